This design comes from an exercise in tuning for small area, a short achievable clock period and few clock cycles on the open sky130 flow, not from production work.
Where RTL was checked, it was by simulation tests only, not by an equivalence proof against the original.
Runs are listed by start time; runs that overlapped did not see each other's results, and the first one shown may already differ from the original design.
The series may have gaps, and a smaller design here may also do less where the tests do not look.
Only the layout flow was run in run 3; the RTL was not checked for function there.
Power and IR drop assume default switching activity.

File: design/flow/constraint.sdc
create_clock -name core_clock -period 9.0 [get_ports {clk}]
set_input_delay 1.8000 -clock core_clock [delete_from_list [all_inputs] [get_ports {clk}]]
set_output_delay 1.8000 -clock core_clock [all_outputs]
set_load 0.01 [all_outputs]
File: design/flow/config.mk
export PLATFORM = sky130hd
export DESIGN_NAME = SET
export DESIGN_NICKNAME = SET
export VERILOG_FILES = /design/flow/design.v
export SDC_FILE = /design/flow/constraint.sdc
export NUM_CORES = 4
export LEC_CHECK = 0
export CAP_MARGIN = 20
export CORE_MARGIN = 2
export CORE_UTILIZATION = 40
export SLEW_MARGIN = 20
File: design/flow/design.v
module SET ( clk , rst, en, central, radius, mode, busy, valid, candidate );
input clk, rst;
input en;
input [23:0] central;
input [11:0] radius;
input [1:0] mode;
output reg busy;
output reg valid;
output reg [7:0] candidate;
parameter IDLE = 0,
          GET = 1,
          CAL = 2,
          SCAN_MVX = 3,
          SCAN_MVY = 4,
          SCAN_DONE = 5;
reg [ 5: 0] cs,ns;
reg [3:0] x1;
reg [3:0] x2;
reg [3:0] x3;
reg [3:0] y1;
reg [3:0] y2;
reg [3:0] y3;
reg [3:0] r1;
reg [3:0] r2;
reg [3:0] r3;
reg [1:0] mode_r;
reg [3:0] scan_x;
reg [3:0] scan_y;
wire [8:0] square_plus_1;
wire [8:0] square_plus_2;
wire [8:0] square_plus_3;
wire belong1;
wire belong2;
wire belong3;
wire belong1n2;
wire belong2n3;
wire belong1n3;
wire belong_all;
wire [3:0] sign_x1;
wire [3:0] sign_x2;
wire [3:0] sign_x3;
wire [3:0] sign_y1;
wire [3:0] sign_y2;
wire [3:0] sign_y3;
wire [3:0] sign_r1;
wire [3:0] sign_r2;
wire [3:0] sign_r3;
wire [7:0] sign_square_x1;
wire [7:0] sign_square_y1;
wire [7:0] sign_square_x2;
wire [7:0] sign_square_y2;
wire [7:0] sign_square_x3;
wire [7:0] sign_square_y3;
wire [7:0] sign_square_r1;
wire [7:0] sign_square_r2;
wire [7:0] sign_square_r3;
assign sign_x1 = (scan_x <= x1)? (x1 - scan_x):(scan_x - x1);
assign sign_y1 = (scan_y <= y1)? (y1 - scan_y):(scan_y - y1);
assign sign_r1 = r1;
assign sign_x2 = (scan_x <= x2)? (x2 - scan_x):(scan_x - x2);
assign sign_y2 = (scan_y <= y2)? (y2 - scan_y):(scan_y - y2);
assign sign_r2 = r2;
assign sign_x3 = (scan_x <= x3)? (x3 - scan_x):(scan_x - x3);
assign sign_y3 = (scan_y <= y3)? (y3 - scan_y):(scan_y - y3);
assign sign_r3 = r3;
assign sign_square_x1 = sign_x1 * sign_x1;
assign sign_square_y1 = sign_y1 * sign_y1;
assign sign_square_r1 = sign_r1 * sign_r1;
assign square_plus_1 = sign_square_x1 + sign_square_y1;
assign belong1 = (square_plus_1 <= sign_square_r1)? 1'b1: 1'b0;
assign sign_square_x2 = sign_x2 * sign_x2;
assign sign_square_y2 = sign_y2 * sign_y2;
assign sign_square_r2 = sign_r2 * sign_r2;
assign square_plus_2 = sign_square_x2 + sign_square_y2;
assign belong2 = (square_plus_2 <= sign_square_r2)? 1'b1: 1'b0;
assign sign_square_x3 = sign_x3 * sign_x3;
assign sign_square_y3 = sign_y3 * sign_y3;
assign sign_square_r3 = sign_r3 * sign_r3;
assign square_plus_3 = sign_square_x3 + sign_square_y3;
assign belong3 = (square_plus_3 <= sign_square_r3)? 1'b1: 1'b0;
assign belong1n2 = (belong1 && belong2);
assign belong2n3 = (belong2 && belong3);
assign belong1n3 = (belong1 && belong3);
assign belong_all = (belong1 && belong2 && belong3);
always@(posedge clk or posedge rst)begin
    if(rst)begin
        cs <= 'd0;
        cs[IDLE] <= 1'd1;
    end
    else cs <= ns;
end
always@(*)begin
    ns = 'd0;
    case(1'd1)
        cs[IDLE]:begin
            if(en) ns[GET] = 1'd1;
            else ns[IDLE] = 1'd1;
        end
        cs[GET]: ns[CAL] = 1'd1;
        cs[CAL]:begin
            if(scan_x == 4'd8 && scan_y == 4'd8) ns[SCAN_DONE] = 1'd1;
            else if(scan_x == 4'd8) ns[SCAN_MVY] = 1'd1;
            else ns[SCAN_MVX] = 1'd1; 
        end
        cs[SCAN_MVX]: ns[CAL] = 1'd1;
        cs[SCAN_MVY]: ns[CAL] = 1'd1;
        cs[SCAN_DONE]: ns[IDLE] = 1'd1;
        default: ns[IDLE] = 1'd1;
    endcase
end
always@(posedge clk or posedge rst)begin
    if(rst)begin
        busy <= 1'd0;
        valid <= 1'd0;
        candidate <= 'd0;
        x1 <= 'd0;
        x2 <= 'd0;
        x3 <= 'd0;
        y1 <= 'd0;
        y2 <= 'd0;
        y3 <= 'd0;
        r1 <= 'd0;
        r2 <= 'd0;
        r3 <= 'd0;
        scan_x <= 4'd1;
        scan_y <= 4'd1;
        mode_r <= 'd0;
    end
    else begin
        case(1'd1)
            cs[IDLE]:begin 
                busy <= 1'd0;
                valid <= 1'd0;
                candidate <= 'd0;
                scan_x <= 4'd1;
                scan_y <= 4'd1;
            end
            cs[GET]: begin
                busy <= 1'd1;
                x1 <= central[23:20];
                y1 <= central[19:16];
                x2 <= central[15:12];
                y2 <= central[11:8];
                x3 <= central[7:4];
                y3 <= central[3:0];
                r1 <= radius[11:8];
                r2 <= radius[7:4];
                r3 <= radius[3:0];
                mode_r <= mode;
            end
            cs[CAL]:begin
                case(mode_r)
                    2'b00:begin
                        candidate <= (belong1)? (candidate + 1'd1): candidate;
                    end
                    2'b01:begin
                        candidate <= (belong1n2)? (candidate + 1'd1): candidate;
                    end
                    2'b10:begin
                        if(belong1n2) candidate <= candidate;
                        else if(belong1 || belong2) candidate <= candidate + 1'd1;
                    end
                    2'b11:begin
                        if(belong_all) candidate <= candidate;
                        else if(belong1n2 || belong1n3 || belong2n3) candidate <= candidate + 1'd1;
                    end
                endcase
            end
            cs[SCAN_MVX]:begin
                scan_x <= scan_x + 1'd1;
            end
            cs[SCAN_MVY]:begin
                scan_x <= 4'd1;
                scan_y <= scan_y + 1'd1;
            end
            cs[SCAN_DONE]:begin
                scan_x <= 4'd1;
                scan_y <= 4'd1;
                valid <= 1'd1;
                busy <= 1'd1;
            end
        endcase
    end
end
endmodule
File: design/flow/run.sh
#!/bin/bash
# synth_recipe.tcl (not shown) runs the flow's synth.tcl, then flattens the netlist and writes it again
# the make line also repeats each setting of config.mk as NAME=value (left out here)
make -C /OpenROAD-flow-scripts/flow DESIGN_CONFIG=/design/flow/config.mk WORK_HOME=/design/flow/orfs CLKGATE_MAP_FILE= SYNTH_SCRIPT=/design/flow/synth_recipe.tcl finish
==> flow_results.xml, run 1 <==
<?xml version="1.0" encoding="UTF-8"?>
<metrics>
  <group name="outcome">
    <metric name="result_of_the_run" unit="">timing/DRC/antenna clean</metric>
  </group>
  <group name="setup_path">
    <metric name="worstPathArrival" unit="ps">8510</metric>
    <metric name="worst_path_max_delay_cell" unit="">sky130_fd_sc_hd__or4_1</metric>
    <metric name="worst-path-max-fanout" unit="">16</metric>
    <metric name="timing_worst_setup_path_type" unit="">reg -&gt; reg</metric>
    <metric name="critPathCaptureType" unit="">flop</metric>
    <metric name="path_common_cell" unit="">sky130_fd_sc_hd__fa_1</metric>
    <metric name="timing.reg2reg.worst_path_depth" unit="">30</metric>
    <metric name="worstPathRequired" unit="ps">9260</metric>
    <metric name="worst_path_largest_cell_delay" unit="ps">630</metric>
    <metric name="cp-start-kind" unit="">flop</metric>
  </group>
  <group name="clock_network">
    <metric name="cts_tree" unit="">done</metric>
    <metric name="worstSkewPairLatency" unit="ps">340</metric>
    <metric name="post_cts_resize_count" unit="">0</metric>
    <metric name="cts_post_setup_buffers_inserted" unit="">0</metric>
    <metric name="root_buf_cell" unit="">sky130_fd_sc_hd__clkbuf_16</metric>
    <metric name="path_clk_slew" unit="ps">50</metric>
    <metric name="max-clock-path-buffers" unit="">2</metric>
    <metric name="clkSinkCount" unit="">62</metric>
    <metric name="cts_inserted_buffers" unit="">9</metric>
    <metric name="cts_max_level" unit="">3</metric>
    <metric name="cts_hold_repair.buffers" unit="">0</metric>
  </group>
  <group name="floorplan">
    <metric name="core_area" unit="um2">18000</metric>
    <metric name="die_area" unit="um2">19300</metric>
    <metric name="die_height" unit="um">139</metric>
    <metric name="initial_utilization" unit="">0.406</metric>
    <metric name="placementRows" unit="">49</metric>
    <metric name="top_level_ports" unit="">51</metric>
    <metric name="fp.dieW" unit="um">139</metric>
  </group>
  <group name="grt">
    <metric name="grt_pass1_vias" unit="">5435</metric>
    <metric name="globalRouteTotalUtil" unit="">0.166</metric>
    <metric name="global_route.overflow_total" unit="">0</metric>
    <metric name="wire_length_of_the_first_global_routing_pass" unit="um">26200</metric>
    <metric name="grt_start_max_net_pins" unit="">63</metric>
    <metric name="antenna_violations_before_repair" unit="">0</metric>
  </group>
  <group name="sta">
    <metric name="fmax" unit="GHz">0.121</metric>
    <metric name="slew_violations" unit="">0</metric>
    <metric name="timing.slew.headroom" unit="">0.313</metric>
    <metric name="skew_final" unit="ps">8.07</metric>
    <metric name="grt_setup_unrepaired" unit="">no</metric>
    <metric name="final.period_utilization" unit="">0.917</metric>
    <metric name="setup-violations-final" unit="">0</metric>
    <metric name="hold_viol_final" unit="">0</metric>
    <metric name="setup_tns" unit="ps">0</metric>
    <metric name="finalCriticalPeriod" unit="ps">8250</metric>
    <metric name="tightestPinTransition" unit="ps">1030</metric>
  </group>
  <group name="layout">
    <metric name="number_of_flip_flops_in_the_largest_register" unit="">8</metric>
    <metric name="area_growth_syn_to_layout" unit="%">14.6</metric>
    <metric name="largest_register" unit="">candidate</metric>
    <metric name="drive_above_1_share" unit="">0.0482</metric>
    <metric name="antenna_cells_inserted" unit="">0</metric>
    <metric name="nets" unit="">1068</metric>
    <metric name="largestRegisters" unit="">candidate x8, cs x6</metric>
  </group>
  <group name="logic_synthesis">
    <metric name="synthCells" unit="">794</metric>
    <metric name="synthesis.area" unit="um2">7300</metric>
    <metric name="synthTopCellsByArea" unit="">sky130_fd_sc_hd__ha_1 23%, sky130_fd_sc_hd__dfrtp_1 20%, sky130_fd_sc_hd__fa_1 13%</metric>
    <metric name="asyncSetResetFlopFracSynth" unit="">1.00</metric>
    <metric name="netlist.area_leader.share" unit="">0.231</metric>
    <metric name="yosysTopAreaCell" unit="">sky130_fd_sc_hd__ha_1</metric>
    <metric name="ys_ff_latch" unit="">62</metric>
    <metric name="synth-seq-area-share" unit="">0.213</metric>
    <metric name="average_footprint_of_a_synthesized_cell" unit="um2">9.19</metric>
    <metric name="synthesis.yosys.warnings" unit="">1</metric>
    <metric name="synthFlopType" unit="">sky130_fd_sc_hd__dfrtp_1</metric>
    <metric name="yosysUniqueCellTypes" unit="">55</metric>
    <metric name="synthTopCellsByCount" unit="">142 x sky130_fd_sc_hd__inv_1, 135 x sky130_fd_sc_hd__ha_1, 59 x sky130_fd_sc_hd__dfrtp_1, 46 x sky130_fd_sc_hd__fa_1, 46 x sky130_fd_sc_hd__nor2_1</metric>
    <metric name="yosys.cell_count.top_type" unit="">sky130_fd_sc_hd__inv_1</metric>
    <metric name="number_of_synthesized_flops_with_an_enable_pin" unit="">0</metric>
    <metric name="mappedNetlistNets" unit="">1016</metric>
  </group>
  <group name="drt">
    <metric name="remaining_drc_errors" unit="">0</metric>
    <metric name="wl" unit="um">15300</metric>
    <metric name="final_antenna_net_count" unit="">0</metric>
    <metric name="drt_iter0_markers" unit="">251</metric>
    <metric name="first_pass_iters" unit="">4</metric>
    <metric name="vias" unit="">5462</metric>
    <metric name="routedWlPerCell" unit="um">14.2</metric>
    <metric name="route.detailed.vias_per_inst" unit="">5.06</metric>
  </group>
  <group name="place">
    <metric name="finalWeightedCongestion" unit="">0.840</metric>
    <metric name="post-dp-hpwl" unit="um">12200</metric>
    <metric name="port_buf_inserts" unit="">50</metric>
  </group>
  <group name="run">
    <metric name="timing.max_cap.violations" unit="">0</metric>
  </group>
  <group name="worst_hold_path">
    <metric name="hold_path.class" unit="">reg -&gt; reg</metric>
    <metric name="hold_depth" unit="">2</metric>
  </group>
</metrics>
[worst max-delay path, delay by kind of cell, from the launching register on]
kind                       cells  cell delay (ps)
AOI/OAI and AO/OA             10             2300
buffers and inverters          4              350
adders and majority gates      9             3250
DFF                            1              620
muxes                          1              270
xor gates and xnor gates       2              410
and+or+nand+nor                4              970
[cells by family after synthesis]
| family | synth area share |
|---|---|
| compound gates | 0.145 |
| xor+xnor | 0.0408 |
| fa+ha+maj | 0.358 |
| buf+inv | 0.0804 |
| flops | 0.213 |
| mux | 0.0432 |
| simple gates | 0.120 |
[path summary, 6_finish.rpt]
check	end	from	slack (ps)
min in group asynchronous	mode_r[1]$_DFFE_PP0P_	rst	1990
worst min register to register	valid$_DFFE_PP0P_	valid$_DFFE_PP0P_	510
worst max register to register	candidate[3]$_DFFE_PP0P_	scan_x[0]$_DFFE_PP1P_	750
worst max-delay path	candidate[3]$_DFFE_PP0P_	scan_x[0]$_DFFE_PP1P_	750
max in group asynchronous	r3[0]$_DFFE_PP0P_	rst	6450
worst min-delay path	valid$_DFFE_PP0P_	valid$_DFFE_PP0P_	510
[through the flow]
stage	instance area, um2	setup WS [ps]	hold WS (ps)	util	std cells
floorplan	7300	1560	494	-	794
global placement	8060	786	492	0.449	1064
detailed placement	8060	704	498	0.449	1064
CTS	8360	693	511	0.465	1080
global route	8360	210	546	0.465	1080
finish	8360	749	507	0.465	1080
[placed cells by master, fill, tap and decap left out, types with 18 or more instances in the layout]
| master | synthesis | routed |
|---|---|---|
| sky130_fd_sc_hd__mux2i_1 | 18 | 18 |
| sky130_fd_sc_hd__dfrtp_1 | 59 | 59 |
| sky130_fd_sc_hd__xnor2_1 | 18 | 18 |
| sky130_fd_sc_hd__nor2_1 | 46 | 46 |
| sky130_fd_sc_hd__inv_1 | 142 | 141 |
| sky130_fd_sc_hd__fa_1 | 46 | 46 |
| sky130_fd_sc_hd__a21o_1 | 27 | 27 |
| sky130_fd_sc_hd__ha_1 | 135 | 135 |
| sky130_fd_sc_hd__nand2_1 | 45 | 45 |
| sky130_fd_sc_hd__a21oi_1 | 37 | 37 |
| sky130_fd_sc_hd__o21ai_0 | 41 | 41 |
| sky130_fd_sc_hd__clkdlybuf4s50_1 | 0 | 50 |
[cell type report]
cell class	count	area, um2
clock buffer	12	246
clock inverter	4	56.3
fill	1741	9600
inverter	143	537
multi-input combinational	578	5160
sequential	62	1560
tap	229	287
timing repair buffer	52	515
[metal layers]
metal / part of all wire / track usage / routed length (um) / up-vias
li1: - / - / - / 2797
met1: 0.51 / 0.235 / 7740 / 2579
met2: 0.45 / 0.260 / 6840 / 70
met3: 0.031 / 0.0311 / 468 / 16
met4: 0.017 / 0.0447 / 259 / 0
met5: 0 / 0 / 0 / -
Testbench counts, summed over its fixed seeds: cycles 41,608.
Power of run 1 is not shown: default switching activity piles up to over one toggle a cycle in this logic, so the estimate is an artifact.
--- run 2: outline of the changes from run 1 ---
design/flow/design.v: 185 -> 2361 lines; modules unchanged: 0
  SET: edited, 185 -> 2361 lines, shown in part
==> module SET as of run 2, first 69 of 2361 lines <==
module SET ( clk , rst, en, central, radius, mode, busy, valid, candidate );
input clk, rst;
input en;
input [23:0] central;
input [11:0] radius;
input [1:0] mode;
output busy;
output reg valid;
output reg [7:0] candidate;
function [4:0] rowh1; input [3:0] yc; input [3:0] r;
  case ({yc, r})
    8'd0: rowh1 = 5'd0;
    8'd1: rowh1 = 5'd16;
    8'd2: rowh1 = 5'd17;
    8'd3: rowh1 = 5'd18;
    8'd4: rowh1 = 5'd19;
    8'd5: rowh1 = 5'd20;
    8'd6: rowh1 = 5'd21;
    8'd7: rowh1 = 5'd22;
    8'd8: rowh1 = 5'd23;
    8'd9: rowh1 = 5'd24;
    8'd10: rowh1 = 5'd25;
    8'd11: rowh1 = 5'd26;
    8'd12: rowh1 = 5'd27;
    8'd13: rowh1 = 5'd28;
    8'd14: rowh1 = 5'd29;
    8'd15: rowh1 = 5'd30;
    8'd16: rowh1 = 5'd16;
    8'd17: rowh1 = 5'd17;
    8'd18: rowh1 = 5'd18;
    8'd19: rowh1 = 5'd19;
    8'd20: rowh1 = 5'd20;
    8'd21: rowh1 = 5'd21;
    8'd22: rowh1 = 5'd22;
    8'd23: rowh1 = 5'd23;
    8'd24: rowh1 = 5'd24;
    8'd25: rowh1 = 5'd25;
    8'd26: rowh1 = 5'd26;
    8'd27: rowh1 = 5'd27;
    8'd28: rowh1 = 5'd28;
    8'd29: rowh1 = 5'd29;
    8'd30: rowh1 = 5'd30;
    8'd31: rowh1 = 5'd31;
    8'd32: rowh1 = 5'd0;
    8'd33: rowh1 = 5'd16;
    8'd34: rowh1 = 5'd17;
    8'd35: rowh1 = 5'd18;
    8'd36: rowh1 = 5'd19;
    8'd37: rowh1 = 5'd20;
    8'd38: rowh1 = 5'd21;
    8'd39: rowh1 = 5'd22;
    8'd40: rowh1 = 5'd23;
    8'd41: rowh1 = 5'd24;
    8'd42: rowh1 = 5'd25;
    8'd43: rowh1 = 5'd26;
    8'd44: rowh1 = 5'd27;
    8'd45: rowh1 = 5'd28;
    8'd46: rowh1 = 5'd29;
    8'd47: rowh1 = 5'd30;
    8'd48: rowh1 = 5'd0;
    8'd49: rowh1 = 5'd0;
    8'd50: rowh1 = 5'd16;
    8'd51: rowh1 = 5'd18;
    8'd52: rowh1 = 5'd19;
    8'd53: rowh1 = 5'd20;
    8'd54: rowh1 = 5'd21;
    8'd55: rowh1 = 5'd22;
    8'd56: rowh1 = 5'd23;
    8'd57: rowh1 = 5'd24;
==> flow_results.xml, run 2 <==
<?xml version="1.0" encoding="UTF-8"?>
<metrics>
  <group name="outcome">
    <metric name="result_of_the_run" unit="">failed layout checks</metric>
    <metric name="so.violations" unit="">setup timing</metric>
  </group>
  <group name="logic_synthesis">
    <metric name="synthCells" unit="">4350</metric>
    <metric name="synthesis.yosys.warnings" unit="">1</metric>
    <metric name="yosysUniqueCellTypes" unit="">114</metric>
    <metric name="synthTopCellsByCount" unit="">729 x sky130_fd_sc_hd__ha_1, 443 x sky130_fd_sc_hd__a21oi_1, 410 x sky130_fd_sc_hd__o21ai_0, 368 x sky130_fd_sc_hd__nand2_1, 278 x sky130_fd_sc_hd__nor2_1</metric>
    <metric name="synthTopCellsByArea" unit="">sky130_fd_sc_hd__ha_1 29%, sky130_fd_sc_hd__a21oi_1 7.0%, sky130_fd_sc_hd__o21ai_0 6.5%</metric>
    <metric name="yosys.cell_count.top_type" unit="">sky130_fd_sc_hd__ha_1</metric>
    <metric name="mappedNetlistNets" unit="">5174</metric>
    <metric name="asyncSetResetFlopFracSynth" unit="">0.125</metric>
    <metric name="number_of_synthesized_flops_with_an_enable_pin" unit="">0</metric>
    <metric name="synth-seq-area-share" unit="">0.00520</metric>
    <metric name="average_footprint_of_a_synthesized_cell" unit="um2">7.31</metric>
    <metric name="ys_ff_latch" unit="">8</metric>
    <metric name="synthesis.area" unit="um2">31800</metric>
    <metric name="synthFlopType" unit="">sky130_fd_sc_hd__dfxtp_1</metric>
    <metric name="netlist.area_leader.share" unit="">0.287</metric>
    <metric name="yosysTopAreaCell" unit="">sky130_fd_sc_hd__ha_1</metric>
  </group>
  <group name="setup_path">
    <metric name="worst_path_max_delay_cell" unit="">sky130_fd_sc_hd__fa_2</metric>
    <metric name="cp-start-kind" unit="">input pin</metric>
    <metric name="critPathCaptureType" unit="">flop</metric>
    <metric name="worst-path-max-fanout" unit="">8</metric>
    <metric name="worst_path_largest_cell_delay" unit="ps">570</metric>
    <metric name="worstPathRequired" unit="ps">9130</metric>
    <metric name="timing_worst_setup_path_type" unit="">in -&gt; reg</metric>
    <metric name="worstPathArrival" unit="ps">10730</metric>
  </group>
  <group name="place">
    <metric name="port_buf_inserts" unit="">49</metric>
    <metric name="finalWeightedCongestion" unit="">1.01</metric>
    <metric name="place_inst" unit="">6528</metric>
    <metric name="post-dp-hpwl" unit="um">120000</metric>
  </group>
  <group name="layout">
    <metric name="drive_above_1_share" unit="">0.356</metric>
    <metric name="antenna_cells_inserted" unit="">0</metric>
    <metric name="number_of_flip_flops_in_the_largest_register" unit="">7</metric>
    <metric name="most_frequent_cells_in_the_layout" unit="">1347 x sky130_fd_sc_hd__buf_4, 667 x sky130_fd_sc_hd__ha_1, 372 x sky130_fd_sc_hd__a21oi_1</metric>
    <metric name="fill_cells" unit="">7293</metric>
    <metric name="nets" unit="">6383</metric>
    <metric name="area_growth_syn_to_layout" unit="%">45.0</metric>
    <metric name="largest_register" unit="">candidate</metric>
    <metric name="layout.cells.most_common" unit="">sky130_fd_sc_hd__buf_4</metric>
    <metric name="largestRegisters" unit="">candidate x7, valid x1</metric>
    <metric name="final_cells" unit="">6608</metric>
  </group>
  <group name="grt">
    <metric name="grt_start_max_net_pins" unit="">38</metric>
    <metric name="wire_length_of_the_first_global_routing_pass" unit="um">226000</metric>
    <metric name="globalRouteTotalUtil" unit="">0.345</metric>
    <metric name="antenna_violations_before_repair" unit="">1</metric>
    <metric name="grt_pass1_vias" unit="">38637</metric>
    <metric name="global_route.overflow_total" unit="">0</metric>
  </group>
  <group name="clock_network">
    <metric name="cts_max_level" unit="">1</metric>
    <metric name="clkSinkCount" unit="">8</metric>
    <metric name="path_clk_slew" unit="ps">50</metric>
    <metric name="max-clock-path-buffers" unit="">2</metric>
    <metric name="cts_hold_repair.buffers" unit="">0</metric>
    <metric name="cts_inserted_buffers" unit="">3</metric>
    <metric name="root_buf_cell" unit="">sky130_fd_sc_hd__clkbuf_16</metric>
    <metric name="cts_tree" unit="">done</metric>
  </group>
  <group name="floorplan">
    <metric name="fp.dieW" unit="um">286</metric>
    <metric name="top_level_ports" unit="">51</metric>
    <metric name="die_area" unit="um2">81700</metric>
    <metric name="initial_utilization" unit="">0.403</metric>
    <metric name="core_area" unit="um2">78900</metric>
    <metric name="die_height" unit="um">286</metric>
    <metric name="placementRows" unit="">103</metric>
  </group>
  <group name="drt">
    <metric name="remaining_drc_errors" unit="">0</metric>
    <metric name="first_pass_iters" unit="">9</metric>
    <metric name="routedWlPerCell" unit="um">22.1</metric>
    <metric name="route.detailed.vias_per_inst" unit="">6.10</metric>
    <metric name="vias" unit="">40279</metric>
    <metric name="wl" unit="um">146000</metric>
    <metric name="drt_iter0_markers" unit="">4211</metric>
    <metric name="final_antenna_net_count" unit="">0</metric>
  </group>
  <group name="sta">
    <metric name="fmax" unit="GHz">0.0943</metric>
    <metric name="setup-violations-final" unit="">7</metric>
    <metric name="final.period_utilization" unit="">1.18</metric>
    <metric name="slew_violations" unit="">0</metric>
    <metric name="final.hold.worst_slack" unit="ps">1700</metric>
    <metric name="grt_setup_unrepaired" unit="">yes</metric>
    <metric name="final.setup.worst_slack" unit="ps">-1600</metric>
    <metric name="timing.slew.headroom" unit="">0.373</metric>
    <metric name="finalCriticalPeriod" unit="ps">10600</metric>
    <metric name="tightestPinTransition" unit="ps">929</metric>
    <metric name="hold_viol_final" unit="">0</metric>
    <metric name="setup_tns" unit="ps">-9950</metric>
  </group>
  <group name="run">
    <metric name="timing.max_cap.violations" unit="">0</metric>
  </group>
  <group name="worst_hold_path">
    <metric name="hold_path.class" unit="">in -&gt; async</metric>
  </group>
</metrics>
-- run 2: changes by cell type after synthesis, sizes merged, moves of 58 or more --
cell	change
ha	+594
dfrtp	-58
a211oi	+118
nor2b	+205
clkbuf	+134
nand3	+65
a31oi	+70
buf	+120
a21oi	+410
nor2	+234
a41o	+130
nand2	+324
o21ai	+377
nand2b	+190
-- run 2: metrics by stage --
step | util | setup WS (ps) | area, um2
floorplan | - | -1680 | 32400
global placement | 0.553 | -2270 | 43600
detailed placement | 0.553 | -2260 | 43600
CTS | 0.570 | -1550 | 44900
global route | 0.584 | -1900 | 46100
finish | 0.584 | -1600 | 46100
-- run 2: worst max-delay path: cells and delay by family --
kind            cells  cell delay, ps
simple gates        7            1090
xor+xnor            2             290
buf+inv            11             950
fa+ha+maj          12            4870
compound gates     10            1700
-- run 2: logic make-up after synthesis --
logic type      share of synthesized area
compound gates                      0.349
xor+xnor                           0.0273
fa+ha+maj                           0.322
buf+inv                            0.0511
flops                             0.00520
mux                                0.0374
other cells                      0.000118
simple gates                        0.208
-- run 2: final cells by class --
type / instances / area (um2) / area share
inverter: 113 / 430 / 0.00934
sequential: 8 / 165 / 0.00358
multi-input combinational: 3964 / 32200 / 0.699
tap: 1050 / 1310 / 0.0285
clock buffer: 4 / 78.8 / 0.00171
timing repair buffer: 1469 / 11900 / 0.257
-- run 2: per-layer routing --
metal | GRT usage | vias up | wire, um
met5 | 0 | - | 10
met4 | 0.120 | 2 | 6310
met3 | 0.0408 | 378 | 12000
met2 | 0.556 | 1834 | 64200
met1 | 0.473 | 19060 | 63600
li1 | - | 19005 | -
-- run 2: how the worst max path moves through the flow --
| stage | from | endpoint | slack (ps) | depth (start not counted) |
|---|---|---|---|---|
| finish | mode[0] | candidate[4]$_DFF_P_ | -1600 | 42 |
| global route | mode[1] | candidate[6]$_DFF_P_ | -1900 | 45 |
| CTS | mode[1] | candidate[5]$_DFF_P_ | -1550 | 40 |
| detailed placement | radius[1] | candidate[5]$_DFF_P_ | -2260 | 40 |
| global placement | radius[1] | candidate[6]$_DFF_P_ | -2270 | 42 |
| floorplan | mode[0] | candidate[6]$_DFF_P_ | -1680 | 44 |
-- run 2: what timing repair did --
item	CTS	global route
buffers inserted	37	41
endpoints found under the setup margin	7	7
pin swaps	92	105
gates resized for setup	259	234
Testbench counts for the RTL of run 2, summed over its fixed seeds: cycles 328.
Power of run 2 is not shown: the default activity estimate is doubtful for this run.
==> inputs of run 3 (changes only) <==
==> design/flow/design.v (replaced) <==
module SET ( clk , rst, en, central, radius, mode, busy, valid, candidate );
input clk, rst;
input en;
input [23:0] central;
input [11:0] radius;
input [1:0] mode;
output busy;
output reg valid;
output reg [7:0] candidate;
function [79:0] profile; input [3:0] r;
  case (r)
    4'd0: profile = 80'd16;
    4'd1: profile = 80'd529;
    4'd2: profile = 80'd16946;
    4'd3: profile = 80'd543315;
    4'd4: profile = 80'd17387124;
    4'd5: profile = 80'd557470357;
    4'd6: profile = 80'd17839085238;
    4'd7: profile = 80'd570850761431;
    4'd8: profile = 80'd18268331695864;
    4'd9: profile = 80'd585686160532249;
    4'd10: profile = 80'd18743092083222330;
    4'd11: profile = 80'd599778947737938779;
    4'd12: profile = 80'd19192926328688865148;
    4'd13: profile = 80'd615327726207549469597;
    4'd14: profile = 80'd19691640161280095877054;
    4'd15: profile = 80'd630133675272383367183327;
    default: profile = 80'd0;
  endcase
endfunction
wire [3:0] xa = central[23:20], ya = central[19:16], ra = radius[11:8];
wire bempty = (mode == 2'd0);
wire [3:0] xb = bempty ? 4'd15 : central[15:12];
wire [3:0] yb = bempty ? 4'd15 : central[11:8];
wire [3:0] rb = bempty ? 4'd0 : radius[7:4];
wire call = ~mode[0];
wire cempty = (mode == 2'd1);
wire [3:0] xc = call ? 4'd4 : cempty ? 4'd15 : central[7:4];
wire [3:0] yc = call ? 4'd4 : cempty ? 4'd15 : central[3:0];
wire [3:0] rc = call ? 4'd15 : cempty ? 4'd0 : radius[3:0];
wire [63:0] ma, mb, mc;
wire [79:0] pa = profile(ra);
wire [4:0] s3a_14 = ya[3] ? pa[74:70] : pa[34:30];
wire [4:0] s3a_15 = ya[3] ? pa[69:65] : pa[29:25];
wire [4:0] s3a_16 = ya[3] ? pa[64:60] : pa[24:20];
wire [4:0] s3a_17 = ya[3] ? pa[59:55] : pa[19:15];
wire [4:0] s3a_18 = ya[3] ? pa[54:50] : pa[14:10];
wire [4:0] s3a_19 = ya[3] ? pa[49:45] : pa[9:5];
wire [4:0] s3a_20 = ya[3] ? pa[44:40] : pa[4:0];
wire [4:0] s3a_21 = ya[3] ? pa[39:35] : pa[9:5];
wire [4:0] s3a_22 = ya[3] ? pa[34:30] : pa[14:10];
wire [4:0] s3a_23 = ya[3] ? pa[29:25] : pa[19:15];
wire [4:0] s3a_24 = ya[3] ? pa[24:20] : pa[24:20];
wire [4:0] s3a_25 = ya[3] ? pa[19:15] : pa[29:25];
wire [4:0] s3a_26 = ya[3] ? pa[14:10] : pa[34:30];
wire [4:0] s3a_27 = ya[3] ? pa[9:5] : pa[39:35];
wire [4:0] s3a_28 = ya[3] ? pa[4:0] : pa[44:40];
wire [4:0] s2a_18 = ya[2] ? s3a_14 : s3a_18;
wire [4:0] s2a_19 = ya[2] ? s3a_15 : s3a_19;
wire [4:0] s2a_20 = ya[2] ? s3a_16 : s3a_20;
wire [4:0] s2a_21 = ya[2] ? s3a_17 : s3a_21;
wire [4:0] s2a_22 = ya[2] ? s3a_18 : s3a_22;
wire [4:0] s2a_23 = ya[2] ? s3a_19 : s3a_23;
wire [4:0] s2a_24 = ya[2] ? s3a_20 : s3a_24;
wire [4:0] s2a_25 = ya[2] ? s3a_21 : s3a_25;
wire [4:0] s2a_26 = ya[2] ? s3a_22 : s3a_26;
wire [4:0] s2a_27 = ya[2] ? s3a_23 : s3a_27;
wire [4:0] s2a_28 = ya[2] ? s3a_24 : s3a_28;
wire [4:0] s1a_20 = ya[1] ? s2a_18 : s2a_20;
wire [4:0] s1a_21 = ya[1] ? s2a_19 : s2a_21;
wire [4:0] s1a_22 = ya[1] ? s2a_20 : s2a_22;
wire [4:0] s1a_23 = ya[1] ? s2a_21 : s2a_23;
wire [4:0] s1a_24 = ya[1] ? s2a_22 : s2a_24;
wire [4:0] s1a_25 = ya[1] ? s2a_23 : s2a_25;
wire [4:0] s1a_26 = ya[1] ? s2a_24 : s2a_26;
wire [4:0] s1a_27 = ya[1] ? s2a_25 : s2a_27;
wire [4:0] s1a_28 = ya[1] ? s2a_26 : s2a_28;
wire [4:0] ha1 = ya[0] ? s1a_20 : s1a_21;
wire [4:0] ha2 = ya[0] ? s1a_21 : s1a_22;
wire [4:0] ha3 = ya[0] ? s1a_22 : s1a_23;
wire [4:0] ha4 = ya[0] ? s1a_23 : s1a_24;
wire [4:0] ha5 = ya[0] ? s1a_24 : s1a_25;
wire [4:0] ha6 = ya[0] ? s1a_25 : s1a_26;
wire [4:0] ha7 = ya[0] ? s1a_26 : s1a_27;
wire [4:0] ha8 = ya[0] ? s1a_27 : s1a_28;
reg [3:0] da1;
always @(*) case (xa)
  4'd0: da1 = 4'd1;
  4'd1: da1 = 4'd0;
  4'd2: da1 = 4'd1;
  4'd3: da1 = 4'd2;
  4'd4: da1 = 4'd3;
  4'd5: da1 = 4'd4;
  4'd6: da1 = 4'd5;
  4'd7: da1 = 4'd6;
  4'd8: da1 = 4'd7;
  4'd9: da1 = 4'd8;
  4'd10: da1 = 4'd9;
  4'd11: da1 = 4'd10;
  4'd12: da1 = 4'd11;
  4'd13: da1 = 4'd12;
  4'd14: da1 = 4'd13;
  4'd15: da1 = 4'd14;
endcase
reg [3:0] da2;
always @(*) case (xa)
  4'd0: da2 = 4'd2;
  4'd1: da2 = 4'd1;
  4'd2: da2 = 4'd0;
  4'd3: da2 = 4'd1;
  4'd4: da2 = 4'd2;
  4'd5: da2 = 4'd3;
  4'd6: da2 = 4'd4;
  4'd7: da2 = 4'd5;
  4'd8: da2 = 4'd6;
  4'd9: da2 = 4'd7;
  4'd10: da2 = 4'd8;
  4'd11: da2 = 4'd9;
  4'd12: da2 = 4'd10;
  4'd13: da2 = 4'd11;
  4'd14: da2 = 4'd12;
  4'd15: da2 = 4'd13;
endcase
reg [3:0] da3;
always @(*) case (xa)
  4'd0: da3 = 4'd3;
  4'd1: da3 = 4'd2;
  4'd2: da3 = 4'd1;
  4'd3: da3 = 4'd0;
  4'd4: da3 = 4'd1;
  4'd5: da3 = 4'd2;
  4'd6: da3 = 4'd3;
  4'd7: da3 = 4'd4;
  4'd8: da3 = 4'd5;
  4'd9: da3 = 4'd6;
  4'd10: da3 = 4'd7;
  4'd11: da3 = 4'd8;
  4'd12: da3 = 4'd9;
  4'd13: da3 = 4'd10;
  4'd14: da3 = 4'd11;
  4'd15: da3 = 4'd12;
endcase
reg [3:0] da4;
always @(*) case (xa)
  4'd0: da4 = 4'd4;
  4'd1: da4 = 4'd3;
  4'd2: da4 = 4'd2;
  4'd3: da4 = 4'd1;
  4'd4: da4 = 4'd0;
  4'd5: da4 = 4'd1;
  4'd6: da4 = 4'd2;
  4'd7: da4 = 4'd3;
  4'd8: da4 = 4'd4;
  4'd9: da4 = 4'd5;
  4'd10: da4 = 4'd6;
  4'd11: da4 = 4'd7;
  4'd12: da4 = 4'd8;
  4'd13: da4 = 4'd9;
  4'd14: da4 = 4'd10;
  4'd15: da4 = 4'd11;
endcase
reg [3:0] da5;
always @(*) case (xa)
  4'd0: da5 = 4'd5;
  4'd1: da5 = 4'd4;
  4'd2: da5 = 4'd3;
  4'd3: da5 = 4'd2;
  4'd4: da5 = 4'd1;
  4'd5: da5 = 4'd0;
  4'd6: da5 = 4'd1;
  4'd7: da5 = 4'd2;
  4'd8: da5 = 4'd3;
  4'd9: da5 = 4'd4;
  4'd10: da5 = 4'd5;
  4'd11: da5 = 4'd6;
  4'd12: da5 = 4'd7;
  4'd13: da5 = 4'd8;
  4'd14: da5 = 4'd9;
  4'd15: da5 = 4'd10;
endcase
reg [3:0] da6;
always @(*) case (xa)
  4'd0: da6 = 4'd6;
  4'd1: da6 = 4'd5;
  4'd2: da6 = 4'd4;
  4'd3: da6 = 4'd3;
  4'd4: da6 = 4'd2;
  4'd5: da6 = 4'd1;
  4'd6: da6 = 4'd0;
  4'd7: da6 = 4'd1;
  4'd8: da6 = 4'd2;
  4'd9: da6 = 4'd3;
  4'd10: da6 = 4'd4;
  4'd11: da6 = 4'd5;
  4'd12: da6 = 4'd6;
  4'd13: da6 = 4'd7;
  4'd14: da6 = 4'd8;
  4'd15: da6 = 4'd9;
endcase
reg [3:0] da7;
always @(*) case (xa)
  4'd0: da7 = 4'd7;
  4'd1: da7 = 4'd6;
  4'd2: da7 = 4'd5;
  4'd3: da7 = 4'd4;
  4'd4: da7 = 4'd3;
  4'd5: da7 = 4'd2;
  4'd6: da7 = 4'd1;
  4'd7: da7 = 4'd0;
  4'd8: da7 = 4'd1;
  4'd9: da7 = 4'd2;
  4'd10: da7 = 4'd3;
  4'd11: da7 = 4'd4;
  4'd12: da7 = 4'd5;
  4'd13: da7 = 4'd6;
  4'd14: da7 = 4'd7;
  4'd15: da7 = 4'd8;
endcase
reg [3:0] da8;
always @(*) case (xa)
  4'd0: da8 = 4'd8;
  4'd1: da8 = 4'd7;
  4'd2: da8 = 4'd6;
  4'd3: da8 = 4'd5;
  4'd4: da8 = 4'd4;
  4'd5: da8 = 4'd3;
  4'd6: da8 = 4'd2;
  4'd7: da8 = 4'd1;
  4'd8: da8 = 4'd0;
  4'd9: da8 = 4'd1;
  4'd10: da8 = 4'd2;
  4'd11: da8 = 4'd3;
  4'd12: da8 = 4'd4;
  4'd13: da8 = 4'd5;
  4'd14: da8 = 4'd6;
  4'd15: da8 = 4'd7;
endcase
assign ma[0] = ha1[4] & ~((da1[3]&~ha1[3]) | ((da1[3]|~ha1[3]) & ((da1[2]&~ha1[2]) | ((da1[2]|~ha1[2]) & ((da1[1]&~ha1[1]) | ((da1[1]|~ha1[1]) & (da1[0]&~ha1[0])))))));
assign ma[1] = ha1[4] & ~((da2[3]&~ha1[3]) | ((da2[3]|~ha1[3]) & ((da2[2]&~ha1[2]) | ((da2[2]|~ha1[2]) & ((da2[1]&~ha1[1]) | ((da2[1]|~ha1[1]) & (da2[0]&~ha1[0])))))));
assign ma[2] = ha1[4] & ~((da3[3]&~ha1[3]) | ((da3[3]|~ha1[3]) & ((da3[2]&~ha1[2]) | ((da3[2]|~ha1[2]) & ((da3[1]&~ha1[1]) | ((da3[1]|~ha1[1]) & (da3[0]&~ha1[0])))))));
assign ma[3] = ha1[4] & ~((da4[3]&~ha1[3]) | ((da4[3]|~ha1[3]) & ((da4[2]&~ha1[2]) | ((da4[2]|~ha1[2]) & ((da4[1]&~ha1[1]) | ((da4[1]|~ha1[1]) & (da4[0]&~ha1[0])))))));
assign ma[4] = ha1[4] & ~((da5[3]&~ha1[3]) | ((da5[3]|~ha1[3]) & ((da5[2]&~ha1[2]) | ((da5[2]|~ha1[2]) & ((da5[1]&~ha1[1]) | ((da5[1]|~ha1[1]) & (da5[0]&~ha1[0])))))));
assign ma[5] = ha1[4] & ~((da6[3]&~ha1[3]) | ((da6[3]|~ha1[3]) & ((da6[2]&~ha1[2]) | ((da6[2]|~ha1[2]) & ((da6[1]&~ha1[1]) | ((da6[1]|~ha1[1]) & (da6[0]&~ha1[0])))))));
assign ma[6] = ha1[4] & ~((da7[3]&~ha1[3]) | ((da7[3]|~ha1[3]) & ((da7[2]&~ha1[2]) | ((da7[2]|~ha1[2]) & ((da7[1]&~ha1[1]) | ((da7[1]|~ha1[1]) & (da7[0]&~ha1[0])))))));
assign ma[7] = ha1[4] & ~((da8[3]&~ha1[3]) | ((da8[3]|~ha1[3]) & ((da8[2]&~ha1[2]) | ((da8[2]|~ha1[2]) & ((da8[1]&~ha1[1]) | ((da8[1]|~ha1[1]) & (da8[0]&~ha1[0])))))));
assign ma[8] = ha2[4] & ~((da1[3]&~ha2[3]) | ((da1[3]|~ha2[3]) & ((da1[2]&~ha2[2]) | ((da1[2]|~ha2[2]) & ((da1[1]&~ha2[1]) | ((da1[1]|~ha2[1]) & (da1[0]&~ha2[0])))))));
assign ma[9] = ha2[4] & ~((da2[3]&~ha2[3]) | ((da2[3]|~ha2[3]) & ((da2[2]&~ha2[2]) | ((da2[2]|~ha2[2]) & ((da2[1]&~ha2[1]) | ((da2[1]|~ha2[1]) & (da2[0]&~ha2[0])))))));
assign ma[10] = ha2[4] & ~((da3[3]&~ha2[3]) | ((da3[3]|~ha2[3]) & ((da3[2]&~ha2[2]) | ((da3[2]|~ha2[2]) & ((da3[1]&~ha2[1]) | ((da3[1]|~ha2[1]) & (da3[0]&~ha2[0])))))));
assign ma[11] = ha2[4] & ~((da4[3]&~ha2[3]) | ((da4[3]|~ha2[3]) & ((da4[2]&~ha2[2]) | ((da4[2]|~ha2[2]) & ((da4[1]&~ha2[1]) | ((da4[1]|~ha2[1]) & (da4[0]&~ha2[0])))))));
assign ma[12] = ha2[4] & ~((da5[3]&~ha2[3]) | ((da5[3]|~ha2[3]) & ((da5[2]&~ha2[2]) | ((da5[2]|~ha2[2]) & ((da5[1]&~ha2[1]) | ((da5[1]|~ha2[1]) & (da5[0]&~ha2[0])))))));
assign ma[13] = ha2[4] & ~((da6[3]&~ha2[3]) | ((da6[3]|~ha2[3]) & ((da6[2]&~ha2[2]) | ((da6[2]|~ha2[2]) & ((da6[1]&~ha2[1]) | ((da6[1]|~ha2[1]) & (da6[0]&~ha2[0])))))));
assign ma[14] = ha2[4] & ~((da7[3]&~ha2[3]) | ((da7[3]|~ha2[3]) & ((da7[2]&~ha2[2]) | ((da7[2]|~ha2[2]) & ((da7[1]&~ha2[1]) | ((da7[1]|~ha2[1]) & (da7[0]&~ha2[0])))))));
assign ma[15] = ha2[4] & ~((da8[3]&~ha2[3]) | ((da8[3]|~ha2[3]) & ((da8[2]&~ha2[2]) | ((da8[2]|~ha2[2]) & ((da8[1]&~ha2[1]) | ((da8[1]|~ha2[1]) & (da8[0]&~ha2[0])))))));
assign ma[16] = ha3[4] & ~((da1[3]&~ha3[3]) | ((da1[3]|~ha3[3]) & ((da1[2]&~ha3[2]) | ((da1[2]|~ha3[2]) & ((da1[1]&~ha3[1]) | ((da1[1]|~ha3[1]) & (da1[0]&~ha3[0])))))));
assign ma[17] = ha3[4] & ~((da2[3]&~ha3[3]) | ((da2[3]|~ha3[3]) & ((da2[2]&~ha3[2]) | ((da2[2]|~ha3[2]) & ((da2[1]&~ha3[1]) | ((da2[1]|~ha3[1]) & (da2[0]&~ha3[0])))))));
assign ma[18] = ha3[4] & ~((da3[3]&~ha3[3]) | ((da3[3]|~ha3[3]) & ((da3[2]&~ha3[2]) | ((da3[2]|~ha3[2]) & ((da3[1]&~ha3[1]) | ((da3[1]|~ha3[1]) & (da3[0]&~ha3[0])))))));
assign ma[19] = ha3[4] & ~((da4[3]&~ha3[3]) | ((da4[3]|~ha3[3]) & ((da4[2]&~ha3[2]) | ((da4[2]|~ha3[2]) & ((da4[1]&~ha3[1]) | ((da4[1]|~ha3[1]) & (da4[0]&~ha3[0])))))));
assign ma[20] = ha3[4] & ~((da5[3]&~ha3[3]) | ((da5[3]|~ha3[3]) & ((da5[2]&~ha3[2]) | ((da5[2]|~ha3[2]) & ((da5[1]&~ha3[1]) | ((da5[1]|~ha3[1]) & (da5[0]&~ha3[0])))))));
assign ma[21] = ha3[4] & ~((da6[3]&~ha3[3]) | ((da6[3]|~ha3[3]) & ((da6[2]&~ha3[2]) | ((da6[2]|~ha3[2]) & ((da6[1]&~ha3[1]) | ((da6[1]|~ha3[1]) & (da6[0]&~ha3[0])))))));
assign ma[22] = ha3[4] & ~((da7[3]&~ha3[3]) | ((da7[3]|~ha3[3]) & ((da7[2]&~ha3[2]) | ((da7[2]|~ha3[2]) & ((da7[1]&~ha3[1]) | ((da7[1]|~ha3[1]) & (da7[0]&~ha3[0])))))));
assign ma[23] = ha3[4] & ~((da8[3]&~ha3[3]) | ((da8[3]|~ha3[3]) & ((da8[2]&~ha3[2]) | ((da8[2]|~ha3[2]) & ((da8[1]&~ha3[1]) | ((da8[1]|~ha3[1]) & (da8[0]&~ha3[0])))))));
assign ma[24] = ha4[4] & ~((da1[3]&~ha4[3]) | ((da1[3]|~ha4[3]) & ((da1[2]&~ha4[2]) | ((da1[2]|~ha4[2]) & ((da1[1]&~ha4[1]) | ((da1[1]|~ha4[1]) & (da1[0]&~ha4[0])))))));
assign ma[25] = ha4[4] & ~((da2[3]&~ha4[3]) | ((da2[3]|~ha4[3]) & ((da2[2]&~ha4[2]) | ((da2[2]|~ha4[2]) & ((da2[1]&~ha4[1]) | ((da2[1]|~ha4[1]) & (da2[0]&~ha4[0])))))));
assign ma[26] = ha4[4] & ~((da3[3]&~ha4[3]) | ((da3[3]|~ha4[3]) & ((da3[2]&~ha4[2]) | ((da3[2]|~ha4[2]) & ((da3[1]&~ha4[1]) | ((da3[1]|~ha4[1]) & (da3[0]&~ha4[0])))))));
assign ma[27] = ha4[4] & ~((da4[3]&~ha4[3]) | ((da4[3]|~ha4[3]) & ((da4[2]&~ha4[2]) | ((da4[2]|~ha4[2]) & ((da4[1]&~ha4[1]) | ((da4[1]|~ha4[1]) & (da4[0]&~ha4[0])))))));
assign ma[28] = ha4[4] & ~((da5[3]&~ha4[3]) | ((da5[3]|~ha4[3]) & ((da5[2]&~ha4[2]) | ((da5[2]|~ha4[2]) & ((da5[1]&~ha4[1]) | ((da5[1]|~ha4[1]) & (da5[0]&~ha4[0])))))));
assign ma[29] = ha4[4] & ~((da6[3]&~ha4[3]) | ((da6[3]|~ha4[3]) & ((da6[2]&~ha4[2]) | ((da6[2]|~ha4[2]) & ((da6[1]&~ha4[1]) | ((da6[1]|~ha4[1]) & (da6[0]&~ha4[0])))))));
assign ma[30] = ha4[4] & ~((da7[3]&~ha4[3]) | ((da7[3]|~ha4[3]) & ((da7[2]&~ha4[2]) | ((da7[2]|~ha4[2]) & ((da7[1]&~ha4[1]) | ((da7[1]|~ha4[1]) & (da7[0]&~ha4[0])))))));
assign ma[31] = ha4[4] & ~((da8[3]&~ha4[3]) | ((da8[3]|~ha4[3]) & ((da8[2]&~ha4[2]) | ((da8[2]|~ha4[2]) & ((da8[1]&~ha4[1]) | ((da8[1]|~ha4[1]) & (da8[0]&~ha4[0])))))));
assign ma[32] = ha5[4] & ~((da1[3]&~ha5[3]) | ((da1[3]|~ha5[3]) & ((da1[2]&~ha5[2]) | ((da1[2]|~ha5[2]) & ((da1[1]&~ha5[1]) | ((da1[1]|~ha5[1]) & (da1[0]&~ha5[0])))))));
assign ma[33] = ha5[4] & ~((da2[3]&~ha5[3]) | ((da2[3]|~ha5[3]) & ((da2[2]&~ha5[2]) | ((da2[2]|~ha5[2]) & ((da2[1]&~ha5[1]) | ((da2[1]|~ha5[1]) & (da2[0]&~ha5[0])))))));
assign ma[34] = ha5[4] & ~((da3[3]&~ha5[3]) | ((da3[3]|~ha5[3]) & ((da3[2]&~ha5[2]) | ((da3[2]|~ha5[2]) & ((da3[1]&~ha5[1]) | ((da3[1]|~ha5[1]) & (da3[0]&~ha5[0])))))));
assign ma[35] = ha5[4] & ~((da4[3]&~ha5[3]) | ((da4[3]|~ha5[3]) & ((da4[2]&~ha5[2]) | ((da4[2]|~ha5[2]) & ((da4[1]&~ha5[1]) | ((da4[1]|~ha5[1]) & (da4[0]&~ha5[0])))))));
assign ma[36] = ha5[4] & ~((da5[3]&~ha5[3]) | ((da5[3]|~ha5[3]) & ((da5[2]&~ha5[2]) | ((da5[2]|~ha5[2]) & ((da5[1]&~ha5[1]) | ((da5[1]|~ha5[1]) & (da5[0]&~ha5[0])))))));
assign ma[37] = ha5[4] & ~((da6[3]&~ha5[3]) | ((da6[3]|~ha5[3]) & ((da6[2]&~ha5[2]) | ((da6[2]|~ha5[2]) & ((da6[1]&~ha5[1]) | ((da6[1]|~ha5[1]) & (da6[0]&~ha5[0])))))));
assign ma[38] = ha5[4] & ~((da7[3]&~ha5[3]) | ((da7[3]|~ha5[3]) & ((da7[2]&~ha5[2]) | ((da7[2]|~ha5[2]) & ((da7[1]&~ha5[1]) | ((da7[1]|~ha5[1]) & (da7[0]&~ha5[0])))))));
assign ma[39] = ha5[4] & ~((da8[3]&~ha5[3]) | ((da8[3]|~ha5[3]) & ((da8[2]&~ha5[2]) | ((da8[2]|~ha5[2]) & ((da8[1]&~ha5[1]) | ((da8[1]|~ha5[1]) & (da8[0]&~ha5[0])))))));
assign ma[40] = ha6[4] & ~((da1[3]&~ha6[3]) | ((da1[3]|~ha6[3]) & ((da1[2]&~ha6[2]) | ((da1[2]|~ha6[2]) & ((da1[1]&~ha6[1]) | ((da1[1]|~ha6[1]) & (da1[0]&~ha6[0])))))));
assign ma[41] = ha6[4] & ~((da2[3]&~ha6[3]) | ((da2[3]|~ha6[3]) & ((da2[2]&~ha6[2]) | ((da2[2]|~ha6[2]) & ((da2[1]&~ha6[1]) | ((da2[1]|~ha6[1]) & (da2[0]&~ha6[0])))))));
assign ma[42] = ha6[4] & ~((da3[3]&~ha6[3]) | ((da3[3]|~ha6[3]) & ((da3[2]&~ha6[2]) | ((da3[2]|~ha6[2]) & ((da3[1]&~ha6[1]) | ((da3[1]|~ha6[1]) & (da3[0]&~ha6[0])))))));
assign ma[43] = ha6[4] & ~((da4[3]&~ha6[3]) | ((da4[3]|~ha6[3]) & ((da4[2]&~ha6[2]) | ((da4[2]|~ha6[2]) & ((da4[1]&~ha6[1]) | ((da4[1]|~ha6[1]) & (da4[0]&~ha6[0])))))));
assign ma[44] = ha6[4] & ~((da5[3]&~ha6[3]) | ((da5[3]|~ha6[3]) & ((da5[2]&~ha6[2]) | ((da5[2]|~ha6[2]) & ((da5[1]&~ha6[1]) | ((da5[1]|~ha6[1]) & (da5[0]&~ha6[0])))))));
assign ma[45] = ha6[4] & ~((da6[3]&~ha6[3]) | ((da6[3]|~ha6[3]) & ((da6[2]&~ha6[2]) | ((da6[2]|~ha6[2]) & ((da6[1]&~ha6[1]) | ((da6[1]|~ha6[1]) & (da6[0]&~ha6[0])))))));
assign ma[46] = ha6[4] & ~((da7[3]&~ha6[3]) | ((da7[3]|~ha6[3]) & ((da7[2]&~ha6[2]) | ((da7[2]|~ha6[2]) & ((da7[1]&~ha6[1]) | ((da7[1]|~ha6[1]) & (da7[0]&~ha6[0])))))));
assign ma[47] = ha6[4] & ~((da8[3]&~ha6[3]) | ((da8[3]|~ha6[3]) & ((da8[2]&~ha6[2]) | ((da8[2]|~ha6[2]) & ((da8[1]&~ha6[1]) | ((da8[1]|~ha6[1]) & (da8[0]&~ha6[0])))))));
assign ma[48] = ha7[4] & ~((da1[3]&~ha7[3]) | ((da1[3]|~ha7[3]) & ((da1[2]&~ha7[2]) | ((da1[2]|~ha7[2]) & ((da1[1]&~ha7[1]) | ((da1[1]|~ha7[1]) & (da1[0]&~ha7[0])))))));
assign ma[49] = ha7[4] & ~((da2[3]&~ha7[3]) | ((da2[3]|~ha7[3]) & ((da2[2]&~ha7[2]) | ((da2[2]|~ha7[2]) & ((da2[1]&~ha7[1]) | ((da2[1]|~ha7[1]) & (da2[0]&~ha7[0])))))));
assign ma[50] = ha7[4] & ~((da3[3]&~ha7[3]) | ((da3[3]|~ha7[3]) & ((da3[2]&~ha7[2]) | ((da3[2]|~ha7[2]) & ((da3[1]&~ha7[1]) | ((da3[1]|~ha7[1]) & (da3[0]&~ha7[0])))))));
assign ma[51] = ha7[4] & ~((da4[3]&~ha7[3]) | ((da4[3]|~ha7[3]) & ((da4[2]&~ha7[2]) | ((da4[2]|~ha7[2]) & ((da4[1]&~ha7[1]) | ((da4[1]|~ha7[1]) & (da4[0]&~ha7[0])))))));
assign ma[52] = ha7[4] & ~((da5[3]&~ha7[3]) | ((da5[3]|~ha7[3]) & ((da5[2]&~ha7[2]) | ((da5[2]|~ha7[2]) & ((da5[1]&~ha7[1]) | ((da5[1]|~ha7[1]) & (da5[0]&~ha7[0])))))));
assign ma[53] = ha7[4] & ~((da6[3]&~ha7[3]) | ((da6[3]|~ha7[3]) & ((da6[2]&~ha7[2]) | ((da6[2]|~ha7[2]) & ((da6[1]&~ha7[1]) | ((da6[1]|~ha7[1]) & (da6[0]&~ha7[0])))))));
assign ma[54] = ha7[4] & ~((da7[3]&~ha7[3]) | ((da7[3]|~ha7[3]) & ((da7[2]&~ha7[2]) | ((da7[2]|~ha7[2]) & ((da7[1]&~ha7[1]) | ((da7[1]|~ha7[1]) & (da7[0]&~ha7[0])))))));
assign ma[55] = ha7[4] & ~((da8[3]&~ha7[3]) | ((da8[3]|~ha7[3]) & ((da8[2]&~ha7[2]) | ((da8[2]|~ha7[2]) & ((da8[1]&~ha7[1]) | ((da8[1]|~ha7[1]) & (da8[0]&~ha7[0])))))));
assign ma[56] = ha8[4] & ~((da1[3]&~ha8[3]) | ((da1[3]|~ha8[3]) & ((da1[2]&~ha8[2]) | ((da1[2]|~ha8[2]) & ((da1[1]&~ha8[1]) | ((da1[1]|~ha8[1]) & (da1[0]&~ha8[0])))))));
assign ma[57] = ha8[4] & ~((da2[3]&~ha8[3]) | ((da2[3]|~ha8[3]) & ((da2[2]&~ha8[2]) | ((da2[2]|~ha8[2]) & ((da2[1]&~ha8[1]) | ((da2[1]|~ha8[1]) & (da2[0]&~ha8[0])))))));
assign ma[58] = ha8[4] & ~((da3[3]&~ha8[3]) | ((da3[3]|~ha8[3]) & ((da3[2]&~ha8[2]) | ((da3[2]|~ha8[2]) & ((da3[1]&~ha8[1]) | ((da3[1]|~ha8[1]) & (da3[0]&~ha8[0])))))));
assign ma[59] = ha8[4] & ~((da4[3]&~ha8[3]) | ((da4[3]|~ha8[3]) & ((da4[2]&~ha8[2]) | ((da4[2]|~ha8[2]) & ((da4[1]&~ha8[1]) | ((da4[1]|~ha8[1]) & (da4[0]&~ha8[0])))))));
assign ma[60] = ha8[4] & ~((da5[3]&~ha8[3]) | ((da5[3]|~ha8[3]) & ((da5[2]&~ha8[2]) | ((da5[2]|~ha8[2]) & ((da5[1]&~ha8[1]) | ((da5[1]|~ha8[1]) & (da5[0]&~ha8[0])))))));
assign ma[61] = ha8[4] & ~((da6[3]&~ha8[3]) | ((da6[3]|~ha8[3]) & ((da6[2]&~ha8[2]) | ((da6[2]|~ha8[2]) & ((da6[1]&~ha8[1]) | ((da6[1]|~ha8[1]) & (da6[0]&~ha8[0])))))));
assign ma[62] = ha8[4] & ~((da7[3]&~ha8[3]) | ((da7[3]|~ha8[3]) & ((da7[2]&~ha8[2]) | ((da7[2]|~ha8[2]) & ((da7[1]&~ha8[1]) | ((da7[1]|~ha8[1]) & (da7[0]&~ha8[0])))))));
assign ma[63] = ha8[4] & ~((da8[3]&~ha8[3]) | ((da8[3]|~ha8[3]) & ((da8[2]&~ha8[2]) | ((da8[2]|~ha8[2]) & ((da8[1]&~ha8[1]) | ((da8[1]|~ha8[1]) & (da8[0]&~ha8[0])))))));
wire [79:0] pb = profile(rb);
wire [4:0] s3b_14 = yb[3] ? pb[74:70] : pb[34:30];
wire [4:0] s3b_15 = yb[3] ? pb[69:65] : pb[29:25];
wire [4:0] s3b_16 = yb[3] ? pb[64:60] : pb[24:20];
wire [4:0] s3b_17 = yb[3] ? pb[59:55] : pb[19:15];
wire [4:0] s3b_18 = yb[3] ? pb[54:50] : pb[14:10];
wire [4:0] s3b_19 = yb[3] ? pb[49:45] : pb[9:5];
wire [4:0] s3b_20 = yb[3] ? pb[44:40] : pb[4:0];
wire [4:0] s3b_21 = yb[3] ? pb[39:35] : pb[9:5];
wire [4:0] s3b_22 = yb[3] ? pb[34:30] : pb[14:10];
wire [4:0] s3b_23 = yb[3] ? pb[29:25] : pb[19:15];
wire [4:0] s3b_24 = yb[3] ? pb[24:20] : pb[24:20];
wire [4:0] s3b_25 = yb[3] ? pb[19:15] : pb[29:25];
wire [4:0] s3b_26 = yb[3] ? pb[14:10] : pb[34:30];
wire [4:0] s3b_27 = yb[3] ? pb[9:5] : pb[39:35];
wire [4:0] s3b_28 = yb[3] ? pb[4:0] : pb[44:40];
wire [4:0] s2b_18 = yb[2] ? s3b_14 : s3b_18;
wire [4:0] s2b_19 = yb[2] ? s3b_15 : s3b_19;
wire [4:0] s2b_20 = yb[2] ? s3b_16 : s3b_20;
wire [4:0] s2b_21 = yb[2] ? s3b_17 : s3b_21;
wire [4:0] s2b_22 = yb[2] ? s3b_18 : s3b_22;
wire [4:0] s2b_23 = yb[2] ? s3b_19 : s3b_23;
wire [4:0] s2b_24 = yb[2] ? s3b_20 : s3b_24;
wire [4:0] s2b_25 = yb[2] ? s3b_21 : s3b_25;
wire [4:0] s2b_26 = yb[2] ? s3b_22 : s3b_26;
wire [4:0] s2b_27 = yb[2] ? s3b_23 : s3b_27;
wire [4:0] s2b_28 = yb[2] ? s3b_24 : s3b_28;
wire [4:0] s1b_20 = yb[1] ? s2b_18 : s2b_20;
wire [4:0] s1b_21 = yb[1] ? s2b_19 : s2b_21;
wire [4:0] s1b_22 = yb[1] ? s2b_20 : s2b_22;
wire [4:0] s1b_23 = yb[1] ? s2b_21 : s2b_23;
wire [4:0] s1b_24 = yb[1] ? s2b_22 : s2b_24;
wire [4:0] s1b_25 = yb[1] ? s2b_23 : s2b_25;
wire [4:0] s1b_26 = yb[1] ? s2b_24 : s2b_26;
wire [4:0] s1b_27 = yb[1] ? s2b_25 : s2b_27;
wire [4:0] s1b_28 = yb[1] ? s2b_26 : s2b_28;
wire [4:0] hb1 = yb[0] ? s1b_20 : s1b_21;
wire [4:0] hb2 = yb[0] ? s1b_21 : s1b_22;
wire [4:0] hb3 = yb[0] ? s1b_22 : s1b_23;
wire [4:0] hb4 = yb[0] ? s1b_23 : s1b_24;
wire [4:0] hb5 = yb[0] ? s1b_24 : s1b_25;
wire [4:0] hb6 = yb[0] ? s1b_25 : s1b_26;
wire [4:0] hb7 = yb[0] ? s1b_26 : s1b_27;
wire [4:0] hb8 = yb[0] ? s1b_27 : s1b_28;
reg [3:0] db1;
always @(*) case (xb)
  4'd0: db1 = 4'd1;
  4'd1: db1 = 4'd0;
  4'd2: db1 = 4'd1;
  4'd3: db1 = 4'd2;
  4'd4: db1 = 4'd3;
  4'd5: db1 = 4'd4;
  4'd6: db1 = 4'd5;
  4'd7: db1 = 4'd6;
  4'd8: db1 = 4'd7;
  4'd9: db1 = 4'd8;
  4'd10: db1 = 4'd9;
  4'd11: db1 = 4'd10;
  4'd12: db1 = 4'd11;
  4'd13: db1 = 4'd12;
  4'd14: db1 = 4'd13;
  4'd15: db1 = 4'd14;
endcase
reg [3:0] db2;
always @(*) case (xb)
  4'd0: db2 = 4'd2;
  4'd1: db2 = 4'd1;
  4'd2: db2 = 4'd0;
  4'd3: db2 = 4'd1;
  4'd4: db2 = 4'd2;
  4'd5: db2 = 4'd3;
  4'd6: db2 = 4'd4;
  4'd7: db2 = 4'd5;
  4'd8: db2 = 4'd6;
  4'd9: db2 = 4'd7;
  4'd10: db2 = 4'd8;
  4'd11: db2 = 4'd9;
  4'd12: db2 = 4'd10;
  4'd13: db2 = 4'd11;
  4'd14: db2 = 4'd12;
  4'd15: db2 = 4'd13;
endcase
reg [3:0] db3;
always @(*) case (xb)
  4'd0: db3 = 4'd3;
  4'd1: db3 = 4'd2;
  4'd2: db3 = 4'd1;
  4'd3: db3 = 4'd0;
  4'd4: db3 = 4'd1;
  4'd5: db3 = 4'd2;
  4'd6: db3 = 4'd3;
  4'd7: db3 = 4'd4;
  4'd8: db3 = 4'd5;
  4'd9: db3 = 4'd6;
  4'd10: db3 = 4'd7;
  4'd11: db3 = 4'd8;
  4'd12: db3 = 4'd9;
  4'd13: db3 = 4'd10;
  4'd14: db3 = 4'd11;
  4'd15: db3 = 4'd12;
endcase
reg [3:0] db4;
always @(*) case (xb)
  4'd0: db4 = 4'd4;
  4'd1: db4 = 4'd3;
  4'd2: db4 = 4'd2;
  4'd3: db4 = 4'd1;
  4'd4: db4 = 4'd0;
  4'd5: db4 = 4'd1;
  4'd6: db4 = 4'd2;
  4'd7: db4 = 4'd3;
  4'd8: db4 = 4'd4;
  4'd9: db4 = 4'd5;
  4'd10: db4 = 4'd6;
  4'd11: db4 = 4'd7;
  4'd12: db4 = 4'd8;
  4'd13: db4 = 4'd9;
  4'd14: db4 = 4'd10;
  4'd15: db4 = 4'd11;
endcase
reg [3:0] db5;
always @(*) case (xb)
  4'd0: db5 = 4'd5;
  4'd1: db5 = 4'd4;
  4'd2: db5 = 4'd3;
  4'd3: db5 = 4'd2;
  4'd4: db5 = 4'd1;
  4'd5: db5 = 4'd0;
  4'd6: db5 = 4'd1;
  4'd7: db5 = 4'd2;
  4'd8: db5 = 4'd3;
  4'd9: db5 = 4'd4;
  4'd10: db5 = 4'd5;
  4'd11: db5 = 4'd6;
  4'd12: db5 = 4'd7;
  4'd13: db5 = 4'd8;
  4'd14: db5 = 4'd9;
  4'd15: db5 = 4'd10;
endcase
reg [3:0] db6;
always @(*) case (xb)
  4'd0: db6 = 4'd6;
  4'd1: db6 = 4'd5;
  4'd2: db6 = 4'd4;
  4'd3: db6 = 4'd3;
  4'd4: db6 = 4'd2;
  4'd5: db6 = 4'd1;
  4'd6: db6 = 4'd0;
  4'd7: db6 = 4'd1;
  4'd8: db6 = 4'd2;
  4'd9: db6 = 4'd3;
  4'd10: db6 = 4'd4;
  4'd11: db6 = 4'd5;
  4'd12: db6 = 4'd6;
  4'd13: db6 = 4'd7;
  4'd14: db6 = 4'd8;
  4'd15: db6 = 4'd9;
endcase
reg [3:0] db7;
always @(*) case (xb)
  4'd0: db7 = 4'd7;
  4'd1: db7 = 4'd6;
  4'd2: db7 = 4'd5;
  4'd3: db7 = 4'd4;
  4'd4: db7 = 4'd3;
  4'd5: db7 = 4'd2;
  4'd6: db7 = 4'd1;
  4'd7: db7 = 4'd0;
  4'd8: db7 = 4'd1;
  4'd9: db7 = 4'd2;
  4'd10: db7 = 4'd3;
  4'd11: db7 = 4'd4;
  4'd12: db7 = 4'd5;
  4'd13: db7 = 4'd6;
  4'd14: db7 = 4'd7;
  4'd15: db7 = 4'd8;
endcase
reg [3:0] db8;
always @(*) case (xb)
  4'd0: db8 = 4'd8;
  4'd1: db8 = 4'd7;
  4'd2: db8 = 4'd6;
  4'd3: db8 = 4'd5;
  4'd4: db8 = 4'd4;
  4'd5: db8 = 4'd3;
  4'd6: db8 = 4'd2;
  4'd7: db8 = 4'd1;
  4'd8: db8 = 4'd0;
  4'd9: db8 = 4'd1;
  4'd10: db8 = 4'd2;
  4'd11: db8 = 4'd3;
  4'd12: db8 = 4'd4;
  4'd13: db8 = 4'd5;
  4'd14: db8 = 4'd6;
  4'd15: db8 = 4'd7;
endcase
assign mb[0] = hb1[4] & ~((db1[3]&~hb1[3]) | ((db1[3]|~hb1[3]) & ((db1[2]&~hb1[2]) | ((db1[2]|~hb1[2]) & ((db1[1]&~hb1[1]) | ((db1[1]|~hb1[1]) & (db1[0]&~hb1[0])))))));
assign mb[1] = hb1[4] & ~((db2[3]&~hb1[3]) | ((db2[3]|~hb1[3]) & ((db2[2]&~hb1[2]) | ((db2[2]|~hb1[2]) & ((db2[1]&~hb1[1]) | ((db2[1]|~hb1[1]) & (db2[0]&~hb1[0])))))));
assign mb[2] = hb1[4] & ~((db3[3]&~hb1[3]) | ((db3[3]|~hb1[3]) & ((db3[2]&~hb1[2]) | ((db3[2]|~hb1[2]) & ((db3[1]&~hb1[1]) | ((db3[1]|~hb1[1]) & (db3[0]&~hb1[0])))))));
assign mb[3] = hb1[4] & ~((db4[3]&~hb1[3]) | ((db4[3]|~hb1[3]) & ((db4[2]&~hb1[2]) | ((db4[2]|~hb1[2]) & ((db4[1]&~hb1[1]) | ((db4[1]|~hb1[1]) & (db4[0]&~hb1[0])))))));
assign mb[4] = hb1[4] & ~((db5[3]&~hb1[3]) | ((db5[3]|~hb1[3]) & ((db5[2]&~hb1[2]) | ((db5[2]|~hb1[2]) & ((db5[1]&~hb1[1]) | ((db5[1]|~hb1[1]) & (db5[0]&~hb1[0])))))));
assign mb[5] = hb1[4] & ~((db6[3]&~hb1[3]) | ((db6[3]|~hb1[3]) & ((db6[2]&~hb1[2]) | ((db6[2]|~hb1[2]) & ((db6[1]&~hb1[1]) | ((db6[1]|~hb1[1]) & (db6[0]&~hb1[0])))))));
assign mb[6] = hb1[4] & ~((db7[3]&~hb1[3]) | ((db7[3]|~hb1[3]) & ((db7[2]&~hb1[2]) | ((db7[2]|~hb1[2]) & ((db7[1]&~hb1[1]) | ((db7[1]|~hb1[1]) & (db7[0]&~hb1[0])))))));
assign mb[7] = hb1[4] & ~((db8[3]&~hb1[3]) | ((db8[3]|~hb1[3]) & ((db8[2]&~hb1[2]) | ((db8[2]|~hb1[2]) & ((db8[1]&~hb1[1]) | ((db8[1]|~hb1[1]) & (db8[0]&~hb1[0])))))));
assign mb[8] = hb2[4] & ~((db1[3]&~hb2[3]) | ((db1[3]|~hb2[3]) & ((db1[2]&~hb2[2]) | ((db1[2]|~hb2[2]) & ((db1[1]&~hb2[1]) | ((db1[1]|~hb2[1]) & (db1[0]&~hb2[0])))))));
assign mb[9] = hb2[4] & ~((db2[3]&~hb2[3]) | ((db2[3]|~hb2[3]) & ((db2[2]&~hb2[2]) | ((db2[2]|~hb2[2]) & ((db2[1]&~hb2[1]) | ((db2[1]|~hb2[1]) & (db2[0]&~hb2[0])))))));
assign mb[10] = hb2[4] & ~((db3[3]&~hb2[3]) | ((db3[3]|~hb2[3]) & ((db3[2]&~hb2[2]) | ((db3[2]|~hb2[2]) & ((db3[1]&~hb2[1]) | ((db3[1]|~hb2[1]) & (db3[0]&~hb2[0])))))));
assign mb[11] = hb2[4] & ~((db4[3]&~hb2[3]) | ((db4[3]|~hb2[3]) & ((db4[2]&~hb2[2]) | ((db4[2]|~hb2[2]) & ((db4[1]&~hb2[1]) | ((db4[1]|~hb2[1]) & (db4[0]&~hb2[0])))))));
assign mb[12] = hb2[4] & ~((db5[3]&~hb2[3]) | ((db5[3]|~hb2[3]) & ((db5[2]&~hb2[2]) | ((db5[2]|~hb2[2]) & ((db5[1]&~hb2[1]) | ((db5[1]|~hb2[1]) & (db5[0]&~hb2[0])))))));
assign mb[13] = hb2[4] & ~((db6[3]&~hb2[3]) | ((db6[3]|~hb2[3]) & ((db6[2]&~hb2[2]) | ((db6[2]|~hb2[2]) & ((db6[1]&~hb2[1]) | ((db6[1]|~hb2[1]) & (db6[0]&~hb2[0])))))));
assign mb[14] = hb2[4] & ~((db7[3]&~hb2[3]) | ((db7[3]|~hb2[3]) & ((db7[2]&~hb2[2]) | ((db7[2]|~hb2[2]) & ((db7[1]&~hb2[1]) | ((db7[1]|~hb2[1]) & (db7[0]&~hb2[0])))))));
assign mb[15] = hb2[4] & ~((db8[3]&~hb2[3]) | ((db8[3]|~hb2[3]) & ((db8[2]&~hb2[2]) | ((db8[2]|~hb2[2]) & ((db8[1]&~hb2[1]) | ((db8[1]|~hb2[1]) & (db8[0]&~hb2[0])))))));
assign mb[16] = hb3[4] & ~((db1[3]&~hb3[3]) | ((db1[3]|~hb3[3]) & ((db1[2]&~hb3[2]) | ((db1[2]|~hb3[2]) & ((db1[1]&~hb3[1]) | ((db1[1]|~hb3[1]) & (db1[0]&~hb3[0])))))));
assign mb[17] = hb3[4] & ~((db2[3]&~hb3[3]) | ((db2[3]|~hb3[3]) & ((db2[2]&~hb3[2]) | ((db2[2]|~hb3[2]) & ((db2[1]&~hb3[1]) | ((db2[1]|~hb3[1]) & (db2[0]&~hb3[0])))))));
assign mb[18] = hb3[4] & ~((db3[3]&~hb3[3]) | ((db3[3]|~hb3[3]) & ((db3[2]&~hb3[2]) | ((db3[2]|~hb3[2]) & ((db3[1]&~hb3[1]) | ((db3[1]|~hb3[1]) & (db3[0]&~hb3[0])))))));
assign mb[19] = hb3[4] & ~((db4[3]&~hb3[3]) | ((db4[3]|~hb3[3]) & ((db4[2]&~hb3[2]) | ((db4[2]|~hb3[2]) & ((db4[1]&~hb3[1]) | ((db4[1]|~hb3[1]) & (db4[0]&~hb3[0])))))));
assign mb[20] = hb3[4] & ~((db5[3]&~hb3[3]) | ((db5[3]|~hb3[3]) & ((db5[2]&~hb3[2]) | ((db5[2]|~hb3[2]) & ((db5[1]&~hb3[1]) | ((db5[1]|~hb3[1]) & (db5[0]&~hb3[0])))))));
assign mb[21] = hb3[4] & ~((db6[3]&~hb3[3]) | ((db6[3]|~hb3[3]) & ((db6[2]&~hb3[2]) | ((db6[2]|~hb3[2]) & ((db6[1]&~hb3[1]) | ((db6[1]|~hb3[1]) & (db6[0]&~hb3[0])))))));
assign mb[22] = hb3[4] & ~((db7[3]&~hb3[3]) | ((db7[3]|~hb3[3]) & ((db7[2]&~hb3[2]) | ((db7[2]|~hb3[2]) & ((db7[1]&~hb3[1]) | ((db7[1]|~hb3[1]) & (db7[0]&~hb3[0])))))));
assign mb[23] = hb3[4] & ~((db8[3]&~hb3[3]) | ((db8[3]|~hb3[3]) & ((db8[2]&~hb3[2]) | ((db8[2]|~hb3[2]) & ((db8[1]&~hb3[1]) | ((db8[1]|~hb3[1]) & (db8[0]&~hb3[0])))))));
assign mb[24] = hb4[4] & ~((db1[3]&~hb4[3]) | ((db1[3]|~hb4[3]) & ((db1[2]&~hb4[2]) | ((db1[2]|~hb4[2]) & ((db1[1]&~hb4[1]) | ((db1[1]|~hb4[1]) & (db1[0]&~hb4[0])))))));
assign mb[25] = hb4[4] & ~((db2[3]&~hb4[3]) | ((db2[3]|~hb4[3]) & ((db2[2]&~hb4[2]) | ((db2[2]|~hb4[2]) & ((db2[1]&~hb4[1]) | ((db2[1]|~hb4[1]) & (db2[0]&~hb4[0])))))));
assign mb[26] = hb4[4] & ~((db3[3]&~hb4[3]) | ((db3[3]|~hb4[3]) & ((db3[2]&~hb4[2]) | ((db3[2]|~hb4[2]) & ((db3[1]&~hb4[1]) | ((db3[1]|~hb4[1]) & (db3[0]&~hb4[0])))))));
assign mb[27] = hb4[4] & ~((db4[3]&~hb4[3]) | ((db4[3]|~hb4[3]) & ((db4[2]&~hb4[2]) | ((db4[2]|~hb4[2]) & ((db4[1]&~hb4[1]) | ((db4[1]|~hb4[1]) & (db4[0]&~hb4[0])))))));
assign mb[28] = hb4[4] & ~((db5[3]&~hb4[3]) | ((db5[3]|~hb4[3]) & ((db5[2]&~hb4[2]) | ((db5[2]|~hb4[2]) & ((db5[1]&~hb4[1]) | ((db5[1]|~hb4[1]) & (db5[0]&~hb4[0])))))));
assign mb[29] = hb4[4] & ~((db6[3]&~hb4[3]) | ((db6[3]|~hb4[3]) & ((db6[2]&~hb4[2]) | ((db6[2]|~hb4[2]) & ((db6[1]&~hb4[1]) | ((db6[1]|~hb4[1]) & (db6[0]&~hb4[0])))))));
assign mb[30] = hb4[4] & ~((db7[3]&~hb4[3]) | ((db7[3]|~hb4[3]) & ((db7[2]&~hb4[2]) | ((db7[2]|~hb4[2]) & ((db7[1]&~hb4[1]) | ((db7[1]|~hb4[1]) & (db7[0]&~hb4[0])))))));
assign mb[31] = hb4[4] & ~((db8[3]&~hb4[3]) | ((db8[3]|~hb4[3]) & ((db8[2]&~hb4[2]) | ((db8[2]|~hb4[2]) & ((db8[1]&~hb4[1]) | ((db8[1]|~hb4[1]) & (db8[0]&~hb4[0])))))));
assign mb[32] = hb5[4] & ~((db1[3]&~hb5[3]) | ((db1[3]|~hb5[3]) & ((db1[2]&~hb5[2]) | ((db1[2]|~hb5[2]) & ((db1[1]&~hb5[1]) | ((db1[1]|~hb5[1]) & (db1[0]&~hb5[0])))))));
assign mb[33] = hb5[4] & ~((db2[3]&~hb5[3]) | ((db2[3]|~hb5[3]) & ((db2[2]&~hb5[2]) | ((db2[2]|~hb5[2]) & ((db2[1]&~hb5[1]) | ((db2[1]|~hb5[1]) & (db2[0]&~hb5[0])))))));
assign mb[34] = hb5[4] & ~((db3[3]&~hb5[3]) | ((db3[3]|~hb5[3]) & ((db3[2]&~hb5[2]) | ((db3[2]|~hb5[2]) & ((db3[1]&~hb5[1]) | ((db3[1]|~hb5[1]) & (db3[0]&~hb5[0])))))));
assign mb[35] = hb5[4] & ~((db4[3]&~hb5[3]) | ((db4[3]|~hb5[3]) & ((db4[2]&~hb5[2]) | ((db4[2]|~hb5[2]) & ((db4[1]&~hb5[1]) | ((db4[1]|~hb5[1]) & (db4[0]&~hb5[0])))))));
assign mb[36] = hb5[4] & ~((db5[3]&~hb5[3]) | ((db5[3]|~hb5[3]) & ((db5[2]&~hb5[2]) | ((db5[2]|~hb5[2]) & ((db5[1]&~hb5[1]) | ((db5[1]|~hb5[1]) & (db5[0]&~hb5[0])))))));
assign mb[37] = hb5[4] & ~((db6[3]&~hb5[3]) | ((db6[3]|~hb5[3]) & ((db6[2]&~hb5[2]) | ((db6[2]|~hb5[2]) & ((db6[1]&~hb5[1]) | ((db6[1]|~hb5[1]) & (db6[0]&~hb5[0])))))));
assign mb[38] = hb5[4] & ~((db7[3]&~hb5[3]) | ((db7[3]|~hb5[3]) & ((db7[2]&~hb5[2]) | ((db7[2]|~hb5[2]) & ((db7[1]&~hb5[1]) | ((db7[1]|~hb5[1]) & (db7[0]&~hb5[0])))))));
assign mb[39] = hb5[4] & ~((db8[3]&~hb5[3]) | ((db8[3]|~hb5[3]) & ((db8[2]&~hb5[2]) | ((db8[2]|~hb5[2]) & ((db8[1]&~hb5[1]) | ((db8[1]|~hb5[1]) & (db8[0]&~hb5[0])))))));
assign mb[40] = hb6[4] & ~((db1[3]&~hb6[3]) | ((db1[3]|~hb6[3]) & ((db1[2]&~hb6[2]) | ((db1[2]|~hb6[2]) & ((db1[1]&~hb6[1]) | ((db1[1]|~hb6[1]) & (db1[0]&~hb6[0])))))));
assign mb[41] = hb6[4] & ~((db2[3]&~hb6[3]) | ((db2[3]|~hb6[3]) & ((db2[2]&~hb6[2]) | ((db2[2]|~hb6[2]) & ((db2[1]&~hb6[1]) | ((db2[1]|~hb6[1]) & (db2[0]&~hb6[0])))))));
assign mb[42] = hb6[4] & ~((db3[3]&~hb6[3]) | ((db3[3]|~hb6[3]) & ((db3[2]&~hb6[2]) | ((db3[2]|~hb6[2]) & ((db3[1]&~hb6[1]) | ((db3[1]|~hb6[1]) & (db3[0]&~hb6[0])))))));
assign mb[43] = hb6[4] & ~((db4[3]&~hb6[3]) | ((db4[3]|~hb6[3]) & ((db4[2]&~hb6[2]) | ((db4[2]|~hb6[2]) & ((db4[1]&~hb6[1]) | ((db4[1]|~hb6[1]) & (db4[0]&~hb6[0])))))));
assign mb[44] = hb6[4] & ~((db5[3]&~hb6[3]) | ((db5[3]|~hb6[3]) & ((db5[2]&~hb6[2]) | ((db5[2]|~hb6[2]) & ((db5[1]&~hb6[1]) | ((db5[1]|~hb6[1]) & (db5[0]&~hb6[0])))))));
assign mb[45] = hb6[4] & ~((db6[3]&~hb6[3]) | ((db6[3]|~hb6[3]) & ((db6[2]&~hb6[2]) | ((db6[2]|~hb6[2]) & ((db6[1]&~hb6[1]) | ((db6[1]|~hb6[1]) & (db6[0]&~hb6[0])))))));
assign mb[46] = hb6[4] & ~((db7[3]&~hb6[3]) | ((db7[3]|~hb6[3]) & ((db7[2]&~hb6[2]) | ((db7[2]|~hb6[2]) & ((db7[1]&~hb6[1]) | ((db7[1]|~hb6[1]) & (db7[0]&~hb6[0])))))));
assign mb[47] = hb6[4] & ~((db8[3]&~hb6[3]) | ((db8[3]|~hb6[3]) & ((db8[2]&~hb6[2]) | ((db8[2]|~hb6[2]) & ((db8[1]&~hb6[1]) | ((db8[1]|~hb6[1]) & (db8[0]&~hb6[0])))))));
assign mb[48] = hb7[4] & ~((db1[3]&~hb7[3]) | ((db1[3]|~hb7[3]) & ((db1[2]&~hb7[2]) | ((db1[2]|~hb7[2]) & ((db1[1]&~hb7[1]) | ((db1[1]|~hb7[1]) & (db1[0]&~hb7[0])))))));
assign mb[49] = hb7[4] & ~((db2[3]&~hb7[3]) | ((db2[3]|~hb7[3]) & ((db2[2]&~hb7[2]) | ((db2[2]|~hb7[2]) & ((db2[1]&~hb7[1]) | ((db2[1]|~hb7[1]) & (db2[0]&~hb7[0])))))));
assign mb[50] = hb7[4] & ~((db3[3]&~hb7[3]) | ((db3[3]|~hb7[3]) & ((db3[2]&~hb7[2]) | ((db3[2]|~hb7[2]) & ((db3[1]&~hb7[1]) | ((db3[1]|~hb7[1]) & (db3[0]&~hb7[0])))))));
assign mb[51] = hb7[4] & ~((db4[3]&~hb7[3]) | ((db4[3]|~hb7[3]) & ((db4[2]&~hb7[2]) | ((db4[2]|~hb7[2]) & ((db4[1]&~hb7[1]) | ((db4[1]|~hb7[1]) & (db4[0]&~hb7[0])))))));
assign mb[52] = hb7[4] & ~((db5[3]&~hb7[3]) | ((db5[3]|~hb7[3]) & ((db5[2]&~hb7[2]) | ((db5[2]|~hb7[2]) & ((db5[1]&~hb7[1]) | ((db5[1]|~hb7[1]) & (db5[0]&~hb7[0])))))));
assign mb[53] = hb7[4] & ~((db6[3]&~hb7[3]) | ((db6[3]|~hb7[3]) & ((db6[2]&~hb7[2]) | ((db6[2]|~hb7[2]) & ((db6[1]&~hb7[1]) | ((db6[1]|~hb7[1]) & (db6[0]&~hb7[0])))))));
assign mb[54] = hb7[4] & ~((db7[3]&~hb7[3]) | ((db7[3]|~hb7[3]) & ((db7[2]&~hb7[2]) | ((db7[2]|~hb7[2]) & ((db7[1]&~hb7[1]) | ((db7[1]|~hb7[1]) & (db7[0]&~hb7[0])))))));
assign mb[55] = hb7[4] & ~((db8[3]&~hb7[3]) | ((db8[3]|~hb7[3]) & ((db8[2]&~hb7[2]) | ((db8[2]|~hb7[2]) & ((db8[1]&~hb7[1]) | ((db8[1]|~hb7[1]) & (db8[0]&~hb7[0])))))));
assign mb[56] = hb8[4] & ~((db1[3]&~hb8[3]) | ((db1[3]|~hb8[3]) & ((db1[2]&~hb8[2]) | ((db1[2]|~hb8[2]) & ((db1[1]&~hb8[1]) | ((db1[1]|~hb8[1]) & (db1[0]&~hb8[0])))))));
assign mb[57] = hb8[4] & ~((db2[3]&~hb8[3]) | ((db2[3]|~hb8[3]) & ((db2[2]&~hb8[2]) | ((db2[2]|~hb8[2]) & ((db2[1]&~hb8[1]) | ((db2[1]|~hb8[1]) & (db2[0]&~hb8[0])))))));
assign mb[58] = hb8[4] & ~((db3[3]&~hb8[3]) | ((db3[3]|~hb8[3]) & ((db3[2]&~hb8[2]) | ((db3[2]|~hb8[2]) & ((db3[1]&~hb8[1]) | ((db3[1]|~hb8[1]) & (db3[0]&~hb8[0])))))));
assign mb[59] = hb8[4] & ~((db4[3]&~hb8[3]) | ((db4[3]|~hb8[3]) & ((db4[2]&~hb8[2]) | ((db4[2]|~hb8[2]) & ((db4[1]&~hb8[1]) | ((db4[1]|~hb8[1]) & (db4[0]&~hb8[0])))))));
assign mb[60] = hb8[4] & ~((db5[3]&~hb8[3]) | ((db5[3]|~hb8[3]) & ((db5[2]&~hb8[2]) | ((db5[2]|~hb8[2]) & ((db5[1]&~hb8[1]) | ((db5[1]|~hb8[1]) & (db5[0]&~hb8[0])))))));
assign mb[61] = hb8[4] & ~((db6[3]&~hb8[3]) | ((db6[3]|~hb8[3]) & ((db6[2]&~hb8[2]) | ((db6[2]|~hb8[2]) & ((db6[1]&~hb8[1]) | ((db6[1]|~hb8[1]) & (db6[0]&~hb8[0])))))));
assign mb[62] = hb8[4] & ~((db7[3]&~hb8[3]) | ((db7[3]|~hb8[3]) & ((db7[2]&~hb8[2]) | ((db7[2]|~hb8[2]) & ((db7[1]&~hb8[1]) | ((db7[1]|~hb8[1]) & (db7[0]&~hb8[0])))))));
assign mb[63] = hb8[4] & ~((db8[3]&~hb8[3]) | ((db8[3]|~hb8[3]) & ((db8[2]&~hb8[2]) | ((db8[2]|~hb8[2]) & ((db8[1]&~hb8[1]) | ((db8[1]|~hb8[1]) & (db8[0]&~hb8[0])))))));
wire [79:0] pc = profile(rc);
wire [4:0] s3c_14 = yc[3] ? pc[74:70] : pc[34:30];
wire [4:0] s3c_15 = yc[3] ? pc[69:65] : pc[29:25];
wire [4:0] s3c_16 = yc[3] ? pc[64:60] : pc[24:20];
wire [4:0] s3c_17 = yc[3] ? pc[59:55] : pc[19:15];
wire [4:0] s3c_18 = yc[3] ? pc[54:50] : pc[14:10];
wire [4:0] s3c_19 = yc[3] ? pc[49:45] : pc[9:5];
wire [4:0] s3c_20 = yc[3] ? pc[44:40] : pc[4:0];
wire [4:0] s3c_21 = yc[3] ? pc[39:35] : pc[9:5];
wire [4:0] s3c_22 = yc[3] ? pc[34:30] : pc[14:10];
wire [4:0] s3c_23 = yc[3] ? pc[29:25] : pc[19:15];
wire [4:0] s3c_24 = yc[3] ? pc[24:20] : pc[24:20];
wire [4:0] s3c_25 = yc[3] ? pc[19:15] : pc[29:25];
wire [4:0] s3c_26 = yc[3] ? pc[14:10] : pc[34:30];
wire [4:0] s3c_27 = yc[3] ? pc[9:5] : pc[39:35];
wire [4:0] s3c_28 = yc[3] ? pc[4:0] : pc[44:40];
wire [4:0] s2c_18 = yc[2] ? s3c_14 : s3c_18;
wire [4:0] s2c_19 = yc[2] ? s3c_15 : s3c_19;
wire [4:0] s2c_20 = yc[2] ? s3c_16 : s3c_20;
wire [4:0] s2c_21 = yc[2] ? s3c_17 : s3c_21;
wire [4:0] s2c_22 = yc[2] ? s3c_18 : s3c_22;
wire [4:0] s2c_23 = yc[2] ? s3c_19 : s3c_23;
wire [4:0] s2c_24 = yc[2] ? s3c_20 : s3c_24;
wire [4:0] s2c_25 = yc[2] ? s3c_21 : s3c_25;
wire [4:0] s2c_26 = yc[2] ? s3c_22 : s3c_26;
wire [4:0] s2c_27 = yc[2] ? s3c_23 : s3c_27;
wire [4:0] s2c_28 = yc[2] ? s3c_24 : s3c_28;
wire [4:0] s1c_20 = yc[1] ? s2c_18 : s2c_20;
wire [4:0] s1c_21 = yc[1] ? s2c_19 : s2c_21;
wire [4:0] s1c_22 = yc[1] ? s2c_20 : s2c_22;
wire [4:0] s1c_23 = yc[1] ? s2c_21 : s2c_23;
wire [4:0] s1c_24 = yc[1] ? s2c_22 : s2c_24;
wire [4:0] s1c_25 = yc[1] ? s2c_23 : s2c_25;
wire [4:0] s1c_26 = yc[1] ? s2c_24 : s2c_26;
wire [4:0] s1c_27 = yc[1] ? s2c_25 : s2c_27;
wire [4:0] s1c_28 = yc[1] ? s2c_26 : s2c_28;
wire [4:0] hc1 = yc[0] ? s1c_20 : s1c_21;
wire [4:0] hc2 = yc[0] ? s1c_21 : s1c_22;
wire [4:0] hc3 = yc[0] ? s1c_22 : s1c_23;
wire [4:0] hc4 = yc[0] ? s1c_23 : s1c_24;
wire [4:0] hc5 = yc[0] ? s1c_24 : s1c_25;
wire [4:0] hc6 = yc[0] ? s1c_25 : s1c_26;
wire [4:0] hc7 = yc[0] ? s1c_26 : s1c_27;
wire [4:0] hc8 = yc[0] ? s1c_27 : s1c_28;
reg [3:0] dc1;
always @(*) case (xc)
  4'd0: dc1 = 4'd1;
  4'd1: dc1 = 4'd0;
  4'd2: dc1 = 4'd1;
  4'd3: dc1 = 4'd2;
  4'd4: dc1 = 4'd3;
  4'd5: dc1 = 4'd4;
  4'd6: dc1 = 4'd5;
  4'd7: dc1 = 4'd6;
  4'd8: dc1 = 4'd7;
  4'd9: dc1 = 4'd8;
  4'd10: dc1 = 4'd9;
  4'd11: dc1 = 4'd10;
  4'd12: dc1 = 4'd11;
  4'd13: dc1 = 4'd12;
  4'd14: dc1 = 4'd13;
  4'd15: dc1 = 4'd14;
endcase
reg [3:0] dc2;
always @(*) case (xc)
  4'd0: dc2 = 4'd2;
  4'd1: dc2 = 4'd1;
  4'd2: dc2 = 4'd0;
  4'd3: dc2 = 4'd1;
  4'd4: dc2 = 4'd2;
  4'd5: dc2 = 4'd3;
  4'd6: dc2 = 4'd4;
  4'd7: dc2 = 4'd5;
  4'd8: dc2 = 4'd6;
  4'd9: dc2 = 4'd7;
  4'd10: dc2 = 4'd8;
  4'd11: dc2 = 4'd9;
  4'd12: dc2 = 4'd10;
  4'd13: dc2 = 4'd11;
  4'd14: dc2 = 4'd12;
  4'd15: dc2 = 4'd13;
endcase
reg [3:0] dc3;
always @(*) case (xc)
  4'd0: dc3 = 4'd3;
  4'd1: dc3 = 4'd2;
  4'd2: dc3 = 4'd1;
  4'd3: dc3 = 4'd0;
  4'd4: dc3 = 4'd1;
  4'd5: dc3 = 4'd2;
  4'd6: dc3 = 4'd3;
  4'd7: dc3 = 4'd4;
  4'd8: dc3 = 4'd5;
  4'd9: dc3 = 4'd6;
  4'd10: dc3 = 4'd7;
  4'd11: dc3 = 4'd8;
  4'd12: dc3 = 4'd9;
  4'd13: dc3 = 4'd10;
  4'd14: dc3 = 4'd11;
  4'd15: dc3 = 4'd12;
endcase
reg [3:0] dc4;
always @(*) case (xc)
  4'd0: dc4 = 4'd4;
  4'd1: dc4 = 4'd3;
  4'd2: dc4 = 4'd2;
  4'd3: dc4 = 4'd1;
  4'd4: dc4 = 4'd0;
  4'd5: dc4 = 4'd1;
  4'd6: dc4 = 4'd2;
  4'd7: dc4 = 4'd3;
  4'd8: dc4 = 4'd4;
  4'd9: dc4 = 4'd5;
  4'd10: dc4 = 4'd6;
  4'd11: dc4 = 4'd7;
  4'd12: dc4 = 4'd8;
  4'd13: dc4 = 4'd9;
  4'd14: dc4 = 4'd10;
  4'd15: dc4 = 4'd11;
endcase
reg [3:0] dc5;
always @(*) case (xc)
  4'd0: dc5 = 4'd5;
  4'd1: dc5 = 4'd4;
  4'd2: dc5 = 4'd3;
  4'd3: dc5 = 4'd2;
  4'd4: dc5 = 4'd1;
  4'd5: dc5 = 4'd0;
  4'd6: dc5 = 4'd1;
  4'd7: dc5 = 4'd2;
  4'd8: dc5 = 4'd3;
  4'd9: dc5 = 4'd4;
  4'd10: dc5 = 4'd5;
  4'd11: dc5 = 4'd6;
  4'd12: dc5 = 4'd7;
  4'd13: dc5 = 4'd8;
  4'd14: dc5 = 4'd9;
  4'd15: dc5 = 4'd10;
endcase
reg [3:0] dc6;
always @(*) case (xc)
  4'd0: dc6 = 4'd6;
  4'd1: dc6 = 4'd5;
  4'd2: dc6 = 4'd4;
  4'd3: dc6 = 4'd3;
  4'd4: dc6 = 4'd2;
  4'd5: dc6 = 4'd1;
  4'd6: dc6 = 4'd0;
  4'd7: dc6 = 4'd1;
  4'd8: dc6 = 4'd2;
  4'd9: dc6 = 4'd3;
  4'd10: dc6 = 4'd4;
  4'd11: dc6 = 4'd5;
  4'd12: dc6 = 4'd6;
  4'd13: dc6 = 4'd7;
  4'd14: dc6 = 4'd8;
  4'd15: dc6 = 4'd9;
endcase
reg [3:0] dc7;
always @(*) case (xc)
  4'd0: dc7 = 4'd7;
  4'd1: dc7 = 4'd6;
  4'd2: dc7 = 4'd5;
  4'd3: dc7 = 4'd4;
  4'd4: dc7 = 4'd3;
  4'd5: dc7 = 4'd2;
  4'd6: dc7 = 4'd1;
  4'd7: dc7 = 4'd0;
  4'd8: dc7 = 4'd1;
  4'd9: dc7 = 4'd2;
  4'd10: dc7 = 4'd3;
  4'd11: dc7 = 4'd4;
  4'd12: dc7 = 4'd5;
  4'd13: dc7 = 4'd6;
  4'd14: dc7 = 4'd7;
  4'd15: dc7 = 4'd8;
endcase
reg [3:0] dc8;
always @(*) case (xc)
  4'd0: dc8 = 4'd8;
  4'd1: dc8 = 4'd7;
  4'd2: dc8 = 4'd6;
  4'd3: dc8 = 4'd5;
  4'd4: dc8 = 4'd4;
  4'd5: dc8 = 4'd3;
  4'd6: dc8 = 4'd2;
  4'd7: dc8 = 4'd1;
  4'd8: dc8 = 4'd0;
  4'd9: dc8 = 4'd1;
  4'd10: dc8 = 4'd2;
  4'd11: dc8 = 4'd3;
  4'd12: dc8 = 4'd4;
  4'd13: dc8 = 4'd5;
  4'd14: dc8 = 4'd6;
  4'd15: dc8 = 4'd7;
endcase
assign mc[0] = hc1[4] & ~((dc1[3]&~hc1[3]) | ((dc1[3]|~hc1[3]) & ((dc1[2]&~hc1[2]) | ((dc1[2]|~hc1[2]) & ((dc1[1]&~hc1[1]) | ((dc1[1]|~hc1[1]) & (dc1[0]&~hc1[0])))))));
assign mc[1] = hc1[4] & ~((dc2[3]&~hc1[3]) | ((dc2[3]|~hc1[3]) & ((dc2[2]&~hc1[2]) | ((dc2[2]|~hc1[2]) & ((dc2[1]&~hc1[1]) | ((dc2[1]|~hc1[1]) & (dc2[0]&~hc1[0])))))));
assign mc[2] = hc1[4] & ~((dc3[3]&~hc1[3]) | ((dc3[3]|~hc1[3]) & ((dc3[2]&~hc1[2]) | ((dc3[2]|~hc1[2]) & ((dc3[1]&~hc1[1]) | ((dc3[1]|~hc1[1]) & (dc3[0]&~hc1[0])))))));
assign mc[3] = hc1[4] & ~((dc4[3]&~hc1[3]) | ((dc4[3]|~hc1[3]) & ((dc4[2]&~hc1[2]) | ((dc4[2]|~hc1[2]) & ((dc4[1]&~hc1[1]) | ((dc4[1]|~hc1[1]) & (dc4[0]&~hc1[0])))))));
assign mc[4] = hc1[4] & ~((dc5[3]&~hc1[3]) | ((dc5[3]|~hc1[3]) & ((dc5[2]&~hc1[2]) | ((dc5[2]|~hc1[2]) & ((dc5[1]&~hc1[1]) | ((dc5[1]|~hc1[1]) & (dc5[0]&~hc1[0])))))));
assign mc[5] = hc1[4] & ~((dc6[3]&~hc1[3]) | ((dc6[3]|~hc1[3]) & ((dc6[2]&~hc1[2]) | ((dc6[2]|~hc1[2]) & ((dc6[1]&~hc1[1]) | ((dc6[1]|~hc1[1]) & (dc6[0]&~hc1[0])))))));
assign mc[6] = hc1[4] & ~((dc7[3]&~hc1[3]) | ((dc7[3]|~hc1[3]) & ((dc7[2]&~hc1[2]) | ((dc7[2]|~hc1[2]) & ((dc7[1]&~hc1[1]) | ((dc7[1]|~hc1[1]) & (dc7[0]&~hc1[0])))))));
assign mc[7] = hc1[4] & ~((dc8[3]&~hc1[3]) | ((dc8[3]|~hc1[3]) & ((dc8[2]&~hc1[2]) | ((dc8[2]|~hc1[2]) & ((dc8[1]&~hc1[1]) | ((dc8[1]|~hc1[1]) & (dc8[0]&~hc1[0])))))));
assign mc[8] = hc2[4] & ~((dc1[3]&~hc2[3]) | ((dc1[3]|~hc2[3]) & ((dc1[2]&~hc2[2]) | ((dc1[2]|~hc2[2]) & ((dc1[1]&~hc2[1]) | ((dc1[1]|~hc2[1]) & (dc1[0]&~hc2[0])))))));
assign mc[9] = hc2[4] & ~((dc2[3]&~hc2[3]) | ((dc2[3]|~hc2[3]) & ((dc2[2]&~hc2[2]) | ((dc2[2]|~hc2[2]) & ((dc2[1]&~hc2[1]) | ((dc2[1]|~hc2[1]) & (dc2[0]&~hc2[0])))))));
assign mc[10] = hc2[4] & ~((dc3[3]&~hc2[3]) | ((dc3[3]|~hc2[3]) & ((dc3[2]&~hc2[2]) | ((dc3[2]|~hc2[2]) & ((dc3[1]&~hc2[1]) | ((dc3[1]|~hc2[1]) & (dc3[0]&~hc2[0])))))));
assign mc[11] = hc2[4] & ~((dc4[3]&~hc2[3]) | ((dc4[3]|~hc2[3]) & ((dc4[2]&~hc2[2]) | ((dc4[2]|~hc2[2]) & ((dc4[1]&~hc2[1]) | ((dc4[1]|~hc2[1]) & (dc4[0]&~hc2[0])))))));
assign mc[12] = hc2[4] & ~((dc5[3]&~hc2[3]) | ((dc5[3]|~hc2[3]) & ((dc5[2]&~hc2[2]) | ((dc5[2]|~hc2[2]) & ((dc5[1]&~hc2[1]) | ((dc5[1]|~hc2[1]) & (dc5[0]&~hc2[0])))))));
assign mc[13] = hc2[4] & ~((dc6[3]&~hc2[3]) | ((dc6[3]|~hc2[3]) & ((dc6[2]&~hc2[2]) | ((dc6[2]|~hc2[2]) & ((dc6[1]&~hc2[1]) | ((dc6[1]|~hc2[1]) & (dc6[0]&~hc2[0])))))));
assign mc[14] = hc2[4] & ~((dc7[3]&~hc2[3]) | ((dc7[3]|~hc2[3]) & ((dc7[2]&~hc2[2]) | ((dc7[2]|~hc2[2]) & ((dc7[1]&~hc2[1]) | ((dc7[1]|~hc2[1]) & (dc7[0]&~hc2[0])))))));
assign mc[15] = hc2[4] & ~((dc8[3]&~hc2[3]) | ((dc8[3]|~hc2[3]) & ((dc8[2]&~hc2[2]) | ((dc8[2]|~hc2[2]) & ((dc8[1]&~hc2[1]) | ((dc8[1]|~hc2[1]) & (dc8[0]&~hc2[0])))))));
assign mc[16] = hc3[4] & ~((dc1[3]&~hc3[3]) | ((dc1[3]|~hc3[3]) & ((dc1[2]&~hc3[2]) | ((dc1[2]|~hc3[2]) & ((dc1[1]&~hc3[1]) | ((dc1[1]|~hc3[1]) & (dc1[0]&~hc3[0])))))));
assign mc[17] = hc3[4] & ~((dc2[3]&~hc3[3]) | ((dc2[3]|~hc3[3]) & ((dc2[2]&~hc3[2]) | ((dc2[2]|~hc3[2]) & ((dc2[1]&~hc3[1]) | ((dc2[1]|~hc3[1]) & (dc2[0]&~hc3[0])))))));
assign mc[18] = hc3[4] & ~((dc3[3]&~hc3[3]) | ((dc3[3]|~hc3[3]) & ((dc3[2]&~hc3[2]) | ((dc3[2]|~hc3[2]) & ((dc3[1]&~hc3[1]) | ((dc3[1]|~hc3[1]) & (dc3[0]&~hc3[0])))))));
assign mc[19] = hc3[4] & ~((dc4[3]&~hc3[3]) | ((dc4[3]|~hc3[3]) & ((dc4[2]&~hc3[2]) | ((dc4[2]|~hc3[2]) & ((dc4[1]&~hc3[1]) | ((dc4[1]|~hc3[1]) & (dc4[0]&~hc3[0])))))));
assign mc[20] = hc3[4] & ~((dc5[3]&~hc3[3]) | ((dc5[3]|~hc3[3]) & ((dc5[2]&~hc3[2]) | ((dc5[2]|~hc3[2]) & ((dc5[1]&~hc3[1]) | ((dc5[1]|~hc3[1]) & (dc5[0]&~hc3[0])))))));
assign mc[21] = hc3[4] & ~((dc6[3]&~hc3[3]) | ((dc6[3]|~hc3[3]) & ((dc6[2]&~hc3[2]) | ((dc6[2]|~hc3[2]) & ((dc6[1]&~hc3[1]) | ((dc6[1]|~hc3[1]) & (dc6[0]&~hc3[0])))))));
assign mc[22] = hc3[4] & ~((dc7[3]&~hc3[3]) | ((dc7[3]|~hc3[3]) & ((dc7[2]&~hc3[2]) | ((dc7[2]|~hc3[2]) & ((dc7[1]&~hc3[1]) | ((dc7[1]|~hc3[1]) & (dc7[0]&~hc3[0])))))));
assign mc[23] = hc3[4] & ~((dc8[3]&~hc3[3]) | ((dc8[3]|~hc3[3]) & ((dc8[2]&~hc3[2]) | ((dc8[2]|~hc3[2]) & ((dc8[1]&~hc3[1]) | ((dc8[1]|~hc3[1]) & (dc8[0]&~hc3[0])))))));
assign mc[24] = hc4[4] & ~((dc1[3]&~hc4[3]) | ((dc1[3]|~hc4[3]) & ((dc1[2]&~hc4[2]) | ((dc1[2]|~hc4[2]) & ((dc1[1]&~hc4[1]) | ((dc1[1]|~hc4[1]) & (dc1[0]&~hc4[0])))))));
assign mc[25] = hc4[4] & ~((dc2[3]&~hc4[3]) | ((dc2[3]|~hc4[3]) & ((dc2[2]&~hc4[2]) | ((dc2[2]|~hc4[2]) & ((dc2[1]&~hc4[1]) | ((dc2[1]|~hc4[1]) & (dc2[0]&~hc4[0])))))));
assign mc[26] = hc4[4] & ~((dc3[3]&~hc4[3]) | ((dc3[3]|~hc4[3]) & ((dc3[2]&~hc4[2]) | ((dc3[2]|~hc4[2]) & ((dc3[1]&~hc4[1]) | ((dc3[1]|~hc4[1]) & (dc3[0]&~hc4[0])))))));
assign mc[27] = hc4[4] & ~((dc4[3]&~hc4[3]) | ((dc4[3]|~hc4[3]) & ((dc4[2]&~hc4[2]) | ((dc4[2]|~hc4[2]) & ((dc4[1]&~hc4[1]) | ((dc4[1]|~hc4[1]) & (dc4[0]&~hc4[0])))))));
assign mc[28] = hc4[4] & ~((dc5[3]&~hc4[3]) | ((dc5[3]|~hc4[3]) & ((dc5[2]&~hc4[2]) | ((dc5[2]|~hc4[2]) & ((dc5[1]&~hc4[1]) | ((dc5[1]|~hc4[1]) & (dc5[0]&~hc4[0])))))));
assign mc[29] = hc4[4] & ~((dc6[3]&~hc4[3]) | ((dc6[3]|~hc4[3]) & ((dc6[2]&~hc4[2]) | ((dc6[2]|~hc4[2]) & ((dc6[1]&~hc4[1]) | ((dc6[1]|~hc4[1]) & (dc6[0]&~hc4[0])))))));
assign mc[30] = hc4[4] & ~((dc7[3]&~hc4[3]) | ((dc7[3]|~hc4[3]) & ((dc7[2]&~hc4[2]) | ((dc7[2]|~hc4[2]) & ((dc7[1]&~hc4[1]) | ((dc7[1]|~hc4[1]) & (dc7[0]&~hc4[0])))))));
assign mc[31] = hc4[4] & ~((dc8[3]&~hc4[3]) | ((dc8[3]|~hc4[3]) & ((dc8[2]&~hc4[2]) | ((dc8[2]|~hc4[2]) & ((dc8[1]&~hc4[1]) | ((dc8[1]|~hc4[1]) & (dc8[0]&~hc4[0])))))));
assign mc[32] = hc5[4] & ~((dc1[3]&~hc5[3]) | ((dc1[3]|~hc5[3]) & ((dc1[2]&~hc5[2]) | ((dc1[2]|~hc5[2]) & ((dc1[1]&~hc5[1]) | ((dc1[1]|~hc5[1]) & (dc1[0]&~hc5[0])))))));
assign mc[33] = hc5[4] & ~((dc2[3]&~hc5[3]) | ((dc2[3]|~hc5[3]) & ((dc2[2]&~hc5[2]) | ((dc2[2]|~hc5[2]) & ((dc2[1]&~hc5[1]) | ((dc2[1]|~hc5[1]) & (dc2[0]&~hc5[0])))))));
assign mc[34] = hc5[4] & ~((dc3[3]&~hc5[3]) | ((dc3[3]|~hc5[3]) & ((dc3[2]&~hc5[2]) | ((dc3[2]|~hc5[2]) & ((dc3[1]&~hc5[1]) | ((dc3[1]|~hc5[1]) & (dc3[0]&~hc5[0])))))));
assign mc[35] = hc5[4] & ~((dc4[3]&~hc5[3]) | ((dc4[3]|~hc5[3]) & ((dc4[2]&~hc5[2]) | ((dc4[2]|~hc5[2]) & ((dc4[1]&~hc5[1]) | ((dc4[1]|~hc5[1]) & (dc4[0]&~hc5[0])))))));
assign mc[36] = hc5[4] & ~((dc5[3]&~hc5[3]) | ((dc5[3]|~hc5[3]) & ((dc5[2]&~hc5[2]) | ((dc5[2]|~hc5[2]) & ((dc5[1]&~hc5[1]) | ((dc5[1]|~hc5[1]) & (dc5[0]&~hc5[0])))))));
assign mc[37] = hc5[4] & ~((dc6[3]&~hc5[3]) | ((dc6[3]|~hc5[3]) & ((dc6[2]&~hc5[2]) | ((dc6[2]|~hc5[2]) & ((dc6[1]&~hc5[1]) | ((dc6[1]|~hc5[1]) & (dc6[0]&~hc5[0])))))));
assign mc[38] = hc5[4] & ~((dc7[3]&~hc5[3]) | ((dc7[3]|~hc5[3]) & ((dc7[2]&~hc5[2]) | ((dc7[2]|~hc5[2]) & ((dc7[1]&~hc5[1]) | ((dc7[1]|~hc5[1]) & (dc7[0]&~hc5[0])))))));
assign mc[39] = hc5[4] & ~((dc8[3]&~hc5[3]) | ((dc8[3]|~hc5[3]) & ((dc8[2]&~hc5[2]) | ((dc8[2]|~hc5[2]) & ((dc8[1]&~hc5[1]) | ((dc8[1]|~hc5[1]) & (dc8[0]&~hc5[0])))))));
assign mc[40] = hc6[4] & ~((dc1[3]&~hc6[3]) | ((dc1[3]|~hc6[3]) & ((dc1[2]&~hc6[2]) | ((dc1[2]|~hc6[2]) & ((dc1[1]&~hc6[1]) | ((dc1[1]|~hc6[1]) & (dc1[0]&~hc6[0])))))));
assign mc[41] = hc6[4] & ~((dc2[3]&~hc6[3]) | ((dc2[3]|~hc6[3]) & ((dc2[2]&~hc6[2]) | ((dc2[2]|~hc6[2]) & ((dc2[1]&~hc6[1]) | ((dc2[1]|~hc6[1]) & (dc2[0]&~hc6[0])))))));
assign mc[42] = hc6[4] & ~((dc3[3]&~hc6[3]) | ((dc3[3]|~hc6[3]) & ((dc3[2]&~hc6[2]) | ((dc3[2]|~hc6[2]) & ((dc3[1]&~hc6[1]) | ((dc3[1]|~hc6[1]) & (dc3[0]&~hc6[0])))))));
assign mc[43] = hc6[4] & ~((dc4[3]&~hc6[3]) | ((dc4[3]|~hc6[3]) & ((dc4[2]&~hc6[2]) | ((dc4[2]|~hc6[2]) & ((dc4[1]&~hc6[1]) | ((dc4[1]|~hc6[1]) & (dc4[0]&~hc6[0])))))));
assign mc[44] = hc6[4] & ~((dc5[3]&~hc6[3]) | ((dc5[3]|~hc6[3]) & ((dc5[2]&~hc6[2]) | ((dc5[2]|~hc6[2]) & ((dc5[1]&~hc6[1]) | ((dc5[1]|~hc6[1]) & (dc5[0]&~hc6[0])))))));
assign mc[45] = hc6[4] & ~((dc6[3]&~hc6[3]) | ((dc6[3]|~hc6[3]) & ((dc6[2]&~hc6[2]) | ((dc6[2]|~hc6[2]) & ((dc6[1]&~hc6[1]) | ((dc6[1]|~hc6[1]) & (dc6[0]&~hc6[0])))))));
assign mc[46] = hc6[4] & ~((dc7[3]&~hc6[3]) | ((dc7[3]|~hc6[3]) & ((dc7[2]&~hc6[2]) | ((dc7[2]|~hc6[2]) & ((dc7[1]&~hc6[1]) | ((dc7[1]|~hc6[1]) & (dc7[0]&~hc6[0])))))));
assign mc[47] = hc6[4] & ~((dc8[3]&~hc6[3]) | ((dc8[3]|~hc6[3]) & ((dc8[2]&~hc6[2]) | ((dc8[2]|~hc6[2]) & ((dc8[1]&~hc6[1]) | ((dc8[1]|~hc6[1]) & (dc8[0]&~hc6[0])))))));
assign mc[48] = hc7[4] & ~((dc1[3]&~hc7[3]) | ((dc1[3]|~hc7[3]) & ((dc1[2]&~hc7[2]) | ((dc1[2]|~hc7[2]) & ((dc1[1]&~hc7[1]) | ((dc1[1]|~hc7[1]) & (dc1[0]&~hc7[0])))))));
assign mc[49] = hc7[4] & ~((dc2[3]&~hc7[3]) | ((dc2[3]|~hc7[3]) & ((dc2[2]&~hc7[2]) | ((dc2[2]|~hc7[2]) & ((dc2[1]&~hc7[1]) | ((dc2[1]|~hc7[1]) & (dc2[0]&~hc7[0])))))));
assign mc[50] = hc7[4] & ~((dc3[3]&~hc7[3]) | ((dc3[3]|~hc7[3]) & ((dc3[2]&~hc7[2]) | ((dc3[2]|~hc7[2]) & ((dc3[1]&~hc7[1]) | ((dc3[1]|~hc7[1]) & (dc3[0]&~hc7[0])))))));
assign mc[51] = hc7[4] & ~((dc4[3]&~hc7[3]) | ((dc4[3]|~hc7[3]) & ((dc4[2]&~hc7[2]) | ((dc4[2]|~hc7[2]) & ((dc4[1]&~hc7[1]) | ((dc4[1]|~hc7[1]) & (dc4[0]&~hc7[0])))))));
assign mc[52] = hc7[4] & ~((dc5[3]&~hc7[3]) | ((dc5[3]|~hc7[3]) & ((dc5[2]&~hc7[2]) | ((dc5[2]|~hc7[2]) & ((dc5[1]&~hc7[1]) | ((dc5[1]|~hc7[1]) & (dc5[0]&~hc7[0])))))));
assign mc[53] = hc7[4] & ~((dc6[3]&~hc7[3]) | ((dc6[3]|~hc7[3]) & ((dc6[2]&~hc7[2]) | ((dc6[2]|~hc7[2]) & ((dc6[1]&~hc7[1]) | ((dc6[1]|~hc7[1]) & (dc6[0]&~hc7[0])))))));
assign mc[54] = hc7[4] & ~((dc7[3]&~hc7[3]) | ((dc7[3]|~hc7[3]) & ((dc7[2]&~hc7[2]) | ((dc7[2]|~hc7[2]) & ((dc7[1]&~hc7[1]) | ((dc7[1]|~hc7[1]) & (dc7[0]&~hc7[0])))))));
assign mc[55] = hc7[4] & ~((dc8[3]&~hc7[3]) | ((dc8[3]|~hc7[3]) & ((dc8[2]&~hc7[2]) | ((dc8[2]|~hc7[2]) & ((dc8[1]&~hc7[1]) | ((dc8[1]|~hc7[1]) & (dc8[0]&~hc7[0])))))));
assign mc[56] = hc8[4] & ~((dc1[3]&~hc8[3]) | ((dc1[3]|~hc8[3]) & ((dc1[2]&~hc8[2]) | ((dc1[2]|~hc8[2]) & ((dc1[1]&~hc8[1]) | ((dc1[1]|~hc8[1]) & (dc1[0]&~hc8[0])))))));
assign mc[57] = hc8[4] & ~((dc2[3]&~hc8[3]) | ((dc2[3]|~hc8[3]) & ((dc2[2]&~hc8[2]) | ((dc2[2]|~hc8[2]) & ((dc2[1]&~hc8[1]) | ((dc2[1]|~hc8[1]) & (dc2[0]&~hc8[0])))))));
assign mc[58] = hc8[4] & ~((dc3[3]&~hc8[3]) | ((dc3[3]|~hc8[3]) & ((dc3[2]&~hc8[2]) | ((dc3[2]|~hc8[2]) & ((dc3[1]&~hc8[1]) | ((dc3[1]|~hc8[1]) & (dc3[0]&~hc8[0])))))));
assign mc[59] = hc8[4] & ~((dc4[3]&~hc8[3]) | ((dc4[3]|~hc8[3]) & ((dc4[2]&~hc8[2]) | ((dc4[2]|~hc8[2]) & ((dc4[1]&~hc8[1]) | ((dc4[1]|~hc8[1]) & (dc4[0]&~hc8[0])))))));
assign mc[60] = hc8[4] & ~((dc5[3]&~hc8[3]) | ((dc5[3]|~hc8[3]) & ((dc5[2]&~hc8[2]) | ((dc5[2]|~hc8[2]) & ((dc5[1]&~hc8[1]) | ((dc5[1]|~hc8[1]) & (dc5[0]&~hc8[0])))))));
assign mc[61] = hc8[4] & ~((dc6[3]&~hc8[3]) | ((dc6[3]|~hc8[3]) & ((dc6[2]&~hc8[2]) | ((dc6[2]|~hc8[2]) & ((dc6[1]&~hc8[1]) | ((dc6[1]|~hc8[1]) & (dc6[0]&~hc8[0])))))));
assign mc[62] = hc8[4] & ~((dc7[3]&~hc8[3]) | ((dc7[3]|~hc8[3]) & ((dc7[2]&~hc8[2]) | ((dc7[2]|~hc8[2]) & ((dc7[1]&~hc8[1]) | ((dc7[1]|~hc8[1]) & (dc7[0]&~hc8[0])))))));
assign mc[63] = hc8[4] & ~((dc8[3]&~hc8[3]) | ((dc8[3]|~hc8[3]) & ((dc8[2]&~hc8[2]) | ((dc8[2]|~hc8[2]) & ((dc8[1]&~hc8[1]) | ((dc8[1]|~hc8[1]) & (dc8[0]&~hc8[0])))))));
wire [63:0] hit = (ma & mb & ~mc) | (ma & ~mb & mc) | (~ma & mb & mc);
wire [6:0] cnt;
wire pc1;
wire pc2;
assign pc1 = hit[0] ^ hit[1] ^ hit[2];
assign pc2 = (hit[0] & hit[1]) | (hit[0] & hit[2]) | (hit[1] & hit[2]);
wire pc3;
wire pc4;
assign pc3 = hit[3] ^ hit[4] ^ hit[5];
assign pc4 = (hit[3] & hit[4]) | (hit[3] & hit[5]) | (hit[4] & hit[5]);
wire pc5;
wire pc6;
assign pc5 = hit[6] ^ hit[7] ^ hit[8];
assign pc6 = (hit[6] & hit[7]) | (hit[6] & hit[8]) | (hit[7] & hit[8]);
wire pc7;
wire pc8;
assign pc7 = hit[9] ^ hit[10] ^ hit[11];
assign pc8 = (hit[9] & hit[10]) | (hit[9] & hit[11]) | (hit[10] & hit[11]);
wire pc9;
wire pc10;
assign pc9 = hit[12] ^ hit[13] ^ hit[14];
assign pc10 = (hit[12] & hit[13]) | (hit[12] & hit[14]) | (hit[13] & hit[14]);
wire pc11;
wire pc12;
assign pc11 = hit[15] ^ hit[16] ^ hit[17];
assign pc12 = (hit[15] & hit[16]) | (hit[15] & hit[17]) | (hit[16] & hit[17]);
wire pc13;
wire pc14;
assign pc13 = hit[18] ^ hit[19] ^ hit[20];
assign pc14 = (hit[18] & hit[19]) | (hit[18] & hit[20]) | (hit[19] & hit[20]);
wire pc15;
wire pc16;
assign pc15 = hit[21] ^ hit[22] ^ hit[23];
assign pc16 = (hit[21] & hit[22]) | (hit[21] & hit[23]) | (hit[22] & hit[23]);
wire pc17;
wire pc18;
assign pc17 = hit[24] ^ hit[25] ^ hit[26];
assign pc18 = (hit[24] & hit[25]) | (hit[24] & hit[26]) | (hit[25] & hit[26]);
wire pc19;
wire pc20;
assign pc19 = hit[27] ^ hit[28] ^ hit[29];
assign pc20 = (hit[27] & hit[28]) | (hit[27] & hit[29]) | (hit[28] & hit[29]);
wire pc21;
wire pc22;
assign pc21 = hit[30] ^ hit[31] ^ hit[32];
assign pc22 = (hit[30] & hit[31]) | (hit[30] & hit[32]) | (hit[31] & hit[32]);
wire pc23;
wire pc24;
assign pc23 = hit[33] ^ hit[34] ^ hit[35];
assign pc24 = (hit[33] & hit[34]) | (hit[33] & hit[35]) | (hit[34] & hit[35]);
wire pc25;
wire pc26;
assign pc25 = hit[36] ^ hit[37] ^ hit[38];
assign pc26 = (hit[36] & hit[37]) | (hit[36] & hit[38]) | (hit[37] & hit[38]);
wire pc27;
wire pc28;
assign pc27 = hit[39] ^ hit[40] ^ hit[41];
assign pc28 = (hit[39] & hit[40]) | (hit[39] & hit[41]) | (hit[40] & hit[41]);
wire pc29;
wire pc30;
assign pc29 = hit[42] ^ hit[43] ^ hit[44];
assign pc30 = (hit[42] & hit[43]) | (hit[42] & hit[44]) | (hit[43] & hit[44]);
wire pc31;
wire pc32;
assign pc31 = hit[45] ^ hit[46] ^ hit[47];
assign pc32 = (hit[45] & hit[46]) | (hit[45] & hit[47]) | (hit[46] & hit[47]);
wire pc33;
wire pc34;
assign pc33 = hit[48] ^ hit[49] ^ hit[50];
assign pc34 = (hit[48] & hit[49]) | (hit[48] & hit[50]) | (hit[49] & hit[50]);
wire pc35;
wire pc36;
assign pc35 = hit[51] ^ hit[52] ^ hit[53];
assign pc36 = (hit[51] & hit[52]) | (hit[51] & hit[53]) | (hit[52] & hit[53]);
wire pc37;
wire pc38;
assign pc37 = hit[54] ^ hit[55] ^ hit[56];
assign pc38 = (hit[54] & hit[55]) | (hit[54] & hit[56]) | (hit[55] & hit[56]);
wire pc39;
wire pc40;
assign pc39 = hit[57] ^ hit[58] ^ hit[59];
assign pc40 = (hit[57] & hit[58]) | (hit[57] & hit[59]) | (hit[58] & hit[59]);
wire pc41;
wire pc42;
assign pc41 = hit[60] ^ hit[61] ^ hit[62];
assign pc42 = (hit[60] & hit[61]) | (hit[60] & hit[62]) | (hit[61] & hit[62]);
wire pc43;
wire pc44;
assign pc43 = pc1 ^ pc3 ^ pc5;
assign pc44 = (pc1 & pc3) | (pc1 & pc5) | (pc3 & pc5);
wire pc45;
wire pc46;
assign pc45 = pc7 ^ pc9 ^ pc11;
assign pc46 = (pc7 & pc9) | (pc7 & pc11) | (pc9 & pc11);
wire pc47;
wire pc48;
assign pc47 = pc13 ^ pc15 ^ pc17;
assign pc48 = (pc13 & pc15) | (pc13 & pc17) | (pc15 & pc17);
wire pc49;
wire pc50;
assign pc49 = pc19 ^ pc21 ^ pc23;
assign pc50 = (pc19 & pc21) | (pc19 & pc23) | (pc21 & pc23);
wire pc51;
wire pc52;
assign pc51 = pc25 ^ pc27 ^ pc29;
assign pc52 = (pc25 & pc27) | (pc25 & pc29) | (pc27 & pc29);
wire pc53;
wire pc54;
assign pc53 = pc31 ^ pc33 ^ pc35;
assign pc54 = (pc31 & pc33) | (pc31 & pc35) | (pc33 & pc35);
wire pc55;
wire pc56;
assign pc55 = pc37 ^ pc39 ^ pc41;
assign pc56 = (pc37 & pc39) | (pc37 & pc41) | (pc39 & pc41);
wire pc57;
wire pc58;
assign pc57 = pc2 ^ pc4 ^ pc6;
assign pc58 = (pc2 & pc4) | (pc2 & pc6) | (pc4 & pc6);
wire pc59;
wire pc60;
assign pc59 = pc8 ^ pc10 ^ pc12;
assign pc60 = (pc8 & pc10) | (pc8 & pc12) | (pc10 & pc12);
wire pc61;
wire pc62;
assign pc61 = pc14 ^ pc16 ^ pc18;
assign pc62 = (pc14 & pc16) | (pc14 & pc18) | (pc16 & pc18);
wire pc63;
wire pc64;
assign pc63 = pc20 ^ pc22 ^ pc24;
assign pc64 = (pc20 & pc22) | (pc20 & pc24) | (pc22 & pc24);
wire pc65;
wire pc66;
assign pc65 = pc26 ^ pc28 ^ pc30;
assign pc66 = (pc26 & pc28) | (pc26 & pc30) | (pc28 & pc30);
wire pc67;
wire pc68;
assign pc67 = pc32 ^ pc34 ^ pc36;
assign pc68 = (pc32 & pc34) | (pc32 & pc36) | (pc34 & pc36);
wire pc69;
wire pc70;
assign pc69 = pc38 ^ pc40 ^ pc42;
assign pc70 = (pc38 & pc40) | (pc38 & pc42) | (pc40 & pc42);
wire pc71;
wire pc72;
assign pc71 = pc43 ^ pc45 ^ pc47;
assign pc72 = (pc43 & pc45) | (pc43 & pc47) | (pc45 & pc47);
wire pc73;
wire pc74;
assign pc73 = pc49 ^ pc51 ^ pc53;
assign pc74 = (pc49 & pc51) | (pc49 & pc53) | (pc51 & pc53);
wire pc75;
wire pc76;
assign pc75 = pc55 ^ hit[63];
assign pc76 = pc55 & hit[63];
wire pc77;
wire pc78;
assign pc77 = pc44 ^ pc46 ^ pc48;
assign pc78 = (pc44 & pc46) | (pc44 & pc48) | (pc46 & pc48);
wire pc79;
wire pc80;
assign pc79 = pc50 ^ pc52 ^ pc54;
assign pc80 = (pc50 & pc52) | (pc50 & pc54) | (pc52 & pc54);
wire pc81;
wire pc82;
assign pc81 = pc56 ^ pc57 ^ pc59;
assign pc82 = (pc56 & pc57) | (pc56 & pc59) | (pc57 & pc59);
wire pc83;
wire pc84;
assign pc83 = pc61 ^ pc63 ^ pc65;
assign pc84 = (pc61 & pc63) | (pc61 & pc65) | (pc63 & pc65);
wire pc85;
wire pc86;
assign pc85 = pc67 ^ pc69;
assign pc86 = pc67 & pc69;
wire pc87;
wire pc88;
assign pc87 = pc58 ^ pc60 ^ pc62;
assign pc88 = (pc58 & pc60) | (pc58 & pc62) | (pc60 & pc62);
wire pc89;
wire pc90;
assign pc89 = pc64 ^ pc66 ^ pc68;
assign pc90 = (pc64 & pc66) | (pc64 & pc68) | (pc66 & pc68);
wire pc91;
wire pc92;
assign pc91 = pc71 ^ pc73 ^ pc75;
assign pc92 = (pc71 & pc73) | (pc71 & pc75) | (pc73 & pc75);
wire pc93;
wire pc94;
assign pc93 = pc72 ^ pc74 ^ pc76;
assign pc94 = (pc72 & pc74) | (pc72 & pc76) | (pc74 & pc76);
wire pc95;
wire pc96;
assign pc95 = pc77 ^ pc79 ^ pc81;
assign pc96 = (pc77 & pc79) | (pc77 & pc81) | (pc79 & pc81);
wire pc97;
wire pc98;
assign pc97 = pc83 ^ pc85;
assign pc98 = pc83 & pc85;
wire pc99;
wire pc100;
assign pc99 = pc78 ^ pc80 ^ pc82;
assign pc100 = (pc78 & pc80) | (pc78 & pc82) | (pc80 & pc82);
wire pc101;
wire pc102;
assign pc101 = pc84 ^ pc86 ^ pc87;
assign pc102 = (pc84 & pc86) | (pc84 & pc87) | (pc86 & pc87);
wire pc103;
wire pc104;
assign pc103 = pc89 ^ pc70;
assign pc104 = pc89 & pc70;
wire pc105;
wire pc106;
assign pc105 = pc92 ^ pc93 ^ pc95;
assign pc106 = (pc92 & pc93) | (pc92 & pc95) | (pc93 & pc95);
wire pc107;
wire pc108;
assign pc107 = pc94 ^ pc96 ^ pc98;
assign pc108 = (pc94 & pc96) | (pc94 & pc98) | (pc96 & pc98);
wire pc109;
wire pc110;
assign pc109 = pc99 ^ pc101 ^ pc103;
assign pc110 = (pc99 & pc101) | (pc99 & pc103) | (pc101 & pc103);
wire pc111;
wire pc112;
assign pc111 = pc100 ^ pc102 ^ pc104;
assign pc112 = (pc100 & pc102) | (pc100 & pc104) | (pc102 & pc104);
wire pc113;
wire pc114;
assign pc113 = pc88 ^ pc90;
assign pc114 = pc88 & pc90;
wire pc115;
wire pc116;
assign pc115 = pc106 ^ pc107 ^ pc109;
assign pc116 = (pc106 & pc107) | (pc106 & pc109) | (pc107 & pc109);
wire pc117;
wire pc118;
assign pc117 = pc108 ^ pc110 ^ pc111;
assign pc118 = (pc108 & pc110) | (pc108 & pc111) | (pc110 & pc111);
wire pc119;
wire pc120;
assign pc119 = pc116 ^ pc117 ^ pc113;
assign pc120 = (pc116 & pc117) | (pc116 & pc113) | (pc117 & pc113);
wire pc121;
wire pc122;
assign pc121 = pc118 ^ pc112 ^ pc114;
assign pc122 = (pc118 & pc112) | (pc118 & pc114) | (pc112 & pc114);
wire [6:0] pc_sum = {1'b0,pc122,pc120,pc119,pc115,pc105,pc91} + {1'b0,1'b0,pc121,1'b0,1'b0,pc97,1'b0};
assign cnt = pc_sum[6:0];
always @(posedge clk or posedge rst)
  if (rst) valid <= 1'b0;
  else valid <= en;
assign busy = valid;
always @(posedge clk) candidate <= {1'b0, cnt};
endmodule
==> flow_results.xml, run 3 <==
<?xml version="1.0" encoding="UTF-8"?>
<metrics>
  <group name="logic_synthesis">
    <metric name="netlist.area_leader.share" unit="">0.106</metric>
    <metric name="asyncSetResetFlopFracSynth" unit="">0.125</metric>
    <metric name="synthTopCellsByArea" unit="">sky130_fd_sc_hd__maj3_1 11%, sky130_fd_sc_hd__a21oi_1 6.2%, sky130_fd_sc_hd__o21ai_0 5.9%</metric>
    <metric name="number_of_synthesized_flops_with_an_enable_pin" unit="">0</metric>
    <metric name="yosysTopAreaCell" unit="">sky130_fd_sc_hd__maj3_1</metric>
    <metric name="average_footprint_of_a_synthesized_cell" unit="um2">6.66</metric>
    <metric name="synthFlopType" unit="">sky130_fd_sc_hd__dfxtp_1</metric>
    <metric name="synthCells" unit="">3511</metric>
    <metric name="synth-seq-area-share" unit="">0.00707</metric>
    <metric name="yosysUniqueCellTypes" unit="">109</metric>
    <metric name="ys_ff_latch" unit="">8</metric>
    <metric name="synthTopCellsByCount" unit="">306 x sky130_fd_sc_hd__nand2_1, 299 x sky130_fd_sc_hd__nor2_1, 289 x sky130_fd_sc_hd__a21oi_1, 275 x sky130_fd_sc_hd__o21ai_0, 247 x sky130_fd_sc_hd__maj3_1</metric>
    <metric name="yosys.cell_count.top_type" unit="">sky130_fd_sc_hd__nand2_1</metric>
    <metric name="synthesis.area" unit="um2">23400</metric>
    <metric name="mappedNetlistNets" unit="">3668</metric>
    <metric name="synthesis.yosys.warnings" unit="">1</metric>
  </group>
  <group name="clock_network">
    <metric name="clkSinkCount" unit="">8</metric>
    <metric name="cts_tree" unit="">done</metric>
    <metric name="max-clock-path-buffers" unit="">2</metric>
    <metric name="cts_inserted_buffers" unit="">3</metric>
    <metric name="cts_max_level" unit="">1</metric>
    <metric name="root_buf_cell" unit="">sky130_fd_sc_hd__clkbuf_16</metric>
    <metric name="path_clk_slew" unit="ps">40</metric>
    <metric name="cts_hold_repair.buffers" unit="">0</metric>
  </group>
  <group name="sta">
    <metric name="slew_violations" unit="">0</metric>
    <metric name="hold_viol_final" unit="">0</metric>
    <metric name="final.period_utilization" unit="">1.02</metric>
    <metric name="setup-violations-final" unit="">4</metric>
    <metric name="grt_setup_unrepaired" unit="">yes</metric>
    <metric name="setup_tns" unit="ps">-462</metric>
    <metric name="fmax" unit="GHz">0.109</metric>
    <metric name="finalCriticalPeriod" unit="ps">9150</metric>
    <metric name="final.hold.worst_slack" unit="ps">1700</metric>
    <metric name="timing.slew.headroom" unit="">0.252</metric>
    <metric name="final.setup.worst_slack" unit="ps">-150</metric>
    <metric name="tightestPinTransition" unit="ps">1120</metric>
  </group>
  <group name="layout">
    <metric name="layout.cells.most_common" unit="">sky130_fd_sc_hd__buf_4</metric>
    <metric name="largest_register" unit="">candidate</metric>
    <metric name="most_frequent_cells_in_the_layout" unit="">1105 x sky130_fd_sc_hd__buf_4, 290 x sky130_fd_sc_hd__nand2_1, 278 x sky130_fd_sc_hd__nor2_1</metric>
    <metric name="area_growth_syn_to_layout" unit="%">49.3</metric>
    <metric name="number_of_flip_flops_in_the_largest_register" unit="">7</metric>
    <metric name="fill_cells" unit="">5600</metric>
    <metric name="drive_above_1_share" unit="">0.390</metric>
    <metric name="largestRegisters" unit="">candidate x7, valid x1</metric>
    <metric name="final_cells" unit="">5187</metric>
    <metric name="nets" unit="">4580</metric>
    <metric name="antenna_cells_inserted" unit="">0</metric>
  </group>
  <group name="outcome">
    <metric name="so.violations" unit="">setup timing</metric>
    <metric name="result_of_the_run" unit="">failed layout checks</metric>
  </group>
  <group name="power_and_ir_drop">
    <metric name="leakagePower" unit="nW">14.3</metric>
    <metric name="pwr_density_cell" unit="nW/um2">277</metric>
    <metric name="ir_drop" unit="uV">2400</metric>
  </group>
  <group name="floorplan">
    <metric name="die_height" unit="um">246</metric>
    <metric name="die_area" unit="um2">60400</metric>
    <metric name="initial_utilization" unit="">0.405</metric>
    <metric name="fp.dieW" unit="um">246</metric>
    <metric name="placementRows" unit="">88</metric>
    <metric name="core_area" unit="um2">57700</metric>
    <metric name="top_level_ports" unit="">51</metric>
  </group>
  <group name="grt">
    <metric name="globalRouteTotalUtil" unit="">0.417</metric>
    <metric name="global_route.overflow_total" unit="">0</metric>
    <metric name="wire_length_of_the_first_global_routing_pass" unit="um">194000</metric>
    <metric name="antenna_violations_before_repair" unit="">1</metric>
    <metric name="grt_pass1_vias" unit="">30591</metric>
    <metric name="grt_start_max_net_pins" unit="">55</metric>
  </group>
  <group name="drt">
    <metric name="routedWlPerCell" unit="um">25.4</metric>
    <metric name="vias" unit="">33514</metric>
    <metric name="remaining_drc_errors" unit="">0</metric>
    <metric name="wl" unit="um">132000</metric>
    <metric name="drt_iter0_markers" unit="">4352</metric>
    <metric name="final_antenna_net_count" unit="">0</metric>
    <metric name="first_pass_iters" unit="">5</metric>
    <metric name="route.detailed.vias_per_inst" unit="">6.46</metric>
  </group>
  <group name="setup_path">
    <metric name="worstPathArrival" unit="ps">9270</metric>
    <metric name="path_common_cell" unit="">sky130_fd_sc_hd__fa_2</metric>
    <metric name="worst_path_max_delay_cell" unit="">sky130_fd_sc_hd__fa_2</metric>
    <metric name="worstPathRequired" unit="ps">9120</metric>
    <metric name="critPathCaptureType" unit="">flop</metric>
    <metric name="worst_path_largest_cell_delay" unit="ps">560</metric>
    <metric name="timing_worst_setup_path_type" unit="">in -&gt; reg</metric>
    <metric name="worst-path-max-fanout" unit="">5</metric>
    <metric name="critical_path.endpoint" unit="">candidate[4]$_DFF_P_</metric>
    <metric name="cp-start-kind" unit="">input pin</metric>
    <metric name="critPathLaunch" unit="">mode[0]</metric>
  </group>
  <group name="place">
    <metric name="finalWeightedCongestion" unit="">1.06</metric>
    <metric name="post-dp-hpwl" unit="um">108000</metric>
    <metric name="port_buf_inserts" unit="">49</metric>
    <metric name="preCtsSetupSlack" unit="ps">-808</metric>
    <metric name="place_inst" unit="">5133</metric>
  </group>
  <group name="run">
    <metric name="timing.max_cap.violations" unit="">0</metric>
  </group>
  <group name="worst_hold_path">
    <metric name="hold_path.class" unit="">in -&gt; async</metric>
  </group>
</metrics>
-- run 3: cell types whose count changed after synthesis, moves of 25 or more --
cell,change
sky130_fd_sc_hd__ha_1,-669
sky130_fd_sc_hd__nand2_1,-62
sky130_fd_sc_hd__nor3_1,+31
sky130_fd_sc_hd__xor2_1,-26
sky130_fd_sc_hd__a41o_1,-128
sky130_fd_sc_hd__nor2b_1,-180
sky130_fd_sc_hd__maj3_1,+246
sky130_fd_sc_hd__nand2b_1,-137
sky130_fd_sc_hd__a21oi_1,-154
sky130_fd_sc_hd__a31o_2,-25
sky130_fd_sc_hd__o21ai_0,-135
sky130_fd_sc_hd__a211oi_1,-60
-- run 3: worst min-delay path by stage --
stage,to,cells past startpoint
floorplan,valid$_DFF_PP0_,1
global placement,valid$_DFF_PP0_,2
detailed placement,valid$_DFF_PP0_,2
CTS,valid$_DFF_PP0_,2
global route,valid$_DFF_PP0_,2
finish,valid$_DFF_PP0_,2
-- run 3: area by class of cell --
class                      count  area (um2)  area share
clock buffer                   4        78.8     0.00226
inverter                     121         469      0.0134
multi-input combinational   3078       23500       0.672
sequential                     8         165     0.00473
tap                          765         957      0.0274
timing repair buffer        1211        9770       0.280
-- run 3: cells by family after synthesis --
logic type | count (synthesis) | share of synthesized area
compound gates | 1384 | 0.401
xor+xnor | 78 | 0.0292
mux | 118 | 0.0560
buf+inv | 425 | 0.0774
flops | 8 | 0.00707
simple gates | 1112 | 0.233
other cells | 1 | 0.000160
fa+ha+maj | 385 | 0.196
-- run 3: routing by layer --
| metal | GRT usage | routed length [um] | vias to the layer above | share of wire |
|---|---|---|---|---|
| met5 | 0 | 0 | - | 0 |
| met4 | 0.0829 | 3640 | 0 | 0.028 |
| met3 | 0.0717 | 15500 | 281 | 0.12 |
| met2 | 0.619 | 53900 | 2139 | 0.41 |
| met1 | 0.621 | 58800 | 15901 | 0.45 |
| li1 | - | - | 15193 | - |
-- run 3: report_power, final --
group	leakage (nW)	switching, mW	internal (mW)
sequential	0.0701	0.00358	0.167
combinational	14.2	4.74	4.68
clock	0.0382	0.0180	0.0590
total	14.3	4.76	4.91
-- run 3: worst max-delay path: cells and delay by family --
family / cells / cell delay [ps]
compound gates: 4 / 1010
xor+xnor: 2 / 310
fa+ha+maj: 11 / 4470
buf+inv: 7 / 620
mux: 1 / 110
simple gates: 5 / 940
-- run 3: what timing repair did --
item,in CTS,in global routing
setup endpoints to repair,5,5
setup buffers,27,22
cloned,0,3
resized for setup,152,260
pin swaps,74,102
-- run 3: stage by stage --
stage               power [mW]  cell area [um2]   util
floorplan                 5.30            24200      -
global placement          8.19            32800  0.569
detailed placement        8.29            32800  0.569
CTS                       9.32            33600  0.583
global route              10.5            34900  0.605
finish                    9.67            34900  0.605
==> inputs of run 4 (changes only) <==
--- a/design/flow/design.v
+++ b/design/flow/design.v
@@ -31,11 +31,7 @@
 wire [3:0] xa = central[23:20], ya = central[19:16], ra = radius[11:8];
+wire [3:0] xb = central[15:12], yb = central[11:8],  rb = radius[7:4];
+wire [3:0] xc = central[7:4],   yc = central[3:0],   rc = radius[3:0];
 wire bempty = (mode == 2'd0);
-wire [3:0] xb = bempty ? 4'd15 : central[15:12];
-wire [3:0] yb = bempty ? 4'd15 : central[11:8];
-wire [3:0] rb = bempty ? 4'd0 : radius[7:4];
-wire call = ~mode[0];
 wire cempty = (mode == 2'd1);
-wire [3:0] xc = call ? 4'd4 : cempty ? 4'd15 : central[7:4];
-wire [3:0] yc = call ? 4'd4 : cempty ? 4'd15 : central[3:0];
-wire [3:0] rc = call ? 4'd15 : cempty ? 4'd0 : radius[3:0];
+wire call = ~mode[0];
 wire [63:0] ma, mb, mc;
@@ -77,10 +73,18 @@
 wire [4:0] s1a_28 = ya[1] ? s2a_26 : s2a_28;
-wire [4:0] ha1 = ya[0] ? s1a_20 : s1a_21;
-wire [4:0] ha2 = ya[0] ? s1a_21 : s1a_22;
-wire [4:0] ha3 = ya[0] ? s1a_22 : s1a_23;
-wire [4:0] ha4 = ya[0] ? s1a_23 : s1a_24;
-wire [4:0] ha5 = ya[0] ? s1a_24 : s1a_25;
-wire [4:0] ha6 = ya[0] ? s1a_25 : s1a_26;
-wire [4:0] ha7 = ya[0] ? s1a_26 : s1a_27;
-wire [4:0] ha8 = ya[0] ? s1a_27 : s1a_28;
+wire [4:0] ga1 = ya[0] ? s1a_20 : s1a_21;
+wire [4:0] ha1 = ga1;
+wire [4:0] ga2 = ya[0] ? s1a_21 : s1a_22;
+wire [4:0] ha2 = ga2;
+wire [4:0] ga3 = ya[0] ? s1a_22 : s1a_23;
+wire [4:0] ha3 = ga3;
+wire [4:0] ga4 = ya[0] ? s1a_23 : s1a_24;
+wire [4:0] ha4 = ga4;
+wire [4:0] ga5 = ya[0] ? s1a_24 : s1a_25;
+wire [4:0] ha5 = ga5;
+wire [4:0] ga6 = ya[0] ? s1a_25 : s1a_26;
+wire [4:0] ha6 = ga6;
+wire [4:0] ga7 = ya[0] ? s1a_26 : s1a_27;
+wire [4:0] ha7 = ga7;
+wire [4:0] ga8 = ya[0] ? s1a_27 : s1a_28;
+wire [4:0] ha8 = ga8;
 reg [3:0] da1;
@@ -337,10 +341,18 @@
 wire [4:0] s1b_28 = yb[1] ? s2b_26 : s2b_28;
-wire [4:0] hb1 = yb[0] ? s1b_20 : s1b_21;
-wire [4:0] hb2 = yb[0] ? s1b_21 : s1b_22;
-wire [4:0] hb3 = yb[0] ? s1b_22 : s1b_23;
-wire [4:0] hb4 = yb[0] ? s1b_23 : s1b_24;
-wire [4:0] hb5 = yb[0] ? s1b_24 : s1b_25;
-wire [4:0] hb6 = yb[0] ? s1b_25 : s1b_26;
-wire [4:0] hb7 = yb[0] ? s1b_26 : s1b_27;
-wire [4:0] hb8 = yb[0] ? s1b_27 : s1b_28;
+wire [4:0] gb1 = yb[0] ? s1b_20 : s1b_21;
+wire [4:0] hb1 = {gb1[4] & ~bempty, gb1[3:0]};
+wire [4:0] gb2 = yb[0] ? s1b_21 : s1b_22;
+wire [4:0] hb2 = {gb2[4] & ~bempty, gb2[3:0]};
+wire [4:0] gb3 = yb[0] ? s1b_22 : s1b_23;
+wire [4:0] hb3 = {gb3[4] & ~bempty, gb3[3:0]};
+wire [4:0] gb4 = yb[0] ? s1b_23 : s1b_24;
+wire [4:0] hb4 = {gb4[4] & ~bempty, gb4[3:0]};
+wire [4:0] gb5 = yb[0] ? s1b_24 : s1b_25;
+wire [4:0] hb5 = {gb5[4] & ~bempty, gb5[3:0]};
+wire [4:0] gb6 = yb[0] ? s1b_25 : s1b_26;
+wire [4:0] hb6 = {gb6[4] & ~bempty, gb6[3:0]};
+wire [4:0] gb7 = yb[0] ? s1b_26 : s1b_27;
+wire [4:0] hb7 = {gb7[4] & ~bempty, gb7[3:0]};
+wire [4:0] gb8 = yb[0] ? s1b_27 : s1b_28;
+wire [4:0] hb8 = {gb8[4] & ~bempty, gb8[3:0]};
 reg [3:0] db1;
@@ -597,10 +609,18 @@
 wire [4:0] s1c_28 = yc[1] ? s2c_26 : s2c_28;
-wire [4:0] hc1 = yc[0] ? s1c_20 : s1c_21;
-wire [4:0] hc2 = yc[0] ? s1c_21 : s1c_22;
-wire [4:0] hc3 = yc[0] ? s1c_22 : s1c_23;
-wire [4:0] hc4 = yc[0] ? s1c_23 : s1c_24;
-wire [4:0] hc5 = yc[0] ? s1c_24 : s1c_25;
-wire [4:0] hc6 = yc[0] ? s1c_25 : s1c_26;
-wire [4:0] hc7 = yc[0] ? s1c_26 : s1c_27;
-wire [4:0] hc8 = yc[0] ? s1c_27 : s1c_28;
+wire [4:0] gc1 = yc[0] ? s1c_20 : s1c_21;
+wire [4:0] hc1 = {(gc1[4] & ~cempty) | call, gc1[3:0] | {4{call}}};
+wire [4:0] gc2 = yc[0] ? s1c_21 : s1c_22;
+wire [4:0] hc2 = {(gc2[4] & ~cempty) | call, gc2[3:0] | {4{call}}};
+wire [4:0] gc3 = yc[0] ? s1c_22 : s1c_23;
+wire [4:0] hc3 = {(gc3[4] & ~cempty) | call, gc3[3:0] | {4{call}}};
+wire [4:0] gc4 = yc[0] ? s1c_23 : s1c_24;
+wire [4:0] hc4 = {(gc4[4] & ~cempty) | call, gc4[3:0] | {4{call}}};
+wire [4:0] gc5 = yc[0] ? s1c_24 : s1c_25;
+wire [4:0] hc5 = {(gc5[4] & ~cempty) | call, gc5[3:0] | {4{call}}};
+wire [4:0] gc6 = yc[0] ? s1c_25 : s1c_26;
+wire [4:0] hc6 = {(gc6[4] & ~cempty) | call, gc6[3:0] | {4{call}}};
+wire [4:0] gc7 = yc[0] ? s1c_26 : s1c_27;
+wire [4:0] hc7 = {(gc7[4] & ~cempty) | call, gc7[3:0] | {4{call}}};
+wire [4:0] gc8 = yc[0] ? s1c_27 : s1c_28;
+wire [4:0] hc8 = {(gc8[4] & ~cempty) | call, gc8[3:0] | {4{call}}};
 reg [3:0] dc1;
@@ -822,2 +842,4 @@
 wire [63:0] hit = (ma & mb & ~mc) | (ma & ~mb & mc) | (~ma & mb & mc);
+reg [63:0] hit_r;
+always @(posedge clk) hit_r <= hit;
 wire [6:0] cnt;
@@ -825,84 +847,84 @@
 wire pc2;
-assign pc1 = hit[0] ^ hit[1] ^ hit[2];
-assign pc2 = (hit[0] & hit[1]) | (hit[0] & hit[2]) | (hit[1] & hit[2]);
+assign pc1 = hit_r[0] ^ hit_r[1] ^ hit_r[2];
+assign pc2 = (hit_r[0] & hit_r[1]) | (hit_r[0] & hit_r[2]) | (hit_r[1] & hit_r[2]);
 wire pc3;
 wire pc4;
-assign pc3 = hit[3] ^ hit[4] ^ hit[5];
-assign pc4 = (hit[3] & hit[4]) | (hit[3] & hit[5]) | (hit[4] & hit[5]);
+assign pc3 = hit_r[3] ^ hit_r[4] ^ hit_r[5];
+assign pc4 = (hit_r[3] & hit_r[4]) | (hit_r[3] & hit_r[5]) | (hit_r[4] & hit_r[5]);
 wire pc5;
 wire pc6;
-assign pc5 = hit[6] ^ hit[7] ^ hit[8];
-assign pc6 = (hit[6] & hit[7]) | (hit[6] & hit[8]) | (hit[7] & hit[8]);
+assign pc5 = hit_r[6] ^ hit_r[7] ^ hit_r[8];
+assign pc6 = (hit_r[6] & hit_r[7]) | (hit_r[6] & hit_r[8]) | (hit_r[7] & hit_r[8]);
 wire pc7;
 wire pc8;
-assign pc7 = hit[9] ^ hit[10] ^ hit[11];
-assign pc8 = (hit[9] & hit[10]) | (hit[9] & hit[11]) | (hit[10] & hit[11]);
+assign pc7 = hit_r[9] ^ hit_r[10] ^ hit_r[11];
+assign pc8 = (hit_r[9] & hit_r[10]) | (hit_r[9] & hit_r[11]) | (hit_r[10] & hit_r[11]);
 wire pc9;
 wire pc10;
-assign pc9 = hit[12] ^ hit[13] ^ hit[14];
-assign pc10 = (hit[12] & hit[13]) | (hit[12] & hit[14]) | (hit[13] & hit[14]);
+assign pc9 = hit_r[12] ^ hit_r[13] ^ hit_r[14];
+assign pc10 = (hit_r[12] & hit_r[13]) | (hit_r[12] & hit_r[14]) | (hit_r[13] & hit_r[14]);
 wire pc11;
 wire pc12;
-assign pc11 = hit[15] ^ hit[16] ^ hit[17];
-assign pc12 = (hit[15] & hit[16]) | (hit[15] & hit[17]) | (hit[16] & hit[17]);
+assign pc11 = hit_r[15] ^ hit_r[16] ^ hit_r[17];
+assign pc12 = (hit_r[15] & hit_r[16]) | (hit_r[15] & hit_r[17]) | (hit_r[16] & hit_r[17]);
 wire pc13;
 wire pc14;
-assign pc13 = hit[18] ^ hit[19] ^ hit[20];
-assign pc14 = (hit[18] & hit[19]) | (hit[18] & hit[20]) | (hit[19] & hit[20]);
+assign pc13 = hit_r[18] ^ hit_r[19] ^ hit_r[20];
+assign pc14 = (hit_r[18] & hit_r[19]) | (hit_r[18] & hit_r[20]) | (hit_r[19] & hit_r[20]);
 wire pc15;
 wire pc16;
-assign pc15 = hit[21] ^ hit[22] ^ hit[23];
-assign pc16 = (hit[21] & hit[22]) | (hit[21] & hit[23]) | (hit[22] & hit[23]);
+assign pc15 = hit_r[21] ^ hit_r[22] ^ hit_r[23];
+assign pc16 = (hit_r[21] & hit_r[22]) | (hit_r[21] & hit_r[23]) | (hit_r[22] & hit_r[23]);
 wire pc17;
 wire pc18;
-assign pc17 = hit[24] ^ hit[25] ^ hit[26];
-assign pc18 = (hit[24] & hit[25]) | (hit[24] & hit[26]) | (hit[25] & hit[26]);
+assign pc17 = hit_r[24] ^ hit_r[25] ^ hit_r[26];
+assign pc18 = (hit_r[24] & hit_r[25]) | (hit_r[24] & hit_r[26]) | (hit_r[25] & hit_r[26]);
 wire pc19;
 wire pc20;
-assign pc19 = hit[27] ^ hit[28] ^ hit[29];
-assign pc20 = (hit[27] & hit[28]) | (hit[27] & hit[29]) | (hit[28] & hit[29]);
+assign pc19 = hit_r[27] ^ hit_r[28] ^ hit_r[29];
+assign pc20 = (hit_r[27] & hit_r[28]) | (hit_r[27] & hit_r[29]) | (hit_r[28] & hit_r[29]);
 wire pc21;
 wire pc22;
-assign pc21 = hit[30] ^ hit[31] ^ hit[32];
-assign pc22 = (hit[30] & hit[31]) | (hit[30] & hit[32]) | (hit[31] & hit[32]);
+assign pc21 = hit_r[30] ^ hit_r[31] ^ hit_r[32];
+assign pc22 = (hit_r[30] & hit_r[31]) | (hit_r[30] & hit_r[32]) | (hit_r[31] & hit_r[32]);
 wire pc23;
 wire pc24;
-assign pc23 = hit[33] ^ hit[34] ^ hit[35];
-assign pc24 = (hit[33] & hit[34]) | (hit[33] & hit[35]) | (hit[34] & hit[35]);
+assign pc23 = hit_r[33] ^ hit_r[34] ^ hit_r[35];
+assign pc24 = (hit_r[33] & hit_r[34]) | (hit_r[33] & hit_r[35]) | (hit_r[34] & hit_r[35]);
 wire pc25;
 wire pc26;
-assign pc25 = hit[36] ^ hit[37] ^ hit[38];
-assign pc26 = (hit[36] & hit[37]) | (hit[36] & hit[38]) | (hit[37] & hit[38]);
+assign pc25 = hit_r[36] ^ hit_r[37] ^ hit_r[38];
+assign pc26 = (hit_r[36] & hit_r[37]) | (hit_r[36] & hit_r[38]) | (hit_r[37] & hit_r[38]);
 wire pc27;
 wire pc28;
-assign pc27 = hit[39] ^ hit[40] ^ hit[41];
-assign pc28 = (hit[39] & hit[40]) | (hit[39] & hit[41]) | (hit[40] & hit[41]);
+assign pc27 = hit_r[39] ^ hit_r[40] ^ hit_r[41];
+assign pc28 = (hit_r[39] & hit_r[40]) | (hit_r[39] & hit_r[41]) | (hit_r[40] & hit_r[41]);
 wire pc29;
 wire pc30;
-assign pc29 = hit[42] ^ hit[43] ^ hit[44];
-assign pc30 = (hit[42] & hit[43]) | (hit[42] & hit[44]) | (hit[43] & hit[44]);
+assign pc29 = hit_r[42] ^ hit_r[43] ^ hit_r[44];
+assign pc30 = (hit_r[42] & hit_r[43]) | (hit_r[42] & hit_r[44]) | (hit_r[43] & hit_r[44]);
 wire pc31;
 wire pc32;
-assign pc31 = hit[45] ^ hit[46] ^ hit[47];
-assign pc32 = (hit[45] & hit[46]) | (hit[45] & hit[47]) | (hit[46] & hit[47]);
+assign pc31 = hit_r[45] ^ hit_r[46] ^ hit_r[47];
+assign pc32 = (hit_r[45] & hit_r[46]) | (hit_r[45] & hit_r[47]) | (hit_r[46] & hit_r[47]);
 wire pc33;
 wire pc34;
-assign pc33 = hit[48] ^ hit[49] ^ hit[50];
-assign pc34 = (hit[48] & hit[49]) | (hit[48] & hit[50]) | (hit[49] & hit[50]);
+assign pc33 = hit_r[48] ^ hit_r[49] ^ hit_r[50];
+assign pc34 = (hit_r[48] & hit_r[49]) | (hit_r[48] & hit_r[50]) | (hit_r[49] & hit_r[50]);
 wire pc35;
 wire pc36;
-assign pc35 = hit[51] ^ hit[52] ^ hit[53];
-assign pc36 = (hit[51] & hit[52]) | (hit[51] & hit[53]) | (hit[52] & hit[53]);
+assign pc35 = hit_r[51] ^ hit_r[52] ^ hit_r[53];
+assign pc36 = (hit_r[51] & hit_r[52]) | (hit_r[51] & hit_r[53]) | (hit_r[52] & hit_r[53]);
 wire pc37;
 wire pc38;
-assign pc37 = hit[54] ^ hit[55] ^ hit[56];
-assign pc38 = (hit[54] & hit[55]) | (hit[54] & hit[56]) | (hit[55] & hit[56]);
+assign pc37 = hit_r[54] ^ hit_r[55] ^ hit_r[56];
+assign pc38 = (hit_r[54] & hit_r[55]) | (hit_r[54] & hit_r[56]) | (hit_r[55] & hit_r[56]);
 wire pc39;
 wire pc40;
-assign pc39 = hit[57] ^ hit[58] ^ hit[59];
-assign pc40 = (hit[57] & hit[58]) | (hit[57] & hit[59]) | (hit[58] & hit[59]);
+assign pc39 = hit_r[57] ^ hit_r[58] ^ hit_r[59];
+assign pc40 = (hit_r[57] & hit_r[58]) | (hit_r[57] & hit_r[59]) | (hit_r[58] & hit_r[59]);
 wire pc41;
 wire pc42;
-assign pc41 = hit[60] ^ hit[61] ^ hit[62];
-assign pc42 = (hit[60] & hit[61]) | (hit[60] & hit[62]) | (hit[61] & hit[62]);
+assign pc41 = hit_r[60] ^ hit_r[61] ^ hit_r[62];
+assign pc42 = (hit_r[60] & hit_r[61]) | (hit_r[60] & hit_r[62]) | (hit_r[61] & hit_r[62]);
 wire pc43;
@@ -973,4 +995,4 @@
 wire pc76;
-assign pc75 = pc55 ^ hit[63];
-assign pc76 = pc55 & hit[63];
+assign pc75 = pc55 ^ hit_r[63];
+assign pc76 = pc55 & hit_r[63];
 wire pc77;
@@ -1069,6 +1091,12 @@
 assign cnt = pc_sum[6:0];
+reg stage1;
 always @(posedge clk or posedge rst)
-  if (rst) valid <= 1'b0;
-  else valid <= en;
-assign busy = valid;
+  if (rst) begin
+    stage1 <= 1'b0;
+    valid <= 1'b0;
+  end else begin
+    stage1 <= en;
+    valid <= stage1;
+  end
+assign busy = stage1;
 always @(posedge clk) candidate <= {1'b0, cnt};
==> flow_results.xml, run 4 <==
<?xml version="1.0" encoding="UTF-8"?>
<metrics>
  <group name="floorplan">
    <metric name="initial_utilization" unit="">0.404</metric>
    <metric name="placementRows" unit="">91</metric>
    <metric name="fp.dieW" unit="um">253</metric>
    <metric name="die_area" unit="um2">64100</metric>
    <metric name="top_level_ports" unit="">51</metric>
    <metric name="core_area" unit="um2">61500</metric>
    <metric name="die_height" unit="um">253</metric>
  </group>
  <group name="logic_synthesis">
    <metric name="synth_xor_area_frac" unit="">0.0301</metric>
    <metric name="average_footprint_of_a_synthesized_cell" unit="um2">6.91</metric>
    <metric name="number_of_synthesized_flops_with_an_enable_pin" unit="">0</metric>
    <metric name="synthTopCellsByArea" unit="">sky130_fd_sc_hd__maj3_1 9.6%, sky130_fd_sc_hd__dfxtp_1 5.7%, sky130_fd_sc_hd__a21oi_1 5.6%</metric>
    <metric name="synth-adder-area-share" unit="">0.181</metric>
    <metric name="synthMuxAreaShare" unit="">0.0501</metric>
    <metric name="synthFlopType" unit="">sky130_fd_sc_hd__dfxtp_1</metric>
    <metric name="synth_compound_area_frac" unit="">0.375</metric>
    <metric name="yosysUniqueCellTypes" unit="">116</metric>
    <metric name="synthesis.yosys.warnings" unit="">1</metric>
    <metric name="ys_ff_latch" unit="">73</metric>
    <metric name="mappedNetlistNets" unit="">3749</metric>
    <metric name="synthTopCellsByCount" unit="">348 x sky130_fd_sc_hd__nand2_1, 277 x sky130_fd_sc_hd__a21oi_1, 274 x sky130_fd_sc_hd__nor2_1, 248 x sky130_fd_sc_hd__o21ai_0, 239 x sky130_fd_sc_hd__maj3_1</metric>
    <metric name="yosys.cell_count.top_type" unit="">sky130_fd_sc_hd__nand2_1</metric>
    <metric name="synthCells" unit="">3594</metric>
    <metric name="synth-seq-area-share" unit="">0.0593</metric>
    <metric name="synthesis.area" unit="um2">24800</metric>
    <metric name="yosysTopAreaCell" unit="">sky130_fd_sc_hd__maj3_1</metric>
    <metric name="netlist.area_leader.share" unit="">0.0964</metric>
    <metric name="combinational_family_with_the_most_area_after_synthesis" unit="">compound AO/OA/AOI/OAI gates</metric>
    <metric name="synth_simple_gate_area_frac" unit="">0.226</metric>
    <metric name="asyncSetResetFlopFracSynth" unit="">0.0274</metric>
  </group>
  <group name="drt">
    <metric name="route.detailed.vias_per_inst" unit="">6.86</metric>
    <metric name="final_antenna_net_count" unit="">0</metric>
    <metric name="wirelength_met1" unit="um">44800</metric>
    <metric name="wl" unit="um">105000</metric>
    <metric name="routedWlPerCell" unit="um">24.9</metric>
    <metric name="drt_iter0_markers" unit="">4222</metric>
    <metric name="route.met3.wl" unit="um">10800</metric>
    <metric name="first_pass_iters" unit="">8</metric>
    <metric name="vias" unit="">28842</metric>
    <metric name="wl_met2" unit="um">44700</metric>
    <metric name="highest_layer" unit="">met4</metric>
    <metric name="remaining_drc_errors" unit="">0</metric>
  </group>
  <group name="power_and_ir_drop">
    <metric name="ir_drop" unit="uV">921</metric>
    <metric name="leakagePower" unit="nW">9.35</metric>
    <metric name="pwr_density_cell" unit="nW/um2">272</metric>
  </group>
  <group name="layout">
    <metric name="number_of_flip_flops_in_the_largest_register" unit="">64</metric>
    <metric name="most_frequent_cells_in_the_layout" unit="">348 x sky130_fd_sc_hd__nand2_1, 276 x sky130_fd_sc_hd__a21oi_1, 274 x sky130_fd_sc_hd__nor2_1</metric>
    <metric name="area_growth_syn_to_layout" unit="%">3.04</metric>
    <metric name="nets" unit="">3567</metric>
    <metric name="antenna_cells_inserted" unit="">0</metric>
    <metric name="final_cells" unit="">4207</metric>
    <metric name="largest_register" unit="">hit_r</metric>
    <metric name="largestRegisters" unit="">hit_r x64, candidate x7</metric>
    <metric name="drive_above_1_share" unit="">0.0755</metric>
    <metric name="layout.cells.most_common" unit="">sky130_fd_sc_hd__nand2_1</metric>
    <metric name="fill_cells" unit="">6464</metric>
  </group>
  <group name="setup_path">
    <metric name="timing.reg2reg.setup_slack" unit="ps">4420</metric>
    <metric name="worstPathRequired" unit="ps">9210</metric>
    <metric name="worst-path-stages" unit="">14</metric>
    <metric name="critPathCaptureType" unit="">flop</metric>
    <metric name="timing_worst_setup_path_type" unit="">in -&gt; reg</metric>
    <metric name="cp-start-kind" unit="">input pin</metric>
    <metric name="worstPathArrival" unit="ps">6990</metric>
    <metric name="worst_path_dominant_cell_family" unit="">compound AO/OA/AOI/OAI gates</metric>
    <metric name="worst_path_max_delay_cell" unit="">sky130_fd_sc_hd__clkdlybuf4s50_1</metric>
    <metric name="critical_path.reg2reg.startpoint" unit="">hit_r[51]$_DFF_P_</metric>
    <metric name="timing.critical_path.buf_inv" unit="">2</metric>
    <metric name="crit_path_cell_trace" unit="">clkdlybuf4s50_1 &gt; inv_1 &gt; ha_1 &gt; and3_1 &gt; a211oi_1 &gt; nand2_1 &gt; mux4_2 &gt; a22oi_1 &gt; a221oi_1 &gt; a221oi_1 &gt; o21ai_0 &gt; a21boi_0 &gt; xor2_1 &gt; o22ai_1</metric>
    <metric name="crit-reg2reg-capture" unit="">candidate[5]$_DFF_P_</metric>
    <metric name="critPathLaunch" unit="">radius[4]</metric>
    <metric name="worst-path-max-fanout" unit="">20</metric>
    <metric name="timing.reg2reg.worst_path_depth" unit="">14</metric>
    <metric name="worst_path_largest_cell_delay" unit="ps">900</metric>
    <metric name="path_common_cell" unit="">sky130_fd_sc_hd__a221oi_1</metric>
  </group>
  <group name="worst_hold_path">
    <metric name="holdPathEnd" unit="">valid$_DFF_PP0_</metric>
    <metric name="hold_depth" unit="">0</metric>
    <metric name="hold_path.class" unit="">reg -&gt; reg</metric>
    <metric name="hold_start" unit="">stage1$_DFF_PP0_</metric>
  </group>
  <group name="place">
    <metric name="port_buf_inserts" unit="">49</metric>
    <metric name="finalWeightedCongestion" unit="">1.05</metric>
    <metric name="post-dp-hpwl" unit="um">81000</metric>
    <metric name="place_inst" unit="">4190</metric>
  </group>
  <group name="sta">
    <metric name="final.period_utilization" unit="">0.754</metric>
    <metric name="hold_viol_final" unit="">0</metric>
    <metric name="finalCriticalPeriod" unit="ps">6790</metric>
    <metric name="timing.slew.headroom" unit="">0.221</metric>
    <metric name="grt_setup_unrepaired" unit="">no</metric>
    <metric name="setup_tns" unit="ps">0</metric>
    <metric name="tightestPinTransition" unit="ps">1170</metric>
    <metric name="setup-violations-final" unit="">0</metric>
    <metric name="slew_violations" unit="">0</metric>
    <metric name="skew_final" unit="ps">8.14</metric>
    <metric name="fmax" unit="GHz">0.147</metric>
  </group>
  <group name="clock_network">
    <metric name="clkSinkCount" unit="">73</metric>
    <metric name="post_cts_resize_count" unit="">0</metric>
    <metric name="cts_max_level" unit="">3</metric>
    <metric name="path_clk_slew" unit="ps">60</metric>
    <metric name="cts_tree" unit="">done</metric>
    <metric name="cts_inserted_buffers" unit="">9</metric>
    <metric name="root_buf_cell" unit="">sky130_fd_sc_hd__clkbuf_16</metric>
    <metric name="cts_hold_repair.buffers" unit="">0</metric>
    <metric name="max-clock-path-buffers" unit="">2</metric>
    <metric name="worstSkewPairLatency" unit="ps">340</metric>
    <metric name="cts_post_setup_buffers_inserted" unit="">0</metric>
  </group>
  <group name="outcome">
    <metric name="result_of_the_run" unit="">timing/DRC/antenna clean</metric>
  </group>
  <group name="grt">
    <metric name="grt_pass1_vias" unit="">25058</metric>
    <metric name="globalRouteTotalUtil" unit="">0.314</metric>
    <metric name="antenna_violations_before_repair" unit="">0</metric>
    <metric name="global_route.overflow_total" unit="">0</metric>
    <metric name="grt_start_max_net_pins" unit="">76</metric>
    <metric name="wire_length_of_the_first_global_routing_pass" unit="um">158000</metric>
  </group>
  <group name="run">
    <metric name="timing.max_cap.violations" unit="">0</metric>
  </group>
</metrics>
==> run 4: report_power, final <==
part           total, mW  switching (mW)  internal (mW)
clock network      0.385           0.143          0.242
logic               5.98            3.45           2.53
registers          0.604          0.0562          0.548
total               6.96            3.65           3.32
==> run 4: worst max-delay path by stage <==
| stage | endpoint | slack (ps) |
|---|---|---|
| 2_1_floorplan | hit_r[36]$_DFF_P_ | 3610 |
| 3_3_place_gp | hit_r[34]$_DFF_P_ | 2130 |
| 3_5_place_dp | hit_r[34]$_DFF_P_ | 1970 |
| 4_1_cts | hit_r[34]$_DFF_P_ | 2330 |
| 5_1_grt | hit_r[34]$_DFF_P_ | 1960 |
| 6_report | hit_r[34]$_DFF_P_ | 2210 |
==> run 4: per-layer routing <==
metal  vias up  GRT usage
met5         -          0
met3       255     0.0394
met1     13541      0.451
li1      13184          -
met4         0      0.114
met2      1862      0.477
==> run 4: worst register-to-register path: stages, from the launching register on <==
cell and delay (ps):
sky130_fd_sc_hd__dfxtp_1 350, sky130_fd_sc_hd__fa_1 550, sky130_fd_sc_hd__inv_1 70, sky130_fd_sc_hd__fa_1 510, sky130_fd_sc_hd__fa_1 510, sky130_fd_sc_hd__inv_1 110, sky130_fd_sc_hd__fa_1 420, sky130_fd_sc_hd__inv_1 80
sky130_fd_sc_hd__fa_1 430, sky130_fd_sc_hd__fa_1 450, sky130_fd_sc_hd__fa_1 360, sky130_fd_sc_hd__inv_1 60, sky130_fd_sc_hd__ha_1 260, sky130_fd_sc_hd__a31oi_1 210, sky130_fd_sc_hd__xnor2_1 130
==> run 4: through the flow <==
stage / hold slack [ps] / setup WS (ps) / instance area (um2) / utilization / power [mW]
6_report: 384 / 2210 / 25600 / 0.416 / 6.96
5_1_grt: 396 / 1960 / 25600 / 0.416 / 7.95
2_1_floorplan: 416 / 3610 / 24800 / - / 5.06
4_1_cts: 386 / 2330 / 25600 / 0.416 / 7.03
3_5_place_dp: 372 / 1970 / 25200 / 0.411 / 6.59
3_3_place_gp: 364 / 2130 / 25200 / 0.410 / 6.59
==> run 4: logic make-up (layout without fill, tap and decap cells) <==
kind of cell / after synthesis / after routing
AO/OA/AOI/OAI: 1357 / 1357
buffers and inverters: 444 / 267
XOR/XNOR: 81 / 81
flip-flops: 73 / 73
other: 1 / 1
adder cells (fa/ha/maj): 376 / 376
multiplexers: 116 / 116
AND/OR/NAND/NOR: 1146 / 1146
==> run 4: final cells by class <==
| cell class | count | area, um2 | share of cell area |
|---|---|---|---|
| clock buffers | 10 | 229 | 0.00895 |
| well taps | 790 | 988 | 0.0387 |
| clock inverters | 6 | 83.8 | 0.00328 |
| repair buffers | 104 | 808 | 0.0316 |
| multi-input cells | 3077 | 21400 | 0.838 |
| inverters | 147 | 552 | 0.0216 |
| flip-flops and latches | 73 | 1470 | 0.0575 |
Testbench counts for the RTL of run 4, summed over its fixed seeds: cycles 648.
==> inputs of run 5 (changes only) <==
==> design/flow/design.v (replaced) <==
module SET ( clk , rst, en, central, radius, mode, busy, valid, candidate );
input clk, rst;
input en;
input [23:0] central;
input [11:0] radius;
input [1:0] mode;
output busy;
output reg valid;
output [7:0] candidate;
function [3:0] dist0; input [4:0] i;
  case (i)
    5'd0: dist0 = 4'd1;
    5'd1: dist0 = 4'd5;
    5'd2: dist0 = 4'd0;
    5'd3: dist0 = 4'd4;
    5'd4: dist0 = 4'd1;
    5'd5: dist0 = 4'd3;
    5'd6: dist0 = 4'd2;
    5'd7: dist0 = 4'd2;
    5'd8: dist0 = 4'd3;
    5'd9: dist0 = 4'd1;
    5'd10: dist0 = 4'd4;
    5'd11: dist0 = 4'd0;
    5'd12: dist0 = 4'd5;
    5'd13: dist0 = 4'd1;
    5'd14: dist0 = 4'd6;
    5'd15: dist0 = 4'd2;
    5'd16: dist0 = 4'd7;
    5'd17: dist0 = 4'd3;
    5'd18: dist0 = 4'd8;
    5'd19: dist0 = 4'd4;
    5'd20: dist0 = 4'd9;
    5'd21: dist0 = 4'd5;
    5'd22: dist0 = 4'd10;
    5'd23: dist0 = 4'd6;
    5'd24: dist0 = 4'd11;
    5'd25: dist0 = 4'd7;
    5'd26: dist0 = 4'd12;
    5'd27: dist0 = 4'd8;
    5'd28: dist0 = 4'd13;
    5'd29: dist0 = 4'd9;
    5'd30: dist0 = 4'd14;
    5'd31: dist0 = 4'd10;
    default: dist0 = 4'd0;
  endcase
endfunction
function [3:0] dist1; input [4:0] i;
  case (i)
    5'd0: dist1 = 4'd2;
    5'd1: dist1 = 4'd6;
    5'd2: dist1 = 4'd1;
    5'd3: dist1 = 4'd5;
    5'd4: dist1 = 4'd0;
    5'd5: dist1 = 4'd4;
    5'd6: dist1 = 4'd1;
    5'd7: dist1 = 4'd3;
    5'd8: dist1 = 4'd2;
    5'd9: dist1 = 4'd2;
    5'd10: dist1 = 4'd3;
    5'd11: dist1 = 4'd1;
    5'd12: dist1 = 4'd4;
    5'd13: dist1 = 4'd0;
    5'd14: dist1 = 4'd5;
    5'd15: dist1 = 4'd1;
    5'd16: dist1 = 4'd6;
    5'd17: dist1 = 4'd2;
    5'd18: dist1 = 4'd7;
    5'd19: dist1 = 4'd3;
    5'd20: dist1 = 4'd8;
    5'd21: dist1 = 4'd4;
    5'd22: dist1 = 4'd9;
    5'd23: dist1 = 4'd5;
    5'd24: dist1 = 4'd10;
    5'd25: dist1 = 4'd6;
    5'd26: dist1 = 4'd11;
    5'd27: dist1 = 4'd7;
    5'd28: dist1 = 4'd12;
    5'd29: dist1 = 4'd8;
    5'd30: dist1 = 4'd13;
    5'd31: dist1 = 4'd9;
    default: dist1 = 4'd0;
  endcase
endfunction
function [3:0] dist2; input [4:0] i;
  case (i)
    5'd0: dist2 = 4'd3;
    5'd1: dist2 = 4'd7;
    5'd2: dist2 = 4'd2;
    5'd3: dist2 = 4'd6;
    5'd4: dist2 = 4'd1;
    5'd5: dist2 = 4'd5;
    5'd6: dist2 = 4'd0;
    5'd7: dist2 = 4'd4;
    5'd8: dist2 = 4'd1;
    5'd9: dist2 = 4'd3;
    5'd10: dist2 = 4'd2;
    5'd11: dist2 = 4'd2;
    5'd12: dist2 = 4'd3;
    5'd13: dist2 = 4'd1;
    5'd14: dist2 = 4'd4;
    5'd15: dist2 = 4'd0;
    5'd16: dist2 = 4'd5;
    5'd17: dist2 = 4'd1;
    5'd18: dist2 = 4'd6;
    5'd19: dist2 = 4'd2;
    5'd20: dist2 = 4'd7;
    5'd21: dist2 = 4'd3;
    5'd22: dist2 = 4'd8;
    5'd23: dist2 = 4'd4;
    5'd24: dist2 = 4'd9;
    5'd25: dist2 = 4'd5;
    5'd26: dist2 = 4'd10;
    5'd27: dist2 = 4'd6;
    5'd28: dist2 = 4'd11;
    5'd29: dist2 = 4'd7;
    5'd30: dist2 = 4'd12;
    5'd31: dist2 = 4'd8;
    default: dist2 = 4'd0;
  endcase
endfunction
function [3:0] dist3; input [4:0] i;
  case (i)
    5'd0: dist3 = 4'd4;
    5'd1: dist3 = 4'd8;
    5'd2: dist3 = 4'd3;
    5'd3: dist3 = 4'd7;
    5'd4: dist3 = 4'd2;
    5'd5: dist3 = 4'd6;
    5'd6: dist3 = 4'd1;
    5'd7: dist3 = 4'd5;
    5'd8: dist3 = 4'd0;
    5'd9: dist3 = 4'd4;
    5'd10: dist3 = 4'd1;
    5'd11: dist3 = 4'd3;
    5'd12: dist3 = 4'd2;
    5'd13: dist3 = 4'd2;
    5'd14: dist3 = 4'd3;
    5'd15: dist3 = 4'd1;
    5'd16: dist3 = 4'd4;
    5'd17: dist3 = 4'd0;
    5'd18: dist3 = 4'd5;
    5'd19: dist3 = 4'd1;
    5'd20: dist3 = 4'd6;
    5'd21: dist3 = 4'd2;
    5'd22: dist3 = 4'd7;
    5'd23: dist3 = 4'd3;
    5'd24: dist3 = 4'd8;
    5'd25: dist3 = 4'd4;
    5'd26: dist3 = 4'd9;
    5'd27: dist3 = 4'd5;
    5'd28: dist3 = 4'd10;
    5'd29: dist3 = 4'd6;
    5'd30: dist3 = 4'd11;
    5'd31: dist3 = 4'd7;
    default: dist3 = 4'd0;
  endcase
endfunction
wire [3:0] xa = central[23:20], ya = central[19:16], ra = radius[11:8];
wire [3:0] xb = central[15:12], yb = central[11:8],  rb = radius[7:4];
wire [3:0] xc = central[7:4],   yc = central[3:0],   rc = radius[3:0];
wire bempty = (mode == 2'd0);
wire cempty = (mode == 2'd1);
wire call = ~mode[0];
reg phase;
wire [31:0] ma, mb, mc;
wire [4:0] ga0;
chordm u_cha0 (.i({dist0({ya, phase}), ra}), .o(ga0));
wire [4:0] ha0 = ga0;
rowm u_rma0 (.i({xa, ha0}), .o(ma[7:0]));
wire [4:0] ga1;
chordm u_cha1 (.i({dist1({ya, phase}), ra}), .o(ga1));
wire [4:0] ha1 = ga1;
rowm u_rma1 (.i({xa, ha1}), .o(ma[15:8]));
wire [4:0] ga2;
chordm u_cha2 (.i({dist2({ya, phase}), ra}), .o(ga2));
wire [4:0] ha2 = ga2;
rowm u_rma2 (.i({xa, ha2}), .o(ma[23:16]));
wire [4:0] ga3;
chordm u_cha3 (.i({dist3({ya, phase}), ra}), .o(ga3));
wire [4:0] ha3 = ga3;
rowm u_rma3 (.i({xa, ha3}), .o(ma[31:24]));
wire [4:0] gb0;
chordm u_chb0 (.i({dist0({yb, phase}), rb}), .o(gb0));
wire [4:0] hb0 = {gb0[4] & ~bempty, gb0[3:0]};
rowm u_rmb0 (.i({xb, hb0}), .o(mb[7:0]));
wire [4:0] gb1;
chordm u_chb1 (.i({dist1({yb, phase}), rb}), .o(gb1));
wire [4:0] hb1 = {gb1[4] & ~bempty, gb1[3:0]};
rowm u_rmb1 (.i({xb, hb1}), .o(mb[15:8]));
wire [4:0] gb2;
chordm u_chb2 (.i({dist2({yb, phase}), rb}), .o(gb2));
wire [4:0] hb2 = {gb2[4] & ~bempty, gb2[3:0]};
rowm u_rmb2 (.i({xb, hb2}), .o(mb[23:16]));
wire [4:0] gb3;
chordm u_chb3 (.i({dist3({yb, phase}), rb}), .o(gb3));
wire [4:0] hb3 = {gb3[4] & ~bempty, gb3[3:0]};
rowm u_rmb3 (.i({xb, hb3}), .o(mb[31:24]));
wire [4:0] gc0;
chordm u_chc0 (.i({dist0({yc, phase}), rc}), .o(gc0));
wire [4:0] hc0 = {(gc0[4] & ~cempty) | call, gc0[3:0] | {4{call}}};
rowm u_rmc0 (.i({xc, hc0}), .o(mc[7:0]));
wire [4:0] gc1;
chordm u_chc1 (.i({dist1({yc, phase}), rc}), .o(gc1));
wire [4:0] hc1 = {(gc1[4] & ~cempty) | call, gc1[3:0] | {4{call}}};
rowm u_rmc1 (.i({xc, hc1}), .o(mc[15:8]));
wire [4:0] gc2;
chordm u_chc2 (.i({dist2({yc, phase}), rc}), .o(gc2));
wire [4:0] hc2 = {(gc2[4] & ~cempty) | call, gc2[3:0] | {4{call}}};
rowm u_rmc2 (.i({xc, hc2}), .o(mc[23:16]));
wire [4:0] gc3;
chordm u_chc3 (.i({dist3({yc, phase}), rc}), .o(gc3));
wire [4:0] hc3 = {(gc3[4] & ~cempty) | call, gc3[3:0] | {4{call}}};
rowm u_rmc3 (.i({xc, hc3}), .o(mc[31:24]));
wire [31:0] hit = (ma & mb & ~mc) | (ma & ~mb & mc) | (~ma & mb & mc);
reg [6:0] cs_a, cs_b;
wire [6:0] acc_a = cs_a & {7{phase}};
wire [6:0] acc_b = cs_b & {7{phase}};
wire pc1;
wire pc2;
assign pc1 = hit[0] ^ hit[1] ^ hit[2];
assign pc2 = (hit[0] & hit[1]) | (hit[0] & hit[2]) | (hit[1] & hit[2]);
wire pc3;
wire pc4;
assign pc3 = hit[3] ^ hit[4] ^ hit[5];
assign pc4 = (hit[3] & hit[4]) | (hit[3] & hit[5]) | (hit[4] & hit[5]);
wire pc5;
wire pc6;
assign pc5 = hit[6] ^ hit[7] ^ hit[8];
assign pc6 = (hit[6] & hit[7]) | (hit[6] & hit[8]) | (hit[7] & hit[8]);
wire pc7;
wire pc8;
assign pc7 = hit[9] ^ hit[10] ^ hit[11];
assign pc8 = (hit[9] & hit[10]) | (hit[9] & hit[11]) | (hit[10] & hit[11]);
wire pc9;
wire pc10;
assign pc9 = hit[12] ^ hit[13] ^ hit[14];
assign pc10 = (hit[12] & hit[13]) | (hit[12] & hit[14]) | (hit[13] & hit[14]);
wire pc11;
wire pc12;
assign pc11 = hit[15] ^ hit[16] ^ hit[17];
assign pc12 = (hit[15] & hit[16]) | (hit[15] & hit[17]) | (hit[16] & hit[17]);
wire pc13;
wire pc14;
assign pc13 = hit[18] ^ hit[19] ^ hit[20];
assign pc14 = (hit[18] & hit[19]) | (hit[18] & hit[20]) | (hit[19] & hit[20]);
wire pc15;
wire pc16;
assign pc15 = hit[21] ^ hit[22] ^ hit[23];
assign pc16 = (hit[21] & hit[22]) | (hit[21] & hit[23]) | (hit[22] & hit[23]);
wire pc17;
wire pc18;
assign pc17 = hit[24] ^ hit[25] ^ hit[26];
assign pc18 = (hit[24] & hit[25]) | (hit[24] & hit[26]) | (hit[25] & hit[26]);
wire pc19;
wire pc20;
assign pc19 = hit[27] ^ hit[28] ^ hit[29];
assign pc20 = (hit[27] & hit[28]) | (hit[27] & hit[29]) | (hit[28] & hit[29]);
wire pc21;
wire pc22;
assign pc21 = hit[30] ^ hit[31] ^ acc_a[0];
assign pc22 = (hit[30] & hit[31]) | (hit[30] & acc_a[0]) | (hit[31] & acc_a[0]);
wire pc23;
wire pc24;
assign pc23 = pc1 ^ pc3 ^ pc5;
assign pc24 = (pc1 & pc3) | (pc1 & pc5) | (pc3 & pc5);
wire pc25;
wire pc26;
assign pc25 = pc7 ^ pc9 ^ pc11;
assign pc26 = (pc7 & pc9) | (pc7 & pc11) | (pc9 & pc11);
wire pc27;
wire pc28;
assign pc27 = pc13 ^ pc15 ^ pc17;
assign pc28 = (pc13 & pc15) | (pc13 & pc17) | (pc15 & pc17);
wire pc29;
wire pc30;
assign pc29 = pc19 ^ pc21 ^ acc_b[0];
assign pc30 = (pc19 & pc21) | (pc19 & acc_b[0]) | (pc21 & acc_b[0]);
wire pc31;
wire pc32;
assign pc31 = pc2 ^ pc4 ^ pc6;
assign pc32 = (pc2 & pc4) | (pc2 & pc6) | (pc4 & pc6);
wire pc33;
wire pc34;
assign pc33 = pc8 ^ pc10 ^ pc12;
assign pc34 = (pc8 & pc10) | (pc8 & pc12) | (pc10 & pc12);
wire pc35;
wire pc36;
assign pc35 = pc14 ^ pc16 ^ pc18;
assign pc36 = (pc14 & pc16) | (pc14 & pc18) | (pc16 & pc18);
wire pc37;
wire pc38;
assign pc37 = pc20 ^ pc22 ^ acc_a[1];
assign pc38 = (pc20 & pc22) | (pc20 & acc_a[1]) | (pc22 & acc_a[1]);
wire pc39;
wire pc40;
assign pc39 = pc23 ^ pc25 ^ pc27;
assign pc40 = (pc23 & pc25) | (pc23 & pc27) | (pc25 & pc27);
wire pc41;
wire pc42;
assign pc41 = pc24 ^ pc26 ^ pc28;
assign pc42 = (pc24 & pc26) | (pc24 & pc28) | (pc26 & pc28);
wire pc43;
wire pc44;
assign pc43 = pc30 ^ pc31 ^ pc33;
assign pc44 = (pc30 & pc31) | (pc30 & pc33) | (pc31 & pc33);
wire pc45;
wire pc46;
assign pc45 = pc35 ^ pc37 ^ acc_b[1];
assign pc46 = (pc35 & pc37) | (pc35 & acc_b[1]) | (pc37 & acc_b[1]);
wire pc47;
wire pc48;
assign pc47 = pc32 ^ pc34 ^ pc36;
assign pc48 = (pc32 & pc34) | (pc32 & pc36) | (pc34 & pc36);
wire pc49;
wire pc50;
assign pc49 = pc38 ^ acc_a[2] ^ acc_b[2];
assign pc50 = (pc38 & acc_a[2]) | (pc38 & acc_b[2]) | (acc_a[2] & acc_b[2]);
wire pc51;
wire pc52;
assign pc51 = pc40 ^ pc41 ^ pc43;
assign pc52 = (pc40 & pc41) | (pc40 & pc43) | (pc41 & pc43);
wire pc53;
wire pc54;
assign pc53 = pc42 ^ pc44 ^ pc46;
assign pc54 = (pc42 & pc44) | (pc42 & pc46) | (pc44 & pc46);
wire pc55;
wire pc56;
assign pc55 = pc47 ^ pc49;
assign pc56 = pc47 & pc49;
wire pc57;
wire pc58;
assign pc57 = pc48 ^ pc50 ^ acc_a[3];
assign pc58 = (pc48 & pc50) | (pc48 & acc_a[3]) | (pc50 & acc_a[3]);
wire pc59;
wire pc60;
assign pc59 = pc52 ^ pc53 ^ pc55;
assign pc60 = (pc52 & pc53) | (pc52 & pc55) | (pc53 & pc55);
wire pc61;
wire pc62;
assign pc61 = pc54 ^ pc56 ^ pc57;
assign pc62 = (pc54 & pc56) | (pc54 & pc57) | (pc56 & pc57);
wire pc63;
wire pc64;
assign pc63 = pc58 ^ acc_a[4] ^ acc_b[4];
assign pc64 = (pc58 & acc_a[4]) | (pc58 & acc_b[4]) | (acc_a[4] & acc_b[4]);
wire pc65;
wire pc66;
assign pc65 = pc60 ^ pc61 ^ acc_b[3];
assign pc66 = (pc60 & pc61) | (pc60 & acc_b[3]) | (pc61 & acc_b[3]);
wire pc67;
wire pc68;
assign pc67 = pc64 ^ acc_a[5] ^ acc_b[5];
assign pc68 = (pc64 & acc_a[5]) | (pc64 & acc_b[5]) | (acc_a[5] & acc_b[5]);
wire pc69;
wire pc70;
assign pc69 = pc66 ^ pc62 ^ pc63;
assign pc70 = (pc66 & pc62) | (pc66 & pc63) | (pc62 & pc63);
wire pc71;
wire pc72;
assign pc71 = pc68 ^ acc_a[6] ^ acc_b[6];
assign pc72 = (pc68 & acc_a[6]) | (pc68 & acc_b[6]) | (acc_a[6] & acc_b[6]);
always @(posedge clk) begin
  cs_a <= {pc71,pc70,pc69,pc65,pc59,pc51,pc39};
  cs_b <= {1'b0,pc67,1'b0,1'b0,1'b0,pc45,pc29};
end
assign candidate = {1'b0, cs_a + cs_b};
always @(posedge clk or posedge rst)
  if (rst) begin
    phase <= 1'b0;
    valid <= 1'b0;
  end else begin
    phase <= en;
    valid <= phase;
  end
assign busy = phase;
endmodule
module chordm(i, o);
  input [7:0] i;
  wire [7:0] i;
  output [4:0] o;
  wire [4:0] o;
  wire _000_;
  wire _001_;
  wire _002_;
  wire _003_;
  wire _004_;
  wire _005_;
  wire _006_;
  wire _007_;
  wire _008_;
  wire _009_;
  wire _010_;
  wire _011_;
  wire _012_;
  wire _013_;
  wire _014_;
  wire _015_;
  wire _016_;
  wire _017_;
  wire _018_;
  wire _019_;
  wire _020_;
  wire _021_;
  wire _022_;
  wire _023_;
  wire _024_;
  wire _025_;
  wire _026_;
  wire _027_;
  wire _028_;
  wire _029_;
  wire _030_;
  wire _031_;
  wire _032_;
  wire _033_;
  wire _034_;
  wire _035_;
  wire _036_;
  wire _037_;
  wire _038_;
  wire _039_;
  wire _040_;
  wire _041_;
  wire _042_;
  wire _043_;
  wire _044_;
  wire _045_;
  wire _046_;
  wire _047_;
  wire _048_;
  wire _049_;
  wire _050_;
  wire _051_;
  wire _052_;
  wire _053_;
  wire _054_;
  wire _055_;
  wire _056_;
  wire _057_;
  wire _058_;
  wire _059_;
  wire _060_;
  wire _061_;
  wire _062_;
  wire _063_;
  wire _064_;
  wire _065_;
  wire _066_;
  wire _067_;
  wire _068_;
  wire _069_;
  wire _070_;
  wire _071_;
  wire _072_;
  wire _073_;
  wire _074_;
  wire _075_;
  wire _076_;
  wire _077_;
  wire _078_;
  wire _079_;
  wire _080_;
  wire _081_;
  wire _082_;
  wire _083_;
  wire _084_;
  wire _085_;
  wire _086_;
  wire _087_;
  assign _005_ = ~i[2];
  assign _006_ = ~i[7];
  assign _007_ = i[0] & ~(i[4]);
  assign _008_ = i[1] & ~(i[5]);
  assign _009_ = ~((_008_ & _007_) | _006_);
  assign _010_ = _009_ | _005_;
  assign _011_ = ~i[1];
  assign _012_ = i[0] & ~(i[5]);
  assign _013_ = _012_ ^ _011_;
  assign _014_ = i[4] & ~(i[2]);
  assign _015_ = i[5] & ~(i[0]);
  assign _016_ = ~(_015_ | _014_);
  assign _017_ = i[2] & ~(i[4]);
  assign _018_ = _011_ & ~(_017_);
  assign _019_ = _016_ & ~(_018_);
  assign _020_ = _013_ & ~(_019_);
  assign _021_ = i[2] & ~(i[6]);
  assign _022_ = ~_021_;
  assign _023_ = ~((_022_ | _020_) & _010_);
  assign _024_ = ~i[6];
  assign _025_ = i[5] & ~(i[1]);
  assign _026_ = _025_ & ~(_024_);
  assign _027_ = ~_026_;
  assign _028_ = ~i[3];
  assign _029_ = ~(_008_ | _007_);
  assign _030_ = ~((i[6] & _005_) | _025_);
  assign _031_ = _030_ & ~(_029_);
  assign _032_ = _022_ & ~(_031_);
  assign _033_ = _032_ | _028_;
  assign _034_ = i[7] & ~(_033_);
  assign _035_ = _016_ & _013_;
  assign _036_ = ~((_012_ & i[4]) | _015_);
  assign _037_ = _035_ | ~(_036_);
  assign _038_ = i[4] & ~(i[0]);
  assign _039_ = ~(_038_ | _007_);
  assign _040_ = ~(_039_ | _035_);
  assign _041_ = _023_ ? _037_ : _040_;
  assign _042_ = _041_ | ~(_034_);
  assign _043_ = ~_014_;
  assign _044_ = i[4] & ~(i[1]);
  assign _045_ = _044_ & ~(i[5]);
  assign _046_ = ~(_045_ | _015_);
  assign _047_ = _046_ | _043_;
  assign _048_ = ~_017_;
  assign _049_ = ~_025_;
  assign _050_ = ~((_049_ | _048_) & i[6]);
  assign _051_ = _047_ & ~(_050_);
  assign _052_ = ~((_035_ | i[3]) & _051_);
  assign _053_ = ~((_035_ & i[3]) | _052_);
  assign _054_ = ~((_039_ & i[6]) | _032_);
  assign _055_ = _028_ & ~(_054_);
  assign _056_ = _013_ & ~(_046_);
  assign _057_ = _038_ | _011_;
  assign _058_ = ~((_057_ | _015_) & _024_);
  assign _059_ = ~((_058_ | _056_) & _006_);
  assign _060_ = _059_ | _055_;
  assign o[1] = ~((_060_ | _053_) & _042_);
  assign _061_ = _057_ & ~(_007_);
  assign _062_ = ~((_061_ & o[1]) | i[7]);
  assign _063_ = ~((_062_ & _027_) | _023_);
  assign o[3] = i[3] & ~(_063_);
  assign _064_ = i[1] & ~(i[6]);
  assign _065_ = ~(_064_ & _012_);
  assign _066_ = ~((_065_ & _023_) | _033_);
  assign _067_ = _005_ & ~(_026_);
  assign _068_ = _067_ & o[1];
  assign _069_ = _068_ | _066_;
  assign _070_ = i[6] & ~(i[3]);
  assign _071_ = _070_ & ~(_008_);
  assign _072_ = ~((_026_ & i[2]) | _071_);
  assign _073_ = _072_ & ~(_067_);
  assign o[2] = _062_ ? _073_ : _069_;
  assign _074_ = _024_ & ~(_015_);
  assign _075_ = _044_ & ~(i[3]);
  assign _076_ = _039_ | i[5];
  assign _077_ = ~((_075_ | _074_) & _076_);
  assign _078_ = ~((_068_ | _006_) & _077_);
  assign _079_ = i[1] & ~(_012_);
  assign _080_ = _079_ & ~(_048_);
  assign _081_ = _080_ | _045_;
  assign _082_ = ~((_081_ | i[6]) & _034_);
  assign _083_ = ~((_036_ & _049_) | _043_);
  assign _084_ = i[3] & ~(i[7]);
  assign _085_ = ~(_084_ & _012_);
  assign _086_ = _018_ ? _015_ : _016_;
  assign _087_ = ~((_086_ & _085_) | _024_);
  assign _000_ = _087_ & ~(_083_);
  assign _001_ = _000_ | _055_;
  assign o[0] = ~((_082_ & _078_) | _001_);
  assign _002_ = ~_038_;
  assign _003_ = ~((_002_ & _030_) | _084_);
  assign _004_ = _003_ & ~(_054_);
  assign o[4] = ~((i[7] & _028_) | _004_);
endmodule
module rowm(i, o);
  input [8:0] i;
  wire [8:0] i;
  output [7:0] o;
  wire [7:0] o;
  wire _000_;
  wire _001_;
  wire _002_;
  wire _003_;
  wire _004_;
  wire _005_;
  wire _006_;
  wire _007_;
  wire _008_;
  wire _009_;
  wire _010_;
  wire _011_;
  wire _012_;
  wire _013_;
  wire _014_;
  wire _015_;
  wire _016_;
  wire _017_;
  wire _018_;
  wire _019_;
  wire _020_;
  wire _021_;
  wire _022_;
  wire _023_;
  wire _024_;
  wire _025_;
  wire _026_;
  wire _027_;
  wire _028_;
  wire _029_;
  wire _030_;
  wire _031_;
  wire _032_;
  wire _033_;
  wire _034_;
  wire _035_;
  wire _036_;
  wire _037_;
  wire _038_;
  wire _039_;
  wire _040_;
  wire _041_;
  wire _042_;
  wire _043_;
  wire _044_;
  wire _045_;
  wire _046_;
  wire _047_;
  wire _048_;
  wire _049_;
  wire _050_;
  wire _051_;
  wire _052_;
  wire _053_;
  wire _054_;
  wire _055_;
  wire _056_;
  wire _057_;
  wire _058_;
  wire _059_;
  wire _060_;
  wire _061_;
  wire _062_;
  wire _063_;
  wire _064_;
  wire _065_;
  wire _066_;
  wire _067_;
  wire _068_;
  wire _069_;
  wire _070_;
  wire _071_;
  wire _072_;
  wire _073_;
  assign _000_ = ~(i[2] | i[3]);
  assign _001_ = ~_000_;
  assign _002_ = ~(i[6] | i[1]);
  assign _003_ = ~_002_;
  assign _004_ = ~(i[5] | i[0]);
  assign _005_ = i[6] & i[1];
  assign _006_ = _004_ & ~(_005_);
  assign _007_ = ~_006_;
  assign _008_ = ~((_007_ & _003_) | _001_);
  assign _009_ = i[8] & ~(i[3]);
  assign _010_ = ~_009_;
  assign _011_ = i[1] & ~(i[6]);
  assign _012_ = ~((_011_ & i[2]) | _010_);
  assign _013_ = i[4] & ~(_012_);
  assign _014_ = i[0] & ~(i[5]);
  assign _015_ = ~i[2];
  assign _016_ = i[6] & ~(i[1]);
  assign _017_ = i[5] & ~(i[0]);
  assign _018_ = ~(_017_ | _016_);
  assign _019_ = ~(_018_ | _011_);
  assign _020_ = i[4] & ~(_019_);
  assign _021_ = _020_ & ~(_015_);
  assign _022_ = ~((_021_ & _014_) | _013_);
  assign _023_ = ~(_022_ | _008_);
  assign _024_ = ~_023_;
  assign _025_ = _015_ & ~(_011_);
  assign _026_ = _025_ & ~(_014_);
  assign _027_ = _019_ & ~(_001_);
  assign _028_ = i[7] | ~(i[4]);
  assign _029_ = _028_ | _027_;
  assign _030_ = _029_ | _026_;
  assign _031_ = i[7] | i[3];
  assign _032_ = _031_ | i[8];
  assign _033_ = i[2] & ~(_002_);
  assign _034_ = ~((_033_ & _007_) | _032_);
  assign o[6] = ~((_030_ & _024_) | _034_);
  assign _035_ = ~_017_;
  assign _036_ = ~((_016_ & _015_) | _009_);
  assign _037_ = i[3] & ~(i[8]);
  assign _038_ = _037_ | _036_;
  assign _039_ = ~(_038_ | _035_);
  assign _040_ = _039_ | _012_;
  assign _041_ = ~i[3];
  assign _042_ = i[2] & ~(_016_);
  assign _043_ = ~_042_;
  assign _044_ = ~((_043_ & _017_) | _025_);
  assign _045_ = _041_ & ~(_044_);
  assign _046_ = ~((_045_ | i[7]) & _040_);
  assign _047_ = i[5] & i[0];
  assign _048_ = _047_ | _005_;
  assign _049_ = _048_ | _001_;
  assign _050_ = ~((_049_ | _003_) & i[4]);
  assign _051_ = _033_ | _032_;
  assign _052_ = _015_ & ~(_005_);
  assign _053_ = _047_ & ~(_052_);
  assign _054_ = ~(_053_ | _051_);
  assign _055_ = _054_ | _050_;
  assign o[5] = _046_ & ~(_055_);
  assign _056_ = ~(_033_ | _031_);
  assign _057_ = ~((_052_ | _004_) & _056_);
  assign _058_ = ~((_038_ | _014_) & _013_);
  assign _059_ = ~((_045_ & _006_) | _058_);
  assign _060_ = _014_ & ~(_025_);
  assign _061_ = _043_ & ~(_060_);
  assign _062_ = ~((_061_ & _041_) | _029_);
  assign o[4] = _059_ ? _057_ : _062_;
  assign _063_ = ~((_023_ | _021_) & _049_);
  assign _064_ = ~(_020_ & i[7]);
  assign _065_ = _036_ & ~(_026_);
  assign _066_ = i[7] & ~(_037_);
  assign _067_ = _066_ & ~(_065_);
  assign _068_ = _038_ & _020_;
  assign _069_ = _067_ & ~(_068_);
  assign o[3] = ~((_064_ & _063_) | _069_);
  assign o[2] = ~((_064_ & _024_) | _067_);
  assign _070_ = ~(_044_ & _010_);
  assign _071_ = ~((_070_ & _066_) | _040_);
  assign o[1] = _071_ & ~(_050_);
  assign _072_ = ~((_061_ | _009_) & _066_);
  assign o[0] = _072_ & _059_;
  assign _073_ = ~((_048_ & _033_) | _032_);
  assign o[7] = ~((_063_ & _029_) | _073_);
endmodule
--- a/design/flow/config.mk
+++ b/design/flow/config.mk
@@ -7,2 +7,3 @@
 export LEC_CHECK = 0
+export ABC_AREA = 1
 export CAP_MARGIN = 20
==> flow_results.xml, run 5 <==
<?xml version="1.0" encoding="UTF-8"?>
<metrics>
  <group name="layout">
    <metric name="nets" unit="">3107</metric>
    <metric name="fill_cells" unit="">3922</metric>
    <metric name="area_growth_syn_to_layout" unit="%">12.0</metric>
    <metric name="drive_above_1_share" unit="">0.123</metric>
    <metric name="layout.area.seq" unit="um2">250</metric>
    <metric name="finish.utilization" unit="">0.452</metric>
    <metric name="largestRegisters" unit="">cs_a x7, cs_b x3</metric>
    <metric name="most_frequent_cells_in_the_layout" unit="">1034 x sky130_fd_sc_hd__nand2_1, 387 x sky130_fd_sc_hd__inv_1, 262 x sky130_fd_sc_hd__nor2_1</metric>
    <metric name="multi_input_comb_area" unit="um2">12300</metric>
    <metric name="layout.cells.most_common" unit="">sky130_fd_sc_hd__nand2_1</metric>
    <metric name="number_of_flip_flops_in_the_largest_register" unit="">7</metric>
    <metric name="largest_register" unit="">cs_a</metric>
  </group>
  <group name="logic_synthesis">
    <metric name="netlist.area_leader.share" unit="">0.274</metric>
    <metric name="synth-seq-area-share" unit="">0.0175</metric>
    <metric name="synthTopCellsByArea" unit="">sky130_fd_sc_hd__nand2_1 27%, sky130_fd_sc_hd__inv_1 10%, sky130_fd_sc_hd__nand3_1 8.1%</metric>
    <metric name="ys_ff_latch" unit="">12</metric>
    <metric name="number_of_synthesized_flops_with_an_enable_pin" unit="">0</metric>
    <metric name="average_footprint_of_a_synthesized_cell" unit="um2">4.96</metric>
    <metric name="yosysTopAreaCell" unit="">sky130_fd_sc_hd__nand2_1</metric>
    <metric name="synthFlopType" unit="">sky130_fd_sc_hd__dfxtp_1</metric>
    <metric name="mappedNetlistNets" unit="">3026</metric>
    <metric name="synthesis.yosys.warnings" unit="">1</metric>
    <metric name="yosys.cell_count.top_type" unit="">sky130_fd_sc_hd__nand2_1</metric>
    <metric name="yosysUniqueCellTypes" unit="">61</metric>
    <metric name="synthesis.area" unit="um2">14300</metric>
    <metric name="asyncSetResetFlopFracSynth" unit="">0.167</metric>
    <metric name="synthCells" unit="">2883</metric>
    <metric name="synthTopCellsByCount" unit="">1045 x sky130_fd_sc_hd__nand2_1, 388 x sky130_fd_sc_hd__inv_1, 271 x sky130_fd_sc_hd__nor2_1, 230 x sky130_fd_sc_hd__nand3_1, 155 x sky130_fd_sc_hd__o21ai_0</metric>
  </group>
  <group name="sta">
    <metric name="setup_tns" unit="ps">0</metric>
    <metric name="final.period_utilization" unit="">0.954</metric>
    <metric name="hold_viol_final" unit="">0</metric>
    <metric name="finalCriticalPeriod" unit="ps">8590</metric>
    <metric name="timing.slew.headroom" unit="">0.440</metric>
    <metric name="slew_violations" unit="">0</metric>
    <metric name="skew_final" unit="ps">5.04</metric>
    <metric name="fmax" unit="GHz">0.116</metric>
    <metric name="final.setup.worst_slack" unit="ps">412</metric>
    <metric name="setup-violations-final" unit="">0</metric>
    <metric name="tightestPinTransition" unit="ps">839</metric>
  </group>
  <group name="floorplan">
    <metric name="die_height" unit="um">193</metric>
    <metric name="placementRows" unit="">69</metric>
    <metric name="fp.dieW" unit="um">193</metric>
    <metric name="top_level_ports" unit="">51</metric>
    <metric name="die_area" unit="um2">37300</metric>
    <metric name="initial_utilization" unit="">0.404</metric>
    <metric name="core_area" unit="um2">35400</metric>
  </group>
  <group name="drt">
    <metric name="vias" unit="">18459</metric>
    <metric name="routedWlPerCell" unit="um">14.7</metric>
    <metric name="first_pass_iters" unit="">6</metric>
    <metric name="route.detailed.vias_per_inst" unit="">5.39</metric>
    <metric name="wl" unit="um">50200</metric>
    <metric name="drt_iter0_markers" unit="">1413</metric>
    <metric name="remaining_drc_errors" unit="">0</metric>
    <metric name="final_antenna_net_count" unit="">0</metric>
  </group>
  <group name="power_and_ir_drop">
    <metric name="leakagePower" unit="nW">8.93</metric>
    <metric name="pwr_density_cell" unit="nW/um2">163</metric>
    <metric name="ir_drop" unit="uV">186</metric>
    <metric name="p_total" unit="mW">2.61</metric>
  </group>
  <group name="setup_path">
    <metric name="worstPathRequired" unit="ps">9110</metric>
    <metric name="worst-path-max-fanout" unit="">8</metric>
    <metric name="timing.reg2reg.setup_slack" unit="ps">1690</metric>
    <metric name="worst_path_largest_cell_delay" unit="ps">540</metric>
    <metric name="worst_path_dominant_cell_family" unit="">adder cells</metric>
    <metric name="timing.critical_path.buf_inv" unit="">7</metric>
    <metric name="worstPathArrival" unit="ps">8700</metric>
    <metric name="worst_path_max_delay_cell" unit="">sky130_fd_sc_hd__fa_1</metric>
    <metric name="timing.reg2reg.worst_path_depth" unit="">42</metric>
    <metric name="critical_path.reg2reg.startpoint" unit="">phase$_DFF_PP0_</metric>
    <metric name="cp-start-kind" unit="">input pin</metric>
    <metric name="crit-reg2reg-capture" unit="">cs_a[4]$_DFF_P_</metric>
    <metric name="path_common_cell" unit="">sky130_fd_sc_hd__nand2_1</metric>
    <metric name="critPathCaptureType" unit="">flop</metric>
    <metric name="critPathLaunch" unit="">central[0]</metric>
    <metric name="timing_worst_setup_path_type" unit="">in -&gt; reg</metric>
  </group>
  <group name="worst_hold_path">
    <metric name="hold_depth" unit="">2</metric>
    <metric name="holdPathEnd" unit="">cs_a[6]$_DFF_P_</metric>
    <metric name="hold_start" unit="">cs_a[6]$_DFF_P_</metric>
    <metric name="hold_path.class" unit="">reg -&gt; reg</metric>
  </group>
  <group name="clock_network">
    <metric name="worstSkewPairLatency" unit="ps">240</metric>
    <metric name="clkSinkCount" unit="">12</metric>
    <metric name="max-clock-path-buffers" unit="">2</metric>
    <metric name="cts_tree" unit="">done</metric>
    <metric name="root_buf_cell" unit="">sky130_fd_sc_hd__clkbuf_16</metric>
    <metric name="path_clk_slew" unit="ps">40</metric>
    <metric name="cts_inserted_buffers" unit="">3</metric>
    <metric name="cts_max_level" unit="">1</metric>
  </group>
  <group name="grt">
    <metric name="globalRouteTotalUtil" unit="">0.263</metric>
    <metric name="antenna_violations_before_repair" unit="">1</metric>
    <metric name="grt_start_max_net_pins" unit="">32</metric>
    <metric name="wire_length_of_the_first_global_routing_pass" unit="um">81200</metric>
    <metric name="global_route.overflow_total" unit="">0</metric>
    <metric name="grt_pass1_vias" unit="">17096</metric>
  </group>
  <group name="place">
    <metric name="port_buf_inserts" unit="">49</metric>
    <metric name="finalWeightedCongestion" unit="">1.00</metric>
    <metric name="preCtsSetupSlack" unit="ps">13.6</metric>
    <metric name="post-dp-hpwl" unit="um">41000</metric>
  </group>
  <group name="run">
    <metric name="timing.max_cap.violations" unit="">0</metric>
  </group>
  <group name="outcome">
    <metric name="result_of_the_run" unit="">timing/DRC/antenna clean</metric>
  </group>
</metrics>
run 5: metal layers:
metal / global-route usage / up-vias / routed length, um
met5: 0 / - / 0
met4: 0.0825 / 0 / 1310
met3: 0.0152 / 99 / 2720
met2: 0.459 / 589 / 23300
met1: 0.346 / 8382 / 22900
li1: - / 9389 / -
run 5: cell families (layout without fill, tap and decap cells):
logic type               Yosys count  after routing  synth area share
AO/OA/AOI/OAI                    480            480             0.193
XOR/XNOR                          12             12           0.00735
adder cells (fa/ha/maj)          102            102             0.106
buffers and inverters            511            591             0.142
flip-flops                        12             12            0.0175
other                              1              2          0.000262
AND/OR/NAND/NOR                 1765           1765             0.534
run 5: cell type report:
class                   instances  share of cell area
multi-input cells            2360               0.766
inverters                     454               0.107
repair buffers                133              0.0702
well taps                     461              0.0360
flip-flops and latches         12              0.0156
clock buffers                   4             0.00493
diodes                          1            0.000156
run 5: metrics by stage:
step | area, um2 | std cells | hold WS, ps
floorplan | 14300 | 2883 | 472
global placement | 15600 | 3415 | 494
detailed placement | 15600 | 3415 | 498
CTS | 15700 | 3419 | 523
global route | 16000 | 3424 | 549
finish | 16000 | 3425 | 525
run 5: tightest hold or removal path, delay by kind of cell (launching register included):
| kind | cells | cell delay (ps) |
|---|---|---|
| DFF | 1 | 320 |
| and+or+nand+nor | 1 | 90 |
| xor gates and xnor gates | 1 | 70 |
run 5: timing repair:
item	CTS	global route
hold buffers	0	0
setup buffers	0	5
gates resized for setup	0	62
setup endpoints to repair	0	2
run 5: how the worst max path moves through the flow:
stage / endpoint / cells after the start / slack, ps
floorplan: cs_a[4]$_DFF_P_ / 37 / 960
global placement: cs_a[4]$_DFF_P_ / 38 / 120
detailed placement: cs_a[4]$_DFF_P_ / 38 / 10
CTS: cs_a[4]$_DFF_P_ / 40 / 270
global route: cs_a[4]$_DFF_P_ / 43 / -30
finish: cs_a[4]$_DFF_P_ / 43 / 410
run 5: where the power goes:
part,internal (mW),leakage (nW),switching (mW)
clock network,0.0594,0.0382,0.0215
logic,0.900,8.78,1.50
registers,0.107,0.107,0.0178
total,1.07,8.93,1.54
Testbench counts for the RTL of run 5, summed over its fixed seeds: cycles 648.
==> inputs of run 6 (changes only) <==
--- a/design/flow/design.v
+++ b/design/flow/design.v
@@ -219,104 +219,104 @@
 wire pc2;
-assign pc1 = hit[0] ^ hit[1] ^ hit[2];
-assign pc2 = (hit[0] & hit[1]) | (hit[0] & hit[2]) | (hit[1] & hit[2]);
+assign pc1 = acc_a[0] ^ acc_b[0] ^ hit[0];
+assign pc2 = (acc_a[0] & acc_b[0]) | (acc_a[0] & hit[0]) | (acc_b[0] & hit[0]);
 wire pc3;
 wire pc4;
-assign pc3 = hit[3] ^ hit[4] ^ hit[5];
-assign pc4 = (hit[3] & hit[4]) | (hit[3] & hit[5]) | (hit[4] & hit[5]);
+assign pc3 = hit[10] ^ hit[11] ^ hit[12];
+assign pc4 = (hit[10] & hit[11]) | (hit[10] & hit[12]) | (hit[11] & hit[12]);
 wire pc5;
 wire pc6;
-assign pc5 = hit[6] ^ hit[7] ^ hit[8];
-assign pc6 = (hit[6] & hit[7]) | (hit[6] & hit[8]) | (hit[7] & hit[8]);
+assign pc5 = hit[13] ^ hit[14] ^ hit[15];
+assign pc6 = (hit[13] & hit[14]) | (hit[13] & hit[15]) | (hit[14] & hit[15]);
 wire pc7;
 wire pc8;
-assign pc7 = hit[9] ^ hit[10] ^ hit[11];
-assign pc8 = (hit[9] & hit[10]) | (hit[9] & hit[11]) | (hit[10] & hit[11]);
+assign pc7 = hit[16] ^ hit[17] ^ hit[18];
+assign pc8 = (hit[16] & hit[17]) | (hit[16] & hit[18]) | (hit[17] & hit[18]);
 wire pc9;
 wire pc10;
-assign pc9 = hit[12] ^ hit[13] ^ hit[14];
-assign pc10 = (hit[12] & hit[13]) | (hit[12] & hit[14]) | (hit[13] & hit[14]);
+assign pc9 = hit[19] ^ hit[1] ^ hit[20];
+assign pc10 = (hit[19] & hit[1]) | (hit[19] & hit[20]) | (hit[1] & hit[20]);
 wire pc11;
 wire pc12;
-assign pc11 = hit[15] ^ hit[16] ^ hit[17];
-assign pc12 = (hit[15] & hit[16]) | (hit[15] & hit[17]) | (hit[16] & hit[17]);
+assign pc11 = hit[21] ^ hit[22] ^ hit[23];
+assign pc12 = (hit[21] & hit[22]) | (hit[21] & hit[23]) | (hit[22] & hit[23]);
 wire pc13;
 wire pc14;
-assign pc13 = hit[18] ^ hit[19] ^ hit[20];
-assign pc14 = (hit[18] & hit[19]) | (hit[18] & hit[20]) | (hit[19] & hit[20]);
+assign pc13 = hit[24] ^ hit[25] ^ hit[26];
+assign pc14 = (hit[24] & hit[25]) | (hit[24] & hit[26]) | (hit[25] & hit[26]);
 wire pc15;
 wire pc16;
-assign pc15 = hit[21] ^ hit[22] ^ hit[23];
-assign pc16 = (hit[21] & hit[22]) | (hit[21] & hit[23]) | (hit[22] & hit[23]);
+assign pc15 = hit[27] ^ hit[28] ^ hit[29];
+assign pc16 = (hit[27] & hit[28]) | (hit[27] & hit[29]) | (hit[28] & hit[29]);
 wire pc17;
 wire pc18;
-assign pc17 = hit[24] ^ hit[25] ^ hit[26];
-assign pc18 = (hit[24] & hit[25]) | (hit[24] & hit[26]) | (hit[25] & hit[26]);
+assign pc17 = hit[2] ^ hit[30] ^ hit[31];
+assign pc18 = (hit[2] & hit[30]) | (hit[2] & hit[31]) | (hit[30] & hit[31]);
 wire pc19;
 wire pc20;
-assign pc19 = hit[27] ^ hit[28] ^ hit[29];
-assign pc20 = (hit[27] & hit[28]) | (hit[27] & hit[29]) | (hit[28] & hit[29]);
+assign pc19 = hit[3] ^ hit[4] ^ hit[5];
+assign pc20 = (hit[3] & hit[4]) | (hit[3] & hit[5]) | (hit[4] & hit[5]);
 wire pc21;
 wire pc22;
-assign pc21 = hit[30] ^ hit[31] ^ acc_a[0];
-assign pc22 = (hit[30] & hit[31]) | (hit[30] & acc_a[0]) | (hit[31] & acc_a[0]);
+assign pc21 = hit[6] ^ hit[7] ^ hit[8];
+assign pc22 = (hit[6] & hit[7]) | (hit[6] & hit[8]) | (hit[7] & hit[8]);
 wire pc23;
 wire pc24;
-assign pc23 = pc1 ^ pc3 ^ pc5;
-assign pc24 = (pc1 & pc3) | (pc1 & pc5) | (pc3 & pc5);
+assign pc23 = hit[9] ^ pc1 ^ pc11;
+assign pc24 = (hit[9] & pc1) | (hit[9] & pc11) | (pc1 & pc11);
 wire pc25;
 wire pc26;
-assign pc25 = pc7 ^ pc9 ^ pc11;
-assign pc26 = (pc7 & pc9) | (pc7 & pc11) | (pc9 & pc11);
+assign pc25 = pc13 ^ pc15 ^ pc17;
+assign pc26 = (pc13 & pc15) | (pc13 & pc17) | (pc15 & pc17);
 wire pc27;
 wire pc28;
-assign pc27 = pc13 ^ pc15 ^ pc17;
-assign pc28 = (pc13 & pc15) | (pc13 & pc17) | (pc15 & pc17);
+assign pc27 = pc19 ^ pc21 ^ pc3;
+assign pc28 = (pc19 & pc21) | (pc19 & pc3) | (pc21 & pc3);
 wire pc29;
 wire pc30;
-assign pc29 = pc19 ^ pc21 ^ acc_b[0];
-assign pc30 = (pc19 & pc21) | (pc19 & acc_b[0]) | (pc21 & acc_b[0]);
+assign pc29 = pc5 ^ pc7 ^ pc9;
+assign pc30 = (pc5 & pc7) | (pc5 & pc9) | (pc7 & pc9);
 wire pc31;
 wire pc32;
-assign pc31 = pc2 ^ pc4 ^ pc6;
-assign pc32 = (pc2 & pc4) | (pc2 & pc6) | (pc4 & pc6);
+assign pc31 = pc23 ^ pc25 ^ pc27;
+assign pc32 = (pc23 & pc25) | (pc23 & pc27) | (pc25 & pc27);
 wire pc33;
 wire pc34;
-assign pc33 = pc8 ^ pc10 ^ pc12;
-assign pc34 = (pc8 & pc10) | (pc8 & pc12) | (pc10 & pc12);
+assign pc33 = acc_a[1] ^ acc_b[1] ^ pc10;
+assign pc34 = (acc_a[1] & acc_b[1]) | (acc_a[1] & pc10) | (acc_b[1] & pc10);
 wire pc35;
 wire pc36;
-assign pc35 = pc14 ^ pc16 ^ pc18;
-assign pc36 = (pc14 & pc16) | (pc14 & pc18) | (pc16 & pc18);
+assign pc35 = pc12 ^ pc14 ^ pc16;
+assign pc36 = (pc12 & pc14) | (pc12 & pc16) | (pc14 & pc16);
 wire pc37;
 wire pc38;
-assign pc37 = pc20 ^ pc22 ^ acc_a[1];
-assign pc38 = (pc20 & pc22) | (pc20 & acc_a[1]) | (pc22 & acc_a[1]);
+assign pc37 = pc18 ^ pc2 ^ pc20;
+assign pc38 = (pc18 & pc2) | (pc18 & pc20) | (pc2 & pc20);
 wire pc39;
 wire pc40;
-assign pc39 = pc23 ^ pc25 ^ pc27;
-assign pc40 = (pc23 & pc25) | (pc23 & pc27) | (pc25 & pc27);
+assign pc39 = pc22 ^ pc4 ^ pc6;
+assign pc40 = (pc22 & pc4) | (pc22 & pc6) | (pc4 & pc6);
 wire pc41;
 wire pc42;
-assign pc41 = pc24 ^ pc26 ^ pc28;
-assign pc42 = (pc24 & pc26) | (pc24 & pc28) | (pc26 & pc28);
+assign pc41 = pc8 ^ pc24 ^ pc26;
+assign pc42 = (pc8 & pc24) | (pc8 & pc26) | (pc24 & pc26);
 wire pc43;
 wire pc44;
-assign pc43 = pc30 ^ pc31 ^ pc33;
-assign pc44 = (pc30 & pc31) | (pc30 & pc33) | (pc31 & pc33);
+assign pc43 = pc28 ^ pc30 ^ pc33;
+assign pc44 = (pc28 & pc30) | (pc28 & pc33) | (pc30 & pc33);
 wire pc45;
 wire pc46;
-assign pc45 = pc35 ^ pc37 ^ acc_b[1];
-assign pc46 = (pc35 & pc37) | (pc35 & acc_b[1]) | (pc37 & acc_b[1]);
+assign pc45 = pc35 ^ pc37 ^ pc39;
+assign pc46 = (pc35 & pc37) | (pc35 & pc39) | (pc37 & pc39);
 wire pc47;
 wire pc48;
-assign pc47 = pc32 ^ pc34 ^ pc36;
-assign pc48 = (pc32 & pc34) | (pc32 & pc36) | (pc34 & pc36);
+assign pc47 = pc32 ^ pc41 ^ pc43;
+assign pc48 = (pc32 & pc41) | (pc32 & pc43) | (pc41 & pc43);
 wire pc49;
 wire pc50;
-assign pc49 = pc38 ^ acc_a[2] ^ acc_b[2];
-assign pc50 = (pc38 & acc_a[2]) | (pc38 & acc_b[2]) | (acc_a[2] & acc_b[2]);
+assign pc49 = acc_a[2] ^ acc_b[2] ^ pc34;
+assign pc50 = (acc_a[2] & acc_b[2]) | (acc_a[2] & pc34) | (acc_b[2] & pc34);
 wire pc51;
 wire pc52;
-assign pc51 = pc40 ^ pc41 ^ pc43;
-assign pc52 = (pc40 & pc41) | (pc40 & pc43) | (pc41 & pc43);
+assign pc51 = pc36 ^ pc38 ^ pc40;
+assign pc52 = (pc36 & pc38) | (pc36 & pc40) | (pc38 & pc40);
 wire pc53;
@@ -327,39 +327,27 @@
 wire pc56;
-assign pc55 = pc47 ^ pc49;
-assign pc56 = pc47 & pc49;
+assign pc55 = pc49 ^ pc51 ^ pc48;
+assign pc56 = (pc49 & pc51) | (pc49 & pc48) | (pc51 & pc48);
 wire pc57;
 wire pc58;
-assign pc57 = pc48 ^ pc50 ^ acc_a[3];
-assign pc58 = (pc48 & pc50) | (pc48 & acc_a[3]) | (pc50 & acc_a[3]);
+assign pc57 = acc_a[3] ^ acc_b[3] ^ pc50;
+assign pc58 = (acc_a[3] & acc_b[3]) | (acc_a[3] & pc50) | (acc_b[3] & pc50);
 wire pc59;
 wire pc60;
-assign pc59 = pc52 ^ pc53 ^ pc55;
-assign pc60 = (pc52 & pc53) | (pc52 & pc55) | (pc53 & pc55);
+assign pc59 = pc52 ^ pc54 ^ pc57;
+assign pc60 = (pc52 & pc54) | (pc52 & pc57) | (pc54 & pc57);
 wire pc61;
 wire pc62;
-assign pc61 = pc54 ^ pc56 ^ pc57;
-assign pc62 = (pc54 & pc56) | (pc54 & pc57) | (pc56 & pc57);
+assign pc61 = acc_a[4] ^ acc_b[4] ^ pc58;
+assign pc62 = (acc_a[4] & acc_b[4]) | (acc_a[4] & pc58) | (acc_b[4] & pc58);
 wire pc63;
 wire pc64;
-assign pc63 = pc58 ^ acc_a[4] ^ acc_b[4];
-assign pc64 = (pc58 & acc_a[4]) | (pc58 & acc_b[4]) | (acc_a[4] & acc_b[4]);
+assign pc63 = acc_a[5] ^ acc_b[5] ^ pc62;
+assign pc64 = (acc_a[5] & acc_b[5]) | (acc_a[5] & pc62) | (acc_b[5] & pc62);
 wire pc65;
 wire pc66;
-assign pc65 = pc60 ^ pc61 ^ acc_b[3];
-assign pc66 = (pc60 & pc61) | (pc60 & acc_b[3]) | (pc61 & acc_b[3]);
-wire pc67;
-wire pc68;
-assign pc67 = pc64 ^ acc_a[5] ^ acc_b[5];
-assign pc68 = (pc64 & acc_a[5]) | (pc64 & acc_b[5]) | (acc_a[5] & acc_b[5]);
-wire pc69;
-wire pc70;
-assign pc69 = pc66 ^ pc62 ^ pc63;
-assign pc70 = (pc66 & pc62) | (pc66 & pc63) | (pc62 & pc63);
-wire pc71;
-wire pc72;
-assign pc71 = pc68 ^ acc_a[6] ^ acc_b[6];
-assign pc72 = (pc68 & acc_a[6]) | (pc68 & acc_b[6]) | (acc_a[6] & acc_b[6]);
+assign pc65 = acc_a[6] ^ acc_b[6] ^ pc64;
+assign pc66 = (acc_a[6] & acc_b[6]) | (acc_a[6] & pc64) | (acc_b[6] & pc64);
 always @(posedge clk) begin
-  cs_a <= {pc71,pc70,pc69,pc65,pc59,pc51,pc39};
-  cs_b <= {1'b0,pc67,1'b0,1'b0,1'b0,pc45,pc29};
+  cs_a <= {pc65,pc63,pc60,pc56,pc53,pc45,pc29};
+  cs_b <= {1'b0,1'b0,pc61,pc59,pc55,pc47,pc31};
 end
--- a/design/flow/config.mk
+++ b/design/flow/config.mk
@@ -10,3 +10,3 @@
 export CORE_MARGIN = 2
-export CORE_UTILIZATION = 40
+export CORE_UTILIZATION = 60
 export SLEW_MARGIN = 20
==> flow_results.xml, run 6 <==
<?xml version="1.0" encoding="UTF-8"?>
<metrics>
  <group name="logic_synthesis">
    <metric name="asyncSetResetFlopFracSynth" unit="">0.143</metric>
    <metric name="mappedNetlistNets" unit="">3071</metric>
    <metric name="netlist.area_leader.share" unit="">0.270</metric>
    <metric name="yosys.cell_count.top_type" unit="">sky130_fd_sc_hd__nand2_1</metric>
    <metric name="synthTopCellsByCount" unit="">1047 x sky130_fd_sc_hd__nand2_1, 407 x sky130_fd_sc_hd__inv_1, 284 x sky130_fd_sc_hd__nor2_1, 243 x sky130_fd_sc_hd__nand3_1, 173 x sky130_fd_sc_hd__o21ai_0</metric>
    <metric name="synth-seq-area-share" unit="">0.0199</metric>
    <metric name="yosysUniqueCellTypes" unit="">63</metric>
    <metric name="synthFlopType" unit="">sky130_fd_sc_hd__dfxtp_1</metric>
    <metric name="yosysTopAreaCell" unit="">sky130_fd_sc_hd__nand2_1</metric>
    <metric name="synthTopCellsByArea" unit="">sky130_fd_sc_hd__nand2_1 27%, sky130_fd_sc_hd__inv_1 10%, sky130_fd_sc_hd__nand3_1 8.4%</metric>
    <metric name="average_footprint_of_a_synthesized_cell" unit="um2">4.97</metric>
    <metric name="ys_ff_latch" unit="">14</metric>
    <metric name="synthesis.area" unit="um2">14600</metric>
    <metric name="synthCells" unit="">2927</metric>
    <metric name="synthesis.yosys.warnings" unit="">1</metric>
    <metric name="number_of_synthesized_flops_with_an_enable_pin" unit="">0</metric>
  </group>
  <group name="grt">
    <metric name="grt_pass1_vias" unit="">17446</metric>
    <metric name="grt_start_max_net_pins" unit="">37</metric>
    <metric name="globalRouteTotalUtil" unit="">0.367</metric>
    <metric name="wire_length_of_the_first_global_routing_pass" unit="um">80300</metric>
    <metric name="antenna_violations_before_repair" unit="">0</metric>
    <metric name="global_route.overflow_total" unit="">0</metric>
  </group>
  <group name="drt">
    <metric name="route.detailed.vias_per_inst" unit="">5.78</metric>
    <metric name="routedWlPerCell" unit="um">14.9</metric>
    <metric name="wl_met2" unit="um">22200</metric>
    <metric name="vias" unit="">18944</metric>
    <metric name="wirelength_met1" unit="um">20600</metric>
    <metric name="first_pass_iters" unit="">12</metric>
    <metric name="drt_iter0_markers" unit="">2026</metric>
    <metric name="final_antenna_net_count" unit="">0</metric>
    <metric name="route.met3.wl" unit="um">4080</metric>
    <metric name="wl" unit="um">48800</metric>
    <metric name="highest_layer" unit="">met4</metric>
    <metric name="remaining_drc_errors" unit="">0</metric>
  </group>
  <group name="power_and_ir_drop">
    <metric name="pwr_density_cell" unit="nW/um2">159</metric>
    <metric name="leakagePower" unit="nW">8.78</metric>
    <metric name="ir_drop" unit="uV">200</metric>
  </group>
  <group name="layout">
    <metric name="final_cells" unit="">3276</metric>
    <metric name="fill_cells" unit="">2482</metric>
    <metric name="nets" unit="">3097</metric>
    <metric name="largest_register" unit="">cs_a</metric>
    <metric name="antenna_cells_inserted" unit="">0</metric>
    <metric name="most_frequent_cells_in_the_layout" unit="">1047 x sky130_fd_sc_hd__nand2_1, 406 x sky130_fd_sc_hd__inv_1, 284 x sky130_fd_sc_hd__nor2_1</metric>
    <metric name="layout.cells.most_common" unit="">sky130_fd_sc_hd__nand2_1</metric>
    <metric name="drive_above_1_share" unit="">0.0837</metric>
    <metric name="largestRegisters" unit="">cs_a x7, cs_b x5</metric>
    <metric name="area_growth_syn_to_layout" unit="%">6.09</metric>
    <metric name="number_of_flip_flops_in_the_largest_register" unit="">7</metric>
  </group>
  <group name="place">
    <metric name="finalWeightedCongestion" unit="">1.04</metric>
    <metric name="post-dp-hpwl" unit="um">39300</metric>
    <metric name="place_inst" unit="">3268</metric>
    <metric name="port_buf_inserts" unit="">49</metric>
  </group>
  <group name="clock_network">
    <metric name="path_clk_slew" unit="ps">50</metric>
    <metric name="cts_hold_repair.buffers" unit="">0</metric>
    <metric name="worstSkewPairLatency" unit="ps">250</metric>
    <metric name="cts_tree" unit="">done</metric>
    <metric name="max-clock-path-buffers" unit="">2</metric>
    <metric name="clkSinkCount" unit="">14</metric>
    <metric name="root_buf_cell" unit="">sky130_fd_sc_hd__clkbuf_16</metric>
    <metric name="cts_inserted_buffers" unit="">3</metric>
    <metric name="cts_max_level" unit="">1</metric>
  </group>
  <group name="sta">
    <metric name="slew_violations" unit="">0</metric>
    <metric name="setup-violations-final" unit="">0</metric>
    <metric name="fmax" unit="GHz">0.118</metric>
    <metric name="grt_setup_unrepaired" unit="">no</metric>
    <metric name="skew_final" unit="ps">6.32</metric>
    <metric name="final.hold.worst_slack" unit="ps">514</metric>
    <metric name="final.period_utilization" unit="">0.939</metric>
    <metric name="setup_tns" unit="ps">0</metric>
    <metric name="finalCriticalPeriod" unit="ps">8450</metric>
    <metric name="tightestPinTransition" unit="ps">859</metric>
    <metric name="hold_viol_final" unit="">0</metric>
    <metric name="timing.slew.headroom" unit="">0.423</metric>
  </group>
  <group name="setup_path">
    <metric name="worst-path-max-fanout" unit="">6</metric>
    <metric name="timing_worst_setup_path_type" unit="">in -&gt; reg</metric>
    <metric name="worstPathRequired" unit="ps">9120</metric>
    <metric name="worst_path_max_delay_cell" unit="">sky130_fd_sc_hd__clkdlybuf4s50_1</metric>
    <metric name="critPathCaptureType" unit="">flop</metric>
    <metric name="cp-start-kind" unit="">input pin</metric>
    <metric name="worst_path_largest_cell_delay" unit="ps">650</metric>
    <metric name="worstPathArrival" unit="ps">8570</metric>
    <metric name="path_common_cell" unit="">sky130_fd_sc_hd__nand2_1</metric>
  </group>
  <group name="outcome">
    <metric name="result_of_the_run" unit="">timing/DRC/antenna clean</metric>
  </group>
  <group name="worst_hold_path">
    <metric name="hold_path.class" unit="">reg -&gt; reg</metric>
  </group>
  <group name="floorplan">
    <metric name="core_area" unit="um2">24000</metric>
    <metric name="initial_utilization" unit="">0.606</metric>
    <metric name="die_area" unit="um2">25500</metric>
    <metric name="fp.dieW" unit="um">160</metric>
    <metric name="top_level_ports" unit="">51</metric>
    <metric name="placementRows" unit="">57</metric>
    <metric name="die_height" unit="um">160</metric>
  </group>
  <group name="run">
    <metric name="timing.max_cap.violations" unit="">0</metric>
  </group>
</metrics>
-- run 6: cell types whose count changed after synthesis, sizes merged, moves of 5 or more --
cell | before | now
o21ai | 264 | 246
nor2 | 296 | 310
buf | 33 | 43
clkbuf | 24 | 15
nand4 | 47 | 56
nand3 | 251 | 259
nand2 | 1122 | 1129
nor3 | 29 | 24
-- run 6: routing by layer --
metal / up-vias / track usage
met4: 0 / 0.160
met1: 8408 / 0.478
met2: 963 / 0.620
met5: - / 0
met3: 150 / 0.0314
li1: 9423 / -
-- run 6: logic make-up after synthesis --
group	after synthesis	share of synthesized area
flip-flops	14	0.0199
other	1	0.000258
AO/OA/AOI/OAI	475	0.191
XOR/XNOR	10	0.00602
buffers and inverters	516	0.142
AND/OR/NAND/NOR	1805	0.534
multiplexers	3	0.00206
adder cells (fa/ha/maj)	103	0.105
-- run 6: stage by stage --
step                      cell area (um2)   util  power (mW)  setup slack [ps]
after floorplan                     14600      -        1.74              1600
after global placement              15300  0.637        2.27               386
after detailed placement            15300  0.637        2.32               156
after CTS                           15400  0.640        2.42               435
after global routing                15400  0.643        2.77              24.8
final                               15400  0.643        2.46               546
-- run 6: power breakdown --
group          internal [mW]  leakage, nW  switching (mW)  total, mW
Sequential             0.114        0.124          0.0190      0.133
Combinational          0.802         8.62            1.44       2.24
Clock                 0.0598       0.0382          0.0254     0.0853
Total                  0.976         8.78            1.48       2.46
-- run 6: timing repair --
item,4_1_cts,5_1_grt
endpoints found under the setup margin,0,3
hold endpoints to repair,0,0
gates resized for setup,0,6
buffers inserted,0,4
-- run 6: final timing paths --
path,slack [ps],start,cells after the start,end
worst max-delay path,550,central[16],38,cs_b[3]$_DFF_P_
worst min-delay path,510,cs_a[6]$_DFF_P_,2,cs_a[6]$_DFF_P_
worst max register to register,2110,phase$_DFF_PP0_,37,cs_b[3]$_DFF_P_
worst min register to register,510,cs_a[6]$_DFF_P_,2,cs_a[6]$_DFF_P_
max in group asynchronous,7180,rst,2,phase$_DFF_PP0_
min in group asynchronous,1710,rst,2,valid$_DFF_PP0_
-- run 6: worst max-delay path, delay by kind of cell --
family / cells / cell delay, ps
adders and majority gates: 7 / 2980
AOI/OAI and AO/OA: 4 / 650
and+or+nand+nor: 22 / 2090
buffers and inverters: 5 / 1050
-- run 6: layout make-up --
cell class,instances,area (um2),area share
Sequential cell,14,290,0.0188
Multi-Input combinational cell,2397,12200,0.791
Clock buffer,4,78.8,0.00510
Tap cell,324,405,0.0263
Inverter,458,1740,0.113
Timing Repair Buffer,79,716,0.0463
Testbench counts for the RTL of run 6, summed over its fixed seeds: cycles 648.
==> inputs of run 7 (changes only) <==
--- a/design/flow/config.mk
+++ b/design/flow/config.mk
@@ -11,2 +11,3 @@
 export CORE_UTILIZATION = 60
+export SETUP_SLACK_MARGIN = 1.0
 export SLEW_MARGIN = 20
==> flow_results.xml, run 7 <==
<?xml version="1.0" encoding="UTF-8"?>
<metrics>
  <group name="logic_synthesis">
    <metric name="synth-seq-area-share" unit="">0.0199</metric>
    <metric name="synthCells" unit="">2927</metric>
    <metric name="yosys.cell_count.top_type" unit="">sky130_fd_sc_hd__nand2_1</metric>
    <metric name="number_of_synthesized_flops_with_an_enable_pin" unit="">0</metric>
    <metric name="ys_ff_latch" unit="">14</metric>
    <metric name="average_footprint_of_a_synthesized_cell" unit="um2">4.97</metric>
    <metric name="asyncSetResetFlopFracSynth" unit="">0.143</metric>
    <metric name="synthFlopType" unit="">sky130_fd_sc_hd__dfxtp_1</metric>
    <metric name="netlist.area_leader.share" unit="">0.270</metric>
    <metric name="yosysUniqueCellTypes" unit="">63</metric>
    <metric name="synthesis.yosys.warnings" unit="">1</metric>
    <metric name="yosysTopAreaCell" unit="">sky130_fd_sc_hd__nand2_1</metric>
    <metric name="synthesis.area" unit="um2">14600</metric>
    <metric name="synthTopCellsByArea" unit="">sky130_fd_sc_hd__nand2_1 27%, sky130_fd_sc_hd__inv_1 10%, sky130_fd_sc_hd__nand3_1 8.4%</metric>
    <metric name="mappedNetlistNets" unit="">3071</metric>
    <metric name="synthTopCellsByCount" unit="">1047 x sky130_fd_sc_hd__nand2_1, 407 x sky130_fd_sc_hd__inv_1, 284 x sky130_fd_sc_hd__nor2_1, 243 x sky130_fd_sc_hd__nand3_1, 173 x sky130_fd_sc_hd__o21ai_0</metric>
  </group>
  <group name="power_and_ir_drop">
    <metric name="ir_drop" unit="uV">200</metric>
    <metric name="leakagePower" unit="nW">9.05</metric>
    <metric name="pwr_density_cell" unit="nW/um2">157</metric>
  </group>
  <group name="clock_network">
    <metric name="cts_max_level" unit="">1</metric>
    <metric name="cts_hold_repair.buffers" unit="">0</metric>
    <metric name="root_buf_cell" unit="">sky130_fd_sc_hd__clkbuf_16</metric>
    <metric name="cts_inserted_buffers" unit="">3</metric>
    <metric name="path_clk_slew" unit="ps">50</metric>
    <metric name="worstSkewPairLatency" unit="ps">250</metric>
    <metric name="clkSinkCount" unit="">14</metric>
    <metric name="cts_tree" unit="">done</metric>
    <metric name="max-clock-path-buffers" unit="">2</metric>
  </group>
  <group name="setup_path">
    <metric name="timing.reg2reg.worst_path_depth" unit="">40</metric>
    <metric name="timing.reg2reg.setup_slack" unit="ps">2350</metric>
    <metric name="worst_path_dominant_cell_family" unit="">adder cells</metric>
    <metric name="worst_path_max_delay_cell" unit="">sky130_fd_sc_hd__fa_1</metric>
    <metric name="worstPathRequired" unit="ps">9120</metric>
    <metric name="worst_path_largest_cell_delay" unit="ps">530</metric>
    <metric name="path_common_cell" unit="">sky130_fd_sc_hd__nand2_1</metric>
    <metric name="worst-path-max-fanout" unit="">10</metric>
    <metric name="timing_worst_setup_path_type" unit="">in -&gt; reg</metric>
    <metric name="cp-start-kind" unit="">input pin</metric>
    <metric name="worstPathArrival" unit="ps">7750</metric>
    <metric name="critPathCaptureType" unit="">flop</metric>
    <metric name="crit-reg2reg-capture" unit="">cs_b[2]$_DFF_P_</metric>
    <metric name="critical_path.reg2reg.startpoint" unit="">phase$_DFF_PP0_</metric>
    <metric name="timing.critical_path.buf_inv" unit="">5</metric>
  </group>
  <group name="place">
    <metric name="placedInstanceArea" unit="um2">15300</metric>
    <metric name="post-dp-hpwl" unit="um">39300</metric>
    <metric name="port_buf_inserts" unit="">49</metric>
    <metric name="preCtsSetupSlack" unit="ps">156</metric>
    <metric name="finalWeightedCongestion" unit="">1.04</metric>
  </group>
  <group name="drt">
    <metric name="drt_iter0_markers" unit="">2052</metric>
    <metric name="vias" unit="">19278</metric>
    <metric name="remaining_drc_errors" unit="">0</metric>
    <metric name="route.detailed.vias_per_inst" unit="">5.84</metric>
    <metric name="first_pass_iters" unit="">7</metric>
    <metric name="final_antenna_net_count" unit="">0</metric>
    <metric name="wl" unit="um">50300</metric>
    <metric name="routedWlPerCell" unit="um">15.2</metric>
  </group>
  <group name="layout">
    <metric name="antenna_cells_inserted" unit="">0</metric>
    <metric name="fill_cells" unit="">2386</metric>
    <metric name="area_growth_syn_to_layout" unit="%">10.8</metric>
    <metric name="finish.utilization" unit="">0.671</metric>
    <metric name="layout.cells.most_common" unit="">sky130_fd_sc_hd__nand2_1</metric>
    <metric name="largestRegisters" unit="">cs_a x7, cs_b x5</metric>
    <metric name="largest_register" unit="">cs_a</metric>
    <metric name="nets" unit="">3120</metric>
    <metric name="final_cell_area" unit="um2">16100</metric>
    <metric name="number_of_flip_flops_in_the_largest_register" unit="">7</metric>
    <metric name="most_frequent_cells_in_the_layout" unit="">1022 x sky130_fd_sc_hd__nand2_1, 403 x sky130_fd_sc_hd__inv_1, 269 x sky130_fd_sc_hd__nor2_1</metric>
    <metric name="drive_above_1_share" unit="">0.124</metric>
  </group>
  <group name="grt">
    <metric name="antenna_violations_before_repair" unit="">0</metric>
    <metric name="grt_start_max_net_pins" unit="">37</metric>
    <metric name="grt_pass1_vias" unit="">17573</metric>
    <metric name="globalRouteTotalUtil" unit="">0.370</metric>
    <metric name="global_route.overflow_total" unit="">0</metric>
    <metric name="wire_length_of_the_first_global_routing_pass" unit="um">81100</metric>
  </group>
  <group name="floorplan">
    <metric name="core_area" unit="um2">24000</metric>
    <metric name="fp.dieW" unit="um">160</metric>
    <metric name="placementRows" unit="">57</metric>
    <metric name="top_level_ports" unit="">51</metric>
    <metric name="die_height" unit="um">160</metric>
    <metric name="initial_utilization" unit="">0.606</metric>
    <metric name="die_area" unit="um2">25500</metric>
  </group>
  <group name="worst_hold_path">
    <metric name="holdPathEnd" unit="">cs_a[6]$_DFF_P_</metric>
    <metric name="hold_start" unit="">cs_a[6]$_DFF_P_</metric>
    <metric name="hold_depth" unit="">2</metric>
    <metric name="hold_path.class" unit="">reg -&gt; reg</metric>
  </group>
  <group name="sta">
    <metric name="grt_setup_unrepaired" unit="">no</metric>
    <metric name="final.hold.worst_slack" unit="ps">514</metric>
    <metric name="hold_viol_final" unit="">0</metric>
    <metric name="fmax" unit="GHz">0.131</metric>
    <metric name="skew_final" unit="ps">5.67</metric>
    <metric name="tightestPinTransition" unit="ps">853</metric>
    <metric name="slew_violations" unit="">0</metric>
    <metric name="setup-violations-final" unit="">0</metric>
    <metric name="timing.slew.headroom" unit="">0.429</metric>
    <metric name="final.setup.worst_slack" unit="ps">1360</metric>
    <metric name="finalCriticalPeriod" unit="ps">7640</metric>
    <metric name="setup_tns" unit="ps">0</metric>
    <metric name="final.period_utilization" unit="">0.848</metric>
  </group>
  <group name="run">
    <metric name="timing.max_cap.violations" unit="">0</metric>
  </group>
  <group name="outcome">
    <metric name="result_of_the_run" unit="">timing/DRC/antenna clean</metric>
  </group>
</metrics>
## run 7: worst max-delay path by stage
stage | start | cells after the start | slack [ps] | end
after floorplan | central[8] | 35 | 1600 | cs_b[2]$_DFF_P_
final | central[3] | 30 | 1360 | cs_b[3]$_DFF_P_
after global routing | central[16] | 41 | 950 | cs_b[2]$_DFF_P_
after global placement | central[8] | 33 | 390 | cs_b[2]$_DFF_P_
after detailed placement | central[8] | 33 | 160 | cs_b[3]$_DFF_P_
after CTS | central[17] | 38 | 990 | cs_b[3]$_DFF_P_
## run 7: kinds of logic after synthesis
kind of cell               after synthesis  share of synthesized area
buffers and inverters                  516                      0.142
xor gates and xnor gates                10                    0.00602
adders and majority gates              103                      0.105
and+or+nand+nor                       1805                      0.534
DFF                                     14                     0.0199
other                                    1                   0.000258
muxes                                    3                    0.00206
AOI/OAI and AO/OA                      475                      0.191
## run 7: metrics by stage
stage / instances / power (mW)
after global routing: 3299 / 2.85
final: 3299 / 2.53
after floorplan: 2927 / 1.74
after CTS: 3279 / 2.43
after detailed placement: 3268 / 2.32
after global placement: 3268 / 2.27
## run 7: tightest hold or removal path, delay by kind of cell, from the launching register on
family                    cells  cell delay (ps)
xor gates and xnor gates      1               60
DFF                           1              320
and+or+nand+nor               1               80
## run 7: repair_timing
item	in CTS	in global routing
pin swaps	2	14
setup buffers	7	19
gates cloned	0	1
endpoints found under the setup margin	9	9
gates resized for setup	34	127
## run 7: layer usage
| layer | share of wire | up-vias | GRT usage |
|---|---|---|---|
| li1 | - | 9470 | - |
| met1 | 0.41 | 8539 | 0.482 |
| met2 | 0.46 | 1099 | 0.632 |
| met3 | 0.093 | 170 | 0.0301 |
| met4 | 0.037 | 0 | 0.153 |
| met5 | 0 | - | 0 |
## run 7: area by class of cell
class	count	area [um2]	share of cell area
Inverter	458	1760	0.109
Tap cell	324	405	0.0251
Multi-Input combinational cell	2397	12700	0.787
Timing Repair Buffer	102	898	0.0557
Sequential cell	14	290	0.0180
Clock buffer	4	78.8	0.00489
## run 7: power breakdown
part | internal [mW] | total, mW | switching, mW
clock | 0.0599 | 0.0856 | 0.0257
sequential | 0.114 | 0.132 | 0.0183
combinational | 0.843 | 2.32 | 1.47
==> inputs of run 8 (changes only) <==
--- a/design/flow/design.v
+++ b/design/flow/design.v
@@ -214,142 +214,149 @@
 wire [31:0] hit = (ma & mb & ~mc) | (ma & ~mb & mc) | (~ma & mb & mc);
-reg [6:0] cs_a, cs_b;
-wire [6:0] acc_a = cs_a & {7{phase}};
-wire [6:0] acc_b = cs_b & {7{phase}};
+reg [6:0] cs0;
+wire [6:0] acc0 = cs0 & {7{phase}};
+reg [6:0] cs1;
+wire [6:0] acc1 = cs1 & {7{phase}};
+reg [6:0] cs2;
+wire [6:0] acc2 = cs2 & {7{phase}};
+reg [6:0] cs3;
+wire [6:0] acc3 = cs3 & {7{phase}};
 wire pc1;
 wire pc2;
-assign pc1 = acc_a[0] ^ acc_b[0] ^ hit[0];
-assign pc2 = (acc_a[0] & acc_b[0]) | (acc_a[0] & hit[0]) | (acc_b[0] & hit[0]);
+assign pc1 = acc0[0] ^ acc1[0] ^ acc2[0];
+assign pc2 = (acc0[0] & acc1[0]) | (acc0[0] & acc2[0]) | (acc1[0] & acc2[0]);
 wire pc3;
 wire pc4;
-assign pc3 = hit[10] ^ hit[11] ^ hit[12];
-assign pc4 = (hit[10] & hit[11]) | (hit[10] & hit[12]) | (hit[11] & hit[12]);
+assign pc3 = acc3[0] ^ pc1 ^ hit[0];
+assign pc4 = (acc3[0] & pc1) | (acc3[0] & hit[0]) | (pc1 & hit[0]);
 wire pc5;
 wire pc6;
-assign pc5 = hit[13] ^ hit[14] ^ hit[15];
-assign pc6 = (hit[13] & hit[14]) | (hit[13] & hit[15]) | (hit[14] & hit[15]);
+assign pc5 = hit[10] ^ hit[11] ^ hit[12];
+assign pc6 = (hit[10] & hit[11]) | (hit[10] & hit[12]) | (hit[11] & hit[12]);
 wire pc7;
 wire pc8;
-assign pc7 = hit[16] ^ hit[17] ^ hit[18];
-assign pc8 = (hit[16] & hit[17]) | (hit[16] & hit[18]) | (hit[17] & hit[18]);
+assign pc7 = hit[13] ^ hit[14] ^ hit[15];
+assign pc8 = (hit[13] & hit[14]) | (hit[13] & hit[15]) | (hit[14] & hit[15]);
 wire pc9;
 wire pc10;
-assign pc9 = hit[19] ^ hit[1] ^ hit[20];
-assign pc10 = (hit[19] & hit[1]) | (hit[19] & hit[20]) | (hit[1] & hit[20]);
+assign pc9 = hit[16] ^ hit[17] ^ hit[18];
+assign pc10 = (hit[16] & hit[17]) | (hit[16] & hit[18]) | (hit[17] & hit[18]);
 wire pc11;
 wire pc12;
-assign pc11 = hit[21] ^ hit[22] ^ hit[23];
-assign pc12 = (hit[21] & hit[22]) | (hit[21] & hit[23]) | (hit[22] & hit[23]);
+assign pc11 = hit[19] ^ hit[1] ^ hit[20];
+assign pc12 = (hit[19] & hit[1]) | (hit[19] & hit[20]) | (hit[1] & hit[20]);
 wire pc13;
 wire pc14;
-assign pc13 = hit[24] ^ hit[25] ^ hit[26];
-assign pc14 = (hit[24] & hit[25]) | (hit[24] & hit[26]) | (hit[25] & hit[26]);
+assign pc13 = hit[21] ^ hit[22] ^ hit[23];
+assign pc14 = (hit[21] & hit[22]) | (hit[21] & hit[23]) | (hit[22] & hit[23]);
 wire pc15;
 wire pc16;
-assign pc15 = hit[27] ^ hit[28] ^ hit[29];
-assign pc16 = (hit[27] & hit[28]) | (hit[27] & hit[29]) | (hit[28] & hit[29]);
+assign pc15 = hit[24] ^ hit[25] ^ hit[26];
+assign pc16 = (hit[24] & hit[25]) | (hit[24] & hit[26]) | (hit[25] & hit[26]);
 wire pc17;
 wire pc18;
-assign pc17 = hit[2] ^ hit[30] ^ hit[31];
-assign pc18 = (hit[2] & hit[30]) | (hit[2] & hit[31]) | (hit[30] & hit[31]);
+assign pc17 = hit[27] ^ hit[28] ^ hit[29];
+assign pc18 = (hit[27] & hit[28]) | (hit[27] & hit[29]) | (hit[28] & hit[29]);
 wire pc19;
 wire pc20;
-assign pc19 = hit[3] ^ hit[4] ^ hit[5];
-assign pc20 = (hit[3] & hit[4]) | (hit[3] & hit[5]) | (hit[4] & hit[5]);
+assign pc19 = hit[2] ^ hit[30] ^ hit[31];
+assign pc20 = (hit[2] & hit[30]) | (hit[2] & hit[31]) | (hit[30] & hit[31]);
 wire pc21;
 wire pc22;
-assign pc21 = hit[6] ^ hit[7] ^ hit[8];
-assign pc22 = (hit[6] & hit[7]) | (hit[6] & hit[8]) | (hit[7] & hit[8]);
+assign pc21 = hit[3] ^ hit[4] ^ hit[5];
+assign pc22 = (hit[3] & hit[4]) | (hit[3] & hit[5]) | (hit[4] & hit[5]);
 wire pc23;
 wire pc24;
-assign pc23 = hit[9] ^ pc1 ^ pc11;
-assign pc24 = (hit[9] & pc1) | (hit[9] & pc11) | (pc1 & pc11);
+assign pc23 = hit[6] ^ hit[7] ^ hit[8];
+assign pc24 = (hit[6] & hit[7]) | (hit[6] & hit[8]) | (hit[7] & hit[8]);
 wire pc25;
 wire pc26;
-assign pc25 = pc13 ^ pc15 ^ pc17;
-assign pc26 = (pc13 & pc15) | (pc13 & pc17) | (pc15 & pc17);
+assign pc25 = hit[9] ^ pc11 ^ pc13;
+assign pc26 = (hit[9] & pc11) | (hit[9] & pc13) | (pc11 & pc13);
 wire pc27;
 wire pc28;
-assign pc27 = pc19 ^ pc21 ^ pc3;
-assign pc28 = (pc19 & pc21) | (pc19 & pc3) | (pc21 & pc3);
+assign pc27 = pc15 ^ pc17 ^ pc19;
+assign pc28 = (pc15 & pc17) | (pc15 & pc19) | (pc17 & pc19);
 wire pc29;
 wire pc30;
-assign pc29 = pc5 ^ pc7 ^ pc9;
-assign pc30 = (pc5 & pc7) | (pc5 & pc9) | (pc7 & pc9);
+assign pc29 = pc21 ^ pc23 ^ pc3;
+assign pc30 = (pc21 & pc23) | (pc21 & pc3) | (pc23 & pc3);
 wire pc31;
 wire pc32;
-assign pc31 = pc23 ^ pc25 ^ pc27;
-assign pc32 = (pc23 & pc25) | (pc23 & pc27) | (pc25 & pc27);
+assign pc31 = pc5 ^ pc7 ^ pc9;
+assign pc32 = (pc5 & pc7) | (pc5 & pc9) | (pc7 & pc9);
 wire pc33;
 wire pc34;
-assign pc33 = acc_a[1] ^ acc_b[1] ^ pc10;
-assign pc34 = (acc_a[1] & acc_b[1]) | (acc_a[1] & pc10) | (acc_b[1] & pc10);
+assign pc33 = acc0[1] ^ acc1[1] ^ acc2[1];
+assign pc34 = (acc0[1] & acc1[1]) | (acc0[1] & acc2[1]) | (acc1[1] & acc2[1]);
 wire pc35;
 wire pc36;
-assign pc35 = pc12 ^ pc14 ^ pc16;
-assign pc36 = (pc12 & pc14) | (pc12 & pc16) | (pc14 & pc16);
+assign pc35 = acc3[1] ^ pc2 ^ pc33;
+assign pc36 = (acc3[1] & pc2) | (acc3[1] & pc33) | (pc2 & pc33);
 wire pc37;
 wire pc38;
-assign pc37 = pc18 ^ pc2 ^ pc20;
-assign pc38 = (pc18 & pc2) | (pc18 & pc20) | (pc2 & pc20);
+assign pc37 = pc35 ^ pc10 ^ pc12;
+assign pc38 = (pc35 & pc10) | (pc35 & pc12) | (pc10 & pc12);
 wire pc39;
 wire pc40;
-assign pc39 = pc22 ^ pc4 ^ pc6;
-assign pc40 = (pc22 & pc4) | (pc22 & pc6) | (pc4 & pc6);
+assign pc39 = pc14 ^ pc16 ^ pc18;
+assign pc40 = (pc14 & pc16) | (pc14 & pc18) | (pc16 & pc18);
 wire pc41;
 wire pc42;
-assign pc41 = pc8 ^ pc24 ^ pc26;
-assign pc42 = (pc8 & pc24) | (pc8 & pc26) | (pc24 & pc26);
+assign pc41 = pc20 ^ pc22 ^ pc24;
+assign pc42 = (pc20 & pc22) | (pc20 & pc24) | (pc22 & pc24);
 wire pc43;
 wire pc44;
-assign pc43 = pc28 ^ pc30 ^ pc33;
-assign pc44 = (pc28 & pc30) | (pc28 & pc33) | (pc30 & pc33);
+assign pc43 = pc4 ^ pc6 ^ pc8;
+assign pc44 = (pc4 & pc6) | (pc4 & pc8) | (pc6 & pc8);
 wire pc45;
 wire pc46;
-assign pc45 = pc35 ^ pc37 ^ pc39;
-assign pc46 = (pc35 & pc37) | (pc35 & pc39) | (pc37 & pc39);
+assign pc45 = pc26 ^ pc28 ^ pc30;
+assign pc46 = (pc26 & pc28) | (pc26 & pc30) | (pc28 & pc30);
 wire pc47;
 wire pc48;
-assign pc47 = pc32 ^ pc41 ^ pc43;
-assign pc48 = (pc32 & pc41) | (pc32 & pc43) | (pc41 & pc43);
+assign pc47 = pc32 ^ pc37 ^ pc39;
+assign pc48 = (pc32 & pc37) | (pc32 & pc39) | (pc37 & pc39);
 wire pc49;
 wire pc50;
-assign pc49 = acc_a[2] ^ acc_b[2] ^ pc34;
-assign pc50 = (acc_a[2] & acc_b[2]) | (acc_a[2] & pc34) | (acc_b[2] & pc34);
+assign pc49 = acc0[2] ^ acc1[2] ^ acc2[2];
+assign pc50 = (acc0[2] & acc1[2]) | (acc0[2] & acc2[2]) | (acc1[2] & acc2[2]);
 wire pc51;
 wire pc52;
-assign pc51 = pc36 ^ pc38 ^ pc40;
-assign pc52 = (pc36 & pc38) | (pc36 & pc40) | (pc38 & pc40);
+assign pc51 = acc3[2] ^ pc34 ^ pc49;
+assign pc52 = (acc3[2] & pc34) | (acc3[2] & pc49) | (pc34 & pc49);
 wire pc53;
 wire pc54;
-assign pc53 = pc42 ^ pc44 ^ pc46;
-assign pc54 = (pc42 & pc44) | (pc42 & pc46) | (pc44 & pc46);
+assign pc53 = pc36 ^ pc51 ^ pc38;
+assign pc54 = (pc36 & pc51) | (pc36 & pc38) | (pc51 & pc38);
 wire pc55;
 wire pc56;
-assign pc55 = pc49 ^ pc51 ^ pc48;
-assign pc56 = (pc49 & pc51) | (pc49 & pc48) | (pc51 & pc48);
+assign pc55 = pc40 ^ pc42 ^ pc44;
+assign pc56 = (pc40 & pc42) | (pc40 & pc44) | (pc42 & pc44);
 wire pc57;
 wire pc58;
-assign pc57 = acc_a[3] ^ acc_b[3] ^ pc50;
-assign pc58 = (acc_a[3] & acc_b[3]) | (acc_a[3] & pc50) | (acc_b[3] & pc50);
+assign pc57 = acc0[3] ^ acc1[3] ^ acc2[3];
+assign pc58 = (acc0[3] & acc1[3]) | (acc0[3] & acc2[3]) | (acc1[3] & acc2[3]);
 wire pc59;
 wire pc60;
-assign pc59 = pc52 ^ pc54 ^ pc57;
-assign pc60 = (pc52 & pc54) | (pc52 & pc57) | (pc54 & pc57);
+assign pc59 = acc3[3] ^ pc50 ^ pc57;
+assign pc60 = (acc3[3] & pc50) | (acc3[3] & pc57) | (pc50 & pc57);
 wire pc61;
 wire pc62;
-assign pc61 = acc_a[4] ^ acc_b[4] ^ pc58;
-assign pc62 = (acc_a[4] & acc_b[4]) | (acc_a[4] & pc58) | (acc_b[4] & pc58);
+assign pc61 = acc0[4] ^ acc1[4] ^ acc2[4];
+assign pc62 = (acc0[4] & acc1[4]) | (acc0[4] & acc2[4]) | (acc1[4] & acc2[4]);
 wire pc63;
 wire pc64;
-assign pc63 = acc_a[5] ^ acc_b[5] ^ pc62;
-assign pc64 = (acc_a[5] & acc_b[5]) | (acc_a[5] & pc62) | (acc_b[5] & pc62);
+assign pc63 = acc0[5] ^ acc1[5] ^ acc2[5];
+assign pc64 = (acc0[5] & acc1[5]) | (acc0[5] & acc2[5]) | (acc1[5] & acc2[5]);
 wire pc65;
 wire pc66;
-assign pc65 = acc_a[6] ^ acc_b[6] ^ pc64;
-assign pc66 = (acc_a[6] & acc_b[6]) | (acc_a[6] & pc64) | (acc_b[6] & pc64);
+assign pc65 = acc0[6] ^ acc1[6] ^ acc2[6];
+assign pc66 = (acc0[6] & acc1[6]) | (acc0[6] & acc2[6]) | (acc1[6] & acc2[6]);
 always @(posedge clk) begin
-  cs_a <= {pc65,pc63,pc60,pc56,pc53,pc45,pc29};
-  cs_b <= {1'b0,1'b0,pc61,pc59,pc55,pc47,pc31};
+  cs0 <= {acc3[6],acc3[5],acc3[4],pc52,pc46,pc41,pc25};
+  cs1 <= {pc64,pc62,pc58,pc54,pc48,pc43,pc27};
+  cs2 <= {pc65,pc63,pc60,pc56,pc53,pc45,pc29};
+  cs3 <= {1'b0,1'b0,pc61,pc59,pc55,pc47,pc31};
 end
-assign candidate = {1'b0, cs_a + cs_b};
+assign candidate = {1'b0, cs0 + cs1 + cs2 + cs3};
 always @(posedge clk or posedge rst)
--- a/design/flow/config.mk
+++ b/design/flow/config.mk
@@ -11,3 +11,2 @@
 export CORE_UTILIZATION = 60
-export SETUP_SLACK_MARGIN = 1.0
 export SLEW_MARGIN = 20
==> flow_results.xml, run 8 <==
<?xml version="1.0" encoding="UTF-8"?>
<metrics>
  <group name="floorplan">
    <metric name="die_area" unit="um2">26100</metric>
    <metric name="die_height" unit="um">162</metric>
    <metric name="core_area" unit="um2">24300</metric>
    <metric name="fp.dieW" unit="um">162</metric>
    <metric name="top_level_ports" unit="">51</metric>
    <metric name="initial_utilization" unit="">0.612</metric>
    <metric name="placementRows" unit="">57</metric>
  </group>
  <group name="place">
    <metric name="place_inst" unit="">3266</metric>
    <metric name="post-dp-hpwl" unit="um">40100</metric>
    <metric name="placedInstanceArea" unit="um2">15500</metric>
    <metric name="preCtsSetupSlack" unit="ps">1100</metric>
    <metric name="finalWeightedCongestion" unit="">1.08</metric>
    <metric name="port_buf_inserts" unit="">49</metric>
  </group>
  <group name="sta">
    <metric name="finalCriticalPeriod" unit="ps">7700</metric>
    <metric name="setup-violations-final" unit="">0</metric>
    <metric name="slew_violations" unit="">0</metric>
    <metric name="setup_tns" unit="ps">0</metric>
    <metric name="timing.slew.headroom" unit="">0.391</metric>
    <metric name="final.period_utilization" unit="">0.856</metric>
    <metric name="final.setup.worst_slack" unit="ps">1300</metric>
    <metric name="skew_final" unit="ps">6.86</metric>
    <metric name="grt_setup_unrepaired" unit="">no</metric>
    <metric name="hold_viol_final" unit="">0</metric>
    <metric name="fmax" unit="GHz">0.130</metric>
    <metric name="tightestPinTransition" unit="ps">911</metric>
  </group>
  <group name="logic_synthesis">
    <metric name="yosysTopAreaCell" unit="">sky130_fd_sc_hd__nand2_1</metric>
    <metric name="average_footprint_of_a_synthesized_cell" unit="um2">5.05</metric>
    <metric name="synthTopCellsByCount" unit="">1049 x sky130_fd_sc_hd__nand2_1, 381 x sky130_fd_sc_hd__inv_1, 284 x sky130_fd_sc_hd__nor2_1, 241 x sky130_fd_sc_hd__nand3_1, 135 x sky130_fd_sc_hd__o21ai_0</metric>
    <metric name="synth-seq-area-share" unit="">0.0356</metric>
    <metric name="synthesis.yosys.warnings" unit="">1</metric>
    <metric name="mappedNetlistNets" unit="">3098</metric>
    <metric name="netlist.area_leader.share" unit="">0.265</metric>
    <metric name="synthTopCellsByArea" unit="">sky130_fd_sc_hd__nand2_1 26%, sky130_fd_sc_hd__inv_1 9.6%, sky130_fd_sc_hd__nand3_1 8.1%</metric>
    <metric name="synthCells" unit="">2945</metric>
    <metric name="synthFlopType" unit="">sky130_fd_sc_hd__dfxtp_1</metric>
    <metric name="yosys.cell_count.top_type" unit="">sky130_fd_sc_hd__nand2_1</metric>
    <metric name="asyncSetResetFlopFracSynth" unit="">0.0769</metric>
    <metric name="synthesis.area" unit="um2">14900</metric>
    <metric name="yosysUniqueCellTypes" unit="">67</metric>
    <metric name="ys_ff_latch" unit="">26</metric>
    <metric name="number_of_synthesized_flops_with_an_enable_pin" unit="">0</metric>
  </group>
  <group name="drt">
    <metric name="first_pass_iters" unit="">8</metric>
    <metric name="routedWlPerCell" unit="um">15.1</metric>
    <metric name="wl" unit="um">49200</metric>
    <metric name="remaining_drc_errors" unit="">0</metric>
    <metric name="vias" unit="">19159</metric>
    <metric name="route.detailed.vias_per_inst" unit="">5.86</metric>
    <metric name="final_antenna_net_count" unit="">0</metric>
    <metric name="drt_iter0_markers" unit="">1845</metric>
  </group>
  <group name="clock_network">
    <metric name="max-clock-path-buffers" unit="">2</metric>
    <metric name="post_cts_resize_count" unit="">0</metric>
    <metric name="root_buf_cell" unit="">sky130_fd_sc_hd__clkbuf_16</metric>
    <metric name="cts_inserted_buffers" unit="">3</metric>
    <metric name="cts_hold_repair.buffers" unit="">0</metric>
    <metric name="cts_post_setup_buffers_inserted" unit="">0</metric>
    <metric name="cts_max_level" unit="">1</metric>
    <metric name="worstSkewPairLatency" unit="ps">270</metric>
    <metric name="cts_tree" unit="">done</metric>
    <metric name="path_clk_slew" unit="ps">70</metric>
    <metric name="clkSinkCount" unit="">26</metric>
  </group>
  <group name="layout">
    <metric name="layout.cells.most_common" unit="">sky130_fd_sc_hd__nand2_1</metric>
    <metric name="antenna_cells_inserted" unit="">0</metric>
    <metric name="multi_input_comb_area" unit="um2">12300</metric>
    <metric name="most_frequent_cells_in_the_layout" unit="">1049 x sky130_fd_sc_hd__nand2_1, 381 x sky130_fd_sc_hd__inv_1, 284 x sky130_fd_sc_hd__nor2_1</metric>
    <metric name="final_cells" unit="">3270</metric>
    <metric name="nets" unit="">3100</metric>
    <metric name="layout.area.seq" unit="um2">532</metric>
    <metric name="fill_cells" unit="">2542</metric>
    <metric name="final_cell_area" unit="um2">15600</metric>
    <metric name="drive_above_1_share" unit="">0.0835</metric>
    <metric name="largestRegisters" unit="">cs1 x7, cs2 x7</metric>
    <metric name="area_growth_syn_to_layout" unit="%">5.08</metric>
  </group>
  <group name="grt">
    <metric name="grt_use_met2" unit="">0.632</metric>
    <metric name="wire_length_of_the_first_global_routing_pass" unit="um">81500</metric>
    <metric name="globalRouteTotalUtil" unit="">0.369</metric>
    <metric name="grt_start_max_net_pins" unit="">37</metric>
    <metric name="global_route.overflow_total" unit="">0</metric>
    <metric name="grt_util_met3" unit="">0.0362</metric>
    <metric name="grt.met1_usage" unit="">0.475</metric>
    <metric name="antenna_violations_before_repair" unit="">0</metric>
    <metric name="grt_pass1_vias" unit="">17876</metric>
    <metric name="gr-max-usage-layer" unit="">met2</metric>
  </group>
  <group name="setup_path">
    <metric name="critPathCaptureType" unit="">flop</metric>
    <metric name="cp-start-kind" unit="">input pin</metric>
    <metric name="worst_path_largest_cell_delay" unit="ps">1010</metric>
    <metric name="path_common_cell" unit="">sky130_fd_sc_hd__nand2_1</metric>
    <metric name="timing_worst_setup_path_type" unit="">in -&gt; reg</metric>
    <metric name="worst_path_max_delay_cell" unit="">sky130_fd_sc_hd__clkdlybuf4s50_1</metric>
    <metric name="worst_path_dominant_cell_family" unit="">simple AND/OR/NAND/NOR gates</metric>
    <metric name="worstPathRequired" unit="ps">9140</metric>
    <metric name="timing.critical_path.buf_inv" unit="">4</metric>
    <metric name="worstPathArrival" unit="ps">7840</metric>
    <metric name="worst-path-max-fanout" unit="">19</metric>
  </group>
  <group name="power_and_ir_drop">
    <metric name="ir_drop" unit="uV">457</metric>
    <metric name="pwr_density_cell" unit="nW/um2">177</metric>
    <metric name="leakagePower" unit="nW">8.81</metric>
    <metric name="p_total" unit="mW">2.77</metric>
  </group>
  <group name="run">
    <metric name="timing.max_cap.violations" unit="">0</metric>
  </group>
  <group name="worst_hold_path">
    <metric name="hold_path.class" unit="">reg -&gt; reg</metric>
  </group>
  <group name="outcome">
    <metric name="result_of_the_run" unit="">timing/DRC/antenna clean</metric>
  </group>
</metrics>
[run 8: cell types whose count changed in the layout (fill, tap and decap cells not counted), moves of 14 or more]
cell / change
sky130_fd_sc_hd__nand2_2: -34
sky130_fd_sc_hd__a21oi_1: +14
sky130_fd_sc_hd__o21ai_1: +45
sky130_fd_sc_hd__buf_4: -38
sky130_fd_sc_hd__clkdlybuf4s50_1: +14
sky130_fd_sc_hd__inv_1: -22
sky130_fd_sc_hd__nor2_2: -14
sky130_fd_sc_hd__nor2_1: +15
sky130_fd_sc_hd__inv_2: +42
sky130_fd_sc_hd__fa_1: +15
sky130_fd_sc_hd__nand2_1: +27
sky130_fd_sc_hd__o21ai_0: -27
[run 8: final timing paths]
check / cells past startpoint / slack, ps / from / endpoint
max in group asynchronous: 2 / 7210 / rst / phase$_DFF_PP0_
hold reg to reg: 2 / 480 / cs3[4]$_DFF_P_ / cs0[4]$_DFF_P_
hold / removal: 2 / 480 / cs3[4]$_DFF_P_ / cs0[4]$_DFF_P_
setup / recovery: 28 / 1300 / radius[2] / cs3[1]$_DFF_P_
setup reg to reg: 33 / 2750 / phase$_DFF_PP0_ / cs3[1]$_DFF_P_
min in group asynchronous: 2 / 1670 / rst / valid$_DFF_PP0_
[run 8: cell type report]
class / count / area share
Inverter: 465 / 0.112
Tap cell: 324 / 0.0259
Clock inverter: 1 / 0.00192
Clock buffer: 3 / 0.00480
Sequential cell: 26 / 0.0340
Multi-Input combinational cell: 2390 / 0.784
Timing Repair Buffer: 61 / 0.0371
[run 8: power by group]
| group | internal (mW) | switching [mW] | total [mW] |
|---|---|---|---|
| Sequential | 0.173 | 0.0391 | 0.212 |
| Clock | 0.0886 | 0.0421 | 0.131 |
| Combinational | 0.937 | 1.49 | 2.42 |
| Total | 1.20 | 1.57 | 2.77 |
[run 8: cells by family after synthesis]
group,count (synthesis),synth area share
mux,2,0.00134
fa+ha+maj,112,0.115
other cells,1,0.000252
flops,26,0.0356
compound gates,477,0.184
buf+inv,529,0.140
xor+xnor,11,0.00647
simple gates,1787,0.517
[run 8: worst register-to-register path: cells and delay by family, from the launching register on]
kind                     cells  cell delay (ps)
AO/OA/AOI/OAI                3              860
adder cells (fa/ha/maj)      5             2010
AND/OR/NAND/NOR             22             2110
flip-flops                   1              550
buffers and inverters        3              590
[run 8: metrics by stage]
stage / utilization / hold slack [ps]
after CTS: 0.643 / 481
after detailed placement: 0.639 / 470
after global routing: 0.643 / 507
after global placement: 0.639 / 471
after floorplan: - / 442
final: 0.643 / 480
[run 8: per-layer routing]
metal | vias up | part of all wire
met5 | - | 0
met4 | 0 | 0.037
met3 | 147 | 0.096
met2 | 1042 | 0.45
met1 | 8565 | 0.41
li1 | 9405 | -
Testbench counts for the RTL of run 8, summed over its fixed seeds: cycles 648.
==> inputs of run 9 (changes only) <==
==> design/flow/flow/run.sh (new file) <==
#!/bin/bash
# Layout: the standard flow (standard.sh) with one change: buffer_ports
# puts a sky130_fd_sc_hd__buf_4 on every input and output port instead of the
# slow delay-cell buffer it picks by default. Every port still gets a buffer.
set -e
export BUFFER_PORTS_ARGS="-buffer_cell sky130_fd_sc_hd__buf_4"
bash standard.sh finish > standard.log 2>&1
==> design/flow/standard.sh (new file) <==
#!/bin/bash
# synth_recipe.tcl (not shown) runs the flow's synth.tcl, then flattens the netlist and writes it again
# the make line also repeats each setting of config.mk as NAME=value (left out here)
make -C /OpenROAD-flow-scripts/flow DESIGN_CONFIG=/design/flow/config.mk WORK_HOME=/design/flow/orfs CLKGATE_MAP_FILE= SYNTH_SCRIPT=/design/flow/synth_recipe.tcl "${@:-finish}"
--- a/design/flow/config.mk
+++ b/design/flow/config.mk
@@ -11,2 +11,3 @@
 export CORE_UTILIZATION = 60
+export SETUP_SLACK_MARGIN = 1.5
 export SLEW_MARGIN = 20
removed: design/flow/run.sh
==> flow_results.xml, run 9 <==
<?xml version="1.0" encoding="UTF-8"?>
<metrics>
  <group name="layout">
    <metric name="nets" unit="">3090</metric>
    <metric name="most_frequent_cells_in_the_layout" unit="">1049 x sky130_fd_sc_hd__nand2_1, 381 x sky130_fd_sc_hd__inv_1, 284 x sky130_fd_sc_hd__nor2_1</metric>
    <metric name="layout.cells.most_common" unit="">sky130_fd_sc_hd__nand2_1</metric>
    <metric name="area_growth_syn_to_layout" unit="%">3.79</metric>
    <metric name="fill_cells" unit="">2452</metric>
    <metric name="drive_above_1_share" unit="">0.0971</metric>
    <metric name="largestRegisters" unit="">cs1 x7, cs2 x7</metric>
    <metric name="antenna_cells_inserted" unit="">0</metric>
  </group>
  <group name="drt">
    <metric name="remaining_drc_errors" unit="">0</metric>
    <metric name="routedWlPerCell" unit="um">14.8</metric>
    <metric name="first_pass_iters" unit="">8</metric>
    <metric name="wl" unit="um">48300</metric>
    <metric name="route.detailed.vias_per_inst" unit="">5.84</metric>
    <metric name="drt_iter0_markers" unit="">2118</metric>
    <metric name="final_antenna_net_count" unit="">0</metric>
    <metric name="vias" unit="">19027</metric>
  </group>
  <group name="logic_synthesis">
    <metric name="yosys.cell_count.top_type" unit="">sky130_fd_sc_hd__nand2_1</metric>
    <metric name="number_of_synthesized_flops_with_an_enable_pin" unit="">0</metric>
    <metric name="mappedNetlistNets" unit="">3098</metric>
    <metric name="asyncSetResetFlopFracSynth" unit="">0.0769</metric>
    <metric name="yosysTopAreaCell" unit="">sky130_fd_sc_hd__nand2_1</metric>
    <metric name="synthTopCellsByArea" unit="">sky130_fd_sc_hd__nand2_1 26%, sky130_fd_sc_hd__inv_1 9.6%, sky130_fd_sc_hd__nand3_1 8.1%</metric>
    <metric name="average_footprint_of_a_synthesized_cell" unit="um2">5.05</metric>
    <metric name="synthFlopType" unit="">sky130_fd_sc_hd__dfxtp_1</metric>
    <metric name="synthesis.yosys.warnings" unit="">1</metric>
    <metric name="netlist.area_leader.share" unit="">0.265</metric>
    <metric name="synthTopCellsByCount" unit="">1049 x sky130_fd_sc_hd__nand2_1, 381 x sky130_fd_sc_hd__inv_1, 284 x sky130_fd_sc_hd__nor2_1, 241 x sky130_fd_sc_hd__nand3_1, 135 x sky130_fd_sc_hd__o21ai_0</metric>
    <metric name="ys_ff_latch" unit="">26</metric>
    <metric name="synth-seq-area-share" unit="">0.0356</metric>
    <metric name="synthCells" unit="">2945</metric>
    <metric name="yosysUniqueCellTypes" unit="">67</metric>
    <metric name="synthesis.area" unit="um2">14900</metric>
  </group>
  <group name="sta">
    <metric name="fmax" unit="GHz">0.143</metric>
    <metric name="setup_tns" unit="ps">0</metric>
    <metric name="tightestPinTransition" unit="ps">738</metric>
    <metric name="timing.slew.headroom" unit="">0.507</metric>
    <metric name="final.period_utilization" unit="">0.778</metric>
    <metric name="slew_violations" unit="">0</metric>
    <metric name="skew_final" unit="ps">4.16</metric>
    <metric name="hold_viol_final" unit="">0</metric>
    <metric name="final.hold.worst_slack" unit="ps">472</metric>
    <metric name="grt_setup_unrepaired" unit="">no</metric>
    <metric name="finalCriticalPeriod" unit="ps">7000</metric>
    <metric name="setup-violations-final" unit="">0</metric>
  </group>
  <group name="grt">
    <metric name="globalRouteTotalUtil" unit="">0.362</metric>
    <metric name="antenna_violations_before_repair" unit="">0</metric>
    <metric name="wire_length_of_the_first_global_routing_pass" unit="um">80000</metric>
    <metric name="global_route.overflow_total" unit="">0</metric>
    <metric name="grt_start_max_net_pins" unit="">47</metric>
    <metric name="grt_pass1_vias" unit="">17235</metric>
  </group>
  <group name="clock_network">
    <metric name="clkSinkCount" unit="">26</metric>
    <metric name="cts_inserted_buffers" unit="">3</metric>
    <metric name="max-clock-path-buffers" unit="">2</metric>
    <metric name="cts_post_setup_buffers_inserted" unit="">0</metric>
    <metric name="worstSkewPairLatency" unit="ps">260</metric>
    <metric name="cts_max_level" unit="">1</metric>
    <metric name="cts_tree" unit="">done</metric>
    <metric name="root_buf_cell" unit="">sky130_fd_sc_hd__clkbuf_16</metric>
    <metric name="post_cts_resize_count" unit="">0</metric>
    <metric name="path_clk_slew" unit="ps">70</metric>
    <metric name="cts_hold_repair.buffers" unit="">0</metric>
  </group>
  <group name="floorplan">
    <metric name="fp.dieW" unit="um">162</metric>
    <metric name="top_level_ports" unit="">51</metric>
    <metric name="core_area" unit="um2">24300</metric>
    <metric name="placementRows" unit="">57</metric>
    <metric name="initial_utilization" unit="">0.612</metric>
    <metric name="die_height" unit="um">162</metric>
    <metric name="die_area" unit="um2">26100</metric>
  </group>
  <group name="place">
    <metric name="finalWeightedCongestion" unit="">1.08</metric>
    <metric name="port_buf_inserts" unit="">49</metric>
    <metric name="post-dp-hpwl" unit="um">39500</metric>
  </group>
  <group name="power_and_ir_drop">
    <metric name="power_frac_comb" unit="">0.872</metric>
    <metric name="netSwitchingFraction" unit="">0.581</metric>
    <metric name="pwr_density_cell" unit="nW/um2">174</metric>
    <metric name="p_int" unit="mW">1.13</metric>
    <metric name="ir_drop" unit="uV">536</metric>
    <metric name="leakagePower" unit="nW">8.80</metric>
    <metric name="sequentialPowerShare" unit="">0.079</metric>
    <metric name="p_sw" unit="mW">1.56</metric>
    <metric name="clkPwrFrac" unit="">0.049</metric>
  </group>
  <group name="setup_path">
    <metric name="timing.reg2reg.setup_slack" unit="ps">2810</metric>
    <metric name="worstPathRequired" unit="ps">9150</metric>
    <metric name="worst_path_max_delay_cell" unit="">sky130_fd_sc_hd__fa_1</metric>
    <metric name="worstPathArrival" unit="ps">7150</metric>
    <metric name="crit-reg2reg-capture" unit="">cs2[1]$_DFF_P_</metric>
    <metric name="timing_worst_setup_path_type" unit="">in -&gt; reg</metric>
    <metric name="path_common_cell" unit="">sky130_fd_sc_hd__nand2_1</metric>
    <metric name="timing.critical_path.buf_inv" unit="">6</metric>
    <metric name="worst_path_dominant_cell_family" unit="">adder cells</metric>
    <metric name="cp-start-kind" unit="">input pin</metric>
    <metric name="timing.reg2reg.worst_path_depth" unit="">31</metric>
    <metric name="critical_path.reg2reg.startpoint" unit="">phase$_DFF_PP0_</metric>
    <metric name="worst_path_largest_cell_delay" unit="ps">500</metric>
    <metric name="worst-path-max-fanout" unit="">12</metric>
    <metric name="critPathCaptureType" unit="">flop</metric>
  </group>
  <group name="worst_hold_path">
    <metric name="holdPathEnd" unit="">cs0[4]$_DFF_P_</metric>
    <metric name="hold_start" unit="">cs3[4]$_DFF_P_</metric>
    <metric name="hold_path.class" unit="">reg -&gt; reg</metric>
    <metric name="hold_depth" unit="">2</metric>
  </group>
  <group name="outcome">
    <metric name="result_of_the_run" unit="">timing/DRC/antenna clean</metric>
  </group>
  <group name="run">
    <metric name="timing.max_cap.violations" unit="">0</metric>
  </group>
</metrics>
run 9: cell counts after synthesis:
No cell type changed its count.
run 9: how the worst max path moves through the flow:
| stage | slack (ps) | end | startpoint | depth (start not counted) |
|---|---|---|---|---|
| 2_1_floorplan | 2600 | cs2[1]$_DFF_P_ | central[16] | 36 |
| 3_3_place_gp | 1820 | cs3[1]$_DFF_P_ | central[8] | 35 |
| 3_5_place_dp | 1780 | cs3[1]$_DFF_P_ | central[8] | 33 |
| 4_1_cts | 2040 | cs3[1]$_DFF_P_ | central[8] | 35 |
| 5_1_grt | 1560 | cs3[1]$_DFF_P_ | central[8] | 33 |
| 6_report | 2000 | cs2[1]$_DFF_P_ | central[16] | 37 |
run 9: worst register-to-register path, delay by kind of cell, from the launching register on:
kind | cells | cell delay, ps
buffers and inverters | 5 | 1070
AND/OR/NAND/NOR | 17 | 1800
adder cells (fa/ha/maj) | 5 | 1910
AO/OA/AOI/OAI | 4 | 910
flip-flops | 1 | 400
run 9: final cells by class:
type | count | area (um2) | area share
clock inverters | 1 | 30.0 | 0.00194
inverters | 465 | 1750 | 0.113
well taps | 324 | 405 | 0.0262
repair buffers | 51 | 383 | 0.0248
multi-input cells | 2390 | 12300 | 0.794
flip-flops and latches | 26 | 532 | 0.0344
clock buffers | 3 | 75.1 | 0.00486
run 9: kinds of logic (layout without fill, tap and decap cells):
family / count (synthesis) / after routing / share of synthesized area
other: 1 / 1 / 0.000252
AND/OR/NAND/NOR: 1787 / 1787 / 0.517
AO/OA/AOI/OAI: 477 / 477 / 0.184
multiplexers: 2 / 2 / 0.00134
flip-flops: 26 / 26 / 0.0356
buffers and inverters: 529 / 520 / 0.140
adder cells (fa/ha/maj): 112 / 112 / 0.115
XOR/XNOR: 11 / 11 / 0.00647
run 9: routing by layer:
layer	global-route usage	vias to the layer above	routed length [um]
met4	0.147	0	2060
met5	0	-	0
met3	0.0344	151	4290
met1	0.489	8415	20800
li1	-	9416	-
met2	0.593	1045	21200
run 9: power groups by stage:
stage | combinational (mW) | sequential (mW) | clock (mW)
final | 2.35 | 0.213 | 0.131
after global routing | 2.64 | 0.217 | 0.135
after CTS | 2.31 | 0.212 | 0.131
after detailed placement | 2.30 | 0.214 | 0
after global placement | 2.23 | 0.213 | 0
after floorplan | 1.63 | 0.201 | 0
run 9: stage by stage:
stage | total power, mW | std cells | setup WS (ps) | instance area [um2] | utilization
3_3_place_gp | 2.44 | 3256 | 1820 | 15300 | 0.631
5_1_grt | 3.00 | 3260 | 1560 | 15400 | 0.635
4_1_cts | 2.66 | 3260 | 2040 | 15400 | 0.635
2_1_floorplan | 1.83 | 2945 | 2600 | 14900 | -
6_report | 2.69 | 3260 | 2000 | 15400 | 0.635
3_5_place_dp | 2.52 | 3256 | 1780 | 15300 | 0.631
==> inputs of run 10 (changes only) <==
--- a/design/flow/design.v
+++ b/design/flow/design.v
@@ -464,95 +464,99 @@
   wire _087_;
-  assign _005_ = ~i[2];
-  assign _006_ = ~i[7];
-  assign _007_ = i[0] & ~(i[4]);
-  assign _008_ = i[1] & ~(i[5]);
-  assign _009_ = ~((_008_ & _007_) | _006_);
-  assign _010_ = _009_ | _005_;
-  assign _011_ = ~i[1];
-  assign _012_ = i[0] & ~(i[5]);
-  assign _013_ = _012_ ^ _011_;
-  assign _014_ = i[4] & ~(i[2]);
-  assign _015_ = i[5] & ~(i[0]);
-  assign _016_ = ~(_015_ | _014_);
-  assign _017_ = i[2] & ~(i[4]);
-  assign _018_ = _011_ & ~(_017_);
-  assign _019_ = _016_ & ~(_018_);
-  assign _020_ = _013_ & ~(_019_);
-  assign _021_ = i[2] & ~(i[6]);
-  assign _022_ = ~_021_;
-  assign _023_ = ~((_022_ | _020_) & _010_);
-  assign _024_ = ~i[6];
-  assign _025_ = i[5] & ~(i[1]);
-  assign _026_ = _025_ & ~(_024_);
-  assign _027_ = ~_026_;
-  assign _028_ = ~i[3];
-  assign _029_ = ~(_008_ | _007_);
-  assign _030_ = ~((i[6] & _005_) | _025_);
-  assign _031_ = _030_ & ~(_029_);
-  assign _032_ = _022_ & ~(_031_);
-  assign _033_ = _032_ | _028_;
-  assign _034_ = i[7] & ~(_033_);
-  assign _035_ = _016_ & _013_;
-  assign _036_ = ~((_012_ & i[4]) | _015_);
-  assign _037_ = _035_ | ~(_036_);
-  assign _038_ = i[4] & ~(i[0]);
-  assign _039_ = ~(_038_ | _007_);
-  assign _040_ = ~(_039_ | _035_);
-  assign _041_ = _023_ ? _037_ : _040_;
-  assign _042_ = _041_ | ~(_034_);
-  assign _043_ = ~_014_;
-  assign _044_ = i[4] & ~(i[1]);
-  assign _045_ = _044_ & ~(i[5]);
-  assign _046_ = ~(_045_ | _015_);
-  assign _047_ = _046_ | _043_;
-  assign _048_ = ~_017_;
-  assign _049_ = ~_025_;
-  assign _050_ = ~((_049_ | _048_) & i[6]);
-  assign _051_ = _047_ & ~(_050_);
-  assign _052_ = ~((_035_ | i[3]) & _051_);
-  assign _053_ = ~((_035_ & i[3]) | _052_);
-  assign _054_ = ~((_039_ & i[6]) | _032_);
-  assign _055_ = _028_ & ~(_054_);
-  assign _056_ = _013_ & ~(_046_);
-  assign _057_ = _038_ | _011_;
-  assign _058_ = ~((_057_ | _015_) & _024_);
-  assign _059_ = ~((_058_ | _056_) & _006_);
-  assign _060_ = _059_ | _055_;
-  assign o[1] = ~((_060_ | _053_) & _042_);
-  assign _061_ = _057_ & ~(_007_);
-  assign _062_ = ~((_061_ & o[1]) | i[7]);
-  assign _063_ = ~((_062_ & _027_) | _023_);
-  assign o[3] = i[3] & ~(_063_);
-  assign _064_ = i[1] & ~(i[6]);
-  assign _065_ = ~(_064_ & _012_);
-  assign _066_ = ~((_065_ & _023_) | _033_);
-  assign _067_ = _005_ & ~(_026_);
-  assign _068_ = _067_ & o[1];
-  assign _069_ = _068_ | _066_;
-  assign _070_ = i[6] & ~(i[3]);
-  assign _071_ = _070_ & ~(_008_);
-  assign _072_ = ~((_026_ & i[2]) | _071_);
-  assign _073_ = _072_ & ~(_067_);
-  assign o[2] = _062_ ? _073_ : _069_;
-  assign _074_ = _024_ & ~(_015_);
-  assign _075_ = _044_ & ~(i[3]);
-  assign _076_ = _039_ | i[5];
-  assign _077_ = ~((_075_ | _074_) & _076_);
-  assign _078_ = ~((_068_ | _006_) & _077_);
-  assign _079_ = i[1] & ~(_012_);
-  assign _080_ = _079_ & ~(_048_);
-  assign _081_ = _080_ | _045_;
-  assign _082_ = ~((_081_ | i[6]) & _034_);
-  assign _083_ = ~((_036_ & _049_) | _043_);
-  assign _084_ = i[3] & ~(i[7]);
-  assign _085_ = ~(_084_ & _012_);
-  assign _086_ = _018_ ? _015_ : _016_;
-  assign _087_ = ~((_086_ & _085_) | _024_);
-  assign _000_ = _087_ & ~(_083_);
-  assign _001_ = _000_ | _055_;
-  assign o[0] = ~((_082_ & _078_) | _001_);
-  assign _002_ = ~_038_;
-  assign _003_ = ~((_002_ & _030_) | _084_);
-  assign _004_ = _003_ & ~(_054_);
-  assign o[4] = ~((i[7] & _028_) | _004_);
+  wire _088_;
+  wire _089_;
+  assign _007_ = ~i[2];
+  assign _008_ = ~i[6];
+  assign _009_ = i[0] & ~(i[4]);
+  assign _010_ = i[5] & ~(i[1]);
+  assign _011_ = i[1] | ~(i[4]);
+  assign _012_ = _011_ & ~(_010_);
+  assign _013_ = ~((_012_ | _009_) & _008_);
+  assign _014_ = i[4] | ~(i[1]);
+  assign _015_ = i[5] | ~(i[0]);
+  assign _016_ = ~((_014_ & i[6]) | _015_);
+  assign _017_ = i[7] & ~(_016_);
+  assign _018_ = ~((_017_ & _013_) | _007_);
+  assign _019_ = ~(_018_ & i[0]);
+  assign _020_ = i[5] | ~(i[1]);
+  assign _021_ = ~(_020_ & _012_);
+  assign _022_ = _021_ & ~(_019_);
+  assign _023_ = ~((_018_ & i[0]) | _021_);
+  assign _024_ = ~((_020_ & i[6]) | _007_);
+  assign _025_ = i[4] | ~(i[0]);
+  assign _026_ = ~(_020_ & _025_);
+  assign _027_ = i[6] & ~(i[2]);
+  assign _028_ = ~(_027_ | _010_);
+  assign _029_ = ~((_028_ & _026_) | _024_);
+  assign _030_ = ~(i[7] & i[3]);
+  assign _031_ = ~(_030_ | _029_);
+  assign _032_ = i[0] | ~(i[4]);
+  assign _033_ = ~(_011_ | i[5]);
+  assign _034_ = _033_ | _032_;
+  assign _035_ = ~((_034_ | _018_) & _031_);
+  assign _036_ = _035_ | _023_;
+  assign _037_ = i[6] & ~(_009_);
+  assign _038_ = ~((_037_ & _032_) | _029_);
+  assign _039_ = ~(_038_ | i[3]);
+  assign _040_ = i[4] & ~(i[2]);
+  assign _041_ = i[0] | ~(i[5]);
+  assign _042_ = _040_ & ~(_041_);
+  assign _043_ = _042_ | _008_;
+  assign _044_ = i[1] | ~(i[5]);
+  assign _045_ = _025_ & ~(_044_);
+  assign _046_ = i[4] & ~(i[0]);
+  assign _047_ = ~((_046_ | _007_) & _045_);
+  assign _048_ = _040_ | _015_;
+  assign _049_ = ~(i[3] & i[1]);
+  assign _050_ = ~(i[3] ^ i[1]);
+  assign _051_ = _048_ ? _049_ : _050_;
+  assign _052_ = ~((_051_ & _047_) | _043_);
+  assign _053_ = ~(_041_ & _032_);
+  assign _054_ = _053_ | i[6];
+  assign _055_ = ~i[7];
+  assign _056_ = i[6] | ~(i[1]);
+  assign _057_ = ~((_041_ & _032_) | _056_);
+  assign _058_ = _055_ & ~(_057_);
+  assign _059_ = ~((_054_ | i[1]) & _058_);
+  assign _060_ = _059_ | _052_;
+  assign _061_ = _060_ | _039_;
+  assign o[1] = ~((_036_ | _022_) & _061_);
+  assign _062_ = _014_ & ~(i[0]);
+  assign _063_ = ~((_062_ & o[1]) | i[7]);
+  assign _064_ = i[6] & ~(_012_);
+  assign _065_ = ~_064_;
+  assign _066_ = ~((_065_ & _063_) | _018_);
+  assign o[3] = i[3] & ~(_066_);
+  assign _067_ = _056_ | _015_;
+  assign _068_ = _067_ & ~(_066_);
+  assign _069_ = _031_ & ~(_068_);
+  assign _070_ = ~((_027_ | _044_) & i[3]);
+  assign _071_ = _070_ & ~(_024_);
+  assign _072_ = ~((_044_ & _007_) | _071_);
+  assign _073_ = ~_072_;
+  assign _074_ = ~(_073_ & o[1]);
+  assign _075_ = _066_ & ~(_074_);
+  assign _076_ = _063_ & ~(_073_);
+  assign _077_ = _076_ | _075_;
+  assign o[2] = _077_ | _069_;
+  assign _078_ = _025_ | i[5];
+  assign _079_ = _078_ & ~(_054_);
+  assign _080_ = i[4] & ~(i[3]);
+  assign _081_ = ~((_080_ & _010_) | _079_);
+  assign _082_ = ~((_075_ | _055_) & _081_);
+  assign _083_ = _014_ | _007_;
+  assign _084_ = _015_ & ~(_083_);
+  assign _085_ = _033_ | i[6];
+  assign _086_ = ~((_085_ | _084_) & _031_);
+  assign _087_ = ~(_015_ & _014_);
+  assign _088_ = i[2] ? _011_ : _087_;
+  assign _089_ = i[3] & ~(i[7]);
+  assign _000_ = _089_ & ~(_048_);
+  assign _001_ = _041_ & ~(_000_);
+  assign _002_ = _043_ | ~(_047_);
+  assign _003_ = ~((_001_ & _088_) | _002_);
+  assign _004_ = _003_ | _039_;
+  assign o[0] = ~((_086_ & _082_) | _004_);
+  assign _005_ = i[7] & ~(i[3]);
+  assign _006_ = ~((_032_ & _028_) | _089_);
+  assign o[4] = ~((_006_ & _029_) | _005_);
 endmodule
==> flow_results.xml, run 10 <==
<?xml version="1.0" encoding="UTF-8"?>
<metrics>
  <group name="grt">
    <metric name="grt_pass1_vias" unit="">17350</metric>
    <metric name="global_route.overflow_total" unit="">0</metric>
    <metric name="wire_length_of_the_first_global_routing_pass" unit="um">80800</metric>
    <metric name="antenna_violations_before_repair" unit="">0</metric>
    <metric name="globalRouteTotalUtil" unit="">0.368</metric>
    <metric name="grt_start_max_net_pins" unit="">51</metric>
  </group>
  <group name="layout">
    <metric name="layout.area.seq" unit="um2">532</metric>
    <metric name="final_cell_area" unit="um2">15300</metric>
    <metric name="area_growth_syn_to_layout" unit="%">4.64</metric>
    <metric name="fill_cells" unit="">2485</metric>
    <metric name="drive_above_1_share" unit="">0.0894</metric>
    <metric name="nets" unit="">3073</metric>
    <metric name="largestRegisters" unit="">cs1 x7, cs2 x7</metric>
    <metric name="multi_input_comb_area" unit="um2">12000</metric>
    <metric name="antenna_cells_inserted" unit="">0</metric>
    <metric name="layout.cells.most_common" unit="">sky130_fd_sc_hd__nand2_1</metric>
    <metric name="most_frequent_cells_in_the_layout" unit="">980 x sky130_fd_sc_hd__nand2_1, 381 x sky130_fd_sc_hd__inv_1, 349 x sky130_fd_sc_hd__nor2_1</metric>
  </group>
  <group name="worst_hold_path">
    <metric name="hold_path.class" unit="">reg -&gt; reg</metric>
  </group>
  <group name="clock_network">
    <metric name="cts_hold_repair.buffers" unit="">0</metric>
    <metric name="cts_max_level" unit="">1</metric>
    <metric name="cts_inserted_buffers" unit="">3</metric>
    <metric name="clkSinkCount" unit="">26</metric>
    <metric name="path_clk_slew" unit="ps">70</metric>
    <metric name="root_buf_cell" unit="">sky130_fd_sc_hd__clkbuf_16</metric>
    <metric name="max-clock-path-buffers" unit="">2</metric>
    <metric name="worstSkewPairLatency" unit="ps">260</metric>
    <metric name="cts_tree" unit="">done</metric>
  </group>
  <group name="setup_path">
    <metric name="worstPathRequired" unit="ps">9140</metric>
    <metric name="cp-start-kind" unit="">input pin</metric>
    <metric name="timing_worst_setup_path_type" unit="">in -&gt; reg</metric>
    <metric name="worst_path_dominant_cell_family" unit="">simple AND/OR/NAND/NOR gates</metric>
    <metric name="critPathCaptureType" unit="">flop</metric>
    <metric name="worst_path_max_delay_cell" unit="">sky130_fd_sc_hd__fa_1</metric>
    <metric name="path_common_cell" unit="">sky130_fd_sc_hd__nand2_1</metric>
    <metric name="worstPathArrival" unit="ps">7220</metric>
    <metric name="worst_path_largest_cell_delay" unit="ps">520</metric>
    <metric name="timing.critical_path.buf_inv" unit="">6</metric>
    <metric name="worst-path-max-fanout" unit="">8</metric>
  </group>
  <group name="logic_synthesis">
    <metric name="yosysUniqueCellTypes" unit="">68</metric>
    <metric name="mappedNetlistNets" unit="">3069</metric>
    <metric name="number_of_synthesized_flops_with_an_enable_pin" unit="">0</metric>
    <metric name="yosysTopAreaCell" unit="">sky130_fd_sc_hd__nand2_1</metric>
    <metric name="synth-seq-area-share" unit="">0.0364</metric>
    <metric name="yosys.cell_count.top_type" unit="">sky130_fd_sc_hd__nand2_1</metric>
    <metric name="netlist.area_leader.share" unit="">0.252</metric>
    <metric name="synthesis.area" unit="um2">14600</metric>
    <metric name="synthTopCellsByArea" unit="">sky130_fd_sc_hd__nand2_1 25%, sky130_fd_sc_hd__inv_1 9.9%, sky130_fd_sc_hd__nor2_1 9.0%</metric>
    <metric name="synthFlopType" unit="">sky130_fd_sc_hd__dfxtp_1</metric>
    <metric name="synthesis.yosys.warnings" unit="">1</metric>
    <metric name="synthTopCellsByCount" unit="">980 x sky130_fd_sc_hd__nand2_1, 385 x sky130_fd_sc_hd__inv_1, 350 x sky130_fd_sc_hd__nor2_1, 259 x sky130_fd_sc_hd__nand3_1, 156 x sky130_fd_sc_hd__a21oi_1</metric>
    <metric name="asyncSetResetFlopFracSynth" unit="">0.0769</metric>
    <metric name="synthCells" unit="">2939</metric>
    <metric name="average_footprint_of_a_synthesized_cell" unit="um2">4.96</metric>
    <metric name="ys_ff_latch" unit="">26</metric>
  </group>
  <group name="floorplan">
    <metric name="placementRows" unit="">57</metric>
    <metric name="die_area" unit="um2">25600</metric>
    <metric name="die_height" unit="um">160</metric>
    <metric name="fp.dieW" unit="um">160</metric>
    <metric name="initial_utilization" unit="">0.605</metric>
    <metric name="top_level_ports" unit="">51</metric>
    <metric name="core_area" unit="um2">24100</metric>
  </group>
  <group name="place">
    <metric name="finalWeightedCongestion" unit="">0.999</metric>
    <metric name="port_buf_inserts" unit="">49</metric>
    <metric name="post-dp-hpwl" unit="um">38700</metric>
    <metric name="placedInstanceArea" unit="um2">15100</metric>
  </group>
  <group name="sta">
    <metric name="skew_final" unit="ps">1.71</metric>
    <metric name="hold_viol_final" unit="">0</metric>
    <metric name="slew_violations" unit="">0</metric>
    <metric name="tightestPinTransition" unit="ps">1110</metric>
    <metric name="timing.slew.headroom" unit="">0.262</metric>
    <metric name="setup_tns" unit="ps">0</metric>
    <metric name="fmax" unit="GHz">0.141</metric>
    <metric name="finalCriticalPeriod" unit="ps">7090</metric>
    <metric name="grt_setup_unrepaired" unit="">yes</metric>
    <metric name="setup-violations-final" unit="">0</metric>
    <metric name="final.period_utilization" unit="">0.787</metric>
  </group>
  <group name="drt">
    <metric name="routedWlPerCell" unit="um">14.7</metric>
    <metric name="remaining_drc_errors" unit="">0</metric>
    <metric name="route.detailed.vias_per_inst" unit="">5.83</metric>
    <metric name="final_antenna_net_count" unit="">0</metric>
    <metric name="wl" unit="um">48200</metric>
    <metric name="vias" unit="">19042</metric>
    <metric name="drt_iter0_markers" unit="">2380</metric>
    <metric name="first_pass_iters" unit="">6</metric>
  </group>
  <group name="outcome">
    <metric name="result_of_the_run" unit="">timing/DRC/antenna clean</metric>
  </group>
  <group name="power_and_ir_drop">
    <metric name="ir_drop" unit="uV">564</metric>
    <metric name="p_total" unit="mW">2.67</metric>
    <metric name="pwr_density_cell" unit="nW/um2">175</metric>
    <metric name="leakagePower" unit="nW">8.59</metric>
  </group>
  <group name="run">
    <metric name="timing.max_cap.violations" unit="">0</metric>
  </group>
</metrics>
## run 10: changes by cell type in the layout (fill, tap and decap cells not counted), moves of 14 or more
cell	change
sky130_fd_sc_hd__o21ai_1	-18
sky130_fd_sc_hd__a21oi_1	+33
sky130_fd_sc_hd__nand2_2	-14
sky130_fd_sc_hd__ha_1	-23
sky130_fd_sc_hd__nor2_1	+65
sky130_fd_sc_hd__nand4_1	-18
sky130_fd_sc_hd__nand3_1	+18
sky130_fd_sc_hd__nand2_1	-69
## run 10: cells by family after synthesis
group           share of synthesized area
compound gates                      0.198
xor+xnor                          0.00480
fa+ha+maj                          0.0990
other cells                      0.000257
flops                              0.0364
mux                              0.000686
simple gates                        0.520
buf+inv                             0.141
## run 10: worst paths after layout
| kind | start | to | slack [ps] | depth (start not counted) |
|---|---|---|---|---|
| worst min-delay path | cs3[4]$_DFF_P_ | cs0[4]$_DFF_P_ | 470 | 2 |
| worst max-delay path | central[0] | cs2[1]$_DFF_P_ | 1910 | 35 |
| worst max register to register | phase$_DFF_PP0_ | cs2[1]$_DFF_P_ | 2570 | 34 |
| max in group asynchronous | rst | phase$_DFF_PP0_ | 7500 | 2 |
| worst min register to register | cs3[4]$_DFF_P_ | cs0[4]$_DFF_P_ | 470 | 2 |
| min in group asynchronous | rst | valid$_DFF_PP0_ | 1380 | 2 |
## run 10: cell type report
| cell class | count | share of cell area |
|---|---|---|
| Timing Repair Buffer | 60 | 0.0295 |
| Clock inverter | 1 | 0.00197 |
| Sequential cell | 26 | 0.0348 |
| Tap cell | 324 | 0.0266 |
| Clock buffer | 3 | 0.00492 |
| Multi-Input combinational cell | 2390 | 0.787 |
| Inverter | 462 | 0.115 |
## run 10: worst register-to-register path, delay by kind of cell, from the launching register on
| family | cells | cell delay [ps] |
|---|---|---|
| buf+inv | 4 | 990 |
| simple gates | 21 | 1970 |
| fa+ha+maj | 4 | 1860 |
| flops | 1 | 400 |
| compound gates | 5 | 1080 |
## run 10: where the power goes
group	switching, mW	total (mW)	internal [mW]
Sequential	0.0370	0.211	0.174
Clock	0.0413	0.130	0.0885
Combinational	1.45	2.33	0.871
## run 10: repair_timing
item | in CTS | in global routing
setup buffers | 0 | 10
endpoints found under the setup margin | 0 | 6
gates resized for setup | 0 | 8
## run 10: stage by stage
stage / std cells / util / setup slack, ps / hold WS, ps
6_report: 3266 / 0.633 / 1910 / 471
3_3_place_gp: 3252 / 0.625 / 1700 / 458
4_1_cts: 3256 / 0.629 / 1880 / 471
2_1_floorplan: 2939 / - / 2730 / 442
5_1_grt: 3266 / 0.633 / 1440 / 500
3_5_place_dp: 3252 / 0.625 / 1650 / 463
## run 10: routing by layer
layer,vias to the layer above,GRT usage,share of wire
li1,9453,-,-
met1,8372,0.505,0.43
met2,1089,0.604,0.43
met3,128,0.0486,0.11
met4,0,0.107,0.027
met5,-,0,0
Testbench counts for the RTL of run 10, summed over its fixed seeds: cycles 648.
==> inputs of run 11 (changes only) <==
==> design/flow/design.v: back to that of run 8 <==
--- a/design/flow/config.mk
+++ b/design/flow/config.mk
@@ -10,3 +10,4 @@
 export CORE_MARGIN = 2
-export CORE_UTILIZATION = 60
+export CORE_UTILIZATION = 70
+export PLACE_DENSITY = 0.72
 export SETUP_SLACK_MARGIN = 1.5
==> flow_results.xml, run 11 <==
<?xml version="1.0" encoding="UTF-8"?>
<metrics>
  <group name="floorplan">
    <metric name="die_height" unit="um">150</metric>
    <metric name="fp.dieW" unit="um">150</metric>
    <metric name="initial_utilization" unit="">0.710</metric>
    <metric name="core_area" unit="um2">21000</metric>
    <metric name="die_area" unit="um2">22400</metric>
    <metric name="placementRows" unit="">53</metric>
    <metric name="top_level_ports" unit="">51</metric>
  </group>
  <group name="sta">
    <metric name="setup-violations-final" unit="">0</metric>
    <metric name="tightestPinTransition" unit="ps">1100</metric>
    <metric name="fmax" unit="GHz">0.142</metric>
    <metric name="setup_tns" unit="ps">0</metric>
    <metric name="final.period_utilization" unit="">0.783</metric>
    <metric name="hold_viol_final" unit="">0</metric>
    <metric name="final.setup.worst_slack" unit="ps">1950</metric>
    <metric name="timing.slew.headroom" unit="">0.268</metric>
    <metric name="grt_setup_unrepaired" unit="">no</metric>
    <metric name="slew_violations" unit="">0</metric>
    <metric name="finalCriticalPeriod" unit="ps">7050</metric>
    <metric name="skew_final" unit="ps">2.39</metric>
  </group>
  <group name="power_and_ir_drop">
    <metric name="clkPwrFrac" unit="">0.048</metric>
    <metric name="p_int" unit="mW">1.14</metric>
    <metric name="netSwitchingFraction" unit="">0.580</metric>
    <metric name="sequentialPowerShare" unit="">0.077</metric>
    <metric name="ir_drop" unit="uV">304</metric>
    <metric name="power_frac_comb" unit="">0.875</metric>
    <metric name="pwr_density_cell" unit="nW/um2">177</metric>
    <metric name="p_sw" unit="mW">1.58</metric>
    <metric name="leakagePower" unit="nW">8.80</metric>
  </group>
  <group name="clock_network">
    <metric name="post_cts_resize_count" unit="">0</metric>
    <metric name="max-clock-path-buffers" unit="">2</metric>
    <metric name="cts_tree" unit="">done</metric>
    <metric name="path_clk_slew" unit="ps">70</metric>
    <metric name="cts_hold_repair.buffers" unit="">0</metric>
    <metric name="worstSkewPairLatency" unit="ps">260</metric>
    <metric name="cts_post_setup_buffers_inserted" unit="">0</metric>
    <metric name="root_buf_cell" unit="">sky130_fd_sc_hd__clkbuf_16</metric>
    <metric name="clkSinkCount" unit="">26</metric>
    <metric name="cts_max_level" unit="">1</metric>
    <metric name="cts_inserted_buffers" unit="">3</metric>
  </group>
  <group name="drt">
    <metric name="vias" unit="">19312</metric>
    <metric name="first_pass_iters" unit="">9</metric>
    <metric name="final_antenna_net_count" unit="">0</metric>
    <metric name="route.detailed.vias_per_inst" unit="">6.02</metric>
    <metric name="remaining_drc_errors" unit="">0</metric>
    <metric name="drt_iter0_markers" unit="">2141</metric>
    <metric name="wl" unit="um">48100</metric>
    <metric name="routedWlPerCell" unit="um">15.0</metric>
  </group>
  <group name="grt">
    <metric name="wire_length_of_the_first_global_routing_pass" unit="um">80100</metric>
    <metric name="grt.met1_usage" unit="">0.556</metric>
    <metric name="antenna_violations_before_repair" unit="">0</metric>
    <metric name="gr-max-usage-layer" unit="">met2</metric>
    <metric name="grt_pass1_vias" unit="">17524</metric>
    <metric name="global_route.overflow_total" unit="">0</metric>
    <metric name="grt_use_met2" unit="">0.694</metric>
    <metric name="globalRouteTotalUtil" unit="">0.424</metric>
    <metric name="grt_start_max_net_pins" unit="">47</metric>
    <metric name="grt_util_met3" unit="">0.0601</metric>
  </group>
  <group name="layout">
    <metric name="area_growth_syn_to_layout" unit="%">3.29</metric>
    <metric name="antenna_cells_inserted" unit="">0</metric>
    <metric name="final_cell_area" unit="um2">15400</metric>
    <metric name="nets" unit="">3089</metric>
    <metric name="layout.cells.most_common" unit="">sky130_fd_sc_hd__nand2_1</metric>
    <metric name="drive_above_1_share" unit="">0.0968</metric>
    <metric name="largestRegisters" unit="">cs1 x7, cs2 x7</metric>
    <metric name="most_frequent_cells_in_the_layout" unit="">1049 x sky130_fd_sc_hd__nand2_1, 381 x sky130_fd_sc_hd__inv_1, 284 x sky130_fd_sc_hd__nor2_1</metric>
  </group>
  <group name="run">
    <metric name="timing.max_cap.violations" unit="">0</metric>
  </group>
  <group name="logic_synthesis">
    <metric name="synthTopCellsByArea" unit="">sky130_fd_sc_hd__nand2_1 26%, sky130_fd_sc_hd__inv_1 9.6%, sky130_fd_sc_hd__nand3_1 8.1%</metric>
    <metric name="yosysUniqueCellTypes" unit="">67</metric>
    <metric name="average_footprint_of_a_synthesized_cell" unit="um2">5.05</metric>
    <metric name="synthesis.yosys.warnings" unit="">1</metric>
    <metric name="synthTopCellsByCount" unit="">1049 x sky130_fd_sc_hd__nand2_1, 381 x sky130_fd_sc_hd__inv_1, 284 x sky130_fd_sc_hd__nor2_1, 241 x sky130_fd_sc_hd__nand3_1, 135 x sky130_fd_sc_hd__o21ai_0</metric>
    <metric name="mappedNetlistNets" unit="">3098</metric>
    <metric name="yosysTopAreaCell" unit="">sky130_fd_sc_hd__nand2_1</metric>
    <metric name="synth-seq-area-share" unit="">0.0356</metric>
    <metric name="ys_ff_latch" unit="">26</metric>
    <metric name="number_of_synthesized_flops_with_an_enable_pin" unit="">0</metric>
    <metric name="asyncSetResetFlopFracSynth" unit="">0.0769</metric>
    <metric name="synthCells" unit="">2945</metric>
    <metric name="synthesis.area" unit="um2">14900</metric>
    <metric name="yosys.cell_count.top_type" unit="">sky130_fd_sc_hd__nand2_1</metric>
    <metric name="netlist.area_leader.share" unit="">0.265</metric>
    <metric name="synthFlopType" unit="">sky130_fd_sc_hd__dfxtp_1</metric>
  </group>
  <group name="setup_path">
    <metric name="timing.critical_path.buf_inv" unit="">5</metric>
    <metric name="path_common_cell" unit="">sky130_fd_sc_hd__nand2_1</metric>
    <metric name="worstPathArrival" unit="ps">7190</metric>
    <metric name="worstPathRequired" unit="ps">9140</metric>
    <metric name="worst_path_dominant_cell_family" unit="">simple AND/OR/NAND/NOR gates</metric>
    <metric name="worst_path_max_delay_cell" unit="">sky130_fd_sc_hd__a211oi_1</metric>
    <metric name="critPathCaptureType" unit="">flop</metric>
    <metric name="worst-path-max-fanout" unit="">14</metric>
    <metric name="timing_worst_setup_path_type" unit="">in -&gt; reg</metric>
    <metric name="worst_path_largest_cell_delay" unit="ps">630</metric>
    <metric name="cp-start-kind" unit="">input pin</metric>
  </group>
  <group name="place">
    <metric name="finalWeightedCongestion" unit="">1.08</metric>
    <metric name="post-dp-hpwl" unit="um">38300</metric>
    <metric name="placedInstanceArea" unit="um2">15300</metric>
    <metric name="preCtsSetupSlack" unit="ps">1830</metric>
    <metric name="port_buf_inserts" unit="">49</metric>
  </group>
  <group name="outcome">
    <metric name="result_of_the_run" unit="">timing/DRC/antenna clean</metric>
  </group>
  <group name="worst_hold_path">
    <metric name="hold_path.class" unit="">reg -&gt; reg</metric>
  </group>
</metrics>
==> run 11: cell types whose count changed after synthesis, moves of 14 or more <==
cell	before	now
sky130_fd_sc_hd__ha_1	48	71
sky130_fd_sc_hd__a21oi_1	156	122
sky130_fd_sc_hd__nor2_1	350	284
sky130_fd_sc_hd__o21ai_1	86	102
sky130_fd_sc_hd__nand3_1	259	241
sky130_fd_sc_hd__nand2_1	980	1049
sky130_fd_sc_hd__nand4_1	37	55
sky130_fd_sc_hd__nand2_2	46	60
==> run 11: logic make-up (layout without fill, tap and decap cells) <==
group	Yosys count	count (layout)	share of synthesized area
simple gates	1787	1787	0.517
buf+inv	529	519	0.140
compound gates	477	477	0.184
fa+ha+maj	112	112	0.115
flops	26	26	0.0356
xor+xnor	11	11	0.00647
mux	2	2	0.00134
other cells	1	1	0.000252
==> run 11: per-layer routing <==
layer | share of wire | wire, um
met1 | 0.39 | 18800
met2 | 0.44 | 21200
met3 | 0.12 | 5840
met4 | 0.046 | 2230
met5 | 0 | 0
==> run 11: layout make-up <==
type                            instances  area (um2)
Multi-Input combinational cell       2390       12300
Inverter                              465        1750
Clock buffer                            3        75.1
Timing Repair Buffer                   50         375
Fill cell                            1921        5580
Tap cell                              275         344
Sequential cell                        26         532
Clock inverter                          1        30.0
==> run 11: through the flow <==
stage / instances / hold slack [ps] / power (mW) / util
6_report: 3210 / 484 / 2.71 / 0.734
4_1_cts: 3210 / 485 / 2.66 / 0.734
2_1_floorplan: 2945 / 442 / 1.83 / -
3_3_place_gp: 3206 / 472 / 2.39 / 0.729
3_5_place_dp: 3206 / 477 / 2.49 / 0.729
5_1_grt: 3210 / 512 / 3.01 / 0.734
==> run 11: power groups by stage <==
stage               Sequential (mW)  Combinational, mW  Clock (mW)
CTS                           0.209               2.32       0.130
detailed placement            0.209               2.28           0
global route                  0.214               2.66       0.136
finish                        0.210               2.37       0.129
floorplan                     0.201               1.63           0
global placement              0.208               2.19           0
==> run 11: path summary, 6_finish.rpt <==
check / endpoint / start / cells after the start / slack [ps]
max: cs3[1]$_DFF_P_ / central[1] / 25 / 1950
min: cs0[4]$_DFF_P_ / cs3[4]$_DFF_P_ / 2 / 480
max reg2reg: cs3[1]$_DFF_P_ / phase$_DFF_PP0_ / 23 / 2490
min reg2reg: cs0[4]$_DFF_P_ / cs3[4]$_DFF_P_ / 2 / 480
max in group asynchronous: phase$_DFF_PP0_ / rst / 2 / 7500
min in group asynchronous: phase$_DFF_PP0_ / rst / 2 / 1380
==> run 11: worst min-delay path, stage by stage (launching register included) <==
cell	delay (ps)
sky130_fd_sc_hd__dfxtp_1	330
sky130_fd_sc_hd__nand2_1	80
sky130_fd_sc_hd__inv_1	40
Testbench counts for the RTL of run 11, summed over its fixed seeds: cycles 648.
==> inputs of run 12 (changes only) <==
==> design/flow/design.v: back to that of run 10 <==
--- a/design/flow/config.mk
+++ b/design/flow/config.mk
@@ -10,4 +10,4 @@
 export CORE_MARGIN = 2
-export CORE_UTILIZATION = 70
-export PLACE_DENSITY = 0.72
+export CORE_UTILIZATION = 60
+export GPL_ROUTABILITY_DRIVEN = 0
 export SETUP_SLACK_MARGIN = 1.5
==> flow_results.xml, run 12 <==
<?xml version="1.0" encoding="UTF-8"?>
<metrics>
  <group name="logic_synthesis">
    <metric name="synthMuxAreaShare" unit="">0.000686</metric>
    <metric name="netlist.area_leader.share" unit="">0.252</metric>
    <metric name="yosys.cell_count.top_type" unit="">sky130_fd_sc_hd__nand2_1</metric>
    <metric name="number_of_synthesized_flops_with_an_enable_pin" unit="">0</metric>
    <metric name="synthTopCellsByCount" unit="">980 x sky130_fd_sc_hd__nand2_1, 385 x sky130_fd_sc_hd__inv_1, 350 x sky130_fd_sc_hd__nor2_1, 259 x sky130_fd_sc_hd__nand3_1, 156 x sky130_fd_sc_hd__a21oi_1</metric>
    <metric name="synthesis.area" unit="um2">14600</metric>
    <metric name="synth-seq-area-share" unit="">0.0364</metric>
    <metric name="synth-adder-area-share" unit="">0.0990</metric>
    <metric name="synth_simple_gate_area_frac" unit="">0.520</metric>
    <metric name="mappedNetlistNets" unit="">3069</metric>
    <metric name="synthFlopType" unit="">sky130_fd_sc_hd__dfxtp_1</metric>
    <metric name="synth_compound_area_frac" unit="">0.198</metric>
    <metric name="average_footprint_of_a_synthesized_cell" unit="um2">4.96</metric>
    <metric name="combinational_family_with_the_most_area_after_synthesis" unit="">simple AND/OR/NAND/NOR gates</metric>
    <metric name="ys_ff_latch" unit="">26</metric>
    <metric name="synthesis.yosys.warnings" unit="">1</metric>
    <metric name="asyncSetResetFlopFracSynth" unit="">0.0769</metric>
    <metric name="yosysUniqueCellTypes" unit="">68</metric>
    <metric name="synthCells" unit="">2939</metric>
    <metric name="synth_xor_area_frac" unit="">0.00480</metric>
    <metric name="synthTopCellsByArea" unit="">sky130_fd_sc_hd__nand2_1 25%, sky130_fd_sc_hd__inv_1 9.9%, sky130_fd_sc_hd__nor2_1 9.0%</metric>
    <metric name="yosysTopAreaCell" unit="">sky130_fd_sc_hd__nand2_1</metric>
  </group>
  <group name="clock_network">
    <metric name="cts_tree" unit="">done</metric>
    <metric name="path_clk_slew" unit="ps">70</metric>
    <metric name="cts_hold_repair.buffers" unit="">0</metric>
    <metric name="worstSkewPairLatency" unit="ps">260</metric>
    <metric name="cts_inserted_buffers" unit="">3</metric>
    <metric name="cts_max_level" unit="">1</metric>
    <metric name="max-clock-path-buffers" unit="">2</metric>
    <metric name="clkSinkCount" unit="">26</metric>
    <metric name="root_buf_cell" unit="">sky130_fd_sc_hd__clkbuf_16</metric>
  </group>
  <group name="power_and_ir_drop">
    <metric name="clkPwrFrac" unit="">0.048</metric>
    <metric name="p_sw" unit="mW">1.52</metric>
    <metric name="sequentialPowerShare" unit="">0.079</metric>
    <metric name="ir_drop" unit="uV">556</metric>
    <metric name="netSwitchingFraction" unit="">0.573</metric>
    <metric name="pwr_density_cell" unit="nW/um2">173</metric>
    <metric name="p_total" unit="mW">2.65</metric>
    <metric name="leakagePower" unit="nW">8.61</metric>
    <metric name="p_int" unit="mW">1.13</metric>
    <metric name="power_frac_comb" unit="">0.873</metric>
  </group>
  <group name="sta">
    <metric name="timing.slew.headroom" unit="">0.247</metric>
    <metric name="hold_viol_final" unit="">0</metric>
    <metric name="final.hold.worst_slack" unit="ps">480</metric>
    <metric name="grt_setup_unrepaired" unit="">yes</metric>
    <metric name="skew_final" unit="ps">5.02</metric>
    <metric name="fmax" unit="GHz">0.141</metric>
    <metric name="final.period_utilization" unit="">0.786</metric>
    <metric name="setup_tns" unit="ps">0</metric>
    <metric name="slew_violations" unit="">0</metric>
    <metric name="tightestPinTransition" unit="ps">1130</metric>
    <metric name="setup-violations-final" unit="">0</metric>
    <metric name="finalCriticalPeriod" unit="ps">7070</metric>
  </group>
  <group name="layout">
    <metric name="area_growth_syn_to_layout" unit="%">4.83</metric>
    <metric name="layout.cells.most_common" unit="">sky130_fd_sc_hd__nand2_1</metric>
    <metric name="antenna_cells_inserted" unit="">0</metric>
    <metric name="most_frequent_cells_in_the_layout" unit="">980 x sky130_fd_sc_hd__nand2_1, 381 x sky130_fd_sc_hd__inv_1, 348 x sky130_fd_sc_hd__nor2_1</metric>
    <metric name="final_cells" unit="">3269</metric>
    <metric name="drive_above_1_share" unit="">0.0907</metric>
    <metric name="largestRegisters" unit="">cs1 x7, cs2 x7</metric>
    <metric name="finish.utilization" unit="">0.634</metric>
    <metric name="nets" unit="">3076</metric>
  </group>
  <group name="setup_path">
    <metric name="worst_path_max_delay_cell" unit="">sky130_fd_sc_hd__fa_1</metric>
    <metric name="critPathCaptureType" unit="">flop</metric>
    <metric name="worstPathRequired" unit="ps">9120</metric>
    <metric name="cp-start-kind" unit="">input pin</metric>
    <metric name="critPathLaunch" unit="">central[0]</metric>
    <metric name="timing_worst_setup_path_type" unit="">in -&gt; reg</metric>
    <metric name="worst-path-max-fanout" unit="">8</metric>
    <metric name="path_common_cell" unit="">sky130_fd_sc_hd__nand2_1</metric>
    <metric name="worstPathArrival" unit="ps">7190</metric>
    <metric name="critical_path.reg2reg.startpoint" unit="">phase$_DFF_PP0_</metric>
    <metric name="worst_path_largest_cell_delay" unit="ps">540</metric>
  </group>
  <group name="grt">
    <metric name="globalRouteTotalUtil" unit="">0.362</metric>
    <metric name="antenna_violations_before_repair" unit="">0</metric>
    <metric name="global_route.overflow_total" unit="">0</metric>
    <metric name="wire_length_of_the_first_global_routing_pass" unit="um">80100</metric>
    <metric name="grt_pass1_vias" unit="">17328</metric>
    <metric name="grt_start_max_net_pins" unit="">51</metric>
  </group>
  <group name="drt">
    <metric name="first_pass_iters" unit="">6</metric>
    <metric name="final_antenna_net_count" unit="">0</metric>
    <metric name="routedWlPerCell" unit="um">14.5</metric>
    <metric name="wl" unit="um">47500</metric>
    <metric name="remaining_drc_errors" unit="">0</metric>
    <metric name="drt_iter0_markers" unit="">2301</metric>
    <metric name="vias" unit="">19107</metric>
    <metric name="route.detailed.vias_per_inst" unit="">5.84</metric>
  </group>
  <group name="floorplan">
    <metric name="die_height" unit="um">160</metric>
    <metric name="placementRows" unit="">57</metric>
    <metric name="fp.dieW" unit="um">160</metric>
    <metric name="core_area" unit="um2">24100</metric>
    <metric name="top_level_ports" unit="">51</metric>
    <metric name="die_area" unit="um2">25600</metric>
    <metric name="initial_utilization" unit="">0.605</metric>
  </group>
  <group name="worst_hold_path">
    <metric name="hold_start" unit="">cs3[4]$_DFF_P_</metric>
    <metric name="hold_path.class" unit="">reg -&gt; reg</metric>
  </group>
  <group name="place">
    <metric name="port_buf_inserts" unit="">49</metric>
    <metric name="place_inst" unit="">3252</metric>
    <metric name="post-dp-hpwl" unit="um">38300</metric>
  </group>
  <group name="outcome">
    <metric name="result_of_the_run" unit="">timing/DRC/antenna clean</metric>
  </group>
  <group name="run">
    <metric name="timing.max_cap.violations" unit="">0</metric>
  </group>
</metrics>
[run 12: changes by cell type after synthesis, moves of 13 or more]
cell                      delta
sky130_fd_sc_hd__a21oi_1    +34
sky130_fd_sc_hd__nand2_2    -14
sky130_fd_sc_hd__o21ai_1    -16
sky130_fd_sc_hd__ha_1       -23
sky130_fd_sc_hd__nand2_1    -69
sky130_fd_sc_hd__nand3_1    +18
sky130_fd_sc_hd__nand4_1    -18
sky130_fd_sc_hd__nor2_1     +66
sky130_fd_sc_hd__o31ai_1    +13
[run 12: per-layer routing]
layer | wire length (um) | track usage
met1 | 20500 | 0.498
met2 | 21000 | 0.598
met3 | 4700 | 0.0338
met4 | 1290 | 0.118
met5 | 0 | 0
[run 12: cell type report]
class,count,area (um2)
Inverter,462,1750
Clock buffer,3,75.1
Tap cell,324,405
Multi-Input combinational cell,2390,12000
Fill cell,2494,8810
Timing Repair Buffer,63,473
Clock inverter,1,30.0
Sequential cell,26,532
[run 12: worst paths after layout]
kind	cells past startpoint	slack [ps]	to
max	34	1930	cs0[2]$_DFF_P_
min	2	480	cs0[4]$_DFF_P_
max reg2reg	33	2610	cs0[2]$_DFF_P_
min reg2reg	2	480	cs0[4]$_DFF_P_
max in group asynchronous	2	7500	phase$_DFF_PP0_
min in group asynchronous	2	1380	phase$_DFF_PP0_
[run 12: power groups by stage]
stage	registers (mW)	logic (mW)	clock network, mW
global placement	0.213	2.19	0
finish	0.209	2.31	0.128
global route	0.214	2.62	0.135
CTS	0.209	2.28	0.129
floorplan	0.203	1.61	0
detailed placement	0.212	2.27	0
[run 12: logic make-up (layout without fill, tap and decap cells)]
kind of cell | Yosys count | in the layout
compound gates | 510 | 510
mux | 1 | 1
xor+xnor | 8 | 8
simple gates | 1779 | 1779
other cells | 1 | 1
flops | 26 | 26
buf+inv | 523 | 529
fa+ha+maj | 91 | 91
[run 12: repair_timing]
item	CTS	global route
setup endpoints to repair	0	6
gates resized for setup	0	10
buffers inserted	0	13
[run 12: through the flow]
| stage | setup WS [ps] | area, um2 |
|---|---|---|
| 2_1_floorplan | 2730 | 14600 |
| 3_3_place_gp | 1910 | 15100 |
| 3_5_place_dp | 1790 | 15100 |
| 4_1_cts | 1980 | 15200 |
| 5_1_grt | 1500 | 15300 |
| 6_report | 1930 | 15300 |
[run 12: critical path, delay by kind of cell]
kind | cells | cell delay (ps)
buffers and inverters | 7 | 760
adders and majority gates | 4 | 1680
and+or+nand+nor | 19 | 2020
AOI/OAI and AO/OA | 4 | 910
Testbench counts for the RTL of run 12, summed over its fixed seeds: cycles 648.
==> inputs of run 13 (changes only) <==
--- a/design/flow/config.mk
+++ b/design/flow/config.mk
@@ -11,3 +11,3 @@
 export CORE_UTILIZATION = 60
-export GPL_ROUTABILITY_DRIVEN = 0
+export PLACE_DENSITY = 0.85
 export SETUP_SLACK_MARGIN = 1.5
==> flow_results.xml, run 13 <==
<?xml version="1.0" encoding="UTF-8"?>
<metrics>
  <group name="layout">
    <metric name="drive_above_1_share" unit="">0.0907</metric>
    <metric name="finish.utilization" unit="">0.634</metric>
    <metric name="layout.cells.most_common" unit="">sky130_fd_sc_hd__nand2_1</metric>
    <metric name="fill_cells" unit="">2513</metric>
    <metric name="multi_input_comb_area" unit="um2">12000</metric>
    <metric name="nets" unit="">3076</metric>
    <metric name="most_frequent_cells_in_the_layout" unit="">980 x sky130_fd_sc_hd__nand2_1, 382 x sky130_fd_sc_hd__inv_1, 347 x sky130_fd_sc_hd__nor2_1</metric>
    <metric name="layout.area.seq" unit="um2">532</metric>
    <metric name="area_growth_syn_to_layout" unit="%">4.73</metric>
    <metric name="final_cell_area" unit="um2">15300</metric>
    <metric name="largestRegisters" unit="">cs1 x7, cs2 x7</metric>
    <metric name="antenna_cells_inserted" unit="">0</metric>
  </group>
  <group name="grt">
    <metric name="wire_length_of_the_first_global_routing_pass" unit="um">83300</metric>
    <metric name="globalRouteTotalUtil" unit="">0.381</metric>
    <metric name="antenna_violations_before_repair" unit="">0</metric>
    <metric name="global_route.overflow_total" unit="">0</metric>
    <metric name="grt_use_met2" unit="">0.619</metric>
    <metric name="grt.met1_usage" unit="">0.501</metric>
    <metric name="gr-max-usage-layer" unit="">met2</metric>
    <metric name="grt_util_met3" unit="">0.0571</metric>
    <metric name="grt_start_max_net_pins" unit="">51</metric>
    <metric name="grt_pass1_vias" unit="">17718</metric>
  </group>
  <group name="setup_path">
    <metric name="worst-path-max-fanout" unit="">9</metric>
    <metric name="cp-start-kind" unit="">input pin</metric>
    <metric name="critPathLaunch" unit="">central[0]</metric>
    <metric name="worstPathArrival" unit="ps">7220</metric>
    <metric name="critical_path.reg2reg.startpoint" unit="">phase$_DFF_PP0_</metric>
    <metric name="timing.reg2reg.setup_slack" unit="ps">2840</metric>
    <metric name="worst_path_largest_cell_delay" unit="ps">530</metric>
    <metric name="timing_worst_setup_path_type" unit="">in -&gt; reg</metric>
    <metric name="path_common_cell" unit="">sky130_fd_sc_hd__nand2_1</metric>
    <metric name="critPathCaptureType" unit="">flop</metric>
    <metric name="worst_path_max_delay_cell" unit="">sky130_fd_sc_hd__fa_1</metric>
    <metric name="worstPathRequired" unit="ps">9140</metric>
  </group>
  <group name="floorplan">
    <metric name="top_level_ports" unit="">51</metric>
    <metric name="placementRows" unit="">57</metric>
    <metric name="fp.dieW" unit="um">160</metric>
    <metric name="die_area" unit="um2">25600</metric>
    <metric name="core_area" unit="um2">24100</metric>
    <metric name="die_height" unit="um">160</metric>
    <metric name="initial_utilization" unit="">0.605</metric>
  </group>
  <group name="outcome">
    <metric name="result_of_the_run" unit="">timing/DRC/antenna clean</metric>
  </group>
  <group name="clock_network">
    <metric name="worstSkewPairLatency" unit="ps">260</metric>
    <metric name="cts_hold_repair.buffers" unit="">0</metric>
    <metric name="max-clock-path-buffers" unit="">2</metric>
    <metric name="clkSinkCount" unit="">26</metric>
    <metric name="cts_max_level" unit="">1</metric>
    <metric name="path_clk_slew" unit="ps">70</metric>
    <metric name="cts_tree" unit="">done</metric>
    <metric name="root_buf_cell" unit="">sky130_fd_sc_hd__clkbuf_16</metric>
    <metric name="cts_inserted_buffers" unit="">3</metric>
  </group>
  <group name="sta">
    <metric name="timing.slew.headroom" unit="">0.502</metric>
    <metric name="setup_tns" unit="ps">0</metric>
    <metric name="finalCriticalPeriod" unit="ps">7090</metric>
    <metric name="final.hold.worst_slack" unit="ps">474</metric>
    <metric name="final.period_utilization" unit="">0.787</metric>
    <metric name="slew_violations" unit="">0</metric>
    <metric name="grt_setup_unrepaired" unit="">no</metric>
    <metric name="hold_viol_final" unit="">0</metric>
    <metric name="fmax" unit="GHz">0.141</metric>
    <metric name="setup-violations-final" unit="">0</metric>
    <metric name="tightestPinTransition" unit="ps">741</metric>
    <metric name="skew_final" unit="ps">7.71</metric>
  </group>
  <group name="worst_hold_path">
    <metric name="hold_path.class" unit="">reg -&gt; reg</metric>
    <metric name="hold_start" unit="">cs3[4]$_DFF_P_</metric>
  </group>
  <group name="power_and_ir_drop">
    <metric name="leakagePower" unit="nW">8.61</metric>
    <metric name="p_total" unit="mW">2.67</metric>
    <metric name="pwr_density_cell" unit="nW/um2">175</metric>
    <metric name="ir_drop" unit="uV">642</metric>
  </group>
  <group name="drt">
    <metric name="first_pass_iters" unit="">6</metric>
    <metric name="routedWlPerCell" unit="um">15.2</metric>
    <metric name="vias" unit="">19359</metric>
    <metric name="wl" unit="um">49800</metric>
    <metric name="remaining_drc_errors" unit="">0</metric>
    <metric name="final_antenna_net_count" unit="">0</metric>
    <metric name="route.detailed.vias_per_inst" unit="">5.92</metric>
    <metric name="drt_iter0_markers" unit="">2296</metric>
  </group>
  <group name="logic_synthesis">
    <metric name="synth_xor_area_frac" unit="">0.00480</metric>
    <metric name="ys_ff_latch" unit="">26</metric>
    <metric name="synth_compound_area_frac" unit="">0.198</metric>
    <metric name="synth-seq-area-share" unit="">0.0364</metric>
    <metric name="synthTopCellsByArea" unit="">sky130_fd_sc_hd__nand2_1 25%, sky130_fd_sc_hd__inv_1 9.9%, sky130_fd_sc_hd__nor2_1 9.0%</metric>
    <metric name="yosysUniqueCellTypes" unit="">68</metric>
    <metric name="synthFlopType" unit="">sky130_fd_sc_hd__dfxtp_1</metric>
    <metric name="synth-adder-area-share" unit="">0.0990</metric>
    <metric name="synthCells" unit="">2939</metric>
    <metric name="mappedNetlistNets" unit="">3069</metric>
    <metric name="asyncSetResetFlopFracSynth" unit="">0.0769</metric>
    <metric name="synth_simple_gate_area_frac" unit="">0.520</metric>
    <metric name="average_footprint_of_a_synthesized_cell" unit="um2">4.96</metric>
    <metric name="yosysTopAreaCell" unit="">sky130_fd_sc_hd__nand2_1</metric>
    <metric name="synthTopCellsByCount" unit="">980 x sky130_fd_sc_hd__nand2_1, 385 x sky130_fd_sc_hd__inv_1, 350 x sky130_fd_sc_hd__nor2_1, 259 x sky130_fd_sc_hd__nand3_1, 156 x sky130_fd_sc_hd__a21oi_1</metric>
    <metric name="synthesis.yosys.warnings" unit="">1</metric>
    <metric name="synthMuxAreaShare" unit="">0.000686</metric>
    <metric name="netlist.area_leader.share" unit="">0.252</metric>
    <metric name="combinational_family_with_the_most_area_after_synthesis" unit="">simple AND/OR/NAND/NOR gates</metric>
    <metric name="yosys.cell_count.top_type" unit="">sky130_fd_sc_hd__nand2_1</metric>
    <metric name="synthesis.area" unit="um2">14600</metric>
    <metric name="number_of_synthesized_flops_with_an_enable_pin" unit="">0</metric>
  </group>
  <group name="place">
    <metric name="post-dp-hpwl" unit="um">39800</metric>
    <metric name="finalWeightedCongestion" unit="">1.11</metric>
    <metric name="placedInstanceArea" unit="um2">15100</metric>
    <metric name="port_buf_inserts" unit="">49</metric>
  </group>
  <group name="run">
    <metric name="timing.max_cap.violations" unit="">0</metric>
  </group>
</metrics>
==> run 13: cell counts after synthesis <==
No cell type changed its count.
==> run 13: critical path, delay by kind of cell <==
kind	cells	cell delay [ps]
AO/OA/AOI/OAI	2	490
adder cells (fa/ha/maj)	4	1700
buffers and inverters	6	640
AND/OR/NAND/NOR	26	2590
==> run 13: layout make-up <==
| type | instances | share of cell area |
|---|---|---|
| Tap cell | 324 | 0.0265 |
| Clock buffer | 4 | 0.00581 |
| Inverter | 462 | 0.114 |
| Multi-Input combinational cell | 2390 | 0.788 |
| Timing Repair Buffer | 63 | 0.0310 |
| Sequential cell | 26 | 0.0348 |
==> run 13: report_power, final <==
part	switching [mW]	leakage, nW	internal [mW]
Sequential	0.0351	0.221	0.174
Clock	0.0387	0.0442	0.0680
Combinational	1.48	8.34	0.873
Total	1.55	8.61	1.11
==> run 13: per-stage QoR <==
step | cells | setup WS, ps
final | 3269 | 1910
after global routing | 3269 | 1490
after CTS | 3257 | 1810
after detailed placement | 3253 | 1560
after global placement | 3253 | 1600
after floorplan | 2939 | 2730
==> run 13: kinds of logic after synthesis <==
kind of cell               after synthesis
and+or+nand+nor                       1779
buffers and inverters                  523
AOI/OAI and AO/OA                      510
adders and majority gates               91
DFF                                     26
xor gates and xnor gates                 8
other                                    1
muxes                                    1
==> run 13: what timing repair did <==
action                                  CTS  global route
setup buffers                             0            12
hold endpoints to repair                  0             0
resized for setup                         0            12
endpoints found under the setup margin    0             5
==> run 13: path summary, 6_finish.rpt <==
path	end	cells past startpoint
worst max-delay path	cs2[1]$_DFF_P_	38
worst min-delay path	cs0[4]$_DFF_P_	2
worst max register to register	cs3[1]$_DFF_P_	37
worst min register to register	cs0[4]$_DFF_P_	2
max in group asynchronous	phase$_DFF_PP0_	2
min in group asynchronous	valid$_DFF_PP0_	2
==> run 13: routing by layer <==
metal	up-vias	part of all wire	wire length [um]
li1	9444	-	-
met3	201	0.10	5010
met4	0	0.047	2320
met5	-	0	0
met2	1166	0.44	22000
met1	8548	0.41	20500
==> inputs of run 14 (changes only) <==
--- a/design/flow/design.v
+++ b/design/flow/design.v
@@ -163,6 +163,5 @@
 wire call = ~mode[0];
-reg phase;
-wire [31:0] ma, mb, mc;
+wire [63:0] ma, mb, mc;
 wire [4:0] ga0;
-chordm u_cha0 (.i({dist0({ya, phase}), ra}), .o(ga0));
+chordm u_cha0 (.i({dist0({ya, 1'b0}), ra}), .o(ga0));
 wire [4:0] ha0 = ga0;
@@ -170,3 +169,3 @@
 wire [4:0] ga1;
-chordm u_cha1 (.i({dist1({ya, phase}), ra}), .o(ga1));
+chordm u_cha1 (.i({dist1({ya, 1'b0}), ra}), .o(ga1));
 wire [4:0] ha1 = ga1;
@@ -174,3 +173,3 @@
 wire [4:0] ga2;
-chordm u_cha2 (.i({dist2({ya, phase}), ra}), .o(ga2));
+chordm u_cha2 (.i({dist2({ya, 1'b0}), ra}), .o(ga2));
 wire [4:0] ha2 = ga2;
@@ -178,7 +177,23 @@
 wire [4:0] ga3;
-chordm u_cha3 (.i({dist3({ya, phase}), ra}), .o(ga3));
+chordm u_cha3 (.i({dist3({ya, 1'b0}), ra}), .o(ga3));
 wire [4:0] ha3 = ga3;
 rowm u_rma3 (.i({xa, ha3}), .o(ma[31:24]));
+wire [4:0] ga4;
+chordm u_cha4 (.i({dist0({ya, 1'b1}), ra}), .o(ga4));
+wire [4:0] ha4 = ga4;
+rowm u_rma4 (.i({xa, ha4}), .o(ma[39:32]));
+wire [4:0] ga5;
+chordm u_cha5 (.i({dist1({ya, 1'b1}), ra}), .o(ga5));
+wire [4:0] ha5 = ga5;
+rowm u_rma5 (.i({xa, ha5}), .o(ma[47:40]));
+wire [4:0] ga6;
+chordm u_cha6 (.i({dist2({ya, 1'b1}), ra}), .o(ga6));
+wire [4:0] ha6 = ga6;
+rowm u_rma6 (.i({xa, ha6}), .o(ma[55:48]));
+wire [4:0] ga7;
+chordm u_cha7 (.i({dist3({ya, 1'b1}), ra}), .o(ga7));
+wire [4:0] ha7 = ga7;
+rowm u_rma7 (.i({xa, ha7}), .o(ma[63:56]));
 wire [4:0] gb0;
-chordm u_chb0 (.i({dist0({yb, phase}), rb}), .o(gb0));
+chordm u_chb0 (.i({dist0({yb, 1'b0}), rb}), .o(gb0));
 wire [4:0] hb0 = {gb0[4] & ~bempty, gb0[3:0]};
@@ -186,3 +201,3 @@
 wire [4:0] gb1;
-chordm u_chb1 (.i({dist1({yb, phase}), rb}), .o(gb1));
+chordm u_chb1 (.i({dist1({yb, 1'b0}), rb}), .o(gb1));
 wire [4:0] hb1 = {gb1[4] & ~bempty, gb1[3:0]};
@@ -190,3 +205,3 @@
 wire [4:0] gb2;
-chordm u_chb2 (.i({dist2({yb, phase}), rb}), .o(gb2));
+chordm u_chb2 (.i({dist2({yb, 1'b0}), rb}), .o(gb2));
 wire [4:0] hb2 = {gb2[4] & ~bempty, gb2[3:0]};
@@ -194,7 +209,23 @@
 wire [4:0] gb3;
-chordm u_chb3 (.i({dist3({yb, phase}), rb}), .o(gb3));
+chordm u_chb3 (.i({dist3({yb, 1'b0}), rb}), .o(gb3));
 wire [4:0] hb3 = {gb3[4] & ~bempty, gb3[3:0]};
 rowm u_rmb3 (.i({xb, hb3}), .o(mb[31:24]));
+wire [4:0] gb4;
+chordm u_chb4 (.i({dist0({yb, 1'b1}), rb}), .o(gb4));
+wire [4:0] hb4 = {gb4[4] & ~bempty, gb4[3:0]};
+rowm u_rmb4 (.i({xb, hb4}), .o(mb[39:32]));
+wire [4:0] gb5;
+chordm u_chb5 (.i({dist1({yb, 1'b1}), rb}), .o(gb5));
+wire [4:0] hb5 = {gb5[4] & ~bempty, gb5[3:0]};
+rowm u_rmb5 (.i({xb, hb5}), .o(mb[47:40]));
+wire [4:0] gb6;
+chordm u_chb6 (.i({dist2({yb, 1'b1}), rb}), .o(gb6));
+wire [4:0] hb6 = {gb6[4] & ~bempty, gb6[3:0]};
+rowm u_rmb6 (.i({xb, hb6}), .o(mb[55:48]));
+wire [4:0] gb7;
+chordm u_chb7 (.i({dist3({yb, 1'b1}), rb}), .o(gb7));
+wire [4:0] hb7 = {gb7[4] & ~bempty, gb7[3:0]};
+rowm u_rmb7 (.i({xb, hb7}), .o(mb[63:56]));
 wire [4:0] gc0;
-chordm u_chc0 (.i({dist0({yc, phase}), rc}), .o(gc0));
+chordm u_chc0 (.i({dist0({yc, 1'b0}), rc}), .o(gc0));
 wire [4:0] hc0 = {(gc0[4] & ~cempty) | call, gc0[3:0] | {4{call}}};
@@ -202,3 +233,3 @@
 wire [4:0] gc1;
-chordm u_chc1 (.i({dist1({yc, phase}), rc}), .o(gc1));
+chordm u_chc1 (.i({dist1({yc, 1'b0}), rc}), .o(gc1));
 wire [4:0] hc1 = {(gc1[4] & ~cempty) | call, gc1[3:0] | {4{call}}};
@@ -206,3 +237,3 @@
 wire [4:0] gc2;
-chordm u_chc2 (.i({dist2({yc, phase}), rc}), .o(gc2));
+chordm u_chc2 (.i({dist2({yc, 1'b0}), rc}), .o(gc2));
 wire [4:0] hc2 = {(gc2[4] & ~cempty) | call, gc2[3:0] | {4{call}}};
@@ -210,162 +241,217 @@
 wire [4:0] gc3;
-chordm u_chc3 (.i({dist3({yc, phase}), rc}), .o(gc3));
+chordm u_chc3 (.i({dist3({yc, 1'b0}), rc}), .o(gc3));
 wire [4:0] hc3 = {(gc3[4] & ~cempty) | call, gc3[3:0] | {4{call}}};
 rowm u_rmc3 (.i({xc, hc3}), .o(mc[31:24]));
-wire [31:0] hit = (ma & mb & ~mc) | (ma & ~mb & mc) | (~ma & mb & mc);
+wire [4:0] gc4;
+chordm u_chc4 (.i({dist0({yc, 1'b1}), rc}), .o(gc4));
+wire [4:0] hc4 = {(gc4[4] & ~cempty) | call, gc4[3:0] | {4{call}}};
+rowm u_rmc4 (.i({xc, hc4}), .o(mc[39:32]));
+wire [4:0] gc5;
+chordm u_chc5 (.i({dist1({yc, 1'b1}), rc}), .o(gc5));
+wire [4:0] hc5 = {(gc5[4] & ~cempty) | call, gc5[3:0] | {4{call}}};
+rowm u_rmc5 (.i({xc, hc5}), .o(mc[47:40]));
+wire [4:0] gc6;
+chordm u_chc6 (.i({dist2({yc, 1'b1}), rc}), .o(gc6));
+wire [4:0] hc6 = {(gc6[4] & ~cempty) | call, gc6[3:0] | {4{call}}};
+rowm u_rmc6 (.i({xc, hc6}), .o(mc[55:48]));
+wire [4:0] gc7;
+chordm u_chc7 (.i({dist3({yc, 1'b1}), rc}), .o(gc7));
+wire [4:0] hc7 = {(gc7[4] & ~cempty) | call, gc7[3:0] | {4{call}}};
+rowm u_rmc7 (.i({xc, hc7}), .o(mc[63:56]));
+wire [63:0] hit = (ma & mb & ~mc) | (ma & ~mb & mc) | (~ma & mb & mc);
 reg [6:0] cs0;
-wire [6:0] acc0 = cs0 & {7{phase}};
 reg [6:0] cs1;
-wire [6:0] acc1 = cs1 & {7{phase}};
 reg [6:0] cs2;
-wire [6:0] acc2 = cs2 & {7{phase}};
 reg [6:0] cs3;
-wire [6:0] acc3 = cs3 & {7{phase}};
+reg [6:0] cs4;
+reg [6:0] cs5;
 wire pc1;
 wire pc2;
-assign pc1 = acc0[0] ^ acc1[0] ^ acc2[0];
-assign pc2 = (acc0[0] & acc1[0]) | (acc0[0] & acc2[0]) | (acc1[0] & acc2[0]);
+assign pc1 = hit[0] ^ hit[10] ^ hit[11];
+assign pc2 = (hit[0] & hit[10]) | (hit[0] & hit[11]) | (hit[10] & hit[11]);
 wire pc3;
 wire pc4;
-assign pc3 = acc3[0] ^ pc1 ^ hit[0];
-assign pc4 = (acc3[0] & pc1) | (acc3[0] & hit[0]) | (pc1 & hit[0]);
+assign pc3 = hit[12] ^ hit[13] ^ hit[14];
+assign pc4 = (hit[12] & hit[13]) | (hit[12] & hit[14]) | (hit[13] & hit[14]);
 wire pc5;
 wire pc6;
-assign pc5 = hit[10] ^ hit[11] ^ hit[12];
-assign pc6 = (hit[10] & hit[11]) | (hit[10] & hit[12]) | (hit[11] & hit[12]);
+assign pc5 = hit[15] ^ hit[16] ^ hit[17];
+assign pc6 = (hit[15] & hit[16]) | (hit[15] & hit[17]) | (hit[16] & hit[17]);
 wire pc7;
 wire pc8;
-assign pc7 = hit[13] ^ hit[14] ^ hit[15];
-assign pc8 = (hit[13] & hit[14]) | (hit[13] & hit[15]) | (hit[14] & hit[15]);
+assign pc7 = hit[18] ^ hit[19] ^ hit[1];
+assign pc8 = (hit[18] & hit[19]) | (hit[18] & hit[1]) | (hit[19] & hit[1]);
 wire pc9;
 wire pc10;
-assign pc9 = hit[16] ^ hit[17] ^ hit[18];
-assign pc10 = (hit[16] & hit[17]) | (hit[16] & hit[18]) | (hit[17] & hit[18]);
+assign pc9 = hit[20] ^ hit[21] ^ hit[22];
+assign pc10 = (hit[20] & hit[21]) | (hit[20] & hit[22]) | (hit[21] & hit[22]);
 wire pc11;
 wire pc12;
-assign pc11 = hit[19] ^ hit[1] ^ hit[20];
-assign pc12 = (hit[19] & hit[1]) | (hit[19] & hit[20]) | (hit[1] & hit[20]);
+assign pc11 = hit[23] ^ hit[24] ^ hit[25];
+assign pc12 = (hit[23] & hit[24]) | (hit[23] & hit[25]) | (hit[24] & hit[25]);
 wire pc13;
 wire pc14;
-assign pc13 = hit[21] ^ hit[22] ^ hit[23];
-assign pc14 = (hit[21] & hit[22]) | (hit[21] & hit[23]) | (hit[22] & hit[23]);
+assign pc13 = hit[26] ^ hit[27] ^ hit[28];
+assign pc14 = (hit[26] & hit[27]) | (hit[26] & hit[28]) | (hit[27] & hit[28]);
 wire pc15;
 wire pc16;
-assign pc15 = hit[24] ^ hit[25] ^ hit[26];
-assign pc16 = (hit[24] & hit[25]) | (hit[24] & hit[26]) | (hit[25] & hit[26]);
+assign pc15 = hit[29] ^ hit[2] ^ hit[30];
+assign pc16 = (hit[29] & hit[2]) | (hit[29] & hit[30]) | (hit[2] & hit[30]);
 wire pc17;
 wire pc18;
-assign pc17 = hit[27] ^ hit[28] ^ hit[29];
-assign pc18 = (hit[27] & hit[28]) | (hit[27] & hit[29]) | (hit[28] & hit[29]);
+assign pc17 = hit[31] ^ hit[32] ^ hit[33];
+assign pc18 = (hit[31] & hit[32]) | (hit[31] & hit[33]) | (hit[32] & hit[33]);
 wire pc19;
 wire pc20;
-assign pc19 = hit[2] ^ hit[30] ^ hit[31];
-assign pc20 = (hit[2] & hit[30]) | (hit[2] & hit[31]) | (hit[30] & hit[31]);
+assign pc19 = hit[34] ^ hit[35] ^ hit[36];
+assign pc20 = (hit[34] & hit[35]) | (hit[34] & hit[36]) | (hit[35] & hit[36]);
 wire pc21;
 wire pc22;
-assign pc21 = hit[3] ^ hit[4] ^ hit[5];
-assign pc22 = (hit[3] & hit[4]) | (hit[3] & hit[5]) | (hit[4] & hit[5]);
+assign pc21 = hit[37] ^ hit[38] ^ hit[39];
+assign pc22 = (hit[37] & hit[38]) | (hit[37] & hit[39]) | (hit[38] & hit[39]);
 wire pc23;
 wire pc24;
-assign pc23 = hit[6] ^ hit[7] ^ hit[8];
-assign pc24 = (hit[6] & hit[7]) | (hit[6] & hit[8]) | (hit[7] & hit[8]);
+assign pc23 = hit[3] ^ hit[40] ^ hit[41];
+assign pc24 = (hit[3] & hit[40]) | (hit[3] & hit[41]) | (hit[40] & hit[41]);
 wire pc25;
 wire pc26;
-assign pc25 = hit[9] ^ pc11 ^ pc13;
-assign pc26 = (hit[9] & pc11) | (hit[9] & pc13) | (pc11 & pc13);
+assign pc25 = hit[42] ^ hit[43] ^ hit[44];
+assign pc26 = (hit[42] & hit[43]) | (hit[42] & hit[44]) | (hit[43] & hit[44]);
 wire pc27;
 wire pc28;
-assign pc27 = pc15 ^ pc17 ^ pc19;
-assign pc28 = (pc15 & pc17) | (pc15 & pc19) | (pc17 & pc19);
+assign pc27 = hit[45] ^ hit[46] ^ hit[47];
+assign pc28 = (hit[45] & hit[46]) | (hit[45] & hit[47]) | (hit[46] & hit[47]);
 wire pc29;
 wire pc30;
-assign pc29 = pc21 ^ pc23 ^ pc3;
-assign pc30 = (pc21 & pc23) | (pc21 & pc3) | (pc23 & pc3);
+assign pc29 = hit[48] ^ hit[49] ^ hit[4];
+assign pc30 = (hit[48] & hit[49]) | (hit[48] & hit[4]) | (hit[49] & hit[4]);
 wire pc31;
 wire pc32;
-assign pc31 = pc5 ^ pc7 ^ pc9;
-assign pc32 = (pc5 & pc7) | (pc5 & pc9) | (pc7 & pc9);
+assign pc31 = hit[50] ^ hit[51] ^ hit[52];
+assign pc32 = (hit[50] & hit[51]) | (hit[50] & hit[52]) | (hit[51] & hit[52]);
 wire pc33;
 wire pc34;
-assign pc33 = acc0[1] ^ acc1[1] ^ acc2[1];
-assign pc34 = (acc0[1] & acc1[1]) | (acc0[1] & acc2[1]) | (acc1[1] & acc2[1]);
+assign pc33 = hit[53] ^ hit[54] ^ hit[55];
+assign pc34 = (hit[53] & hit[54]) | (hit[53] & hit[55]) | (hit[54] & hit[55]);
 wire pc35;
 wire pc36;
-assign pc35 = acc3[1] ^ pc2 ^ pc33;
-assign pc36 = (acc3[1] & pc2) | (acc3[1] & pc33) | (pc2 & pc33);
+assign pc35 = hit[56] ^ hit[57] ^ hit[58];
+assign pc36 = (hit[56] & hit[57]) | (hit[56] & hit[58]) | (hit[57] & hit[58]);
 wire pc37;
 wire pc38;
-assign pc37 = pc35 ^ pc10 ^ pc12;
-assign pc38 = (pc35 & pc10) | (pc35 & pc12) | (pc10 & pc12);
+assign pc37 = hit[59] ^ hit[5] ^ hit[60];
+assign pc38 = (hit[59] & hit[5]) | (hit[59] & hit[60]) | (hit[5] & hit[60]);
 wire pc39;
 wire pc40;
-assign pc39 = pc14 ^ pc16 ^ pc18;
-assign pc40 = (pc14 & pc16) | (pc14 & pc18) | (pc16 & pc18);
+assign pc39 = hit[61] ^ hit[62] ^ hit[63];
+assign pc40 = (hit[61] & hit[62]) | (hit[61] & hit[63]) | (hit[62] & hit[63]);
 wire pc41;
 wire pc42;
-assign pc41 = pc20 ^ pc22 ^ pc24;
-assign pc42 = (pc20 & pc22) | (pc20 & pc24) | (pc22 & pc24);
+assign pc41 = hit[6] ^ hit[7] ^ hit[8];
+assign pc42 = (hit[6] & hit[7]) | (hit[6] & hit[8]) | (hit[7] & hit[8]);
 wire pc43;
 wire pc44;
-assign pc43 = pc4 ^ pc6 ^ pc8;
-assign pc44 = (pc4 & pc6) | (pc4 & pc8) | (pc6 & pc8);
+assign pc43 = hit[9] ^ pc1 ^ pc11;
+assign pc44 = (hit[9] & pc1) | (hit[9] & pc11) | (pc1 & pc11);
 wire pc45;
 wire pc46;
-assign pc45 = pc26 ^ pc28 ^ pc30;
-assign pc46 = (pc26 & pc28) | (pc26 & pc30) | (pc28 & pc30);
+assign pc45 = pc13 ^ pc15 ^ pc17;
+assign pc46 = (pc13 & pc15) | (pc13 & pc17) | (pc15 & pc17);
 wire pc47;
 wire pc48;
-assign pc47 = pc32 ^ pc37 ^ pc39;
-assign pc48 = (pc32 & pc37) | (pc32 & pc39) | (pc37 & pc39);
+assign pc47 = pc19 ^ pc21 ^ pc23;
+assign pc48 = (pc19 & pc21) | (pc19 & pc23) | (pc21 & pc23);
 wire pc49;
 wire pc50;
-assign pc49 = acc0[2] ^ acc1[2] ^ acc2[2];
-assign pc50 = (acc0[2] & acc1[2]) | (acc0[2] & acc2[2]) | (acc1[2] & acc2[2]);
+assign pc49 = pc25 ^ pc27 ^ pc29;
+assign pc50 = (pc25 & pc27) | (pc25 & pc29) | (pc27 & pc29);
 wire pc51;
 wire pc52;
-assign pc51 = acc3[2] ^ pc34 ^ pc49;
-assign pc52 = (acc3[2] & pc34) | (acc3[2] & pc49) | (pc34 & pc49);
+assign pc51 = pc3 ^ pc31 ^ pc33;
+assign pc52 = (pc3 & pc31) | (pc3 & pc33) | (pc31 & pc33);
 wire pc53;
 wire pc54;
-assign pc53 = pc36 ^ pc51 ^ pc38;
-assign pc54 = (pc36 & pc51) | (pc36 & pc38) | (pc51 & pc38);
+assign pc53 = pc35 ^ pc37 ^ pc39;
+assign pc54 = (pc35 & pc37) | (pc35 & pc39) | (pc37 & pc39);
 wire pc55;
 wire pc56;
-assign pc55 = pc40 ^ pc42 ^ pc44;
-assign pc56 = (pc40 & pc42) | (pc40 & pc44) | (pc42 & pc44);
+assign pc55 = pc41 ^ pc5 ^ pc7;
+assign pc56 = (pc41 & pc5) | (pc41 & pc7) | (pc5 & pc7);
 wire pc57;
 wire pc58;
-assign pc57 = acc0[3] ^ acc1[3] ^ acc2[3];
-assign pc58 = (acc0[3] & acc1[3]) | (acc0[3] & acc2[3]) | (acc1[3] & acc2[3]);
+assign pc57 = pc9 ^ pc43 ^ pc45;
+assign pc58 = (pc9 & pc43) | (pc9 & pc45) | (pc43 & pc45);
 wire pc59;
 wire pc60;
-assign pc59 = acc3[3] ^ pc50 ^ pc57;
-assign pc60 = (acc3[3] & pc50) | (acc3[3] & pc57) | (pc50 & pc57);
+assign pc59 = pc10 ^ pc12 ^ pc14;
+assign pc60 = (pc10 & pc12) | (pc10 & pc14) | (pc12 & pc14);
 wire pc61;
 wire pc62;
-assign pc61 = acc0[4] ^ acc1[4] ^ acc2[4];
-assign pc62 = (acc0[4] & acc1[4]) | (acc0[4] & acc2[4]) | (acc1[4] & acc2[4]);
+assign pc61 = pc16 ^ pc18 ^ pc2;
+assign pc62 = (pc16 & pc18) | (pc16 & pc2) | (pc18 & pc2);
 wire pc63;
 wire pc64;
-assign pc63 = acc0[5] ^ acc1[5] ^ acc2[5];
-assign pc64 = (acc0[5] & acc1[5]) | (acc0[5] & acc2[5]) | (acc1[5] & acc2[5]);
+assign pc63 = pc20 ^ pc22 ^ pc24;
+assign pc64 = (pc20 & pc22) | (pc20 & pc24) | (pc22 & pc24);
 wire pc65;
 wire pc66;
-assign pc65 = acc0[6] ^ acc1[6] ^ acc2[6];
-assign pc66 = (acc0[6] & acc1[6]) | (acc0[6] & acc2[6]) | (acc1[6] & acc2[6]);
+assign pc65 = pc26 ^ pc28 ^ pc30;
+assign pc66 = (pc26 & pc28) | (pc26 & pc30) | (pc28 & pc30);
+wire pc67;
+wire pc68;
+assign pc67 = pc32 ^ pc34 ^ pc36;
+assign pc68 = (pc32 & pc34) | (pc32 & pc36) | (pc34 & pc36);
+wire pc69;
+wire pc70;
+assign pc69 = pc38 ^ pc4 ^ pc40;
+assign pc70 = (pc38 & pc4) | (pc38 & pc40) | (pc4 & pc40);
+wire pc71;
+wire pc72;
+assign pc71 = pc42 ^ pc6 ^ pc8;
+assign pc72 = (pc42 & pc6) | (pc42 & pc8) | (pc6 & pc8);
+wire pc73;
+wire pc74;
+assign pc73 = pc44 ^ pc46 ^ pc48;
+assign pc74 = (pc44 & pc46) | (pc44 & pc48) | (pc46 & pc48);
+wire pc75;
+wire pc76;
+assign pc75 = pc50 ^ pc52 ^ pc54;
+assign pc76 = (pc50 & pc52) | (pc50 & pc54) | (pc52 & pc54);
+wire pc77;
+wire pc78;
+assign pc77 = pc56 ^ pc59 ^ pc61;
+assign pc78 = (pc56 & pc59) | (pc56 & pc61) | (pc59 & pc61);
+wire pc79;
+wire pc80;
+assign pc79 = pc63 ^ pc65 ^ pc67;
+assign pc80 = (pc63 & pc65) | (pc63 & pc67) | (pc65 & pc67);
+wire pc81;
+wire pc82;
+assign pc81 = pc69 ^ pc71 ^ pc58;
+assign pc82 = (pc69 & pc71) | (pc69 & pc58) | (pc71 & pc58);
+wire pc83;
+wire pc84;
+assign pc83 = pc60 ^ pc62 ^ pc64;
+assign pc84 = (pc60 & pc62) | (pc60 & pc64) | (pc62 & pc64);
+wire pc85;
+wire pc86;
+assign pc85 = pc66 ^ pc68 ^ pc70;
+assign pc86 = (pc66 & pc68) | (pc66 & pc70) | (pc68 & pc70);
+wire pc87;
+wire pc88;
+assign pc87 = pc72 ^ pc74 ^ pc76;
+assign pc88 = (pc72 & pc74) | (pc72 & pc76) | (pc74 & pc76);
 always @(posedge clk) begin
-  cs0 <= {acc3[6],acc3[5],acc3[4],pc52,pc46,pc41,pc25};
-  cs1 <= {pc64,pc62,pc58,pc54,pc48,pc43,pc27};
-  cs2 <= {pc65,pc63,pc60,pc56,pc53,pc45,pc29};
-  cs3 <= {1'b0,1'b0,pc61,pc59,pc55,pc47,pc31};
+  cs0 <= {1'b0,1'b0,1'b0,pc84,pc78,pc73,pc47};
+  cs1 <= {1'b0,1'b0,1'b0,pc86,pc80,pc75,pc49};
+  cs2 <= {1'b0,1'b0,1'b0,pc88,pc83,pc77,pc51};
+  cs3 <= {1'b0,1'b0,1'b0,1'b0,pc85,pc79,pc53};
+  cs4 <= {1'b0,1'b0,1'b0,1'b0,pc82,pc81,pc55};
+  cs5 <= {1'b0,1'b0,1'b0,1'b0,pc87,1'b0,pc57};
 end
-assign candidate = {1'b0, cs0 + cs1 + cs2 + cs3};
+assign candidate = {1'b0, cs0 + cs1 + cs2 + cs3 + cs4 + cs5};
 always @(posedge clk or posedge rst)
-  if (rst) begin
-    phase <= 1'b0;
-    valid <= 1'b0;
-  end else begin
-    phase <= en;
-    valid <= phase;
-  end
-assign busy = phase;
+  if (rst) valid <= 1'b0;
+  else valid <= en;
+assign busy = valid;
 endmodule
--- a/design/flow/config.mk
+++ b/design/flow/config.mk
@@ -11,3 +11,2 @@
 export CORE_UTILIZATION = 60
-export PLACE_DENSITY = 0.85
 export SETUP_SLACK_MARGIN = 1.5
==> flow_results.xml, run 14 <==
<?xml version="1.0" encoding="UTF-8"?>
<metrics>
  <group name="place">
    <metric name="post-dp-hpwl" unit="um">77500</metric>
    <metric name="finalWeightedCongestion" unit="">1.08</metric>
    <metric name="port_buf_inserts" unit="">49</metric>
    <metric name="place_inst" unit="">5628</metric>
  </group>
  <group name="logic_synthesis">
    <metric name="synthTopCellsByCount" unit="">1773 x sky130_fd_sc_hd__nand2_1, 739 x sky130_fd_sc_hd__inv_1, 667 x sky130_fd_sc_hd__nor2_1, 363 x sky130_fd_sc_hd__nand3_1, 292 x sky130_fd_sc_hd__a21oi_1</metric>
    <metric name="synthFlopType" unit="">sky130_fd_sc_hd__dfxtp_1</metric>
    <metric name="netlist.area_leader.share" unit="">0.270</metric>
    <metric name="synthTopCellsByArea" unit="">sky130_fd_sc_hd__nand2_1 27%, sky130_fd_sc_hd__inv_1 11%, sky130_fd_sc_hd__nor2_1 10%</metric>
    <metric name="average_footprint_of_a_synthesized_cell" unit="um2">4.76</metric>
    <metric name="asyncSetResetFlopFracSynth" unit="">0.0476</metric>
    <metric name="yosysUniqueCellTypes" unit="">76</metric>
    <metric name="synthesis.yosys.warnings" unit="">1</metric>
    <metric name="ys_ff_latch" unit="">21</metric>
    <metric name="yosysTopAreaCell" unit="">sky130_fd_sc_hd__nand2_1</metric>
    <metric name="synth-seq-area-share" unit="">0.0173</metric>
    <metric name="synthCells" unit="">5166</metric>
    <metric name="synthesis.area" unit="um2">24600</metric>
    <metric name="yosys.cell_count.top_type" unit="">sky130_fd_sc_hd__nand2_1</metric>
    <metric name="number_of_synthesized_flops_with_an_enable_pin" unit="">0</metric>
    <metric name="mappedNetlistNets" unit="">5273</metric>
  </group>
  <group name="worst_hold_path">
    <metric name="hold_path.class" unit="">in -&gt; async</metric>
  </group>
  <group name="layout">
    <metric name="nets" unit="">5229</metric>
    <metric name="final_cells" unit="">5655</metric>
    <metric name="largestRegisters" unit="">cs0 x4, cs1 x4, cs2 x4</metric>
    <metric name="area_growth_syn_to_layout" unit="%">4.07</metric>
    <metric name="layout.cells.most_common" unit="">sky130_fd_sc_hd__nand2_1</metric>
    <metric name="fill_cells" unit="">4324</metric>
    <metric name="most_frequent_cells_in_the_layout" unit="">1759 x sky130_fd_sc_hd__nand2_1, 731 x sky130_fd_sc_hd__inv_1, 657 x sky130_fd_sc_hd__nor2_1</metric>
    <metric name="drive_above_1_share" unit="">0.0969</metric>
    <metric name="finish.utilization" unit="">0.630</metric>
  </group>
  <group name="power_and_ir_drop">
    <metric name="p_total" unit="mW">4.40</metric>
    <metric name="clkPwrFrac" unit="">0.021</metric>
    <metric name="pwr_density_cell" unit="nW/um2">172</metric>
    <metric name="leakagePower" unit="nW">14.3</metric>
    <metric name="ir_drop" unit="uV">482</metric>
    <metric name="p_sw" unit="mW">2.73</metric>
    <metric name="power_frac_comb" unit="">0.935</metric>
    <metric name="netSwitchingFraction" unit="">0.620</metric>
    <metric name="p_int" unit="mW">1.67</metric>
    <metric name="sequentialPowerShare" unit="">0.044</metric>
  </group>
  <group name="setup_path">
    <metric name="path_common_cell" unit="">sky130_fd_sc_hd__nand2_1</metric>
    <metric name="worst_path_largest_cell_delay" unit="ps">610</metric>
    <metric name="cp-start-kind" unit="">input pin</metric>
    <metric name="critPathLaunch" unit="">radius[2]</metric>
    <metric name="worstPathRequired" unit="ps">9130</metric>
    <metric name="timing_worst_setup_path_type" unit="">in -&gt; reg</metric>
    <metric name="worst-path-max-fanout" unit="">37</metric>
    <metric name="critPathCaptureType" unit="">flop</metric>
    <metric name="worstPathArrival" unit="ps">7350</metric>
    <metric name="worst_path_max_delay_cell" unit="">sky130_fd_sc_hd__a31oi_2</metric>
  </group>
  <group name="clock_network">
    <metric name="cts_max_level" unit="">1</metric>
    <metric name="max-clock-path-buffers" unit="">2</metric>
    <metric name="root_buf_cell" unit="">sky130_fd_sc_hd__clkbuf_16</metric>
    <metric name="path_clk_slew" unit="ps">60</metric>
    <metric name="cts_hold_repair.buffers" unit="">0</metric>
    <metric name="clkSinkCount" unit="">21</metric>
    <metric name="cts_tree" unit="">done</metric>
    <metric name="cts_inserted_buffers" unit="">3</metric>
  </group>
  <group name="sta">
    <metric name="tightestPinTransition" unit="ps">1160</metric>
    <metric name="hold_viol_final" unit="">0</metric>
    <metric name="timing.slew.headroom" unit="">0.224</metric>
    <metric name="finalCriticalPeriod" unit="ps">7220</metric>
    <metric name="fmax" unit="GHz">0.139</metric>
    <metric name="slew_violations" unit="">0</metric>
    <metric name="setup_tns" unit="ps">0</metric>
    <metric name="final.period_utilization" unit="">0.802</metric>
    <metric name="grt_setup_unrepaired" unit="">no</metric>
    <metric name="setup-violations-final" unit="">0</metric>
  </group>
  <group name="floorplan">
    <metric name="placementRows" unit="">74</metric>
    <metric name="fp.dieW" unit="um">207</metric>
    <metric name="initial_utilization" unit="">0.605</metric>
    <metric name="die_area" unit="um2">42700</metric>
    <metric name="core_area" unit="um2">40600</metric>
    <metric name="top_level_ports" unit="">51</metric>
    <metric name="die_height" unit="um">207</metric>
  </group>
  <group name="drt">
    <metric name="wl" unit="um">98100</metric>
    <metric name="final_antenna_net_count" unit="">0</metric>
    <metric name="remaining_drc_errors" unit="">0</metric>
    <metric name="routedWlPerCell" unit="um">17.4</metric>
    <metric name="drt_iter0_markers" unit="">4343</metric>
    <metric name="vias" unit="">33631</metric>
    <metric name="route.detailed.vias_per_inst" unit="">5.95</metric>
    <metric name="first_pass_iters" unit="">10</metric>
  </group>
  <group name="grt">
    <metric name="grt_util_met3" unit="">0.122</metric>
    <metric name="grt.met1_usage" unit="">0.579</metric>
    <metric name="gr-max-usage-layer" unit="">met2</metric>
    <metric name="global_route.overflow_total" unit="">0</metric>
    <metric name="grt_start_max_net_pins" unit="">44</metric>
    <metric name="globalRouteTotalUtil" unit="">0.449</metric>
    <metric name="antenna_violations_before_repair" unit="">4</metric>
    <metric name="wire_length_of_the_first_global_routing_pass" unit="um">154000</metric>
    <metric name="grt_pass1_vias" unit="">29341</metric>
    <metric name="grt_use_met2" unit="">0.678</metric>
  </group>
  <group name="run">
    <metric name="timing.max_cap.violations" unit="">0</metric>
  </group>
  <group name="outcome">
    <metric name="result_of_the_run" unit="">timing/DRC/antenna clean</metric>
  </group>
</metrics>
[run 14: changes by cell type after synthesis, sizes merged, moves of 116 or more]
cell   change
inv      +365
a21oi    +159
nor2     +347
nand3    +116
nand2    +856
o21ai    +178
[run 14: path summary, 6_finish.rpt]
kind,to,slack (ps),cells after the start
max,cs5[2]$_DFF_P_,1780,34
min,valid$_DFF_PP0_,1380,2
max in group asynchronous,valid$_DFF_PP0_,7530,2
min in group core_clock,valid$_DFF_PP0_,1650,1
[run 14: cell families (layout without fill, tap and decap cells)]
| group | Yosys count | in the layout | share of synthesized area |
|---|---|---|---|
| AND/OR/NAND/NOR | 3171 | 3171 | 0.552 |
| buffers and inverters | 962 | 917 | 0.153 |
| AO/OA/AOI/OAI | 932 | 932 | 0.221 |
| adder cells (fa/ha/maj) | 68 | 68 | 0.0515 |
| flip-flops | 21 | 21 | 0.0173 |
| multiplexers | 7 | 7 | 0.00290 |
| XOR/XNOR | 4 | 4 | 0.00142 |
| other | 1 | 3 | 0.000152 |
[run 14: through the flow]
step / hold slack [ps] / area (um2) / setup WS [ps]
6_report: 1380 / 25600 / 1780
5_1_grt: 1380 / 25600 / 1420
4_1_cts: 1380 / 25200 / 1610
3_5_place_dp: 1650 / 25100 / 1360
3_3_place_gp: 1640 / 25100 / 1340
2_1_floorplan: 1530 / 24600 / 2630
[run 14: area by class of cell]
class,instances,area (um2),area share
multi-input cells,4183,20600,0.805
repair inverters,2,10.0,0.000391
diodes,2,5.00,0.000195
clock buffers,3,75.1,0.00293
flip-flops and latches,21,425,0.0166
inverters,836,3210,0.125
well taps,532,666,0.0260
repair buffers,75,604,0.0236
clock inverters,1,5.00,0.000195
[run 14: routing by layer]
metal  vias up  part of all wire
met5         -           0.00033
met4         4             0.063
met3       417              0.14
li1      16376                 -
met1     14547              0.39
met2      2287              0.41
[run 14: power groups by stage]
| stage | logic (mW) | registers [mW] | clock network (mW) |
|---|---|---|---|
| 2_1_floorplan | 2.59 | 0.189 | 0 |
| 3_3_place_gp | 3.92 | 0.196 | 0 |
| 3_5_place_dp | 3.97 | 0.197 | 0 |
| 4_1_cts | 3.98 | 0.195 | 0.0948 |
| 5_1_grt | 4.57 | 0.202 | 0.0989 |
| 6_report | 4.11 | 0.195 | 0.0931 |
[run 14: worst max-delay path: cells and delay by family]
kind,cells,cell delay [ps]
simple gates,22,2110
fa+ha+maj,4,1860
buf+inv,6,800
compound gates,2,760
[run 14: what timing repair did]
action / CTS / global route
resized for setup: 0 / 91
setup endpoints to repair: 0 / 15
setup buffers: 0 / 18
Testbench counts for the RTL of run 14, summed over its fixed seeds: cycles 328.
==> inputs of run 15 (changes only) <==
--- a/design/flow/design.v
+++ b/design/flow/design.v
@@ -267,2 +267,4 @@
 reg [6:0] cs5;
+reg [6:0] cs6;
+reg [6:0] cs7;
 wire pc1;
@@ -381,73 +383,55 @@
 wire pc58;
-assign pc57 = pc9 ^ pc43 ^ pc45;
-assign pc58 = (pc9 & pc43) | (pc9 & pc45) | (pc43 & pc45);
+assign pc57 = pc10 ^ pc12 ^ pc14;
+assign pc58 = (pc10 & pc12) | (pc10 & pc14) | (pc12 & pc14);
 wire pc59;
 wire pc60;
-assign pc59 = pc10 ^ pc12 ^ pc14;
-assign pc60 = (pc10 & pc12) | (pc10 & pc14) | (pc12 & pc14);
+assign pc59 = pc16 ^ pc18 ^ pc2;
+assign pc60 = (pc16 & pc18) | (pc16 & pc2) | (pc18 & pc2);
 wire pc61;
 wire pc62;
-assign pc61 = pc16 ^ pc18 ^ pc2;
-assign pc62 = (pc16 & pc18) | (pc16 & pc2) | (pc18 & pc2);
+assign pc61 = pc20 ^ pc22 ^ pc24;
+assign pc62 = (pc20 & pc22) | (pc20 & pc24) | (pc22 & pc24);
 wire pc63;
 wire pc64;
-assign pc63 = pc20 ^ pc22 ^ pc24;
-assign pc64 = (pc20 & pc22) | (pc20 & pc24) | (pc22 & pc24);
+assign pc63 = pc26 ^ pc28 ^ pc30;
+assign pc64 = (pc26 & pc28) | (pc26 & pc30) | (pc28 & pc30);
 wire pc65;
 wire pc66;
-assign pc65 = pc26 ^ pc28 ^ pc30;
-assign pc66 = (pc26 & pc28) | (pc26 & pc30) | (pc28 & pc30);
+assign pc65 = pc32 ^ pc34 ^ pc36;
+assign pc66 = (pc32 & pc34) | (pc32 & pc36) | (pc34 & pc36);
 wire pc67;
 wire pc68;
-assign pc67 = pc32 ^ pc34 ^ pc36;
-assign pc68 = (pc32 & pc34) | (pc32 & pc36) | (pc34 & pc36);
+assign pc67 = pc38 ^ pc4 ^ pc40;
+assign pc68 = (pc38 & pc4) | (pc38 & pc40) | (pc4 & pc40);
 wire pc69;
 wire pc70;
-assign pc69 = pc38 ^ pc4 ^ pc40;
-assign pc70 = (pc38 & pc4) | (pc38 & pc40) | (pc4 & pc40);
+assign pc69 = pc42 ^ pc6 ^ pc8;
+assign pc70 = (pc42 & pc6) | (pc42 & pc8) | (pc6 & pc8);
 wire pc71;
 wire pc72;
-assign pc71 = pc42 ^ pc6 ^ pc8;
-assign pc72 = (pc42 & pc6) | (pc42 & pc8) | (pc6 & pc8);
+assign pc71 = pc44 ^ pc46 ^ pc48;
+assign pc72 = (pc44 & pc46) | (pc44 & pc48) | (pc46 & pc48);
 wire pc73;
 wire pc74;
-assign pc73 = pc44 ^ pc46 ^ pc48;
-assign pc74 = (pc44 & pc46) | (pc44 & pc48) | (pc46 & pc48);
+assign pc73 = pc50 ^ pc52 ^ pc54;
+assign pc74 = (pc50 & pc52) | (pc50 & pc54) | (pc52 & pc54);
 wire pc75;
 wire pc76;
-assign pc75 = pc50 ^ pc52 ^ pc54;
-assign pc76 = (pc50 & pc52) | (pc50 & pc54) | (pc52 & pc54);
+assign pc75 = pc56 ^ pc57 ^ pc59;
+assign pc76 = (pc56 & pc57) | (pc56 & pc59) | (pc57 & pc59);
 wire pc77;
 wire pc78;
-assign pc77 = pc56 ^ pc59 ^ pc61;
-assign pc78 = (pc56 & pc59) | (pc56 & pc61) | (pc59 & pc61);
-wire pc79;
-wire pc80;
-assign pc79 = pc63 ^ pc65 ^ pc67;
-assign pc80 = (pc63 & pc65) | (pc63 & pc67) | (pc65 & pc67);
-wire pc81;
-wire pc82;
-assign pc81 = pc69 ^ pc71 ^ pc58;
-assign pc82 = (pc69 & pc71) | (pc69 & pc58) | (pc71 & pc58);
-wire pc83;
-wire pc84;
-assign pc83 = pc60 ^ pc62 ^ pc64;
-assign pc84 = (pc60 & pc62) | (pc60 & pc64) | (pc62 & pc64);
-wire pc85;
-wire pc86;
-assign pc85 = pc66 ^ pc68 ^ pc70;
-assign pc86 = (pc66 & pc68) | (pc66 & pc70) | (pc68 & pc70);
-wire pc87;
-wire pc88;
-assign pc87 = pc72 ^ pc74 ^ pc76;
-assign pc88 = (pc72 & pc74) | (pc72 & pc76) | (pc74 & pc76);
+assign pc77 = pc58 ^ pc60 ^ pc62;
+assign pc78 = (pc58 & pc60) | (pc58 & pc62) | (pc60 & pc62);
 always @(posedge clk) begin
-  cs0 <= {1'b0,1'b0,1'b0,pc84,pc78,pc73,pc47};
-  cs1 <= {1'b0,1'b0,1'b0,pc86,pc80,pc75,pc49};
-  cs2 <= {1'b0,1'b0,1'b0,pc88,pc83,pc77,pc51};
-  cs3 <= {1'b0,1'b0,1'b0,1'b0,pc85,pc79,pc53};
-  cs4 <= {1'b0,1'b0,1'b0,1'b0,pc82,pc81,pc55};
-  cs5 <= {1'b0,1'b0,1'b0,1'b0,pc87,1'b0,pc57};
+  cs0 <= {1'b0,1'b0,1'b0,pc78,pc64,pc61,pc9};
+  cs1 <= {1'b0,1'b0,1'b0,1'b0,pc66,pc63,pc43};
+  cs2 <= {1'b0,1'b0,1'b0,1'b0,pc68,pc65,pc45};
+  cs3 <= {1'b0,1'b0,1'b0,1'b0,pc70,pc67,pc47};
+  cs4 <= {1'b0,1'b0,1'b0,1'b0,pc72,pc69,pc49};
+  cs5 <= {1'b0,1'b0,1'b0,1'b0,pc74,pc71,pc51};
+  cs6 <= {1'b0,1'b0,1'b0,1'b0,pc76,pc73,pc53};
+  cs7 <= {1'b0,1'b0,1'b0,1'b0,pc77,pc75,pc55};
 end
-assign candidate = {1'b0, cs0 + cs1 + cs2 + cs3 + cs4 + cs5};
+assign candidate = {1'b0, cs0 + cs1 + cs2 + cs3 + cs4 + cs5 + cs6 + cs7};
 always @(posedge clk or posedge rst)
==> flow_results.xml, run 15 <==
<?xml version="1.0" encoding="UTF-8"?>
<metrics>
  <group name="layout">
    <metric name="layout.area.seq" unit="um2">526</metric>
    <metric name="finish.utilization" unit="">0.624</metric>
    <metric name="layout.cells.most_common" unit="">sky130_fd_sc_hd__nand2_1</metric>
    <metric name="antenna_cells_inserted" unit="">0</metric>
    <metric name="largest_register" unit="">cs0</metric>
    <metric name="final_cell_area" unit="um2">24800</metric>
    <metric name="fill_cells" unit="">4303</metric>
    <metric name="most_frequent_cells_in_the_layout" unit="">1800 x sky130_fd_sc_hd__nand2_1, 743 x sky130_fd_sc_hd__inv_1, 658 x sky130_fd_sc_hd__nor2_1</metric>
    <metric name="area_growth_syn_to_layout" unit="%">2.49</metric>
    <metric name="number_of_flip_flops_in_the_largest_register" unit="">4</metric>
    <metric name="drive_above_1_share" unit="">0.0600</metric>
    <metric name="final_cells" unit="">5624</metric>
    <metric name="multi_input_comb_area" unit="um2">19900</metric>
    <metric name="nets" unit="">5208</metric>
  </group>
  <group name="outcome">
    <metric name="result_of_the_run" unit="">timing/DRC/antenna clean</metric>
  </group>
  <group name="logic_synthesis">
    <metric name="yosysTopAreaCell" unit="">sky130_fd_sc_hd__nand2_1</metric>
    <metric name="number_of_synthesized_flops_with_an_enable_pin" unit="">0</metric>
    <metric name="synthCells" unit="">5170</metric>
    <metric name="yosysUniqueCellTypes" unit="">73</metric>
    <metric name="average_footprint_of_a_synthesized_cell" unit="um2">4.68</metric>
    <metric name="asyncSetResetFlopFracSynth" unit="">0.0385</metric>
    <metric name="yosys.cell_count.top_type" unit="">sky130_fd_sc_hd__nand2_1</metric>
    <metric name="mappedNetlistNets" unit="">5278</metric>
    <metric name="ys_ff_latch" unit="">26</metric>
    <metric name="synthFlopType" unit="">sky130_fd_sc_hd__dfxtp_1</metric>
    <metric name="synthTopCellsByCount" unit="">1800 x sky130_fd_sc_hd__nand2_1, 746 x sky130_fd_sc_hd__inv_1, 658 x sky130_fd_sc_hd__nor2_1, 435 x sky130_fd_sc_hd__nand3_1, 319 x sky130_fd_sc_hd__a21oi_1</metric>
    <metric name="synthesis.area" unit="um2">24200</metric>
    <metric name="netlist.area_leader.share" unit="">0.279</metric>
    <metric name="synthesis.yosys.warnings" unit="">1</metric>
    <metric name="synthTopCellsByArea" unit="">sky130_fd_sc_hd__nand2_1 28%, sky130_fd_sc_hd__inv_1 12%, sky130_fd_sc_hd__nor2_1 10%</metric>
    <metric name="synth-seq-area-share" unit="">0.0217</metric>
  </group>
  <group name="setup_path">
    <metric name="path_common_cell" unit="">sky130_fd_sc_hd__nand2_1</metric>
    <metric name="timing_worst_setup_path_type" unit="">in -&gt; reg</metric>
    <metric name="worstPathRequired" unit="ps">9150</metric>
    <metric name="worst_path_max_delay_cell" unit="">sky130_fd_sc_hd__a21oi_1</metric>
    <metric name="worst-path-max-fanout" unit="">33</metric>
    <metric name="cp-start-kind" unit="">input pin</metric>
    <metric name="worstPathArrival" unit="ps">7450</metric>
    <metric name="timing.critical_path.buf_inv" unit="">6</metric>
    <metric name="worst_path_largest_cell_delay" unit="ps">640</metric>
    <metric name="critPathLaunch" unit="">radius[1]</metric>
    <metric name="critPathCaptureType" unit="">flop</metric>
    <metric name="worst_path_dominant_cell_family" unit="">simple AND/OR/NAND/NOR gates</metric>
  </group>
  <group name="sta">
    <metric name="fmax" unit="GHz">0.137</metric>
    <metric name="setup_tns" unit="ps">0</metric>
    <metric name="finalCriticalPeriod" unit="ps">7300</metric>
    <metric name="slew_violations" unit="">0</metric>
    <metric name="setup-violations-final" unit="">0</metric>
    <metric name="final.hold.worst_slack" unit="ps">1360</metric>
    <metric name="final.period_utilization" unit="">0.811</metric>
    <metric name="tightestPinTransition" unit="ps">1010</metric>
    <metric name="timing.slew.headroom" unit="">0.326</metric>
    <metric name="hold_viol_final" unit="">0</metric>
    <metric name="grt_setup_unrepaired" unit="">yes</metric>
    <metric name="final.setup.worst_slack" unit="ps">1700</metric>
  </group>
  <group name="grt">
    <metric name="antenna_violations_before_repair" unit="">0</metric>
    <metric name="globalRouteTotalUtil" unit="">0.445</metric>
    <metric name="wire_length_of_the_first_global_routing_pass" unit="um">151000</metric>
    <metric name="grt_pass1_vias" unit="">29564</metric>
    <metric name="grt_start_max_net_pins" unit="">45</metric>
    <metric name="global_route.overflow_total" unit="">0</metric>
  </group>
  <group name="clock_network">
    <metric name="clkSinkCount" unit="">26</metric>
    <metric name="cts_inserted_buffers" unit="">3</metric>
    <metric name="cts_max_level" unit="">1</metric>
    <metric name="max-clock-path-buffers" unit="">2</metric>
    <metric name="path_clk_slew" unit="ps">80</metric>
    <metric name="cts_tree" unit="">done</metric>
    <metric name="root_buf_cell" unit="">sky130_fd_sc_hd__clkbuf_16</metric>
  </group>
  <group name="drt">
    <metric name="first_pass_iters" unit="">10</metric>
    <metric name="drt_iter0_markers" unit="">4401</metric>
    <metric name="route.detailed.vias_per_inst" unit="">5.99</metric>
    <metric name="final_antenna_net_count" unit="">0</metric>
    <metric name="remaining_drc_errors" unit="">0</metric>
    <metric name="wl" unit="um">96400</metric>
    <metric name="routedWlPerCell" unit="um">17.1</metric>
    <metric name="vias" unit="">33680</metric>
  </group>
  <group name="power_and_ir_drop">
    <metric name="pwr_density_cell" unit="nW/um2">195</metric>
    <metric name="p_total" unit="mW">4.83</metric>
    <metric name="ir_drop" unit="uV">588</metric>
    <metric name="leakagePower" unit="nW">14.2</metric>
  </group>
  <group name="worst_hold_path">
    <metric name="hold_path.class" unit="">in -&gt; async</metric>
  </group>
  <group name="floorplan">
    <metric name="die_area" unit="um2">41900</metric>
    <metric name="initial_utilization" unit="">0.609</metric>
    <metric name="core_area" unit="um2">39700</metric>
    <metric name="fp.dieW" unit="um">205</metric>
    <metric name="die_height" unit="um">205</metric>
    <metric name="top_level_ports" unit="">51</metric>
    <metric name="placementRows" unit="">73</metric>
  </group>
  <group name="place">
    <metric name="preCtsSetupSlack" unit="ps">1660</metric>
    <metric name="place_inst" unit="">5616</metric>
    <metric name="placedInstanceArea" unit="um2">24700</metric>
    <metric name="port_buf_inserts" unit="">49</metric>
    <metric name="post-dp-hpwl" unit="um">76500</metric>
    <metric name="finalWeightedCongestion" unit="">1.11</metric>
  </group>
  <group name="run">
    <metric name="timing.max_cap.violations" unit="">0</metric>
  </group>
</metrics>
==> run 15: changes by cell type after synthesis, moves of 15 or more <==
cell                      before   now
sky130_fd_sc_hd__o21ai_0     282   256
sky130_fd_sc_hd__nand3_2      26     9
sky130_fd_sc_hd__nand3_1     363   435
sky130_fd_sc_hd__nand2_2      95    68
sky130_fd_sc_hd__nand2_1    1773  1800
sky130_fd_sc_hd__a21oi_1     292   319
sky130_fd_sc_hd__o21ai_2      20     5
==> run 15: worst max-delay path by stage <==
stage          depth (start not counted)             end  slack [ps]
2_1_floorplan                         34  cs7[1]$_DFF_P_        3030
3_3_place_gp                          33  cs7[1]$_DFF_P_        1680
3_5_place_dp                          25  cs5[1]$_DFF_P_        1660
4_1_cts                               25  cs5[1]$_DFF_P_        1930
5_1_grt                               32  cs6[1]$_DFF_P_        1460
6_report                              29  cs6[1]$_DFF_P_        1700
==> run 15: power by group <==
group / total [mW] / switching [mW] / internal, mW
logic: 4.48 / 2.78 / 1.70
clock network: 0.117 / 0.0491 / 0.0684
registers: 0.233 / 0.0374 / 0.196
==> run 15: what timing repair did <==
item	CTS	global route
setup buffers	0	2
gates resized for setup	0	6
hold buffers	0	0
endpoints found under the setup margin	0	8
==> run 15: cell families (layout without fill, tap and decap cells) <==
group / count (synthesis) / after routing / share of synthesized area
xor gates and xnor gates: 7 / 7 / 0.00253
adders and majority gates: 69 / 69 / 0.0530
buffers and inverters: 967 / 896 / 0.154
DFF: 26 / 26 / 0.0217
muxes: 4 / 4 / 0.00166
other: 1 / 1 / 0.000155
AOI/OAI and AO/OA: 905 / 905 / 0.216
and+or+nand+nor: 3191 / 3191 / 0.550
==> run 15: final cells by class <==
class / count / area share
Multi-Input combinational cell: 4177 / 0.804
Inverter: 833 / 0.127
Tap cell: 525 / 0.0265
Sequential cell: 26 / 0.0212
Clock buffer: 4 / 0.00358
Timing Repair inverter: 2 / 0.000404
Timing Repair Buffer: 57 / 0.0173
==> run 15: metal layers <==
layer	part of all wire	track usage	vias up	routed length, um
met2	0.41	0.675	2321	39400
met3	0.14	0.0929	401	13700
met5	0	0	-	0
li1	-	-	16396	-
met4	0.060	0.230	0	5830
met1	0.39	0.592	14562	37400
Testbench counts for the RTL of run 15, summed over its fixed seeds: cycles 328.
==> inputs of run 16 (changes only) <==
--- a/design/flow/design.v
+++ b/design/flow/design.v
@@ -269,2 +269,4 @@
 reg [6:0] cs7;
+reg [6:0] cs8;
+reg [6:0] cs9;
 wire pc1;
@@ -379,59 +381,49 @@
 wire pc56;
-assign pc55 = pc41 ^ pc5 ^ pc7;
-assign pc56 = (pc41 & pc5) | (pc41 & pc7) | (pc5 & pc7);
+assign pc55 = pc10 ^ pc12 ^ pc14;
+assign pc56 = (pc10 & pc12) | (pc10 & pc14) | (pc12 & pc14);
 wire pc57;
 wire pc58;
-assign pc57 = pc10 ^ pc12 ^ pc14;
-assign pc58 = (pc10 & pc12) | (pc10 & pc14) | (pc12 & pc14);
+assign pc57 = pc16 ^ pc18 ^ pc2;
+assign pc58 = (pc16 & pc18) | (pc16 & pc2) | (pc18 & pc2);
 wire pc59;
 wire pc60;
-assign pc59 = pc16 ^ pc18 ^ pc2;
-assign pc60 = (pc16 & pc18) | (pc16 & pc2) | (pc18 & pc2);
+assign pc59 = pc20 ^ pc22 ^ pc24;
+assign pc60 = (pc20 & pc22) | (pc20 & pc24) | (pc22 & pc24);
 wire pc61;
 wire pc62;
-assign pc61 = pc20 ^ pc22 ^ pc24;
-assign pc62 = (pc20 & pc22) | (pc20 & pc24) | (pc22 & pc24);
+assign pc61 = pc26 ^ pc28 ^ pc30;
+assign pc62 = (pc26 & pc28) | (pc26 & pc30) | (pc28 & pc30);
 wire pc63;
 wire pc64;
-assign pc63 = pc26 ^ pc28 ^ pc30;
-assign pc64 = (pc26 & pc28) | (pc26 & pc30) | (pc28 & pc30);
+assign pc63 = pc32 ^ pc34 ^ pc36;
+assign pc64 = (pc32 & pc34) | (pc32 & pc36) | (pc34 & pc36);
 wire pc65;
 wire pc66;
-assign pc65 = pc32 ^ pc34 ^ pc36;
-assign pc66 = (pc32 & pc34) | (pc32 & pc36) | (pc34 & pc36);
+assign pc65 = pc38 ^ pc4 ^ pc40;
+assign pc66 = (pc38 & pc4) | (pc38 & pc40) | (pc4 & pc40);
 wire pc67;
 wire pc68;
-assign pc67 = pc38 ^ pc4 ^ pc40;
-assign pc68 = (pc38 & pc4) | (pc38 & pc40) | (pc4 & pc40);
+assign pc67 = pc42 ^ pc6 ^ pc8;
+assign pc68 = (pc42 & pc6) | (pc42 & pc8) | (pc6 & pc8);
 wire pc69;
 wire pc70;
-assign pc69 = pc42 ^ pc6 ^ pc8;
-assign pc70 = (pc42 & pc6) | (pc42 & pc8) | (pc6 & pc8);
+assign pc69 = pc44 ^ pc46 ^ pc48;
+assign pc70 = (pc44 & pc46) | (pc44 & pc48) | (pc46 & pc48);
 wire pc71;
 wire pc72;
-assign pc71 = pc44 ^ pc46 ^ pc48;
-assign pc72 = (pc44 & pc46) | (pc44 & pc48) | (pc46 & pc48);
-wire pc73;
-wire pc74;
-assign pc73 = pc50 ^ pc52 ^ pc54;
-assign pc74 = (pc50 & pc52) | (pc50 & pc54) | (pc52 & pc54);
-wire pc75;
-wire pc76;
-assign pc75 = pc56 ^ pc57 ^ pc59;
-assign pc76 = (pc56 & pc57) | (pc56 & pc59) | (pc57 & pc59);
-wire pc77;
-wire pc78;
-assign pc77 = pc58 ^ pc60 ^ pc62;
-assign pc78 = (pc58 & pc60) | (pc58 & pc62) | (pc60 & pc62);
+assign pc71 = pc50 ^ pc52 ^ pc54;
+assign pc72 = (pc50 & pc52) | (pc50 & pc54) | (pc52 & pc54);
 always @(posedge clk) begin
-  cs0 <= {1'b0,1'b0,1'b0,pc78,pc64,pc61,pc9};
-  cs1 <= {1'b0,1'b0,1'b0,1'b0,pc66,pc63,pc43};
-  cs2 <= {1'b0,1'b0,1'b0,1'b0,pc68,pc65,pc45};
-  cs3 <= {1'b0,1'b0,1'b0,1'b0,pc70,pc67,pc47};
-  cs4 <= {1'b0,1'b0,1'b0,1'b0,pc72,pc69,pc49};
-  cs5 <= {1'b0,1'b0,1'b0,1'b0,pc74,pc71,pc51};
-  cs6 <= {1'b0,1'b0,1'b0,1'b0,pc76,pc73,pc53};
-  cs7 <= {1'b0,1'b0,1'b0,1'b0,pc77,pc75,pc55};
+  cs0 <= {1'b0,1'b0,1'b0,1'b0,pc56,pc55,pc41};
+  cs1 <= {1'b0,1'b0,1'b0,1'b0,pc58,pc57,pc5};
+  cs2 <= {1'b0,1'b0,1'b0,1'b0,pc60,pc59,pc7};
+  cs3 <= {1'b0,1'b0,1'b0,1'b0,pc62,pc61,pc9};
+  cs4 <= {1'b0,1'b0,1'b0,1'b0,pc64,pc63,pc43};
+  cs5 <= {1'b0,1'b0,1'b0,1'b0,pc66,pc65,pc45};
+  cs6 <= {1'b0,1'b0,1'b0,1'b0,pc68,pc67,pc47};
+  cs7 <= {1'b0,1'b0,1'b0,1'b0,pc70,pc69,pc49};
+  cs8 <= {1'b0,1'b0,1'b0,1'b0,pc72,pc71,pc51};
+  cs9 <= {1'b0,1'b0,1'b0,1'b0,1'b0,1'b0,pc53};
 end
-assign candidate = {1'b0, cs0 + cs1 + cs2 + cs3 + cs4 + cs5 + cs6 + cs7};
+assign candidate = {1'b0, cs0 + cs1 + cs2 + cs3 + cs4 + cs5 + cs6 + cs7 + cs8 + cs9};
 always @(posedge clk or posedge rst)
==> flow_results.xml, run 16 <==
<?xml version="1.0" encoding="UTF-8"?>
<metrics>
  <group name="floorplan">
    <metric name="initial_utilization" unit="">0.606</metric>
    <metric name="core_area" unit="um2">39500</metric>
    <metric name="placementRows" unit="">73</metric>
    <metric name="top_level_ports" unit="">51</metric>
    <metric name="fp.dieW" unit="um">204</metric>
    <metric name="die_area" unit="um2">41600</metric>
    <metric name="die_height" unit="um">204</metric>
  </group>
  <group name="worst_hold_path">
    <metric name="hold_path.class" unit="">in -&gt; async</metric>
  </group>
  <group name="sta">
    <metric name="slew_violations" unit="">0</metric>
    <metric name="timing.slew.headroom" unit="">0.213</metric>
    <metric name="grt_setup_unrepaired" unit="">no</metric>
    <metric name="final.period_utilization" unit="">0.803</metric>
    <metric name="tightestPinTransition" unit="ps">1170</metric>
    <metric name="setup_tns" unit="ps">0</metric>
    <metric name="finalCriticalPeriod" unit="ps">7220</metric>
    <metric name="setup-violations-final" unit="">0</metric>
    <metric name="fmax" unit="GHz">0.138</metric>
    <metric name="hold_viol_final" unit="">0</metric>
  </group>
  <group name="clock_network">
    <metric name="cts_tree" unit="">done</metric>
    <metric name="post_cts_resize_count" unit="">0</metric>
    <metric name="path_clk_slew" unit="ps">50</metric>
    <metric name="cts_inserted_buffers" unit="">5</metric>
    <metric name="cts_hold_repair.buffers" unit="">0</metric>
    <metric name="cts_max_level" unit="">2</metric>
    <metric name="clkSinkCount" unit="">29</metric>
    <metric name="root_buf_cell" unit="">sky130_fd_sc_hd__clkbuf_16</metric>
    <metric name="cts_post_setup_buffers_inserted" unit="">0</metric>
    <metric name="max-clock-path-buffers" unit="">2</metric>
  </group>
  <group name="place">
    <metric name="port_buf_inserts" unit="">49</metric>
    <metric name="post-dp-hpwl" unit="um">78400</metric>
    <metric name="place_inst" unit="">5590</metric>
    <metric name="finalWeightedCongestion" unit="">1.09</metric>
  </group>
  <group name="outcome">
    <metric name="result_of_the_run" unit="">timing/DRC/antenna clean</metric>
  </group>
  <group name="logic_synthesis">
    <metric name="ys_ff_latch" unit="">29</metric>
    <metric name="number_of_synthesized_flops_with_an_enable_pin" unit="">0</metric>
    <metric name="mappedNetlistNets" unit="">5241</metric>
    <metric name="synthFlopType" unit="">sky130_fd_sc_hd__dfxtp_1</metric>
    <metric name="synthesis.area" unit="um2">24000</metric>
    <metric name="synthTopCellsByCount" unit="">1762 x sky130_fd_sc_hd__nand2_1, 741 x sky130_fd_sc_hd__inv_1, 675 x sky130_fd_sc_hd__nor2_1, 410 x sky130_fd_sc_hd__nand3_1, 315 x sky130_fd_sc_hd__a21oi_1</metric>
    <metric name="yosysUniqueCellTypes" unit="">70</metric>
    <metric name="yosys.cell_count.top_type" unit="">sky130_fd_sc_hd__nand2_1</metric>
    <metric name="yosysTopAreaCell" unit="">sky130_fd_sc_hd__nand2_1</metric>
    <metric name="synthCells" unit="">5134</metric>
    <metric name="netlist.area_leader.share" unit="">0.276</metric>
    <metric name="asyncSetResetFlopFracSynth" unit="">0.0345</metric>
    <metric name="average_footprint_of_a_synthesized_cell" unit="um2">4.67</metric>
    <metric name="synth-seq-area-share" unit="">0.0244</metric>
    <metric name="synthesis.yosys.warnings" unit="">1</metric>
    <metric name="synthTopCellsByArea" unit="">sky130_fd_sc_hd__nand2_1 28%, sky130_fd_sc_hd__inv_1 12%, sky130_fd_sc_hd__nor2_1 11%</metric>
  </group>
  <group name="grt">
    <metric name="wire_length_of_the_first_global_routing_pass" unit="um">154000</metric>
    <metric name="global_route.overflow_total" unit="">0</metric>
    <metric name="grt_pass1_vias" unit="">29809</metric>
    <metric name="grt_start_max_net_pins" unit="">49</metric>
    <metric name="antenna_violations_before_repair" unit="">0</metric>
    <metric name="globalRouteTotalUtil" unit="">0.456</metric>
  </group>
  <group name="setup_path">
    <metric name="critPathCaptureType" unit="">flop</metric>
    <metric name="worst-path-max-fanout" unit="">28</metric>
    <metric name="worstPathArrival" unit="ps">7380</metric>
    <metric name="cp-start-kind" unit="">input pin</metric>
    <metric name="worstPathRequired" unit="ps">9150</metric>
    <metric name="timing_worst_setup_path_type" unit="">in -&gt; reg</metric>
  </group>
  <group name="drt">
    <metric name="drt_iter0_markers" unit="">4630</metric>
    <metric name="vias" unit="">33570</metric>
    <metric name="wl" unit="um">97200</metric>
    <metric name="remaining_drc_errors" unit="">0</metric>
    <metric name="routedWlPerCell" unit="um">17.4</metric>
    <metric name="first_pass_iters" unit="">9</metric>
    <metric name="final_antenna_net_count" unit="">0</metric>
    <metric name="route.detailed.vias_per_inst" unit="">6.00</metric>
  </group>
  <group name="layout">
    <metric name="fill_cells" unit="">4378</metric>
    <metric name="layout.cells.most_common" unit="">sky130_fd_sc_hd__nand2_1</metric>
    <metric name="most_frequent_cells_in_the_layout" unit="">1762 x sky130_fd_sc_hd__nand2_1, 741 x sky130_fd_sc_hd__inv_1, 675 x sky130_fd_sc_hd__nor2_1</metric>
    <metric name="area_growth_syn_to_layout" unit="%">2.79</metric>
    <metric name="antenna_cells_inserted" unit="">0</metric>
    <metric name="nets" unit="">5179</metric>
    <metric name="drive_above_1_share" unit="">0.0564</metric>
    <metric name="final_cells" unit="">5598</metric>
  </group>
  <group name="power_and_ir_drop">
    <metric name="pwr_density_cell" unit="nW/um2">201</metric>
    <metric name="ir_drop" unit="uV">664</metric>
    <metric name="p_total" unit="mW">4.96</metric>
    <metric name="leakagePower" unit="nW">13.9</metric>
  </group>
  <group name="run">
    <metric name="timing.max_cap.violations" unit="">0</metric>
  </group>
</metrics>
[run 16: layer usage]
layer / vias up / global-route usage / routed length, um
met3: 430 / 0.0875 / 12700
li1: 16277 / - / -
met1: 14618 / 0.602 / 38600
met4: 0 / 0.224 / 5880
met2: 2245 / 0.710 / 40000
met5: - / 0 / 0
[run 16: cells by family after synthesis]
| logic type | synth area share |
|---|---|
| simple gates | 0.537 |
| buf+inv | 0.154 |
| compound gates | 0.227 |
| fa+ha+maj | 0.0533 |
| flops | 0.0244 |
| mux | 0.00256 |
| xor+xnor | 0.00183 |
| other cells | 0.000156 |
[run 16: layout make-up]
class                   count  area, um2  share of cell area
clock inverters             3       17.5            0.000711
clock buffers               5        125             0.00508
flip-flops and latches     29        586              0.0238
well taps                 525        657              0.0267
repair buffers             57        428              0.0174
inverters                 834       3140               0.127
multi-input cells        4145      19700               0.799
[run 16: path summary, 6_finish.rpt]
| check | cells past startpoint | from | slack, ps | endpoint |
|---|---|---|---|---|
| min | 2 | rst | 1360 | valid$_DFF_PP0_ |
| max in group asynchronous | 2 | rst | 7560 | valid$_DFF_PP0_ |
| min in group core_clock | 1 | en | 1630 | valid$_DFF_PP0_ |
| max | 25 | radius[1] | 1780 | cs6[1]$_DFF_P_ |
[run 16: power breakdown]
part	internal (mW)	leakage (nW)	switching (mW)
sequential	0.213	0.247	0.0436
combinational	1.72	13.6	2.83
clock	0.101	0.0696	0.0592
total	2.03	13.9	2.93
[run 16: worst max-delay path: stages]
cell and delay (ps):
sky130_fd_sc_hd__buf_4 300, sky130_fd_sc_hd__clkinv_1 300, sky130_fd_sc_hd__buf_4 300, sky130_fd_sc_hd__nor2_1 370
sky130_fd_sc_hd__o21ai_1 130, sky130_fd_sc_hd__nand3_1 120, sky130_fd_sc_hd__nand2_1 120, sky130_fd_sc_hd__nand3_1 100
sky130_fd_sc_hd__nand3_1 100, sky130_fd_sc_hd__nand2_1 110, sky130_fd_sc_hd__nand2_1 80, sky130_fd_sc_hd__nand3b_1 130
sky130_fd_sc_hd__nand2_1 80, sky130_fd_sc_hd__o21ai_0 80, sky130_fd_sc_hd__nand2_1 80, sky130_fd_sc_hd__nand2_2 200
sky130_fd_sc_hd__inv_2 70, sky130_fd_sc_hd__o21ai_1 160, sky130_fd_sc_hd__nand2_1 100, sky130_fd_sc_hd__a31oi_1 150
sky130_fd_sc_hd__nand2_1 120, sky130_fd_sc_hd__a21oi_1 580, sky130_fd_sc_hd__o21ai_0 620, sky130_fd_sc_hd__fa_1 660
sky130_fd_sc_hd__fa_1 490
[run 16: metrics by stage]
| stage | hold slack [ps] | util | worst slack [ps] | instance area [um2] |
|---|---|---|---|---|
| 2_1_floorplan | 1530 | - | 3060 | 24000 |
| 3_3_place_gp | 1640 | 0.619 | 1850 | 24500 |
| 3_5_place_dp | 1640 | 0.619 | 1780 | 24500 |
| 4_1_cts | 1350 | 0.623 | 2020 | 24600 |
| 5_1_grt | 1360 | 0.623 | 1510 | 24600 |
| 6_report | 1360 | 0.623 | 1780 | 24600 |
Testbench counts for the RTL of run 16, summed over its fixed seeds: cycles 328.
==> inputs of run 17 (changes only) <==
==> design/flow/design.v: back to that of run 15 <==
--- a/design/flow/config.mk
+++ b/design/flow/config.mk
@@ -11,3 +11,2 @@
 export CORE_UTILIZATION = 60
-export SETUP_SLACK_MARGIN = 1.5
 export SLEW_MARGIN = 20
==> flow_results.xml, run 17 <==
<?xml version="1.0" encoding="UTF-8"?>
<metrics>
  <group name="outcome">
    <metric name="result_of_the_run" unit="">timing/DRC/antenna clean</metric>
  </group>
  <group name="floorplan">
    <metric name="fp.dieW" unit="um">205</metric>
    <metric name="die_height" unit="um">205</metric>
    <metric name="initial_utilization" unit="">0.609</metric>
    <metric name="core_area" unit="um2">39700</metric>
    <metric name="die_area" unit="um2">41900</metric>
    <metric name="placementRows" unit="">73</metric>
    <metric name="top_level_ports" unit="">51</metric>
  </group>
  <group name="worst_hold_path">
    <metric name="hold_path.class" unit="">in -&gt; async</metric>
  </group>
  <group name="sta">
    <metric name="final.setup.worst_slack" unit="ps">1550</metric>
    <metric name="tightestPinTransition" unit="ps">1080</metric>
    <metric name="slew_violations" unit="">0</metric>
    <metric name="hold_viol_final" unit="">0</metric>
    <metric name="fmax" unit="GHz">0.134</metric>
    <metric name="finalCriticalPeriod" unit="ps">7450</metric>
    <metric name="timing.slew.headroom" unit="">0.276</metric>
    <metric name="setup_tns" unit="ps">0</metric>
    <metric name="grt_setup_unrepaired" unit="">no</metric>
    <metric name="final.period_utilization" unit="">0.828</metric>
    <metric name="setup-violations-final" unit="">0</metric>
  </group>
  <group name="layout">
    <metric name="layout.cells.most_common" unit="">sky130_fd_sc_hd__nand2_1</metric>
    <metric name="number_of_flip_flops_in_the_largest_register" unit="">4</metric>
    <metric name="final_cells" unit="">5620</metric>
    <metric name="finish.utilization" unit="">0.623</metric>
    <metric name="nets" unit="">5204</metric>
    <metric name="drive_above_1_share" unit="">0.0583</metric>
    <metric name="antenna_cells_inserted" unit="">0</metric>
    <metric name="most_frequent_cells_in_the_layout" unit="">1800 x sky130_fd_sc_hd__nand2_1, 746 x sky130_fd_sc_hd__inv_1, 658 x sky130_fd_sc_hd__nor2_1</metric>
    <metric name="largest_register" unit="">cs0</metric>
    <metric name="area_growth_syn_to_layout" unit="%">2.31</metric>
  </group>
  <group name="drt">
    <metric name="first_pass_iters" unit="">9</metric>
    <metric name="wl" unit="um">96100</metric>
    <metric name="final_antenna_net_count" unit="">0</metric>
    <metric name="drt_iter0_markers" unit="">4395</metric>
    <metric name="remaining_drc_errors" unit="">0</metric>
    <metric name="route.detailed.vias_per_inst" unit="">5.98</metric>
    <metric name="vias" unit="">33627</metric>
    <metric name="routedWlPerCell" unit="um">17.1</metric>
  </group>
  <group name="clock_network">
    <metric name="cts_max_level" unit="">1</metric>
    <metric name="cts_post_setup_buffers_inserted" unit="">0</metric>
    <metric name="cts_hold_repair.buffers" unit="">0</metric>
    <metric name="cts_inserted_buffers" unit="">3</metric>
    <metric name="cts_tree" unit="">done</metric>
    <metric name="root_buf_cell" unit="">sky130_fd_sc_hd__clkbuf_16</metric>
    <metric name="max-clock-path-buffers" unit="">2</metric>
    <metric name="post_cts_resize_count" unit="">0</metric>
    <metric name="path_clk_slew" unit="ps">80</metric>
    <metric name="clkSinkCount" unit="">26</metric>
  </group>
  <group name="setup_path">
    <metric name="path_common_cell" unit="">sky130_fd_sc_hd__nand2_1</metric>
    <metric name="worstPathArrival" unit="ps">7600</metric>
    <metric name="worst-path-max-fanout" unit="">31</metric>
    <metric name="cp-start-kind" unit="">input pin</metric>
    <metric name="worstPathRequired" unit="ps">9150</metric>
    <metric name="worst_path_max_delay_cell" unit="">sky130_fd_sc_hd__inv_1</metric>
    <metric name="timing_worst_setup_path_type" unit="">in -&gt; reg</metric>
    <metric name="critPathCaptureType" unit="">flop</metric>
    <metric name="worst_path_largest_cell_delay" unit="ps">710</metric>
  </group>
  <group name="grt">
    <metric name="grt_start_max_net_pins" unit="">45</metric>
    <metric name="antenna_violations_before_repair" unit="">0</metric>
    <metric name="global_route.overflow_total" unit="">0</metric>
    <metric name="globalRouteTotalUtil" unit="">0.445</metric>
    <metric name="grt_pass1_vias" unit="">29564</metric>
    <metric name="wire_length_of_the_first_global_routing_pass" unit="um">151000</metric>
  </group>
  <group name="logic_synthesis">
    <metric name="synthTopCellsByArea" unit="">sky130_fd_sc_hd__nand2_1 28%, sky130_fd_sc_hd__inv_1 12%, sky130_fd_sc_hd__nor2_1 10%</metric>
    <metric name="yosys.cell_count.top_type" unit="">sky130_fd_sc_hd__nand2_1</metric>
    <metric name="synthesis.area" unit="um2">24200</metric>
    <metric name="synthCells" unit="">5170</metric>
    <metric name="yosysUniqueCellTypes" unit="">73</metric>
    <metric name="synthTopCellsByCount" unit="">1800 x sky130_fd_sc_hd__nand2_1, 746 x sky130_fd_sc_hd__inv_1, 658 x sky130_fd_sc_hd__nor2_1, 435 x sky130_fd_sc_hd__nand3_1, 319 x sky130_fd_sc_hd__a21oi_1</metric>
    <metric name="ys_ff_latch" unit="">26</metric>
    <metric name="synth-seq-area-share" unit="">0.0217</metric>
    <metric name="netlist.area_leader.share" unit="">0.279</metric>
    <metric name="synthFlopType" unit="">sky130_fd_sc_hd__dfxtp_1</metric>
    <metric name="number_of_synthesized_flops_with_an_enable_pin" unit="">0</metric>
    <metric name="asyncSetResetFlopFracSynth" unit="">0.0385</metric>
    <metric name="average_footprint_of_a_synthesized_cell" unit="um2">4.68</metric>
    <metric name="synthesis.yosys.warnings" unit="">1</metric>
    <metric name="mappedNetlistNets" unit="">5278</metric>
    <metric name="yosysTopAreaCell" unit="">sky130_fd_sc_hd__nand2_1</metric>
  </group>
  <group name="place">
    <metric name="preCtsSetupSlack" unit="ps">1660</metric>
    <metric name="post-dp-hpwl" unit="um">76500</metric>
    <metric name="port_buf_inserts" unit="">49</metric>
    <metric name="finalWeightedCongestion" unit="">1.11</metric>
    <metric name="place_inst" unit="">5616</metric>
  </group>
  <group name="power_and_ir_drop">
    <metric name="pwr_density_cell" unit="nW/um2">195</metric>
    <metric name="ir_drop" unit="uV">589</metric>
    <metric name="leakagePower" unit="nW">14.2</metric>
  </group>
  <group name="run">
    <metric name="timing.max_cap.violations" unit="">0</metric>
  </group>
</metrics>
==> run 17: critical path, delay by kind of cell <==
family,cells,cell delay [ps]
simple gates,12,2000
fa+ha+maj,4,1530
buf+inv,5,1320
compound gates,4,910
==> run 17: cell type report <==
class	count	area, um2
flip-flops and latches	26	526
well taps	525	657
repair buffers	55	413
inverters	833	3130
clock buffers	4	88.8
multi-input cells	4177	19900
fillers	4306	15000
==> run 17: worst paths after layout <==
path                       slack, ps         endpoint  cells past startpoint  startpoint
max in group asynchronous       7530  valid$_DFF_PP0_                      2         rst
min in group core_clock         1650  valid$_DFF_PP0_                      1          en
min                             1370  valid$_DFF_PP0_                      2         rst
max                             1550   cs5[1]$_DFF_P_                     25  radius[10]
==> run 17: report_power, final <==
part,switching [mW],leakage (nW),total [mW],internal (mW)
Clock,0.0478,0.0442,0.116,0.0684
Combinational,2.78,13.9,4.48,1.70
Sequential,0.0371,0.222,0.233,0.196
Total,2.87,14.2,4.83,1.96
==> run 17: cell families (layout without fill, tap and decap cells) <==
| logic type | Yosys count | in the layout | synth area share |
|---|---|---|---|
| simple gates | 3191 | 3191 | 0.550 |
| buf+inv | 967 | 892 | 0.154 |
| compound gates | 905 | 905 | 0.216 |
| fa+ha+maj | 69 | 69 | 0.0530 |
| flops | 26 | 26 | 0.0217 |
| xor+xnor | 7 | 7 | 0.00253 |
| mux | 4 | 4 | 0.00166 |
| other cells | 1 | 1 | 0.000155 |
==> run 17: through the flow <==
stage / power (mW) / instance area [um2] / hold slack (ps)
after floorplan: 3.15 / 24200 / 1530
after global placement: 4.55 / 24700 / 1640
after detailed placement: 4.61 / 24700 / 1660
after CTS: 4.75 / 24800 / 1370
after global routing: 5.35 / 24800 / 1370
final: 4.83 / 24800 / 1370
==> run 17: metal layers <==
layer,global-route usage,part of all wire,vias up
li1,-,-,16373
met1,0.592,0.39,14479
met2,0.675,0.41,2369
met3,0.0929,0.14,406
met4,0.230,0.060,0
met5,0,0,-
Testbench counts for the RTL of run 17, summed over its fixed seeds: cycles 328.

==> separate check: timing with driven ports <==
Ports are ideal in the flow. The routed layouts listed here were re-timed in OpenROAD.
Step 1, drivers: a clkbuf_16 drives clk and a buf_2 each remaining input, both assumed.
Step 2 also shifts input and output timing later by t, the mid clock arrival at the registers, as if the neighbouring blocks saw the same clock.
a / b / c = ideal / step 1 / step 2; a / b = the first two.
run | t, ns | slack for setup (ns) | worst setup path at the end | worst slew at a driven data input, ns
run 1 | 0.376 | 0.749 / 0.749 / 0.749 | register to register | 0.04
run 2 | 0.269 | -1.605 / -1.616 / -1.885 | input to register | 0.05
run 3 | 0.258 | -0.150 / -0.164 / -0.422 | input to register | 0.06
run 4 | 0.387 | 2.212 / 2.238 / 1.851 | input to register | 0.05
run 5 | 0.263 | 0.412 / 0.416 / 0.153 | input to register | 0.05
run 6 | 0.272 | 0.546 / 0.550 / 0.278 | input to register | 0.04
run 7 | 0.272 | 1.365 / 1.358 / 1.086 | input to register | 0.04
run 8 | 0.296 | 1.295 / 1.298 / 1.002 | input to register | 0.04
run 9 | 0.292 | 1.999 / 2.010 / 1.718 | input to register | 0.04
run 10 | 0.291 | 1.914 / 1.917 / 1.626 | input to register | 0.04
run 11 | 0.289 | 1.950 / 1.955 / 1.666 | input to register | 0.03
run 12 | 0.287 | 1.930 / 1.933 / 1.645 | input to register | 0.03
run 13 | 0.285 | 1.914 / 1.919 / 1.634 | input to register | 0.04
run 14 | 0.279 | 1.780 / 1.771 / 1.492 | input to register | 0.05
run 15 | 0.311 | 1.698 / 1.718 / 1.407 | input to register | 0.04
run 16 | 0.306 | 1.776 / 1.781 / 1.475 | input to register | 0.04
run 17 | 0.308 | 1.549 / 1.570 / 1.262 | input to register | 0.04
For run 4, which loses most, drivers alone change the setup slack by +0.026 ns; drivers and shift together by -0.361 ns.
